From an optimization exercise on the open Yosys and OpenROAD flow, aimed at small area, a short achievable clock period and few clock cycles; shortcuts taken in it are not production practice. The RTL was checked by simulation tests, not by an equivalence proof against the original design. Runs are listed by start time; runs that overlapped did not see each other's results, and the first one shown may already differ from the original design. Some runs may be left out. An edit can pass the tests and still lose a function that they never use. Power is estimated from default activity; no workload was simulated.

`design.v`:
```
module PC(
	input CLK,
	input RST,
	input EN,
	input [15:0] NEXT,
	output reg [15:0] ADDR
);
always @(posedge CLK) begin
	if (RST)
		ADDR <= 16'd0;
	else if (EN)
		ADDR <= NEXT;
end
endmodule
module DECODER(
	input [15:0] COMMAND,
	output reg [3:0] CAL,
	output reg [1:0] MODE,
	output reg [7:0] IM,
	output reg [3:0] REG_A,
	output reg [3:0] REG_B,
	output reg [3:0] REG_O,
	output reg [1:0] REG_O_TYPE,
	output reg [1:0] JUMP_MODE,  
	output reg REG_WRITE,
	output reg [1:0] SEL,  
	output reg MEM_WRITE,
	output reg INOUT_FLAG
);
always @* begin
	CAL = 4'b0000;
	MODE = 2'b10;
	IM = 8'd0;
	REG_A = 4'd0;
	REG_B = 4'd0;
	REG_O = 4'd0;
	REG_O_TYPE = 2'b11;
	JUMP_MODE = 2'b11;
	REG_WRITE = 1'b0;
	SEL = 2'b00;
	MEM_WRITE = 1'b0;
	INOUT_FLAG = 1'b0;
	if (COMMAND[15] == 1) begin
		CAL[3] = 1'b0;
		CAL[2:0] = COMMAND[14:12];
		MODE = 2'b00;
		IM = COMMAND[7:0];
		REG_A = COMMAND[11:8];
		SEL = 2'b10;
		REG_WRITE = 1;
	end
	else if (COMMAND[14] == 1) begin
		CAL = COMMAND[13:10];
		if (COMMAND[9:8] == 2'b00) begin
			MODE = 2'b00;
			REG_A = COMMAND[7:4];
			REG_B = COMMAND[3:0];
			SEL = 2'b00;
			REG_WRITE = 1;
		end
		else if (COMMAND[9:8] == 2'b01) begin
			MODE = 2'b01;
			REG_A = COMMAND[7:4];
			REG_B = COMMAND[3:0];
			SEL = 2'b00;
			REG_WRITE = 0;
		end
		else if (COMMAND[9:8] == 2'b10) begin
			MODE = 2'b10;
			REG_O_TYPE = COMMAND[13:12];
			INOUT_FLAG = COMMAND[11];
			REG_O = COMMAND[7:4];
			REG_A = COMMAND[3:0];
			SEL = 2'b01;
			REG_WRITE = 1;
		end
		else begin
			MODE = 2'b11;
			REG_A = COMMAND[7:4];
			REG_B = COMMAND[3:0];
			SEL = 2'b00;
			REG_WRITE = COMMAND[10];
			MEM_WRITE = ~COMMAND[10];
		end
	end
	else if (COMMAND[12] == 1) begin
		if (COMMAND[7:4] == 4'b0000) begin
			CAL = 4'b0000;
			MODE = 2'b10;
			SEL = 2'b11;
			JUMP_MODE = COMMAND[9:8];
			if (COMMAND[3:0] == 4'b0000) begin
				REG_A = 4'd12;
				REG_B = 4'd13;
			end
			else begin
				REG_A = 4'd14;
				REG_B = 4'd15;
			end
			REG_WRITE = 0;
		end
		else if (COMMAND[7:4] == 4'b0001) begin
			CAL = 4'b1011;
			MODE = 2'b00;
			REG_A = COMMAND[3:0];
			IM = 8'b00000000;
			SEL = 2'b10;
			REG_WRITE = 1;
		end
		else if (COMMAND[7:4] == 4'b0010) begin
			CAL = 4'b0000;
			MODE = 2'b10;
			REG_O_TYPE = 2'b10;
			REG_O = COMMAND[3:0];
			SEL = 2'b01;
			REG_WRITE = 0;
			JUMP_MODE = 2'b10;
		end
	end
end
endmodule
module REG_DC (
	input CLK,
	input EN,
	input [127:0] REG_R,
	input [1:0] SEL,
	input [3:0] REG_A_ADDR,
	input [3:0] REG_B_ADDR,
	input [3:0] REG_O_ADDR,
	input [7:0] IM,
	output reg [7:0] REG_A,
	output reg [7:0] REG_B
 );
 wire [7:0] REG_A_VALUE = REG_R[REG_A_ADDR*8 +: 8];
 wire [7:0] REG_B_VALUE = REG_R[REG_B_ADDR*8 +: 8];
 always @(posedge CLK) begin
	if (EN) begin
		case (SEL)
			2'b00: begin
				REG_A <= REG_A_VALUE;
				REG_B <= REG_B_VALUE;
			end
			2'b01: begin
				REG_A <= {4'b0000, REG_O_ADDR};
				REG_B <= 8'd0;
			end
			2'b10: begin
				REG_A <= REG_A_VALUE;
				REG_B <= IM;
			end
			2'b11: begin
				REG_A <= {4'b0000, REG_B_ADDR};
				REG_B <= 8'd0;
			end
		endcase
	end
 end
 endmodule
module ALU(
	input CLK,
	input RST,
	input EN,
	input KILL,
	input [7:0] IN_A,
	input [7:0] IN_B,
	input [3:0] CAL,
	input [1:0] MODE,
	output [7:0] OUT,
	output C_OUT,
	output reg F_OUT
);
reg [8:0] RESULT;
assign C_OUT = RESULT[8];
assign OUT = RESULT[7:0];
wire C_IN = RESULT[8];
always @(posedge CLK) begin
	if (RST) begin
		RESULT <= 9'd0;
		F_OUT <= 1'b0;
	end
	else if (EN) begin
		if (KILL) begin
			RESULT <= 9'd0;
			F_OUT <= 1'b0;
		end
		else begin
			case (MODE)
				2'b00: begin
					case (CAL)
						4'b0000: RESULT <= IN_A + IN_B;
						4'b0001: RESULT <= IN_A - IN_B;
						4'b0010: RESULT <= $signed(IN_A) * $signed(IN_B);
						4'b0011: RESULT <= IN_A << IN_B;
						4'b0100: RESULT <= IN_A >> IN_B;
						4'b0101: RESULT <= IN_A & IN_B;
						4'b0110: RESULT <= IN_A | IN_B;
						4'b0111: RESULT <= IN_A ^ IN_B;
						4'b1000: RESULT <= $unsigned(IN_A) * $unsigned(IN_B);
						4'b1001: RESULT <= IN_A + IN_B + C_IN;
						4'b1010: RESULT <= IN_A - IN_B - C_IN;
						4'b1011: RESULT <= ~IN_A;
						default: RESULT <= 9'b000000000;
					endcase
					F_OUT <= 0;
				end
				2'b01: begin
					case (CAL)
						4'b0000: F_OUT <= IN_A == IN_B;
						4'b0001: F_OUT <= IN_A != IN_B;
						4'b0010: F_OUT <= IN_A < IN_B;
						4'b0011: F_OUT <= IN_A > IN_B;
						4'b0100: F_OUT <= IN_A <= IN_B;
						4'b0101: F_OUT <= IN_A >= IN_B;
						default: F_OUT <= 0;
					endcase
					RESULT <= 9'b000000000;
				end
				default: begin
					F_OUT <= 0;
					RESULT <= {1'b0, IN_A};
				end
			endcase
		end
	end
end
endmodule
module MEM(
	input CLK,
	input EN,
	input KILL,
	input [7:0] REG_A,
	input [7:0] REG_B,
	input [7:0] ADDR,
	input [1:0] MODE,
	input MEM_WRITE,
	output reg [7:0] Q
);
reg [7:0] MEM [255:0];
always @(posedge CLK) begin
	if (EN) begin
		if (MODE == 2'b11) begin
			if (MEM_WRITE) begin
				if (!KILL)
					MEM[REG_B] <= REG_A;
			end
			else
				Q <= MEM[REG_B];
		end
		else
			Q <= ADDR;
	end
end
endmodule
module REG_WB(
	input CLK,
	input RST,
	input EN,
	input REG_WRITE,
	input F_FLAG,
	input INOUT_FLAG,
	input [7:0] INT_FLAG_OUT,
	input [15:0] PC,
	input [3:0] REG_A_ADDR,
	input [1:0] MODE,
	input [1:0] JUMP_MODE,
	input [1:0] REG_O_TYPE,
	input [7:0] DATA,
	input [31:0] INPUT,
	output reg [15:0] NEXT,
	output [127:0] REG_R_OUT,
	output [63:0] REG_IO_OUT,
	output [63:0] REG_INT_FLAG_OUT,
	output INT_PROCESS
);
reg [7:0]  REG_R  [15:0];
reg [7:0]  REG_IO [7:0];
reg [23:0] REG_INT [7:0];
reg INT_FLAG;
reg [15:0] INT_PREV_PC;
assign INT_PROCESS = INT_FLAG;
genvar g;
generate
	for (g = 0; g < 16; g = g + 1) begin : gen_r
		assign REG_R_OUT[g*8 +: 8] = REG_R[g];
	end
	for (g = 0; g < 8; g = g + 1) begin : gen_io
		assign REG_IO_OUT[g*8 +: 8] = REG_IO[g];
		assign REG_INT_FLAG_OUT[g*8 +: 8] = REG_INT[g][23:16];
	end
endgenerate
wire [7:0] IO_READ = DATA[2] ? INPUT[DATA[1:0]*8 +: 8] : REG_IO[DATA[2:0]];
integer i;
always @(posedge CLK) begin
	if (RST) begin
		NEXT <= 16'd0;
		INT_FLAG <= 1'b0;
		INT_PREV_PC <= 16'd0;
		for (i = 0; i < 16; i = i + 1)
			REG_R[i] <= 8'd0;
		for (i = 0; i < 8; i = i + 1) begin
			REG_IO[i] <= 8'd0;
			REG_INT[i] <= 24'd0;
		end
	end
	else if (EN) begin
		if ((INT_FLAG_OUT != 8'b0) & !INT_FLAG) begin
			INT_FLAG <= 1;
			if (INT_FLAG_OUT[0])
				NEXT <= REG_INT[0][15:0];
			else if (INT_FLAG_OUT[1])
				NEXT <= REG_INT[1][15:0];
			else if (INT_FLAG_OUT[2])
				NEXT <= REG_INT[2][15:0];
			else if (INT_FLAG_OUT[3])
				NEXT <= REG_INT[3][15:0];
			else if (INT_FLAG_OUT[4])
				NEXT <= REG_INT[4][15:0];
			else if (INT_FLAG_OUT[5])
				NEXT <= REG_INT[5][15:0];
			else if (INT_FLAG_OUT[6])
				NEXT <= REG_INT[6][15:0];
			else
				NEXT <= REG_INT[7][15:0];
			INT_PREV_PC <= PC;
		end
		else if (REG_WRITE) begin
			case (MODE)
				2'b00: REG_R[REG_A_ADDR] <= DATA;
				2'b11: REG_R[REG_A_ADDR] <= DATA;
				2'b10: begin
					REG_IO[4] <= INPUT[7:0];
					REG_IO[5] <= INPUT[15:8];
					REG_IO[6] <= INPUT[23:16];
					REG_IO[7] <= INPUT[31:24];
					case (REG_O_TYPE)
						2'b00: begin
							if (INOUT_FLAG)
								REG_R[REG_A_ADDR] <= IO_READ;
							else
								REG_IO[DATA[2:0]] <= REG_R[REG_A_ADDR];
						end
						2'b01: begin
							if (REG_A_ADDR == 4'd0) begin
								REG_INT[DATA[2:0]][15:8] <= REG_R[12];
								REG_INT[DATA[2:0]][7:0] <= REG_R[13];
							end
							else begin
								REG_INT[DATA[2:0]][15:8] <= REG_R[14];
								REG_INT[DATA[2:0]][7:0] <= REG_R[15];
							end
						end
						2'b10: REG_INT[DATA[2:0]][23:16] <= REG_R[REG_A_ADDR];
						default: ;
					endcase
				end
				default: ;
			endcase
			NEXT <= PC + 16'b1;
		end
		else begin
			case (JUMP_MODE)
				2'b00: begin
					NEXT[15:8] <= REG_R[REG_A_ADDR];
					NEXT[7:0] <= REG_R[DATA[3:0]];
				end
				2'b01: begin
					if (F_FLAG) begin
						NEXT[15:8] <= REG_R[REG_A_ADDR];
						NEXT[7:0] <= REG_R[DATA[3:0]];
					end
					else
						NEXT <= PC + 16'b1;
				end
				2'b10: begin
					NEXT <= INT_PREV_PC;
					INT_FLAG <= 0;
				end
				default: NEXT <= PC + 16'b1;
			endcase
		end
	end
end
endmodule
module INPUT_INT(
	input CLK,
	input RST,
	input EN,
	input [7:0] INPUT,
	input [7:0] REG_INT,
	output reg INT_FLAG
);
reg [7:0] PREV_INPUT;
always @(posedge CLK) begin
	if (RST) begin
		INT_FLAG <= 1'b0;
		PREV_INPUT <= 8'd0;
	end
	else if (EN) begin
		if (REG_INT[1:0] == 2'b01)
			INT_FLAG <= |(~PREV_INPUT & INPUT);
		else if (REG_INT[1:0] == 2'b11)
			INT_FLAG <= |(PREV_INPUT & ~INPUT);
		else
			INT_FLAG <= 0;
		PREV_INPUT <= INPUT;
	end
end
endmodule
module TIMER_INT(
	input CLK,
	input RST,
	input EN,
	input [7:0] REG_INT,
	output reg INT_FLAG
);
reg [5:0] TIMER_COUNT;
reg [9:0] CNT;
wire CLK_TIMER = CNT == 10'd999;
always @(posedge CLK) begin
	if (RST) begin
		INT_FLAG <= 1'b0;
		TIMER_COUNT <= 6'd0;
		CNT <= 10'd0;
	end
	else if (EN) begin
		if (REG_INT[0] & (REG_INT[7:2] == TIMER_COUNT) & CLK_TIMER) begin
			INT_FLAG <= 1;
			TIMER_COUNT <= 6'b0;
		end
		else if (CLK_TIMER) begin
			TIMER_COUNT <= TIMER_COUNT + 6'b1;
		end
		else
			INT_FLAG <= 0;
		if (CNT == 10'd999)
			CNT <= 10'd0;
		else
			CNT <= CNT + 10'd1;
	end
end
endmodule
module AYUMU(
	input CLK,
	input RST,
	input [31:0] INPUT,
	output [31:0] OUTPUT,
	output [15:0] IADDR,
	input [15:0] IDATA
);
reg [4:0] CLKS;
always @(posedge CLK) begin
	if (RST)
		CLKS <= 5'b00001;
	else begin
		case (CLKS)
			5'b00001: CLKS <= 5'b00010;
			5'b00010: CLKS <= 5'b00100;
			5'b00100: CLKS <= 5'b01000;
			5'b01000: CLKS <= 5'b10000;
			5'b10000: CLKS <= 5'b00001;
			default: CLKS <= 5'b00001;
		endcase
	end
end
wire EN_DC  = CLKS[0];
wire EN_EX  = CLKS[1];
wire EN_MEM = CLKS[2];
wire EN_WB  = CLKS[3];
wire EN_FT  = CLKS[4];
reg F_FLAG;
always @(posedge CLK) begin
	if (RST)
		F_FLAG <= 1'b0;
	else if (EN_EX)
		F_FLAG <= F_OUT;
end
wire [15:0] NEXT;
wire [15:0] ADDR;
wire [15:0] COMMAND;
wire [3:0] CAL;
wire [1:0] MODE;
wire [7:0] IM;
wire [3:0] REG_A_ADDR;
wire [3:0] REG_B_ADDR;
wire [3:0] REG_O_ADDR;
wire [1:0] REG_O_TYPE;
wire [1:0] JUMP_MODE;
wire REG_WRITE;
wire [1:0] SEL;
wire MEM_WRITE;
wire INOUT_FLAG;
wire [127:0] REG_R;
wire [63:0] REG_IO;
wire [63:0] REG_INT;
wire [7:0] REG_A;
wire [7:0] REG_B;
wire [7:0] INT_FLAG_OUT;
wire [7:0] ALU_OUT;
wire C_OUT;
wire F_OUT;
wire [7:0] DATA;
wire INT_PROCESS;
wire INT_TAKE = (INT_FLAG_OUT != 8'b0) & !INT_PROCESS;
assign OUTPUT[31:0] = REG_IO[31:0];
assign IADDR = ADDR;
assign COMMAND = IDATA;
PC PC(.CLK(CLK), .RST(RST), .EN(EN_FT), .NEXT(NEXT), .ADDR(ADDR));
DECODER DECODER(.COMMAND(COMMAND), .CAL(CAL), .MODE(MODE), .IM(IM), .REG_A(REG_A_ADDR), .REG_B(REG_B_ADDR),
															 .REG_O(REG_O_ADDR), .REG_O_TYPE(REG_O_TYPE), .JUMP_MODE(JUMP_MODE), .REG_WRITE(REG_WRITE),
															 .SEL(SEL), .MEM_WRITE(MEM_WRITE), .INOUT_FLAG(INOUT_FLAG));
REG_DC REG_DC(.CLK(CLK), .EN(EN_DC), .REG_R(REG_R), .SEL(SEL), .REG_A_ADDR(REG_A_ADDR),
													.REG_B_ADDR(REG_B_ADDR), .REG_O_ADDR(REG_O_ADDR), .IM(IM), .REG_A(REG_A), .REG_B(REG_B));
ALU ALU(.CLK(CLK), .RST(RST), .EN(EN_EX), .KILL(INT_TAKE), .IN_A(REG_A), .IN_B(REG_B), .CAL(CAL), .MODE(MODE), .OUT(ALU_OUT), .C_OUT(C_OUT), .F_OUT(F_OUT));
MEM MEM(.CLK(CLK), .EN(EN_MEM), .KILL(INT_TAKE), .REG_A(REG_A), .REG_B(REG_B), .ADDR(ALU_OUT), .MODE(MODE), .MEM_WRITE(MEM_WRITE), .Q(DATA));
REG_WB REG_WB(.CLK(CLK), .RST(RST), .EN(EN_WB), .REG_WRITE(REG_WRITE), .F_FLAG(F_FLAG), .INOUT_FLAG(INOUT_FLAG), .INT_FLAG_OUT(INT_FLAG_OUT), .PC(ADDR), .REG_A_ADDR(REG_A_ADDR), .MODE(MODE),
													  .JUMP_MODE(JUMP_MODE), .REG_O_TYPE(REG_O_TYPE), .DATA(DATA), .INPUT(INPUT), .NEXT(NEXT), .REG_R_OUT(REG_R), .REG_IO_OUT(REG_IO), .REG_INT_FLAG_OUT(REG_INT), .INT_PROCESS(INT_PROCESS));
INPUT_INT INPUT_0(.CLK(CLK), .RST(RST), .EN(EN_WB), .INPUT(INPUT[7:0]), .REG_INT(REG_INT[7:0]), .INT_FLAG(INT_FLAG_OUT[0]));
INPUT_INT INPUT_1(.CLK(CLK), .RST(RST), .EN(EN_WB), .INPUT(INPUT[15:8]), .REG_INT(REG_INT[15:8]), .INT_FLAG(INT_FLAG_OUT[1]));
INPUT_INT INPUT_2(.CLK(CLK), .RST(RST), .EN(EN_WB), .INPUT(INPUT[23:16]), .REG_INT(REG_INT[23:16]), .INT_FLAG(INT_FLAG_OUT[2]));
INPUT_INT INPUT_3(.CLK(CLK), .RST(RST), .EN(EN_WB), .INPUT(INPUT[31:24]), .REG_INT(REG_INT[31:24]), .INT_FLAG(INT_FLAG_OUT[3]));
TIMER_INT TIMER_0 (.CLK(CLK), .RST(RST), .EN(EN_WB), .REG_INT(REG_INT[39:32]), .INT_FLAG(INT_FLAG_OUT[4]));
TIMER_INT TIMER_1 (.CLK(CLK), .RST(RST), .EN(EN_WB), .REG_INT(REG_INT[47:40]), .INT_FLAG(INT_FLAG_OUT[5]));
TIMER_INT TIMER_2 (.CLK(CLK), .RST(RST), .EN(EN_WB), .REG_INT(REG_INT[55:48]), .INT_FLAG(INT_FLAG_OUT[6]));
TIMER_INT TIMER_3 (.CLK(CLK), .RST(RST), .EN(EN_WB), .REG_INT(REG_INT[63:56]), .INT_FLAG(INT_FLAG_OUT[7]));
endmodule
```
`constraint.sdc`:
```
create_clock -name core_clock -period 10.0 [get_ports {CLK}]
set_input_delay 2.0000 -clock core_clock [delete_from_list [all_inputs] [get_ports {CLK}]]
set_output_delay 2.0000 -clock core_clock [all_outputs]
set_load 0.01 [all_outputs]
```
`config.mk`:
```
export PLATFORM = sky130hd
export DESIGN_NAME = AYUMU
export DESIGN_NICKNAME = AYUMU
export VERILOG_FILES = /design/flow/design.v
export SDC_FILE = /design/flow/constraint.sdc
export NUM_CORES = 4
export LEC_CHECK = 0
export CAP_MARGIN = 20
export CORE_MARGIN = 2
export CORE_UTILIZATION = 40
export SLEW_MARGIN = 20
```
`run.sh`:
```
#!/bin/bash
# synth_recipe.tcl (not shown) runs the flow's synth.tcl, then flattens the netlist and writes it again
# the make line also repeats each setting of config.mk as NAME=value (left out here)
make -C /OpenROAD-flow-scripts/flow DESIGN_CONFIG=/design/flow/config.mk WORK_HOME=/design/flow/orfs CLKGATE_MAP_FILE= SYNTH_SCRIPT=/design/flow/synth_recipe.tcl finish
```
==> reports/metrics.yaml, run 1 <==
setup_tns_ns: 0
nets: 6916
ir_worst_vdd_v: 0.000172
worst_setup_path_end_kind: "flop"
synth_ff_type: "edfxtp_1"
min_period_over_period: 0.673
rr_startpoint: "REG_DC.REG_B[0]"
yosysMostFrequentCell: "edfxtp_1"
crit_required_ns: 10.47
ys_warn_count: 9
clock-sinks: 2609
slew_violations: 0
io-pin-count: 98
crit_path_start_kind: "primary input"
initial_core_util: 0.403
drc: 0
grt-ovfl-total: 0
synthDistinctLibCells: 109
min_period_ns: 6.73
max_cap_viol_count: 0
placeableCoreArea_um2: 280000
cts_tree: "yes"
leakagePower_nw: 40.1
pwr-share-seq: 0.450
crit_type: "primary input to flop"
critPathBufInv: 1
totalWireLength_um: 312000
post_cts_buffers: 0
yosys_register_bits: 2609
cts_made_buffers: 281
clock_latency_ns: 0.87
internal-power_mw: 20.5
cpPeakStageDelay_ns: 1.08
cts_resized: 0
cpMostUsedCell: "nand3_1"
power_frac_comb: 0.182
io_buffers: 97
setup_viol: 0
wire_per_inst_um: 29.2
fmax_ghz: 0.149
finClkSkew_ns: 0.0819
cts-hold-fix-buffers: 0
worst_slew_pin_slew_ns: 1.16
slowest_stage: "clkdlybuf4s50_1"
reg2reg_slack_ns: 4.20
area_growth_pct: 12.2
postRouteAntennaNets: 0
die_h_um: 535
synthCells: 6659
cts.path.max_buffers: 4
grt_pass1_wl_um: 447000
rsz0062_at_grt: "false"
synth_area_um2: 113000
first_iter_violations: 7752
synth_top_area_share: 0.647
clkPwrFrac: 0.368
crit_fanout: 26
status: "timing/DRC/antenna clean"
post-dp-hpwl_um: 197000
synth-seq-area-share: 0.679
setup_ws_ns: 3.27
root_buffer: "clkbuf_16"
holdPathStages: 2
p_sw_mw: 7.77
antenna_found_initial: 10
hold_path_end: "REG_WB.INT_PREV_PC[11]"
die_w_um: 535
cts.htree.levels: 5
yosysTopAreaCell: "edfxtp_1"
p_per_area_nw_per_um2: 223
cp-startpoint: "IDATA[14]"
dieArea_um2: 286000
synthesis.nets: 6811
fp-row-count: 194
grt_max_degree: 198
drive_gt1_frac: 0.193
cpLargestDelayFamily: "simple AND/OR/NAND/NOR gates"
place_congestion: 0.935
ff2ff_path_depth: 19
vias: 62873
worst-path-stages: 7
worst_slew_margin_rel: 0.227
cp_cell_sequence: "clkdlybuf4s50_1 > nor2b_1 > nand3_1 > nor3b_1 > and3_2 > nand3_1 > nor2_1"
r2r-end: "ALU.RESULT[8]"
first_pass_iters: 5
grt_pass1_vias: 62141
pre_cts_ws_ns: 2.51
power.share.switching: 0.275
synth_edf_count: 2428
arrival_ns: 7.20
min_path_type: "flop to flop"
finalPower_mw: 28.3
vias_per_cell: 5.87
yosys-top-cells-count: "edfxtp_1, nor2_1, mux4_2"
cts.clk_slew.worst_paths_ns: 0.06
hold_violations: 0
syn_avg_cell_area_um2: 16.9
async_flop_share: 0
synth_area_leaders: "edfxtp_1, mux4_2, dfxtp_1, nor2_1, mux2i_1"
grt_usage: 0.214
hold_start: "REG_WB.INT_PREV_PC[11]"
kinds of logic (layout without fill, tap and decap cells):
| family | Yosys count | count (layout) | synth area share |
|---|---|---|---|
| compound gates | 612 | 612 | 0.0365 |
| flops | 2609 | 2609 | 0.679 |
| fa+ha+maj | 102 | 102 | 0.0135 |
| mux | 1053 | 1053 | 0.172 |
| other cells | 0 | 2 | 0 |
| xor+xnor | 131 | 131 | 0.0102 |
| buf+inv | 553 | 874 | 0.0246 |
| simple gates | 1599 | 1599 | 0.0640 |
worst max-delay path by stage:
stage,end
3_5_place_dp,MEM.MEM[112][5]
3_3_place_gp,MEM.MEM[202][7]
4_1_cts,MEM.MEM[112][4]
2_1_floorplan,ALU.RESULT[8]
6_report,MEM.MEM[64][6]
5_1_grt,MEM.MEM[64][6]
sequential cells by signal, summed over array words and instances, names as in the netlist, 6 cells and up, named ones only:
name                 cells
ALU.RESULT               9
INPUT_0.PREV_INPUT       8
INPUT_1.PREV_INPUT       8
INPUT_2.PREV_INPUT       8
INPUT_3.PREV_INPUT       8
MEM.MEM               2048
MEM.Q                    8
PC.ADDR                 16
REG_DC.REG_A             8
REG_DC.REG_B             8
REG_WB.INT_PREV_PC      16
REG_WB.NEXT             16
REG_WB.REG_INT         164
REG_WB.REG_IO           64
REG_WB.REG_R           128
TIMER_0.CNT             10
TIMER_0.TIMER_COUNT      6
TIMER_1.CNT             10
TIMER_1.TIMER_COUNT      6
TIMER_2.CNT             10
TIMER_2.TIMER_COUNT      6
TIMER_3.CNT             10
TIMER_3.TIMER_COUNT      6
layout by cell type, fill, tap and decap left out, types with 23 or more instances in the layout:
master,instances
a211oi_1,23
a21oi_1,172
a22oi_1,30
buf_4,113
bufinv_16,29
clkbuf_1,60
clkbuf_16,291
clkdlybuf4s50_1,96
clkinv_1,52
clkinv_2,31
dfxtp_1,171
edfxtp_1,2428
fa_1,33
ha_1,69
inv_1,147
mux2_2,37
mux2i_1,309
mux4_2,676
nand2_1,260
nand2b_1,57
nand3_1,119
nand3b_1,25
nand4_1,49
nor2_1,856
nor2b_1,43
nor3_1,50
o21ai_0,91
o21ai_1,30
o22ai_1,31
xnor2_1,64
xor2_1,67
metal layers:
layer,share of wire,track usage,vias to the layer above
li1,-,-,26457
met5,0.00020,0,-
met4,0.035,0.0717,10
met2,0.46,0.332,3190
met3,0.092,0.0417,544
met1,0.41,0.303,32672
tightest hold or removal path, delay by kind of cell, from the launching register on:
kind	cells	cell delay, ns
flip-flops	1	0.31
AO/OA/AOI/OAI	1	0.05
AND/OR/NAND/NOR	1	0.05
through the flow:
stage               area [µm²]  std cells   util  hold WS [ns]
floorplan               113000       6659      -         0.436
global placement        117000      10203  0.419         0.441
detailed placement      117000      10204  0.419         0.449
CTS                     126000      10703  0.452         0.457
global route            126000      10705  0.452         0.479
finish                  126000      10706  0.452         0.457
power groups by stage:
stage                     clock [mW]  combinational [mW]  sequential (mW)
after floorplan                    0                2.97             13.3
after global placement             0                5.10             13.0
after detailed placement           0                5.11             13.0
after CTS                       10.5                5.13             12.7
after global routing            11.0                5.42             12.7
final                           10.4                5.14             12.7
cell type report:
cell class	instances	area (µm²)
Clock buffer	354	7550
Inverter	151	567
Timing Repair Buffer	224	2090
Sequential cell	2609	76600
Multi-Input combinational cell	3497	33400
Fill cell	23786	153000
Tap cell	3724	4660
Antenna cell	2	5.00
Clock inverter	145	1570
Testbench counts, summed over its fixed seeds: cycles 725,950.
==> run 2, diff against run 1 <==
==> design.v (replaced) <==
module ALU(
	input [7:0] A,
	input [7:0] B,
	input [3:0] OP,
	input CIN,
	output reg [8:0] RES,
	input [3:0] CMP_OP,
	output reg CMP
);
wire sub = (OP == 4'd1) | (OP == 4'd10);
wire use_c = (OP == 4'd9) | (OP == 4'd10);
wire [8:0] bx = sub ? {1'b1, ~B} : {1'b0, B};
wire cin = sub ? ~(use_c & CIN) : (use_c & CIN);
wire [8:0] sum = {1'b0, A} + bx + {8'd0, cin};
wire sgn = (OP == 4'd2);
wire [8:0] ma = {sgn & A[7], A};
wire [8:0] mb = {sgn & B[7], B};
wire [8:0] prod = ma * mb;
wire [8:0] shl = {1'b0, A} << B;
wire [8:0] shr = {1'b0, A} >> B;
always @* begin
	case (OP)
		4'd0, 4'd1, 4'd9, 4'd10: RES = sum;
		4'd2, 4'd8: RES = prod;
		4'd3: RES = shl;
		4'd4: RES = shr;
		4'd5: RES = {1'b0, A & B};
		4'd6: RES = {1'b0, A | B};
		4'd7: RES = {1'b0, A ^ B};
		4'd11: RES = {1'b1, ~A};
		default: RES = 9'd0;
	endcase
	case (CMP_OP)
		4'd0: CMP = A == B;
		4'd1: CMP = A != B;
		4'd2: CMP = A < B;
		4'd3: CMP = A > B;
		4'd4: CMP = A <= B;
		4'd5: CMP = A >= B;
		default: CMP = 1'b0;
	endcase
end
endmodule
module MEM(
	input CLK,
	input WE,
	input [7:0] ADDR,
	input [7:0] D,
	output [7:0] Q
);
reg [7:0] M [0:255];
assign Q = M[ADDR];
always @(posedge CLK) begin
	if (WE)
		M[ADDR] <= D;
end
endmodule
module INPUT_INT(
	input CLK,
	input RST,
	input EN,
	input [7:0] INPUT,
	input [1:0] CFG,
	output reg INT_FLAG
);
reg [7:0] PREV_INPUT;
always @(posedge CLK) begin
	if (RST) begin
		INT_FLAG <= 1'b0;
		PREV_INPUT <= 8'd0;
	end
	else if (EN) begin
		if (CFG == 2'b01)
			INT_FLAG <= |(~PREV_INPUT & INPUT);
		else if (CFG == 2'b11)
			INT_FLAG <= |(PREV_INPUT & ~INPUT);
		else
			INT_FLAG <= 1'b0;
		PREV_INPUT <= INPUT;
	end
end
endmodule
module TIMER_INT(
	input CLK,
	input RST,
	input EN,
	input [6:0] CFG0,
	input [6:0] CFG1,
	input [6:0] CFG2,
	input [6:0] CFG3,
	output reg [3:0] INT_FLAG
);
reg [9:0] CNT;
reg [5:0] TICK [0:3];
wire WRAP = CNT == 10'd999;
wire [6:0] CFG [0:3];
assign CFG[0] = CFG0;
assign CFG[1] = CFG1;
assign CFG[2] = CFG2;
assign CFG[3] = CFG3;
integer i;
always @(posedge CLK) begin
	if (RST) begin
		CNT <= 10'd0;
		INT_FLAG <= 4'd0;
		for (i = 0; i < 4; i = i + 1)
			TICK[i] <= 6'd0;
	end
	else if (EN) begin
		CNT <= WRAP ? 10'd0 : CNT + 10'd1;
		for (i = 0; i < 4; i = i + 1) begin
			if (WRAP & CFG[i][0] & (CFG[i][6:1] == TICK[i])) begin
				INT_FLAG[i] <= 1'b1;
				TICK[i] <= 6'd0;
			end
			else begin
				INT_FLAG[i] <= 1'b0;
				if (WRAP)
					TICK[i] <= TICK[i] + 6'd1;
			end
		end
	end
end
endmodule
module AYUMU(
	input CLK,
	input RST,
	input [31:0] INPUT,
	output [31:0] OUTPUT,
	output [15:0] IADDR,
	input [15:0] IDATA
);
reg        RUN;       
reg [15:0] IR;        
reg [15:0] PC;        
reg [15:0] PC1;       
reg        C_FLAG;
reg        F_FLAG;
reg        INSERV;    
reg [15:0] SAVED_PC;
reg [7:0]  REQ;       
reg [7:0]  R   [0:15];
reg [7:0]  IO  [0:3];
reg [15:0] VEC [0:7];
reg [1:0]  ICFG [0:3];    
reg [6:0]  TCFG [0:3];    
assign OUTPUT = {IO[3], IO[2], IO[1], IO[0]};
wire c_alui = IR[15];
wire c_01   = ~IR[15] & IR[14];
wire c_alur = c_01 & (IR[9:8] == 2'b00);
wire c_cmp  = c_01 & (IR[9:8] == 2'b01);
wire c_io   = c_01 & (IR[9:8] == 2'b10);
wire c_mem  = c_01 & (IR[9:8] == 2'b11);
wire c_x1   = ~IR[15] & ~IR[14] & IR[12];
wire c_jmp  = c_x1 & (IR[7:4] == 4'd0);
wire c_not  = c_x1 & (IR[7:4] == 4'd1);
wire c_reti = c_x1 & (IR[7:4] == 4'd2);
wire [3:0] a_idx = c_alui ? IR[11:8] : (c_io | c_not) ? IR[3:0] : IR[7:4];
wire [3:0] b_idx = IR[3:0];
wire [3:0] op    = c_alui ? {1'b0, IR[14:12]} : c_not ? 4'd11 : IR[13:10];
wire [7:0] RA = R[a_idx];
wire [7:0] RB = R[b_idx];
wire [7:0] B  = c_alui ? IR[7:0] : RB;
wire [1:0] tt = IR[13:12];
wire [2:0] k  = IR[6:4];
wire int_take = RUN & (REQ != 8'd0) & ~INSERV;
wire exe      = RUN & ~int_take;
reg [15:0] vec;
always @* begin
	if (REQ[0])      vec = VEC[0];
	else if (REQ[1]) vec = VEC[1];
	else if (REQ[2]) vec = VEC[2];
	else if (REQ[3]) vec = VEC[3];
	else if (REQ[4]) vec = VEC[4];
	else if (REQ[5]) vec = VEC[5];
	else if (REQ[6]) vec = VEC[6];
	else             vec = VEC[7];
end
wire [15:0] tgt = (IR[3:0] == 4'd0) ? {R[12], R[13]} : {R[14], R[15]};
wire jump_taken = c_jmp & ((IR[9:8] == 2'b00) | ((IR[9:8] == 2'b01) & F_FLAG));
wire reti = c_reti | (c_jmp & (IR[9:8] == 2'b10));
wire [15:0] NPC = ~RUN ? PC :
                  int_take ? vec :
                  jump_taken ? tgt :
                  reti ? SAVED_PC : PC1;
assign IADDR = NPC;
wire [8:0] alu_res;
wire       cmp_res;
ALU ALU(.A(RA), .B(B), .OP(op), .CIN(C_FLAG), .RES(alu_res), .CMP_OP(IR[13:10]), .CMP(cmp_res));
wire [7:0] mem_q;
wire mem_we = exe & c_mem & ~IR[10];
MEM MEM(.CLK(CLK), .WE(mem_we), .ADDR(RB), .D(RA), .Q(mem_q));
wire [7:0] in_val = k[2] ? INPUT[k[1:0]*8 +: 8] : IO[k[1:0]];
wire is_alu = c_alui | c_alur | c_not;
wire reg_we = exe & (is_alu | (c_mem & IR[10]) | (c_io & (tt == 2'b00) & IR[11]));
wire [7:0] wd = c_mem ? mem_q : c_io ? in_val : alu_res[7:0];
integer i;
always @(posedge CLK) begin
	IR <= IDATA;
	if (RST) begin
		RUN <= 1'b0;
		PC <= 16'd0;
		PC1 <= 16'd1;
		C_FLAG <= 1'b0;
		F_FLAG <= 1'b0;
		INSERV <= 1'b0;
		SAVED_PC <= 16'd0;
		for (i = 0; i < 16; i = i + 1)
			R[i] <= 8'd0;
		for (i = 0; i < 4; i = i + 1) begin
			IO[i] <= 8'd0;
			ICFG[i] <= 2'd0;
			TCFG[i] <= 7'd0;
		end
		for (i = 0; i < 8; i = i + 1)
			VEC[i] <= 16'd0;
	end
	else if (RUN) begin
		PC <= NPC;
		PC1 <= NPC + 16'd1;
		C_FLAG <= exe & is_alu & alu_res[8];
		F_FLAG <= exe & c_cmp & cmp_res;
		if (int_take) begin
			INSERV <= 1'b1;
			SAVED_PC <= PC;
		end
		else if (reti)
			INSERV <= 1'b0;
		if (reg_we)
			R[a_idx] <= wd;
		if (exe & c_io) begin
			case (tt)
				2'b00: if (~IR[11] & ~k[2]) IO[k[1:0]] <= RA;
				2'b01: VEC[k] <= (IR[3:0] == 4'd0) ? {R[12], R[13]} : {R[14], R[15]};
				2'b10: if (k[2]) TCFG[k[1:0]] <= {RA[7:2], RA[0]};
				       else ICFG[k[1:0]] <= RA[1:0];
				default: ;
			endcase
		end
	end
	else
		RUN <= 1'b1;
end
wire [3:0] in_req;
wire [3:0] tm_req;
genvar g;
generate
	for (g = 0; g < 4; g = g + 1) begin : gen_in
		INPUT_INT INPUT_INT(.CLK(CLK), .RST(RST), .EN(RUN), .INPUT(INPUT[g*8 +: 8]), .CFG(ICFG[g]), .INT_FLAG(in_req[g]));
	end
endgenerate
TIMER_INT TIMER_INT(.CLK(CLK), .RST(RST), .EN(RUN),
	.CFG0(TCFG[0]), .CFG1(TCFG[1]), .CFG2(TCFG[2]), .CFG3(TCFG[3]), .INT_FLAG(tm_req));
always @(*) REQ = {tm_req, in_req};
endmodule
==> reports/metrics.yaml, run 2 <==
status: "timing/DRC/antenna clean"
synth_edf_count: 2372  # -2.3%
fin_util: 0.454  # +0.00230
p_per_area_nw_per_um2: 212  # -5.2%
ff2ff_path_depth: 25  # +6
grt_pass1_vias: 57595  # -7.3%
met3_usage: 0.0402  # -0.00159
area_growth_pct: 13.0
ir_worst_vdd_v: 0.000156  # -9.1%
vias_per_cell: 5.87  # -0.12%
setup_viol: 0  # unchanged
nets: 6315  # -8.7%
io_buffers: 97  # unchanged
rsz0062_at_grt: "false"
totalWireLength_um: 290000  # -7.1%
crit_fanout: 29  # +12%
holdPathStages: 2  # unchanged
place_congestion: 0.885  # -5.4%
largest_register: "MEM.M"
cts_tree: "yes"
postRouteAntennaNets: 0  # unchanged
synthesis.nets: 6176  # -9.3%
cts.htree.levels: 5  # unchanged
grt_max_degree: 184  # -7.1%
yosysMostFrequentCell: "edfxtp_1"
crit_required_ns: 10.51  # +0.04 ns
fp-row-count: 188  # -3.1%
leakagePower_nw: 37.7  # -6.1%
hold_path_end: "SAVED_PC[15]"
yosys-top-cells-count: "edfxtp_1, nor2_1, mux4_2"
crit_type: "flop to flop"
root_buffer: "clkbuf_16"
yosys_register_bits: 2514  # -3.6%
vias: 58157  # -7.5%
arrival_ns: 9.08  # +1.88 ns
die_h_um: 517  # -3.2%
grt_usage: 0.214  # +0.000430
placeableCoreArea_um2: 262000  # -6.3%
gr-usage-met2: 0.342  # +0.0102
clock_latency_ns: 0.88  # about the same
antenna_found_initial: 5  # -5
cts_made_buffers: 275  # -2.1%
synth_area_leaders: "edfxtp_1, mux4_2, dfxtp_1, nor2_1, mux2i_1"
post_cts_buffers: 0  # unchanged
ys_warn_count: 6  # -3
async_flop_share: 0  # unchanged
slew_violations: 0  # unchanged
synthDistinctLibCells: 92  # -16%
min_period_over_period: 0.857  # +0.184
min_path_type: "flop to flop"
cts_resized: 0  # unchanged
crit_path_start_kind: "flop"
largest_reg_flops: 2048  # unchanged
largest_registers: "MEM.M: 2048 flops, R: 128 flops, VEC: 128 flops"
worst_setup_path_end_kind: "flop"
worst_slew_pin_slew_ns: 1.29  # +0.138 ns
max_cap_viol_count: 0  # unchanged
grt_pass1_wl_um: 418000  # -6.5%
min_period_ns: 8.57  # +1.84 ns
clock-sinks: 2514  # -3.6%
first_iter_violations: 6764  # -13%
cts.path.max_buffers: 4  # unchanged
synth-seq-area-share: 0.703  # +0.0234
initial_core_util: 0.402  # -0.000636
setup_tns_ns: 0  # unchanged
synth_top_area_share: 0.676  # +0.0285
worst_slew_margin_rel: 0.131  # -0.0959
synthCells: 6055  # -9.1%
reg2reg_slack_ns: 1.43  # -2.77 ns
rr_startpoint: "IR[15]"
fmax_ghz: 0.117  # -22%
final.fill_count: 22327  # -6.1%
wire_per_inst_um: 29.3  # +0.31%
io-pin-count: 98  # unchanged
die_w_um: 517  # -3.2%
post-dp-hpwl_um: 183000  # -7.0%
drive_gt1_frac: 0.199  # +0.00570
r2r-end: "R[14][7]"
drc: 0  # unchanged
synth_area_um2: 105000  # -6.4%
synth_ff_type: "edfxtp_1"
grt-ovfl-total: 0  # unchanged
hold_violations: 0  # unchanged
hold_start: "SAVED_PC[15]"
layout_common_cells: "edfxtp_1, nor2_1, mux4_2, nand2_1, clkbuf_16"
cts-hold-fix-buffers: 0  # unchanged
mostFrequentLayoutCell: "edfxtp_1"
yosysTopAreaCell: "edfxtp_1"
busiest_layer: "met2"
use_met1: 0.294  # -0.00902
first_pass_iters: 6  # +1
dieArea_um2: 268000  # -6.4%
cts.clk_slew.worst_paths_ns: 0.06  # about the same
finClkSkew_ns: 0.106  # +0.0244 ns
syn_avg_cell_area_um2: 17.4  # +2.9%
==> run 2: power by group <==
part | switching [mW] | internal [mW] | leakage [nW]
clock network | 4.12 | 5.64 | 4.15
logic | 2.22 | 1.16 | 10.6
registers | 0.0555 | 12.0 | 22.9
==> run 2: routing by layer <==
metal | share of wire | vias to the layer above
met3 | 0.080 | 507
met1 | 0.41 | 30740
li1 | - | 24361
met4 | 0.039 | 0
met2 | 0.47 | 2549
met5 | 0 | -
==> run 2: cell type report <==
cell class | count | area [µm²] | area share
Clock inverter | 138 | 1250 | 0.0105
Inverter | 122 | 465 | 0.00391
Clock buffer | 343 | 7310 | 0.0614
Timing Repair Buffer | 240 | 2200 | 0.0184
Tap cell | 3515 | 4400 | 0.0369
Antenna cell | 2 | 5.00 | 0.0000420
Multi-Input combinational cell | 3041 | 29400 | 0.247
Sequential cell | 2514 | 74100 | 0.622
==> run 2: cell families after synthesis <==
| logic type | count (synthesis) | share of synthesized area |
|---|---|---|
| AO/OA/AOI/OAI | 594 | 0.0407 |
| XOR/XNOR | 85 | 0.00719 |
| adder cells (fa/ha/maj) | 73 | 0.00997 |
| buffers and inverters | 500 | 0.0211 |
| flip-flops | 2514 | 0.703 |
| multiplexers | 851 | 0.159 |
| AND/OR/NAND/NOR | 1438 | 0.0598 |
==> run 2: worst max-delay path by stage <==
| stage | from | endpoint | slack [ns] | cells after the start |
|---|---|---|---|---|
| detailed placement | IR[15] | R[15][7] | 1.44 | 25 |
| global route | IR[12] | R[4][7] | 0.95 | 24 |
| finish | IR[15] | R[14][7] | 1.43 | 25 |
| floorplan | IR[4] | R[10][6] | 1.08 | 29 |
| CTS | IR[15] | R[14][7] | 1.46 | 25 |
| global placement | IR[15] | R[12][7] | 1.61 | 25 |
==> run 2: through the flow <==
step	power [mW]	setup slack [ns]	hold WS (ns)	instance area, µm²	cells
floorplan	14.4	1.08	0.432	105000	6055
global placement	15.6	1.61	0.439	110000	9432
detailed placement	15.7	1.44	0.446	111000	9432
CTS	25.4	1.46	0.453	119000	9913
global route	26.0	0.945	0.478	119000	9914
finish	25.2	1.43	0.453	119000	9915
==> run 2: critical path, cell delays in order (launching register included) <==
cell       delay (ns)
dfxtp_1          0.30
buf_4            0.22
nor4b_2          0.56
and4_1           0.87
or3_1            0.22
buf_4            0.32
mux2i_1          0.14
mux2_2           0.31
a2111oi_4        0.85
clkinv_1         0.60
nor2_1           0.30
fa_1             0.43
ha_1             0.30
ha_1             0.14
inv_1            0.05
fa_1             0.44
inv_1            0.08
ha_1             0.23
a21o_1           0.19
a21oi_1          0.19
xnor2_1          0.09
nand2_1          0.06
o221ai_1         0.14
a222oi_1         0.37
a2bb2oi_2        0.78
nor2_1           0.08
Testbench counts for the RTL of run 2, summed over its fixed seeds: cycles 145,254.
==> run 3, diff against run 2 <==
==> design.v (replaced) <==
module ALU(
	input [7:0] A,
	input [7:0] B,
	input CIN,
	input SUB,         
	input USE_C,       
	input SGN,         
	input S_SUM, S_MUL, S_SHL, S_SHR, S_AND, S_OR, S_XOR, S_NOT,
	input [8:0] P_LO,
	input [4:0] P_HI,
	output [8:0] MUL_LO,
	output [4:0] MUL_HI,
	output [8:0] RES,
	input [3:0] CMP_OP,
	output reg CMP
);
wire [8:0] bx = SUB ? {1'b1, ~B} : {1'b0, B};
wire cin = SUB ? ~(USE_C & CIN) : (USE_C & CIN);
wire [8:0] sum = {1'b0, A} + bx + {8'd0, cin};
wire [8:0] ma = {SGN & A[7], A};
wire [8:0] mb = {SGN & B[7], B};
assign MUL_LO = ma * mb[3:0];
assign MUL_HI = ma[4:0] * mb[8:4];
wire [8:0] prod = P_LO + {P_HI, 4'd0};
wire [8:0] shl = {1'b0, A} << B;
wire [8:0] shr = {1'b0, A} >> B;
assign RES = ({9{S_SUM}} & sum)
           | ({9{S_MUL}} & prod)
           | ({9{S_SHL}} & shl)
           | ({9{S_SHR}} & shr)
           | ({9{S_AND}} & {1'b0, A & B})
           | ({9{S_OR}}  & {1'b0, A | B})
           | ({9{S_XOR}} & {1'b0, A ^ B})
           | ({9{S_NOT}} & {1'b1, ~A});
always @* begin
	case (CMP_OP)
		4'd0: CMP = A == B;
		4'd1: CMP = A != B;
		4'd2: CMP = A < B;
		4'd3: CMP = A > B;
		4'd4: CMP = A <= B;
		4'd5: CMP = A >= B;
		default: CMP = 1'b0;
	endcase
end
endmodule
module MEM(
	input CLK,
	input WE,
	input [7:0] ADDR,
	input [7:0] D,
	output reg [7:0] Q
);
reg [7:0] M [0:255];
wire [15:0] hi = 16'd1 << ADDR[7:4];
wire [15:0] lo = 16'd1 << ADDR[3:0];
reg [7:0] part;
integer i, j;
always @* begin
	Q = 8'd0;
	for (j = 0; j < 16; j = j + 1) begin
		part = 8'd0;
		for (i = 0; i < 16; i = i + 1)
			part = part | (M[16*j+i] & {8{lo[i]}});
		Q = Q | (part & {8{hi[j]}});
	end
end
always @(posedge CLK) begin
	if (WE)
		M[ADDR] <= D;
end
endmodule
module INPUT_INT(
	input CLK,
	input RST,
	input EN,
	input [7:0] INPUT,
	input [1:0] CFG,
	output reg INT_FLAG
);
reg [7:0] PREV_INPUT;
always @(posedge CLK) begin
	if (RST) begin
		INT_FLAG <= 1'b0;
		PREV_INPUT <= 8'd0;
	end
	else if (EN) begin
		if (CFG == 2'b01)
			INT_FLAG <= |(~PREV_INPUT & INPUT);
		else if (CFG == 2'b11)
			INT_FLAG <= |(PREV_INPUT & ~INPUT);
		else
			INT_FLAG <= 1'b0;
		PREV_INPUT <= INPUT;
	end
end
endmodule
module TIMER_INT(
	input CLK,
	input RST,
	input EN,
	input [6:0] CFG0,
	input [6:0] CFG1,
	input [6:0] CFG2,
	input [6:0] CFG3,
	output reg [3:0] INT_FLAG
);
reg [9:0] CNT;
reg [5:0] TICK [0:3];
wire WRAP = CNT == 10'd999;
wire [6:0] CFG [0:3];
assign CFG[0] = CFG0;
assign CFG[1] = CFG1;
assign CFG[2] = CFG2;
assign CFG[3] = CFG3;
integer i;
always @(posedge CLK) begin
	if (RST) begin
		CNT <= 10'd0;
		INT_FLAG <= 4'd0;
		for (i = 0; i < 4; i = i + 1)
			TICK[i] <= 6'd0;
	end
	else if (EN) begin
		CNT <= WRAP ? 10'd0 : CNT + 10'd1;
		for (i = 0; i < 4; i = i + 1) begin
			if (WRAP & CFG[i][0] & (CFG[i][6:1] == TICK[i])) begin
				INT_FLAG[i] <= 1'b1;
				TICK[i] <= 6'd0;
			end
			else begin
				INT_FLAG[i] <= 1'b0;
				if (WRAP)
					TICK[i] <= TICK[i] + 6'd1;
			end
		end
	end
end
endmodule
module AYUMU(
	input CLK,
	input RST,
	input [31:0] INPUT,
	output [31:0] OUTPUT,
	output [15:0] IADDR,
	input [15:0] IDATA
);
reg        RUN;       
reg        MULDONE;   
reg [15:0] PC;        
reg [15:0] PC1;       
reg        C_FLAG;
reg        F_FLAG;
reg        INSERV;    
reg [15:0] SAVED_PC;
reg [8:0]  P_LO;
reg [4:0]  P_HI;
reg [7:0]  R   [0:15];
reg [7:0]  IO  [0:3];
reg [15:0] VEC [0:7];
reg [1:0]  ICFG [0:3];    
reg [6:0]  TCFG [0:3];    
assign OUTPUT = {IO[3], IO[2], IO[1], IO[0]};
wire [15:0] w = IDATA;
wire f_alui = w[15];
wire f_01   = ~w[15] & w[14];
wire f_alur = f_01 & (w[9:8] == 2'b00);
wire f_cmp  = f_01 & (w[9:8] == 2'b01);
wire f_io   = f_01 & (w[9:8] == 2'b10);
wire f_mem  = f_01 & (w[9:8] == 2'b11);
wire f_x1   = ~w[15] & ~w[14] & w[12];
wire f_jmp  = f_x1 & (w[7:4] == 4'd0);
wire f_not  = f_x1 & (w[7:4] == 4'd1);
wire f_reti = f_x1 & (w[7:4] == 4'd2);
wire [3:0] f_a  = f_alui ? w[11:8] : (f_io | f_not) ? w[3:0] : w[7:4];
wire [3:0] f_op = f_alui ? {1'b0, w[14:12]} : w[13:10];
wire f_alu2 = f_alui | f_alur;    
wire [15:0] f_opd = {16{f_alu2}} & (16'd1 << f_op);
reg [15:0] A_OH;        
reg [15:0] B_OH;        
reg [7:0]  IMM;         
reg        S_SUM, S_MUL, S_SHL, S_SHR, S_AND, S_OR, S_XOR, S_NOT;
reg        D_SUB, D_USEC, D_SGN;
reg [3:0]  CMPOP;       
reg        D_ALU, D_CMP, D_MEM, D_LD, D_IN, D_OUT, D_SETV, D_SETC;
reg        D_JMP, D_JCOND, D_RETI, D_VSEL;
reg [2:0]  D_K;         
always @(posedge CLK) begin
	A_OH   <= 16'd1 << f_a;
	B_OH   <= f_alui ? 16'd0 : 16'd1 << w[3:0];
	IMM    <= f_alui ? w[7:0] : 8'd0;
	S_SUM  <= f_opd[0] | f_opd[1] | f_opd[9] | f_opd[10];
	S_MUL  <= f_opd[2] | f_opd[8];
	S_SHL  <= f_opd[3];
	S_SHR  <= f_opd[4];
	S_AND  <= f_opd[5];
	S_OR   <= f_opd[6];
	S_XOR  <= f_opd[7];
	S_NOT  <= f_opd[11] | f_not;
	D_SUB  <= (f_op == 4'd1) | (f_op == 4'd10);
	D_USEC <= (f_op == 4'd9) | (f_op == 4'd10);
	D_SGN  <= f_op == 4'd2;
	CMPOP  <= w[13:10];
	D_ALU  <= f_alu2 | f_not;
	D_CMP  <= f_cmp;
	D_MEM  <= f_mem;
	D_LD   <= f_mem & w[10];
	D_IN   <= f_io & (w[13:12] == 2'b00) & w[11];
	D_OUT  <= f_io & (w[13:12] == 2'b00) & ~w[11] & ~w[6];
	D_SETV <= f_io & (w[13:12] == 2'b01);
	D_SETC <= f_io & (w[13:12] == 2'b10);
	D_JMP  <= f_jmp & (w[9:8] == 2'b00);
	D_JCOND <= f_jmp & (w[9:8] == 2'b01);
	D_RETI <= f_reti | (f_jmp & (w[9:8] == 2'b10));
	D_VSEL <= w[3:0] != 4'd0;
	D_K    <= w[6:4];
end
reg [7:0] RA, RB;
integer i;
always @* begin
	RA = 8'd0;
	RB = 8'd0;
	for (i = 0; i < 16; i = i + 1) begin
		RA = RA | (R[i] & {8{A_OH[i]}});
		RB = RB | (R[i] & {8{B_OH[i]}});
	end
end
wire [7:0] B = RB | IMM;
wire [15:0] PAIR = D_VSEL ? {R[14], R[15]} : {R[12], R[13]};
wire [7:0] REQ;
wire int_take = RUN & (REQ != 8'd0) & ~INSERV;
wire stall    = RUN & ~int_take & S_MUL & ~MULDONE;   
wire adv      = RUN & ~stall;                         
wire exe      = adv & ~int_take;
reg [15:0] vec;
always @* begin
	if (REQ[0])      vec = VEC[0];
	else if (REQ[1]) vec = VEC[1];
	else if (REQ[2]) vec = VEC[2];
	else if (REQ[3]) vec = VEC[3];
	else if (REQ[4]) vec = VEC[4];
	else if (REQ[5]) vec = VEC[5];
	else if (REQ[6]) vec = VEC[6];
	else             vec = VEC[7];
end
wire jump_taken = D_JMP | (D_JCOND & F_FLAG);
wire [15:0] NPC = ~adv ? PC :
                  int_take ? vec :
                  jump_taken ? PAIR :
                  D_RETI ? SAVED_PC : PC1;
assign IADDR = NPC;
wire [8:0] alu_res;
wire       cmp_res;
wire [8:0] mul_lo;
wire [4:0] mul_hi;
ALU ALU(.A(RA), .B(B), .CIN(C_FLAG), .SUB(D_SUB), .USE_C(D_USEC), .SGN(D_SGN),
	.S_SUM(S_SUM), .S_MUL(S_MUL), .S_SHL(S_SHL), .S_SHR(S_SHR), .S_AND(S_AND), .S_OR(S_OR),
	.S_XOR(S_XOR), .S_NOT(S_NOT), .P_LO(P_LO), .P_HI(P_HI), .MUL_LO(mul_lo), .MUL_HI(mul_hi),
	.RES(alu_res), .CMP_OP(CMPOP), .CMP(cmp_res));
wire [7:0] mem_q;
wire mem_we = exe & D_MEM & ~D_LD;
MEM MEM(.CLK(CLK), .WE(mem_we), .ADDR(B), .D(RA), .Q(mem_q));
wire [7:0] in_val = D_K[2] ? INPUT[D_K[1:0]*8 +: 8] : IO[D_K[1:0]];
wire reg_we = exe & (D_ALU | D_LD | D_IN);
wire [7:0] wd = alu_res[7:0] | ({8{D_LD}} & mem_q) | ({8{D_IN}} & in_val);
always @(posedge CLK) begin
	if (stall) begin
		P_LO <= mul_lo;
		P_HI <= mul_hi;
	end
end
always @(posedge CLK) begin
	if (RST) begin
		RUN <= 1'b0;
		MULDONE <= 1'b0;
		PC <= 16'd0;
		PC1 <= 16'd1;
		C_FLAG <= 1'b0;
		F_FLAG <= 1'b0;
		INSERV <= 1'b0;
		SAVED_PC <= 16'd0;
		for (i = 0; i < 16; i = i + 1)
			R[i] <= 8'd0;
		for (i = 0; i < 4; i = i + 1) begin
			IO[i] <= 8'd0;
			ICFG[i] <= 2'd0;
			TCFG[i] <= 7'd0;
		end
		for (i = 0; i < 8; i = i + 1)
			VEC[i] <= 16'd0;
	end
	else if (stall)
		MULDONE <= 1'b1;
	else if (RUN) begin
		MULDONE <= 1'b0;
		PC <= NPC;
		PC1 <= NPC + 16'd1;
		C_FLAG <= exe & alu_res[8];
		F_FLAG <= exe & D_CMP & cmp_res;
		if (int_take) begin
			INSERV <= 1'b1;
			SAVED_PC <= PC;
		end
		else if (D_RETI)
			INSERV <= 1'b0;
		for (i = 0; i < 16; i = i + 1)
			if (reg_we & A_OH[i])
				R[i] <= wd;
		if (exe & D_OUT)
			IO[D_K[1:0]] <= RA;
		if (exe & D_SETV)
			VEC[D_K] <= PAIR;
		if (exe & D_SETC) begin
			if (D_K[2]) TCFG[D_K[1:0]] <= {RA[7:2], RA[0]};
			else ICFG[D_K[1:0]] <= RA[1:0];
		end
	end
	else
		RUN <= 1'b1;
end
genvar g;
generate
	for (g = 0; g < 4; g = g + 1) begin : gen_in
		INPUT_INT INPUT_INT(.CLK(CLK), .RST(RST), .EN(adv), .INPUT(INPUT[g*8 +: 8]), .CFG(ICFG[g]), .INT_FLAG(REQ[g]));
	end
endgenerate
TIMER_INT TIMER_INT(.CLK(CLK), .RST(RST), .EN(adv),
	.CFG0(TCFG[0]), .CFG1(TCFG[1]), .CFG2(TCFG[2]), .CFG3(TCFG[3]), .INT_FLAG(REQ[7:4]));
endmodule
--- a/config.mk
+++ b/config.mk
@@ -8,4 +8,6 @@
 export CAP_MARGIN = 20
 export CORE_MARGIN = 2
 export CORE_UTILIZATION = 40
+export CTS_BUF_LIST = sky130_fd_sc_hd__clkbuf_4 sky130_fd_sc_hd__clkbuf_8
+export SETUP_SLACK_MARGIN = 5
 export SLEW_MARGIN = 20
==> reports/metrics.yaml, run 3 <==
status: "timing/DRC/antenna clean"
yosys-top-cells-count: "edfxtp_1, nand2_1, nor2_1"
synth_area_um2: 106000  # +0.63%
holdPathStages: 2  # unchanged
die_w_um: 519  # +0.31%
cts.clk_slew.worst_paths_ns: 0.06  # about the same
clock_latency_ns: 1.12  # +0.24 ns
synth_top_family_by_area: "compound AO/OA/AOI/OAI gates"
cts_made_buffers: 419  # +52%
totalWireLength_um: 495000  # +71%
root_buffer: "clkbuf_8"
postRouteAntennaNets: 0  # unchanged
fp-row-count: 189  # +0.53%
synthDistinctLibCells: 100  # +8.7%
io-pin-count: 98  # unchanged
min_period_over_period: 0.541  # -0.316
place_congestion: 1.02  # +16%
placeableCoreArea_um2: 264000  # +0.80%
worst_slew_pin_slew_ns: 1.36  # +0.0621 ns
crit_fanout: 16  # -45%
yosysTopAreaCell: "edfxtp_1"
cts.htree.levels: 5  # unchanged
synth_ff_type: "edfxtp_1"
post-dp-hpwl_um: 291000  # +59%
synthesis.nets: 8075  # +31%
grt_pass1_wl_um: 653000  # +56%
cts.path.max_buffers: 4  # unchanged
wire_per_inst_um: 39.8  # +36%
cp-startpoint: "gen_in[2].INPUT_INT.INT_FLAG"
final.fill_count: 23088  # +3.4%
antenna_found_initial: 44  # +39
synthCells: 7953  # +31%
arrival_ns: 6.10  # -2.98 ns
syn_avg_cell_area_um2: 13.3  # -23%
synthMuxAreaShare: 0.0368  # -0.122
finClkSkew_ns: 0.128  # +0.0216 ns
yosysMostFrequentCell: "edfxtp_1"
yosys_register_bits: 2583  # +2.7%
crit_required_ns: 10.69  # +0.18 ns
synth-seq-area-share: 0.700  # -0.00216
synth-adder-area-share: 0.00962  # -0.000346
largest_reg_flops: 2048  # unchanged
io_buffers: 97  # unchanged
setup_viol: 0  # unchanged
p_per_area_nw_per_um2: 180  # -15%
worst_slew_margin_rel: 0.0954  # -0.0355
synth_compound_area_frac: 0.137  # +0.0961
die_h_um: 519  # +0.31%
hold_violations: 0  # unchanged
nets: 8667  # +37%
grt_pass1_vias: 76139  # +32%
area_growth_pct: 19.8
setup_tns_ns: 0  # unchanged
mostFrequentLayoutCell: "edfxtp_1"
vias: 82885  # +43%
synth_edf_count: 2258  # -4.8%
largest_registers: "MEM.M: 2048 flops, R: 128 flops, VEC: 128 flops"
drc: 0  # unchanged
synth_area_leaders: "edfxtp_1, dfxtp_1, nand2_1, nor2_1, a22oi_1"
r2r-end: "MEM.M[51][4]"
largest_register: "MEM.M"
vias_per_cell: 6.67  # +14%
async_flop_share: 0  # unchanged
cts_tree: "yes"
drive_gt1_frac: 0.212  # +0.0129
initial_core_util: 0.401  # -0.000673
slew_violations: 0  # unchanged
ff2ff_path_depth: 10  # -60%
first_iter_violations: 15232  # +130%
layout_common_cells: "edfxtp_1, nand2_1, nor2_1, clkbuf_8, a21oi_1"
ys_warn_count: 8  # +2
crit_path_start_kind: "flop"
grt_usage: 0.352  # +0.137
rsz0062_at_grt: "true"
reg2reg_slack_ns: 4.59  # +3.16 ns
leakagePower_nw: 42.7  # +13%
max_cap_viol_count: 0  # unchanged
crit_type: "flop to flop"
synth_top_area_share: 0.639  # -0.0365
grt-ovfl-total: 0  # unchanged
dieArea_um2: 269000  # +0.63%
crit_end: "MEM.M[51][4]"
finalPower_mw: 22.9  # -9.3%
first_pass_iters: 8  # +2
fin_util: 0.481  # +0.0267
grt_max_degree: 176  # -4.3%
min_period_ns: 5.41  # -3.16 ns
cts-hold-fix-buffers: 0  # unchanged
min_path_type: "flop to flop"
ir_worst_vdd_v: 0.000132  # -15%
fmax_ghz: 0.185  # +58%
rr_startpoint: "gen_in[2].INPUT_INT.INT_FLAG"
clock-sinks: 2583  # +2.7%
worst_setup_path_end_kind: "flop"
synth-xor-area-share: 0.00776  # +0.000568
synth_simple_gate_area_frac: 0.0830  # +0.0231
## run 3: repair_timing
action	4_1_cts	5_1_grt
pin swaps	77	90
resized for setup	489	305
setup endpoints to repair	2135	411
gates cloned	31	15
setup buffers	137	113
## run 3: through the flow
step                      cells  hold WS, ns  worst slack [ns]  instance area, µm²
after global routing      12402        0.470              4.61              127000
after detailed placement  11353        0.446              2.81              113000
after floorplan            7953        0.429              4.09              107000
final                     12434        0.453              4.59              127000
after global placement    11349        0.438              2.57              112000
after CTS                 12261        0.454              4.71              124000
## run 3: cell families after synthesis
logic type / count (synthesis)
XOR/XNOR: 94
AND/OR/NAND/NOR: 2096
multiplexers: 363
adder cells (fa/ha/maj): 72
AO/OA/AOI/OAI: 2106
buffers and inverters: 639
flip-flops: 2583
## run 3: routing by layer
layer	vias up	wire length, µm	GRT usage
met5	-	563	0.00196
met3	2006	78600	0.148
met2	7987	205000	0.498
met1	40995	167000	0.427
li1	31857	-	-
met4	40	44200	0.257
## run 3: worst min-delay path by stage
stage / from / slack, ns / endpoint
final: gen_in[0].INPUT_INT.PREV_INPUT[7] / 0.45 / gen_in[0].INPUT_INT.PREV_INPUT[7]
after global placement: SAVED_PC[11] / 0.44 / SAVED_PC[11]
after CTS: gen_in[1].INPUT_INT.PREV_INPUT[6] / 0.45 / gen_in[1].INPUT_INT.PREV_INPUT[6]
after global routing: PC1[2] / 0.47 / PC1[2]
after detailed placement: gen_in[1].INPUT_INT.PREV_INPUT[6] / 0.45 / gen_in[1].INPUT_INT.PREV_INPUT[6]
after floorplan: PC[0] / 0.43 / SAVED_PC[0]
## run 3: where the power goes
part           switching, mW  total [mW]  internal (mW)
registers             0.0557        11.7           11.7
logic                   1.42        1.97          0.548
clock network           4.43        9.18           4.75
total                   5.91        22.9           17.0
## run 3: cell type report
| type | instances | area (µm²) | area share |
|---|---|---|---|
| Sequential cell | 2583 | 74400 | 0.585 |
| Multi-Input combinational cell | 4739 | 32000 | 0.251 |
| Timing Repair Buffer | 696 | 7630 | 0.0600 |
| Clock buffer | 564 | 6930 | 0.0545 |
| Tap cell | 3533 | 4420 | 0.0348 |
| Clock inverter | 176 | 1110 | 0.00872 |
| Inverter | 94 | 488 | 0.00384 |
| Timing Repair inverter | 12 | 93.8 | 0.000738 |
| Antenna cell | 37 | 92.6 | 0.000728 |
## run 3: critical path, cell delays in order, from the launching register on
cell,delay [ns]
dfxtp_4,0.35
buf_12,0.12
nor4_4,0.40
a21oi_4,0.15
buf_4,0.17
nand2b_1,0.16
nor2_1,0.51
and3_4,0.68
nand3_1,0.86
buf_4,0.57
nor2_1,0.99
Testbench counts for the RTL of run 3, summed over its fixed seeds: cycles 149,932.
==> run 4, diff against run 3 <==
==> design.v (replaced) <==
module ALU(
	input [7:0] A,
	input [7:0] B,
	input CIN,
	input SUB,         
	input USE_C,       
	input SGN,         
	input S_SUM, S_MUL, S_SHL, S_SHR, S_AND, S_OR, S_XOR, S_NOT,
	input [8:0] P_LO,
	input [4:0] P_HI,
	output [8:0] MUL_LO,
	output [4:0] MUL_HI,
	output [8:0] RES,
	input [3:0] CMP_OP,
	output reg CMP
);
wire [8:0] bx = SUB ? {1'b1, ~B} : {1'b0, B};
wire cin = SUB ? ~(USE_C & CIN) : (USE_C & CIN);
wire [8:0] sum = {1'b0, A} + bx + {8'd0, cin};
wire [8:0] ma = {SGN & A[7], A};
wire [8:0] mb = {SGN & B[7], B};
assign MUL_LO = ma * mb[3:0];
assign MUL_HI = ma[4:0] * mb[8:4];
wire [8:0] prod = P_LO + {P_HI, 4'd0};
wire [8:0] shl = {1'b0, A} << B;
wire [8:0] shr = {1'b0, A} >> B;
assign RES = ({9{S_SUM}} & sum)
           | ({9{S_MUL}} & prod)
           | ({9{S_SHL}} & shl)
           | ({9{S_SHR}} & shr)
           | ({9{S_AND}} & {1'b0, A & B})
           | ({9{S_OR}}  & {1'b0, A | B})
           | ({9{S_XOR}} & {1'b0, A ^ B})
           | ({9{S_NOT}} & {1'b1, ~A});
always @* begin
	case (CMP_OP)
		4'd0: CMP = A == B;
		4'd1: CMP = A != B;
		4'd2: CMP = A < B;
		4'd3: CMP = A > B;
		4'd4: CMP = A <= B;
		4'd5: CMP = A >= B;
		default: CMP = 1'b0;
	endcase
end
endmodule
module MEM(
	input CLK,
	input WE,
	input [7:0] ADDR,
	input [7:0] D,
	output reg [7:0] Q
);
reg [7:0] M [0:255];
wire [15:0] hi = 16'd1 << ADDR[7:4];
wire [15:0] lo = 16'd1 << ADDR[3:0];
reg [7:0] part;
integer i, j;
always @* begin
	Q = 8'd0;
	for (j = 0; j < 16; j = j + 1) begin
		part = 8'd0;
		for (i = 0; i < 16; i = i + 1)
			part = part | (M[16*j+i] & {8{lo[i]}});
		Q = Q | (part & {8{hi[j]}});
	end
end
always @(posedge CLK) begin
	if (WE)
		M[ADDR] <= D;
end
endmodule
module INPUT_INT(
	input CLK,
	input RST,
	input EN,
	input [7:0] INPUT,
	input [1:0] CFG,
	output reg INT_FLAG,
	output INT_NEXT
);
reg [7:0] PREV_INPUT;
wire edge_hit = (CFG == 2'b01) ? |(~PREV_INPUT & INPUT) :
                (CFG == 2'b11) ? |(PREV_INPUT & ~INPUT) : 1'b0;
assign INT_NEXT = EN ? edge_hit : INT_FLAG;
always @(posedge CLK) begin
	if (RST) begin
		INT_FLAG <= 1'b0;
		PREV_INPUT <= 8'd0;
	end
	else begin
		INT_FLAG <= INT_NEXT;
		if (EN)
			PREV_INPUT <= INPUT;
	end
end
endmodule
module TIMER_INT(
	input CLK,
	input RST,
	input EN,
	input [6:0] CFG0,
	input [6:0] CFG1,
	input [6:0] CFG2,
	input [6:0] CFG3,
	output reg [3:0] INT_FLAG,
	output [3:0] INT_NEXT
);
reg [9:0] CNT;
reg [5:0] TICK [0:3];
wire WRAP = CNT == 10'd999;
wire [6:0] CFG [0:3];
assign CFG[0] = CFG0;
assign CFG[1] = CFG1;
assign CFG[2] = CFG2;
assign CFG[3] = CFG3;
wire [3:0] hit;
genvar g;
generate
	for (g = 0; g < 4; g = g + 1) begin : gen_hit
		assign hit[g] = WRAP & CFG[g][0] & (CFG[g][6:1] == TICK[g]);
	end
endgenerate
assign INT_NEXT = EN ? hit : INT_FLAG;
integer i;
always @(posedge CLK) begin
	if (RST) begin
		CNT <= 10'd0;
		INT_FLAG <= 4'd0;
		for (i = 0; i < 4; i = i + 1)
			TICK[i] <= 6'd0;
	end
	else begin
		INT_FLAG <= INT_NEXT;
		if (EN) begin
			CNT <= WRAP ? 10'd0 : CNT + 10'd1;
			for (i = 0; i < 4; i = i + 1) begin
				if (hit[i])
					TICK[i] <= 6'd0;
				else if (WRAP)
					TICK[i] <= TICK[i] + 6'd1;
			end
		end
	end
end
endmodule
module AYUMU(
	input CLK,
	input RST,
	input [31:0] INPUT,
	output [31:0] OUTPUT,
	output [15:0] IADDR,
	input [15:0] IDATA
);
reg        RUN;       
reg        HOLD;      
reg        TAKE;      
reg [15:0] NPC;       
reg [15:0] PC;        
reg        C_FLAG;
reg        F_FLAG;
reg        INSERV;    
reg [15:0] SAVED_PC;
reg [8:0]  P_LO;      
reg [4:0]  P_HI;
reg [7:0]  R   [0:15];
reg [7:0]  IO  [0:3];
reg [15:0] VEC [0:7];
reg [1:0]  ICFG [0:3];    
reg [6:0]  TCFG [0:3];    
assign OUTPUT = {IO[3], IO[2], IO[1], IO[0]};
assign IADDR = NPC;
integer i;
wire [15:0] w = IDATA;
wire f_alui = w[15];
wire f_01   = ~w[15] & w[14];
wire f_alur = f_01 & (w[9:8] == 2'b00);
wire f_cmp  = f_01 & (w[9:8] == 2'b01);
wire f_io   = f_01 & (w[9:8] == 2'b10);
wire f_mem  = f_01 & (w[9:8] == 2'b11);
wire f_x1   = ~w[15] & ~w[14] & w[12];
wire f_jmp  = f_x1 & (w[7:4] == 4'd0);
wire f_not  = f_x1 & (w[7:4] == 4'd1);
wire f_reti = f_x1 & (w[7:4] == 4'd2);
wire [3:0] f_a  = f_alui ? w[11:8] : (f_io | f_not) ? w[3:0] : w[7:4];
wire [3:0] f_b  = w[3:0];
wire [3:0] f_op = f_alui ? {1'b0, w[14:12]} : w[13:10];
wire f_alu2 = f_alui | f_alur;    
wire [15:0] f_opd = {16{f_alu2}} & (16'd1 << f_op);
wire f_mul  = f_opd[2] | f_opd[8];
wire f_jmpu = f_jmp & (w[9:8] == 2'b00);
wire f_jmpc = f_jmp & (w[9:8] == 2'b01);
wire f_ret  = f_reti | (f_jmp & (w[9:8] == 2'b10));
wire f_vsel = w[3:0] != 4'd0;
reg [15:0] A_OH;        
reg [7:0]  OPA;         
reg [7:0]  OPB;         
reg        FWD_A, FWD_B;    
reg [7:0]  LAST;        
reg        S_SUM, S_MUL, S_SHL, S_SHR, S_AND, S_OR, S_XOR, S_NOT;
reg        D_SUB, D_USEC, D_SGN;
reg [3:0]  CMPOP;       
reg        D_ALU, D_CMP, D_MEM, D_LD, D_IN, D_OUT, D_SETV, D_SETC;
reg        D_RETI, D_VSEL;
reg [2:0]  D_K;         
wire adv = RUN & ~HOLD;       
wire exe = adv & ~TAKE;       
wire reg_we = exe & (D_ALU | D_LD | D_IN);
wire [7:0] wd;
wire [15:0] PAIR = D_VSEL ? {R[14], R[15]} : {R[12], R[13]};
wire [7:0] A = FWD_A ? LAST : OPA;
wire [7:0] B = FWD_B ? LAST : OPB;
wire [8:0] alu_res;
wire       cmp_res;
wire [8:0] mul_lo;
wire [4:0] mul_hi;
ALU ALU(.A(A), .B(B), .CIN(C_FLAG), .SUB(D_SUB), .USE_C(D_USEC), .SGN(D_SGN),
	.S_SUM(S_SUM), .S_MUL(S_MUL), .S_SHL(S_SHL), .S_SHR(S_SHR), .S_AND(S_AND), .S_OR(S_OR),
	.S_XOR(S_XOR), .S_NOT(S_NOT), .P_LO(P_LO), .P_HI(P_HI), .MUL_LO(mul_lo), .MUL_HI(mul_hi),
	.RES(alu_res), .CMP_OP(CMPOP), .CMP(cmp_res));
wire [7:0] mem_q;
wire mem_we = exe & D_MEM & ~D_LD;
MEM MEM(.CLK(CLK), .WE(mem_we), .ADDR(B), .D(A), .Q(mem_q));
wire [7:0] in_val = D_K[2] ? INPUT[D_K[1:0]*8 +: 8] : IO[D_K[1:0]];
assign wd = alu_res[7:0] | ({8{D_LD}} & mem_q) | ({8{D_IN}} & in_val);
wire [7:0] REQ;
wire [7:0] REQ_N;
genvar g;
generate
	for (g = 0; g < 4; g = g + 1) begin : gen_in
		INPUT_INT INPUT_INT(.CLK(CLK), .RST(RST), .EN(adv), .INPUT(INPUT[g*8 +: 8]), .CFG(ICFG[g]),
			.INT_FLAG(REQ[g]), .INT_NEXT(REQ_N[g]));
	end
endgenerate
TIMER_INT TIMER_INT(.CLK(CLK), .RST(RST), .EN(adv),
	.CFG0(TCFG[0]), .CFG1(TCFG[1]), .CFG2(TCFG[2]), .CFG3(TCFG[3]),
	.INT_FLAG(REQ[7:4]), .INT_NEXT(REQ_N[7:4]));
wire insrv_n = (adv & TAKE) ? 1'b1 : (exe & D_RETI) ? 1'b0 : INSERV;
wire f_n     = adv ? (exe & D_CMP & cmp_res) : F_FLAG;
wire [15:0] saved_n = (adv & TAKE) ? PC : SAVED_PC;
wire take_n  = (REQ_N != 8'd0) & ~insrv_n;
reg [15:0] vec_n [0:7];
always @* begin
	for (i = 0; i < 8; i = i + 1)
		vec_n[i] = (exe & D_SETV & (D_K == i)) ? PAIR : VEC[i];
end
reg [15:0] vsel_n;
always @* begin
	if (REQ_N[0])      vsel_n = vec_n[0];
	else if (REQ_N[1]) vsel_n = vec_n[1];
	else if (REQ_N[2]) vsel_n = vec_n[2];
	else if (REQ_N[3]) vsel_n = vec_n[3];
	else if (REQ_N[4]) vsel_n = vec_n[4];
	else if (REQ_N[5]) vsel_n = vec_n[5];
	else if (REQ_N[6]) vsel_n = vec_n[6];
	else               vsel_n = vec_n[7];
end
wire pair_wr = reg_we & (A_OH[12] | A_OH[13] | A_OH[14] | A_OH[15]);
wire hold_n  = ~HOLD & ~take_n & (f_mul | ((f_jmpu | f_jmpc) & pair_wr));
wire jt_n    = f_jmpu | (f_jmpc & f_n);
wire [15:0] tgt_n = f_vsel ? {R[14], R[15]} : {R[12], R[13]};
wire [15:0] npc_n = hold_n ? NPC :
                    take_n ? vsel_n :
                    jt_n ? tgt_n :
                    f_ret ? saved_n : NPC + 16'd1;
wire [15:0] f_aoh = 16'd1 << f_a;
always @(posedge CLK) begin
	A_OH   <= f_aoh;
	OPA    <= R[f_a];
	OPB    <= f_alui ? w[7:0] : R[f_b];
	FWD_A  <= reg_we & A_OH[f_a];
	FWD_B  <= reg_we & ~f_alui & A_OH[f_b];
	LAST   <= wd;
	S_SUM  <= f_opd[0] | f_opd[1] | f_opd[9] | f_opd[10];
	S_MUL  <= f_mul;
	S_SHL  <= f_opd[3];
	S_SHR  <= f_opd[4];
	S_AND  <= f_opd[5];
	S_OR   <= f_opd[6];
	S_XOR  <= f_opd[7];
	S_NOT  <= f_opd[11] | f_not;
	D_SUB  <= (f_op == 4'd1) | (f_op == 4'd10);
	D_USEC <= (f_op == 4'd9) | (f_op == 4'd10);
	D_SGN  <= f_op == 4'd2;
	CMPOP  <= w[13:10];
	D_ALU  <= f_alu2 | f_not;
	D_CMP  <= f_cmp;
	D_MEM  <= f_mem;
	D_LD   <= f_mem & w[10];
	D_IN   <= f_io & (w[13:12] == 2'b00) & w[11];
	D_OUT  <= f_io & (w[13:12] == 2'b00) & ~w[11] & ~w[6];
	D_SETV <= f_io & (w[13:12] == 2'b01);
	D_SETC <= f_io & (w[13:12] == 2'b10);
	D_RETI <= f_ret;
	D_VSEL <= f_vsel;
	D_K    <= w[6:4];
end
always @(posedge CLK) begin
	if (RUN & HOLD) begin
		P_LO <= mul_lo;
		P_HI <= mul_hi;
	end
end
always @(posedge CLK) begin
	if (RST) begin
		RUN <= 1'b0;
		HOLD <= 1'b0;
		TAKE <= 1'b0;
		NPC <= 16'd0;
		PC <= 16'd0;
		C_FLAG <= 1'b0;
		F_FLAG <= 1'b0;
		INSERV <= 1'b0;
		SAVED_PC <= 16'd0;
		for (i = 0; i < 16; i = i + 1)
			R[i] <= 8'd0;
		for (i = 0; i < 4; i = i + 1) begin
			IO[i] <= 8'd0;
			ICFG[i] <= 2'd0;
			TCFG[i] <= 7'd0;
		end
		for (i = 0; i < 8; i = i + 1)
			VEC[i] <= 16'd0;
	end
	else begin
		RUN <= 1'b1;
		HOLD <= hold_n;
		TAKE <= take_n;
		NPC <= npc_n;
		PC <= NPC;
		INSERV <= insrv_n;
		F_FLAG <= f_n;
		SAVED_PC <= saved_n;
		for (i = 0; i < 8; i = i + 1)
			VEC[i] <= vec_n[i];
		if (adv)
			C_FLAG <= exe & alu_res[8];
		for (i = 0; i < 16; i = i + 1)
			if (reg_we & A_OH[i])
				R[i] <= wd;
		if (exe & D_OUT)
			IO[D_K[1:0]] <= A;
		if (exe & D_SETC) begin
			if (D_K[2]) TCFG[D_K[1:0]] <= {A[7:2], A[0]};
			else ICFG[D_K[1:0]] <= A[1:0];
		end
	end
end
endmodule
==> flow/run.sh (new file) <==
#!/bin/bash
set -o pipefail
bash standard.sh SETUP_SLACK_MARGIN=6.3 finish > standard.log 2>&1
==> standard.sh (new file) <==
#!/bin/bash
# synth_recipe.tcl (not shown) runs the flow's synth.tcl, then flattens the netlist and writes it again
# the make line also repeats each setting of config.mk as NAME=value (left out here)
make -C /OpenROAD-flow-scripts/flow DESIGN_CONFIG=/design/flow/config.mk WORK_HOME=/design/flow/orfs CLKGATE_MAP_FILE= SYNTH_SCRIPT=/design/flow/synth_recipe.tcl "${@:-finish}"
--- a/config.mk
+++ b/config.mk
@@ -8,6 +8,4 @@
 export CAP_MARGIN = 20
 export CORE_MARGIN = 2
 export CORE_UTILIZATION = 40
-export CTS_BUF_LIST = sky130_fd_sc_hd__clkbuf_4 sky130_fd_sc_hd__clkbuf_8
-export SETUP_SLACK_MARGIN = 5
 export SLEW_MARGIN = 20
removed: run.sh
==> reports/metrics.yaml, run 4 <==
status: "timing/DRC/antenna clean"
place_congestion: 1.00  # -1.8%
layout_common_cells: "edfxtp_1, nor2_1, nand2_1, a22oi_1, dfxtp_1"
totalWireLength_um: 453000  # -8.5%
max_cap_viol_count: 0  # unchanged
worst_slew_pin_slew_ns: 1.37  # +0.00832 ns
crit_fanout: 8  # -8
ys_warn_count: 12  # +4
synth_ff_type: "edfxtp_1"
rsz0062_at_grt: "true"
root_buffer: "clkbuf_16"
use_met1: 0.419  # -0.00881
synth_top_family_by_area: "compound AO/OA/AOI/OAI gates"
min_path_type: "flop to flop"
cts-hold-fix-buffers: 0  # unchanged
cts.clk_slew.worst_paths_ns: 0.06  # about the same
post-dp-hpwl_um: 246000  # -15%
stdcell_count: 12053  # -3.1%
antenna_found_initial: 33  # -25%
grt_max_degree: 179  # +1.7%
final_cell_area_um2: 130000  # +1.9%
met3_usage: 0.137  # -0.0114
clock_latency_ns: 0.91  # -0.21 ns
async_flop_share: 0  # unchanged
die_w_um: 516  # -0.60%
area_growth_pct: 23.6
largest_registers: "MEM.M: 2048 flops, R: 128 flops, VEC: 128 flops"
busiest_layer: "met2"
synthesis.nets: 7950  # -1.5%
grt_pass1_wl_um: 613000  # -6.2%
yosysTopAreaCell: "edfxtp_1"
fmax_ghz: 0.221  # +19%
drc: 0  # unchanged
finClkSkew_ns: 0.105  # -0.0228 ns
clock-sinks: 2584  # +0.039%
crit_type: "flop to flop"
worst_setup_path_end_kind: "flop"
nets: 8437  # -2.7%
synth_simple_gate_area_frac: 0.0900  # +0.00701
place_area_um2: 111000  # -1.6%
grt_usage: 0.329  # -0.0225
drive_gt1_frac: 0.214  # +0.00229
hold_violations: 0  # unchanged
setup_tns_ns: 0  # unchanged
first_iter_violations: 14938  # -1.9%
leakagePower_nw: 42.6  # -0.23%
die_h_um: 516  # -0.60%
crit_required_ns: 10.68  # about the same
min_period_over_period: 0.453  # -0.0883
fp-row-count: 187  # -1.1%
largest_register: "MEM.M"
synth-adder-area-share: 0.00974  # +0.000117
wire_per_inst_um: 37.6  # -5.6%
synth-seq-area-share: 0.697  # -0.00353
min_period_ns: 4.53  # -0.883 ns
p_per_area_nw_per_um2: 196  # +9.0%
synth_edf_count: 2130  # -5.7%
synth_area_leaders: "edfxtp_1, dfxtp_1, a22oi_1, nor2_1, nand2_1"
cts_made_buffers: 284  # -32%
synthCells: 7828  # -1.6%
yosys-top-cells-count: "edfxtp_1, nor2_1, nand2_1"
cts.path.max_buffers: 4  # unchanged
slew_violations: 0  # unchanged
grt_pass1_vias: 74972  # -1.5%
setup_viol: 0  # unchanged
synth_area_um2: 105000  # -1.2%
ir_worst_vdd_v: 0.000190  # +43%
synth-xor-area-share: 0.00835  # +0.000595
postRouteAntennaNets: 0  # unchanged
io-pin-count: 98  # unchanged
fin_util: 0.498  # +0.0171
whs_ns: 0.455  # +0.00122 ns
gr-usage-met2: 0.468  # -0.0301
grt-ovfl-total: 0  # unchanged
synth_compound_area_frac: 0.153  # +0.0163
syn_avg_cell_area_um2: 13.4  # +0.38%
mostFrequentLayoutCell: "edfxtp_1"
final.fill_count: 21907  # -5.1%
yosys_register_bits: 2584  # +0.039%
cts_tree: "yes"
crit_path_start_kind: "flop"
placeableCoreArea_um2: 260000  # -1.6%
worst_slew_margin_rel: 0.0888  # -0.00652
dp_cells: 11113  # -2.1%
first_pass_iters: 10  # +2
io_buffers: 97  # unchanged
synthMuxAreaShare: 0.0156  # -0.0212
arrival_ns: 5.21  # -0.89 ns
dieArea_um2: 266000  # -1.2%
yosysMostFrequentCell: "edfxtp_1"
synthDistinctLibCells: 98  # -2.0%
largest_reg_flops: 2048  # unchanged
vias_per_cell: 6.75  # +1.3%
synth_top_area_share: 0.610  # -0.0289
cts.htree.levels: 5  # unchanged
vias: 81370  # -1.8%
initial_core_util: 0.403  # +0.00159
-- run 4: timing repair --
item,CTS,global route
endpoints found under the hold margin,0,0
setup endpoints to repair,2535,768
cloned,82,4
gates resized for setup,967,264
buffers inserted,279,46
pin swaps,208,98
-- run 4: metrics by stage --
| step | power (mW) | setup slack (ns) |
|---|---|---|
| 2_1_floorplan | 13.2 | 4.53 |
| 3_5_place_dp | 14.2 | 3.84 |
| 6_report | 25.4 | 5.47 |
| 5_1_grt | 25.8 | 5.59 |
| 4_1_cts | 25.1 | 5.68 |
| 3_3_place_gp | 14.2 | 3.49 |
-- run 4: per-layer routing --
metal,share of wire,up-vias
li1,-,31911
met2,0.41,7240
met4,0.073,44
met5,0.0016,-
met3,0.16,1719
met1,0.35,40456
-- run 4: power by group --
part           internal, mW  total (mW)  switching (mW)
sequential             11.8        11.9          0.0906
clock                  6.13        10.5            4.40
combinational         0.929        2.99            2.07
-- run 4: worst max-delay path: stages (launching register included) --
cell	delay [ns]
dfxtp_4	0.37
buf_12	0.14
mux2i_4	0.27
buf_12	0.18
buf_12	0.11
buf_16	0.13
nor2_4	0.11
buf_12	0.16
buf_16	0.18
a22o_1	0.24
a222oi_1	0.55
nand4_1	0.21
nor2_1	0.43
o22ai_1	0.26
o41ai_4	0.40
buf_12	0.21
buf_12	0.12
buf_16	0.13
a311oi_1	0.09
-- run 4: area by class of cell --
cell class | count | area [µm²] | share of cell area
Tap cell | 3496 | 4370 | 0.0338
Antenna cell | 26 | 65.1 | 0.000502
Clock inverter | 146 | 1450 | 0.0112
Sequential cell | 2584 | 73100 | 0.564
Inverter | 88 | 430 | 0.00332
Timing Repair inverter | 8 | 52.6 | 0.000406
Timing Repair Buffer | 749 | 9440 | 0.0729
Multi-Input combinational cell | 4600 | 33000 | 0.254
Clock buffer | 356 | 7670 | 0.0592
-- run 4: kinds of logic (layout without fill, tap and decap cells) --
family          count (synthesis)  count (layout)
fa+ha+maj                      72              72
compound gates               2168            2168
flops                        2584            2584
xor+xnor                      100             100
simple gates                 2121            2128
mux                           132             132
buf+inv                       651            1347
other cells                     0              26
-- run 4: final timing paths --
kind | cells past startpoint | slack [ns] | to | from
worst max register to register | 18 | 5.47 | R[5][4] | FWD_B
worst min register to register | 2 | 0.45 | gen_in[0].INPUT_INT.PREV_INPUT[7] | gen_in[0].INPUT_INT.PREV_INPUT[7]
worst min-delay path | 2 | 0.45 | gen_in[0].INPUT_INT.PREV_INPUT[7] | gen_in[0].INPUT_INT.PREV_INPUT[7]
worst max-delay path | 18 | 5.47 | R[5][4] | FWD_B
Testbench counts for the RTL of run 4, summed over its fixed seeds: cycles 149,932.
==> run 5, diff against run 4 <==
--- a/design.v
+++ b/design.v
@@ -6,10 +6,6 @@
 	input USE_C,       
 	input SGN,         
 	input S_SUM, S_MUL, S_SHL, S_SHR, S_AND, S_OR, S_XOR, S_NOT,
-	input [8:0] P_LO,
-	input [4:0] P_HI,
-	output [8:0] MUL_LO,
-	output [4:0] MUL_HI,
 	output [8:0] RES,
 	input [3:0] CMP_OP,
 	output reg CMP
@@ -19,9 +15,7 @@
 wire [8:0] sum = {1'b0, A} + bx + {8'd0, cin};
 wire [8:0] ma = {SGN & A[7], A};
 wire [8:0] mb = {SGN & B[7], B};
-assign MUL_LO = ma * mb[3:0];
-assign MUL_HI = ma[4:0] * mb[8:4];
-wire [8:0] prod = P_LO + {P_HI, 4'd0};
+wire [8:0] prod = ma * mb;
 wire [8:0] shl = {1'b0, A} << B;
 wire [8:0] shr = {1'b0, A} >> B;
 assign RES = ({9{S_SUM}} & sum)
@@ -161,8 +155,6 @@
 reg        F_FLAG;
 reg        INSERV;    
 reg [15:0] SAVED_PC;
-reg [8:0]  P_LO;      
-reg [4:0]  P_HI;
 reg [7:0]  R   [0:15];
 reg [7:0]  IO  [0:3];
 reg [15:0] VEC [0:7];
@@ -212,11 +204,9 @@
 wire [7:0] B = FWD_B ? LAST : OPB;
 wire [8:0] alu_res;
 wire       cmp_res;
-wire [8:0] mul_lo;
-wire [4:0] mul_hi;
 ALU ALU(.A(A), .B(B), .CIN(C_FLAG), .SUB(D_SUB), .USE_C(D_USEC), .SGN(D_SGN),
 	.S_SUM(S_SUM), .S_MUL(S_MUL), .S_SHL(S_SHL), .S_SHR(S_SHR), .S_AND(S_AND), .S_OR(S_OR),
-	.S_XOR(S_XOR), .S_NOT(S_NOT), .P_LO(P_LO), .P_HI(P_HI), .MUL_LO(mul_lo), .MUL_HI(mul_hi),
+	.S_XOR(S_XOR), .S_NOT(S_NOT),
 	.RES(alu_res), .CMP_OP(CMPOP), .CMP(cmp_res));
 wire [7:0] mem_q;
 wire mem_we = exe & D_MEM & ~D_LD;
@@ -256,7 +246,7 @@
 	else               vsel_n = vec_n[7];
 end
 wire pair_wr = reg_we & (A_OH[12] | A_OH[13] | A_OH[14] | A_OH[15]);
-wire hold_n  = ~HOLD & ~take_n & (f_mul | ((f_jmpu | f_jmpc) & pair_wr));
+wire hold_n  = ~HOLD & ~take_n & (f_jmpu | f_jmpc) & pair_wr;
 wire jt_n    = f_jmpu | (f_jmpc & f_n);
 wire [15:0] tgt_n = f_vsel ? {R[14], R[15]} : {R[12], R[13]};
 wire [15:0] npc_n = hold_n ? NPC :
@@ -296,12 +286,6 @@
 	D_K    <= w[6:4];
 end
 always @(posedge CLK) begin
-	if (RUN & HOLD) begin
-		P_LO <= mul_lo;
-		P_HI <= mul_hi;
-	end
-end
-always @(posedge CLK) begin
 	if (RST) begin
 		RUN <= 1'b0;
 		HOLD <= 1'b0;
--- a/config.mk
+++ b/config.mk
@@ -7,5 +7,7 @@
 export LEC_CHECK = 0
 export CAP_MARGIN = 20
 export CORE_MARGIN = 2
-export CORE_UTILIZATION = 40
+export CORE_UTILIZATION = 60
+export CTS_CLUSTER_DIAMETER = 80
+export CTS_CLUSTER_SIZE = 30
 export SLEW_MARGIN = 20
==> reports/metrics.yaml, run 5 <==
cts.clk_slew.worst_paths_ns: 0.10  # +0.04 ns
grt_pass1_vias: 71319  # -4.9%
status: "timing/DRC/antenna clean"
initial_core_util: 0.605  # +0.202
rsz0062_at_grt: "true"
clock_latency_ns: 0.86  # -0.05 ns
io-pin-count: 98  # unchanged
max_cap_viol_count: 0  # unchanged
cts_made_buffers: 131  # -54%
drc: 0  # unchanged
post-dp-hpwl_um: 223000  # -9.3%
arrival_ns: 5.83  # +0.62 ns
fp-row-count: 152  # -19%
wire_per_inst_um: 39.9  # +6.3%
clock-sinks: 2570  # -0.54%
mostFrequentLayoutCell: "edfxtp_1"
crit_end: "R[6][7]"
hold_violations: 0  # unchanged
async_flop_share: 0  # unchanged
grt-ovfl-total: 0  # unchanged
grt_max_degree: 124  # -31%
place_congestion: 0.951  # -5.2%
synth_top_area_share: 0.611  # +0.000633
worst_setup_path_end_kind: "flop"
first_pass_iters: 12  # +2
synthesis.nets: 7786  # -2.1%
clkPwrFrac: 0.307  # -0.107
synth_edf_count: 2116  # -0.66%
pwr-share-seq: 0.558  # +0.090
postRouteAntennaNets: 0  # unchanged
power.share.switching: 0.274  # +0.0162
min_period_over_period: 0.512  # +0.0595
layout_common_cells: "edfxtp_1, nand2_1, nor2_1, a22oi_1, dfxtp_1"
stdcell_count: 10325  # -14%
root_buffer: "clkbuf_16"
cts.htree.levels: 4  # -1
crit_fanout: 33  # +25
grt_pass1_wl_um: 557000  # -9.1%
rr_startpoint: "FWD_B"
first_iter_violations: 14490  # -3.0%
setup_viol: 0  # unchanged
leakagePower_nw: 39.0  # -8.3%
internal-power_mw: 15.4  # -19%
vias_per_cell: 7.49  # +11%
r2r-end: "R[6][7]"
yosysMostFrequentCell: "edfxtp_1"
ir_worst_vdd_v: 0.000229  # +21%
dp_cells: 9727  # -12%
ys_warn_count: 12  # unchanged
gr-usage-met2: 0.674  # +0.206
synth_area_leaders: "edfxtp_1, dfxtp_1, a22oi_1, nor2_1, a222oi_1"
min_path_type: "flop to flop"
crit_type: "flop to flop"
nets: 8024  # -4.9%
yosys_register_bits: 2570  # -0.54%
io_buffers: 97  # unchanged
cts-hold-fix-buffers: 0  # unchanged
synthCells: 7662  # -2.1%
p_sw_mw: 5.80  # -11%
power_frac_comb: 0.135  # +0.017
largest_register: "MEM.M"
use_met1: 0.559  # +0.141
synth-seq-area-share: 0.698  # +0.00130
syn_avg_cell_area_um2: 13.6  # +1.4%
vias: 77365  # -4.9%
crit_required_ns: 10.70  # +0.02 ns
antenna_found_initial: 33  # unchanged
largest_registers: "MEM.M: 2048 flops, R: 128 flops, VEC: 128 flops"
drive_gt1_frac: 0.193  # -0.0212
worst_slew_margin_rel: 0.0333  # -0.0556
dieArea_um2: 177000  # -34%
worst_slew_pin_slew_ns: 1.44  # +0.0738 ns
crit_path_start_kind: "flop"
die_h_um: 420  # -19%
yosys-top-cells-count: "edfxtp_1, nor2_1, nand2_1"
ff2ff_path_depth: 15  # -3
placeableCoreArea_um2: 172000  # -34%
grt_usage: 0.455  # +0.126
cts_tree: "yes"
met3_usage: 0.147  # +0.00950
area_growth_pct: 16.3
slew_violations: 0  # unchanged
finClkSkew_ns: 0.0406  # -0.0645 ns
largest_reg_flops: 2048  # unchanged
cts.path.max_buffers: 3  # -1
final.fill_count: 11704  # -47%
cp-startpoint: "FWD_B"
p_per_area_nw_per_um2: 175  # -11%
reg2reg_slack_ns: 4.88  # -0.59 ns
setup_tns_ns: 0  # unchanged
totalWireLength_um: 412000  # -9.0%
fmax_ghz: 0.195  # -12%
synthDistinctLibCells: 100  # +2.0%
yosysTopAreaCell: "edfxtp_1"
synth_area_um2: 104000  # -0.76%
die_w_um: 420  # -19%
min_period_ns: 5.12  # +0.595 ns
busiest_layer: "met2"
synth_ff_type: "edfxtp_1"
run 5: cell count changes after synthesis, moves of 38 or more:
cell	change
nor2_1	-109
a21oi_1	+74
a222oi_1	+67
a22oi_1	-67
nand2_1	-64
a31oi_1	+59
a211oi_1	-58
a311oi_1	-48
mux2i_1	+41
nor3_1	-38
run 5: cell type report:
| cell class | count | area [µm²] | share of cell area |
|---|---|---|---|
| timing repair buffer | 669 | 7870 | 0.0651 |
| sequential | 2570 | 72700 | 0.601 |
| tap | 2310 | 2890 | 0.0239 |
| clock buffer | 138 | 3390 | 0.0280 |
| antenna | 24 | 60.1 | 0.000496 |
| clock inverter | 86 | 1020 | 0.00843 |
| multi-input combinational | 4410 | 32400 | 0.268 |
| inverter | 106 | 571 | 0.00472 |
| timing repair inverter | 12 | 120 | 0.000993 |
run 5: power groups by stage:
stage | Sequential, mW | Combinational (mW) | Clock [mW]
5_1_grt | 11.8 | 2.86 | 6.79
6_report | 11.8 | 2.86 | 6.50
3_5_place_dp | 12.1 | 2.14 | 0
4_1_cts | 11.8 | 2.56 | 6.44
2_1_floorplan | 12.1 | 1.19 | 0
3_3_place_gp | 12.1 | 2.12 | 0
run 5: through the flow:
stage | hold WS (ns) | area [µm²] | power [mW] | setup WS, ns | util
6_report | 0.464 | 121000 | 21.2 | 4.88 | 0.704
5_1_grt | 0.492 | 121000 | 21.5 | 4.89 | 0.703
4_1_cts | 0.463 | 118000 | 20.8 | 5.13 | 0.689
3_5_place_dp | 0.450 | 108000 | 14.2 | 2.93 | 0.630
3_3_place_gp | 0.442 | 108000 | 14.2 | 3.01 | 0.630
2_1_floorplan | 0.432 | 105000 | 13.3 | 3.02 | -
run 5: what timing repair did:
| item | in CTS | in global routing |
|---|---|---|
| endpoints found under the setup margin | 2422 | 895 |
| cloned | 58 | 18 |
| pin swaps | 118 | 138 |
| setup buffers | 184 | 90 |
| resized for setup | 853 | 259 |
run 5: per-layer routing:
| layer | vias up | wire (µm) |
|---|---|---|
| li1 | 30591 | - |
| met1 | 37864 | 132000 |
| met2 | 7063 | 179000 |
| met3 | 1823 | 61400 |
| met4 | 24 | 40300 |
| met5 | - | 184 |
run 5: logic make-up after synthesis:
family / Yosys count / share of synthesized area
XOR/XNOR: 95 / 0.00800
adder cells (fa/ha/maj): 74 / 0.0103
buffers and inverters: 692 / 0.0279
flip-flops: 2570 / 0.698
multiplexers: 202 / 0.0234
AND/OR/NAND/NOR: 1820 / 0.0772
AO/OA/AOI/OAI: 2209 / 0.155
run 5: critical path: stages, from the launching register on:
cell       delay (ns)
dfxtp_4          0.40
buf_6            0.14
mux2i_4          0.20
bufinv_16        0.22
buf_4            0.14
buf_16           0.21
a211oi_4         0.10
bufbuf_16        0.40
a222oi_1         0.40
nand2_1          0.14
o41ai_1          0.85
o2111ai_1        0.28
or4_1            0.83
a21oi_4          0.37
clkbuf_16        0.23
a21oi_1          0.06
run 5: how the worst min path moves through the flow:
stage	endpoint	slack, ns	from	cells past startpoint
2_1_floorplan	C_FLAG	0.43	C_FLAG	2
3_3_place_gp	gen_in[0].INPUT_INT.PREV_INPUT[7]	0.44	gen_in[0].INPUT_INT.PREV_INPUT[7]	2
3_5_place_dp	gen_in[2].INPUT_INT.PREV_INPUT[1]	0.45	gen_in[2].INPUT_INT.PREV_INPUT[1]	2
4_1_cts	gen_in[2].INPUT_INT.PREV_INPUT[1]	0.46	gen_in[2].INPUT_INT.PREV_INPUT[1]	2
5_1_grt	gen_in[2].INPUT_INT.PREV_INPUT[1]	0.49	gen_in[2].INPUT_INT.PREV_INPUT[1]	2
6_report	gen_in[0].INPUT_INT.PREV_INPUT[7]	0.46	gen_in[0].INPUT_INT.PREV_INPUT[7]	2
Testbench counts for the RTL of run 5, summed over its fixed seeds: cycles 145,254.
==> run 6, diff against run 5 <==
--- a/design.v
+++ b/design.v
@@ -1,3 +1,50 @@
+module ADD9(
+	input [8:0] X,
+	input [8:0] Y,
+	input CI,
+	output [8:0] S
+);
+wire [8:0] p = X ^ Y;
+reg [8:0] G, P;
+reg [8:0] Gn, Pn;
+integer i, d;
+always @* begin
+	G = X & Y;
+	P = p;
+	G[0] = G[0] | (P[0] & CI);
+	P[0] = 1'b0;
+	for (d = 1; d < 9; d = d * 2) begin
+		Gn = G;
+		Pn = P;
+		for (i = 0; i < 9; i = i + 1)
+			if (i >= d) begin
+				Gn[i] = G[i] | (P[i] & G[i-d]);
+				Pn[i] = P[i] & P[i-d];
+			end
+		G = Gn;
+		P = Pn;
+	end
+end
+assign S = p ^ {G[7:0], CI};
+endmodule
+module INC16(
+	input [15:0] X,
+	output [15:0] Y
+);
+reg [15:0] A, An;
+integer i, d;
+always @* begin
+	A = X;    
+	for (d = 1; d < 16; d = d * 2) begin
+		An = A;
+		for (i = 0; i < 16; i = i + 1)
+			if (i >= d)
+				An[i] = A[i] & A[i-d];
+		A = An;
+	end
+end
+assign Y = X ^ {A[14:0], 1'b1};
+endmodule
 module ALU(
 	input [7:0] A,
 	input [7:0] B,
@@ -6,16 +53,42 @@
 	input USE_C,       
 	input SGN,         
 	input S_SUM, S_MUL, S_SHL, S_SHR, S_AND, S_OR, S_XOR, S_NOT,
+	input [8:0] P_S,
+	input [8:0] P_C,
+	output [8:0] MUL_S,
+	output [8:0] MUL_C,
 	output [8:0] RES,
 	input [3:0] CMP_OP,
 	output reg CMP
 );
 wire [8:0] bx = SUB ? {1'b1, ~B} : {1'b0, B};
 wire cin = SUB ? ~(USE_C & CIN) : (USE_C & CIN);
-wire [8:0] sum = {1'b0, A} + bx + {8'd0, cin};
+wire [8:0] sum;
+ADD9 ADD(.X({1'b0, A}), .Y(bx), .CI(cin), .S(sum));
 wire [8:0] ma = {SGN & A[7], A};
 wire [8:0] mb = {SGN & B[7], B};
-wire [8:0] prod = ma * mb;
+wire [8:0] r [0:8];
+genvar g;
+generate
+	for (g = 0; g < 9; g = g + 1) begin : gen_pp
+		assign r[g] = ({9{mb[g]}} & ma) << g;
+	end
+endgenerate
+function [17:0] csa;    
+	input [8:0] x, y, z;
+	csa = {((x & y) | (x & z) | (y & z)) << 1, x ^ y ^ z};
+endfunction
+wire [17:0] l1a = csa(r[0], r[1], r[2]);
+wire [17:0] l1b = csa(r[3], r[4], r[5]);
+wire [17:0] l1c = csa(r[6], r[7], r[8]);
+wire [17:0] l2a = csa(l1a[8:0], l1a[17:9], l1b[8:0]);
+wire [17:0] l2b = csa(l1b[17:9], l1c[8:0], l1c[17:9]);
+wire [17:0] l3a = csa(l2a[8:0], l2a[17:9], l2b[8:0]);
+wire [17:0] l4a = csa(l3a[8:0], l3a[17:9], l2b[17:9]);
+assign MUL_S = l4a[8:0];
+assign MUL_C = l4a[17:9];
+wire [8:0] prod;
+ADD9 MADD(.X(P_S), .Y(P_C), .CI(1'b0), .S(prod));
 wire [8:0] shl = {1'b0, A} << B;
 wire [8:0] shr = {1'b0, A} >> B;
 assign RES = ({9{S_SUM}} & sum)
@@ -26,14 +99,16 @@
            | ({9{S_OR}}  & {1'b0, A | B})
            | ({9{S_XOR}} & {1'b0, A ^ B})
            | ({9{S_NOT}} & {1'b1, ~A});
+wire lt = sum[8];
+wire eq = A == B;
 always @* begin
 	case (CMP_OP)
-		4'd0: CMP = A == B;
-		4'd1: CMP = A != B;
-		4'd2: CMP = A < B;
-		4'd3: CMP = A > B;
-		4'd4: CMP = A <= B;
-		4'd5: CMP = A >= B;
+		4'd0: CMP = eq;
+		4'd1: CMP = ~eq;
+		4'd2: CMP = lt;
+		4'd3: CMP = ~lt & ~eq;
+		4'd4: CMP = lt | eq;
+		4'd5: CMP = ~lt;
 		default: CMP = 1'b0;
 	endcase
 end
@@ -41,28 +116,31 @@
 module MEM(
 	input CLK,
 	input WE,
-	input [7:0] ADDR,
+	input [15:0] HI,
+	input [15:0] LO,
 	input [7:0] D,
-	output reg [7:0] Q
+	output [7:0] Q
 );
-reg [7:0] M [0:255];
-wire [15:0] hi = 16'd1 << ADDR[7:4];
-wire [15:0] lo = 16'd1 << ADDR[3:0];
-reg [7:0] part;
-integer i, j;
-always @* begin
-	Q = 8'd0;
-	for (j = 0; j < 16; j = j + 1) begin
-		part = 8'd0;
-		for (i = 0; i < 16; i = i + 1)
-			part = part | (M[16*j+i] & {8{lo[i]}});
-		Q = Q | (part & {8{hi[j]}});
+wire [7:0] part [0:15];
+wire [7:0] grp [0:15];
+genvar j, i;
+generate
+	for (j = 0; j < 16; j = j + 1) begin : hi
+		wire [7:0] sel [0:15];
+		for (i = 0; i < 16; i = i + 1) begin : lo
+			reg [7:0] W;
+			always @(posedge CLK)
+				if (WE & HI[j] & LO[i])
+					W <= D;
+			assign sel[i] = W & {8{LO[i]}};
+		end
+		assign part[j] = sel[0] | sel[1] | sel[2] | sel[3] | sel[4] | sel[5] | sel[6] | sel[7]
+		               | sel[8] | sel[9] | sel[10] | sel[11] | sel[12] | sel[13] | sel[14] | sel[15];
+		assign grp[j] = part[j] & {8{HI[j]}};
 	end
-end
-always @(posedge CLK) begin
-	if (WE)
-		M[ADDR] <= D;
-end
+endgenerate
+assign Q = grp[0] | grp[1] | grp[2] | grp[3] | grp[4] | grp[5] | grp[6] | grp[7]
+         | grp[8] | grp[9] | grp[10] | grp[11] | grp[12] | grp[13] | grp[14] | grp[15];
 endmodule
 module INPUT_INT(
 	input CLK,
@@ -155,6 +233,8 @@
 reg        F_FLAG;
 reg        INSERV;    
 reg [15:0] SAVED_PC;
+reg [8:0]  P_S;       
+reg [8:0]  P_C;
 reg [7:0]  R   [0:15];
 reg [7:0]  IO  [0:3];
 reg [15:0] VEC [0:7];
@@ -187,6 +267,8 @@
 reg [15:0] A_OH;        
 reg [7:0]  OPA;         
 reg [7:0]  OPB;         
+reg [15:0] M_HI;        
+reg [15:0] M_LO;        
 reg        FWD_A, FWD_B;    
 reg [7:0]  LAST;        
 reg        S_SUM, S_MUL, S_SHL, S_SHR, S_AND, S_OR, S_XOR, S_NOT;
@@ -204,13 +286,15 @@
 wire [7:0] B = FWD_B ? LAST : OPB;
 wire [8:0] alu_res;
 wire       cmp_res;
+wire [8:0] mul_s;
+wire [8:0] mul_c;
 ALU ALU(.A(A), .B(B), .CIN(C_FLAG), .SUB(D_SUB), .USE_C(D_USEC), .SGN(D_SGN),
 	.S_SUM(S_SUM), .S_MUL(S_MUL), .S_SHL(S_SHL), .S_SHR(S_SHR), .S_AND(S_AND), .S_OR(S_OR),
-	.S_XOR(S_XOR), .S_NOT(S_NOT),
+	.S_XOR(S_XOR), .S_NOT(S_NOT), .P_S(P_S), .P_C(P_C), .MUL_S(mul_s), .MUL_C(mul_c),
 	.RES(alu_res), .CMP_OP(CMPOP), .CMP(cmp_res));
 wire [7:0] mem_q;
 wire mem_we = exe & D_MEM & ~D_LD;
-MEM MEM(.CLK(CLK), .WE(mem_we), .ADDR(B), .D(A), .Q(mem_q));
+MEM MEM(.CLK(CLK), .WE(mem_we), .HI(M_HI), .LO(M_LO), .D(A), .Q(mem_q));
 wire [7:0] in_val = D_K[2] ? INPUT[D_K[1:0]*8 +: 8] : IO[D_K[1:0]];
 assign wd = alu_res[7:0] | ({8{D_LD}} & mem_q) | ({8{D_IN}} & in_val);
 wire [7:0] REQ;
@@ -229,37 +313,39 @@
 wire f_n     = adv ? (exe & D_CMP & cmp_res) : F_FLAG;
 wire [15:0] saved_n = (adv & TAKE) ? PC : SAVED_PC;
 wire take_n  = (REQ_N != 8'd0) & ~insrv_n;
-reg [15:0] vec_n [0:7];
-always @* begin
-	for (i = 0; i < 8; i = i + 1)
-		vec_n[i] = (exe & D_SETV & (D_K == i)) ? PAIR : VEC[i];
-end
-reg [15:0] vsel_n;
+reg [15:0] vsel;
 always @* begin
-	if (REQ_N[0])      vsel_n = vec_n[0];
-	else if (REQ_N[1]) vsel_n = vec_n[1];
-	else if (REQ_N[2]) vsel_n = vec_n[2];
-	else if (REQ_N[3]) vsel_n = vec_n[3];
-	else if (REQ_N[4]) vsel_n = vec_n[4];
-	else if (REQ_N[5]) vsel_n = vec_n[5];
-	else if (REQ_N[6]) vsel_n = vec_n[6];
-	else               vsel_n = vec_n[7];
+	if (REQ[0])      vsel = VEC[0];
+	else if (REQ[1]) vsel = VEC[1];
+	else if (REQ[2]) vsel = VEC[2];
+	else if (REQ[3]) vsel = VEC[3];
+	else if (REQ[4]) vsel = VEC[4];
+	else if (REQ[5]) vsel = VEC[5];
+	else if (REQ[6]) vsel = VEC[6];
+	else             vsel = VEC[7];
 end
+wire fwd_a_n = reg_we & A_OH[f_a];
+wire fwd_b_n = reg_we & A_OH[f_b];
 wire pair_wr = reg_we & (A_OH[12] | A_OH[13] | A_OH[14] | A_OH[15]);
-wire hold_n  = ~HOLD & ~take_n & (f_jmpu | f_jmpc) & pair_wr;
+wire haz_n   = ~HOLD & (f_mul | ((f_jmpu | f_jmpc) & pair_wr) | (f_mem & fwd_b_n));
+wire hold_n  = ~HOLD & take_n | haz_n;
 wire jt_n    = f_jmpu | (f_jmpc & f_n);
 wire [15:0] tgt_n = f_vsel ? {R[14], R[15]} : {R[12], R[13]};
-wire [15:0] npc_n = hold_n ? NPC :
-                    take_n ? vsel_n :
+wire [15:0] npc_inc;
+INC16 INC(.X(NPC), .Y(npc_inc));
+wire [15:0] npc_n = (HOLD & TAKE) ? vsel :
+                    haz_n ? NPC :
                     jt_n ? tgt_n :
-                    f_ret ? saved_n : NPC + 16'd1;
-wire [15:0] f_aoh = 16'd1 << f_a;
+                    f_ret ? saved_n : npc_inc;
+wire [7:0] rb_n = R[f_b];
 always @(posedge CLK) begin
-	A_OH   <= f_aoh;
+	A_OH   <= 16'd1 << f_a;
 	OPA    <= R[f_a];
-	OPB    <= f_alui ? w[7:0] : R[f_b];
-	FWD_A  <= reg_we & A_OH[f_a];
-	FWD_B  <= reg_we & ~f_alui & A_OH[f_b];
+	OPB    <= f_alui ? w[7:0] : rb_n;
+	M_HI   <= 16'd1 << rb_n[7:4];
+	M_LO   <= 16'd1 << rb_n[3:0];
+	FWD_A  <= fwd_a_n;
+	FWD_B  <= ~f_alui & fwd_b_n;
 	LAST   <= wd;
 	S_SUM  <= f_opd[0] | f_opd[1] | f_opd[9] | f_opd[10];
 	S_MUL  <= f_mul;
@@ -269,9 +355,9 @@
 	S_OR   <= f_opd[6];
 	S_XOR  <= f_opd[7];
 	S_NOT  <= f_opd[11] | f_not;
-	D_SUB  <= (f_op == 4'd1) | (f_op == 4'd10);
-	D_USEC <= (f_op == 4'd9) | (f_op == 4'd10);
-	D_SGN  <= f_op == 4'd2;
+	D_SUB  <= f_opd[1] | f_opd[10] | f_cmp;
+	D_USEC <= f_opd[9] | f_opd[10];
+	D_SGN  <= f_opd[2];
 	CMPOP  <= w[13:10];
 	D_ALU  <= f_alu2 | f_not;
 	D_CMP  <= f_cmp;
@@ -286,6 +372,12 @@
 	D_K    <= w[6:4];
 end
 always @(posedge CLK) begin
+	if (RUN & HOLD) begin
+		P_S <= mul_s;
+		P_C <= mul_c;
+	end
+end
+always @(posedge CLK) begin
 	if (RST) begin
 		RUN <= 1'b0;
 		HOLD <= 1'b0;
@@ -311,12 +403,11 @@
 		HOLD <= hold_n;
 		TAKE <= take_n;
 		NPC <= npc_n;
-		PC <= NPC;
+		if (~(HOLD & TAKE))
+			PC <= NPC;
 		INSERV <= insrv_n;
 		F_FLAG <= f_n;
 		SAVED_PC <= saved_n;
-		for (i = 0; i < 8; i = i + 1)
-			VEC[i] <= vec_n[i];
 		if (adv)
 			C_FLAG <= exe & alu_res[8];
 		for (i = 0; i < 16; i = i + 1)
@@ -324,6 +415,8 @@
 				R[i] <= wd;
 		if (exe & D_OUT)
 			IO[D_K[1:0]] <= A;
+		if (exe & D_SETV)
+			VEC[D_K] <= PAIR;
 		if (exe & D_SETC) begin
 			if (D_K[2]) TCFG[D_K[1:0]] <= {A[7:2], A[0]};
 			else ICFG[D_K[1:0]] <= A[1:0];
==> flow/run.sh (replaced) <==
#!/bin/bash
set -o pipefail
bash standard.sh SETUP_SLACK_MARGIN=6.4 \
	"BUFFER_PORTS_ARGS=-buffer_cell sky130_fd_sc_hd__buf_4" finish > standard.log 2>&1
--- a/config.mk
+++ b/config.mk
@@ -7,7 +7,7 @@
 export LEC_CHECK = 0
 export CAP_MARGIN = 20
 export CORE_MARGIN = 2
-export CORE_UTILIZATION = 60
+export CORE_UTILIZATION = 50
 export CTS_CLUSTER_DIAMETER = 80
 export CTS_CLUSTER_SIZE = 30
 export SLEW_MARGIN = 20
==> reports/metrics.yaml, run 6 <==
status: "timing/DRC/antenna clean"
worst_slew_margin_rel: 0.229  # +0.196
finClkSkew_ns: 0.0579  # +0.0173 ns
final_cell_area_um2: 116000  # -3.7%
arrival_ns: 4.53  # -1.30 ns
synth_edf_count: 2257  # +6.7%
crit_path_start_kind: "flop"
synth_area_leaders: "edfxtp_1, dfxtp_1, a22oi_1, a221oi_1, a22o_1"
dieArea_um2: 209000  # +18%
multi_input_area_um2: 27200  # -16%
crit_required_ns: 10.73  # +0.03 ns
fin_util: 0.570  # -0.134
reg2reg_slack_ns: 6.20  # +1.33 ns
placeableCoreArea_um2: 204000  # +19%
layout_common_cells: "edfxtp_1, a22oi_1, nor2_1, dfxtp_1, buf_4"
nets: 7236  # -9.8%
power.share.switching: 0.254  # -0.0199
grt_pass1_vias: 62479  # -12%
fmax_ghz: 0.263  # +35%
synthesis.nets: 7150  # -8.2%
ir_worst_vdd_v: 0.000162  # -29%
p_sw_mw: 5.19  # -10%
largest_reg_flops: 2048  # unchanged
grt_usage: 0.318  # -0.137
regArea_um2: 75000  # +3.2%
worst_slew_pin_slew_ns: 1.12  # -0.315 ns
first_pass_iters: 7  # -5
ys_warn_count: 10  # -2
antenna_found_initial: 12  # -64%
synthDistinctLibCells: 96  # -4.0%
rsz0062_at_grt: "true"
syn_avg_cell_area_um2: 14.6  # +7.4%
setup_tns_ns: 0  # unchanged
cts.path.max_buffers: 3  # unchanged
post-dp-hpwl_um: 189000  # -15%
crit_type: "flop to flop"
clock_latency_ns: 0.85  # about the same
setup_viol: 0  # unchanged
internal-power_mw: 15.3  # -0.78%
hold_path_end: "PC[12]"
yosys_register_bits: 2615  # +1.8%
hold_violations: 0  # unchanged
place_congestion: 0.952  # about the same
io-pin-count: 98  # unchanged
r2r-end: "NPC[11]"
ff2ff_path_depth: 13  # -2
mostFrequentLayoutCell: "edfxtp_1"
io_buffers: 97  # unchanged
cts.clk_slew.worst_paths_ns: 0.10  # about the same
cts-hold-fix-buffers: 0  # unchanged
drive_gt1_frac: 0.158  # -0.0348
worst_setup_path_end_kind: "flop"
crit_fanout: 7  # -79%
wire_per_inst_um: 35.1  # -12%
yosys-top-cells-count: "edfxtp_1, a22oi_1, nor2_1"
pwr-share-seq: 0.594  # +0.036
yosysMostFrequentCell: "edfxtp_1"
hold_start: "PC[12]"
grt_max_degree: 203  # +64%
dp_cells: 9428  # -3.1%
leakagePower_nw: 38.7  # -0.93%
totalWireLength_um: 348000  # -16%
die_h_um: 457  # +8.7%
power_frac_comb: 0.098  # -0.037
min_path_type: "flop to flop"
min_period_over_period: 0.380  # -0.133
holdPathStages: 2  # unchanged
min_period_ns: 3.80  # -1.33 ns
slew_violations: 0  # unchanged
cts_tree: "yes"
synth_ff_type: "edfxtp_1"
first_iter_violations: 9475  # -35%
p_per_area_nw_per_um2: 176  # +0.32%
clock-sinks: 2615  # +1.8%
yosysTopAreaCell: "edfxtp_1"
root_buffer: "clkbuf_16"
fp-row-count: 166  # +9.2%
final.fill_count: 16025  # +37%
synthCells: 7036  # -8.2%
drc: 0  # unchanged
max_cap_viol_count: 0  # unchanged
place_area_um2: 107000  # -1.6%
stdcell_count: 9910  # -4.0%
finalPower_mw: 20.5  # -3.4%
synth-seq-area-share: 0.730  # +0.0321
die_w_um: 457  # +8.7%
clkPwrFrac: 0.308  # about the same
largest_register: "MEM.hi.lo.W"
area_growth_pct: 13.4
synth_top_area_share: 0.660  # +0.0496
cp-startpoint: "FWD_B"
largest_registers: "MEM.hi.lo.W: 2048 flops, R: 128 flops, VEC: 128 flops"
vias: 67159  # -13%
rr_startpoint: "FWD_B"
grt-ovfl-total: 0  # unchanged
vias_per_cell: 6.78  # -9.6%
synth_area_um2: 103000  # -1.3%
initial_core_util: 0.502  # -0.103
async_flop_share: 0  # unchanged
cts_made_buffers: 121  # -7.6%
cts.htree.levels: 3  # -1
postRouteAntennaNets: 0  # unchanged
grt_pass1_wl_um: 478000  # -14%
run 6: changes by cell type in the layout (fill, tap and decap cells not counted), sizes merged, moves of 95 or more:
cell and change:
buf -101, nor2 -312, a222oi -225, a22oi +109, dfxtp -96, a221oi +232
a22o +112, nand4 +95, edfxtp +141, nand2 -234, and3 +243
run 6: layer usage:
| metal | wire, µm | track usage | up-vias | share of wire |
|---|---|---|---|---|
| met5 | 26 | 0 | - | 0.000075 |
| met3 | 32700 | 0.0494 | 633 | 0.094 |
| li1 | - | - | 28007 | - |
| met2 | 163000 | 0.503 | 3793 | 0.47 |
| met4 | 16600 | 0.123 | 6 | 0.048 |
| met1 | 136000 | 0.444 | 34720 | 0.39 |
run 6: worst max-delay path by stage:
stage              end  slack [ns]
2_1_floorplan  NPC[10]        4.00
3_3_place_gp    NPC[1]        3.67
3_5_place_dp    NPC[7]        3.68
4_1_cts         NPC[7]        6.09
5_1_grt         NPC[3]        6.09
6_report       NPC[11]        6.20
run 6: power by group through the flow:
stage                     clock, mW  sequential [mW]  combinational [mW]
after global placement            0             12.4                1.48
after detailed placement          0             12.4                1.50
after floorplan                   0             12.4               0.903
after CTS                      6.32             12.1                1.83
final                          6.31             12.1                2.01
after global routing           6.67             12.1                2.08
run 6: cells by family after synthesis:
group	Yosys count	share of synthesized area
muxes	154	0.0177
DFF	2615	0.730
and+or+nand+nor	1549	0.0751
xor gates and xnor gates	96	0.00819
AOI/OAI and AO/OA	1920	0.135
buffers and inverters	638	0.0241
adders and majority gates	64	0.00934
run 6: what timing repair did:
item,in CTS,in global routing
gates resized for setup,353,198
gates cloned,41,22
pin swaps,81,109
endpoints found under the setup margin,1720,799
buffers inserted,132,63
run 6: metrics by stage:
| step | worst slack [ns] | hold WS [ns] |
|---|---|---|
| after global placement | 3.67 | 0.437 |
| after detailed placement | 3.68 | 0.447 |
| after global routing | 6.09 | 0.475 |
| final | 6.20 | 0.460 |
| after CTS | 6.09 | 0.461 |
| after floorplan | 4.00 | 0.431 |
run 6: area by class of cell:
cell class	instances	area share
antenna	7	0.000150
clock buffer	127	0.0262
clock inverter	89	0.00982
timing repair buffer	492	0.0527
multi-input combinational	3787	0.234
sequential	2615	0.644
tap	2688	0.0289
timing repair inverter	6	0.000301
inverter	99	0.00366
run 6: critical path: stages (launching register included):
cell,delay [ns]
dfxtp_4,0.39
mux2i_4,0.26
buf_8,0.13
xnor2_2,0.07
fa_2,0.42
fa_2,0.37
a211oi_2,0.28
o21bai_2,0.14
a2111oi_4,0.37
o21ai_2,0.11
a31o_4,0.27
a311o_2,0.47
a21o_1,0.21
a311oi_2,0.22
Testbench counts for the RTL of run 6, summed over its fixed seeds: cycles 152,112.
==> run 7, diff against run 6 <==
--- a/design.v
+++ b/design.v
@@ -58,7 +58,7 @@
 	output [8:0] MUL_S,
 	output [8:0] MUL_C,
 	output [8:0] RES,
-	input [3:0] CMP_OP,
+	input C_EQ, C_NE, C_LT, C_GT, C_LE, C_GE,    
 	output reg CMP
 );
 wire [8:0] bx = SUB ? {1'b1, ~B} : {1'b0, B};
@@ -99,19 +99,17 @@
            | ({9{S_OR}}  & {1'b0, A | B})
            | ({9{S_XOR}} & {1'b0, A ^ B})
            | ({9{S_NOT}} & {1'b1, ~A});
-wire lt = sum[8];
 wire eq = A == B;
+reg lt;
+integer k;
 always @* begin
-	case (CMP_OP)
-		4'd0: CMP = eq;
-		4'd1: CMP = ~eq;
-		4'd2: CMP = lt;
-		4'd3: CMP = ~lt & ~eq;
-		4'd4: CMP = lt | eq;
-		4'd5: CMP = ~lt;
-		default: CMP = 1'b0;
-	endcase
+	lt = 1'b0;    
+	for (k = 0; k < 8; k = k + 1)
+		if (A[k] != B[k])
+			lt = B[k];
 end
+always @* CMP = (C_EQ & eq) | (C_NE & ~eq) | (C_LT & lt) | (C_GT & ~lt & ~eq)
+              | (C_LE & (lt | eq)) | (C_GE & ~lt);
 endmodule
 module MEM(
 	input CLK,
@@ -273,8 +271,8 @@
 reg [7:0]  LAST;        
 reg        S_SUM, S_MUL, S_SHL, S_SHR, S_AND, S_OR, S_XOR, S_NOT;
 reg        D_SUB, D_USEC, D_SGN;
-reg [3:0]  CMPOP;       
-reg        D_ALU, D_CMP, D_MEM, D_LD, D_IN, D_OUT, D_SETV, D_SETC;
+reg        C_EQ, C_NE, C_LT, C_GT, C_LE, C_GE;    
+reg        D_ALU, D_MEM, D_LD, D_IN, D_OUT, D_SETV, D_SETC;
 reg        D_RETI, D_VSEL;
 reg [2:0]  D_K;         
 wire adv = RUN & ~HOLD;       
@@ -291,7 +289,8 @@
 ALU ALU(.A(A), .B(B), .CIN(C_FLAG), .SUB(D_SUB), .USE_C(D_USEC), .SGN(D_SGN),
 	.S_SUM(S_SUM), .S_MUL(S_MUL), .S_SHL(S_SHL), .S_SHR(S_SHR), .S_AND(S_AND), .S_OR(S_OR),
 	.S_XOR(S_XOR), .S_NOT(S_NOT), .P_S(P_S), .P_C(P_C), .MUL_S(mul_s), .MUL_C(mul_c),
-	.RES(alu_res), .CMP_OP(CMPOP), .CMP(cmp_res));
+	.RES(alu_res), .C_EQ(C_EQ), .C_NE(C_NE), .C_LT(C_LT), .C_GT(C_GT), .C_LE(C_LE), .C_GE(C_GE),
+	.CMP(cmp_res));
 wire [7:0] mem_q;
 wire mem_we = exe & D_MEM & ~D_LD;
 MEM MEM(.CLK(CLK), .WE(mem_we), .HI(M_HI), .LO(M_LO), .D(A), .Q(mem_q));
@@ -310,7 +309,7 @@
 	.CFG0(TCFG[0]), .CFG1(TCFG[1]), .CFG2(TCFG[2]), .CFG3(TCFG[3]),
 	.INT_FLAG(REQ[7:4]), .INT_NEXT(REQ_N[7:4]));
 wire insrv_n = (adv & TAKE) ? 1'b1 : (exe & D_RETI) ? 1'b0 : INSERV;
-wire f_n     = adv ? (exe & D_CMP & cmp_res) : F_FLAG;
+wire f_n     = adv ? (exe & cmp_res) : F_FLAG;
 wire [15:0] saved_n = (adv & TAKE) ? PC : SAVED_PC;
 wire take_n  = (REQ_N != 8'd0) & ~insrv_n;
 reg [15:0] vsel;
@@ -329,14 +328,15 @@
 wire pair_wr = reg_we & (A_OH[12] | A_OH[13] | A_OH[14] | A_OH[15]);
 wire haz_n   = ~HOLD & (f_mul | ((f_jmpu | f_jmpc) & pair_wr) | (f_mem & fwd_b_n));
 wire hold_n  = ~HOLD & take_n | haz_n;
-wire jt_n    = f_jmpu | (f_jmpc & f_n);
 wire [15:0] tgt_n = f_vsel ? {R[14], R[15]} : {R[12], R[13]};
 wire [15:0] npc_inc;
 INC16 INC(.X(NPC), .Y(npc_inc));
-wire [15:0] npc_n = (HOLD & TAKE) ? vsel :
-                    haz_n ? NPC :
-                    jt_n ? tgt_n :
-                    f_ret ? saved_n : npc_inc;
+wire [15:0] npc_base = (HOLD & TAKE) ? vsel :
+                       haz_n ? NPC :
+                       f_ret ? saved_n : npc_inc;
+wire jmp_ok  = ~(HOLD & TAKE) & ~haz_n;
+wire jt_n    = jmp_ok & (f_jmpu | (f_jmpc & (adv ? exe & cmp_res : F_FLAG)));
+wire [15:0] npc_n = jt_n ? tgt_n : npc_base;
 wire [7:0] rb_n = R[f_b];
 always @(posedge CLK) begin
 	A_OH   <= 16'd1 << f_a;
@@ -355,12 +355,16 @@
 	S_OR   <= f_opd[6];
 	S_XOR  <= f_opd[7];
 	S_NOT  <= f_opd[11] | f_not;
-	D_SUB  <= f_opd[1] | f_opd[10] | f_cmp;
+	D_SUB  <= f_opd[1] | f_opd[10];
 	D_USEC <= f_opd[9] | f_opd[10];
 	D_SGN  <= f_opd[2];
-	CMPOP  <= w[13:10];
+	C_EQ   <= f_cmp & (w[13:10] == 4'd0);
+	C_NE   <= f_cmp & (w[13:10] == 4'd1);
+	C_LT   <= f_cmp & (w[13:10] == 4'd2);
+	C_GT   <= f_cmp & (w[13:10] == 4'd3);
+	C_LE   <= f_cmp & (w[13:10] == 4'd4);
+	C_GE   <= f_cmp & (w[13:10] == 4'd5);
 	D_ALU  <= f_alu2 | f_not;
-	D_CMP  <= f_cmp;
 	D_MEM  <= f_mem;
 	D_LD   <= f_mem & w[10];
 	D_IN   <= f_io & (w[13:12] == 2'b00) & w[11];
==> reports/metrics.yaml, run 7 <==
arrival_ns: 4.54  # about the same
wire_per_inst_um: 34.9  # -0.61%
max_cap_viol_count: 0  # unchanged
cpPeakStageDelay_ns: 0.52  # +0.05 ns
io-pin-count: 98  # unchanged
initial_core_util: 0.503  # about the same
grt_usage: 0.316  # -0.00156
slew_violations: 0  # unchanged
min_path_type: "flop to flop"
synth_area_leaders: "edfxtp_1, dfxtp_1, a221oi_1, a22oi_1, a22o_1"
antenna_found_initial: 12  # unchanged
regArea_um2: 75000  # about the same
yosys_register_bits: 2616  # +0.038%
synth_area_um2: 103000  # +0.20%
worst_slew_pin_slew_ns: 1.11  # -0.0128 ns
synth_top_area_share: 0.659  # -0.00129
cts_made_buffers: 121  # unchanged
mostFrequentLayoutCell: "edfxtp_1"
worst_setup_path_end_kind: "flop"
multi_input_area_um2: 27200  # -0.17%
place_congestion: 0.942  # -0.99%
die_w_um: 458  # about the same
critPathBufInv: 4  # +3
setup_viol: 0  # unchanged
final.fill_count: 15880  # -0.90%
postRouteAntennaNets: 0  # unchanged
post-dp-hpwl_um: 184000  # -2.7%
cts.path.max_buffers: 3  # unchanged
grt_pass1_wl_um: 477000  # -0.12%
root_buffer: "clkbuf_16"
finClkSkew_ns: 0.0507  # -0.00716 ns
whs_ns: 0.454  # -0.00648 ns
p_per_area_nw_per_um2: 178  # +1.3%
vias: 67558  # +0.59%
nets: 7213  # -0.32%
placeableCoreArea_um2: 205000  # +0.10%
cts-hold-fix-buffers: 0  # unchanged
largest_register: "MEM.hi.lo.W"
grt_max_degree: 213  # +4.9%
largest_reg_flops: 2048  # unchanged
drive_gt1_frac: 0.155  # -0.00291
crit_path_start_kind: "flop"
min_period_over_period: 0.384  # +0.00387
synthCells: 7032  # -0.057%
status: "timing/DRC/antenna clean"
vias_per_cell: 6.84  # +0.86%
synthesis.nets: 7147  # -0.042%
syn_avg_cell_area_um2: 14.6  # +0.25%
die_h_um: 458  # about the same
ir_worst_vdd_v: 0.000166  # +2.3%
drc: 0  # unchanged
yosysTopAreaCell: "edfxtp_1"
first_iter_violations: 9862  # +4.1%
cts.clk_slew.worst_paths_ns: 0.11  # about the same
fp-row-count: 166  # unchanged
area_growth_pct: 13.3
cp_cell_sequence: "buf_4 > bufbuf_16 > a22o_1 > a221oi_1 > nand4_1 > a221oi_4 > nand4_1 > a221oi_4 > buf_12 > clkbuf_16 > a21oi_1"
cts.htree.levels: 3  # unchanged
layout_common_cells: "edfxtp_1, nor2_1, a22oi_1, a22o_1, dfxtp_1"
async_flop_share: 0  # unchanged
first_pass_iters: 6  # -1
slowest_stage: "a221oi_4"
clock-sinks: 2616  # +0.038%
grt-ovfl-total: 0  # unchanged
worst_slew_margin_rel: 0.238  # +0.00880
yosys-top-cells-count: "edfxtp_1, nor2_1, a22oi_1"
crit_type: "flop to flop"
crit_required_ns: 10.70  # -0.03 ns
setup_tns_ns: 0  # unchanged
cpLargestDelayFamily: "compound AO/OA/AOI/OAI gates"
synth_edf_count: 2257  # unchanged
synthDistinctLibCells: 83  # -14%
place_area_um2: 107000  # about the same
leakagePower_nw: 38.7  # about the same
rsz0062_at_grt: "true"
hold_violations: 0  # unchanged
dieArea_um2: 209000  # +0.19%
final_cell_area_um2: 117000  # about the same
ys_warn_count: 10  # unchanged
io_buffers: 97  # unchanged
crit_fanout: 19  # +12
cts_tree: "yes"
synth_ff_type: "edfxtp_1"
fmax_ghz: 0.261  # -1.0%
synth-seq-area-share: 0.729  # -0.00123
totalWireLength_um: 345000  # -0.87%
grt_pass1_vias: 62992  # +0.82%
min_period_ns: 3.84  # +0.0387 ns
largest_registers: "MEM.hi.lo.W: 2048 flops, R: 128 flops, VEC: 128 flops"
yosysMostFrequentCell: "edfxtp_1"
clock_latency_ns: 0.86  # about the same
run 7: path summary, 6_finish.rpt:
path	start	to	slack [ns]	cells past startpoint
max reg2reg	M_LO[11]	R[0][2]	6.16	11
min reg2reg	PC[0]	PC[0]	0.45	2
min	PC[0]	PC[0]	0.45	2
max	M_LO[11]	R[0][2]	6.16	11
run 7: through the flow:
stage / std cells / power, mW / worst slack (ns) / util
3_3_place_gp: 9407 / 14.0 / 4.77 / 0.521
2_1_floorplan: 7032 / 13.4 / 4.49 / -
5_1_grt: 9883 / 21.2 / 6.23 / 0.570
4_1_cts: 9793 / 20.6 / 6.21 / 0.560
3_5_place_dp: 9407 / 14.0 / 4.71 / 0.521
6_report: 9884 / 20.7 / 6.16 / 0.570
run 7: power by group:
| group | leakage [nW] | internal (mW) | switching, mW |
|---|---|---|---|
| Clock | 2.12 | 2.88 | 3.67 |
| Sequential | 23.8 | 12.1 | 0.101 |
| Combinational | 12.7 | 0.659 | 1.37 |
| Total | 38.7 | 15.6 | 5.14 |
run 7: layer usage:
layer | global-route usage | part of all wire | up-vias
met1 | 0.443 | 0.39 | 34691
met5 | 0 | 0.000070 | -
met2 | 0.496 | 0.46 | 4091
met4 | 0.126 | 0.049 | 4
met3 | 0.0526 | 0.10 | 749
li1 | - | - | 28023
run 7: what timing repair did:
action,in CTS,in global routing
setup buffers,135,63
endpoints found under the setup margin,758,329
cloned,37,20
pin swaps,57,78
resized for setup,292,207
run 7: logic make-up (layout without fill, tap and decap cells):
| family | count (synthesis) | count (layout) | share of synthesized area |
|---|---|---|---|
| flops | 2616 | 2616 | 0.729 |
| compound gates | 1934 | 1934 | 0.138 |
| simple gates | 1524 | 1526 | 0.0726 |
| buf+inv | 648 | 801 | 0.0256 |
| mux | 153 | 155 | 0.0173 |
| xor+xnor | 92 | 92 | 0.00784 |
| fa+ha+maj | 65 | 65 | 0.00944 |
| other cells | 0 | 7 | 0 |
run 7: cell type report:
| type | instances | area share |
|---|---|---|
| Sequential cell | 2616 | 0.644 |
| Multi-Input combinational cell | 3772 | 0.233 |
| Timing Repair Buffer | 477 | 0.0518 |
| Tap cell | 2688 | 0.0289 |
| Clock buffer | 132 | 0.0269 |
| Clock inverter | 82 | 0.0110 |
| Inverter | 107 | 0.00380 |
| Antenna cell | 7 | 0.000150 |
| Timing Repair inverter | 3 | 0.000129 |
run 7: worst min-delay path, stage by stage, from the launching register on:
cell and delay, ns:
dfxtp_1 0.31, nand2_1 0.05, a21oi_1 0.05
Testbench counts for the RTL of run 7, summed over its fixed seeds: cycles 152,112.
==> run 8, diff against run 7 <==
--- a/design.v
+++ b/design.v
@@ -323,7 +323,6 @@
 	else if (REQ[6]) vsel = VEC[6];
 	else             vsel = VEC[7];
 end
-wire fwd_a_n = reg_we & A_OH[f_a];
 wire fwd_b_n = reg_we & A_OH[f_b];
 wire pair_wr = reg_we & (A_OH[12] | A_OH[13] | A_OH[14] | A_OH[15]);
 wire haz_n   = ~HOLD & (f_mul | ((f_jmpu | f_jmpc) & pair_wr) | (f_mem & fwd_b_n));
@@ -338,9 +337,16 @@
 wire jt_n    = jmp_ok & (f_jmpu | (f_jmpc & (adv ? exe & cmp_res : F_FLAG)));
 wire [15:0] npc_n = jt_n ? tgt_n : npc_base;
 wire [7:0] rb_n = R[f_b];
+wire [7:0] r74  = R[w[7:4]];
+wire [7:0] rbhi = R[w[11:8]];
+wire a_hi  = f_alui;
+wire a_lo  = ~w[15] & (f_io | f_not);
+wire [7:0] ra_n = a_hi ? rbhi : a_lo ? rb_n : r74;
+wire fwd_a_n_p = a_hi ? A_OH[w[11:8]] : a_lo ? A_OH[w[3:0]] : A_OH[w[7:4]];
+wire fwd_a_n = reg_we & fwd_a_n_p;
 always @(posedge CLK) begin
 	A_OH   <= 16'd1 << f_a;
-	OPA    <= R[f_a];
+	OPA    <= ra_n;
 	OPB    <= f_alui ? w[7:0] : rb_n;
 	M_HI   <= 16'd1 << rb_n[7:4];
 	M_LO   <= 16'd1 << rb_n[3:0];
==> flow/run.sh (replaced) <==
#!/bin/bash
set -o pipefail
bash standard.sh SETUP_SLACK_MARGIN=6.6 \
	"BUFFER_PORTS_ARGS=-buffer_cell sky130_fd_sc_hd__buf_4" finish > standard.log 2>&1
==> reports/metrics.yaml, run 8 <==
status: "timing/DRC/antenna clean"
r2r-end: "R[4][6]"
die_h_um: 463  # +1.2%
worst_slew_margin_rel: 0.209  # -0.0283
place_congestion: 0.965  # +2.4%
stdcell_count: 10378  # +5.0%
cts_made_buffers: 121  # unchanged
finClkSkew_ns: 0.0592  # +0.00850 ns
io-pin-count: 98  # unchanged
grt_pass1_vias: 66518  # +5.6%
syn_avg_cell_area_um2: 14.3  # -2.0%
antenna_found_initial: 15  # +3
vias_per_cell: 6.87  # +0.57%
die_w_um: 463  # +1.2%
synth_compound_area_frac: 0.139  # +0.000409
ys_warn_count: 10  # unchanged
hold_start: "PC[14]"
post-dp-hpwl_um: 194000  # +5.9%
leakagePower_nw: 40.2  # +4.1%
ff2ff_path_depth: 12  # +1
cpPeakStageDelay_ns: 0.61  # +0.09 ns
rr_startpoint: "M_LO[12]"
fmax_ghz: 0.260  # -0.15%
layout_common_cells: "edfxtp_1, a22oi_1, nor2_1, nand2_1, dfxtp_1"
synthDistinctLibCells: 95  # +14%
synthMuxAreaShare: 0.0245  # +0.00720
clock-sinks: 2616  # unchanged
nets: 7595  # +5.3%
min_path_type: "flop to flop"
fp-row-count: 168  # +1.2%
ir_worst_vdd_v: 0.000156  # -5.6%
setup_viol: 0  # unchanged
max_cap_viol_count: 0  # unchanged
first_pass_iters: 6  # unchanged
multi_input_area_um2: 30200  # +11%
setup_tns_ns: 0  # unchanged
synth_ff_type: "edfxtp_1"
p_per_area_nw_per_um2: 173  # -2.9%
root_buffer: "clkbuf_16"
yosys-top-cells-count: "edfxtp_1, a22oi_1, nor2_1"
postRouteAntennaNets: 0  # unchanged
async_flop_share: 0  # unchanged
final.fill_count: 16275  # +2.5%
placeableCoreArea_um2: 210000  # +2.4%
cp_cell_sequence: "buf_16 > a22o_1 > a221oi_1 > nand4_1 > a22oi_2 > nand3_1 > o41a_1 > a2111oi_4 > buf_6 > buf_6 > buf_16 > a211oi_2"
dp_cells: 9803  # +4.2%
cts.clk_slew.worst_paths_ns: 0.11  # about the same
yosysMostFrequentCell: "edfxtp_1"
worst_slew_pin_slew_ns: 1.19  # +0.0742 ns
grt_pass1_wl_um: 524000  # +9.8%
synth-adder-area-share: 0.00922  # -0.000222
grt-ovfl-total: 0  # unchanged
synth-xor-area-share: 0.00782  # -0.0000180
min_period_ns: 3.84  # +0.00595 ns
crit_path_start_kind: "flop"
holdPathStages: 2  # unchanged
arrival_ns: 4.51  # -0.03 ns
reg2reg_slack_ns: 6.16  # about the same
vias: 71342  # +5.6%
synth_top_family_by_area: "compound AO/OA/AOI/OAI gates"
crit_required_ns: 10.67  # -0.03 ns
hold_violations: 0  # unchanged
dieArea_um2: 214000  # +2.4%
synth-seq-area-share: 0.712  # -0.0171
area_growth_pct: 15.3
synthesis.nets: 7467  # +4.5%
critPathBufInv: 4  # unchanged
largest_register: "MEM.hi.lo.W"
hold_path_end: "PC[14]"
grt_usage: 0.341  # +0.0248
whs_ns: 0.458  # +0.00411 ns
first_iter_violations: 10350  # +4.9%
synth_top_area_share: 0.644  # -0.0155
cpLargestDelayFamily: "compound AO/OA/AOI/OAI gates"
drc: 0  # unchanged
clock_latency_ns: 0.84  # -0.02 ns
initial_core_util: 0.502  # about the same
synth_edf_count: 2257  # unchanged
cts.htree.levels: 3  # unchanged
wire_per_inst_um: 36.8  # +5.4%
totalWireLength_um: 382000  # +11%
synth_area_leaders: "edfxtp_1, dfxtp_1, a22oi_1, a221oi_1, a22o_1"
crit_type: "flop to flop"
regArea_um2: 75100  # about the same
synth_simple_gate_area_frac: 0.0795  # +0.00681
worst_setup_path_end_kind: "flop"
cts-hold-fix-buffers: 0  # unchanged
synth_area_um2: 105000  # +2.4%
crit_fanout: 35  # +16
rsz0062_at_grt: "true"
io_buffers: 97  # unchanged
grt_max_degree: 209  # -1.9%
cts.path.max_buffers: 3  # unchanged
cts_tree: "yes"
slowest_stage: "o41a_1"
largest_reg_flops: 2048  # unchanged
yosys_register_bits: 2616  # unchanged
synthCells: 7352  # +4.6%
slew_violations: 0  # unchanged
mostFrequentLayoutCell: "edfxtp_1"
drive_gt1_frac: 0.197  # +0.0415
min_period_over_period: 0.384  # +0.000595
largest_registers: "MEM.hi.lo.W: 2048 flops, R: 128 flops, VEC: 128 flops"
yosysTopAreaCell: "edfxtp_1"
## run 8: cell count changes after synthesis, sizes merged, moves of 77 or more
cell | before | now
a211oi | 55 | 132
a21oi | 314 | 213
a221oi | 370 | 291
a22oi | 423 | 561
nand2 | 311 | 392
nor2 | 453 | 546
## run 8: worst max-delay path by stage
stage | cells past startpoint | slack (ns) | end | start
finish | 12 | 6.16 | R[4][6] | M_LO[12]
global route | 17 | 6.20 | R[6][6] | FWD_A
CTS | 13 | 6.32 | R[6][6] | M_LO[6]
detailed placement | 10 | 3.98 | R[10][1] | FWD_A
global placement | 11 | 4.11 | R[15][6] | FWD_A
floorplan | 13 | 4.47 | R[1][6] | FWD_A
## run 8: timing repair
item | 4_1_cts | 5_1_grt
buffers inserted | 214 | 57
gates cloned | 69 | 19
gates resized for setup | 584 | 285
setup endpoints to repair | 2390 | 1945
pin swaps | 104 | 106
## run 8: metal layers
| metal | vias to the layer above | part of all wire | global-route usage | routed length, µm |
|---|---|---|---|---|
| li1 | 29302 | - | - | - |
| met1 | 36577 | 0.37 | 0.465 | 141000 |
| met2 | 4660 | 0.46 | 0.539 | 176000 |
| met3 | 795 | 0.11 | 0.0626 | 43000 |
| met4 | 8 | 0.055 | 0.146 | 20900 |
| met5 | - | 0.00014 | 0 | 53 |
## run 8: through the flow
| stage | util | total power [mW] | instance area, µm² | setup slack (ns) |
|---|---|---|---|---|
| 3_3_place_gp | 0.520 | 14.0 | 109000 | 4.11 |
| 4_1_cts | 0.570 | 20.8 | 119000 | 6.32 |
| 5_1_grt | 0.580 | 21.4 | 121000 | 6.20 |
| 6_report | 0.580 | 21.0 | 121000 | 6.16 |
| 3_5_place_dp | 0.520 | 14.1 | 109000 | 3.98 |
| 2_1_floorplan | - | 13.4 | 106000 | 4.47 |
## run 8: area by class of cell
cell class	instances	area share
timing repair inverter	8	0.000350
clock inverter	84	0.00957
tap	2805	0.0289
clock buffer	129	0.0257
antenna	3	0.0000618
sequential	2616	0.618
inverter	124	0.00433
timing repair buffer	569	0.0639
multi-input combinational	4040	0.249
## run 8: kinds of logic (layout without fill, tap and decap cells)
kind of cell,after synthesis,in the layout
compound gates,1925,1927
xor+xnor,94,94
fa+ha+maj,65,65
buf+inv,702,914
flops,2616,2616
mux,207,209
other cells,0,3
simple gates,1743,1745
## run 8: power by group
part,total [mW],switching [mW],internal [mW]
registers,12.2,0.101,12.1
logic,2.40,1.57,0.828
clock network,6.43,3.78,2.65
## run 8: worst reg2reg max path: cells and delay by family, from the launching register on
family                 cells  cell delay, ns
buffers and inverters      4            0.57
and+or+nand+nor            2            0.57
AOI/OAI and AO/OA          6            2.13
DFF                        1            0.40
Testbench counts for the RTL of run 8, summed over its fixed seeds: cycles 152,112.
==> run 9, diff against run 8 <==
--- a/design.v
+++ b/design.v
@@ -235,7 +235,8 @@
 reg [8:0]  P_C;
 reg [7:0]  R   [0:15];
 reg [7:0]  IO  [0:3];
-reg [15:0] VEC [0:7];
+reg [15:0] VEC [0:7];    
+reg [7:0]  VSET;
 reg [1:0]  ICFG [0:3];    
 reg [6:0]  TCFG [0:3];    
 assign OUTPUT = {IO[3], IO[2], IO[1], IO[0]};
@@ -263,6 +264,7 @@
 wire f_ret  = f_reti | (f_jmp & (w[9:8] == 2'b10));
 wire f_vsel = w[3:0] != 4'd0;
 reg [15:0] A_OH;        
+reg [3:0]  A_IDX;       
 reg [7:0]  OPA;         
 reg [7:0]  OPB;         
 reg [15:0] M_HI;        
@@ -314,16 +316,16 @@
 wire take_n  = (REQ_N != 8'd0) & ~insrv_n;
 reg [15:0] vsel;
 always @* begin
-	if (REQ[0])      vsel = VEC[0];
-	else if (REQ[1]) vsel = VEC[1];
-	else if (REQ[2]) vsel = VEC[2];
-	else if (REQ[3]) vsel = VEC[3];
-	else if (REQ[4]) vsel = VEC[4];
-	else if (REQ[5]) vsel = VEC[5];
-	else if (REQ[6]) vsel = VEC[6];
-	else             vsel = VEC[7];
+	if (REQ[0])      vsel = VSET[0] ? VEC[0] : 16'd0;
+	else if (REQ[1]) vsel = VSET[1] ? VEC[1] : 16'd0;
+	else if (REQ[2]) vsel = VSET[2] ? VEC[2] : 16'd0;
+	else if (REQ[3]) vsel = VSET[3] ? VEC[3] : 16'd0;
+	else if (REQ[4]) vsel = VSET[4] ? VEC[4] : 16'd0;
+	else if (REQ[5]) vsel = VSET[5] ? VEC[5] : 16'd0;
+	else if (REQ[6]) vsel = VSET[6] ? VEC[6] : 16'd0;
+	else             vsel = VSET[7] ? VEC[7] : 16'd0;
 end
-wire fwd_b_n = reg_we & A_OH[f_b];
+wire fwd_b_n = reg_we & (A_IDX == f_b);
 wire pair_wr = reg_we & (A_OH[12] | A_OH[13] | A_OH[14] | A_OH[15]);
 wire haz_n   = ~HOLD & (f_mul | ((f_jmpu | f_jmpc) & pair_wr) | (f_mem & fwd_b_n));
 wire hold_n  = ~HOLD & take_n | haz_n;
@@ -342,10 +344,11 @@
 wire a_hi  = f_alui;
 wire a_lo  = ~w[15] & (f_io | f_not);
 wire [7:0] ra_n = a_hi ? rbhi : a_lo ? rb_n : r74;
-wire fwd_a_n_p = a_hi ? A_OH[w[11:8]] : a_lo ? A_OH[w[3:0]] : A_OH[w[7:4]];
+wire fwd_a_n_p = a_hi ? (A_IDX == w[11:8]) : a_lo ? (A_IDX == w[3:0]) : (A_IDX == w[7:4]);
 wire fwd_a_n = reg_we & fwd_a_n_p;
 always @(posedge CLK) begin
 	A_OH   <= 16'd1 << f_a;
+	A_IDX  <= f_a;
 	OPA    <= ra_n;
 	OPB    <= f_alui ? w[7:0] : rb_n;
 	M_HI   <= 16'd1 << rb_n[7:4];
@@ -382,6 +385,10 @@
 	D_K    <= w[6:4];
 end
 always @(posedge CLK) begin
+	if (exe & D_SETV)
+		VEC[D_K] <= PAIR;
+end
+always @(posedge CLK) begin
 	if (RUN & HOLD) begin
 		P_S <= mul_s;
 		P_C <= mul_c;
@@ -405,8 +412,7 @@
 			ICFG[i] <= 2'd0;
 			TCFG[i] <= 7'd0;
 		end
-		for (i = 0; i < 8; i = i + 1)
-			VEC[i] <= 16'd0;
+		VSET <= 8'd0;
 	end
 	else begin
 		RUN <= 1'b1;
@@ -426,7 +432,7 @@
 		if (exe & D_OUT)
 			IO[D_K[1:0]] <= A;
 		if (exe & D_SETV)
-			VEC[D_K] <= PAIR;
+			VSET[D_K] <= 1'b1;
 		if (exe & D_SETC) begin
 			if (D_K[2]) TCFG[D_K[1:0]] <= {A[7:2], A[0]};
 			else ICFG[D_K[1:0]] <= A[1:0];
--- a/config.mk
+++ b/config.mk
@@ -8,6 +8,7 @@
 export CAP_MARGIN = 20
 export CORE_MARGIN = 2
 export CORE_UTILIZATION = 50
-export CTS_CLUSTER_DIAMETER = 80
-export CTS_CLUSTER_SIZE = 30
+export CTS_CLUSTER_DIAMETER = 70
+export CTS_CLUSTER_SIZE = 25
 export SLEW_MARGIN = 20
+export TNS_END_PERCENT = 10
==> reports/metrics.yaml, run 9 <==
min_period_over_period: 0.392  # +0.00818
totalWireLength_um: 361000  # -5.3%
ys_warn_count: 10  # unchanged
busiest_layer: "met2"
rsz0062_at_grt: "true"
grt_max_degree: 217  # +3.8%
max_cap_viol_count: 0  # unchanged
nets: 7431  # -2.2%
crit_path_start_kind: "flop"
finClkSkew_ns: 0.0634  # +0.00411 ns
synth_area_um2: 104000  # -0.88%
dieArea_um2: 212000  # -0.87%
synthesis.nets: 7347  # -1.6%
finalPower_mw: 21.0  # about the same
cts.path.max_buffers: 3  # unchanged
crit_required_ns: 10.66  # about the same
cts.htree.levels: 4  # +1
drive_gt1_frac: 0.150  # -0.0463
crit_type: "flop to flop"
synth_ff_type: "edfxtp_1"
ff2ff_path_depth: 11  # -1
use_met1: 0.459  # -0.00587
clock_latency_ns: 0.89  # +0.05 ns
grt_pass1_vias: 65930  # -0.88%
dp_cells: 9696  # -1.1%
die_w_um: 461  # -0.44%
synth-seq-area-share: 0.720  # +0.00862
reg2reg_slack_ns: 6.08  # -0.08 ns
wire_per_inst_um: 35.4  # -3.6%
slew_violations: 0  # unchanged
root_buffer: "clkbuf_16"
hold_violations: 0  # unchanged
layout_common_cells: "edfxtp_1, a22oi_1, nor2_1, nand2_1, dfxtp_1"
synth_edf_count: 2257  # unchanged
status: "timing/DRC/antenna clean"
yosysMostFrequentCell: "edfxtp_1"
cts_made_buffers: 144  # +19%
setup_viol: 0  # unchanged
vias: 70196  # -1.6%
leakagePower_nw: 39.1  # -2.9%
synth_top_area_share: 0.649  # +0.00572
place_congestion: 0.982  # +1.8%
postRouteAntennaNets: 0  # unchanged
ir_worst_vdd_v: 0.000197  # +26%
io-pin-count: 98  # unchanged
worst_slew_pin_slew_ns: 1.22  # +0.0305 ns
mostFrequentLayoutCell: "edfxtp_1"
hold_start: "PC[14]"
drc: 0  # unchanged
yosysTopAreaCell: "edfxtp_1"
crit_fanout: 38  # +8.6%
placeableCoreArea_um2: 207000  # -1.1%
arrival_ns: 4.59  # +0.08 ns
syn_avg_cell_area_um2: 14.4  # +0.82%
cp-startpoint: "M_LO[15]"
yosys-top-cells-count: "edfxtp_1, a22oi_1, nor2_1"
stdcell_count: 10194  # -1.8%
synthDistinctLibCells: 86  # -9.5%
synth_area_leaders: "edfxtp_1, dfxtp_1, a22oi_1, a221oi_1, a22o_1"
cts.clk_slew.worst_paths_ns: 0.09  # -0.02 ns
gr-usage-met2: 0.527  # -0.0124
largest_register: "MEM.hi.lo.W"
vias_per_cell: 6.89  # +0.17%
p_per_area_nw_per_um2: 177  # +2.7%
initial_core_util: 0.504  # +0.00108
whs_ns: 0.454  # -0.00376 ns
min_period_ns: 3.92  # +0.0818 ns
largest_reg_flops: 2048  # unchanged
cts_tree: "yes"
area_growth_pct: 13.5
setup_tns_ns: 0  # unchanged
post-dp-hpwl_um: 195000  # +0.25%
fmax_ghz: 0.255  # -2.1%
io_buffers: 97  # unchanged
die_h_um: 461  # -0.44%
worst_setup_path_end_kind: "flop"
crit_end: "R[9][6]"
grt_pass1_wl_um: 506000  # -3.4%
clock-sinks: 2628  # +0.46%
grt_usage: 0.335  # -0.00579
rr_startpoint: "M_LO[15]"
r2r-end: "R[9][6]"
largest_registers: "MEM.hi.lo.W: 2048 flops, R: 128 flops, VEC: 128 flops"
worst_slew_margin_rel: 0.189  # -0.0203
grt-ovfl-total: 0  # unchanged
first_iter_violations: 9923  # -4.1%
antenna_found_initial: 13  # -2
min_path_type: "flop to flop"
first_pass_iters: 7  # +1
async_flop_share: 0  # unchanged
synthCells: 7228  # -1.7%
met3_usage: 0.0584  # -0.00419
fp-row-count: 167  # -0.60%
yosys_register_bits: 2628  # +0.46%
run 9: per-stage QoR:
step	area [µm²]	setup WS, ns	util
5_1_grt	118000	6.03	0.571
3_3_place_gp	108000	4.68	0.520
6_report	118000	6.08	0.571
2_1_floorplan	105000	4.38	-
4_1_cts	118000	6.16	0.570
3_5_place_dp	108000	4.71	0.520
run 9: worst min-delay path by stage:
| stage | end | slack (ns) | cells past startpoint |
|---|---|---|---|
| after global routing | PC[9] | 0.47 | 2 |
| after detailed placement | PC[9] | 0.44 | 2 |
| after CTS | PC[14] | 0.45 | 2 |
| final | PC[14] | 0.45 | 2 |
| after floorplan | VSET[3] | 0.43 | 2 |
| after global placement | PC[10] | 0.44 | 2 |
run 9: kinds of logic after synthesis:
group	after synthesis	share of synthesized area
compound gates	1965	0.141
xor+xnor	105	0.00881
fa+ha+maj	69	0.00978
buf+inv	653	0.0257
flops	2628	0.720
mux	153	0.0171
simple gates	1655	0.0776
run 9: report_power, final:
part / switching, mW / internal [mW] / total [mW]
Combinational: 1.38 / 0.685 / 2.07
Sequential: 0.0958 / 12.1 / 12.2
Clock: 3.78 / 2.96 / 6.74
Total: 5.26 / 15.8 / 21.0
run 9: cell type report:
class,count,area [µm²]
Fill cell,16236,88900
Sequential cell,2628,75300
Multi-Input combinational cell,3949,28100
Timing Repair Buffer,499,6490
Clock buffer,158,3780
Tap cell,2788,3490
Clock inverter,76,856
Inverter,86,370
Timing Repair inverter,4,20.0
Antenna cell,6,15.0
run 9: critical path, cell delays in order, from the launching register on:
cell and delay, ns:
dfxtp_4 0.39, buf_16 0.20, a22o_4 0.31, a221oi_4 0.25
nand4_1 0.61, a22oi_2 0.42, nand2_2 0.11, o41a_1 0.51
a2111oi_4 0.35, buf_6 0.20, buf_12 0.16, a211oi_1 0.08
run 9: routing by layer:
layer | vias up | part of all wire
met3 | 757 | 0.10
met5 | - | 0.00019
met1 | 36097 | 0.38
met4 | 10 | 0.053
li1 | 28852 | -
met2 | 4480 | 0.46
run 9: timing repair:
action | 4_1_cts | 5_1_grt
hold endpoints to repair | 0 | 0
setup endpoints to repair | 1706 | 1139
gates cloned | 60 | 0
resized for setup | 513 | 34
pin swaps | 96 | 6
hold buffers | 0 | 0
buffers inserted | 194 | 2
Testbench counts for the RTL of run 9, summed over its fixed seeds: cycles 152,112.
==> run 10, diff against run 9 <==
--- a/design.v
+++ b/design.v
@@ -55,8 +55,10 @@
 	input S_SUM, S_MUL, S_SHL, S_SHR, S_AND, S_OR, S_XOR, S_NOT,
 	input [8:0] P_S,
 	input [8:0] P_C,
+	input [8:0] P_D,
 	output [8:0] MUL_S,
 	output [8:0] MUL_C,
+	output [8:0] MUL_D,
 	output [8:0] RES,
 	input C_EQ, C_NE, C_LT, C_GT, C_LE, C_GE,    
 	output reg CMP
@@ -84,11 +86,12 @@
 wire [17:0] l2a = csa(l1a[8:0], l1a[17:9], l1b[8:0]);
 wire [17:0] l2b = csa(l1b[17:9], l1c[8:0], l1c[17:9]);
 wire [17:0] l3a = csa(l2a[8:0], l2a[17:9], l2b[8:0]);
-wire [17:0] l4a = csa(l3a[8:0], l3a[17:9], l2b[17:9]);
-assign MUL_S = l4a[8:0];
-assign MUL_C = l4a[17:9];
+assign MUL_S = l3a[8:0];
+assign MUL_C = l3a[17:9];
+assign MUL_D = l2b[17:9];
+wire [17:0] l4a = csa(P_S, P_C, P_D);
 wire [8:0] prod;
-ADD9 MADD(.X(P_S), .Y(P_C), .CI(1'b0), .S(prod));
+ADD9 MADD(.X(l4a[8:0]), .Y(l4a[17:9]), .CI(1'b0), .S(prod));
 wire [8:0] shl = {1'b0, A} << B;
 wire [8:0] shr = {1'b0, A} >> B;
 assign RES = ({9{S_SUM}} & sum)
@@ -113,8 +116,8 @@
 endmodule
 module MEM(
 	input CLK,
-	input WE,
 	input [15:0] HI,
+	input [15:0] HW,
 	input [15:0] LO,
 	input [7:0] D,
 	output [7:0] Q
@@ -128,7 +131,7 @@
 		for (i = 0; i < 16; i = i + 1) begin : lo
 			reg [7:0] W;
 			always @(posedge CLK)
-				if (WE & HI[j] & LO[i])
+				if (HW[j] & LO[i])
 					W <= D;
 			assign sel[i] = W & {8{LO[i]}};
 		end
@@ -233,6 +236,7 @@
 reg [15:0] SAVED_PC;
 reg [8:0]  P_S;       
 reg [8:0]  P_C;
+reg [8:0]  P_D;
 reg [7:0]  R   [0:15];
 reg [7:0]  IO  [0:3];
 reg [15:0] VEC [0:7];    
@@ -268,13 +272,14 @@
 reg [7:0]  OPA;         
 reg [7:0]  OPB;         
 reg [15:0] M_HI;        
+reg [15:0] M_HW;        
 reg [15:0] M_LO;        
 reg        FWD_A, FWD_B;    
 reg [7:0]  LAST;        
 reg        S_SUM, S_MUL, S_SHL, S_SHR, S_AND, S_OR, S_XOR, S_NOT;
 reg        D_SUB, D_USEC, D_SGN;
 reg        C_EQ, C_NE, C_LT, C_GT, C_LE, C_GE;    
-reg        D_ALU, D_MEM, D_LD, D_IN, D_OUT, D_SETV, D_SETC;
+reg        D_ALU, D_LD, D_IN, D_OUT, D_SETV, D_SETC;
 reg        D_RETI, D_VSEL;
 reg [2:0]  D_K;         
 wire adv = RUN & ~HOLD;       
@@ -288,16 +293,16 @@
 wire       cmp_res;
 wire [8:0] mul_s;
 wire [8:0] mul_c;
+wire [8:0] mul_d;
 ALU ALU(.A(A), .B(B), .CIN(C_FLAG), .SUB(D_SUB), .USE_C(D_USEC), .SGN(D_SGN),
 	.S_SUM(S_SUM), .S_MUL(S_MUL), .S_SHL(S_SHL), .S_SHR(S_SHR), .S_AND(S_AND), .S_OR(S_OR),
-	.S_XOR(S_XOR), .S_NOT(S_NOT), .P_S(P_S), .P_C(P_C), .MUL_S(mul_s), .MUL_C(mul_c),
+	.S_XOR(S_XOR), .S_NOT(S_NOT), .P_S(P_S), .P_C(P_C), .P_D(P_D), .MUL_S(mul_s), .MUL_C(mul_c), .MUL_D(mul_d),
 	.RES(alu_res), .C_EQ(C_EQ), .C_NE(C_NE), .C_LT(C_LT), .C_GT(C_GT), .C_LE(C_LE), .C_GE(C_GE),
 	.CMP(cmp_res));
 wire [7:0] mem_q;
-wire mem_we = exe & D_MEM & ~D_LD;
-MEM MEM(.CLK(CLK), .WE(mem_we), .HI(M_HI), .LO(M_LO), .D(A), .Q(mem_q));
+MEM MEM(.CLK(CLK), .HI(M_HI), .HW(M_HW), .LO(M_LO), .D(A), .Q(mem_q));
 wire [7:0] in_val = D_K[2] ? INPUT[D_K[1:0]*8 +: 8] : IO[D_K[1:0]];
-assign wd = alu_res[7:0] | ({8{D_LD}} & mem_q) | ({8{D_IN}} & in_val);
+assign wd = alu_res[7:0] | mem_q | ({8{D_IN}} & in_val);
 wire [7:0] REQ;
 wire [7:0] REQ_N;
 genvar g;
@@ -351,7 +356,8 @@
 	A_IDX  <= f_a;
 	OPA    <= ra_n;
 	OPB    <= f_alui ? w[7:0] : rb_n;
-	M_HI   <= 16'd1 << rb_n[7:4];
+	M_HI   <= {16{f_mem & w[10]}} & (16'd1 << rb_n[7:4]);
+	M_HW   <= {16{f_mem & ~w[10] & ~hold_n & ~take_n & ~RST}} & (16'd1 << rb_n[7:4]);
 	M_LO   <= 16'd1 << rb_n[3:0];
 	FWD_A  <= fwd_a_n;
 	FWD_B  <= ~f_alui & fwd_b_n;
@@ -374,7 +380,6 @@
 	C_LE   <= f_cmp & (w[13:10] == 4'd4);
 	C_GE   <= f_cmp & (w[13:10] == 4'd5);
 	D_ALU  <= f_alu2 | f_not;
-	D_MEM  <= f_mem;
 	D_LD   <= f_mem & w[10];
 	D_IN   <= f_io & (w[13:12] == 2'b00) & w[11];
 	D_OUT  <= f_io & (w[13:12] == 2'b00) & ~w[11] & ~w[6];
@@ -392,6 +397,7 @@
 	if (RUN & HOLD) begin
 		P_S <= mul_s;
 		P_C <= mul_c;
+		P_D <= mul_d;
 	end
 end
 always @(posedge CLK) begin
==> flow/run.sh (replaced) <==
#!/bin/bash
set -o pipefail
bash standard.sh SETUP_SLACK_MARGIN=6.5 \
	"BUFFER_PORTS_ARGS=-buffer_cell sky130_fd_sc_hd__buf_4" finish > standard.log 2>&1
--- a/config.mk
+++ b/config.mk
@@ -11,4 +11,3 @@
 export CTS_CLUSTER_DIAMETER = 70
 export CTS_CLUSTER_SIZE = 25
 export SLEW_MARGIN = 20
-export TNS_END_PERCENT = 10
==> reports/metrics.yaml, run 10 <==
status: "timing/DRC/antenna clean"
largest_reg_flops: 2048  # unchanged
crit_type: "flop to flop"
min_path_type: "flop to flop"
grt_usage: 0.333  # -0.00241
synth_top_area_share: 0.646  # -0.00379
arrival_ns: 4.99  # +0.40 ns
worst-path-stages: 11  # unchanged
placeableCoreArea_um2: 209000  # +1.0%
grt_pass1_wl_um: 511000  # +0.94%
vias: 69966  # -0.33%
hold_violations: 0  # unchanged
root_buffer: "clkbuf_16"
mostFrequentLayoutCell: "edfxtp_1"
crit_path_start_kind: "flop"
yosys-top-cells-count: "edfxtp_1, a221oi_1, a22o_1"
synth_area_um2: 105000  # +0.72%
synth_area_leaders: "edfxtp_1, dfxtp_1, a221oi_1, a22o_1, nor2_1"
fmax_ghz: 0.232  # -9.2%
die_w_um: 463  # +0.36%
die_h_um: 463  # +0.36%
cts-hold-fix-buffers: 0  # unchanged
synth_edf_count: 2260  # +0.13%
crit_fanout: 17  # -55%
grt_max_degree: 257  # +18%
wire_per_inst_um: 36.7  # +3.5%
synth_ff_type: "edfxtp_1"
clock-sinks: 2646  # +0.68%
hold_path_end: "PC[14]"
reg2reg_slack_ns: 5.68  # -0.40 ns
area_growth_pct: 14.7
syn_avg_cell_area_um2: 14.8  # +2.5%
yosys_register_bits: 2646  # +0.68%
largest_register: "MEM.hi.lo.W"
io_buffers: 97  # unchanged
ys_warn_count: 10  # unchanged
io-pin-count: 98  # unchanged
r2r-end: "R[7][4]"
vias_per_cell: 6.85  # -0.53%
worst_slew_pin_slew_ns: 1.34  # +0.120 ns
max_cap_viol_count: 0  # unchanged
fin_util: 0.576  # +0.00457
largest_registers: "MEM.hi.lo.W: 2048 flops, R: 128 flops, VEC: 128 flops"
clock_latency_ns: 0.88  # about the same
cts_tree: "yes"
min_period_over_period: 0.432  # +0.0396
cp_cell_sequence: "buf_12 > buf_12 > buf_4 > a22o_1 > a221oi_4 > nand4_1 > a222oi_1 > o2111ai_2 > nor3_4 > buf_12 > a211oi_1"
min_period_ns: 4.32  # +0.396 ns
cts.clk_slew.worst_paths_ns: 0.09  # about the same
fp-row-count: 168  # +0.60%
yosysMostFrequentCell: "edfxtp_1"
slew_violations: 0  # unchanged
drive_gt1_frac: 0.164  # +0.0133
cts.htree.levels: 4  # unchanged
hold_start: "PC[14]"
cts.path.max_buffers: 3  # unchanged
rsz0062_at_grt: "true"
totalWireLength_um: 375000  # +3.7%
cts_made_buffers: 151  # +4.9%
critPathBufInv: 4  # +1
holdPathStages: 2  # unchanged
synth-seq-area-share: 0.719  # -0.00145
place_congestion: 0.972  # -1.0%
initial_core_util: 0.502  # -0.00141
first_pass_iters: 8  # +1
leakagePower_nw: 39.2  # +0.38%
worst_slew_margin_rel: 0.109  # -0.0802
finClkSkew_ns: 0.0501  # -0.0133 ns
async_flop_share: 0  # unchanged
synthCells: 7100  # -1.8%
ir_worst_vdd_v: 0.000220  # +12%
dieArea_um2: 214000  # +0.72%
cpLargestDelayFamily: "compound AO/OA/AOI/OAI gates"
ff2ff_path_depth: 11  # unchanged
post-dp-hpwl_um: 207000  # +6.3%
grt-ovfl-total: 0  # unchanged
slowest_stage: "a222oi_1"
drc: 0  # unchanged
first_iter_violations: 10350  # +4.3%
layout_common_cells: "edfxtp_1, a221oi_1, a22o_1, nor2_1, nand2_1"
cpPeakStageDelay_ns: 1.24  # +0.63 ns
crit_required_ns: 10.67  # about the same
setup_tns_ns: 0  # unchanged
setup_viol: 0  # unchanged
p_per_area_nw_per_um2: 181  # +1.8%
worst_setup_path_end_kind: "flop"
grt_pass1_vias: 65248  # -1.0%
cpMostUsedCell: "buf_12"
synthDistinctLibCells: 99  # +15%
postRouteAntennaNets: 0  # unchanged
rr_startpoint: "M_LO[5]"
synthesis.nets: 7219  # -1.7%
yosysTopAreaCell: "edfxtp_1"
nets: 7421  # -0.13%
antenna_found_initial: 12  # -1
run 10: area by class of cell:
| class | instances | area (µm²) |
|---|---|---|
| flip-flops and latches | 2646 | 75700 |
| clock buffers | 173 | 4030 |
| repair inverters | 1 | 5.00 |
| multi-input cells | 3859 | 28500 |
| fillers | 16478 | 88800 |
| clock inverters | 86 | 983 |
| well taps | 2805 | 3510 |
| diodes | 2 | 5.00 |
| repair buffers | 563 | 7440 |
| inverters | 80 | 365 |
run 10: metrics by stage:
step	hold slack [ns]	setup slack [ns]	total power, mW	cell area [µm²]	std cells
final	0.456	5.68	21.8	121000	10215
after global routing	0.474	5.86	22.2	121000	10214
after CTS	0.456	6.03	21.6	119000	10102
after detailed placement	0.444	4.61	14.4	109000	9623
after global placement	0.438	4.72	14.4	109000	9623
after floorplan	0.429	4.32	13.6	106000	7100
run 10: repair_timing:
action,in CTS,in global routing
pin swaps,59,89
endpoints found under the hold margin,0,0
gates cloned,41,24
setup buffers,179,85
resized for setup,393,154
endpoints found under the setup margin,584,389
run 10: worst max-delay path by stage:
stage | from | end
after floorplan | FWD_A | R[1][1]
after global placement | IDATA[0] | M_HW[14]
after detailed placement | FWD_A | R[14][1]
after CTS | M_LO[0] | R[3][5]
after global routing | M_LO[2] | R[7][4]
final | M_LO[5] | R[7][4]
run 10: metal layers:
layer	up-vias	track usage	wire length, µm	share of wire
met2	4224	0.523	172000	0.46
met3	787	0.0635	38400	0.10
met5	-	0	21	0.000056
met4	4	0.144	20100	0.054
met1	36182	0.454	144000	0.38
li1	28769	-	-	-
run 10: cells by family after synthesis:
family | after synthesis | synth area share
fa+ha+maj | 69 | 0.00971
mux | 142 | 0.0159
simple gates | 1674 | 0.0776
xor+xnor | 109 | 0.00908
compound gates | 1863 | 0.143
buf+inv | 597 | 0.0258
flops | 2646 | 0.719
run 10: report_power, final:
group | internal (mW) | switching [mW] | leakage, nW | total, mW
sequential | 12.2 | 0.115 | 23.8 | 12.3
clock | 3.17 | 3.90 | 2.43 | 7.07
combinational | 0.772 | 1.59 | 13.0 | 2.36
total | 16.2 | 5.60 | 39.2 | 21.8
run 10: worst register-to-register path, stage by stage, from the launching register on:
cell       delay [ns]
dfxtp_4          0.38
buf_12           0.15
buf_12           0.16
buf_4            0.18
a22o_1           0.26
a221oi_4         0.27
nand4_1          0.50
a222oi_1         1.24
o2111ai_2        0.38
nor3_4           0.28
buf_12           0.20
a211oi_1         0.12
Testbench counts for the RTL of run 10, summed over its fixed seeds: cycles 152,112.
==> run 11, diff against run 10 <==
==> flow/run.sh (replaced) <==
#!/bin/bash
set -o pipefail
bash standard.sh SETUP_SLACK_MARGIN=6.4 \
	"BUFFER_PORTS_ARGS=-buffer_cell sky130_fd_sc_hd__buf_4" finish > standard.log 2>&1
--- a/config.mk
+++ b/config.mk
@@ -7,7 +7,8 @@
 export LEC_CHECK = 0
 export CAP_MARGIN = 20
 export CORE_MARGIN = 2
-export CORE_UTILIZATION = 50
+export CORE_UTILIZATION = 60
 export CTS_CLUSTER_DIAMETER = 70
 export CTS_CLUSTER_SIZE = 25
+export PLACE_DENSITY = 0.72
 export SLEW_MARGIN = 20
==> reports/metrics.yaml, run 11 <==
ys_warn_count: 10  # unchanged
gr-usage-met2: 0.594  # +0.0710
fmax_ghz: 0.247  # +6.8%
synth_ff_type: "edfxtp_1"
ff2ff_path_depth: 11  # unchanged
crit_fanout: 20  # +3
largest_register: "MEM.hi.lo.W"
antenna_found_initial: 18  # +6
root_buffer: "clkbuf_16"
wire_per_inst_um: 37.2  # +1.4%
yosysMostFrequentCell: "edfxtp_1"
synthDistinctLibCells: 99  # unchanged
met3_usage: 0.0950  # +0.0314
finClkSkew_ns: 0.0500  # -0.0000887 ns
largest_reg_flops: 2048  # unchanged
clock-sinks: 2646  # unchanged
postRouteAntennaNets: 0  # unchanged
vias: 70535  # +0.81%
crit_type: "flop to flop"
status: "timing/DRC/antenna clean"
hold_violations: 0  # unchanged
die_h_um: 423  # -8.6%
slowest_stage: "nand4_1"
cts.path.max_buffers: 3  # unchanged
cp-startpoint: "M_LO[3]"
rr_startpoint: "M_LO[3]"
use_met1: 0.529  # +0.0751
worst_slew_pin_slew_ns: 1.19  # -0.146 ns
worst_setup_path_end_kind: "flop"
reg2reg_slack_ns: 5.96  # +0.27 ns
slew_violations: 0  # unchanged
io_buffers: 97  # unchanged
drive_gt1_frac: 0.152  # -0.0118
synth_area_leaders: "edfxtp_1, dfxtp_1, a221oi_1, a22o_1, nor2_1"
grt_max_degree: 209  # -19%
die_w_um: 423  # -8.6%
yosys_register_bits: 2646  # unchanged
cp_cell_sequence: "buf_16 > a22o_1 > a221oi_2 > nand4_1 > a22o_1 > a221oi_4 > nand4_1 > a211oi_4 > buf_12 > buf_12 > a211oi_1"
synthCells: 7100  # unchanged
hold_path_end: "PC[11]"
p_per_area_nw_per_um2: 179  # -0.76%
dieArea_um2: 179000  # -17%
totalWireLength_um: 358000  # -4.5%
drc: 0  # unchanged
cpPeakStageDelay_ns: 0.59  # -0.65 ns
placeableCoreArea_um2: 174000  # -17%
min_period_over_period: 0.404  # -0.0275
yosys-top-cells-count: "edfxtp_1, a221oi_1, a22o_1"
finalPower_mw: 21.2  # -2.5%
leakagePower_nw: 38.5  # -1.9%
crit_required_ns: 10.67  # about the same
synth_top_area_share: 0.646  # unchanged
area_growth_pct: 12.7
mostFrequentLayoutCell: "edfxtp_1"
yosysTopAreaCell: "edfxtp_1"
setup_tns_ns: 0  # unchanged
initial_core_util: 0.604  # +0.102
rsz0062_at_grt: "true"
cts_made_buffers: 144  # -4.6%
layout_common_cells: "edfxtp_1, a22o_1, a221oi_1, nor2_1, nand2_1"
first_pass_iters: 10  # +2
first_iter_violations: 11446  # +11%
holdPathStages: 2  # unchanged
syn_avg_cell_area_um2: 14.8  # unchanged
synth_area_um2: 105000  # unchanged
cts_tree: "yes"
max_cap_viol_count: 0  # unchanged
largest_registers: "MEM.hi.lo.W: 2048 flops, R: 128 flops, VEC: 128 flops"
worst_slew_margin_rel: 0.186  # +0.0771
grt-ovfl-total: 0  # unchanged
busiest_layer: "met2"
nets: 7333  # -1.2%
crit_path_start_kind: "flop"
grt_usage: 0.391  # +0.0583
place_congestion: 1.01  # +4.3%
io-pin-count: 98  # unchanged
clock_latency_ns: 0.86  # -0.02 ns
min_period_ns: 4.04  # -0.275 ns
post-dp-hpwl_um: 199000  # -4.0%
grt_pass1_vias: 66204  # +1.5%
vias_per_cell: 7.33  # +7.0%
synth_edf_count: 2260  # unchanged
hold_start: "PC[11]"
setup_viol: 0  # unchanged
synth-seq-area-share: 0.719  # unchanged
async_flop_share: 0  # unchanged
ir_worst_vdd_v: 0.000205  # -6.7%
cts.clk_slew.worst_paths_ns: 0.09  # about the same
synthesis.nets: 7219  # unchanged
grt_pass1_wl_um: 497000  # -2.6%
r2r-end: "R[10][3]"
arrival_ns: 4.71  # -0.28 ns
fp-row-count: 153  # -8.9%
min_path_type: "flop to flop"
cts.htree.levels: 4  # unchanged
-- run 11: cell types whose count changed in the layout (fill, tap and decap cells not counted), moves of 9 or more --
cell and delta:
diode_2 +9, clkbuf_16 -23, a211oi_2 +11, buf_16 -12
a221oi_2 +20, a221oi_1 -23, a211oi_1 -11, buf_6 -51
clkinv_4 -9, bufbuf_16 +9, dfxtp_4 -12, dfxtp_2 +10
-- run 11: final cells by class --
cell class	instances	area, µm²
Tap cell	2325	2910
Timing Repair inverter	2	10.0
Timing Repair Buffer	481	6270
Fill cell	11500	55500
Sequential cell	2646	75700
Inverter	80	362
Antenna cell	11	27.5
Multi-Input combinational cell	3859	28700
Clock buffer	160	3810
Clock inverter	57	719
-- run 11: per-stage QoR --
step	worst slack, ns	hold WS [ns]	util	cell area, µm²	instances
3_3_place_gp	4.94	0.438	0.622	108000	9136
5_1_grt	6.06	0.477	0.681	118000	9610
6_report	5.96	0.455	0.681	118000	9621
3_5_place_dp	4.91	0.447	0.622	108000	9136
4_1_cts	6.24	0.458	0.672	117000	9564
2_1_floorplan	4.32	0.429	-	106000	7100
-- run 11: what timing repair did --
| action | 4_1_cts | 5_1_grt |
|---|---|---|
| gates cloned | 47 | 9 |
| hold buffers | 0 | 0 |
| gates resized for setup | 287 | 207 |
| pin swaps | 59 | 80 |
| setup endpoints to repair | 339 | 292 |
| buffers inserted | 164 | 35 |
-- run 11: report_power, final --
group / internal, mW / total (mW) / leakage, nW / switching [mW]
combinational: 0.712 / 2.24 / 12.4 / 1.53
sequential: 12.2 / 12.3 / 23.8 / 0.120
clock: 2.95 / 6.64 / 2.21 / 3.69
-- run 11: logic make-up (layout without fill, tap and decap cells) --
group                    Yosys count  after routing  synth area share
flip-flops                      2646           2646             0.719
XOR/XNOR                         109            109           0.00908
multiplexers                     142            142            0.0159
other                              0             11                 0
adder cells (fa/ha/maj)           69             69           0.00971
buffers and inverters            597            780            0.0258
AO/OA/AOI/OAI                   1863           1863             0.143
AND/OR/NAND/NOR                 1674           1676            0.0776
-- run 11: worst max-delay path by stage --
stage / endpoint / cells past startpoint
2_1_floorplan: R[1][1] / 14
3_3_place_gp: M_HW[7] / 6
3_5_place_dp: M_HW[7] / 6
4_1_cts: R[0][1] / 12
5_1_grt: R[0][1] / 12
6_report: R[10][3] / 11
-- run 11: worst max-delay path, delay by kind of cell (launching register included) --
kind / cells / cell delay, ns
DFF: 1 / 0.40
buffers and inverters: 3 / 0.54
and+or+nand+nor: 2 / 1.09
AOI/OAI and AO/OA: 6 / 1.75
-- run 11: layer usage --
| metal | vias up | share of wire |
|---|---|---|
| met3 | 1020 | 0.13 |
| met1 | 35486 | 0.36 |
| met5 | - | 0.00018 |
| li1 | 28580 | - |
| met2 | 5437 | 0.45 |
| met4 | 12 | 0.061 |
==> run 12, diff against run 11 <==
--- a/design.v
+++ b/design.v
@@ -229,11 +229,10 @@
 reg        HOLD;      
 reg        TAKE;      
 reg [15:0] NPC;       
-reg [15:0] PC;        
 reg        C_FLAG;
 reg        F_FLAG;
 reg        INSERV;    
-reg [15:0] SAVED_PC;
+reg [15:0] SAVED_PC;  
 reg [8:0]  P_S;       
 reg [8:0]  P_C;
 reg [8:0]  P_D;
@@ -317,7 +316,6 @@
 	.INT_FLAG(REQ[7:4]), .INT_NEXT(REQ_N[7:4]));
 wire insrv_n = (adv & TAKE) ? 1'b1 : (exe & D_RETI) ? 1'b0 : INSERV;
 wire f_n     = adv ? (exe & cmp_res) : F_FLAG;
-wire [15:0] saved_n = (adv & TAKE) ? PC : SAVED_PC;
 wire take_n  = (REQ_N != 8'd0) & ~insrv_n;
 reg [15:0] vsel;
 always @* begin
@@ -339,7 +337,7 @@
 INC16 INC(.X(NPC), .Y(npc_inc));
 wire [15:0] npc_base = (HOLD & TAKE) ? vsel :
                        haz_n ? NPC :
-                       f_ret ? saved_n : npc_inc;
+                       f_ret ? SAVED_PC : npc_inc;
 wire jmp_ok  = ~(HOLD & TAKE) & ~haz_n;
 wire jt_n    = jmp_ok & (f_jmpu | (f_jmpc & (adv ? exe & cmp_res : F_FLAG)));
 wire [15:0] npc_n = jt_n ? tgt_n : npc_base;
@@ -406,7 +404,6 @@
 		HOLD <= 1'b0;
 		TAKE <= 1'b0;
 		NPC <= 16'd0;
-		PC <= 16'd0;
 		C_FLAG <= 1'b0;
 		F_FLAG <= 1'b0;
 		INSERV <= 1'b0;
@@ -425,11 +422,10 @@
 		HOLD <= hold_n;
 		TAKE <= take_n;
 		NPC <= npc_n;
-		if (~(HOLD & TAKE))
-			PC <= NPC;
 		INSERV <= insrv_n;
 		F_FLAG <= f_n;
-		SAVED_PC <= saved_n;
+		if (~HOLD & take_n)
+			SAVED_PC <= NPC;
 		if (adv)
 			C_FLAG <= exe & alu_res[8];
 		for (i = 0; i < 16; i = i + 1)
==> flow/run.sh (replaced) <==
#!/bin/bash
set -o pipefail
bash standard.sh SETUP_SLACK_MARGIN=6.3 \
	"BUFFER_PORTS_ARGS=-buffer_cell sky130_fd_sc_hd__buf_4" finish > standard.log 2>&1
--- a/config.mk
+++ b/config.mk
@@ -7,8 +7,7 @@
 export LEC_CHECK = 0
 export CAP_MARGIN = 20
 export CORE_MARGIN = 2
-export CORE_UTILIZATION = 60
+export CORE_UTILIZATION = 50
 export CTS_CLUSTER_DIAMETER = 70
 export CTS_CLUSTER_SIZE = 25
-export PLACE_DENSITY = 0.72
 export SLEW_MARGIN = 20
==> reports/metrics.yaml, run 12 <==
synth_edf_count: 2260  # unchanged
crit_path_start_kind: "flop"
power_frac_comb: 0.099  # -0.007
first_iter_violations: 9357  # -18%
synthesis.nets: 7157  # -0.86%
largest_reg_flops: 2048  # unchanged
max_cap_viol_count: 0  # unchanged
synth_area_leaders: "edfxtp_1, dfxtp_1, a221oi_1, a22o_1, a22oi_1"
fmax_ghz: 0.243  # -1.8%
finClkSkew_ns: 0.0467  # -0.00334 ns
crit_fanout: 4  # -80%
yosys-top-cells-count: "edfxtp_1, a221oi_1, nor2_1"
cts.htree.levels: 4  # unchanged
syn_avg_cell_area_um2: 14.8  # -0.12%
yosysTopAreaCell: "edfxtp_1"
setup_tns_ns: 0  # unchanged
cts.path.max_buffers: 3  # unchanged
r2r-end: "R[12][1]"
min_period_over_period: 0.412  # +0.00757
vias_per_cell: 6.81  # -7.2%
status: "timing/DRC/antenna clean"
drc: 0  # unchanged
dieArea_um2: 212000  # +19%
rr_startpoint: "FWD_A"
hold_violations: 0  # unchanged
worst_slew_margin_rel: 0.200  # +0.0136
pwr-share-seq: 0.578  # -0.004
placeableCoreArea_um2: 207000  # +19%
largest_registers: "MEM.hi.lo.W: 2048 flops, R: 128 flops, VEC: 128 flops"
holdPathStages: 2  # unchanged
synth_ff_type: "edfxtp_1"
grt_max_degree: 225  # +7.7%
largest_register: "MEM.hi.lo.W"
synth_area_um2: 104000  # -0.99%
drive_gt1_frac: 0.140  # -0.0117
place_congestion: 0.954  # -6.0%
antenna_found_initial: 18  # unchanged
routed.top_layer: "met5"
io-pin-count: 98  # unchanged
crit_type: "flop to flop"
vias: 68258  # -3.2%
yosysMostFrequentCell: "edfxtp_1"
post-dp-hpwl_um: 197000  # -0.84%
io_buffers: 97  # unchanged
slew_violations: 0  # unchanged
final.fill_count: 16138  # +40%
cts_tree: "yes"
layout_common_cells: "edfxtp_1, nor2_1, a22o_1, a221oi_1, dfxtp_1"
yosys_register_bits: 2630  # -0.60%
setup_ws_ns: 5.88  # -0.0757 ns
mostFrequentLayoutCell: "edfxtp_1"
worst_slew_pin_slew_ns: 1.20  # +0.0103 ns
grt-ovfl-total: 0  # unchanged
fp-row-count: 167  # +9.2%
synthDistinctLibCells: 86  # -13%
cts_made_buffers: 146  # +1.4%
async_flop_share: 0  # unchanged
die_h_um: 460  # +8.9%
p_sw_mw: 5.27  # -1.3%
min_path_type: "flop to flop"
setup_viol: 0  # unchanged
arrival_ns: 4.80  # +0.09 ns
grt_pass1_vias: 63366  # -4.3%
clkPwrFrac: 0.323  # +0.010
pre_cts_ws_ns: 4.44  # -0.467 ns
clock_latency_ns: 0.86  # about the same
die_w_um: 460  # +8.9%
initial_core_util: 0.503  # -0.101
wire_per_inst_um: 35.9  # -3.4%
worst_setup_path_end_kind: "flop"
power.share.switching: 0.249  # -0.00195
postRouteAntennaNets: 0  # unchanged
crit_required_ns: 10.68  # about the same
ff2ff_path_depth: 14  # +3
rsz0062_at_grt: "true"
cp-startpoint: "FWD_A"
internal-power_mw: 15.9  # -0.26%
nets: 7256  # -1.1%
wl_met2_um: 169000  # +4.2%
root_buffer: "clkbuf_16"
grt_usage: 0.329  # -0.0625
crit_end: "R[12][1]"
synth_top_area_share: 0.652  # +0.00644
ys_warn_count: 10  # unchanged
min_period_ns: 4.12  # +0.0757 ns
leakagePower_nw: 38.3  # -0.61%
reg2reg_slack_ns: 5.88  # -0.08 ns
wl_met1_um: 139000  # +9.5%
first_pass_iters: 6  # -4
grt_pass1_wl_um: 494000  # -0.69%
cts.clk_slew.worst_paths_ns: 0.09  # about the same
clock-sinks: 2630  # -0.60%
wl_met3_um: 35900  # -23%
ir_worst_vdd_v: 0.000214  # +4.3%
p_per_area_nw_per_um2: 179  # -0.12%
synthCells: 7038  # -0.87%
synth-seq-area-share: 0.723  # +0.00410
totalWireLength_um: 360000  # +0.65%
area_growth_pct: 13.4
==> run 12: cell count changes after synthesis, sizes merged, moves of 22 or more <==
cell | before | now
a21oi | 177 | 155
a22oi | 80 | 286
nand2 | 385 | 314
mux2i | 94 | 127
a221oi | 580 | 457
nand3 | 66 | 140
o21ai | 103 | 153
a22o | 529 | 428
buf | 266 | 153
clkbuf | 251 | 369
nor2 | 514 | 438
==> run 12: how the worst min path moves through the flow <==
stage / slack, ns / startpoint / to
2_1_floorplan: 0.43 / VSET[0] / VSET[0]
3_3_place_gp: 0.44 / TIMER_INT.INT_FLAG[3] / TIMER_INT.INT_FLAG[3]
3_5_place_dp: 0.45 / gen_in[3].INPUT_INT.PREV_INPUT[7] / gen_in[3].INPUT_INT.PREV_INPUT[7]
4_1_cts: 0.46 / gen_in[3].INPUT_INT.PREV_INPUT[7] / gen_in[3].INPUT_INT.PREV_INPUT[7]
5_1_grt: 0.48 / gen_in[3].INPUT_INT.PREV_INPUT[7] / gen_in[3].INPUT_INT.PREV_INPUT[7]
6_report: 0.46 / gen_in[3].INPUT_INT.PREV_INPUT[7] / gen_in[3].INPUT_INT.PREV_INPUT[7]
==> run 12: repair_timing <==
action | in CTS | in global routing
gates cloned | 49 | 17
hold buffers | 0 | 0
endpoints found under the setup margin | 368 | 209
buffers inserted | 134 | 47
pin swaps | 59 | 48
gates resized for setup | 300 | 117
==> run 12: per-layer routing <==
metal | track usage | vias up
met3 | 0.0561 | 654
li1 | - | 28264
met2 | 0.524 | 4175
met4 | 0.124 | 12
met5 | 0 | -
met1 | 0.453 | 35153
==> run 12: critical path, stage by stage, from the launching register on <==
cell	delay (ns)
dfxtp_4	0.39
mux2i_4	0.27
buf_12	0.15
clkinvlp_4	0.10
fa_2	0.40
fa_1	0.45
a222oi_1	0.25
o211ai_1	0.27
a221oi_2	0.39
and3_1	0.26
nand4_1	0.27
a311oi_4	0.32
buf_6	0.21
clkbuf_16	0.17
a211oi_1	0.06
==> run 12: through the flow <==
stage	total power, mW	utilization	std cells	cell area (µm²)	hold slack, ns
after detailed placement	14.1	0.522	9530	108000	0.449
after global placement	14.1	0.522	9530	108000	0.444
after global routing	21.6	0.570	10021	118000	0.482
final	21.1	0.570	10028	118000	0.458
after floorplan	13.4	-	7038	105000	0.428
after CTS	21.0	0.563	9953	117000	0.457
==> run 12: final cells by class <==
| cell class | instances | area [µm²] | area share |
|---|---|---|---|
| Multi-Input combinational cell | 3811 | 27900 | 0.236 |
| Sequential cell | 2630 | 75300 | 0.638 |
| Timing Repair Buffer | 466 | 6130 | 0.0519 |
| Timing Repair inverter | 5 | 25.0 | 0.000212 |
| Inverter | 77 | 373 | 0.00316 |
| Clock buffer | 168 | 3930 | 0.0333 |
| Clock inverter | 72 | 808 | 0.00685 |
| Tap cell | 2788 | 3490 | 0.0296 |
| Antenna cell | 11 | 27.5 | 0.000233 |
==> run 12: logic make-up after synthesis <==
group | synth area share
simple gates | 0.0764
mux | 0.0208
compound gates | 0.139
fa+ha+maj | 0.00981
xor+xnor | 0.00892
buf+inv | 0.0222
flops | 0.723
==> run 12: power groups by stage <==
stage / combinational (mW) / sequential [mW] / clock (mW)
2_1_floorplan: 0.954 / 12.5 / 0
3_3_place_gp: 1.59 / 12.5 / 0
3_5_place_dp: 1.62 / 12.5 / 0
4_1_cts: 1.95 / 12.2 / 6.84
5_1_grt: 2.15 / 12.2 / 7.21
6_report: 2.08 / 12.2 / 6.83
Testbench counts for the RTL of run 12, summed over its fixed seeds: cycles 152,112.
==> run 13, diff against run 12 <==
==> flow/run.sh (replaced) <==
#!/bin/bash
set -o pipefail
bash standard.sh SETUP_SLACK_MARGIN=6.1 \
	"BUFFER_PORTS_ARGS=-buffer_cell sky130_fd_sc_hd__buf_4" finish > standard.log 2>&1
==> reports/metrics.yaml, run 13 <==
grt_pass1_vias: 62774  # -0.93%
ys_warn_count: 10  # unchanged
vias: 67244  # -1.5%
fmax_ghz: 0.250  # +3.1%
root_buffer: "clkbuf_16"
first_iter_violations: 9942  # +6.3%
crit_required_ns: 10.67  # about the same
mostFrequentLayoutCell: "edfxtp_1"
die_h_um: 460  # unchanged
cpLargestDelayFamily: "compound AO/OA/AOI/OAI gates"
nets: 7148  # -1.5%
crit_end: "R[4][7]"
placeableCoreArea_um2: 207000  # unchanged
yosys_register_bits: 2630  # unchanged
syn_avg_cell_area_um2: 14.8  # unchanged
rsz0062_at_grt: "true"
synth_ff_type: "edfxtp_1"
synth_top_area_share: 0.652  # unchanged
dieArea_um2: 212000  # unchanged
worst_setup_path_end_kind: "flop"
worst_slew_margin_rel: 0.230  # +0.0307
area_growth_pct: 11.3
synth_area_leaders: "edfxtp_1, dfxtp_1, a221oi_1, a22o_1, a22oi_1"
slowest_stage: "or3_4"
largest_registers: "MEM.hi.lo.W: 2048 flops, R: 128 flops, VEC: 128 flops"
worst-path-stages: 12  # -2
crit_type: "flop to flop"
final_cell_area_um2: 116000  # -1.8%
postRouteAntennaNets: 0  # unchanged
grt_max_degree: 241  # +7.1%
cp-startpoint: "M_LO[4]"
slew_violations: 0  # unchanged
cp_cell_sequence: "buf_4 > buf_12 > a22o_1 > a221oi_1 > nand4_1 > a22oi_2 > nand4_1 > or3_4 > a2111oi_4 > buf_6 > buf_12 > a211oi_1"
synth-seq-area-share: 0.723  # unchanged
yosysTopAreaCell: "edfxtp_1"
min_period_over_period: 0.400  # -0.0125
clock_latency_ns: 0.86  # about the same
min_path_type: "flop to flop"
crit_fanout: 66  # +62
cts_tree: "yes"
grt_usage: 0.319  # -0.00931
cts-hold-fix-buffers: 0  # unchanged
crit_path_start_kind: "flop"
die_w_um: 460  # unchanged
yosysMostFrequentCell: "edfxtp_1"
final.fill_count: 16342  # +1.3%
initial_core_util: 0.503  # unchanged
largest_reg_flops: 2048  # unchanged
antenna_found_initial: 11  # -7
regArea_um2: 75300  # unchanged
hold_violations: 0  # unchanged
cts.htree.levels: 4  # unchanged
p_per_area_nw_per_um2: 183  # +2.2%
io-pin-count: 98  # unchanged
place_congestion: 0.965  # +1.2%
post-dp-hpwl_um: 196000  # -0.51%
critPathBufInv: 4  # unchanged
synthMuxAreaShare: 0.0208  # unchanged
status: "timing/DRC/antenna clean"
cts_made_buffers: 149  # +2.1%
io_buffers: 97  # unchanged
min_period_ns: 4.00  # -0.125 ns
layout_common_cells: "edfxtp_1, nor2_1, a221oi_1, a22o_1, dfxtp_1"
synth_compound_area_frac: 0.139  # unchanged
ir_worst_vdd_v: 0.000189  # -12%
synthesis.nets: 7157  # unchanged
synth_simple_gate_area_frac: 0.0764  # unchanged
cts.path.max_buffers: 3  # unchanged
fin_util: 0.559  # -0.0105
finClkSkew_ns: 0.0493  # +0.00268 ns
totalWireLength_um: 351000  # -2.5%
synth-adder-area-share: 0.00981  # unchanged
synth-xor-area-share: 0.00892  # unchanged
worst_slew_pin_slew_ns: 1.15  # -0.0460 ns
fp-row-count: 167  # unchanged
cpPeakStageDelay_ns: 0.49  # +0.04 ns
clock-sinks: 2630  # unchanged
synth_top_family_by_area: "compound AO/OA/AOI/OAI gates"
reg2reg_slack_ns: 6.00  # +0.12 ns
synth_edf_count: 2260  # unchanged
setup_viol: 0  # unchanged
leakagePower_nw: 37.3  # -2.5%
async_flop_share: 0  # unchanged
yosys-top-cells-count: "edfxtp_1, a221oi_1, nor2_1"
grt_pass1_wl_um: 483000  # -2.3%
grt-ovfl-total: 0  # unchanged
synthCells: 7038  # unchanged
multi_input_area_um2: 27300  # -2.1%
arrival_ns: 4.66  # -0.14 ns
finalPower_mw: 21.2  # +0.33%
largest_register: "MEM.hi.lo.W"
synthDistinctLibCells: 86  # unchanged
synth_area_um2: 104000  # unchanged
first_pass_iters: 6  # unchanged
drc: 0  # unchanged
place_area_um2: 108000  # about the same
drive_gt1_frac: 0.116  # -0.0241
setup_tns_ns: 0  # unchanged
wire_per_inst_um: 35.4  # -1.5%
ff2ff_path_depth: 12  # -2
cts.clk_slew.worst_paths_ns: 0.09  # about the same
max_cap_viol_count: 0  # unchanged
r2r-end: "R[4][7]"
rr_startpoint: "M_LO[4]"
vias_per_cell: 6.78  # -0.46%
==> run 13: cell counts after synthesis <==
Identical to the previous run, type by type.
==> run 13: per-layer routing <==
metal  wire, µm  track usage
met3      35700       0.0574
met1     138000        0.447
met5          0            0
met2     162000        0.504
met4      15700        0.113
==> run 13: what timing repair did <==
action / CTS / global route
gates resized for setup: 106 / 112
pin swaps: 22 / 36
endpoints found under the hold margin: 0 / 0
setup buffers: 60 / 42
endpoints found under the setup margin: 331 / 278
cloned: 19 / 16
==> run 13: stage by stage <==
step	worst slack [ns]	instances	hold WS (ns)
6_report	6.00	9925	0.461
5_1_grt	6.02	9924	0.480
4_1_cts	6.04	9863	0.459
3_5_place_dp	4.34	9527	0.446
3_3_place_gp	4.55	9527	0.440
2_1_floorplan	4.38	7038	0.428
==> run 13: cells by family (layout without fill, tap and decap cells) <==
| logic type | count (synthesis) | count (layout) |
|---|---|---|
| flops | 2630 | 2630 |
| compound gates | 1847 | 1847 |
| simple gates | 1599 | 1599 |
| buf+inv | 599 | 695 |
| mux | 188 | 189 |
| xor+xnor | 106 | 106 |
| fa+ha+maj | 69 | 69 |
| other cells | 0 | 2 |
==> run 13: worst min path at each step <==
stage	to	start	depth (start not counted)	slack [ns]
2_1_floorplan	VSET[0]	VSET[0]	2	0.43
3_3_place_gp	VSET[7]	VSET[7]	2	0.44
3_5_place_dp	gen_in[2].INPUT_INT.PREV_INPUT[7]	gen_in[2].INPUT_INT.PREV_INPUT[7]	2	0.45
4_1_cts	gen_in[2].INPUT_INT.PREV_INPUT[7]	gen_in[2].INPUT_INT.PREV_INPUT[7]	2	0.46
5_1_grt	gen_in[2].INPUT_INT.PREV_INPUT[7]	gen_in[2].INPUT_INT.PREV_INPUT[7]	2	0.48
6_report	gen_in[2].INPUT_INT.PREV_INPUT[7]	gen_in[2].INPUT_INT.PREV_INPUT[7]	2	0.46
==> run 13: cell type report <==
type                            count  share of cell area
Tap cell                         2788              0.0301
Inverter                           77             0.00302
Timing Repair inverter              6            0.000259
Timing Repair Buffer              355              0.0375
Multi-Input combinational cell   3810               0.236
Sequential cell                  2630               0.650
Antenna cell                        2           0.0000432
Clock buffer                      166              0.0334
Clock inverter                     91             0.00966
==> run 13: worst reg2reg max path: cells and delay by family (launching register included) <==
family	cells	cell delay, ns
simple gates	3	1.26
compound gates	5	1.44
flops	1	0.40
buf+inv	4	0.74
==> run 13: where the power goes <==
group          internal (mW)  switching (mW)  leakage (nW)
clock                   3.19            3.84          2.42
sequential              12.1          0.0976          23.8
combinational          0.591            1.36          11.1
total                   15.9            5.30          37.3
==> run 14, diff against run 13 <==
--- a/design.v
+++ b/design.v
@@ -59,9 +59,7 @@
 	output [8:0] MUL_S,
 	output [8:0] MUL_C,
 	output [8:0] MUL_D,
-	output [8:0] RES,
-	input C_EQ, C_NE, C_LT, C_GT, C_LE, C_GE,    
-	output reg CMP
+	output [8:0] RES
 );
 wire [8:0] bx = SUB ? {1'b1, ~B} : {1'b0, B};
 wire cin = SUB ? ~(USE_C & CIN) : (USE_C & CIN);
@@ -102,17 +100,21 @@
            | ({9{S_OR}}  & {1'b0, A | B})
            | ({9{S_XOR}} & {1'b0, A ^ B})
            | ({9{S_NOT}} & {1'b1, ~A});
-wire eq = A == B;
-reg lt;
+endmodule
+module CMP8(
+	input [7:0] A,
+	input [7:0] B,
+	output EQ,
+	output reg LT
+);
+assign EQ = A == B;
 integer k;
 always @* begin
-	lt = 1'b0;    
+	LT = 1'b0;    
 	for (k = 0; k < 8; k = k + 1)
 		if (A[k] != B[k])
-			lt = B[k];
+			LT = B[k];
 end
-always @* CMP = (C_EQ & eq) | (C_NE & ~eq) | (C_LT & lt) | (C_GT & ~lt & ~eq)
-              | (C_LE & (lt | eq)) | (C_GE & ~lt);
 endmodule
 module MEM(
 	input CLK,
@@ -256,7 +258,9 @@
 wire f_jmp  = f_x1 & (w[7:4] == 4'd0);
 wire f_not  = f_x1 & (w[7:4] == 4'd1);
 wire f_reti = f_x1 & (w[7:4] == 4'd2);
-wire [3:0] f_a  = f_alui ? w[11:8] : (f_io | f_not) ? w[3:0] : w[7:4];
+wire a_hi = w[15];
+wire a_lo = ~w[15] & (~w[14] | (w[9] & ~w[8]));
+wire [3:0] f_a  = a_hi ? w[11:8] : a_lo ? w[3:0] : w[7:4];
 wire [3:0] f_b  = w[3:0];
 wire [3:0] f_op = f_alui ? {1'b0, w[14:12]} : w[13:10];
 wire f_alu2 = f_alui | f_alur;    
@@ -296,8 +300,15 @@
 ALU ALU(.A(A), .B(B), .CIN(C_FLAG), .SUB(D_SUB), .USE_C(D_USEC), .SGN(D_SGN),
 	.S_SUM(S_SUM), .S_MUL(S_MUL), .S_SHL(S_SHL), .S_SHR(S_SHR), .S_AND(S_AND), .S_OR(S_OR),
 	.S_XOR(S_XOR), .S_NOT(S_NOT), .P_S(P_S), .P_C(P_C), .P_D(P_D), .MUL_S(mul_s), .MUL_C(mul_c), .MUL_D(mul_d),
-	.RES(alu_res), .C_EQ(C_EQ), .C_NE(C_NE), .C_LT(C_LT), .C_GT(C_GT), .C_LE(C_LE), .C_GE(C_GE),
-	.CMP(cmp_res));
+	.RES(alu_res));
+wire eq_oo, lt_oo, eq_lo, lt_lo, eq_ol, lt_ol;
+CMP8 CMP_OO(.A(OPA), .B(OPB), .EQ(eq_oo), .LT(lt_oo));
+CMP8 CMP_LO(.A(LAST), .B(OPB), .EQ(eq_lo), .LT(lt_lo));
+CMP8 CMP_OL(.A(OPA), .B(LAST), .EQ(eq_ol), .LT(lt_ol));
+wire eq = FWD_A ? (FWD_B | eq_lo) : (FWD_B ? eq_ol : eq_oo);
+wire lt = FWD_A ? (~FWD_B & lt_lo) : (FWD_B ? lt_ol : lt_oo);
+assign cmp_res = (C_EQ & eq) | (C_NE & ~eq) | (C_LT & lt) | (C_GT & ~lt & ~eq)
+               | (C_LE & (lt | eq)) | (C_GE & ~lt);
 wire [7:0] mem_q;
 MEM MEM(.CLK(CLK), .HI(M_HI), .HW(M_HW), .LO(M_LO), .D(A), .Q(mem_q));
 wire [7:0] in_val = D_K[2] ? INPUT[D_K[1:0]*8 +: 8] : IO[D_K[1:0]];
@@ -344,8 +355,6 @@
 wire [7:0] rb_n = R[f_b];
 wire [7:0] r74  = R[w[7:4]];
 wire [7:0] rbhi = R[w[11:8]];
-wire a_hi  = f_alui;
-wire a_lo  = ~w[15] & (f_io | f_not);
 wire [7:0] ra_n = a_hi ? rbhi : a_lo ? rb_n : r74;
 wire fwd_a_n_p = a_hi ? (A_IDX == w[11:8]) : a_lo ? (A_IDX == w[3:0]) : (A_IDX == w[7:4]);
 wire fwd_a_n = reg_we & fwd_a_n_p;
==> flow/run.sh (replaced) <==
#!/bin/bash
set -o pipefail
bash standard.sh SETUP_SLACK_MARGIN=6.3 \
	"BUFFER_PORTS_ARGS=-buffer_cell sky130_fd_sc_hd__buf_4" finish > standard.log 2>&1
==> reports/metrics.yaml, run 14 <==
postRouteAntennaNets: 0  # unchanged
synth_area_leaders: "edfxtp_1, dfxtp_1, a221oi_1, a22o_1, and2_1"
dieArea_um2: 214000  # +1.0%
largest_register: "MEM.hi.lo.W"
synth_area_um2: 105000  # +1.1%
dp_cells: 9610  # +0.87%
synth-adder-area-share: 0.0102  # +0.000373
use_met1: 0.450  # +0.00340
synth_top_area_share: 0.645  # -0.00683
worst_setup_path_end_kind: "flop"
slew_violations: 0  # unchanged
synthCells: 7124  # +1.2%
synthDistinctLibCells: 104  # +21%
gr-usage-met2: 0.520  # +0.0162
clock-sinks: 2630  # unchanged
place_congestion: 0.957  # -0.84%
internal-power_mw: 15.8  # -0.52%
die_w_um: 463  # +0.52%
fmax_ghz: 0.236  # -5.5%
yosysTopAreaCell: "edfxtp_1"
synthesis.nets: 7243  # +1.2%
grt_max_degree: 237  # -1.7%
met3_usage: 0.0512  # -0.00615
largest_registers: "MEM.hi.lo.W: 2048 flops, R: 128 flops, VEC: 128 flops"
crit_fanout: 20  # -70%
cts.path.max_buffers: 3  # unchanged
final.fill_count: 16544  # +1.2%
largest_reg_flops: 2048  # unchanged
vias_per_cell: 6.80  # +0.34%
synth-seq-area-share: 0.716  # -0.00758
synth_compound_area_frac: 0.139  # -0.000241
root_buffer: "clkbuf_16"
synthMuxAreaShare: 0.0227  # +0.00190
p_sw_mw: 5.36  # +1.3%
synth_top_family_by_area: "compound AO/OA/AOI/OAI gates"
die_h_um: 463  # +0.52%
mostFrequentLayoutCell: "edfxtp_1"
cts_tree: "yes"
power.share.switching: 0.253  # +0.00332
ys_warn_count: 11  # +1
grt-ovfl-total: 0  # unchanged
crit_path_start_kind: "flop"
power_frac_comb: 0.099  # +0.007
finClkSkew_ns: 0.0607  # +0.0114 ns
vias: 68382  # +1.7%
synth_ff_type: "edfxtp_1"
initial_core_util: 0.502  # about the same
min_path_type: "flop to flop"
busiest_layer: "met2"
cpPeakStageDelay_ns: 1.05  # +0.56 ns
synth_edf_count: 2260  # unchanged
synth_simple_gate_area_frac: 0.0783  # +0.00185
yosys_register_bits: 2630  # unchanged
crit_required_ns: 10.67  # about the same
setup_viol: 0  # unchanged
first_pass_iters: 8  # +2
totalWireLength_um: 358000  # +2.1%
cts.htree.levels: 4  # unchanged
drc: 0  # unchanged
nets: 7266  # +1.7%
p_per_area_nw_per_um2: 179  # -2.0%
rsz0062_at_grt: "true"
area_growth_pct: 12.2
layout_common_cells: "edfxtp_1, a22o_1, nor2_1, a221oi_1, dfxtp_1"
drive_gt1_frac: 0.145  # +0.0287
min_period_over_period: 0.423  # +0.0234
slowest_stage: "a222oi_1"
syn_avg_cell_area_um2: 14.8  # -0.16%
yosysMostFrequentCell: "edfxtp_1"
clock_latency_ns: 0.86  # about the same
fp-row-count: 168  # +0.60%
placeableCoreArea_um2: 209000  # +1.1%
grt_pass1_wl_um: 498000  # +3.2%
antenna_found_initial: 11  # unchanged
async_flop_share: 0  # unchanged
crit_type: "flop to flop"
hold_violations: 0  # unchanged
cp_cell_sequence: "buf_16 > a22o_1 > a221oi_1 > nand4_1 > a222oi_1 > nand4b_1 > a221oi_4 > buf_12 > clkbuf_16 > a211oi_1"
arrival_ns: 4.90  # +0.24 ns
post-dp-hpwl_um: 199000  # +1.5%
synth-xor-area-share: 0.00966  # +0.000739
worst_slew_pin_slew_ns: 1.25  # +0.0986 ns
wire_per_inst_um: 35.6  # +0.73%
setup_tns_ns: 0  # unchanged
yosys-top-cells-count: "edfxtp_1, a221oi_1, a22o_1"
cts_made_buffers: 147  # -1.3%
cts.clk_slew.worst_paths_ns: 0.09  # about the same
pwr-share-seq: 0.578  # +0.002
io-pin-count: 98  # unchanged
stdcell_count: 10059  # +1.4%
ir_worst_vdd_v: 0.000198  # +4.6%
clkPwrFrac: 0.323  # -0.009
status: "timing/DRC/antenna clean"
io_buffers: 97  # unchanged
max_cap_viol_count: 0  # unchanged
grt_pass1_vias: 64217  # +2.3%
finalPower_mw: 21.2  # about the same
worst_slew_margin_rel: 0.165  # -0.0657
first_iter_violations: 9724  # -2.2%
leakagePower_nw: 38.0  # +1.9%
min_period_ns: 4.23  # +0.234 ns
grt_usage: 0.324  # +0.00442
==> run 14: cell count changes after synthesis, moves of 33 or more <==
| cell | change |
|---|---|
| o21ai_0 | -44 |
| buf_2 | +84 |
| clkbuf_1 | -41 |
| a22oi_1 | -89 |
| a22o_1 | +44 |
| a221oi_1 | +33 |
==> run 14: worst paths after layout <==
kind	cells after the start	to	slack, ns	from
setup / recovery	10	R[14][5]	5.77	M_LO[5]
hold / removal	2	TIMER_INT.INT_FLAG[3]	0.46	TIMER_INT.INT_FLAG[3]
setup reg to reg	10	R[14][5]	5.77	M_LO[5]
hold reg to reg	2	TIMER_INT.INT_FLAG[3]	0.46	TIMER_INT.INT_FLAG[3]
==> run 14: critical path, delay by kind of cell, from the launching register on <==
| family | cells | cell delay [ns] |
|---|---|---|
| AO/OA/AOI/OAI | 5 | 2.06 |
| buffers and inverters | 3 | 0.63 |
| AND/OR/NAND/NOR | 2 | 0.82 |
| flip-flops | 1 | 0.48 |
==> run 14: cells by family (layout without fill, tap and decap cells) <==
group	after synthesis	after routing
muxes	197	197
DFF	2630	2630
xor gates and xnor gates	116	116
AOI/OAI and AO/OA	1830	1831
buffers and inverters	649	769
and+or+nand+nor	1628	1631
other	0	6
adders and majority gates	74	74
==> run 14: repair_timing <==
action                     in CTS  in global routing
hold buffers                    0                  0
gates cloned                   35                 12
pin swaps                      51                 47
resized for setup             209                109
setup endpoints to repair     507                284
setup buffers                 103                 43
==> run 14: power groups by stage <==
stage	Sequential (mW)	Clock, mW	Combinational (mW)
after floorplan	12.5	0	1.02
after global placement	12.5	0	1.65
after detailed placement	12.5	0	1.68
after CTS	12.2	6.85	1.94
after global routing	12.3	7.20	2.18
final	12.2	6.83	2.10
==> run 14: area by class of cell <==
cell class | instances | area (µm²) | area share
Tap cell | 2805 | 3510 | 0.0297
Clock inverter | 81 | 871 | 0.00738
Timing Repair inverter | 4 | 22.5 | 0.000191
Inverter | 99 | 415 | 0.00352
Sequential cell | 2630 | 75300 | 0.638
Timing Repair Buffer | 416 | 5190 | 0.0440
Antenna cell | 6 | 15.0 | 0.000127
Multi-Input combinational cell | 3849 | 28800 | 0.244
Clock buffer | 169 | 3910 | 0.0331
==> run 14: stage by stage <==
stage | hold slack [ns] | utilization | cell area [µm²] | worst slack [ns]
after floorplan | 0.429 | - | 106000 | 4.28
after global placement | 0.440 | 0.521 | 109000 | 4.61
after detailed placement | 0.446 | 0.521 | 109000 | 4.45
after CTS | 0.459 | 0.558 | 117000 | 6.19
after global routing | 0.487 | 0.564 | 118000 | 6.02
final | 0.460 | 0.564 | 118000 | 5.77
==> run 14: metal layers <==
| layer | part of all wire | vias up |
|---|---|---|
| met1 | 0.39 | 35438 |
| li1 | - | 28416 |
| met5 | 0.00014 | - |
| met3 | 0.094 | 600 |
| met2 | 0.47 | 3920 |
| met4 | 0.040 | 8 |
Testbench counts for the RTL of run 14, summed over its fixed seeds: cycles 152,112.
==> run 15, diff against run 14 <==
--- a/design.v
+++ b/design.v
@@ -312,7 +312,7 @@
 wire [7:0] mem_q;
 MEM MEM(.CLK(CLK), .HI(M_HI), .HW(M_HW), .LO(M_LO), .D(A), .Q(mem_q));
 wire [7:0] in_val = D_K[2] ? INPUT[D_K[1:0]*8 +: 8] : IO[D_K[1:0]];
-assign wd = alu_res[7:0] | mem_q | ({8{D_IN}} & in_val);
+assign wd = alu_res[7:0] | ({8{D_LD}} & mem_q) | ({8{D_IN}} & in_val);
 wire [7:0] REQ;
 wire [7:0] REQ_N;
 genvar g;
@@ -363,7 +363,7 @@
 	A_IDX  <= f_a;
 	OPA    <= ra_n;
 	OPB    <= f_alui ? w[7:0] : rb_n;
-	M_HI   <= {16{f_mem & w[10]}} & (16'd1 << rb_n[7:4]);
+	M_HI   <= 16'd1 << rb_n[7:4];
 	M_HW   <= {16{f_mem & ~w[10] & ~hold_n & ~take_n & ~RST}} & (16'd1 << rb_n[7:4]);
 	M_LO   <= 16'd1 << rb_n[3:0];
 	FWD_A  <= fwd_a_n;
==> flow/run.sh (replaced) <==
#!/bin/bash
set -o pipefail
bash standard.sh SETUP_SLACK_MARGIN=6.4 \
	"BUFFER_PORTS_ARGS=-buffer_cell sky130_fd_sc_hd__buf_4" finish > standard.log 2>&1
--- a/config.mk
+++ b/config.mk
@@ -8,6 +8,6 @@
 export CAP_MARGIN = 20
 export CORE_MARGIN = 2
 export CORE_UTILIZATION = 50
-export CTS_CLUSTER_DIAMETER = 70
-export CTS_CLUSTER_SIZE = 25
+export CTS_CLUSTER_DIAMETER = 80
+export CTS_CLUSTER_SIZE = 30
 export SLEW_MARGIN = 20
==> reports/metrics.yaml, run 15 <==
status: "timing/DRC/antenna clean"
layout_common_cells: "edfxtp_1, nor2_1, a22o_1, a221oi_1, a22oi_1"
post-dp-hpwl_um: 203000  # +2.0%
max_cap_viol_count: 0  # unchanged
cts_tree: "yes"
crit_required_ns: 10.67  # about the same
grt_pass1_wl_um: 488000  # -2.1%
drive_gt1_frac: 0.132  # -0.0134
first_iter_violations: 9697  # -0.28%
leakagePower_nw: 37.7  # -0.75%
rr_startpoint: "M_LO[11]"
initial_core_util: 0.503  # about the same
pwr-share-seq: 0.584  # +0.006
synth_area_um2: 104000  # -1.0%
cp_cell_sequence: "buf_4 > buf_6 > a221oi_4 > nand4_1 > a22oi_2 > and4_4 > nand4_1 > a221oi_4 > buf_6 > buf_8 > buf_12 > a211oi_1"
min_path_type: "flop to flop"
yosysMostFrequentCell: "edfxtp_1"
final.fill_count: 16321  # -1.3%
internal-power_mw: 15.7  # -0.89%
yosysTopAreaCell: "edfxtp_1"
worst_slew_margin_rel: 0.239  # +0.0745
finClkSkew_ns: 0.0506  # -0.0101 ns
power.share.switching: 0.252  # -0.00104
grt_pass1_vias: 63617  # -0.93%
cp-startpoint: "M_LO[11]"
synth_ff_type: "edfxtp_1"
synth-seq-area-share: 0.723  # +0.00731
synth_top_area_share: 0.652  # +0.00659
first_pass_iters: 8  # unchanged
area_growth_pct: 12.0
cts.clk_slew.worst_paths_ns: 0.11  # +0.02 ns
min_period_ns: 3.78  # -0.447 ns
largest_reg_flops: 2048  # unchanged
crit_end: "R[6][2]"
vias: 67675  # -1.0%
synth_edf_count: 2260  # unchanged
setup_tns_ns: 0  # unchanged
grt_max_degree: 227  # -4.2%
syn_avg_cell_area_um2: 14.6  # -0.84%
crit_type: "flop to flop"
fp-row-count: 167  # -0.60%
min_period_over_period: 0.378  # -0.0447
drc: 0  # unchanged
placeableCoreArea_um2: 207000  # -1.1%
pre_cts_ws_ns: 4.69  # +0.237 ns
postRouteAntennaNets: 0  # unchanged
setup_viol: 0  # unchanged
crit_path_start_kind: "flop"
vias_per_cell: 6.74  # -0.90%
clock-sinks: 2630  # unchanged
ff2ff_path_depth: 12  # +2
p_sw_mw: 5.29  # -1.4%
arrival_ns: 4.46  # -0.44 ns
slowest_stage: "nand4_1"
yosys_register_bits: 2630  # unchanged
yosys-top-cells-count: "edfxtp_1, nor2_1, a221oi_1"
worst_setup_path_end_kind: "flop"
cts.path.max_buffers: 3  # unchanged
clock_latency_ns: 0.87  # about the same
worst_slew_pin_slew_ns: 1.14  # -0.112 ns
antenna_found_initial: 10  # -1
nets: 7275  # +0.12%
synthCells: 7112  # -0.17%
cpPeakStageDelay_ns: 0.49  # -0.56 ns
fmax_ghz: 0.264  # +12%
hold_violations: 0  # unchanged
dp_cells: 9626  # +0.17%
ir_worst_vdd_v: 0.000199  # +0.45%
wire_per_inst_um: 34.8  # -2.3%
cts.htree.levels: 4  # unchanged
power_frac_comb: 0.101  # +0.002
totalWireLength_um: 350000  # -2.4%
reg2reg_slack_ns: 6.22  # +0.45 ns
mostFrequentLayoutCell: "edfxtp_1"
place_congestion: 0.953  # -0.48%
dieArea_um2: 212000  # -1.0%
io-pin-count: 98  # unchanged
rsz0062_at_grt: "true"
synthesis.nets: 7231  # -0.17%
setup_ws_ns: 6.22  # +0.447 ns
crit_fanout: 29  # +45%
slew_violations: 0  # unchanged
synth_area_leaders: "edfxtp_1, dfxtp_1, a221oi_1, a22o_1, a22oi_1"
die_w_um: 460  # -0.50%
clkPwrFrac: 0.315  # -0.008
grt-ovfl-total: 0  # unchanged
io_buffers: 97  # unchanged
cts_made_buffers: 133  # -9.5%
synthDistinctLibCells: 82  # -21%
largest_register: "MEM.hi.lo.W"
root_buffer: "clkbuf_16"
async_flop_share: 0  # unchanged
p_per_area_nw_per_um2: 180  # +0.15%
largest_registers: "MEM.hi.lo.W: 2048 flops, R: 128 flops, VEC: 128 flops"
stdcell_count: 10045  # -0.14%
die_h_um: 460  # -0.50%
r2r-end: "R[6][2]"
grt_usage: 0.322  # -0.00152
ys_warn_count: 11  # unchanged
## run 15: cell count changes in the layout (fill, tap and decap cells not counted), moves of 16 or more
cell,delta
a22o_1,-71
a221oi_1,-64
a211oi_2,-36
clkbuf_16,-21
a31o_2,-16
nor4_1,-19
nor4b_1,-17
a211oi_1,+54
a22oi_1,+181
nor2b_1,-24
nand3_1,+43
o21ai_0,+42
## run 15: critical path, delay by kind of cell (launching register included)
kind / cells / cell delay (ns)
AND/OR/NAND/NOR: 3 / 1.11
AO/OA/AOI/OAI: 4 / 1.22
flip-flops: 1 / 0.42
buffers and inverters: 5 / 0.79
## run 15: timing repair
action                     4_1_cts  5_1_grt
gates cloned                    28        7
hold buffers                     0        0
setup endpoints to repair      353      302
setup buffers                   98       49
pin swaps                       50       53
gates resized for setup        291      124
## run 15: logic make-up after synthesis
group,after synthesis,synth area share
AOI/OAI and AO/OA,1931,0.142
xor gates and xnor gates,116,0.00976
adders and majority gates,74,0.0103
buffers and inverters,616,0.0226
DFF,2630,0.723
muxes,171,0.0188
and+or+nand+nor,1574,0.0734
## run 15: area by class of cell
class                           count  area [µm²]  area share
Tap cell                         2788        3490      0.0299
Timing Repair inverter              3        15.0    0.000129
Inverter                          105         453     0.00388
Multi-Input combinational cell   3867       27900       0.239
Clock buffer                      154        3500      0.0300
Clock inverter                     79         982     0.00842
Antenna cell                        3        7.51   0.0000643
Timing Repair Buffer              416        4990      0.0428
Sequential cell                  2630       75300       0.646
## run 15: worst min-delay path by stage
stage	startpoint	slack, ns	cells after the start	endpoint
2_1_floorplan	VSET[3]	0.43	2	VSET[3]
3_3_place_gp	gen_in[1].INPUT_INT.PREV_INPUT[7]	0.44	2	gen_in[1].INPUT_INT.PREV_INPUT[7]
3_5_place_dp	gen_in[0].INPUT_INT.PREV_INPUT[7]	0.45	2	gen_in[0].INPUT_INT.PREV_INPUT[7]
4_1_cts	gen_in[0].INPUT_INT.PREV_INPUT[7]	0.46	2	gen_in[0].INPUT_INT.PREV_INPUT[7]
5_1_grt	gen_in[0].INPUT_INT.PREV_INPUT[4]	0.47	2	gen_in[0].INPUT_INT.PREV_INPUT[4]
6_report	gen_in[1].INPUT_INT.PREV_INPUT[4]	0.46	2	gen_in[1].INPUT_INT.PREV_INPUT[4]
## run 15: metal layers
metal	vias up	routed length [µm]	GRT usage
met5	-	74	0
met4	12	14900	0.121
met3	602	33700	0.0580
met2	3822	163000	0.508
met1	34913	138000	0.447
li1	28326	-	-
## run 15: power by group through the flow
stage / sequential [mW] / combinational (mW) / clock, mW
after global routing: 12.2 / 2.19 / 7.00
after detailed placement: 12.5 / 1.75 / 0
after CTS: 12.2 / 1.97 / 6.64
after global placement: 12.5 / 1.73 / 0
final: 12.2 / 2.11 / 6.61
after floorplan: 12.5 / 1.00 / 0
## run 15: per-stage QoR
step / hold slack (ns) / util / power [mW] / instance area [µm²]
final: 0.457 / 0.563 / 21.0 / 117000
after global routing: 0.469 / 0.563 / 21.4 / 117000
after CTS: 0.458 / 0.558 / 20.9 / 115000
after detailed placement: 0.447 / 0.522 / 14.2 / 108000
after global placement: 0.442 / 0.522 / 14.2 / 108000
after floorplan: 0.429 / - / 13.5 / 105000
Testbench counts for the RTL of run 15, summed over its fixed seeds: cycles 152,112.
==> run 16, diff against run 15 <==
--- a/design.v
+++ b/design.v
@@ -312,7 +312,7 @@
 wire [7:0] mem_q;
 MEM MEM(.CLK(CLK), .HI(M_HI), .HW(M_HW), .LO(M_LO), .D(A), .Q(mem_q));
 wire [7:0] in_val = D_K[2] ? INPUT[D_K[1:0]*8 +: 8] : IO[D_K[1:0]];
-assign wd = alu_res[7:0] | ({8{D_LD}} & mem_q) | ({8{D_IN}} & in_val);
+assign wd = alu_res[7:0] | mem_q | ({8{D_IN}} & in_val);
 wire [7:0] REQ;
 wire [7:0] REQ_N;
 genvar g;
@@ -363,7 +363,7 @@
 	A_IDX  <= f_a;
 	OPA    <= ra_n;
 	OPB    <= f_alui ? w[7:0] : rb_n;
-	M_HI   <= 16'd1 << rb_n[7:4];
+	M_HI   <= {16{f_mem & w[10]}} & (16'd1 << rb_n[7:4]);
 	M_HW   <= {16{f_mem & ~w[10] & ~hold_n & ~take_n & ~RST}} & (16'd1 << rb_n[7:4]);
 	M_LO   <= 16'd1 << rb_n[3:0];
 	FWD_A  <= fwd_a_n;
==> reports/metrics.yaml, run 16 <==
area_growth_pct: 14.0
fmax_ghz: 0.254  # -3.8%
grt_max_degree: 253  # +11%
rsz0062_at_grt: "true"
postRouteAntennaNets: 0  # unchanged
die_h_um: 463  # +0.51%
final.fill_count: 16328  # +0.043%
yosys-top-cells-count: "edfxtp_1, a221oi_1, a22o_1"
placeableCoreArea_um2: 209000  # +1.1%
min_period_ns: 3.93  # +0.149 ns
async_flop_share: 0  # unchanged
internal-power_mw: 15.5  # -0.85%
place_congestion: 0.928  # -2.6%
cts-hold-fix-buffers: 0  # unchanged
fp-row-count: 168  # +0.60%
place_area_um2: 109000  # +0.87%
synthDistinctLibCells: 104  # +27%
drc: 0  # unchanged
synth_area_um2: 105000  # +1.0%
synth_top_area_share: 0.645  # -0.00659
hold_violations: 0  # unchanged
ir_worst_vdd_v: 0.000183  # -7.7%
io-pin-count: 98  # unchanged
synthesis.nets: 7243  # +0.17%
totalWireLength_um: 376000  # +7.5%
synth_ff_type: "edfxtp_1"
cts.clk_slew.worst_paths_ns: 0.11  # about the same
nets: 7326  # +0.70%
cts.path.max_buffers: 3  # unchanged
grt_pass1_wl_um: 510000  # +4.5%
root_buffer: "clkbuf_16"
largest_reg_flops: 2048  # unchanged
drive_gt1_frac: 0.161  # +0.0298
post-dp-hpwl_um: 198000  # -2.6%
io_buffers: 97  # unchanged
setup_tns_ns: 0  # unchanged
p_per_area_nw_per_um2: 174  # -3.0%
grt_usage: 0.333  # +0.0111
cts_made_buffers: 121  # -9.0%
yosysMostFrequentCell: "edfxtp_1"
clock-sinks: 2630  # unchanged
min_period_over_period: 0.393  # +0.0149
cts.htree.levels: 3  # -1
crit_required_ns: 10.69  # +0.02 ns
max_cap_viol_count: 0  # unchanged
final_cell_area_um2: 120000  # +2.8%
arrival_ns: 4.63  # +0.17 ns
vias: 69480  # +2.7%
grt-ovfl-total: 0  # unchanged
cts_tree: "yes"
cp_cell_sequence: "buf_16 > a22o_1 > a221oi_2 > nand4_1 > a222oi_1 > and4b_2 > o2111ai_4 > buf_12 > clkbuf_16 > mux2i_1 > nor2_1"
layout_common_cells: "edfxtp_1, a22o_1, nor2_1, a221oi_1, dfxtp_1"
crit_fanout: 4  # -86%
clkPwrFrac: 0.302  # -0.013
slew_violations: 0  # unchanged
wl_met3_um: 39800  # +18%
antenna_found_initial: 16  # +6
dieArea_um2: 214000  # +1.0%
cpLargestDelayFamily: "compound AO/OA/AOI/OAI gates"
crit_type: "flop to flop"
power_frac_comb: 0.112  # +0.011
status: "timing/DRC/antenna clean"
mostFrequentLayoutCell: "edfxtp_1"
yosys_register_bits: 2630  # unchanged
critPathBufInv: 3  # -2
initial_core_util: 0.502  # about the same
clock_latency_ns: 0.87  # about the same
largest_register: "MEM.hi.lo.W"
setup_viol: 0  # unchanged
first_iter_violations: 10616  # +9.5%
crit_path_start_kind: "flop"
finClkSkew_ns: 0.0737  # +0.0231 ns
cpPeakStageDelay_ns: 1.14  # +0.65 ns
first_pass_iters: 8  # unchanged
syn_avg_cell_area_um2: 14.8  # +0.85%
wire_per_inst_um: 37.1  # +6.7%
die_w_um: 463  # +0.51%
vias_per_cell: 6.87  # +1.9%
wl_met2_um: 174000  # +6.4%
largest_registers: "MEM.hi.lo.W: 2048 flops, R: 128 flops, VEC: 128 flops"
routed.top_layer: "met5"
leakagePower_nw: 38.8  # +2.8%
grt_pass1_vias: 64587  # +1.5%
synth_area_leaders: "edfxtp_1, dfxtp_1, a221oi_1, a22o_1, and2_1"
synthCells: 7124  # +0.17%
synth_edf_count: 2260  # unchanged
power.share.switching: 0.256  # +0.00415
yosysTopAreaCell: "edfxtp_1"
min_path_type: "flop to flop"
worst_slew_margin_rel: 0.204  # -0.0347
worst_slew_pin_slew_ns: 1.19  # +0.0520 ns
synth-seq-area-share: 0.716  # -0.00731
pwr-share-seq: 0.586  # +0.002
worst_setup_path_end_kind: "flop"
wl_met1_um: 143000  # +3.9%
p_sw_mw: 5.36  # +1.3%
ys_warn_count: 11  # unchanged
slowest_stage: "a222oi_1"
-- run 16: changes by cell type in the layout (fill, tap and decap cells not counted), sizes merged, moves of 18 or more --
cell and change:
a22o +68, a211oi -18, nor4 +19, nor2b +21
nor2 -30, nor4b +19, a22oi -172, nand3 -35
a221oi +66, buf +48, o21ai -72
-- run 16: final timing paths --
kind / start / endpoint / slack (ns) / cells past startpoint
worst max-delay path: M_LO[1] / R[13][3] / 6.07 / 11
worst min-delay path: gen_in[3].INPUT_INT.PREV_INPUT[6] / gen_in[3].INPUT_INT.PREV_INPUT[6] / 0.46 / 2
worst max register to register: M_LO[1] / R[13][3] / 6.07 / 11
worst min register to register: gen_in[3].INPUT_INT.PREV_INPUT[6] / gen_in[3].INPUT_INT.PREV_INPUT[6] / 0.46 / 2
-- run 16: worst reg2reg max path, cell delays in order (launching register included) --
cell and delay (ns):
dfxtp_4 0.42, buf_16 0.15, a22o_1 0.22, a221oi_2 0.18, nand4_1 0.36, a222oi_1 1.14, and4b_2 0.56, o2111ai_4 0.15
buf_12 0.19, clkbuf_16 0.17, mux2i_1 0.17, nor2_1 0.07
-- run 16: metal layers --
metal / vias to the layer above / track usage
met1: 35880 / 0.460
li1: 28544 / -
met4: 12 / 0.128
met2: 4288 / 0.529
met5: - / 0
met3: 756 / 0.0594
-- run 16: timing repair --
action,CTS,global route
endpoints found under the setup margin,674,242
cloned,63,24
gates resized for setup,275,202
buffers inserted,150,56
pin swaps,63,102
-- run 16: logic make-up (layout without fill, tap and decap cells) --
logic type,count (synthesis),in the layout,share of synthesized area
AOI/OAI and AO/OA,1830,1831,0.139
xor gates and xnor gates,116,116,0.00966
and+or+nand+nor,1628,1631,0.0783
muxes,197,197,0.0227
other,0,10,0
DFF,2630,2630,0.716
adders and majority gates,74,74,0.0102
buffers and inverters,649,823,0.0251
-- run 16: power groups by stage --
stage / Sequential (mW) / Combinational, mW / Clock [mW]
final: 12.2 / 2.34 / 6.31
after global routing: 12.3 / 2.40 / 6.64
after CTS: 12.2 / 2.09 / 6.32
after detailed placement: 12.5 / 1.68 / 0
after global placement: 12.5 / 1.65 / 0
after floorplan: 12.5 / 1.03 / 0
-- run 16: through the flow --
step	std cells	hold slack, ns	setup WS (ns)	utilization	total power, mW
after floorplan	7124	0.429	4.28	-	13.5
after global placement	9594	0.442	4.76	0.521	14.2
after detailed placement	9594	0.448	4.66	0.521	14.2
after CTS	10025	0.459	6.25	0.562	20.6
after global routing	10109	0.486	6.18	0.573	21.3
final	10117	0.462	6.07	0.573	20.9
-- run 16: final cells by class --
type | count | area (µm²) | area share
antenna | 10 | 25.0 | 0.000209
clock buffer | 135 | 3190 | 0.0266
clock inverter | 83 | 966 | 0.00805
inverter | 99 | 417 | 0.00347
multi-input combinational | 3849 | 29400 | 0.245
sequential | 2630 | 75300 | 0.628
tap | 2805 | 3510 | 0.0293
timing repair buffer | 497 | 7010 | 0.0584
timing repair inverter | 9 | 50.0 | 0.000417
Testbench counts for the RTL of run 16, summed over its fixed seeds: cycles 152,112.
==> run 17, diff against run 16 <==
--- a/design.v
+++ b/design.v
@@ -312,7 +312,7 @@
 wire [7:0] mem_q;
 MEM MEM(.CLK(CLK), .HI(M_HI), .HW(M_HW), .LO(M_LO), .D(A), .Q(mem_q));
 wire [7:0] in_val = D_K[2] ? INPUT[D_K[1:0]*8 +: 8] : IO[D_K[1:0]];
-assign wd = alu_res[7:0] | mem_q | ({8{D_IN}} & in_val);
+assign wd = alu_res[7:0] | ({8{D_LD}} & mem_q) | ({8{D_IN}} & in_val);
 wire [7:0] REQ;
 wire [7:0] REQ_N;
 genvar g;
@@ -363,7 +363,7 @@
 	A_IDX  <= f_a;
 	OPA    <= ra_n;
 	OPB    <= f_alui ? w[7:0] : rb_n;
-	M_HI   <= {16{f_mem & w[10]}} & (16'd1 << rb_n[7:4]);
+	M_HI   <= 16'd1 << rb_n[7:4];
 	M_HW   <= {16{f_mem & ~w[10] & ~hold_n & ~take_n & ~RST}} & (16'd1 << rb_n[7:4]);
 	M_LO   <= 16'd1 << rb_n[3:0];
 	FWD_A  <= fwd_a_n;
==> flow/run.sh (replaced) <==
#!/bin/bash
set -o pipefail
bash standard.sh SETUP_SLACK_MARGIN=6.5 \
	"BUFFER_PORTS_ARGS=-buffer_cell sky130_fd_sc_hd__buf_4" finish > standard.log 2>&1
==> reports/metrics.yaml, run 17 <==
yosys_register_bits: 2630  # unchanged
worst_setup_path_end_kind: "flop"
cts.clk_slew.worst_paths_ns: 0.11  # about the same
worst_slew_margin_rel: 0.238  # +0.0338
synth_ff_type: "edfxtp_1"
synth_edf_count: 2260  # unchanged
fmax_ghz: 0.262  # +3.2%
totalWireLength_um: 360000  # -4.3%
wire_per_inst_um: 35.5  # -4.3%
final.fill_count: 16093  # -1.4%
drive_gt1_frac: 0.155  # -0.00664
largest_register: "MEM.hi.lo.W"
post-dp-hpwl_um: 201000  # +1.9%
ff2ff_path_depth: 13  # +2
yosysMostFrequentCell: "edfxtp_1"
grt_max_degree: 109  # -57%
ir_worst_vdd_v: 0.000158  # -14%
ys_warn_count: 11  # unchanged
io_buffers: 97  # unchanged
hold_violations: 0  # unchanged
cts.htree.levels: 3  # unchanged
postRouteAntennaNets: 0  # unchanged
cp_cell_sequence: "buf_12 > buf_16 > buf_12 > a22o_1 > a221oi_2 > nand4_1 > a22o_4 > a221oi_2 > nand4_1 > a221oi_4 > buf_6 > buf_12 > a211oi_1"
crit_path_start_kind: "flop"
finClkSkew_ns: 0.0642  # -0.00947 ns
cts_made_buffers: 121  # unchanged
cts-hold-fix-buffers: 0  # unchanged
synth_top_area_share: 0.652  # +0.00659
synthesis.nets: 7231  # -0.17%
nets: 7362  # +0.49%
synth_area_leaders: "edfxtp_1, dfxtp_1, a221oi_1, a22o_1, a22oi_1"
setup_viol: 0  # unchanged
reg2reg_slack_ns: 6.19  # +0.12 ns
vias_per_cell: 6.79  # -1.1%
pre_cts_ws_ns: 4.93  # +0.271 ns
area_growth_pct: 13.9
drc: 0  # unchanged
slowest_stage: "nand4_1"
max_cap_viol_count: 0  # unchanged
die_w_um: 460  # -0.50%
first_pass_iters: 7  # -1
whs_ns: 0.463  # +0.000960 ns
largest_reg_flops: 2048  # unchanged
vias: 68715  # -1.1%
yosys-top-cells-count: "edfxtp_1, nor2_1, a221oi_1"
cpMostUsedCell: "buf_12"
io-pin-count: 98  # unchanged
regArea_um2: 75400  # about the same
fp-row-count: 167  # -0.60%
synthCells: 7112  # -0.17%
p_per_area_nw_per_um2: 177  # +1.6%
hold_path_end: "gen_in[2].INPUT_INT.PREV_INPUT[1]"
min_period_over_period: 0.381  # -0.0121
holdPathStages: 2  # unchanged
worst_slew_pin_slew_ns: 1.14  # -0.0522 ns
layout_common_cells: "edfxtp_1, nor2_1, a22o_1, a22oi_1, dfxtp_1"
grt-ovfl-total: 0  # unchanged
r2r-end: "R[5][6]"
die_h_um: 460  # -0.50%
multi_input_area_um2: 28400  # -3.5%
antenna_found_initial: 10  # -6
dieArea_um2: 212000  # -1.0%
grt_pass1_wl_um: 494000  # -3.1%
rsz0062_at_grt: "true"
arrival_ns: 4.46  # -0.17 ns
cts.path.max_buffers: 3  # unchanged
cts_tree: "yes"
clock_latency_ns: 0.85  # -0.02 ns
grt_pass1_vias: 64522  # -0.10%
crit_required_ns: 10.65  # -0.04 ns
min_period_ns: 3.81  # -0.121 ns
largest_registers: "MEM.hi.lo.W: 2048 flops, R: 128 flops, VEC: 128 flops"
synth_area_um2: 104000  # -1.0%
placeableCoreArea_um2: 207000  # -1.1%
synthDistinctLibCells: 82  # -21%
async_flop_share: 0  # unchanged
hold_start: "gen_in[2].INPUT_INT.PREV_INPUT[1]"
slew_violations: 0  # unchanged
first_iter_violations: 10542  # -0.70%
setup_tns_ns: 0  # unchanged
place_congestion: 0.992  # +6.9%
mostFrequentLayoutCell: "edfxtp_1"
clock-sinks: 2630  # unchanged
cpLargestDelayFamily: "compound AO/OA/AOI/OAI gates"
crit_type: "flop to flop"
yosysTopAreaCell: "edfxtp_1"
critPathBufInv: 5  # +2
leakagePower_nw: 38.6  # -0.36%
crit_fanout: 8  # +4
min_path_type: "flop to flop"
cpPeakStageDelay_ns: 0.46  # -0.68 ns
synth-seq-area-share: 0.723  # +0.00731
status: "timing/DRC/antenna clean"
rr_startpoint: "M_LO[1]"
syn_avg_cell_area_um2: 14.6  # -0.84%
root_buffer: "clkbuf_16"
initial_core_util: 0.503  # about the same
setup_ws_ns: 6.19  # +0.121 ns
grt_usage: 0.326  # -0.00747
run 17: changes by cell type after synthesis, moves of 18 or more:
cell / previous run / this run
a221oi_1: 490 / 422
nor2b_1: 58 / 37
nand3_1: 110 / 145
a22o_1: 472 / 404
a211oi_1: 113 / 131
clkbuf_1: 328 / 387
buf_2: 118 / 12
o21ai_0: 108 / 180
a22oi_1: 197 / 369
buf_1: 90 / 109
nor2_1: 463 / 492
run 17: what timing repair did:
item	CTS	global route
setup buffers	132	97
gates cloned	37	22
pin swaps	74	63
gates resized for setup	358	215
endpoints found under the setup margin	763	344
run 17: cell families after synthesis:
family,after synthesis,synth area share
adders and majority gates,74,0.0103
DFF,2630,0.723
buffers and inverters,616,0.0226
xor gates and xnor gates,116,0.00976
muxes,171,0.0188
and+or+nand+nor,1574,0.0734
AOI/OAI and AO/OA,1931,0.142
run 17: layer usage:
metal | wire length, µm | share of wire | vias up | track usage
met5 | 72 | 0.00020 | - | 0
met4 | 17400 | 0.048 | 10 | 0.128
met1 | 139000 | 0.39 | 35332 | 0.446
li1 | - | - | 28477 | -
met3 | 35900 | 0.10 | 714 | 0.0564
met2 | 168000 | 0.47 | 4182 | 0.520
run 17: final cells by class:
class,instances,area share
timing repair inverter,7,0.000295
multi-input combinational,3867,0.239
clock inverter,85,0.0106
inverter,105,0.00378
clock buffer,126,0.0260
timing repair buffer,511,0.0549
antenna,2,0.0000422
sequential,2630,0.636
tap,2788,0.0294
run 17: worst reg2reg max path, delay by kind of cell (launching register included):
| kind | cells | cell delay (ns) |
|---|---|---|
| AOI/OAI and AO/OA | 6 | 1.56 |
| buffers and inverters | 5 | 0.85 |
| DFF | 1 | 0.40 |
| and+or+nand+nor | 2 | 0.83 |
run 17: how the worst max path moves through the flow:
stage,start,to,slack [ns],cells after the start
6_report,M_LO[1],R[5][6],6.19,13
5_1_grt,M_LO[7],R[4][0],6.19,12
4_1_cts,M_LO[7],R[2][6],6.35,11
3_5_place_dp,IDATA[4],M_HW[9],4.93,11
3_3_place_gp,IDATA[4],M_HW[11],4.97,11
2_1_floorplan,FWD_A,R[2][6],4.51,13
run 17: per-stage QoR:
stage / cells / total power, mW / cell area [µm²] / util
global placement: 9619 / 14.2 / 108000 / 0.521
floorplan: 7112 / 13.5 / 105000 / -
finish: 10121 / 21.0 / 119000 / 0.573
detailed placement: 9619 / 14.2 / 108000 / 0.521
global route: 10120 / 21.4 / 119000 / 0.573
CTS: 9999 / 20.8 / 116000 / 0.561
run 17: where the power goes:
group          total, mW  leakage [nW]  switching, mW  internal, mW
combinational       2.24          12.8           1.52         0.716
clock               6.51          2.11           3.76          2.75
sequential          12.2          23.7          0.118          12.1
total               21.0          38.6           5.40          15.6
Testbench counts for the RTL of run 17, summed over its fixed seeds: cycles 152,112.
==> run 18, diff against run 17 <==
==> flow/run.sh (replaced) <==
#!/bin/bash
set -o pipefail
bash standard.sh SETUP_SLACK_MARGIN=6.4 \
	"BUFFER_PORTS_ARGS=-buffer_cell sky130_fd_sc_hd__buf_4" finish > standard.log 2>&1
--- a/config.mk
+++ b/config.mk
@@ -7,7 +7,8 @@
 export LEC_CHECK = 0
 export CAP_MARGIN = 20
 export CORE_MARGIN = 2
-export CORE_UTILIZATION = 50
+export CORE_UTILIZATION = 55
 export CTS_CLUSTER_DIAMETER = 80
 export CTS_CLUSTER_SIZE = 30
+export PLACE_DENSITY = 0.65
 export SLEW_MARGIN = 20
==> reports/metrics.yaml, run 18 <==
status: "timing/DRC/antenna clean"
max_cap_viol_count: 0  # unchanged
synth_edf_count: 2260  # unchanged
place_congestion: 1.03  # +3.9%
p_per_area_nw_per_um2: 177  # -0.27%
synth_area_um2: 104000  # unchanged
hold_path_end: "gen_in[3].INPUT_INT.PREV_INPUT[5]"
grt-ovfl-total: 0  # unchanged
clock_latency_ns: 0.86  # about the same
grt_usage: 0.365  # +0.0392
initial_core_util: 0.554  # +0.0510
rr_startpoint: "M_LO[11]"
largest_registers: "MEM.hi.lo.W: 2048 flops, R: 128 flops, VEC: 128 flops"
drive_gt1_frac: 0.143  # -0.0118
mostFrequentLayoutCell: "edfxtp_1"
r2r-end: "R[3][6]"
yosysTopAreaCell: "edfxtp_1"
gr-usage-met2: 0.566  # +0.0467
crit_path_start_kind: "flop"
cts_made_buffers: 119  # -1.7%
whs_ns: 0.459  # -0.00340 ns
crit_fanout: 23  # +15
synth_top_area_share: 0.652  # unchanged
reg2reg_slack_ns: 5.96  # -0.23 ns
cpPeakStageDelay_ns: 0.70  # +0.24 ns
io-pin-count: 98  # unchanged
ys_warn_count: 11  # unchanged
nets: 7332  # -0.41%
synthCells: 7112  # unchanged
vias: 69243  # +0.77%
vias_per_cell: 7.06  # +4.0%
grt_pass1_vias: 64662  # +0.22%
wire_per_inst_um: 36.7  # +3.3%
power_frac_comb: 0.107  # about the same
grt_max_degree: 205  # +88%
yosysMostFrequentCell: "edfxtp_1"
min_period_over_period: 0.404  # +0.0233
pwr-share-seq: 0.589  # +0.006
crit_type: "flop to flop"
cts_tree: "yes"
finalPower_mw: 20.8  # -1.1%
antenna_found_initial: 11  # +1
worst_slew_margin_rel: 0.254  # +0.0156
largest_reg_flops: 2048  # unchanged
busiest_layer: "met2"
placeableCoreArea_um2: 188000  # -9.2%
root_buffer: "clkbuf_16"
yosys-top-cells-count: "edfxtp_1, nor2_1, a221oi_1"
io_buffers: 97  # unchanged
die_h_um: 439  # -4.6%
ff2ff_path_depth: 10  # -3
cts-hold-fix-buffers: 0  # unchanged
synthesis.nets: 7231  # unchanged
area_growth_pct: 13.0
largest_register: "MEM.hi.lo.W"
setup_viol: 0  # unchanged
internal-power_mw: 15.5  # -0.91%
stdcell_count: 9806  # -3.1%
die_w_um: 439  # -4.6%
use_met1: 0.498  # +0.0511
fp-row-count: 159  # -4.8%
min_period_ns: 4.04  # +0.233 ns
postRouteAntennaNets: 0  # unchanged
synth_area_leaders: "edfxtp_1, dfxtp_1, a221oi_1, a22o_1, a22oi_1"
ir_worst_vdd_v: 0.000256  # +62%
min_path_type: "flop to flop"
synth-seq-area-share: 0.723  # unchanged
post-dp-hpwl_um: 194000  # -3.6%
synth_ff_type: "edfxtp_1"
cp_cell_sequence: "buf_16 > a221oi_4 > nand4_1 > a22oi_2 > and3_4 > nand4_1 > a221oi_4 > buf_6 > buf_12 > a211oi_2"
arrival_ns: 4.69  # +0.23 ns
clock-sinks: 2630  # unchanged
leakagePower_nw: 38.3  # -0.86%
yosys_register_bits: 2630  # unchanged
first_iter_violations: 10364  # -1.7%
worst_slew_pin_slew_ns: 1.12  # -0.0234 ns
holdPathStages: 2  # unchanged
setup_tns_ns: 0  # unchanged
dieArea_um2: 193000  # -9.0%
async_flop_share: 0  # unchanged
syn_avg_cell_area_um2: 14.6  # unchanged
layout_common_cells: "edfxtp_1, nor2_1, a22o_1, a22oi_1, dfxtp_1"
slowest_stage: "nand4_1"
cts.htree.levels: 3  # unchanged
rsz0062_at_grt: "true"
power.share.switching: 0.256  # -0.00106
first_pass_iters: 9  # +2
pre_cts_ws_ns: 4.74  # -0.190 ns
clkPwrFrac: 0.304  # -0.006
hold_start: "gen_in[3].INPUT_INT.PREV_INPUT[5]"
dp_cells: 9310  # -3.2%
hold_violations: 0  # unchanged
worst_setup_path_end_kind: "flop"
synthDistinctLibCells: 82  # unchanged
slew_violations: 0  # unchanged
met3_usage: 0.0727  # +0.0162
cts.path.max_buffers: 3  # unchanged
p_sw_mw: 5.32  # -1.5%
setup_ws_ns: 5.96  # -0.233 ns
fmax_ghz: 0.247  # -5.8%
crit_required_ns: 10.65  # about the same
totalWireLength_um: 360000  # +0.11%
drc: 0  # unchanged
grt_pass1_wl_um: 500000  # +1.2%
finClkSkew_ns: 0.0905  # +0.0263 ns
cts.clk_slew.worst_paths_ns: 0.11  # about the same
==> run 18: cell counts after synthesis <==
Identical to the previous run, type by type.
==> run 18: logic make-up (layout without fill, tap and decap cells) <==
logic type	after synthesis	after routing	synth area share
buffers and inverters	616	809	0.0226
other	0	5	0
muxes	171	171	0.0188
xor gates and xnor gates	116	116	0.00976
adders and majority gates	74	74	0.0103
and+or+nand+nor	1574	1574	0.0734
AOI/OAI and AO/OA	1931	1932	0.142
DFF	2630	2630	0.723
==> run 18: layout make-up <==
cell class / count / area, µm²
clock inverters: 89 / 1160
clock buffers: 125 / 3060
multi-input cells: 3867 / 28100
diodes: 5 / 12.5
inverters: 105 / 452
repair buffers: 482 / 6310
flip-flops and latches: 2630 / 75300
repair inverters: 8 / 42.5
fillers: 13733 / 70300
well taps: 2495 / 3120
==> run 18: how the worst max path moves through the flow <==
stage                  start       to  slack (ns)  cells after the start
CTS                  M_LO[1]  R[3][6]        6.14                     11
global placement    IDATA[7]  M_HW[3]        4.85                     10
global route         M_LO[8]  R[1][2]        6.06                     13
detailed placement     FWD_A  R[7][4]        4.74                     12
floorplan              FWD_A  R[2][6]        4.51                     13
finish              M_LO[11]  R[3][6]        5.96                     10
==> run 18: per-stage QoR <==
stage,utilization,cell area [µm²]
2_1_floorplan,-,105000
3_3_place_gp,0.572,108000
3_5_place_dp,0.572,108000
4_1_cts,0.619,116000
5_1_grt,0.626,118000
6_report,0.626,118000
==> run 18: metal layers <==
metal	wire, µm	vias up	part of all wire
li1	-	28405	-
met1	133000	35245	0.37
met2	165000	4785	0.46
met3	41900	802	0.12
met4	20000	6	0.056
met5	46	-	0.00013
==> run 18: timing repair <==
item	4_1_cts	5_1_grt
endpoints found under the hold margin	0	0
setup endpoints to repair	721	244
pin swaps	80	51
setup buffers	153	58
gates cloned	56	9
resized for setup	342	131
==> run 18: power by group through the flow <==
stage / combinational [mW] / sequential (mW) / clock, mW
after floorplan: 1.00 / 12.5 / 0
after global placement: 1.67 / 12.5 / 0
after detailed placement: 1.69 / 12.5 / 0
after CTS: 2.05 / 12.2 / 6.30
after global routing: 2.29 / 12.3 / 6.64
final: 2.22 / 12.2 / 6.31
==> run 18: worst max-delay path: cells and delay by family, from the launching register on <==
family	cells	cell delay, ns
AND/OR/NAND/NOR	3	1.36
AO/OA/AOI/OAI	4	1.30
buffers and inverters	3	0.67
flip-flops	1	0.47
==> run 19, diff against run 18 <==
--- a/design.v
+++ b/design.v
@@ -328,30 +328,31 @@
 wire insrv_n = (adv & TAKE) ? 1'b1 : (exe & D_RETI) ? 1'b0 : INSERV;
 wire f_n     = adv ? (exe & cmp_res) : F_FLAG;
 wire take_n  = (REQ_N != 8'd0) & ~insrv_n;
-reg [15:0] vsel;
+reg [15:0] vsel_n;
+reg [15:0] vec_j;
+integer j;
 always @* begin
-	if (REQ[0])      vsel = VSET[0] ? VEC[0] : 16'd0;
-	else if (REQ[1]) vsel = VSET[1] ? VEC[1] : 16'd0;
-	else if (REQ[2]) vsel = VSET[2] ? VEC[2] : 16'd0;
-	else if (REQ[3]) vsel = VSET[3] ? VEC[3] : 16'd0;
-	else if (REQ[4]) vsel = VSET[4] ? VEC[4] : 16'd0;
-	else if (REQ[5]) vsel = VSET[5] ? VEC[5] : 16'd0;
-	else if (REQ[6]) vsel = VSET[6] ? VEC[6] : 16'd0;
-	else             vsel = VSET[7] ? VEC[7] : 16'd0;
+	vsel_n = 16'd0;
+	for (j = 7; j >= 0; j = j - 1) begin
+		if (exe & D_SETV & (D_K == j))
+			vec_j = PAIR;
+		else
+			vec_j = VSET[j] ? VEC[j] : 16'd0;
+		if (REQ_N[j])
+			vsel_n = vec_j;
+	end
 end
 wire fwd_b_n = reg_we & (A_IDX == f_b);
 wire pair_wr = reg_we & (A_OH[12] | A_OH[13] | A_OH[14] | A_OH[15]);
 wire haz_n   = ~HOLD & (f_mul | ((f_jmpu | f_jmpc) & pair_wr) | (f_mem & fwd_b_n));
-wire hold_n  = ~HOLD & take_n | haz_n;
+wire hold_n  = haz_n & ~take_n;
 wire [15:0] tgt_n = f_vsel ? {R[14], R[15]} : {R[12], R[13]};
 wire [15:0] npc_inc;
 INC16 INC(.X(NPC), .Y(npc_inc));
-wire [15:0] npc_base = (HOLD & TAKE) ? vsel :
-                       haz_n ? NPC :
+wire [15:0] npc_base = haz_n ? NPC :
                        f_ret ? SAVED_PC : npc_inc;
-wire jmp_ok  = ~(HOLD & TAKE) & ~haz_n;
-wire jt_n    = jmp_ok & (f_jmpu | (f_jmpc & (adv ? exe & cmp_res : F_FLAG)));
-wire [15:0] npc_n = jt_n ? tgt_n : npc_base;
+wire jt_n    = ~haz_n & (f_jmpu | (f_jmpc & (adv ? exe & cmp_res : F_FLAG)));
+wire [15:0] npc_n = take_n ? vsel_n : jt_n ? tgt_n : npc_base;
 wire [7:0] rb_n = R[f_b];
 wire [7:0] r74  = R[w[7:4]];
 wire [7:0] rbhi = R[w[11:8]];
@@ -433,7 +434,7 @@
 		NPC <= npc_n;
 		INSERV <= insrv_n;
 		F_FLAG <= f_n;
-		if (~HOLD & take_n)
+		if (take_n)
 			SAVED_PC <= NPC;
 		if (adv)
 			C_FLAG <= exe & alu_res[8];
--- a/config.mk
+++ b/config.mk
@@ -7,8 +7,7 @@
 export LEC_CHECK = 0
 export CAP_MARGIN = 20
 export CORE_MARGIN = 2
-export CORE_UTILIZATION = 55
+export CORE_UTILIZATION = 50
 export CTS_CLUSTER_DIAMETER = 80
 export CTS_CLUSTER_SIZE = 30
-export PLACE_DENSITY = 0.65
 export SLEW_MARGIN = 20
==> reports/metrics.yaml, run 19 <==
fmax_ghz: 0.251  # +1.6%
rr_startpoint: "M_LO[8]"
synthDistinctLibCells: 95  # +16%
nets: 7574  # +3.3%
largest_register: "MEM.hi.lo.W"
dieArea_um2: 215000  # +11%
place_area_um2: 109000  # +1.8%
status: "timing/DRC/antenna clean"
die_w_um: 464  # +5.6%
clkPwrFrac: 0.314  # +0.010
worst_setup_path_end_kind: "flop"
vias: 71411  # +3.1%
io-pin-count: 98  # unchanged
largest_registers: "MEM.hi.lo.W: 2048 flops, R: 128 flops, VEC: 128 flops"
synth_top_area_share: 0.643  # -0.00911
rsz0062_at_grt: "true"
initial_core_util: 0.503  # -0.0505
final_cell_area_um2: 120000  # +1.8%
arrival_ns: 4.68  # about the same
ir_worst_vdd_v: 0.000195  # -24%
setup_viol: 0  # unchanged
cp_cell_sequence: "buf_4 > buf_12 > buf_12 > a22o_1 > a221oi_2 > nand4_1 > a22oi_2 > nand4b_1 > a221oi_4 > buf_12 > clkbuf_16 > a211oi_2"
syn_avg_cell_area_um2: 14.3  # -2.3%
synth_edf_count: 2260  # unchanged
grt_max_degree: 201  # -2.0%
min_period_over_period: 0.398  # -0.00624
yosysMostFrequentCell: "edfxtp_1"
clock-sinks: 2630  # unchanged
slowest_stage: "a221oi_4"
layout_common_cells: "edfxtp_1, nor2_1, a22oi_1, dfxtp_1, a22o_1"
reg2reg_slack_ns: 6.02  # +0.06 ns
min_period_ns: 3.98  # -0.0624 ns
synthCells: 7381  # +3.8%
setup_tns_ns: 0  # unchanged
cts.clk_slew.worst_paths_ns: 0.11  # about the same
synthesis.nets: 7503  # +3.8%
grt_pass1_vias: 65291  # +0.97%
grt-ovfl-total: 0  # unchanged
crit_type: "flop to flop"
mostFrequentLayoutCell: "edfxtp_1"
hold_violations: 0  # unchanged
cpLargestDelayFamily: "compound AO/OA/AOI/OAI gates"
p_per_area_nw_per_um2: 176  # -0.27%
cp-startpoint: "M_LO[8]"
synth_area_leaders: "edfxtp_1, dfxtp_1, a22oi_1, a221oi_1, a22o_1"
worst_slew_margin_rel: 0.219  # -0.0353
crit_fanout: 23  # unchanged
cpPeakStageDelay_ns: 0.59  # -0.11 ns
vias_per_cell: 6.89  # -2.4%
first_iter_violations: 11222  # +8.3%
first_pass_iters: 6  # -3
drive_gt1_frac: 0.144  # +0.00153
area_growth_pct: 13.4
cts-hold-fix-buffers: 0  # unchanged
postRouteAntennaNets: 0  # unchanged
power.share.switching: 0.256  # about the same
die_h_um: 464  # +5.6%
r2r-end: "R[14][4]"
yosys-top-cells-count: "edfxtp_1, nor2_1, a22oi_1"
cts.path.max_buffers: 3  # unchanged
internal-power_mw: 15.7  # +1.5%
fp-row-count: 168  # +5.7%
crit_end: "R[14][4]"
worst-path-stages: 12  # +2
critPathBufInv: 5  # +2
crit_path_start_kind: "flop"
grt_usage: 0.325  # -0.0405
placeableCoreArea_um2: 210000  # +12%
crit_required_ns: 10.70  # +0.05 ns
cts.htree.levels: 4  # +1
place_congestion: 0.952  # -7.7%
pwr-share-seq: 0.580  # -0.009
root_buffer: "clkbuf_16"
totalWireLength_um: 367000  # +1.8%
cts_made_buffers: 131  # +10%
ff2ff_path_depth: 12  # +2
finClkSkew_ns: 0.0642  # -0.0262 ns
cts_tree: "yes"
grt_pass1_wl_um: 503000  # +0.56%
power_frac_comb: 0.105  # -0.002
leakagePower_nw: 38.6  # +0.85%
wire_per_inst_um: 35.4  # -3.6%
ys_warn_count: 11  # unchanged
synth_area_um2: 106000  # +1.4%
yosysTopAreaCell: "edfxtp_1"
cpMostUsedCell: "buf_12"
yosys_register_bits: 2630  # unchanged
io_buffers: 97  # unchanged
antenna_found_initial: 17  # +6
drc: 0  # unchanged
clock_latency_ns: 0.86  # about the same
post-dp-hpwl_um: 203000  # +4.6%
min_path_type: "flop to flop"
largest_reg_flops: 2048  # unchanged
max_cap_viol_count: 0  # unchanged
fin_util: 0.571  # -0.0551
async_flop_share: 0  # unchanged
p_sw_mw: 5.40  # +1.5%
worst_slew_pin_slew_ns: 1.17  # +0.0545 ns
synth-seq-area-share: 0.713  # -0.0101
synth_ff_type: "edfxtp_1"
slew_violations: 0  # unchanged
## run 19: changes by cell type after synthesis, moves of 55 or more
cell and delta:
a221oi_1 -55, a22oi_1 +89, nand3_1 +72, a31oi_1 +66
o21ai_0 +80, a22o_1 -73
## run 19: through the flow
step                total power, mW  cells  worst slack, ns  hold slack, ns
finish                         21.1  10361             6.02           0.467
global route                   21.6  10353             5.96           0.485
CTS                            20.9  10262             6.15           0.467
detailed placement             14.2   9886             4.58           0.453
global placement               14.1   9885             4.36           0.445
floorplan                      13.5   7381             4.52           0.436
## run 19: worst min-delay path by stage
stage	startpoint	endpoint	slack (ns)	cells after the start
2_1_floorplan	gen_in[0].INPUT_INT.PREV_INPUT[1]	gen_in[0].INPUT_INT.PREV_INPUT[1]	0.44	2
3_3_place_gp	gen_in[1].INPUT_INT.PREV_INPUT[1]	gen_in[1].INPUT_INT.PREV_INPUT[1]	0.44	2
3_5_place_dp	gen_in[3].INPUT_INT.PREV_INPUT[5]	gen_in[3].INPUT_INT.PREV_INPUT[5]	0.45	2
4_1_cts	gen_in[2].INPUT_INT.PREV_INPUT[1]	gen_in[2].INPUT_INT.PREV_INPUT[1]	0.47	2
5_1_grt	gen_in[3].INPUT_INT.PREV_INPUT[5]	gen_in[3].INPUT_INT.PREV_INPUT[5]	0.48	2
6_report	gen_in[3].INPUT_INT.PREV_INPUT[4]	gen_in[3].INPUT_INT.PREV_INPUT[4]	0.47	2
## run 19: metal layers
metal	GRT usage	part of all wire	vias to the layer above
li1	-	-	29372
met1	0.484	0.41	36844
met2	0.485	0.44	4595
met3	0.0610	0.12	594
met4	0.0962	0.034	6
met5	0	0.000093	-
## run 19: power by group through the flow
stage	Sequential [mW]	Combinational (mW)	Clock [mW]
2_1_floorplan	12.5	1.01	0
5_1_grt	12.2	2.30	7.01
3_5_place_dp	12.5	1.67	0
4_1_cts	12.2	1.99	6.65
3_3_place_gp	12.5	1.65	0
6_report	12.2	2.22	6.63
## run 19: worst reg2reg max path: cells and delay by family (launching register included)
kind / cells / cell delay, ns
flops: 1 / 0.41
compound gates: 5 / 1.67
simple gates: 2 / 0.81
buf+inv: 5 / 0.94
## run 19: final cells by class
| class | instances | area, µm² |
|---|---|---|
| fill | 16518 | 90100 |
| sequential | 2630 | 75400 |
| multi-input combinational | 4091 | 29600 |
| timing repair buffer | 472 | 6140 |
| tap | 2805 | 3510 |
| clock buffer | 147 | 3490 |
| clock inverter | 81 | 1040 |
| inverter | 123 | 536 |
| antenna | 9 | 22.5 |
| timing repair inverter | 3 | 15.0 |
## run 19: kinds of logic after synthesis
family          after synthesis  synth area share
flops                      2630             0.713
compound gates             2045             0.146
simple gates               1665            0.0770
buf+inv                     663            0.0242
mux                         182            0.0202
xor+xnor                    120           0.00995
fa+ha+maj                    76            0.0104
## run 19: what timing repair did
action                     CTS  global route
resized for setup          327           234
gates cloned                39            22
buffers inserted           109            67
pin swaps                   61            96
setup endpoints to repair  403           286
Testbench counts for the RTL of run 19, summed over its fixed seeds: cycles 150,470.
==> run 20, diff against run 19 <==
--- a/design.v
+++ b/design.v
@@ -118,6 +118,7 @@
 endmodule
 module MEM(
 	input CLK,
+	input WE,
 	input [15:0] HI,
 	input [15:0] HW,
 	input [15:0] LO,
@@ -133,7 +134,7 @@
 		for (i = 0; i < 16; i = i + 1) begin : lo
 			reg [7:0] W;
 			always @(posedge CLK)
-				if (HW[j] & LO[i])
+				if (WE & HW[j] & LO[i])
 					W <= D;
 			assign sel[i] = W & {8{LO[i]}};
 		end
@@ -236,6 +237,8 @@
 reg        INSERV;    
 reg [15:0] SAVED_PC;  
 reg [8:0]  P_S;       
+reg        MWB;       
+reg [3:0]  MW_IDX;    
 reg [8:0]  P_C;
 reg [8:0]  P_D;
 reg [7:0]  R   [0:15];
@@ -287,7 +290,9 @@
 reg [2:0]  D_K;         
 wire adv = RUN & ~HOLD;       
 wire exe = adv & ~TAKE;       
-wire reg_we = exe & (D_ALU | D_LD | D_IN);
+wire reg_we = exe & ((D_ALU & ~S_MUL) | D_LD | D_IN);    
+wire we_any = reg_we | MWB;                   
+wire [3:0] w_idx = MWB ? MW_IDX : A_IDX;      
 wire [7:0] wd;
 wire [15:0] PAIR = D_VSEL ? {R[14], R[15]} : {R[12], R[13]};
 wire [7:0] A = FWD_A ? LAST : OPA;
@@ -298,8 +303,8 @@
 wire [8:0] mul_c;
 wire [8:0] mul_d;
 ALU ALU(.A(A), .B(B), .CIN(C_FLAG), .SUB(D_SUB), .USE_C(D_USEC), .SGN(D_SGN),
-	.S_SUM(S_SUM), .S_MUL(S_MUL), .S_SHL(S_SHL), .S_SHR(S_SHR), .S_AND(S_AND), .S_OR(S_OR),
-	.S_XOR(S_XOR), .S_NOT(S_NOT), .P_S(P_S), .P_C(P_C), .P_D(P_D), .MUL_S(mul_s), .MUL_C(mul_c), .MUL_D(mul_d),
+	.S_SUM(S_SUM & exe), .S_MUL(MWB), .S_SHL(S_SHL & exe), .S_SHR(S_SHR & exe), .S_AND(S_AND & exe),
+	.S_OR(S_OR & exe), .S_XOR(S_XOR & exe), .S_NOT(S_NOT & exe), .P_S(P_S), .P_C(P_C), .P_D(P_D), .MUL_S(mul_s), .MUL_C(mul_c), .MUL_D(mul_d),
 	.RES(alu_res));
 wire eq_oo, lt_oo, eq_lo, lt_lo, eq_ol, lt_ol;
 CMP8 CMP_OO(.A(OPA), .B(OPB), .EQ(eq_oo), .LT(lt_oo));
@@ -310,9 +315,9 @@
 assign cmp_res = (C_EQ & eq) | (C_NE & ~eq) | (C_LT & lt) | (C_GT & ~lt & ~eq)
                | (C_LE & (lt | eq)) | (C_GE & ~lt);
 wire [7:0] mem_q;
-MEM MEM(.CLK(CLK), .HI(M_HI), .HW(M_HW), .LO(M_LO), .D(A), .Q(mem_q));
+MEM MEM(.CLK(CLK), .WE(~TAKE), .HI(M_HI), .HW(M_HW), .LO(M_LO), .D(A), .Q(mem_q));
 wire [7:0] in_val = D_K[2] ? INPUT[D_K[1:0]*8 +: 8] : IO[D_K[1:0]];
-assign wd = alu_res[7:0] | ({8{D_LD}} & mem_q) | ({8{D_IN}} & in_val);
+assign wd = alu_res[7:0] | ({8{D_LD & exe}} & mem_q) | ({8{D_IN & exe}} & in_val);
 wire [7:0] REQ;
 wire [7:0] REQ_N;
 genvar g;
@@ -342,9 +347,12 @@
 			vsel_n = vec_j;
 	end
 end
-wire fwd_b_n = reg_we & (A_IDX == f_b);
-wire pair_wr = reg_we & (A_OH[12] | A_OH[13] | A_OH[14] | A_OH[15]);
-wire haz_n   = ~HOLD & (f_mul | ((f_jmpu | f_jmpc) & pair_wr) | (f_mem & fwd_b_n));
+wire fwd_b_n = we_any & (w_idx == f_b);
+wire pair_wr = we_any & (w_idx[3:2] == 2'b11);
+wire f_wr    = f_alu2 | f_not | (f_mem & w[10]) | (f_io & (w[13:12] == 2'b00) & w[11]);
+wire f_pair  = f_jmpu | f_jmpc | (f_io & (w[13:12] == 2'b01));
+wire mul_haz = exe & S_MUL & (f_wr | (f_a == A_IDX) | (f_b == A_IDX) | (f_pair & (A_IDX[3:2] == 2'b11)));
+wire haz_n   = mul_haz | ((f_jmpu | f_jmpc) & pair_wr) | (f_mem & fwd_b_n);
 wire hold_n  = haz_n & ~take_n;
 wire [15:0] tgt_n = f_vsel ? {R[14], R[15]} : {R[12], R[13]};
 wire [15:0] npc_inc;
@@ -357,15 +365,15 @@
 wire [7:0] r74  = R[w[7:4]];
 wire [7:0] rbhi = R[w[11:8]];
 wire [7:0] ra_n = a_hi ? rbhi : a_lo ? rb_n : r74;
-wire fwd_a_n_p = a_hi ? (A_IDX == w[11:8]) : a_lo ? (A_IDX == w[3:0]) : (A_IDX == w[7:4]);
-wire fwd_a_n = reg_we & fwd_a_n_p;
+wire fwd_a_n_p = a_hi ? (w_idx == w[11:8]) : a_lo ? (w_idx == w[3:0]) : (w_idx == w[7:4]);
+wire fwd_a_n = we_any & fwd_a_n_p;
 always @(posedge CLK) begin
 	A_OH   <= 16'd1 << f_a;
 	A_IDX  <= f_a;
 	OPA    <= ra_n;
 	OPB    <= f_alui ? w[7:0] : rb_n;
 	M_HI   <= 16'd1 << rb_n[7:4];
-	M_HW   <= {16{f_mem & ~w[10] & ~hold_n & ~take_n & ~RST}} & (16'd1 << rb_n[7:4]);
+	M_HW   <= {16{f_mem & ~w[10] & ~haz_n & ~RST}} & (16'd1 << rb_n[7:4]);
 	M_LO   <= 16'd1 << rb_n[3:0];
 	FWD_A  <= fwd_a_n;
 	FWD_B  <= ~f_alui & fwd_b_n;
@@ -402,7 +410,8 @@
 		VEC[D_K] <= PAIR;
 end
 always @(posedge CLK) begin
-	if (RUN & HOLD) begin
+	if (exe & S_MUL) begin
+		MW_IDX <= A_IDX;
 		P_S <= mul_s;
 		P_C <= mul_c;
 		P_D <= mul_d;
@@ -415,6 +424,7 @@
 		TAKE <= 1'b0;
 		NPC <= 16'd0;
 		C_FLAG <= 1'b0;
+		MWB <= 1'b0;
 		F_FLAG <= 1'b0;
 		INSERV <= 1'b0;
 		SAVED_PC <= 16'd0;
@@ -436,10 +446,13 @@
 		F_FLAG <= f_n;
 		if (take_n)
 			SAVED_PC <= NPC;
+		MWB <= exe & S_MUL;
 		if (adv)
-			C_FLAG <= exe & alu_res[8];
+			C_FLAG <= exe & ~MWB & alu_res[8];
+		else if (MWB)
+			C_FLAG <= alu_res[8];
 		for (i = 0; i < 16; i = i + 1)
-			if (reg_we & A_OH[i])
+			if ((reg_we & A_OH[i]) | (MWB & (MW_IDX == i)))
 				R[i] <= wd;
 		if (exe & D_OUT)
 			IO[D_K[1:0]] <= A;
==> reports/metrics.yaml, run 20 <==
worst_slew_margin_rel: 0.190  # -0.0288
pwr-share-seq: 0.583  # +0.003
ys_warn_count: 11  # unchanged
place_congestion: 0.964  # +1.3%
nets: 7810  # +3.1%
yosys-top-cells-count: "edfxtp_1, nor2_1, a22oi_1"
yosysTopAreaCell: "edfxtp_1"
synth-xor-area-share: 0.00997  # +0.0000162
synth_top_area_share: 0.639  # -0.00314
async_flop_share: 0  # unchanged
crit_fanout: 5  # -78%
synth_top_family_by_area: "compound AO/OA/AOI/OAI gates"
cts-hold-fix-buffers: 0  # unchanged
synth_edf_count: 2264  # +0.18%
status: "timing/DRC/antenna clean"
finClkSkew_ns: 0.0564  # -0.00787 ns
worst_slew_pin_slew_ns: 1.22  # +0.0431 ns
min_path_type: "flop to flop"
grt_max_degree: 212  # +5.5%
vias_per_cell: 6.88  # -0.15%
io-pin-count: 98  # unchanged
initial_core_util: 0.502  # -0.00114
syn_avg_cell_area_um2: 14.2  # -0.99%
largest_registers: "MEM.hi.lo.W: 2048 flops, R: 128 flops, VEC: 128 flops"
met3_usage: 0.0552  # -0.00579
min_period_over_period: 0.392  # -0.00580
power_frac_comb: 0.106  # about the same
clkPwrFrac: 0.311  # -0.003
min_period_ns: 3.92  # -0.0580 ns
slew_violations: 0  # unchanged
internal-power_mw: 15.7  # -0.11%
cpPeakStageDelay_ns: 0.46  # -0.13 ns
cpLargestDelayFamily: "simple AND/OR/NAND/NOR gates"
hold_violations: 0  # unchanged
p_per_area_nw_per_um2: 172  # -2.5%
die_w_um: 465  # +0.33%
synth_area_um2: 106000  # +0.67%
use_met1: 0.486  # +0.00143
fmax_ghz: 0.255  # +1.5%
first_iter_violations: 11047  # -1.6%
cts.clk_slew.worst_paths_ns: 0.11  # about the same
wire_per_inst_um: 36.6  # +3.3%
cts_tree: "yes"
dieArea_um2: 216000  # +0.66%
vias: 73040  # +2.3%
synthMuxAreaShare: 0.0191  # -0.00105
p_sw_mw: 5.35  # -1.0%
crit_required_ns: 10.68  # -0.02 ns
grt-ovfl-total: 0  # unchanged
synth-adder-area-share: 0.0105  # +0.000119
gr-usage-met2: 0.542  # +0.0570
placeableCoreArea_um2: 212000  # +0.90%
whs_ns: 0.456  # -0.0116 ns
finalPower_mw: 21.0  # -0.34%
slowest_stage: "nor4_4"
cp_cell_sequence: "buf_12 > buf_6 > buf_6 > a22o_1 > a221oi_2 > nand3_1 > o21ai_4 > nand4_1 > nor4_4 > nor2_2 > nor3_4 > buf_6 > buf_12 > a211oi_1"
synth_compound_area_frac: 0.146  # +0.000656
max_cap_viol_count: 0  # unchanged
synthDistinctLibCells: 94  # -1.1%
crit_type: "flop to flop"
rsz0062_at_grt: "true"
arrival_ns: 4.60  # -0.08 ns
drive_gt1_frac: 0.163  # +0.0182
post-dp-hpwl_um: 207000  # +1.8%
setup_tns_ns: 0  # unchanged
synth_ff_type: "edfxtp_1"
synth_simple_gate_area_frac: 0.0815  # +0.00444
antenna_found_initial: 10  # -7
clock_latency_ns: 0.87  # about the same
ir_worst_vdd_v: 0.000210  # +7.8%
synth-seq-area-share: 0.709  # -0.00342
grt_pass1_wl_um: 532000  # +5.9%
largest_register: "MEM.hi.lo.W"
cts.path.max_buffers: 3  # unchanged
critPathBufInv: 5  # unchanged
first_pass_iters: 10  # +4
worst_setup_path_end_kind: "flop"
totalWireLength_um: 388000  # +5.8%
cpMostUsedCell: "buf_6"
grt_usage: 0.346  # +0.0210
busiest_layer: "met2"
root_buffer: "clkbuf_16"
yosys_register_bits: 2635  # +0.19%
layout_common_cells: "edfxtp_1, nor2_1, a22oi_1, dfxtp_1, a22o_1"
largest_reg_flops: 2048  # unchanged
area_growth_pct: 15.1
io_buffers: 97  # unchanged
synthesis.nets: 7627  # +1.7%
postRouteAntennaNets: 0  # unchanged
grt_pass1_vias: 67782  # +3.8%
leakagePower_nw: 39.9  # +3.4%
cts.htree.levels: 4  # unchanged
synthCells: 7505  # +1.7%
die_h_um: 465  # +0.33%
synth_area_leaders: "edfxtp_1, dfxtp_1, a22oi_1, a221oi_1, a22o_1"
fp-row-count: 169  # +0.60%
cts_made_buffers: 131  # unchanged
clock-sinks: 2635  # +0.19%
power.share.switching: 0.254  # -0.00171
drc: 0  # unchanged
mostFrequentLayoutCell: "edfxtp_1"
yosysMostFrequentCell: "edfxtp_1"
crit_path_start_kind: "flop"
setup_viol: 0  # unchanged
-- run 20: cell types whose count changed in the layout (fill, tap and decap cells not counted), sizes merged, moves of 14 or more --
cell,delta
o21ai,+22
o22ai,+29
nor2,+19
nor2b,+31
buf,+89
a211oi,+41
a31oi,-37
or3,+16
and2,-14
a311oi,+26
o22a,-23
-- run 20: through the flow --
stage,setup WS [ns],instances,instance area [µm²],utilization
global route,6.14,10609,122000,0.578
detailed placement,3.65,10034,111000,0.522
floorplan,4.48,7505,107000,-
global placement,3.77,10033,111000,0.522
finish,6.08,10613,122000,0.578
CTS,6.14,10539,120000,0.568
-- run 20: logic make-up after synthesis --
logic type | after synthesis
flip-flops | 2635
AO/OA/AOI/OAI | 2081
AND/OR/NAND/NOR | 1767
buffers and inverters | 649
multiplexers | 174
XOR/XNOR | 121
adder cells (fa/ha/maj) | 78
-- run 20: final timing paths --
kind | from | endpoint | slack, ns | depth (start not counted)
setup / recovery | M_LO[1] | R[5][0] | 6.08 | 14
hold / removal | gen_in[0].INPUT_INT.PREV_INPUT[7] | gen_in[0].INPUT_INT.PREV_INPUT[7] | 0.46 | 2
setup reg to reg | M_LO[1] | R[5][0] | 6.08 | 14
hold reg to reg | gen_in[0].INPUT_INT.PREV_INPUT[7] | gen_in[0].INPUT_INT.PREV_INPUT[7] | 0.46 | 2
-- run 20: cell type report --
cell class	instances	area [µm²]
clock buffers	147	3480
multi-input cells	4225	30700
repair buffers	571	7690
repair inverters	8	45.0
flip-flops and latches	2635	75500
well taps	2821	3530
diodes	6	15.0
fillers	16479	89300
inverters	116	504
clock inverters	84	918
-- run 20: worst register-to-register path: stages (launching register included) --
cell and delay [ns]:
dfxtp_4 0.45, buf_12 0.19, buf_6 0.12, buf_6 0.11, a22o_1 0.22, a221oi_2 0.29, nand3_1 0.20, o21ai_4 0.42
nand4_1 0.45, nor4_4 0.46, nor2_2 0.10, nor3_4 0.25, buf_6 0.20, buf_12 0.16, a211oi_1 0.11
-- run 20: power by group through the flow --
stage / Sequential [mW] / Combinational [mW] / Clock, mW
after floorplan: 12.5 / 0.984 / 0
after global placement: 12.5 / 1.64 / 0
after detailed placement: 12.5 / 1.66 / 0
after CTS: 12.2 / 2.05 / 6.55
after global routing: 12.3 / 2.29 / 6.91
final: 12.2 / 2.22 / 6.55
-- run 20: timing repair --
action,in CTS,in global routing
setup endpoints to repair,314,205
resized for setup,387,252
setup buffers,216,45
pin swaps,91,114
gates cloned,58,21
-- run 20: per-layer routing --
metal | part of all wire | vias to the layer above
met5 | 0.000062 | -
met4 | 0.050 | 4
met3 | 0.11 | 764
met2 | 0.46 | 4699
met1 | 0.39 | 37479
li1 | - | 30094
Testbench counts for the RTL of run 20, summed over its fixed seeds: cycles 148,940.
==> run 21, diff against run 20 <==
--- a/design.v
+++ b/design.v
@@ -118,7 +118,6 @@
 endmodule
 module MEM(
 	input CLK,
-	input WE,
 	input [15:0] HI,
 	input [15:0] HW,
 	input [15:0] LO,
@@ -134,7 +133,7 @@
 		for (i = 0; i < 16; i = i + 1) begin : lo
 			reg [7:0] W;
 			always @(posedge CLK)
-				if (WE & HW[j] & LO[i])
+				if (HW[j] & LO[i])
 					W <= D;
 			assign sel[i] = W & {8{LO[i]}};
 		end
@@ -315,7 +314,7 @@
 assign cmp_res = (C_EQ & eq) | (C_NE & ~eq) | (C_LT & lt) | (C_GT & ~lt & ~eq)
                | (C_LE & (lt | eq)) | (C_GE & ~lt);
 wire [7:0] mem_q;
-MEM MEM(.CLK(CLK), .WE(~TAKE), .HI(M_HI), .HW(M_HW), .LO(M_LO), .D(A), .Q(mem_q));
+MEM MEM(.CLK(CLK), .HI(M_HI), .HW(M_HW), .LO(M_LO), .D(A), .Q(mem_q));
 wire [7:0] in_val = D_K[2] ? INPUT[D_K[1:0]*8 +: 8] : IO[D_K[1:0]];
 assign wd = alu_res[7:0] | ({8{D_LD & exe}} & mem_q) | ({8{D_IN & exe}} & in_val);
 wire [7:0] REQ;
@@ -333,19 +332,16 @@
 wire insrv_n = (adv & TAKE) ? 1'b1 : (exe & D_RETI) ? 1'b0 : INSERV;
 wire f_n     = adv ? (exe & cmp_res) : F_FLAG;
 wire take_n  = (REQ_N != 8'd0) & ~insrv_n;
-reg [15:0] vsel_n;
-reg [15:0] vec_j;
-integer j;
+reg [15:0] vsel;
 always @* begin
-	vsel_n = 16'd0;
-	for (j = 7; j >= 0; j = j - 1) begin
-		if (exe & D_SETV & (D_K == j))
-			vec_j = PAIR;
-		else
-			vec_j = VSET[j] ? VEC[j] : 16'd0;
-		if (REQ_N[j])
-			vsel_n = vec_j;
-	end
+	if (REQ[0])      vsel = VSET[0] ? VEC[0] : 16'd0;
+	else if (REQ[1]) vsel = VSET[1] ? VEC[1] : 16'd0;
+	else if (REQ[2]) vsel = VSET[2] ? VEC[2] : 16'd0;
+	else if (REQ[3]) vsel = VSET[3] ? VEC[3] : 16'd0;
+	else if (REQ[4]) vsel = VSET[4] ? VEC[4] : 16'd0;
+	else if (REQ[5]) vsel = VSET[5] ? VEC[5] : 16'd0;
+	else if (REQ[6]) vsel = VSET[6] ? VEC[6] : 16'd0;
+	else             vsel = VSET[7] ? VEC[7] : 16'd0;
 end
 wire fwd_b_n = we_any & (w_idx == f_b);
 wire pair_wr = we_any & (w_idx[3:2] == 2'b11);
@@ -353,14 +349,16 @@
 wire f_pair  = f_jmpu | f_jmpc | (f_io & (w[13:12] == 2'b01));
 wire mul_haz = exe & S_MUL & (f_wr | (f_a == A_IDX) | (f_b == A_IDX) | (f_pair & (A_IDX[3:2] == 2'b11)));
 wire haz_n   = mul_haz | ((f_jmpu | f_jmpc) & pair_wr) | (f_mem & fwd_b_n);
-wire hold_n  = haz_n & ~take_n;
+wire hold_n  = ~HOLD & take_n | haz_n;
 wire [15:0] tgt_n = f_vsel ? {R[14], R[15]} : {R[12], R[13]};
 wire [15:0] npc_inc;
 INC16 INC(.X(NPC), .Y(npc_inc));
-wire [15:0] npc_base = haz_n ? NPC :
+wire [15:0] npc_base = (HOLD & TAKE) ? vsel :
+                       haz_n ? NPC :
                        f_ret ? SAVED_PC : npc_inc;
-wire jt_n    = ~haz_n & (f_jmpu | (f_jmpc & (adv ? exe & cmp_res : F_FLAG)));
-wire [15:0] npc_n = take_n ? vsel_n : jt_n ? tgt_n : npc_base;
+wire jmp_ok  = ~(HOLD & TAKE) & ~haz_n;
+wire jt_n    = jmp_ok & (f_jmpu | (f_jmpc & (adv ? exe & cmp_res : F_FLAG)));
+wire [15:0] npc_n = jt_n ? tgt_n : npc_base;
 wire [7:0] rb_n = R[f_b];
 wire [7:0] r74  = R[w[7:4]];
 wire [7:0] rbhi = R[w[11:8]];
@@ -373,7 +371,7 @@
 	OPA    <= ra_n;
 	OPB    <= f_alui ? w[7:0] : rb_n;
 	M_HI   <= 16'd1 << rb_n[7:4];
-	M_HW   <= {16{f_mem & ~w[10] & ~haz_n & ~RST}} & (16'd1 << rb_n[7:4]);
+	M_HW   <= {16{f_mem & ~w[10] & ~hold_n & ~take_n & ~RST}} & (16'd1 << rb_n[7:4]);
 	M_LO   <= 16'd1 << rb_n[3:0];
 	FWD_A  <= fwd_a_n;
 	FWD_B  <= ~f_alui & fwd_b_n;
@@ -444,7 +442,7 @@
 		NPC <= npc_n;
 		INSERV <= insrv_n;
 		F_FLAG <= f_n;
-		if (take_n)
+		if (~HOLD & take_n)
 			SAVED_PC <= NPC;
 		MWB <= exe & S_MUL;
 		if (adv)
==> reports/metrics.yaml, run 21 <==
area_growth_pct: 11.3
p_per_area_nw_per_um2: 179  # +4.4%
dieArea_um2: 213000  # -1.5%
crit_fanout: 45  # +40
setup_viol: 0  # unchanged
crit_end: "R[15][2]"
first_iter_violations: 9029  # -18%
synth_compound_area_frac: 0.143  # -0.00314
postRouteAntennaNets: 0  # unchanged
synth_edf_count: 2264  # unchanged
synthMuxAreaShare: 0.0175  # -0.00165
finClkSkew_ns: 0.0557  # -0.000638 ns
drive_gt1_frac: 0.136  # -0.0267
yosys-top-cells-count: "edfxtp_1, nor2_1, a22oi_1"
largest_reg_flops: 2048  # unchanged
ys_warn_count: 11  # unchanged
min_period_over_period: 0.370  # -0.0221
arrival_ns: 4.36  # -0.24 ns
vias: 67559  # -7.5%
fin_util: 0.558  # -0.0198
synthDistinctLibCells: 97  # +3.2%
max_cap_viol_count: 0  # unchanged
synth-xor-area-share: 0.0104  # +0.000401
leakagePower_nw: 37.2  # -6.9%
cts_tree: "yes"
largest_registers: "MEM.hi.lo.W: 2048 flops, R: 128 flops, VEC: 128 flops"
place_congestion: 0.937  # -2.8%
rr_startpoint: "M_LO[3]"
slew_violations: 0  # unchanged
final.fill_count: 16710  # +1.4%
synth-adder-area-share: 0.0105  # about the same
synth_area_um2: 105000  # -1.5%
crit_type: "flop to flop"
hold_violations: 0  # unchanged
yosysTopAreaCell: "edfxtp_1"
status: "timing/DRC/antenna clean"
synth_area_leaders: "edfxtp_1, dfxtp_1, a221oi_1, a22oi_1, a22o_1"
crit_path_start_kind: "flop"
clock-sinks: 2635  # unchanged
vias_per_cell: 6.69  # -2.9%
yosys_register_bits: 2635  # unchanged
crit_required_ns: 10.66  # -0.02 ns
min_path_type: "flop to flop"
totalWireLength_um: 340000  # -12%
reg2reg_slack_ns: 6.30  # +0.22 ns
r2r-end: "R[15][2]"
wire_per_inst_um: 33.7  # -7.9%
root_buffer: "clkbuf_16"
ff2ff_path_depth: 11  # -3
synth_ff_type: "edfxtp_1"
grt_pass1_vias: 63665  # -6.1%
cts_made_buffers: 120  # -8.4%
syn_avg_cell_area_um2: 14.6  # +3.0%
largest_register: "MEM.hi.lo.W"
grt_max_degree: 218  # +2.8%
worst_setup_path_end_kind: "flop"
synth_top_area_share: 0.649  # +0.00961
synth_top_family_by_area: "compound AO/OA/AOI/OAI gates"
worst_slew_pin_slew_ns: 1.23  # +0.0132 ns
clock_latency_ns: 0.85  # -0.02 ns
io-pin-count: 98  # unchanged
antenna_found_initial: 8  # -2
drc: 0  # unchanged
synth-seq-area-share: 0.720  # +0.0107
grt_usage: 0.308  # -0.0371
initial_core_util: 0.501  # -0.000985
fmax_ghz: 0.270  # +6.0%
async_flop_share: 0  # unchanged
cts.clk_slew.worst_paths_ns: 0.11  # about the same
die_h_um: 462  # -0.74%
worst_slew_margin_rel: 0.181  # -0.00870
rsz0062_at_grt: "true"
yosysMostFrequentCell: "edfxtp_1"
synth_simple_gate_area_frac: 0.0763  # -0.00520
ir_worst_vdd_v: 0.000167  # -20%
min_period_ns: 3.70  # -0.221 ns
layout_common_cells: "edfxtp_1, nor2_1, a22oi_1, a22o_1, dfxtp_1"
die_w_um: 462  # -0.74%
nets: 7320  # -6.3%
placeableCoreArea_um2: 209000  # -1.3%
grt_pass1_wl_um: 475000  # -11%
synthCells: 7179  # -4.3%
post-dp-hpwl_um: 203000  # -2.0%
cts.htree.levels: 3  # -1
grt-ovfl-total: 0  # unchanged
synthesis.nets: 7298  # -4.3%
cts.path.max_buffers: 3  # unchanged
io_buffers: 97  # unchanged
mostFrequentLayoutCell: "edfxtp_1"
first_pass_iters: 9  # -1
fp-row-count: 168  # -0.59%
setup_tns_ns: 0  # unchanged
cp-startpoint: "M_LO[3]"
[run 21: cell count changes after synthesis, moves of 18 or more]
cell,change
a21oi_1,+32
a22oi_1,-18
buf_2,+19
clkbuf_1,-35
inv_1,-29
mux2_2,+26
mux2i_1,-43
nand3_1,-74
nor2_1,-75
o21ai_0,-81
o22ai_1,-37
[run 21: logic make-up after synthesis]
| group | count (synthesis) |
|---|---|
| adder cells (fa/ha/maj) | 77 |
| AO/OA/AOI/OAI | 1979 |
| XOR/XNOR | 124 |
| multiplexers | 154 |
| buffers and inverters | 598 |
| AND/OR/NAND/NOR | 1612 |
| flip-flops | 2635 |
[run 21: critical path, cell delays in order, from the launching register on]
cell and delay [ns]:
dfxtp_4 0.43, buf_16 0.22, a22o_1 0.29, a221oi_2 0.19, nand3_1 0.16, o21ai_4 0.35, nand4_1 0.43, nor4_4 0.74
nor2_2 0.10, nor3_4 0.26, buf_12 0.19, a211oi_1 0.09
[run 21: cell type report]
type                       count  area (µm²)  share of cell area
multi-input combinational   3953       28700               0.246
clock buffer                 134        3150              0.0270
inverter                      91         389             0.00334
timing repair inverter         7        37.5            0.000322
timing repair buffer         393        4290              0.0368
tap                         2805        3510              0.0301
clock inverter                79        1020             0.00871
sequential                  2635       75500               0.647
antenna                        8        20.0            0.000172
[run 21: metal layers]
layer,wire [µm],vias to the layer above,global-route usage
li1,-,28535,-
met2,164000,3488,0.503
met5,23,-,0
met1,137000,35012,0.433
met4,11400,4,0.0923
met3,28600,520,0.0421
[run 21: power by group]
| group | switching (mW) | total (mW) | internal [mW] |
|---|---|---|---|
| Combinational | 1.57 | 2.26 | 0.690 |
| Sequential | 0.152 | 12.4 | 12.2 |
| Clock | 3.73 | 6.29 | 2.56 |
[run 21: worst min path at each step]
stage | startpoint | endpoint | slack [ns] | cells after the start
after detailed placement | TIMER_INT.INT_FLAG[3] | TIMER_INT.INT_FLAG[3] | 0.45 | 2
final | TIMER_INT.INT_FLAG[3] | TIMER_INT.INT_FLAG[3] | 0.46 | 2
after global placement | gen_in[0].INPUT_INT.PREV_INPUT[7] | gen_in[0].INPUT_INT.PREV_INPUT[7] | 0.44 | 2
after CTS | TIMER_INT.INT_FLAG[3] | TIMER_INT.INT_FLAG[3] | 0.47 | 2
after floorplan | VSET[0] | VSET[0] | 0.43 | 2
after global routing | gen_in[3].INPUT_INT.PREV_INPUT[7] | gen_in[3].INPUT_INT.PREV_INPUT[7] | 0.48 | 2
[run 21: repair_timing]
item,CTS,global route
endpoints found under the setup margin,513,235
setup buffers,79,47
hold buffers,0,0
hold endpoints to repair,0,0
pin swaps,50,46
resized for setup,234,170
cloned,18,12
[run 21: stage by stage]
| stage | power (mW) | area, µm² | setup slack [ns] | cells | hold slack (ns) |
|---|---|---|---|---|---|
| 2_1_floorplan | 13.7 | 106000 | 4.45 | 7179 | 0.428 |
| 3_3_place_gp | 14.6 | 109000 | 4.01 | 9726 | 0.442 |
| 3_5_place_dp | 14.6 | 109000 | 3.97 | 9727 | 0.450 |
| 4_1_cts | 20.8 | 115000 | 6.35 | 10037 | 0.466 |
| 5_1_grt | 21.4 | 117000 | 6.31 | 10102 | 0.484 |
| 6_report | 20.9 | 117000 | 6.30 | 10105 | 0.462 |
Testbench counts for the RTL of run 21, summed over its fixed seeds: cycles 150,582.
==> run 22, diff against run 21 <==
==> design.v: back to that of run 15 <==
==> flow/run.sh (replaced) <==
#!/bin/bash
set -o pipefail
bash standard.sh SETUP_SLACK_MARGIN=6.25 \
	"BUFFER_PORTS_ARGS=-buffer_cell sky130_fd_sc_hd__buf_4" finish > standard.log 2>&1
==> reports/metrics.yaml, run 22 <==
status: "timing/DRC/antenna clean"
largest_reg_flops: 2048  # unchanged
cts_made_buffers: 130  # +8.3%
place_area_um2: 108000  # -1.0%
hold_start: "gen_in[2].INPUT_INT.PREV_INPUT[0]"
synth_top_area_share: 0.652  # +0.00264
async_flop_share: 0  # unchanged
crit_required_ns: 10.66  # about the same
worst_slew_pin_slew_ns: 1.15  # -0.0807 ns
synthDistinctLibCells: 82  # -15%
power_frac_comb: 0.097  # -0.011
antenna_found_initial: 14  # +6
crit_fanout: 6  # -87%
layout_common_cells: "edfxtp_1, nor2_1, a22o_1, a221oi_1, a22oi_1"
vias: 67030  # -0.78%
grt_pass1_wl_um: 474000  # -0.28%
ir_worst_vdd_v: 0.000193  # +16%
internal-power_mw: 15.6  # +0.66%
p_per_area_nw_per_um2: 181  # +0.89%
cts.clk_slew.worst_paths_ns: 0.11  # about the same
io-pin-count: 98  # unchanged
cts_tree: "yes"
fmax_ghz: 0.260  # -3.8%
cts.htree.levels: 4  # +1
pwr-share-seq: 0.586  # -0.005
setup_tns_ns: 0  # unchanged
synthesis.nets: 7231  # -0.92%
first_pass_iters: 8  # -1
totalWireLength_um: 340000  # about the same
largest_registers: "MEM.hi.lo.W: 2048 flops, R: 128 flops, VEC: 128 flops"
holdPathStages: 2  # unchanged
clock_latency_ns: 0.84  # about the same
multi_input_area_um2: 27400  # -4.6%
synthCells: 7112  # -0.93%
grt_pass1_vias: 62538  # -1.8%
min_period_ns: 3.85  # +0.144 ns
slew_violations: 0  # unchanged
max_cap_viol_count: 0  # unchanged
regArea_um2: 75300  # -0.20%
first_iter_violations: 9212  # +2.0%
clkPwrFrac: 0.317  # +0.016
post-dp-hpwl_um: 200000  # -1.1%
p_sw_mw: 5.33  # -2.3%
placeableCoreArea_um2: 207000  # -0.89%
final_cell_area_um2: 115000  # -0.99%
synth_ff_type: "edfxtp_1"
setup_viol: 0  # unchanged
ff2ff_path_depth: 13  # +2
syn_avg_cell_area_um2: 14.6  # +0.35%
synth_area_um2: 104000  # -0.58%
finalPower_mw: 20.9  # about the same
r2r-end: "R[9][7]"
drc: 0  # unchanged
dieArea_um2: 212000  # -0.58%
rr_startpoint: "M_LO[2]"
mostFrequentLayoutCell: "edfxtp_1"
final.fill_count: 16438  # -1.6%
crit_path_start_kind: "flop"
area_growth_pct: 10.9
finClkSkew_ns: 0.0556  # -0.0000943 ns
wire_per_inst_um: 34.0  # +0.93%
nets: 7246  # -1.0%
grt_max_degree: 257  # +18%
fp-row-count: 167  # -0.60%
grt_usage: 0.311  # +0.00270
yosysMostFrequentCell: "edfxtp_1"
drive_gt1_frac: 0.117  # -0.0193
rsz0062_at_grt: "true"
vias_per_cell: 6.69  # +0.13%
arrival_ns: 4.50  # +0.14 ns
hold_violations: 0  # unchanged
grt-ovfl-total: 0  # unchanged
synth_edf_count: 2260  # -0.18%
yosys-top-cells-count: "edfxtp_1, nor2_1, a221oi_1"
die_w_um: 460  # -0.29%
hold_path_end: "gen_in[2].INPUT_INT.PREV_INPUT[0]"
ys_warn_count: 11  # unchanged
worst_slew_margin_rel: 0.229  # +0.0479
crit_type: "flop to flop"
place_congestion: 0.979  # +4.5%
worst_setup_path_end_kind: "flop"
cts-hold-fix-buffers: 0  # unchanged
initial_core_util: 0.503  # +0.00159
min_path_type: "flop to flop"
synth-seq-area-share: 0.723  # +0.00287
yosysTopAreaCell: "edfxtp_1"
clock-sinks: 2630  # -0.19%
leakagePower_nw: 37.3  # +0.26%
cts.path.max_buffers: 3  # unchanged
largest_register: "MEM.hi.lo.W"
io_buffers: 97  # unchanged
synth_area_leaders: "edfxtp_1, dfxtp_1, a221oi_1, a22o_1, a22oi_1"
power.share.switching: 0.255  # -0.00564
yosys_register_bits: 2630  # -0.19%
root_buffer: "clkbuf_16"
die_h_um: 460  # -0.29%
reg2reg_slack_ns: 6.15  # -0.14 ns
postRouteAntennaNets: 0  # unchanged
min_period_over_period: 0.385  # +0.0144
run 22: worst max-delay path by stage:
stage                  start       to  slack (ns)
floorplan              FWD_A  R[2][6]        4.51
global placement    IDATA[6]  M_HW[0]        4.77
detailed placement     FWD_A  R[3][5]        4.69
CTS                    FWD_A  R[2][1]        6.22
global route        M_LO[14]  R[1][7]        6.13
finish               M_LO[2]  R[9][7]        6.15
run 22: worst max-delay path: stages, from the launching register on:
cell and delay, ns:
dfxtp_4 0.41, buf_12 0.16, buf_4 0.20, a22o_1 0.22, a221oi_1 0.26, nand3_1 0.21, o21ai_1 0.60, nand4_1 0.24
nor2_1 0.14, nand4_1 0.30, a221oi_4 0.51, buf_4 0.20, buf_12 0.13, a211oi_2 0.07
run 22: area by class of cell:
type / count / share of cell area
well taps: 2788 / 0.0302
diodes: 10 / 0.000217
inverters: 105 / 0.00389
flip-flops and latches: 2630 / 0.652
repair buffers: 387 / 0.0366
repair inverters: 6 / 0.000260
clock inverters: 76 / 0.00879
clock buffers: 144 / 0.0303
multi-input cells: 3867 / 0.237
run 22: metrics by stage:
stage               cells  setup WS, ns  utilization  hold slack [ns]
global placement     9617          4.77        0.521            0.442
CTS                  9923          6.22        0.551            0.461
finish              10013          6.15        0.558            0.458
global route        10010          6.13        0.558            0.477
floorplan            7112          4.51            -            0.429
detailed placement   9617          4.69        0.521            0.447
run 22: kinds of logic (layout without fill, tap and decap cells):
family / Yosys count / after routing / share of synthesized area
xor+xnor: 116 / 116 / 0.00976
compound gates: 1931 / 1932 / 0.142
other cells: 0 / 10 / 0
mux: 171 / 171 / 0.0188
buf+inv: 616 / 718 / 0.0226
fa+ha+maj: 74 / 74 / 0.0103
flops: 2630 / 2630 / 0.723
simple gates: 1574 / 1574 / 0.0734
run 22: routing by layer:
layer	wire, µm	part of all wire	GRT usage
met3	29900	0.088	0.0450
met5	60	0.00018	0
met4	12700	0.037	0.103
met1	137000	0.40	0.440
met2	160000	0.47	0.497
run 22: timing repair:
item                                    4_1_cts  5_1_grt
gates cloned                                 19       10
buffers inserted                             67       69
endpoints found under the setup margin      585      235
endpoints found under the hold margin         0        0
pin swaps                                    40       38
gates resized for setup                     167       93
run 22: power by group through the flow:
stage	Combinational [mW]	Clock (mW)	Sequential, mW
6_report	2.03	6.63	12.2
5_1_grt	2.11	7.00	12.2
4_1_cts	1.90	6.66	12.2
3_5_place_dp	1.72	0	12.5
3_3_place_gp	1.69	0	12.5
2_1_floorplan	0.993	0	12.5
Testbench counts for the RTL of run 22, summed over its fixed seeds: cycles 152,112.

[what the ideal ports hide]
Ports are ideal in the flow. The routed layouts listed here were re-timed in OpenROAD. Step 1, drivers: a clkbuf_16 drives CLK and a buf_2 each remaining input, both assumed. Step 2 times the ports against the registers' clock, not the clock port: input delays grow and output delays shrink by t, the midpoint of the rising clock arrivals with the driver on. a / b / c = ideal ports / drivers / drivers and shift; a / b = the first two.
| run | shift t [ns] | setup WS [ns] | hold slack, ns | worst setup path after step 2 |
|---|---|---|---|---|
| run 1 | 0.935 | 3.273 / 3.274 / 2.338 | 0.457 / 0.457 / 0.457 | input to register |
| run 2 | 0.913 | 1.429 / 1.429 / 1.429 | 0.453 / 0.453 / 0.453 | register to register |
| run 3 | 1.149 | 4.587 / 4.587 / 4.587 | 0.453 / 0.453 / 0.453 | register to register |
| run 4 | 0.943 | 5.470 / 5.470 / 5.269 | 0.455 / 0.455 / 0.455 | input to register |
| run 5 | 0.924 | 4.875 / 4.875 / 4.790 | 0.464 / 0.464 / 0.464 | input to register |
| run 6 | 0.916 | 6.204 / 6.116 / 5.199 | 0.460 / 0.460 / 0.460 | input to register |
| run 7 | 0.912 | 6.165 / 6.165 / 5.438 | 0.454 / 0.454 / 0.454 | input to register |
| run 8 | 0.907 | 6.159 / 6.159 / 5.326 | 0.458 / 0.458 / 0.458 | input to register |
| run 9 | 0.950 | 6.077 / 6.077 / 5.228 | 0.454 / 0.454 / 0.454 | input to register |
| run 10 | 0.940 | 5.681 / 5.681 / 5.182 | 0.456 / 0.456 / 0.456 | input to register |
| run 11 | 0.917 | 5.955 / 5.955 / 5.274 | 0.455 / 0.455 / 0.455 | input to register |
| run 12 | 0.939 | 5.880 / 5.880 / 5.247 | 0.458 / 0.458 / 0.458 | input to register |
| run 13 | 0.925 | 6.004 / 6.004 / 5.183 | 0.461 / 0.461 / 0.461 | input to register |
| run 14 | 0.919 | 5.770 / 5.770 / 5.245 | 0.460 / 0.460 / 0.460 | input to register |
| run 15 | 0.932 | 6.217 / 6.217 / 5.389 | 0.457 / 0.457 / 0.457 | input to register |
| run 16 | 0.928 | 6.068 / 6.068 / 5.440 | 0.462 / 0.462 / 0.462 | input to register |
| run 17 | 0.910 | 6.189 / 6.189 / 5.515 | 0.463 / 0.463 / 0.463 | input to register |
| run 18 | 0.895 | 5.956 / 5.956 / 5.512 | 0.459 / 0.459 / 0.459 | input to register |
| run 19 | 0.941 | 6.019 / 6.019 / 5.154 | 0.467 / 0.467 / 0.467 | input to register |
| run 20 | 0.932 | 6.077 / 6.071 / 5.139 | 0.456 / 0.456 / 0.456 | input to register |
| run 21 | 0.912 | 6.298 / 6.298 / 5.457 | 0.462 / 0.462 / 0.462 | input to register |
| run 22 | 0.909 | 6.153 / 6.153 / 5.338 | 0.458 / 0.458 / 0.458 | input to register |
After both steps every run listed still meets setup and hold. For run 6, which loses most, drivers alone change the setup slack by -0.088 ns; drivers and shift together by -1.005 ns.
